This is an optimization exercise on Yosys and OpenROAD, whose aim is small area and a short achievable clock period, not a production implementation. RTL that was checked went through simulation tests only; none was proved equivalent to the original. Runs are listed by start time; runs that overlapped did not see each other's results, and the first one shown may already differ from the original design. The series may have gaps, and a smaller design here may also do less where the tests do not look. Only the layout flow was run in runs 2 to 9, 11, 12, 14 to 17 and 22 to 24; the RTL was not checked for function there.

[run.sh]
#!/bin/bash
# synth_recipe.tcl (not shown) runs the flow's synth.tcl, then flattens the netlist and writes it again
# the make line also repeats each setting of config.mk as NAME=value (left out here)
make -C /OpenROAD-flow-scripts/flow DESIGN_CONFIG=/design/flow/config.mk WORK_HOME=/design/flow/orfs CLKGATE_MAP_FILE= SYNTH_SCRIPT=/design/flow/synth_recipe.tcl finish
[config.mk]
export PLATFORM = sky130hd
export DESIGN_NAME = resizer
export DESIGN_NICKNAME = resizer
export VERILOG_FILES = /design/flow/design.v
export SDC_FILE = /design/flow/constraint.sdc
export NUM_CORES = 4
export LEC_CHECK = 0
export CAP_MARGIN = 20
export CORE_MARGIN = 2
export CORE_UTILIZATION = 40
export SLEW_MARGIN = 20
[constraint.sdc]
create_clock -name core_clock -period 6.0 [get_ports {clk}]
set_input_delay 1.2000 -clock core_clock [delete_from_list [all_inputs] [get_ports {clk}]]
set_output_delay 1.2000 -clock core_clock [all_outputs]
set_load 0.01 [all_outputs]
[design.v]
module slave #(
	parameter	S_KEEP_WIDTH = 3,
					T_DATA_WIDTH = 1,
					BUF_IN_ENTRY_SZ = (2 + T_DATA_WIDTH)* S_KEEP_WIDTH
)(
	input clk,
	input rst,
	input s_valid_i,
	input s_last_i,
	input [S_KEEP_WIDTH-1:0] s_keep_i,
	input [T_DATA_WIDTH*S_KEEP_WIDTH-1:0] s_data_i,
	output wire s_ready_o,
	input en,
	output reg slave_entry_valid,
	output reg [BUF_IN_ENTRY_SZ-1:0] slave_entry
);
assign s_ready_o = en;
reg [BUF_IN_ENTRY_SZ-1:0] packet;
genvar i;
generate
for (i=0; i<S_KEEP_WIDTH; i=i+1)
begin : gen
	always @*
	begin
		packet[i*(2 + T_DATA_WIDTH)]=s_keep_i[i];
		if (i==S_KEEP_WIDTH-1 && s_last_i==1)
			packet[i*(2 + T_DATA_WIDTH)+1]=1;
		else
			packet[i*(2 + T_DATA_WIDTH)+1]=0;
		packet[i*(2 + T_DATA_WIDTH)+1+T_DATA_WIDTH:i*(2 + T_DATA_WIDTH)+2]=s_data_i[i*T_DATA_WIDTH +: T_DATA_WIDTH];
	end 
end
endgenerate
always @(posedge clk)
begin
	if (rst)
	begin
		slave_entry_valid <= 0;
		slave_entry <= 0;
	end
	else
	begin
		slave_entry_valid <= s_valid_i;
		slave_entry <= packet;
	end
end
endmodule
module buffer #(
	parameter	S_KEEP_WIDTH = 3,
					T_DATA_WIDTH = 1,
					M_KEEP_WIDTH = 2,
					BUF_IN_ENTRY_SZ = (2 + T_DATA_WIDTH)* S_KEEP_WIDTH,
					BUF_OUT_ENTRY_SZ = (2 + T_DATA_WIDTH)* M_KEEP_WIDTH,
					MULTIPLIER=2,
					ADDR_W=8
)(
	input clk,
	input rst,
	input slave_entry_valid,
	input [BUF_IN_ENTRY_SZ-1:0] slave_entry,
	input master_entry_ready,
	output reg [BUF_OUT_ENTRY_SZ-1:0] master_entry,
	output reg overflow,
	output reg underflow,
	output reg [BUF_OUT_ENTRY_SZ-1:0] master_entry_nx,
	output reg underflow_nx
);
reg underflowReg;
reg prevUnderflowReg;
reg [ADDR_W-1:0] waddr, raddr;
reg [ADDR_W-1:0] n_waddr, n_raddr;
reg [BUF_IN_ENTRY_SZ*BUF_OUT_ENTRY_SZ*2-1:0] storage;
reg overflow_nx, underflowReg_nx;
reg [ADDR_W-1:0] waddr_nx, raddr_nx;
reg [BUF_IN_ENTRY_SZ*BUF_OUT_ENTRY_SZ*2-1:0] storage_nx;
wire [(1<<ADDR_W)+BUF_OUT_ENTRY_SZ-1:0] storage_pad = storage;
reg [(1<<ADDR_W)+BUF_OUT_ENTRY_SZ-1:0] rd_shift;
reg [BUF_IN_ENTRY_SZ*BUF_OUT_ENTRY_SZ*2-1:0] wmask, wdata;
always @*
begin
	n_waddr = waddr+BUF_IN_ENTRY_SZ;
	n_raddr = raddr+BUF_OUT_ENTRY_SZ;
	if (slave_entry_valid && !overflow)
	begin
		if (n_waddr>=BUF_IN_ENTRY_SZ*BUF_OUT_ENTRY_SZ*MULTIPLIER)
			n_waddr=0;
	end
	if (master_entry_ready && !underflowReg)
	begin
		if (n_raddr>=BUF_IN_ENTRY_SZ*BUF_OUT_ENTRY_SZ*MULTIPLIER)
			n_raddr=0;
	end
end
always @*
begin
	master_entry_nx = master_entry;
	storage_nx = storage;
	overflow_nx = overflow;
	underflowReg_nx = underflowReg;
	waddr_nx = waddr;
	raddr_nx = raddr;
	rd_shift = storage_pad >> raddr;
	if (master_entry_ready)
		master_entry_nx = rd_shift[BUF_OUT_ENTRY_SZ-1:0];
	wmask = {BUF_IN_ENTRY_SZ{1'b1}};
	wmask = wmask << waddr;
	wdata = slave_entry;
	wdata = wdata << waddr;
	if (slave_entry_valid & ~overflow)
		storage_nx = (storage & ~wmask) | wdata;
	if (slave_entry_valid && !overflow_nx)
	begin
		underflowReg_nx=0;
		if (n_raddr-n_waddr<=BUF_IN_ENTRY_SZ && waddr<raddr)
			overflow_nx=1;
	end
	if (master_entry_ready && !underflowReg_nx)
	begin
		if (!(n_raddr-n_waddr<=BUF_IN_ENTRY_SZ && waddr<raddr))
			overflow_nx=0;
		if (n_waddr-n_raddr<=BUF_OUT_ENTRY_SZ && waddr>=raddr && waddr!=0)
			underflowReg_nx=1;
	end
	if (!underflowReg_nx)
	begin
		if (slave_entry_valid && !overflow_nx)
			waddr_nx = (M_KEEP_WIDTH>=S_KEEP_WIDTH)? 0: n_waddr;
		if (master_entry_ready)
			raddr_nx = (waddr!=raddr)? n_raddr: 0;
	end
	else
	begin
		overflow_nx=0;
		underflowReg_nx=1;
		waddr_nx=0;
		raddr_nx=0;
	end
	underflow_nx = M_KEEP_WIDTH>S_KEEP_WIDTH? 1'b1: prevUnderflowReg||underflowReg_nx;
end
always @(posedge clk)
begin
	if (rst)
	begin
		master_entry <= 0;
		storage <= 0;
		overflow <= 0;
		underflowReg <= 1;
		prevUnderflowReg <= 1;
		underflow <= 1;
		waddr <= 0;
		raddr <= 0;
	end
	else
	begin
		master_entry <= master_entry_nx;
		storage <= storage_nx;
		overflow <= overflow_nx;
		underflowReg <= underflowReg_nx;
		prevUnderflowReg <= underflowReg_nx;
		underflow <= underflow_nx;
		waddr <= waddr_nx;
		raddr <= raddr_nx;
	end
end
endmodule
module master#(
	parameter	S_KEEP_WIDTH = 3,
					T_DATA_WIDTH = 1,
					M_KEEP_WIDTH = 2,
					BUF_OUT_ENTRY_SZ = (2 + T_DATA_WIDTH)* M_KEEP_WIDTH
)(
	input clk,
	input rst,
	output reg m_valid_o,
	input m_ready_i,
	output reg m_last_o,
	output reg [M_KEEP_WIDTH-1:0] m_keep_o,
	output reg [T_DATA_WIDTH*M_KEEP_WIDTH-1:0] m_data_o,
	input underflow,
	output wire master_entry_ready,
	input [BUF_OUT_ENTRY_SZ-1:0] master_entry
);
reg prev_underflow;
reg [M_KEEP_WIDTH-1:0] lasts, keep, keepResult, prevKeepResult;
reg repetitive;
integer i, j;
assign master_entry_ready = m_ready_i & !repetitive;
always @*
begin
	for (i=0; i<M_KEEP_WIDTH; i=i+1)
	begin
		lasts[i] = master_entry[i*(2 + T_DATA_WIDTH)+1];
		keep[i] = master_entry[i*(2 + T_DATA_WIDTH)];
	end
	if (lasts!=0)
	begin
		if (repetitive)
			keepResult= ~prevKeepResult;
		else 
			keepResult=((lasts-1)|lasts)&keep;
	end
	else
		keepResult=keep;
end
always @(posedge clk)
begin
	if (rst)
	begin
		repetitive <= 0;
		prev_underflow <= 1;
		m_data_o <= 0;
		m_keep_o <= 0;
		m_valid_o <= 0;
		m_last_o <= 0;
		prevKeepResult <= 0;
	end
	else
	begin
		if (repetitive==1)
			repetitive<=0;
		prev_underflow<=underflow;
		if (lasts!=0  && lasts[M_KEEP_WIDTH-1]==0)
		begin
			if (!underflow && !repetitive)
			begin
				repetitive<=1;
			end
		end
		for (j=0; j<M_KEEP_WIDTH; j=j+1)
		begin : genr 
			m_data_o[j*T_DATA_WIDTH +: T_DATA_WIDTH] <= master_entry[j*(2 + T_DATA_WIDTH)+1+T_DATA_WIDTH -: T_DATA_WIDTH];
		end
		m_keep_o<=keepResult;
		m_valid_o <= !(underflow & prev_underflow) & keepResult!=0;
		m_last_o <= repetitive?0:lasts>0;
		prevKeepResult<=keepResult;
	end
end
endmodule
module resizer #(
	parameter	S_KEEP_WIDTH = 3,
					T_DATA_WIDTH = 4,
					M_KEEP_WIDTH = 2,
					BUF_IN_ENTRY_SZ = (2 + T_DATA_WIDTH)* S_KEEP_WIDTH,
					BUF_OUT_ENTRY_SZ = (2 + T_DATA_WIDTH)* M_KEEP_WIDTH,
					MULTIPLIER=2,
					ADDR_W=9
)(
	input clk,
	input rst,
	input s_valid_i,
	input s_last_i,
	input [S_KEEP_WIDTH-1:0] s_keep_i,
	input [T_DATA_WIDTH*S_KEEP_WIDTH-1:0] s_data_i,
	output wire s_ready_o,
	output m_valid_o,
	input m_ready_i,
	output m_last_o,
	output [M_KEEP_WIDTH-1:0] m_keep_o,
	output [T_DATA_WIDTH*M_KEEP_WIDTH-1:0] m_data_o
);
wire overflow;
wire underflow;
wire underflow_nx;
wire slave_entry_valid;
wire [BUF_IN_ENTRY_SZ-1:0] slave_entry;
wire master_entry_ready;
wire [BUF_OUT_ENTRY_SZ-1:0] master_entry;
wire [BUF_OUT_ENTRY_SZ-1:0] master_entry_nx;
slave #(.S_KEEP_WIDTH(S_KEEP_WIDTH), .T_DATA_WIDTH(T_DATA_WIDTH))
d0(
	.clk(clk),
	.rst(rst),
	.s_valid_i(s_valid_i),
	.s_last_i(s_last_i),
	.s_keep_i(s_keep_i),
	.s_data_i(s_data_i),
	.s_ready_o(s_ready_o),
	.en(~overflow),
	.slave_entry_valid(slave_entry_valid),
	.slave_entry(slave_entry)
);
buffer #(.S_KEEP_WIDTH(S_KEEP_WIDTH), .T_DATA_WIDTH(T_DATA_WIDTH), .M_KEEP_WIDTH(M_KEEP_WIDTH),
	.MULTIPLIER(MULTIPLIER), .ADDR_W(ADDR_W))
d1(
	.clk(clk),
	.rst(rst),
	.slave_entry_valid(slave_entry_valid),
	.slave_entry(slave_entry),
	.master_entry_ready(master_entry_ready),
	.master_entry(master_entry),
	.overflow(overflow),
	.underflow(underflow),
	.master_entry_nx(master_entry_nx),
	.underflow_nx(underflow_nx)
);
master #(.S_KEEP_WIDTH(S_KEEP_WIDTH), .T_DATA_WIDTH(T_DATA_WIDTH), .M_KEEP_WIDTH(M_KEEP_WIDTH))
d2(
	.clk(clk),
	.rst(rst),
	.m_valid_o(m_valid_o),
	.m_ready_i(m_ready_i),
	.m_last_o(m_last_o),
	.m_keep_o(m_keep_o),
	.m_data_o(m_data_o),
	.underflow(underflow_nx),
	.master_entry_ready(master_entry_ready),
	.master_entry(master_entry_nx)
);
endmodule
==> results by group, run 1 <==
Status
  – Status: no timing/DRC/antenna violations

Timing
  – RSZ-0062 raised after global routing: false
  – Final setup violation count: 0
  – Pins Over Slew Limit: 0
  – Final Cycle Share: 0.860
  – Clk_skew: between 60 and 70 ps
  – Rel. slew slack: 0.0960
  – Final Hold Fails: 0
  – Post-layout min period: 5160 ps
  – Max Freq: 194 MHz
  – Worst-margin pin slew: roughly 1400 ps
  – Setup TNS: 0 ps

Global route
  – First-pass GRT wire length: ~400000 µm
  – GR Layer Usage met1: 0.649
  – Largest net degree at the start of global routing: 197
  – Antenna violations before repair: slightly above 50
  – Grt total ovfl: 0
  – Met3 Resource Use GR: 0.192
  – Global routing's busiest layer: met2
  – GR Util met2: 0.686
  – Vias in the first global route: 45.4k
  – Global Route Usage Sum: 0.510

Route
  – Via density: between 7 and 8
  – First-pass DRT Iterations: 7
  – Antenna-violating nets left: 0
  – Total number of vias: 50.6k
  – DRC errors left: 0
  – DR iter-0 viols: 9388
  – Final WL: 296000 µm
  – Wirelength per Cell: approximately 43 µm

Clocking
  – Hold Buf Count CTS: 0
  – PostCTS Resize Cnt: 0
  – Clock Latency Late Sink: between 700 and 800 ps
  – CTS root buf: clkbuf_16
  – Htree depth: 2
  – CTS max path bufs: 3
  – Clock-pin slew on the worst setup and hold paths: approximately 60 ps
  – Setup bufs post-CTS: 0
  – TritonCTS Buffers: 60
  – CTS tree: done
  – Clk sinks: 487

Synthesis
  – Cell with the most instances after synthesis: nand2_1
  – Seq/Total Area, Yosys: 0.222
  – Main synth FF type: dfxtp_1
  – Post-synth ARST share: 0
  – Cell Area, Synth: roughly 0.044 mm²
  – Share of the synthesized area in the top cell type: 0.222
  – Seq cells post-synth: approximately 490
  – Top cell type by total area after synthesis: dfxtp_1
  – Post-synth cell types: 78
  – Synth area leaders: dfxtp_1 22%, mux4_2 14%, mux2i_1 10%
  – Post-synth EDFFs: 0
  – YS warnings: 3
  – Mean post-synth cell area: 7.88 µm²
  – Top cells by count, synth: 934 x nand2_1, 642 x a21oi_1, 608 x o21ai_0
  – Synth Instances: 5576
  – Post-synthesis net count: ~5.6k

Final layout
  – Final #Nets: 5441
  – Filler cells: between 10k and 15k
  – Synthesis-to-finish area growth: 9.31%
  – Share of cells above drive strength 1: 0.161
  – Final Non-Filler Cells: between 6k and 7k

Critical path
  – Most used cell, CP: o21ai_0
  – CP peak stage delay: a little under 600 ps
  – Reg2Reg Capture Point: d1.waddr[3]
  – Worst setup EP type: flop
  – Critical path launch point type: flop
  – Arrival @ worst endpoint: between 5000 and 6000 ps
  – Critical-path cell list: clkinv_2 > ha_1 > nor3_1 > xnor2_1 > o21ai_0 > nor3_1 > buf_4 > nor2_1 > inv_1 > ha_1 > fa_1 > nor2b_1 > o21ai_0 > a21oi_1 > o21ai_0 > a21oi_1 > nor2_1 > a2111oi_0 > o21ai_0 > o211ai_1 > buf_4 > mux2i_1 > nor2_1
  – Slowest cell on the critical path: dfxtp_4
  – Setup slack, reg-to-reg: 840 ps
  – R2R depth: 23
  – Crit Path Class: flop to flop
  – RR Startpoint: d1.raddr[3]
  – Worst-path maximum fanout: 24
  – CP required: around 6600 ps

Floorplanning
  – Io pins: 33
  – Die Y: approximately 340 µm
  – Core footprint: ~0.11 mm²
  – Die area: about 0.11 mm²
  – Die Wd: between 300 and 400 µm
  – Starting Density: 0.403
  – Num rows: around 120

Placement
  – PortBufs: 32
  – GP Congestion: roughly 1.2
  – Placed cells: approximately 6.7k
  – Placed wire-length estimate: 219000 µm

Worst hold path
  – Hold Crit Class: flop to flop
  – WHS Path Cells: 2
  – Hold endpoint: d1.storage[187]
  – Hold_sp: d1.storage[187]

Run
  – Max-cap violations: 0
[layer usage]
metal  vias to the layer above  routed length (µm)  part of all wire
li1                      20300                   -                 -
met1                     24700              112000              0.38
met2                      4446              114000              0.39
met3                      1068               42000              0.14
met4                        26               27700             0.094
met5                         -                 257           0.00087
[critical path: cells and delay by family, from the launching register on]
family	cells	cell delay, ps
xor+xnor	1	130
mux	1	210
flops	1	580
compound gates	8	1810
fa+ha+maj	3	940
buf+inv	4	640
simple gates	6	750
[stage by stage]
stage               utilization  setup WS [ps]  hold WS, ps  cell area [µm²]
floorplan                     -            127          437            43900
global placement          0.420            394          474            45700
detailed placement        0.420            496          481            45800
CTS                       0.439            875          491            47800
global route              0.440            320          514            47900
finish                    0.441            837          493            48000
[sequential cells by signal (all words and copies together) (netlist names)]
| name | count |
|---|---|
| d1.master_entry | 12 |
| d2.m_valid_o | 1 |
| d2.repetitive | 1 |
| d2.prev_underflow | 1 |
| d2.m_keep_o | 2 |
| d1.overflow | 1 |
| d1.storage | 432 |
| d0.slave_entry_valid | 1 |
| d1.underflowReg | 1 |
| d1.raddr | 9 |
| d2.m_last_o | 1 |
| d1.waddr | 9 |
| d0.slave_entry | 16 |
[layout make-up]
type / instances / area (µm²) / area share
Inverter: 61 / 245 / 0.00511
Tap cell: 1414 / 1770 / 0.0369
Sequential cell: 487 / 9780 / 0.204
Clock inverter: 27 / 407 / 0.00847
Multi-Input combinational cell: 4501 / 31500 / 0.657
Clock buffer: 81 / 1670 / 0.0348
Antenna cell: 64 / 160 / 0.00334
Timing Repair Buffer: 275 / 2440 / 0.0508
[cells by family after synthesis]
family	Yosys count	share of synthesized area
xor+xnor	18	0.00359
buf+inv	588	0.0659
fa+ha+maj	35	0.0103
flops	487	0.222
mux	897	0.289
compound gates	1845	0.247
simple gates	1706	0.163
[how the worst max path moves through the flow]
stage	from	end	depth (start not counted)
2_1_floorplan	d1.raddr[3]	d1.raddr[2]	25
3_3_place_gp	m_ready_i	d1.waddr[6]	21
3_5_place_dp	m_ready_i	d1.waddr[7]	21
4_1_cts	d1.raddr[3]	d1.waddr[7]	23
5_1_grt	d1.raddr[3]	d1.waddr[3]	23
6_report	d1.raddr[3]	d1.waddr[3]	23
[cell usage in the layout (no fill, tap or decap), types with 12 or more instances in the layout]
cell type / Yosys / layout
clkdlybuf4s50_1: 0 / 31
a221oi_1: 29 / 29
mux2_2: 165 / 165
nand3_1: 58 / 58
ha_1: 33 / 33
mux4_2: 277 / 277
xnor2_1: 16 / 16
nand2_1: 934 / 933
o221ai_1: 34 / 34
a31oi_1: 39 / 39
nor2b_1: 84 / 79
a2111oi_0: 13 / 13
nor2_1: 421 / 410
clkbuf_16: 0 / 60
a21o_1: 14 / 14
o21a_1: 18 / 18
a22oi_1: 103 / 102
inv_1: 56 / 52
a211oi_1: 80 / 80
o21ai_1: 12 / 14
or2_2: 23 / 23
nor3_1: 55 / 53
a21oi_1: 642 / 638
buf_4: 57 / 220
and3_1: 21 / 21
o21ai_0: 608 / 599
and2_1: 46 / 44
a311oi_1: 14 / 14
or3_1: 16 / 16
dfxtp_1: 487 / 476
mux2i_1: 453 / 450
clkbuf_1: 255 / 12
nand2b_1: 22 / 22
buf_12: 4 / 21
o22ai_1: 82 / 76
o211ai_1: 42 / 42
diode_2: 0 / 64
Power of run 1 is not shown: the default activity estimate is doubtful for this run.
==> run 2: changes to the inputs <==
==> design.v (replaced) <==
module resizer (
	input clk,
	input rst,
	input s_valid_i,
	input s_last_i,
	input [2:0] s_keep_i,
	input [11:0] s_data_i,
	output wire s_ready_o,
	output m_valid_o,
	input m_ready_i,
	output m_last_o,
	output [1:0] m_keep_o,
	output [7:0] m_data_o
);
reg        sev;         
reg [15:0] se;          
always @(posedge clk) begin
	if (rst) begin
		sev <= 1'b0;
		se  <= 16'd0;
	end else begin
		sev <= s_valid_i;
		se  <= {s_last_i, s_data_i[11:8], s_keep_i[2], s_data_i[7:4], s_keep_i[1], s_data_i[3:0], s_keep_i[0]};
	end
end
reg rst_q;
always @(posedge clk) rst_q <= rst;
reg [4:0] w;        
reg [5:0] r;        
reg ov;             
reg uf;             
reg pu;             
reg rep;            
reg [4:0] keepdat [0:71];    
reg       lastb   [0:23];    
wire wr = sev & ~ov;
genvar gs;
generate
for (gs = 0; gs < 24; gs = gs + 1) begin : slot
	wire en = rst_q | (wr & (w == gs));
	always @(posedge clk) begin
		if (en) begin
			keepdat[3*gs]   <= se[4:0];
			keepdat[3*gs+1] <= se[9:5];
			keepdat[3*gs+2] <= se[14:10];
			lastb[gs]       <= se[15];
		end
	end
end
endgenerate
reg [11:0] rd;
integer i;
always @* begin
	rd = 12'd0;
	for (i = 0; i < 36; i = i + 1) begin
		if (r == i && !rst_q)
			rd = { keepdat[2*i+1][4:1], (((2*i+1)%3)==2) ? lastb[(2*i+1)/3] : 1'b0, keepdat[2*i+1][0],
			       keepdat[2*i][4:1],   (((2*i)%3)==2)   ? lastb[(2*i)/3]   : 1'b0, keepdat[2*i][0] };
	end
end
wire [6:0] W = w * 3;
wire [6:0] R = {r, 1'b0};
reg [4:0] w_n [0:1];
reg [5:0] r_n [0:1];
reg ov_n [0:1];
reg uf_n [0:1];
reg [6:0] nw, nr;
reg c1, c2, mer, ovx, ufx;
integer k;
always @* begin
	for (k = 0; k < 2; k = k + 1) begin
		mer = k;
		nw = W + 7'd3;
		nr = R + 7'd2;
		if (sev && !ov && nw >= 72) nw = 0;
		if (mer && !uf && nr >= 72) nr = 0;
		c1 = (nr - nw) <= 3 && (nr >= nw) && W < R;
		c2 = (nw - nr) <= 2 && (nw >= nr) && W >= R && W != 0;
		ovx = ov; ufx = uf;
		if (sev && !ovx) begin
			ufx = 1'b0;
			if (c1) ovx = 1'b1;
		end
		if (mer && !ufx) begin
			if (!c1) ovx = 1'b0;
			if (c2) ufx = 1'b1;
		end
		w_n[k] = w; r_n[k] = r;
		if (!ufx) begin
			if (sev && !ovx) w_n[k] = (nw == 0) ? 5'd0 : w + 5'd1;
			if (mer) r_n[k] = (W != R) ? ((nr == 0) ? 6'd0 : r + 6'd1) : 6'd0;
		end else begin
			ovx = 1'b0; w_n[k] = 0; r_n[k] = 0;
		end
		ov_n[k] = ovx; uf_n[k] = ufx;
	end
end
reg [11:0] me;       
reg [1:0]  mk;       
reg        mv, ml;
function [1:0] keep_res(input [11:0] e, input rp, input [1:0] pk);
	reg [1:0] la, ke;
	begin
		la = {e[7], e[1]};
		ke = {e[6], e[0]};
		if (la != 0)
			keep_res = rp ? ~pk : (((la - 2'd1) | la) & ke);
		else
			keep_res = ke;
	end
endfunction
wire [11:0] e0 = me, e1 = rd;
wire u0 = uf | uf_n[0];
wire u1 = uf | uf_n[1];
wire [1:0] kr0 = keep_res(e0, rep, mk);
wire [1:0] kr1 = keep_res(e1, rep, mk);
wire mr = m_ready_i & ~rep;
wire [11:0] e_x = mr ? e1 : e0;
wire        u_x = mr ? u1 : u0;
wire [1:0]  kr_x = mr ? kr1 : kr0;
wire [1:0]  la_x = {e_x[7], e_x[1]};
always @(posedge clk) begin
	if (rst) begin
		w <= 0; r <= 0; ov <= 0; uf <= 1; pu <= 1; rep <= 0;
		me <= 0; mk <= 0; mv <= 0; ml <= 0;
	end else begin
		w  <= mr ? w_n[1] : w_n[0];
		r  <= mr ? r_n[1] : r_n[0];
		ov <= mr ? ov_n[1] : ov_n[0];
		uf <= mr ? uf_n[1] : uf_n[0];
		pu <= u_x;
		rep <= !rep && la_x[0] && !la_x[1] && !u_x;
		me <= e_x;
		mk <= kr_x;
		mv <= !(u_x & pu) & (kr_x != 0);
		ml <= rep ? 1'b0 : (la_x != 0);
	end
end
assign s_ready_o = ~ov;
assign m_valid_o = mv;
assign m_last_o  = ml;
assign m_keep_o  = mk;
assign m_data_o  = {me[11:8], me[5:2]};
endmodule
==> results by group, run 2 <==
Synthesis
  – Top cells by count, synth: 384 x edfxtp_1, 144 x nor2_1, 135 x nand2_1 (was 934 x nand2_1, 642 x a21oi_1, 608 x o21ai_0)
  – Post-synth EDFFs: 384 (was 0)
  – Cell with the most instances after synthesis: edfxtp_1 (was nand2_1)
  – YS warnings: 7 (was 3)
  – Synth Instances: 1541 (was 5576)
  – Post-synth ARST share: 0 (unchanged)
  – Post-synth cell types: 85 (was 78)
  – Seq cells post-synth: 433 (was 487)
  – Seq/Total Area, Yosys: 0.647 (was 0.222)
  – Mean post-synth cell area: 12.5 µm² (was 7.88 µm²)
  – Top cell type by total area after synthesis: edfxtp_1 (was dfxtp_1)
  – Share of the synthesized area in the top cell type: 0.597 (was 0.222)
  – Main synth FF type: edfxtp_1 (was dfxtp_1)
  – Cell Area, Synth: 0.0193 mm² (was 0.0439 mm²)
  – Post-synthesis net count: 1606 (was 5631)
  – Synth area leaders: edfxtp_1 60%, dfxtp_1 5.1%, nor2_1 2.8% (was dfxtp_1 22%, mux4_2 14%, mux2i_1 10%)

Clocking
  – Hold Buf Count CTS: 0 (unchanged)
  – TritonCTS Buffers: 46 (was 60)
  – Clk sinks: 433 (was 487)
  – Clock-pin slew on the worst setup and hold paths: 60 ps (about the same)
  – CTS max path bufs: 3 (unchanged)
  – Clock Latency Late Sink: 590 ps (was 740 ps)
  – CTS tree: done (unchanged)
  – CTS root buf: clkbuf_16 (unchanged)
  – Setup bufs post-CTS: 0 (unchanged)
  – PostCTS Resize Cnt: 0 (unchanged)
  – Htree depth: 2 (unchanged)

Global route
  – Largest net degree at the start of global routing: 49 (was 197)
  – Vias in the first global route: 13.6k (was 45.4k)
  – Met3 Resource Use GR: 0.0454 (was 0.192)
  – GR Util met2: 0.384 (was 0.686)
  – Antenna violations before repair: 0 (was 51)
  – Global routing's busiest layer: met2 (unchanged)
  – Global Route Usage Sum: 0.250 (was 0.510)
  – GR Layer Usage met1: 0.356 (was 0.649)
  – Grt total ovfl: 0 (unchanged)
  – First-pass GRT wire length: 92600 µm (was 396000 µm)

Worst hold path
  – Hold_sp: me[0] (was d1.storage[187])
  – Hold Crit Class: flop to flop (unchanged)

Critical path
  – CP required: 6480 ps (was 6570 ps)
  – CP peak stage delay: 470 ps (was 580 ps)
  – Cell family with most CP delay: compound AO/OA/AOI/OAI gates (unchanged)
  – RR Startpoint: w[1] (was d1.raddr[3])
  – Worst-path maximum fanout: 7 (was 24)
  – Critical path launch point type: flop (unchanged)
  – Slowest cell on the critical path: or3_4 (was dfxtp_4)
  – Worst setup EP type: flop (unchanged)
  – Crit Path Class: flop to flop (unchanged)
  – Arrival @ worst endpoint: 6140 ps (was 5740 ps)
  – Worst Setup SP: w[1] (was d1.raddr[3])
  – Setup slack, reg-to-reg: 340 ps (was 840 ps)
  – Critical-path cell list: ha_1 > fa_1 > xnor2_2 > inv_2 > or3_1 > a211o_1 > a211oi_4 > and2_1 > o21ai_1 > o21ai_0 > ha_1 > inv_1 > fa_1 > a21o_1 > a21oi_1 > nor2_1 > a221oi_1 > nand4_1 > a21o_1 > o2111ai_1 > a22oi_1 > or3_4 > mux2i_1 (was clkinv_2 > ha_1 > nor3_1 > xnor2_1 > o21ai_0 > nor3_1 > buf_4 > nor2_1 > inv_1 > ha_1 > fa_1 > nor2b_1 > o21ai_0 > a21oi_1 > o21ai_0 > a21oi_1 > nor2_1 > a2111oi_0 > o21ai_0 > o211ai_1 > buf_4 > mux2i_1 > nor2_1)
  – Crit path buffers/inverters: 2 (was 4)

Final layout
  – Final Core Density: 0.461 (was 0.441)
  – Most frequent cells in the layout: 384 x edfxtp_1, 144 x nor2_1, 135 x nand2_1 (was 933 x nand2_1, 638 x a21oi_1, 599 x o21ai_0)
  – Filler cells: 4247 (was 11.1k)
  – Multi-input gate area in the final layout: 0.00635 mm² (was 0.0315 mm²)
  – Biggest regs: keepdat (360), lastb (24), se (16) (was d1.storage (432), d0.slave_entry (16), d1.master_entry (12))
  – Share of cells above drive strength 1: 0.0971 (was 0.161)
  – Most common cell after layout, fill and taps aside: edfxtp_1 (was nand2_1)
  – FF+latch area: 0.0125 mm² (was 0.00978 mm²)
  – Reg with most FFs: keepdat (was d1.storage)
  – Number of diodes: 0 (was 64)
  – Final #Nets: 1675 (was 5441)
  – Synthesis-to-finish area growth: 13.9% (was 9.31%)
  – Max reg flops: 360 (was 432)

Timing
  – Final Cycle Share: 0.944 (was 0.860)
  – Post-layout min period: 5660 ps (was 5160 ps)
  – Pins Over Slew Limit: 0 (unchanged)
  – Final worst setup slack: 335 ps (was 837 ps)
  – Rel. slew slack: 0.218 (was 0.0960)
  – Setup TNS: 0 ps (unchanged)
  – RSZ-0062 raised after global routing: false (unchanged)
  – Clk_skew: 19.4 ps (was 68.0 ps)
  – Final Hold Fails: 0 (unchanged)
  – Max Freq: 177 MHz (was 194 MHz)
  – Worst-margin pin slew: 1160 ps (was 1360 ps)
  – Final setup violation count: 0 (unchanged)

Placement
  – Pre-CTS setup slack: 319 ps (was 496 ps)
  – Placed wire-length estimate: 40500 µm (was 219000 µm)
  – PortBufs: 32 (unchanged)
  – GP Congestion: 0.931 (was 1.15)

Route
  – First-pass DRT Iterations: 6 (was 7)
  – DR iter-0 viols: 1997 (was 9388)
  – Antenna-violating nets left: 0 (unchanged)
  – DRC errors left: 0 (unchanged)
  – Total number of vias: 14.3k (was 50.6k)
  – Wirelength per Cell: 27.7 µm (was 42.8 µm)
  – Final WL: 62600 µm (was 296000 µm)
  – Via density: 6.32 (was 7.32)

Status
  – Status: no timing/DRC/antenna violations (unchanged)

Floorplanning
  – Core footprint: 0.0477 mm² (was 0.109 mm²)
  – Io pins: 33 (unchanged)
  – Die Y: 224 µm (was 335 µm)
  – Starting Density: 0.405 (was 0.403)
  – Die area: 0.0501 mm² (was 0.112 mm²)
  – Num rows: 80 (was 121)
  – Die Wd: 224 µm (was 335 µm)

Run
  – Max-cap violations: 0 (unchanged)
==> run 2: cell count changes in the layout (fill, tap and decap cells not counted), sizes merged, moves of 277 or more <==
cell / delta
nand2: -799
a21oi: -571
o21ai: -539
mux2i: -447
dfxtp: -438
edfxtp: +384
mux4: -278
nor2: -277
==> run 2: kinds of logic after synthesis <==
family / Yosys count / share of synthesized area
xor+xnor: 12 / 0.00621
fa+ha+maj: 45 / 0.0299
flops: 433 / 0.647
buf+inv: 114 / 0.0245
compound gates: 451 / 0.169
simple gates: 479 / 0.119
mux: 7 / 0.00363
==> run 2: metrics by stage <==
stage | hold WS, ps | cell area [µm²] | instances
6_report | 499 | 22000 | 2262
5_1_grt | 529 | 22000 | 2262
4_1_cts | 495 | 22000 | 2262
3_5_place_dp | 485 | 20600 | 2177
3_3_place_gp | 480 | 20600 | 2177
2_1_floorplan | 469 | 19300 | 1541
==> run 2: layer usage <==
metal | share of wire | vias up
met3 | 0.10 | 127
met5 | 0 | -
met4 | 0.035 | 0
met1 | 0.41 | 7141
met2 | 0.45 | 807
li1 | - | 6214
==> run 2: worst register-to-register path: cells and delay by family, from the launching register on <==
family / cells / cell delay (ps)
compound gates: 10 / 2080
xor+xnor: 1 / 210
fa+ha+maj: 4 / 1350
buf+inv: 2 / 150
flops: 1 / 390
mux: 1 / 130
simple gates: 5 / 1260
==> run 2: layout make-up <==
| cell class | instances | area share |
|---|---|---|
| multi-input cells | 994 | 0.288 |
| clock inverters | 29 | 0.0103 |
| clock buffers | 56 | 0.0554 |
| repair buffers | 92 | 0.0348 |
| well taps | 615 | 0.0350 |
| inverters | 43 | 0.00733 |
| flip-flops and latches | 433 | 0.569 |
==> run 2: path summary, 6_finish.rpt <==
kind,cells after the start,endpoint
max,23,w[1]
min,2,me[0]
max reg2reg,23,w[1]
min reg2reg,2,me[0]
Power of run 2 is not shown: the default activity estimate is doubtful for this run.
==> run 3: changes to the inputs <==
==> design.v (replaced) <==
module resizer (
	input clk,
	input rst,
	input s_valid_i,
	input s_last_i,
	input [2:0] s_keep_i,
	input [11:0] s_data_i,
	output wire s_ready_o,
	output m_valid_o,
	input m_ready_i,
	output m_last_o,
	output [1:0] m_keep_o,
	output [7:0] m_data_o
);
reg        sev;         
reg [15:0] se;          
always @(posedge clk) begin
	if (rst) begin
		sev <= 1'b0;
		se  <= 16'd0;
	end else begin
		sev <= s_valid_i;
		se  <= {s_last_i, s_data_i[11:8], s_keep_i[2], s_data_i[7:4], s_keep_i[1], s_data_i[3:0], s_keep_i[0]};
	end
end
reg rst_q;
always @(posedge clk) rst_q <= rst;
reg [4:0] w;        
reg [5:0] r;        
reg [6:0] q;        
reg ov;             
reg uf;             
reg pu;             
reg rep;            
reg [4:0] keepdat [0:71];    
reg       lastb   [0:23];    
wire wr = sev & ~ov;
genvar gs;
generate
for (gs = 0; gs < 24; gs = gs + 1) begin : slot
	wire en = rst_q | (wr & (w == gs));
	always @(posedge clk) begin
		if (en) begin
			keepdat[3*gs]   <= se[4:0];
			keepdat[3*gs+1] <= se[9:5];
			keepdat[3*gs+2] <= se[14:10];
			lastb[gs]       <= se[15];
		end
	end
end
endgenerate
reg [11:0] rd;
integer i;
always @* begin
	rd = 12'd0;
	for (i = 0; i < 36; i = i + 1) begin
		if (r == i && !rst_q)
			rd = rd | { keepdat[2*i+1][4:1], (((2*i+1)%3)==2) ? lastb[(2*i+1)/3] : 1'b0, keepdat[2*i+1][0],
			            keepdat[2*i][4:1],   (((2*i)%3)==2)   ? lastb[(2*i)/3]   : 1'b0, keepdat[2*i][0] };
	end
end
wire p1  = (q >= 7'd68);           
wire p2  = (q[6:1] == 6'd0);       
wire p0  = (q == 7'd0);
wire w23 = (w == 5'd23);
wire r35 = (r == 6'd35);
wire wz  = (w == 5'd0);
wire a   = sev & ~ov;
wire wrapw = w23 & a;
wire [4:0] winc = w23 ? 5'd0 : w + 5'd1;
wire [5:0] rinc = r35 ? 6'd0 : r + 6'd1;
wire [6:0] q_p3 = (q >= 7'd69) ? q - 7'd69 : q + 7'd3;
wire [6:0] q_m2 = (q <= 7'd1)  ? q + 7'd70 : q - 7'd2;
wire [6:0] q_p1 = (q == 7'd71) ? 7'd0 : q + 7'd1;
reg [4:0] w_n [0:1];
reg [5:0] r_n [0:1];
reg [6:0] q_n [0:1];
reg ov_n [0:1];
reg uf_n [0:1];
reg c1, c2, mer, ovx, ufx, wi, ri;
integer k;
always @* begin
	for (k = 0; k < 2; k = k + 1) begin
		mer = k;
		c1 = p1 & ~(wrapw ^ (r35 & mer & ~uf));
		c2 = p2 & ~wz & ~wrapw;
		ovx = ov; ufx = uf;
		if (a) begin
			ufx = 1'b0;
			if (c1) ovx = 1'b1;
		end
		if (mer && !ufx) begin
			if (!c1) ovx = 1'b0;
			if (c2) ufx = 1'b1;
		end
		wi = sev & ~ovx;
		ri = mer & ~p0;
		w_n[k] = ufx ? 5'd0 : wi ? winc : w;
		r_n[k] = ufx ? 6'd0 : ri ? rinc : r;
		q_n[k] = ufx ? 7'd0 : (wi & ri) ? q_p1 : wi ? q_p3 : ri ? q_m2 : q;
		ov_n[k] = ufx ? 1'b0 : ovx;
		uf_n[k] = ufx;
	end
end
reg [11:0] me;       
reg [1:0]  mk;       
reg        mv, ml;
function [1:0] keep_res(input [11:0] e, input rp, input [1:0] pk);
	reg [1:0] la, ke;
	begin
		la = {e[7], e[1]};
		ke = {e[6], e[0]};
		if (la != 0)
			keep_res = rp ? ~pk : (((la - 2'd1) | la) & ke);
		else
			keep_res = ke;
	end
endfunction
wire u0 = uf | uf_n[0];
wire u1 = uf | uf_n[1];
wire [1:0] kr0 = keep_res(me, rep, mk);
wire [1:0] kr1 = keep_res(rd, 1'b0, mk);
wire rep0 = ~rep & me[1] & ~me[7] & ~u0;
wire rep1 = rd[1] & ~rd[7] & ~u1;
wire mv0 = ~(u0 & pu) & (kr0 != 2'd0);
wire mv1 = ~(u1 & pu) & (kr1 != 2'd0);
wire ml0 = ~rep & (me[1] | me[7]);
wire ml1 = rd[1] | rd[7];
wire mr = m_ready_i & ~rep;
always @(posedge clk) begin
	if (rst) begin
		w <= 0; r <= 0; q <= 0; ov <= 0; uf <= 1; pu <= 1; rep <= 0;
		me <= 0; mk <= 0; mv <= 0; ml <= 0;
	end else begin
		w   <= mr ? w_n[1]  : w_n[0];
		r   <= mr ? r_n[1]  : r_n[0];
		q   <= mr ? q_n[1]  : q_n[0];
		ov  <= mr ? ov_n[1] : ov_n[0];
		uf  <= mr ? uf_n[1] : uf_n[0];
		pu  <= mr ? u1      : u0;
		rep <= mr ? rep1    : rep0;
		me  <= mr ? rd      : me;
		mk  <= mr ? kr1     : kr0;
		mv  <= mr ? mv1     : mv0;
		ml  <= mr ? ml1     : ml0;
	end
end
assign s_ready_o = ~ov;
assign m_valid_o = mv;
assign m_last_o  = ml;
assign m_keep_o  = mk;
assign m_data_o  = {me[11:8], me[5:2]};
endmodule
==> results by group, run 3 <==
Synthesis
  – Top cells by count, synth: 384 x edfxtp_1, 142 x a22oi_1, 77 x nand2_1 (was 384 x edfxtp_1, 144 x nor2_1, 135 x nand2_1)
  – Post-synth ARST share: 0 (unchanged)
  – XOR/XNOR share of the synthesized area: 0.00650 (was 0.00622)
  – Mean post-synth cell area: 14.7 µm² (was 12.5 µm²)
  – Compound-Gate Fraction of Synth Area: 0.123 (was 0.169)
  – Post-synth EDFFs: 384 (unchanged)
  – YS warnings: 8 (was 7)
  – Main synth FF type: edfxtp_1 (unchanged)
  – Seq cells post-synth: 440 (was 433)
  – Share of the synthesized area in the top cell type: 0.659 (was 0.597)
  – Synth area leaders: edfxtp_1 66%, dfxtp_1 6.4%, a22oi_1 6.1% (was edfxtp_1 60%, dfxtp_1 5.1%, nor2_1 2.8%)
  – Post-synthesis adder-cell area fraction: 0.0143 (was 0.0299)
  – Top cell type by total area after synthesis: edfxtp_1 (unchanged)
  – Seq/Total Area, Yosys: 0.723 (was 0.647)
  – Cell Area, Synth: 0.0175 mm² (was 0.0193 mm²)
  – Post-Synth Simple-Gate Area: 0.108 (was 0.119)
  – Post-synthesis net count: 1227 (was 1606)
  – Post-synthesis mux area share: 0.00350 (was 0.00363)
  – Main combinational cell family by area after synthesis: compound AO/OA/AOI/OAI gates (unchanged)
  – Post-synth cell types: 73 (was 85)
  – Synth Instances: 1187 (was 1541)
  – Cell with the most instances after synthesis: edfxtp_1 (unchanged)

Final layout
  – Share of cells above drive strength 1: 0.116 (was 0.0971)
  – Reg with most FFs: keepdat (unchanged)
  – Most common cell after layout, fill and taps aside: edfxtp_1 (unchanged)
  – Max reg flops: 360 (unchanged)
  – Most frequent cells in the layout: 384 x edfxtp_1, 142 x a22oi_1, 77 x nand2_1 (was 384 x edfxtp_1, 144 x nor2_1, 135 x nand2_1)
  – Synthesis-to-finish area growth: 14.5% (was 13.9%)
  – Filler cells: 3771 (was 4247)
  – Number of diodes: 0 (unchanged)
  – Biggest regs: keepdat (360), lastb (24), se (16) (unchanged)
  – FF+latch area: 0.0127 mm² (was 0.0125 mm²)
  – Multi-input gate area in the final layout: 0.00453 mm² (was 0.00635 mm²)
  – Final #Nets: 1281 (was 1675)

Route
  – Final WL: 54300 µm (was 62600 µm)
  – Antenna-violating nets left: 0 (unchanged)
  – Wirelength per Cell: 29.2 µm (was 27.7 µm)
  – DR iter-0 viols: 1664 (was 1997)
  – First-pass DRT Iterations: 6 (unchanged)
  – Total number of vias: 11.3k (was 14.3k)
  – Via density: 6.07 (was 6.32)
  – DRC errors left: 0 (unchanged)

Critical path
  – Reg2Reg Capture Point: mv (was w[1])
  – RR Startpoint: rst_q (was w[1])
  – Arrival @ worst endpoint: 3980 ps (was 6140 ps)
  – Critical path launch point type: primary input (was flop)
  – Worst Setup SP: m_ready_i (was w[1])
  – CP required: 6470 ps (was 6480 ps)
  – Worst setup EP type: flop (unchanged)
  – Worst-path maximum fanout: 15 (was 7)
  – Crit Path Class: primary input to flop (was flop to flop)
  – Setup slack, reg-to-reg: 2600 ps (was 340 ps)
  – R2R depth: 7 (was 23)
  – Setup crit end: w[3] (was w[1])

Timing
  – Final Cycle Share: 0.585 (was 0.944)
  – Pins Over Slew Limit: 0 (unchanged)
  – Final setup violation count: 0 (unchanged)
  – Clk_skew: 24.2 ps (was 19.4 ps)
  – Worst-margin pin slew: 1230 ps (was 1160 ps)
  – Rel. slew slack: 0.177 (was 0.218)
  – Final Hold Fails: 0 (unchanged)
  – Setup TNS: 0 ps (unchanged)
  – Post-layout min period: 3510 ps (was 5660 ps)
  – Max Freq: 285 MHz (was 177 MHz)
  – RSZ-0062 raised after global routing: false (unchanged)

Clocking
  – Clk sinks: 440 (was 433)
  – CTS max path bufs: 3 (unchanged)
  – CTS tree: done (unchanged)
  – PostCTS Resize Cnt: 0 (unchanged)
  – Htree depth: 2 (unchanged)
  – Hold Buf Count CTS: 0 (unchanged)
  – TritonCTS Buffers: 45 (was 46)
  – Setup bufs post-CTS: 0 (unchanged)
  – Clock Latency Late Sink: 570 ps (was 590 ps)
  – Clock-pin slew on the worst setup and hold paths: 60 ps (about the same)
  – CTS root buf: clkbuf_16 (unchanged)

Floorplanning
  – Die Wd: 213 µm (was 224 µm)
  – Io pins: 33 (unchanged)
  – Starting Density: 0.406 (was 0.405)
  – Num rows: 76 (was 80)
  – Die Y: 213 µm (was 224 µm)
  – Die area: 0.0455 mm² (was 0.0501 mm²)
  – Core footprint: 0.0432 mm² (was 0.0477 mm²)

Global route
  – Grt total ovfl: 0 (unchanged)
  – Largest net degree at the start of global routing: 41 (was 49)
  – Vias in the first global route: 10.8k (was 13.6k)
  – Global Route Usage Sum: 0.242 (was 0.250)
  – First-pass GRT wire length: 77000 µm (was 92600 µm)
  – Antenna violations before repair: 0 (unchanged)

Placement
  – GP Congestion: 0.822 (was 0.931)
  – PortBufs: 32 (unchanged)
  – Placed wire-length estimate: 31000 µm (was 40500 µm)

Worst hold path
  – Hold Crit Class: flop to flop (unchanged)

Status
  – Status: no timing/DRC/antenna violations (unchanged)

Run
  – Max-cap violations: 0 (unchanged)
==> run 3: final cells by class <==
type	instances	area share
sequential	440	0.631
multi-input combinational	674	0.226
clock buffer	67	0.0643
tap	585	0.0365
timing repair buffer	63	0.0273
clock inverter	16	0.0115
inverter	17	0.00318
==> run 3: worst min-delay path by stage <==
stage                     slack (ps)  cells after the start     to  startpoint
after floorplan                  460                      2  me[0]       me[0]
after global placement           480                      2  me[0]       me[0]
after detailed placement         480                      2  me[0]       me[0]
after CTS                        490                      2  me[0]       me[0]
after global routing             540                      2    rep       me[1]
final                            500                      2  me[0]       me[0]
==> run 3: kinds of logic (layout without fill, tap and decap cells) <==
family	Yosys count	after routing
flops	440	440
fa+ha+maj	20	20
compound gates	296	296
xor+xnor	13	13
buf+inv	73	163
mux	6	6
simple gates	339	339
==> run 3: worst max-delay path, cell delays in order <==
cell,delay [ps]
clkdlybuf4s50_1,470
nand2b_1,580
o21ai_1,370
a211oi_1,590
o21bai_1,300
and2_1,240
o21ai_0,120
o31ai_1,100
==> run 3: routing by layer <==
layer | global-route usage | share of wire | vias to the layer above | routed length, µm
met3 | 0.0585 | 0.11 | 139 | 5930
met4 | 0.102 | 0.044 | 0 | 2410
li1 | - | - | 4826 | -
met2 | 0.376 | 0.45 | 686 | 24600
met5 | 0 | 0 | - | 0
met1 | 0.325 | 0.39 | 5645 | 21300
==> run 3: metrics by stage <==
step,worst slack [ps],hold WS [ps],area (µm²),instances,util
2_1_floorplan,3440,456,17500,1187,-
3_3_place_gp,2120,476,18500,1778,0.429
3_5_place_dp,2040,479,18500,1778,0.429
4_1_cts,2590,493,20000,1861,0.464
5_1_grt,2290,540,20000,1862,0.464
6_report,2490,496,20000,1862,0.464
Power of run 3 is not shown: the default activity estimate is doubtful for this run.
==> run 4: changes to the inputs <==
==> design.v (replaced) <==
module rz_ao222n (
	input a0, b0, a1, b1, a2, b2,
	output y
);
assign y = ~((a0 & b0) | (a1 & b1) | (a2 & b2));
endmodule
module rz_rdec (
	input  [5:0]  r,
	input         rst_q,
	output [35:0] sel
);
genvar i;
generate
for (i = 0; i < 36; i = i + 1) begin : g
	assign sel[i] = (r == i) & ~rst_q;
end
endgenerate
endmodule
module rz_read (
	input  [359:0] kd,       
	input  [23:0]  lb,       
	input  [5:0]   r,
	input          rst_q,
	output [11:0]  rd
);
wire [35:0] sel;
rz_rdec u_dec (.r(r), .rst_q(rst_q), .sel(sel));
genvar b, g;
generate
for (b = 0; b < 12; b = b + 1) begin : bt
	if ((b % 6) == 1) begin : lastbit
		localparam integer OFF = (b / 6);       
		localparam integer I0 = (OFF == 0) ? 1 : 2;
		wire [3:0] y;
		for (g = 0; g < 4; g = g + 1) begin : grp
			rz_ao222n u (
				.a0(sel[I0 + 9*g]),     .b0(lb[(2*(I0 + 9*g)     + OFF) / 3]),
				.a1(sel[I0 + 9*g + 3]), .b1(lb[(2*(I0 + 9*g + 3) + OFF) / 3]),
				.a2(sel[I0 + 9*g + 6]), .b2(lb[(2*(I0 + 9*g + 6) + OFF) / 3]),
				.y(y[g]));
		end
		assign rd[b] = ~&y;
	end else begin : kdbit
		localparam integer OFF = (b / 6);
		localparam integer F = b % 6;
		localparam integer KB = (F == 0) ? 0 : F - 1;    
		wire [11:0] y;
		for (g = 0; g < 12; g = g + 1) begin : grp
			rz_ao222n u (
				.a0(sel[3*g]),   .b0(kd[5*(2*(3*g)   + OFF) + KB]),
				.a1(sel[3*g+1]), .b1(kd[5*(2*(3*g+1) + OFF) + KB]),
				.a2(sel[3*g+2]), .b2(kd[5*(2*(3*g+2) + OFF) + KB]),
				.y(y[g]));
		end
		assign rd[b] = ~&y;
	end
end
endgenerate
endmodule
module rz_wen (
	input  [4:0]  w,
	input         wr,
	input         rst_q,
	output [23:0] en
);
genvar gs;
generate
for (gs = 0; gs < 24; gs = gs + 1) begin : slot
	assign en[gs] = rst_q | (wr & (w == gs));
end
endgenerate
endmodule
module rz_next (
	input  [4:0]  w,
	input  [5:0]  r,
	input  [6:0]  q,
	input         ov, uf, pu, rep, sev,
	input  [11:0] me,
	input  [1:0]  mk,
	input  [11:0] rd,
	output [4:0]  w_0, w_1,
	output [5:0]  r_0, r_1,
	output [6:0]  q_0, q_1,
	output        ov_0, ov_1, uf_0, uf_1, pu_0, pu_1, rep_0, rep_1,
	output [1:0]  mk_0, mk_1,
	output        mv_0, mv_1, ml_0, ml_1
);
wire p1  = (q >= 7'd68);           
wire p2  = (q[6:1] == 6'd0);       
wire p0  = (q == 7'd0);
wire w23 = (w == 5'd23);
wire r35 = (r == 6'd35);
wire wz  = (w == 5'd0);
wire a   = sev & ~ov;
wire wrapw = w23 & a;
wire [4:0] winc = w23 ? 5'd0 : w + 5'd1;
wire [5:0] rinc = r35 ? 6'd0 : r + 6'd1;
wire [6:0] q_p3 = (q >= 7'd69) ? q - 7'd69 : q + 7'd3;
wire [6:0] q_m2 = (q <= 7'd1)  ? q + 7'd70 : q - 7'd2;
wire [6:0] q_p1 = (q == 7'd71) ? 7'd0 : q + 7'd1;
reg [4:0] w_n [0:1];
reg [5:0] r_n [0:1];
reg [6:0] q_n [0:1];
reg ov_n [0:1];
reg uf_n [0:1];
reg c1, c2, mer, ovx, ufx, wi, ri;
integer k;
always @* begin
	for (k = 0; k < 2; k = k + 1) begin
		mer = k;
		c1 = p1 & ~(wrapw ^ (r35 & mer & ~uf));
		c2 = p2 & ~wz & ~wrapw;
		ovx = ov; ufx = uf;
		if (a) begin
			ufx = 1'b0;
			if (c1) ovx = 1'b1;
		end
		if (mer && !ufx) begin
			if (!c1) ovx = 1'b0;
			if (c2) ufx = 1'b1;
		end
		wi = sev & ~ovx;
		ri = mer & ~p0;
		w_n[k] = ufx ? 5'd0 : wi ? winc : w;
		r_n[k] = ufx ? 6'd0 : ri ? rinc : r;
		q_n[k] = ufx ? 7'd0 : (wi & ri) ? q_p1 : wi ? q_p3 : ri ? q_m2 : q;
		ov_n[k] = ufx ? 1'b0 : ovx;
		uf_n[k] = ufx;
	end
end
function [1:0] keep_res(input [11:0] e, input rp, input [1:0] pk);
	reg [1:0] la, ke;
	begin
		la = {e[7], e[1]};
		ke = {e[6], e[0]};
		if (la != 0)
			keep_res = rp ? ~pk : (((la - 2'd1) | la) & ke);
		else
			keep_res = ke;
	end
endfunction
wire u0 = uf | uf_n[0];
wire u1 = uf | uf_n[1];
wire [1:0] kr0 = keep_res(me, rep, mk);
wire [1:0] kr1 = keep_res(rd, 1'b0, mk);
assign w_0   = w_n[0];
assign r_0   = r_n[0];
assign q_0   = q_n[0];
assign ov_0  = ov_n[0];
assign uf_0  = uf_n[0];
assign pu_0  = u0;
assign rep_0 = ~rep & me[1] & ~me[7] & ~u0;
assign mk_0  = kr0;
assign mv_0  = ~(u0 & pu) & (kr0 != 2'd0);
assign ml_0  = ~rep & (me[1] | me[7]);
assign w_1   = rep ? w_0  : w_n[1];
assign r_1   = rep ? r_0  : r_n[1];
assign q_1   = rep ? q_0  : q_n[1];
assign ov_1  = rep ? ov_0 : ov_n[1];
assign uf_1  = rep ? uf_0 : uf_n[1];
assign pu_1  = rep ? pu_0 : u1;
assign rep_1 = rep ? rep_0 : (rd[1] & ~rd[7] & ~u1);
assign mk_1  = rep ? mk_0 : kr1;
assign mv_1  = rep ? mv_0 : (~(u1 & pu) & (kr1 != 2'd0));
assign ml_1  = rep ? ml_0 : (rd[1] | rd[7]);
endmodule
module resizer (
	input clk,
	input rst,
	input s_valid_i,
	input s_last_i,
	input [2:0] s_keep_i,
	input [11:0] s_data_i,
	output wire s_ready_o,
	output m_valid_o,
	input m_ready_i,
	output m_last_o,
	output [1:0] m_keep_o,
	output [7:0] m_data_o
);
reg        sev;         
reg [15:0] se;          
always @(posedge clk) begin
	if (rst) begin
		sev <= 1'b0;
		se  <= 16'd0;
	end else begin
		sev <= s_valid_i;
		se  <= {s_last_i, s_data_i[11:8], s_keep_i[2], s_data_i[7:4], s_keep_i[1], s_data_i[3:0], s_keep_i[0]};
	end
end
reg rst_q;
always @(posedge clk) rst_q <= rst;
reg [4:0] w;        
reg [5:0] r;        
reg [6:0] q;        
reg nov;            
reg uf;             
reg pu;             
reg rep;            
reg [11:0] me;      
reg [1:0]  mk;      
reg        mv, ml;
reg [359:0] kd;     
reg [23:0]  lb;     
wire [23:0] en;
rz_wen u_wen (.w(w), .wr(sev & nov), .rst_q(rst_q), .en(en));
genvar gs;
generate
for (gs = 0; gs < 24; gs = gs + 1) begin : slot
	always @(posedge clk) begin
		if (en[gs]) begin
			kd[15*gs +: 15] <= se[14:0];
			lb[gs]          <= se[15];
		end
	end
end
endgenerate
wire [11:0] rd;
rz_read u_read (.kd(kd), .lb(lb), .r(r), .rst_q(rst_q), .rd(rd));
wire [4:0] w_0, w_1;
wire [5:0] r_0, r_1;
wire [6:0] q_0, q_1;
wire ov_0, ov_1, uf_0, uf_1, pu_0, pu_1, rep_0, rep_1, mv_0, mv_1, ml_0, ml_1;
wire [1:0] mk_0, mk_1;
rz_next u_next (
	.w(w), .r(r), .q(q), .ov(~nov), .uf(uf), .pu(pu), .rep(rep), .sev(sev),
	.me(me), .mk(mk), .rd(rd),
	.w_0(w_0), .w_1(w_1), .r_0(r_0), .r_1(r_1), .q_0(q_0), .q_1(q_1),
	.ov_0(ov_0), .ov_1(ov_1), .uf_0(uf_0), .uf_1(uf_1), .pu_0(pu_0), .pu_1(pu_1),
	.rep_0(rep_0), .rep_1(rep_1), .mk_0(mk_0), .mk_1(mk_1),
	.mv_0(mv_0), .mv_1(mv_1), .ml_0(ml_0), .ml_1(ml_1));
wire mr = m_ready_i;
always @(posedge clk) begin
	if (rst) begin
		w <= 0; r <= 0; q <= 0; nov <= 1; uf <= 1; pu <= 1; rep <= 0;
		mk <= 0; mv <= 0; ml <= 0;
	end else begin
		w   <= mr ? w_1   : w_0;
		r   <= mr ? r_1   : r_0;
		q   <= mr ? q_1   : q_0;
		nov <= mr ? ~ov_1 : ~ov_0;
		uf  <= mr ? uf_1  : uf_0;
		pu  <= mr ? pu_1  : pu_0;
		rep <= mr ? rep_1 : rep_0;
		mk  <= mr ? mk_1  : mk_0;
		mv  <= mr ? mv_1  : mv_0;
		ml  <= mr ? ml_1  : ml_0;
	end
end
always @(posedge clk) begin
	if (rst)
		me <= 0;
	else if (mr & ~rep)
		me <= rd;
end
assign s_ready_o = nov;
assign m_valid_o = mv;
assign m_last_o  = ml;
assign m_keep_o  = mk;
assign m_data_o  = {me[11:8], me[5:2]};
endmodule
--- a/config.mk
+++ b/config.mk
@@ -9,3 +9,4 @@
 export CORE_MARGIN = 2
 export CORE_UTILIZATION = 40
 export SLEW_MARGIN = 20
+export SYNTH_HIERARCHICAL = 1
==> results by group, run 4 <==
Timing
  – Worst-margin pin slew: 1180 ps (was 1230 ps)
  – Setup TNS: 0 ps (unchanged)
  – Rel. slew slack: 0.212 (was 0.177)
  – Pins Over Slew Limit: 0 (unchanged)
  – Post-layout min period: 3720 ps (was 3510 ps)
  – Clk_skew: 23.1 ps (was 24.2 ps)
  – RSZ-0062 raised after global routing: false (unchanged)
  – Final setup violation count: 0 (unchanged)
  – Max Freq: 269 MHz (was 285 MHz)
  – Final Cycle Share: 0.619 (was 0.585)
  – Final Hold Fails: 0 (unchanged)

Final layout
  – Reg with most FFs: kd (was keepdat)
  – Biggest regs: kd (360), lb (24), se (16) (was keepdat (360), lastb (24), se (16))
  – Final #Nets: 1206 (was 1281)
  – Share of cells above drive strength 1: 0.121 (was 0.116)
  – Most frequent cells in the layout: 384 x edfxtp_1, 128 x a222oi_1, 60 x nor2_1 (was 384 x edfxtp_1, 142 x a22oi_1, 77 x nand2_1)
  – Final Non-Filler Cells: 1793 (was 1862)
  – Max reg flops: 360 (unchanged)
  – Synthesis-to-finish area growth: 13.8% (was 14.5%)
  – Final Core Density: 0.464 (about the same)
  – Most common cell after layout, fill and taps aside: edfxtp_1 (unchanged)
  – Number of diodes: 0 (unchanged)

Critical path
  – CP required: 6440 ps (was 6470 ps)
  – Crit path buffers/inverters: 0 (was 1)
  – Slowest cell on the critical path: dfxtp_1 (was a211oi_1)
  – Crit Path Class: flop to flop (was primary input to flop)
  – Critical-path cell list: or4b_1 > nor3_2 > a222oi_1 > nand4_1 > nand2b_1 > a21oi_1 > nor3_1 > a21o_1 > mux2i_1 > nor2_1 (was clkdlybuf4s50_1 > nand2b_1 > o21ai_1 > a211oi_1 > o21bai_1 > and2_1 > o21ai_0 > o31ai_1)
  – Worst-path maximum fanout: 19 (was 15)
  – Worst setup EP type: flop (unchanged)
  – Cell family with most CP delay: simple AND/OR/NAND/NOR gates (was compound AO/OA/AOI/OAI gates)
  – Arrival @ worst endpoint: 4160 ps (was 3980 ps)
  – Critical path launch point type: flop (was primary input)
  – CP peak stage delay: 820 ps (was 590 ps)

Floorplanning
  – Die Wd: 214 µm (was 213 µm)
  – Die Y: 214 µm (was 213 µm)
  – Die area: 0.0458 mm² (was 0.0455 mm²)
  – Starting Density: 0.408 (was 0.406)
  – Core footprint: 0.0433 mm² (was 0.0432 mm²)
  – Num rows: 76 (unchanged)
  – Io pins: 33 (unchanged)

Clocking
  – CTS tree: done (unchanged)
  – Hold Buf Count CTS: 0 (unchanged)
  – CTS max path bufs: 3 (unchanged)
  – CTS root buf: clkbuf_16 (unchanged)
  – Clock-pin slew on the worst setup and hold paths: 60 ps (about the same)
  – PostCTS Resize Cnt: 0 (unchanged)
  – Htree depth: 2 (unchanged)
  – Setup bufs post-CTS: 0 (unchanged)
  – TritonCTS Buffers: 44 (was 45)
  – Clk sinks: 440 (unchanged)
  – Clock Latency Late Sink: 590 ps (was 570 ps)

Status
  – Status: no timing/DRC/antenna violations (unchanged)

Run
  – Max-cap violations: 0 (unchanged)

Global route
  – Global Route Usage Sum: 0.192 (was 0.242)
  – First-pass GRT wire length: 67000 µm (was 77000 µm)
  – Largest net degree at the start of global routing: 69 (was 41)
  – Grt total ovfl: 0 (unchanged)
  – Vias in the first global route: 10.4k (was 10.8k)
  – Antenna violations before repair: 1 (was 0)

Synthesis
  – Post-synthesis net count: 1145 (was 1227)
  – Top cell type by total area after synthesis: edfxtp_1 (unchanged)
  – Synth area leaders: edfxtp_1 65%, a222oi_1 7.3%, dfxtp_1 6.4% (was edfxtp_1 66%, dfxtp_1 6.4%, a22oi_1 6.1%)
  – Seq cells post-synth: 440 (unchanged)
  – Seq/Total Area, Yosys: 0.717 (was 0.723)
  – Share of the synthesized area in the top cell type: 0.654 (was 0.659)
  – Mean post-synth cell area: 15.9 µm² (was 14.7 µm²)
  – Post-synth EDFFs: 384 (unchanged)
  – Top cells by count, synth: 384 x edfxtp_1, 128 x a222oi_1, 60 x nor2_1 (was 384 x edfxtp_1, 142 x a22oi_1, 77 x nand2_1)
  – Main synth FF type: edfxtp_1 (unchanged)
  – Post-synth cell types: 79 (was 73)
  – Cell with the most instances after synthesis: edfxtp_1 (unchanged)
  – Post-synth ARST share: 0 (unchanged)
  – Synth Instances: 1111 (was 1187)
  – Cell Area, Synth: 0.0176 mm² (was 0.0175 mm²)
  – YS warnings: 13 (was 8)

Route
  – First-pass DRT Iterations: 8 (was 6)
  – Final WL: 44800 µm (was 54300 µm)
  – Total number of vias: 10.9k (was 11.3k)
  – Wirelength per Cell: 25.0 µm (was 29.2 µm)
  – DRC errors left: 0 (unchanged)
  – Via density: 6.06 (was 6.07)
  – DR iter-0 viols: 1799 (was 1664)
  – Antenna-violating nets left: 0 (unchanged)

Placement
  – PortBufs: 32 (unchanged)
  – GP Congestion: 0.829 (was 0.822)
  – Placed wire-length estimate: 28200 µm (was 31000 µm)
  – Placed cells: 1711 (was 1778)

Worst hold path
  – Hold Crit Class: flop to flop (unchanged)
[run 4: worst min-delay path, cell delays in order (launching register included)]
cell      delay [ps]
dfxtp_1          310
nand2b_1          60
o21ai_1           50
[run 4: layout make-up]
class | instances | area, µm²
inverters | 13 | 48.8
multi-input cells | 607 | 4680
clock inverters | 25 | 226
fillers | 3732 | 23200
clock buffers | 57 | 1160
well taps | 585 | 732
repair buffers | 66 | 566
flip-flops and latches | 440 | 12700
[run 4: per-stage QoR]
| stage | worst slack, ps | hold slack (ps) | cell area, µm² |
|---|---|---|---|
| 6_report | 2280 | 462 | 20100 |
| 5_1_grt | 2050 | 479 | 20100 |
| 4_1_cts | 2230 | 465 | 20100 |
| 3_5_place_dp | 2210 | 454 | 18700 |
| 3_3_place_gp | 2270 | 454 | 18700 |
| 2_1_floorplan | 2990 | 438 | 17600 |
[run 4: path summary, 6_finish.rpt]
path         endpoint  slack [ps]  startpoint  depth (start not counted)
min            me[10]         460      me[10]                          2
max reg2reg        mv        2280        r[3]                         10
max                mv        2280        r[3]                         10
min reg2reg    me[10]         460      me[10]                          2
[run 4: layer usage]
metal  GRT usage  vias to the layer above  routed length, µm
met5           0                        -                  0
met4      0.0622                        0               1170
met3      0.0331                       55               3830
met2       0.292                      506              20200
met1       0.282                     5495              19600
li1            -                     4806                  -
[run 4: per-module statistics from Yosys, one instance, submodules excluded]
module | times used | cells inside
resizer | 1 | 569
rz_wen | 1 | 41
rz_next | 1 | 271
rz_ao222n | 128 | 1
rz_rdec | 1 | 60
rz_read | 1 | 42
[run 4: kinds of logic after synthesis]
kind of cell | after synthesis | synth area share
muxes | 34 | 0.0194
AOI/OAI and AO/OA | 256 | 0.125
adders and majority gates | 14 | 0.00993
DFF | 440 | 0.717
buffers and inverters | 64 | 0.0214
and+or+nand+nor | 291 | 0.101
xor gates and xnor gates | 12 | 0.00596
Power of run 4 is not shown: the default activity estimate is doubtful for this run.
==> run 5: changes to the inputs <==
--- a/config.mk
+++ b/config.mk
@@ -8,5 +8,6 @@
 export CAP_MARGIN = 20
 export CORE_MARGIN = 2
 export CORE_UTILIZATION = 40
+export SETUP_SLACK_MARGIN = 3.6
 export SLEW_MARGIN = 20
 export SYNTH_HIERARCHICAL = 1
==> results by group, run 5 <==
Run
  – Max-cap violations: 0 (unchanged)

Route
  – Via density: 6.03 (was 6.06)
  – Total number of vias: 11.5k (was 10.9k)
  – First-pass DRT Iterations: 6 (was 8)
  – Antenna-violating nets left: 0 (unchanged)
  – Final WL: 47800 µm (was 44800 µm)
  – DR iter-0 viols: 1609 (was 1799)
  – Wirelength per Cell: 25.0 µm (about the same)
  – DRC errors left: 0 (unchanged)

Global route
  – Grt total ovfl: 0 (unchanged)
  – Global Route Usage Sum: 0.204 (was 0.192)
  – Antenna violations before repair: 0 (was 1)
  – First-pass GRT wire length: 71100 µm (was 67000 µm)
  – Largest net degree at the start of global routing: 69 (unchanged)
  – Vias in the first global route: 11.0k (was 10.4k)

Synthesis
  – Post-synth ARST share: 0 (unchanged)
  – XOR/XNOR share of the synthesized area: 0.00596 (unchanged)
  – Mean post-synth cell area: 15.9 µm² (unchanged)
  – Compound-Gate Fraction of Synth Area: 0.125 (unchanged)
  – Post-synth EDFFs: 384 (unchanged)
  – Main combinational cell family by area after synthesis: compound AO/OA/AOI/OAI gates (unchanged)
  – Post-Synth Simple-Gate Area: 0.101 (unchanged)
  – Synth Instances: 1111 (unchanged)
  – Post-synth cell types: 79 (unchanged)
  – Top cells by count, synth: 384 x edfxtp_1, 128 x a222oi_1, 60 x nor2_1 (unchanged)
  – Seq/Total Area, Yosys: 0.717 (unchanged)
  – YS warnings: 13 (unchanged)
  – Post-synthesis adder-cell area fraction: 0.00993 (unchanged)
  – Cell Area, Synth: 0.0176 mm² (unchanged)
  – Share of the synthesized area in the top cell type: 0.654 (unchanged)
  – Cell with the most instances after synthesis: edfxtp_1 (unchanged)
  – Synth area leaders: edfxtp_1 65%, a222oi_1 7.3%, dfxtp_1 6.4% (unchanged)
  – Post-synthesis net count: 1145 (unchanged)
  – Main synth FF type: edfxtp_1 (unchanged)
  – Top cell type by total area after synthesis: edfxtp_1 (unchanged)
  – Post-synthesis mux area share: 0.0194 (unchanged)
  – Seq cells post-synth: 440 (unchanged)

Placement
  – Pre-CTS setup slack: 2300 ps (was 2210 ps)
  – Placed wire-length estimate: 28300 µm (was 28200 µm)
  – GP Congestion: 0.868 (was 0.829)
  – PortBufs: 32 (unchanged)

Final layout
  – Max reg flops: 360 (unchanged)
  – Most common cell after layout, fill and taps aside: edfxtp_1 (unchanged)
  – Reg with most FFs: kd (unchanged)
  – Most frequent cells in the layout: 384 x edfxtp_1, 128 x a222oi_1, 115 x buf_4 (was 384 x edfxtp_1, 128 x a222oi_1, 60 x nor2_1)
  – Biggest regs: kd (360), lb (24), se (16) (unchanged)
  – Synthesis-to-finish area growth: 24.7% (was 13.8%)
  – Number of diodes: 0 (unchanged)
  – Final #Nets: 1324 (was 1206)
  – Share of cells above drive strength 1: 0.293 (was 0.121)
  – Final Core Density: 0.508 (was 0.464)

Timing
  – Setup TNS: 0 ps (unchanged)
  – Final Cycle Share: 0.456 (was 0.619)
  – Worst-margin pin slew: 1010 ps (was 1180 ps)
  – Final setup violation count: 0 (unchanged)
  – Final Hold Fails: 0 (unchanged)
  – RSZ-0062 raised after global routing: true (was false)
  – Max Freq: 366 MHz (was 269 MHz)
  – Rel. slew slack: 0.328 (was 0.212)
  – Clk_skew: 27.9 ps (was 23.1 ps)
  – Pins Over Slew Limit: 0 (unchanged)
  – Post-layout min period: 2730 ps (was 3720 ps)
  – Final worst setup slack: 3270 ps (was 2280 ps)

Floorplanning
  – Die area: 0.0458 mm² (unchanged)
  – Die Wd: 214 µm (unchanged)
  – Die Y: 214 µm (unchanged)
  – Io pins: 33 (unchanged)
  – Num rows: 76 (unchanged)
  – Core footprint: 0.0433 mm² (unchanged)
  – Starting Density: 0.408 (unchanged)

Clocking
  – Clock-pin slew on the worst setup and hold paths: 70 ps (was 60 ps)
  – TritonCTS Buffers: 44 (unchanged)
  – CTS max path bufs: 3 (unchanged)
  – CTS root buf: clkbuf_16 (unchanged)
  – Clk sinks: 440 (unchanged)
  – CTS tree: done (unchanged)
  – Clock Latency Late Sink: 580 ps (was 590 ps)
  – Htree depth: 2 (unchanged)

Worst hold path
  – Hold Crit Class: flop to flop (unchanged)

Critical path
  – Crit Path Class: flop to flop (unchanged)
  – Critical path launch point type: flop (unchanged)
  – Arrival @ worst endpoint: 3180 ps (was 4160 ps)
  – Setup slack, reg-to-reg: 3270 ps (was 2280 ps)
  – Worst-path maximum fanout: 7 (was 19)
  – Worst setup EP type: flop (unchanged)
  – CP required: 6450 ps (was 6440 ps)

Status
  – Status: no timing/DRC/antenna violations (unchanged)
## run 5: cell counts after synthesis
Identical to the previous run, type by type.
## run 5: per-layer routing
| metal | GRT usage | vias up | wire, µm | part of all wire |
|---|---|---|---|---|
| li1 | - | 5051 | - | - |
| met1 | 0.299 | 5870 | 20700 | 0.43 |
| met2 | 0.305 | 509 | 21700 | 0.45 |
| met3 | 0.0298 | 92 | 3660 | 0.077 |
| met4 | 0.0834 | 0 | 1740 | 0.036 |
| met5 | 0 | - | 0 | 0 |
## run 5: repair_timing
action | in CTS | in global routing
hold buffers | 0 | 0
endpoints found under the setup margin | 49 | 52
cloned | 2 | 0
pin swaps | 69 | 86
resized for setup | 130 | 91
buffers inserted | 90 | 37
## run 5: kinds of logic (layout without fill, tap and decap cells)
kind of cell,count (synthesis),count (layout)
fa+ha+maj,14,14
buf+inv,64,277
flops,440,440
compound gates,256,256
xor+xnor,12,12
mux,34,34
simple gates,291,292
## run 5: area by class of cell
type	instances	area, µm²
Fill cell	3495	21300
Sequential cell	440	12700
Multi-Input combinational cell	608	5350
Timing Repair Buffer	183	1700
Clock buffer	56	1210
Tap cell	585	732
Clock inverter	25	216
Inverter	13	67.6
## run 5: final timing paths
check	start	endpoint	cells after the start
worst max-delay path	r[5]	me[11]	9
worst min-delay path	me[10]	me[10]	2
worst max register to register	r[5]	me[11]	9
worst min register to register	me[10]	me[10]	2
## run 5: per-module statistics from Yosys (local to each module, per instance)
module	copies in the design	flip-flops and latches
resizer	1	440
rz_wen	1	0
rz_ao222n	128	0
rz_next	1	0
rz_rdec	1	0
rz_read	1	0
## run 5: worst max-delay path: stages (launching register included)
cell	delay, ps
dfxtp_4	390
or3b_4	300
nor4_4	70
buf_4	160
buf_12	130
a222oi_1	530
nand4_1	390
or3_1	440
nand4bb_1	120
o21ai_1	70
## run 5: per-stage QoR
step                      cells  hold WS [ps]  instance area, µm²
after global placement     1700           455               18700
after detailed placement   1700           453               18700
after global routing       1910           482               22000
after CTS                  1873           463               21300
after floorplan            1111           438               17800
final                      1910           462               22000
Power of run 5 is not shown: the default activity estimate is doubtful for this run.
==> run 6: changes to the inputs <==
--- a/design.v
+++ b/design.v
@@ -4,27 +4,20 @@
 );
 assign y = ~((a0 & b0) | (a1 & b1) | (a2 & b2));
 endmodule
-module rz_rdec (
-	input  [5:0]  r,
-	input         rst_q,
-	output [35:0] sel
-);
-genvar i;
-generate
-for (i = 0; i < 36; i = i + 1) begin : g
-	assign sel[i] = (r == i) & ~rst_q;
-end
-endgenerate
-endmodule
 module rz_read (
 	input  [359:0] kd,       
 	input  [23:0]  lb,       
-	input  [5:0]   r,
-	input          rst_q,
+	input  [11:0]  r,        
+	input          rst_qn,   
 	output [11:0]  rd
 );
 wire [35:0] sel;
-rz_rdec u_dec (.r(r), .rst_q(rst_q), .sel(sel));
+genvar s;
+generate
+for (s = 0; s < 36; s = s + 1) begin : dec
+	assign sel[s] = r[6 + s/6] & r[s%6];
+end
+endgenerate
 genvar b, g;
 generate
 for (b = 0; b < 12; b = b + 1) begin : bt
@@ -39,7 +32,7 @@
 				.a2(sel[I0 + 9*g + 6]), .b2(lb[(2*(I0 + 9*g + 6) + OFF) / 3]),
 				.y(y[g]));
 		end
-		assign rd[b] = ~&y;
+		assign rd[b] = ~&y & rst_qn;
 	end else begin : kdbit
 		localparam integer OFF = (b / 6);
 		localparam integer F = b % 6;
@@ -52,7 +45,7 @@
 				.a2(sel[3*g+2]), .b2(kd[5*(2*(3*g+2) + OFF) + KB]),
 				.y(y[g]));
 		end
-		assign rd[b] = ~&y;
+		assign rd[b] = ~&y & rst_qn;
 	end
 end
 endgenerate
@@ -72,34 +65,34 @@
 endmodule
 module rz_next (
 	input  [4:0]  w,
-	input  [5:0]  r,
+	input  [11:0] r,        
 	input  [6:0]  q,
 	input         ov, uf, pu, rep, sev,
 	input  [11:0] me,
 	input  [1:0]  mk,
 	input  [11:0] rd,
 	output [4:0]  w_0, w_1,
-	output [5:0]  r_0, r_1,
+	output [11:0] r_0, r_1,
 	output [6:0]  q_0, q_1,
 	output        ov_0, ov_1, uf_0, uf_1, pu_0, pu_1, rep_0, rep_1,
 	output [1:0]  mk_0, mk_1,
 	output        mv_0, mv_1, ml_0, ml_1
 );
-wire p1  = (q >= 7'd68);           
+wire p1  = q[6] & q[2];            
 wire p2  = (q[6:1] == 6'd0);       
 wire p0  = (q == 7'd0);
 wire w23 = (w == 5'd23);
-wire r35 = (r == 6'd35);
+wire r35 = r[11] & r[5];
 wire wz  = (w == 5'd0);
 wire a   = sev & ~ov;
 wire wrapw = w23 & a;
 wire [4:0] winc = w23 ? 5'd0 : w + 5'd1;
-wire [5:0] rinc = r35 ? 6'd0 : r + 6'd1;
+wire [11:0] rinc = {r[5] ? {r[10:6], r[11]} : r[11:6], r[4:0], r[5]};
 wire [6:0] q_p3 = (q >= 7'd69) ? q - 7'd69 : q + 7'd3;
 wire [6:0] q_m2 = (q <= 7'd1)  ? q + 7'd70 : q - 7'd2;
 wire [6:0] q_p1 = (q == 7'd71) ? 7'd0 : q + 7'd1;
 reg [4:0] w_n [0:1];
-reg [5:0] r_n [0:1];
+reg [11:0] r_n [0:1];
 reg [6:0] q_n [0:1];
 reg ov_n [0:1];
 reg uf_n [0:1];
@@ -122,7 +115,7 @@
 		wi = sev & ~ovx;
 		ri = mer & ~p0;
 		w_n[k] = ufx ? 5'd0 : wi ? winc : w;
-		r_n[k] = ufx ? 6'd0 : ri ? rinc : r;
+		r_n[k] = ufx ? 12'b000001_000001 : ri ? rinc : r;
 		q_n[k] = ufx ? 7'd0 : (wi & ri) ? q_p1 : wi ? q_p3 : ri ? q_m2 : q;
 		ov_n[k] = ufx ? 1'b0 : ovx;
 		uf_n[k] = ufx;
@@ -153,16 +146,16 @@
 assign mk_0  = kr0;
 assign mv_0  = ~(u0 & pu) & (kr0 != 2'd0);
 assign ml_0  = ~rep & (me[1] | me[7]);
-assign w_1   = rep ? w_0  : w_n[1];
-assign r_1   = rep ? r_0  : r_n[1];
-assign q_1   = rep ? q_0  : q_n[1];
-assign ov_1  = rep ? ov_0 : ov_n[1];
-assign uf_1  = rep ? uf_0 : uf_n[1];
-assign pu_1  = rep ? pu_0 : u1;
-assign rep_1 = rep ? rep_0 : (rd[1] & ~rd[7] & ~u1);
-assign mk_1  = rep ? mk_0 : kr1;
-assign mv_1  = rep ? mv_0 : (~(u1 & pu) & (kr1 != 2'd0));
-assign ml_1  = rep ? ml_0 : (rd[1] | rd[7]);
+assign w_1   = w_n[1];
+assign r_1   = r_n[1];
+assign q_1   = q_n[1];
+assign ov_1  = ov_n[1];
+assign uf_1  = uf_n[1];
+assign pu_1  = u1;
+assign rep_1 = rd[1] & ~rd[7] & ~u1;
+assign mk_1  = kr1;
+assign mv_1  = ~(u1 & pu) & (kr1 != 2'd0);
+assign ml_1  = rd[1] | rd[7];
 endmodule
 module resizer (
 	input clk,
@@ -189,10 +182,13 @@
 		se  <= {s_last_i, s_data_i[11:8], s_keep_i[2], s_data_i[7:4], s_keep_i[1], s_data_i[3:0], s_keep_i[0]};
 	end
 end
-reg rst_q;
-always @(posedge clk) rst_q <= rst;
+reg rst_q, rst_qn;
+always @(posedge clk) begin
+	rst_q  <= rst;
+	rst_qn <= ~rst;
+end
 reg [4:0] w;        
-reg [5:0] r;        
+reg [11:0] r;       
 reg [6:0] q;        
 reg nov;            
 reg uf;             
@@ -217,9 +213,9 @@
 end
 endgenerate
 wire [11:0] rd;
-rz_read u_read (.kd(kd), .lb(lb), .r(r), .rst_q(rst_q), .rd(rd));
+rz_read u_read (.kd(kd), .lb(lb), .r(r), .rst_qn(rst_qn), .rd(rd));
 wire [4:0] w_0, w_1;
-wire [5:0] r_0, r_1;
+wire [11:0] r_0, r_1;
 wire [6:0] q_0, q_1;
 wire ov_0, ov_1, uf_0, uf_1, pu_0, pu_1, rep_0, rep_1, mv_0, mv_1, ml_0, ml_1;
 wire [1:0] mk_0, mk_1;
@@ -230,10 +226,10 @@
 	.ov_0(ov_0), .ov_1(ov_1), .uf_0(uf_0), .uf_1(uf_1), .pu_0(pu_0), .pu_1(pu_1),
 	.rep_0(rep_0), .rep_1(rep_1), .mk_0(mk_0), .mk_1(mk_1),
 	.mv_0(mv_0), .mv_1(mv_1), .ml_0(ml_0), .ml_1(ml_1));
-wire mr = m_ready_i;
+wire mr = m_ready_i & ~rep;
 always @(posedge clk) begin
 	if (rst) begin
-		w <= 0; r <= 0; q <= 0; nov <= 1; uf <= 1; pu <= 1; rep <= 0;
+		w <= 0; r <= 12'b000001_000001; q <= 0; nov <= 1; uf <= 1; pu <= 1; rep <= 0;
 		mk <= 0; mv <= 0; ml <= 0;
 	end else begin
 		w   <= mr ? w_1   : w_0;
@@ -248,12 +244,11 @@
 		ml  <= mr ? ml_1  : ml_0;
 	end
 end
-always @(posedge clk) begin
-	if (rst)
-		me <= 0;
-	else if (mr & ~rep)
-		me <= rd;
-end
+wire        me_en = mr | rst;
+wire [11:0] me_d  = rd & {12{~rst}};
+always @(posedge clk)
+	if (me_en)
+		me <= me_d;
 assign s_ready_o = nov;
 assign m_valid_o = mv;
 assign m_last_o  = ml;
==> results by group, run 6 <==
Critical path
  – Slowest cell on the critical path: a222oi_1 (unchanged)
  – Most used cell, CP: and2_4
  – Critical-path cell list: and2_4 > a222oi_1 > nand4_1 > o31a_1 > and2_4 > a2bb2oi_1 > nand4bb_1 > o21ai_1 (was or3b_4 > nor4_4 > buf_4 > buf_12 > a222oi_1 > nand4_1 > or3_1 > nand4bb_1 > o21ai_1)
  – CP peak stage delay: 540 ps (was 530 ps)
  – Worst-path maximum fanout: 8 (was 7)
  – R2R depth: 8 (was 9)
  – CP required: 6440 ps (was 6450 ps)
  – Crit Path Class: flop to flop (unchanged)
  – Setup slack, reg-to-reg: 3560 ps (was 3270 ps)
  – Arrival @ worst endpoint: 2880 ps (was 3180 ps)
  – Critical path launch point type: flop (unchanged)
  – Worst setup EP type: flop (unchanged)

Status
  – Status: no timing/DRC/antenna violations (unchanged)

Timing
  – Final setup violation count: 0 (unchanged)
  – Worst-margin pin slew: 1090 ps (was 1010 ps)
  – Final Cycle Share: 0.407 (was 0.456)
  – Setup TNS: 0 ps (unchanged)
  – Max Freq: 410 MHz (was 366 MHz)
  – Rel. slew slack: 0.274 (was 0.328)
  – Final worst setup slack: 3560 ps (was 3270 ps)
  – RSZ-0062 raised after global routing: true (unchanged)
  – Final Hold Fails: 0 (unchanged)
  – Post-layout min period: 2440 ps (was 2730 ps)
  – Clk_skew: 11.9 ps (was 27.9 ps)
  – Pins Over Slew Limit: 0 (unchanged)

Synthesis
  – Synth area leaders: edfxtp_1 67%, a222oi_1 7.3%, dfxtp_1 5.8% (was edfxtp_1 65%, a222oi_1 7.3%, dfxtp_1 6.4%)
  – Share of the synthesized area in the top cell type: 0.674 (was 0.654)
  – Main synth FF type: edfxtp_1 (unchanged)
  – Top cells by count, synth: 396 x edfxtp_1, 128 x a222oi_1, 51 x dfxtp_1 (was 384 x edfxtp_1, 128 x a222oi_1, 60 x nor2_1)
  – Post-synth EDFFs: 396 (was 384)
  – Seq/Total Area, Yosys: 0.732 (was 0.717)
  – Top cell type by total area after synthesis: edfxtp_1 (unchanged)
  – Mean post-synth cell area: 16.0 µm² (was 15.9 µm²)
  – Post-synthesis net count: 1138 (was 1145)
  – Cell with the most instances after synthesis: edfxtp_1 (unchanged)
  – Post-synth ARST share: 0 (unchanged)
  – Seq cells post-synth: 447 (was 440)
  – YS warnings: 13 (unchanged)
  – Cell Area, Synth: 0.0176 mm² (about the same)
  – Post-synth cell types: 71 (was 79)
  – Synth Instances: 1105 (was 1111)

Global route
  – First-pass GRT wire length: 67700 µm (was 71100 µm)
  – Vias in the first global route: 10.3k (was 11.0k)
  – Global Route Usage Sum: 0.196 (was 0.204)
  – Largest net degree at the start of global routing: 66 (was 69)
  – Grt total ovfl: 0 (unchanged)
  – Antenna violations before repair: 0 (unchanged)

Final layout
  – Max reg flops: 360 (unchanged)
  – Final Non-Filler Cells: 1805 (was 1910)
  – Final #Nets: 1219 (was 1324)
  – Reg with most FFs: kd (unchanged)
  – Share of cells above drive strength 1: 0.190 (was 0.293)
  – Biggest regs: kd (360), lb (24), se (16) (unchanged)
  – Synthesis-to-finish area growth: 16.7% (was 24.7%)
  – Final Core Density: 0.476 (was 0.508)
  – Most frequent cells in the layout: 396 x edfxtp_1, 128 x a222oi_1, 47 x buf_4 (was 384 x edfxtp_1, 128 x a222oi_1, 115 x buf_4)
  – Most common cell after layout, fill and taps aside: edfxtp_1 (unchanged)

Placement
  – GP Congestion: 0.830 (was 0.868)
  – Placed wire-length estimate: 27200 µm (was 28300 µm)
  – PortBufs: 32 (unchanged)
  – Placed cells: 1688 (was 1700)
  – Pre-CTS setup slack: 2960 ps (was 2300 ps)

Worst hold path
  – WHS Path Cells: 3 (was 2)
  – Hold Crit Class: flop to flop (unchanged)

Clocking
  – TritonCTS Buffers: 44 (unchanged)
  – Clk sinks: 447 (was 440)
  – Clock-pin slew on the worst setup and hold paths: 60 ps (was 70 ps)
  – CTS max path bufs: 3 (unchanged)
  – CTS root buf: clkbuf_16 (unchanged)
  – Htree depth: 2 (unchanged)
  – Hold Buf Count CTS: 0 (unchanged)
  – CTS tree: done (unchanged)
  – Clock Latency Late Sink: 570 ps (was 580 ps)

Route
  – Wirelength per Cell: 25.2 µm (was 25.0 µm)
  – First-pass DRT Iterations: 6 (unchanged)
  – DR iter-0 viols: 1526 (was 1609)
  – Antenna-violating nets left: 0 (unchanged)
  – Total number of vias: 10.8k (was 11.5k)
  – Via density: 5.96 (was 6.03)
  – Final WL: 45500 µm (was 47800 µm)
  – DRC errors left: 0 (unchanged)

Floorplanning
  – Die Y: 214 µm (about the same)
  – Starting Density: 0.408 (about the same)
  – Core footprint: 0.0433 mm² (unchanged)
  – Die area: 0.0458 mm² (about the same)
  – Io pins: 33 (unchanged)
  – Num rows: 76 (unchanged)
  – Die Wd: 214 µm (about the same)

Run
  – Max-cap violations: 0 (unchanged)
## run 6: cell types whose count changed in the layout (fill, tap and decap cells not counted), sizes merged, moves of 13 or more
cell and delta:
nand2b +18, nor3 -17, nor2 -29, mux2i -25
nor4 -13, and2 +38, nand4bb +14, buf -93
## run 6: worst paths after layout
kind	start	endpoint
worst min register to register	pu	mv
worst min-delay path	pu	mv
worst max register to register	r[0]	mv
worst max-delay path	r[0]	mv
## run 6: worst max-delay path: cells and delay by family, from the launching register on
| kind | cells | cell delay [ps] |
|---|---|---|
| flops | 1 | 390 |
| compound gates | 4 | 1110 |
| simple gates | 4 | 820 |
## run 6: kinds of logic (layout without fill, tap and decap cells)
family | after synthesis | count (layout) | share of synthesized area
other | 0 | 1 | 0
and+or+nand+nor | 299 | 299 | 0.107
xor gates and xnor gates | 12 | 12 | 0.00596
AOI/OAI and AO/OA | 263 | 263 | 0.124
buffers and inverters | 64 | 178 | 0.0184
DFF | 447 | 447 | 0.732
muxes | 7 | 7 | 0.00397
adders and majority gates | 13 | 13 | 0.00922
## run 6: metal layers
layer,share of wire,GRT usage,routed length (µm),vias to the layer above
met3,0.069,0.0322,3150,58
met5,0,0,0,-
met4,0.022,0.0608,1020,0
met2,0.48,0.311,21700,428
met1,0.43,0.276,19600,5499
li1,-,-,-,4774
## run 6: metrics by stage
step	hold WS [ps]	instance area, µm²
after detailed placement	583	18600
after floorplan	528	17700
after global placement	562	18600
after CTS	594	20300
after global routing	632	20600
final	596	20600
## run 6: Yosys stat by module (local to each module, per instance)
| module | times used | flip-flops and latches |
|---|---|---|
| rz_read | 1 | 0 |
| resizer | 1 | 447 |
| rz_next | 1 | 0 |
| rz_wen | 1 | 0 |
| rz_ao222n | 128 | 0 |
## run 6: area by class of cell
cell class / count / area, µm²
diodes: 1 / 2.50
clock buffers: 60 / 1250
clock inverters: 19 / 158
fillers: 3750 / 22700
inverters: 13 / 61.3
multi-input cells: 594 / 4700
flip-flops and latches: 447 / 13000
well taps: 585 / 732
repair buffers: 86 / 706
## run 6: what timing repair did
| item | in CTS | in global routing |
|---|---|---|
| cloned | 0 | 1 |
| resized for setup | 121 | 44 |
| setup buffers | 19 | 17 |
| pin swaps | 19 | 26 |
| endpoints found under the setup margin | 65 | 49 |
Power of run 6 is not shown: the default activity estimate is doubtful for this run.
==> run 7: changes to the inputs <==
--- a/config.mk
+++ b/config.mk
@@ -8,6 +8,6 @@
 export CAP_MARGIN = 20
 export CORE_MARGIN = 2
 export CORE_UTILIZATION = 40
-export SETUP_SLACK_MARGIN = 3.6
+export SETUP_SLACK_MARGIN = 4.0
 export SLEW_MARGIN = 20
 export SYNTH_HIERARCHICAL = 1
==> results by group, run 7 <==
Status
  – Status: no timing/DRC/antenna violations (unchanged)

Floorplanning
  – Die Y: 214 µm (unchanged)
  – Io pins: 33 (unchanged)
  – Num rows: 76 (unchanged)
  – Starting Density: 0.408 (unchanged)
  – Die area: 0.0458 mm² (unchanged)
  – Die Wd: 214 µm (unchanged)
  – Core footprint: 0.0433 mm² (unchanged)

Timing
  – Pins Over Slew Limit: 0 (unchanged)
  – Setup TNS: 0 ps (unchanged)
  – Rel. slew slack: 0.255 (was 0.274)
  – Post-layout min period: 2480 ps (was 2440 ps)
  – Clk_skew: 24.1 ps (was 11.9 ps)
  – Final setup violation count: 0 (unchanged)
  – Final Hold Fails: 0 (unchanged)
  – Max Freq: 403 MHz (was 410 MHz)
  – Worst-margin pin slew: 1120 ps (was 1090 ps)
  – RSZ-0062 raised after global routing: true (unchanged)
  – Final Cycle Share: 0.413 (was 0.407)

Route
  – DR iter-0 viols: 1537 (was 1526)
  – Final WL: 48400 µm (was 45500 µm)
  – Wirelength per Cell: 25.8 µm (was 25.2 µm)
  – First-pass DRT Iterations: 6 (unchanged)
  – Antenna-violating nets left: 0 (unchanged)
  – Via density: 5.99 (was 5.96)
  – DRC errors left: 0 (unchanged)
  – Total number of vias: 11.2k (was 10.8k)

Synthesis
  – Post-synth ARST share: 0 (unchanged)
  – Post-synth EDFFs: 396 (unchanged)
  – Mean post-synth cell area: 16.0 µm² (unchanged)
  – Top cell type by total area after synthesis: edfxtp_1 (unchanged)
  – Post-synth cell types: 71 (unchanged)
  – Cell Area, Synth: 0.0176 mm² (unchanged)
  – Synth Instances: 1105 (unchanged)
  – Seq/Total Area, Yosys: 0.732 (unchanged)
  – Top cells by count, synth: 396 x edfxtp_1, 128 x a222oi_1, 51 x dfxtp_1 (unchanged)
  – Synth area leaders: edfxtp_1 67%, a222oi_1 7.3%, dfxtp_1 5.8% (unchanged)
  – Seq cells post-synth: 447 (unchanged)
  – Cell with the most instances after synthesis: edfxtp_1 (unchanged)
  – Post-synthesis net count: 1138 (unchanged)
  – Main synth FF type: edfxtp_1 (unchanged)
  – YS warnings: 13 (unchanged)
  – Share of the synthesized area in the top cell type: 0.674 (unchanged)

Clocking
  – Clock Latency Late Sink: 580 ps (was 570 ps)
  – TritonCTS Buffers: 47 (was 44)
  – CTS root buf: clkbuf_16 (unchanged)
  – Hold Buf Count CTS: 0 (unchanged)
  – Clk sinks: 447 (unchanged)
  – Clock-pin slew on the worst setup and hold paths: 60 ps (about the same)
  – Htree depth: 2 (unchanged)
  – CTS tree: done (unchanged)
  – CTS max path bufs: 3 (unchanged)

Worst hold path
  – WHS Path Cells: 3 (unchanged)
  – Hold Crit Class: flop to flop (unchanged)

Final layout
  – Share of cells above drive strength 1: 0.283 (was 0.190)
  – Max reg flops: 360 (unchanged)
  – Reg with most FFs: kd (unchanged)
  – Most frequent cells in the layout: 396 x edfxtp_1, 128 x a222oi_1, 88 x buf_4 (was 396 x edfxtp_1, 128 x a222oi_1, 47 x buf_4)
  – Biggest regs: kd (360), lb (24), se (16) (unchanged)
  – Number of diodes: 0 (was 1)
  – Most common cell after layout, fill and taps aside: edfxtp_1 (unchanged)
  – Synthesis-to-finish area growth: 23.2% (was 16.7%)
  – Final #Nets: 1285 (was 1219)

Critical path
  – Crit Path Class: flop to flop (unchanged)
  – Worst-path maximum fanout: 6 (was 8)
  – Worst Setup SP: r[0] (unchanged)
  – Worst setup EP type: flop (unchanged)
  – CP required: 6460 ps (was 6440 ps)
  – Setup slack, reg-to-reg: 3520 ps (was 3560 ps)
  – Arrival @ worst endpoint: 2940 ps (was 2880 ps)
  – RR Startpoint: r[0] (unchanged)
  – R2R depth: 8 (unchanged)
  – Critical path launch point type: flop (unchanged)
  – Reg2Reg Capture Point: mv (unchanged)
  – Setup crit end: mv (unchanged)

Global route
  – Antenna violations before repair: 0 (unchanged)
  – Vias in the first global route: 10.9k (was 10.3k)
  – Grt total ovfl: 0 (unchanged)
  – Global Route Usage Sum: 0.204 (was 0.196)
  – Largest net degree at the start of global routing: 62 (was 66)
  – First-pass GRT wire length: 70300 µm (was 67700 µm)

Placement
  – PortBufs: 32 (unchanged)
  – Placed wire-length estimate: 27200 µm (about the same)
  – GP Congestion: 0.811 (was 0.830)

Run
  – Max-cap violations: 0 (unchanged)
run 7: cell types whose count changed in the layout (fill, tap and decap cells not counted), moves of 5 or more:
| cell | before | now |
|---|---|---|
| buf_4 | 47 | 88 |
| buf_6 | 4 | 23 |
| a21oi_1 | 23 | 5 |
| a21oi_2 | 3 | 17 |
| a21o_1 | 10 | 1 |
| a21o_4 | 0 | 8 |
| and2_1 | 20 | 13 |
| clkbuf_1 | 8 | 13 |
| clkbuf_16 | 45 | 50 |
| clkbuf_8 | 7 | 2 |
| dfxtp_1 | 24 | 19 |
| dfxtp_4 | 14 | 19 |
run 7: routing by layer:
layer	up-vias	global-route usage	routed length (µm)
met2	435	0.324	22900
met4	0	0.0886	1970
li1	4910	-	-
met5	-	0	0
met3	102	0.0335	3090
met1	5757	0.279	20400
run 7: cells by family (layout without fill, tap and decap cells):
group	Yosys count	in the layout	share of synthesized area
DFF	447	447	0.732
and+or+nand+nor	299	300	0.107
AOI/OAI and AO/OA	263	264	0.124
buffers and inverters	64	244	0.0184
adders and majority gates	13	13	0.00922
xor gates and xnor gates	12	12	0.00596
muxes	7	7	0.00397
run 7: timing repair:
item,in CTS,in global routing
gates cloned,4,2
buffers inserted,60,31
resized for setup,240,64
endpoints found under the setup margin,319,208
pin swaps,79,63
run 7: modules after synthesis (local to each module, per instance):
module,flip-flops and latches,cells
resizer,447,603
rz_next,0,253
rz_read,0,80
rz_wen,0,41
rz_ao222n,0,1
run 7: worst min path at each step:
stage                     startpoint  endpoint  slack, ps
after floorplan                   pu        mv        530
after global placement            pu        mv        570
after detailed placement          pu        mv        580
after CTS                         pu        mv        590
after global routing              pu        mv        650
final                             pu        mv        590
run 7: through the flow:
| step | setup slack, ps | hold WS [ps] | instance area (µm²) | std cells | utilization |
|---|---|---|---|---|---|
| after CTS | 3570 | 587 | 21200 | 1839 | 0.489 |
| after global placement | 2470 | 566 | 18700 | 1691 | 0.432 |
| after floorplan | 3740 | 528 | 17800 | 1105 | - |
| after global routing | 3520 | 655 | 21700 | 1872 | 0.503 |
| final | 3520 | 594 | 21700 | 1872 | 0.503 |
| after detailed placement | 2460 | 580 | 18700 | 1691 | 0.432 |
run 7: critical path: stages (launching register included):
cell and delay (ps):
dfxtp_4 370, and2_4 190, a222oi_1 630, nand4_1 340, o31a_1 380, and2_4 170, a2bb2oi_2 120, nand4bb_1 90
o21ai_1 60
run 7: area by class of cell:
| class | instances | area (µm²) |
|---|---|---|
| clock inverters | 20 | 174 |
| repair buffers | 147 | 1330 |
| inverters | 13 | 61.3 |
| clock buffers | 64 | 1300 |
| flip-flops and latches | 447 | 13000 |
| multi-input cells | 596 | 5140 |
| fillers | 3599 | 21500 |
| well taps | 585 | 732 |
Power of run 7 is not shown: the default activity estimate is doubtful for this run.
==> run 8: changes to the inputs <==
--- a/design.v
+++ b/design.v
@@ -8,7 +8,6 @@
 	input  [359:0] kd,       
 	input  [23:0]  lb,       
 	input  [11:0]  r,        
-	input          rst_qn,   
 	output [11:0]  rd
 );
 wire [35:0] sel;
@@ -32,7 +31,7 @@
 				.a2(sel[I0 + 9*g + 6]), .b2(lb[(2*(I0 + 9*g + 6) + OFF) / 3]),
 				.y(y[g]));
 		end
-		assign rd[b] = ~&y & rst_qn;
+		assign rd[b] = ~&y;
 	end else begin : kdbit
 		localparam integer OFF = (b / 6);
 		localparam integer F = b % 6;
@@ -45,7 +44,7 @@
 				.a2(sel[3*g+2]), .b2(kd[5*(2*(3*g+2) + OFF) + KB]),
 				.y(y[g]));
 		end
-		assign rd[b] = ~&y & rst_qn;
+		assign rd[b] = ~&y;
 	end
 end
 endgenerate
@@ -146,12 +145,12 @@
 assign mk_0  = kr0;
 assign mv_0  = ~(u0 & pu) & (kr0 != 2'd0);
 assign ml_0  = ~rep & (me[1] | me[7]);
-assign w_1   = w_n[1];
-assign r_1   = r_n[1];
-assign q_1   = q_n[1];
-assign ov_1  = ov_n[1];
-assign uf_1  = uf_n[1];
-assign pu_1  = u1;
+assign w_1   = rep ? w_0  : w_n[1];
+assign r_1   = rep ? r_0  : r_n[1];
+assign q_1   = rep ? q_0  : q_n[1];
+assign ov_1  = rep ? ov_0 : ov_n[1];
+assign uf_1  = rep ? uf_0 : uf_n[1];
+assign pu_1  = rep ? pu_0 : u1;
 assign rep_1 = rd[1] & ~rd[7] & ~u1;
 assign mk_1  = kr1;
 assign mv_1  = ~(u1 & pu) & (kr1 != 2'd0);
@@ -182,11 +181,8 @@
 		se  <= {s_last_i, s_data_i[11:8], s_keep_i[2], s_data_i[7:4], s_keep_i[1], s_data_i[3:0], s_keep_i[0]};
 	end
 end
-reg rst_q, rst_qn;
-always @(posedge clk) begin
-	rst_q  <= rst;
-	rst_qn <= ~rst;
-end
+reg rst_q;
+always @(posedge clk) rst_q <= rst;
 reg [4:0] w;        
 reg [11:0] r;       
 reg [6:0] q;        
@@ -213,7 +209,7 @@
 end
 endgenerate
 wire [11:0] rd;
-rz_read u_read (.kd(kd), .lb(lb), .r(r), .rst_qn(rst_qn), .rd(rd));
+rz_read u_read (.kd(kd), .lb(lb), .r(r), .rd(rd));
 wire [4:0] w_0, w_1;
 wire [11:0] r_0, r_1;
 wire [6:0] q_0, q_1;
@@ -226,29 +222,30 @@
 	.ov_0(ov_0), .ov_1(ov_1), .uf_0(uf_0), .uf_1(uf_1), .pu_0(pu_0), .pu_1(pu_1),
 	.rep_0(rep_0), .rep_1(rep_1), .mk_0(mk_0), .mk_1(mk_1),
 	.mv_0(mv_0), .mv_1(mv_1), .ml_0(ml_0), .ml_1(ml_1));
-wire mr = m_ready_i & ~rep;
+wire mr = m_ready_i & ~rep;    
 always @(posedge clk) begin
 	if (rst) begin
-		w <= 0; r <= 12'b000001_000001; q <= 0; nov <= 1; uf <= 1; pu <= 1; rep <= 0;
+		w <= 0; r <= 12'd0; q <= 0; nov <= 1; uf <= 1; pu <= 1; rep <= 0;
 		mk <= 0; mv <= 0; ml <= 0;
 	end else begin
-		w   <= mr ? w_1   : w_0;
-		r   <= mr ? r_1   : r_0;
-		q   <= mr ? q_1   : q_0;
-		nov <= mr ? ~ov_1 : ~ov_0;
-		uf  <= mr ? uf_1  : uf_0;
-		pu  <= mr ? pu_1  : pu_0;
+		w   <= m_ready_i ? w_1   : w_0;
+		r   <= m_ready_i ? r_1   : r_0;
+		q   <= m_ready_i ? q_1   : q_0;
+		nov <= m_ready_i ? ~ov_1 : ~ov_0;
+		uf  <= m_ready_i ? uf_1  : uf_0;
+		pu  <= m_ready_i ? pu_1  : pu_0;
 		rep <= mr ? rep_1 : rep_0;
 		mk  <= mr ? mk_1  : mk_0;
 		mv  <= mr ? mv_1  : mv_0;
 		ml  <= mr ? ml_1  : ml_0;
 	end
 end
-wire        me_en = mr | rst;
-wire [11:0] me_d  = rd & {12{~rst}};
-always @(posedge clk)
-	if (me_en)
-		me <= me_d;
+always @(posedge clk) begin
+	if (rst)
+		me <= 12'd0;
+	else
+		me <= mr ? rd : me;
+end
 assign s_ready_o = nov;
 assign m_valid_o = mv;
 assign m_last_o  = ml;
--- a/config.mk
+++ b/config.mk
@@ -8,6 +8,6 @@
 export CAP_MARGIN = 20
 export CORE_MARGIN = 2
 export CORE_UTILIZATION = 40
-export SETUP_SLACK_MARGIN = 4.0
+export SETUP_SLACK_MARGIN = 3.6
 export SLEW_MARGIN = 20
 export SYNTH_HIERARCHICAL = 1
==> results by group, run 8 <==
Route
  – Antenna-violating nets left: 0 (unchanged)
  – DR top layer: met4 (unchanged)
  – First-pass DRT Iterations: 6 (unchanged)
  – Final WL: 44900 µm (was 48400 µm)
  – Via density: 5.95 (was 5.99)
  – DR iter-0 viols: 1557 (was 1537)
  – Metal1 wirelength: 19700 µm (was 20400 µm)
  – Routed wl met3: 3490 µm (was 3090 µm)
  – Met2 routed WL: 20400 µm (was 22900 µm)
  – Wirelength per Cell: 24.5 µm (was 25.8 µm)
  – DRC errors left: 0 (unchanged)
  – Total number of vias: 10.9k (was 11.2k)

Final layout
  – Multi-input gate area in the final layout: 0.00490 mm² (was 0.00514 mm²)
  – Most frequent cells in the layout: 384 x edfxtp_1, 128 x a222oi_1, 59 x buf_4 (was 396 x edfxtp_1, 128 x a222oi_1, 88 x buf_4)
  – Most common cell after layout, fill and taps aside: edfxtp_1 (unchanged)
  – Filler cells: 3760 (was 3599)
  – Final Core Density: 0.478 (was 0.503)
  – Biggest regs: kd (360), lb (24), se (16) (unchanged)
  – Reg with most FFs: kd (unchanged)
  – FF+latch area: 0.0128 mm² (was 0.0130 mm²)
  – Number of diodes: 0 (unchanged)
  – Final #Nets: 1235 (was 1285)
  – Synthesis-to-finish area growth: 18.5% (was 23.2%)
  – Max reg flops: 360 (unchanged)
  – Share of cells above drive strength 1: 0.225 (was 0.283)

Synthesis
  – Post-synth ARST share: 0 (unchanged)
  – Main synth FF type: edfxtp_1 (unchanged)
  – Seq cells post-synth: 446 (was 447)
  – YS warnings: 13 (unchanged)
  – Top cells by count, synth: 384 x edfxtp_1, 128 x a222oi_1, 62 x dfxtp_1 (was 396 x edfxtp_1, 128 x a222oi_1, 51 x dfxtp_1)
  – Post-synthesis net count: 1134 (was 1138)
  – Cell with the most instances after synthesis: edfxtp_1 (unchanged)
  – Synth area leaders: edfxtp_1 65%, a222oi_1 7.2%, dfxtp_1 7.0% (was edfxtp_1 67%, a222oi_1 7.3%, dfxtp_1 5.8%)
  – Top cell type by total area after synthesis: edfxtp_1 (unchanged)
  – Post-synth EDFFs: 384 (was 396)
  – Mean post-synth cell area: 16.1 µm² (was 16.0 µm²)
  – Share of the synthesized area in the top cell type: 0.651 (was 0.674)
  – Seq/Total Area, Yosys: 0.721 (was 0.732)
  – Post-synth cell types: 78 (was 71)
  – Cell Area, Synth: 0.0177 mm² (was 0.0176 mm²)
  – Synth Instances: 1101 (was 1105)

Floorplanning
  – Die Y: 214 µm (about the same)
  – Starting Density: 0.403 (was 0.408)
  – Die Wd: 214 µm (about the same)
  – Num rows: 77 (was 76)
  – Core footprint: 0.0439 mm² (was 0.0433 mm²)
  – Io pins: 33 (unchanged)
  – Die area: 0.0460 mm² (was 0.0458 mm²)

Critical path
  – Worst setup EP type: flop (unchanged)
  – Crit path buffers/inverters: 0 (unchanged)
  – Setup slack, reg-to-reg: 3440 ps (was 3520 ps)
  – Critical path launch point type: flop (unchanged)
  – Critical-path cell list: nor4_4 > o21ai_4 > ha_4 > or3_4 > o221a_4 > xnor2_2 > mux2i_1 > o32ai_1 > mux2i_1 > nor2_1 (was and2_4 > a222oi_1 > nand4_1 > o31a_1 > and2_4 > a2bb2oi_2 > nand4bb_1 > o21ai_1)
  – Slowest cell on the critical path: or3_4 (was a222oi_1)
  – Arrival @ worst endpoint: 3050 ps (was 2940 ps)
  – Most used cell, CP: mux2i_1 (was and2_4)
  – Worst-path maximum fanout: 6 (unchanged)
  – CP peak stage delay: 380 ps (was 630 ps)
  – Crit Path Class: flop to flop (unchanged)
  – CP required: 6490 ps (was 6460 ps)
  – Cell family with most CP delay: simple AND/OR/NAND/NOR gates (was compound AO/OA/AOI/OAI gates)

Timing
  – Worst-margin pin slew: 1110 ps (was 1120 ps)
  – Final Cycle Share: 0.426 (was 0.413)
  – Final setup violation count: 0 (unchanged)
  – Clk_skew: 23.4 ps (was 24.1 ps)
  – Rel. slew slack: 0.257 (was 0.255)
  – Final Hold Fails: 0 (unchanged)
  – Max Freq: 391 MHz (was 403 MHz)
  – Post-layout min period: 2560 ps (was 2480 ps)
  – Setup TNS: 0 ps (unchanged)
  – Pins Over Slew Limit: 0 (unchanged)
  – RSZ-0062 raised after global routing: true (unchanged)

Clocking
  – CTS tree: done (unchanged)
  – Clk sinks: 446 (was 447)
  – TritonCTS Buffers: 47 (unchanged)
  – Htree depth: 2 (unchanged)
  – CTS max path bufs: 3 (unchanged)
  – CTS root buf: clkbuf_16 (unchanged)
  – Clock-pin slew on the worst setup and hold paths: 60 ps (about the same)
  – Clock Latency Late Sink: 590 ps (was 580 ps)

Global route
  – Antenna violations before repair: 0 (unchanged)
  – Vias in the first global route: 10.5k (was 10.9k)
  – Grt total ovfl: 0 (unchanged)
  – Largest net degree at the start of global routing: 80 (was 62)
  – Global Route Usage Sum: 0.190 (was 0.204)
  – First-pass GRT wire length: 66400 µm (was 70300 µm)

Run
  – Max-cap violations: 0 (unchanged)

Placement
  – PortBufs: 32 (unchanged)
  – Placed wire-length estimate: 27100 µm (was 27200 µm)
  – GP Congestion: 0.833 (was 0.811)

Worst hold path
  – Hold Crit Class: flop to flop (unchanged)

Status
  – Status: no timing/DRC/antenna violations (unchanged)
## run 8: cells by family after synthesis
logic type                 synth area share
adders and majority gates           0.00918
AOI/OAI and AO/OA                     0.126
xor gates and xnor gates            0.00346
DFF                                   0.721
buffers and inverters                0.0229
and+or+nand+nor                      0.0976
muxes                                0.0198
## run 8: cell type report
class                           instances  area share
Clock buffer                           64      0.0655
Clock inverter                         22     0.00983
Inverter                               16     0.00322
Multi-Input combinational cell        593       0.234
Sequential cell                       446       0.612
Tap cell                              592      0.0353
Timing Repair Buffer                   98      0.0405
## run 8: per-stage QoR
step	instances	setup WS, ps	hold WS, ps	cell area, µm²
floorplan	1101	3560	439	17800
CTS	1803	3450	471	20600
finish	1831	3440	469	21000
detailed placement	1695	3100	465	18600
global route	1831	3340	491	21000
global placement	1695	3120	460	18600
## run 8: modules after synthesis, one instance, submodules excluded
module | copies in the design | flip-flops and latches
rz_read | 1 | 0
resizer | 1 | 446
rz_next | 1 | 0
rz_ao222n | 128 | 0
rz_wen | 1 | 0
## run 8: final timing paths
check / startpoint / endpoint / cells past startpoint
min: me[8] / me[8] / 2
min reg2reg: me[8] / me[8] / 2
max reg2reg: q[6] / q[6] / 10
max: q[6] / q[6] / 10
## run 8: worst register-to-register path: cells and delay by family (launching register included)
| kind | cells | cell delay [ps] |
|---|---|---|
| compound gates | 3 | 680 |
| xor+xnor | 1 | 160 |
| flops | 1 | 370 |
| fa+ha+maj | 1 | 200 |
| mux | 2 | 230 |
| simple gates | 3 | 850 |
## run 8: what timing repair did
action,4_1_cts,5_1_grt
buffers inserted,21,26
pin swaps,30,42
setup endpoints to repair,52,41
gates cloned,1,2
hold buffers,0,0
resized for setup,133,59
## run 8: routing by layer
metal | global-route usage | vias to the layer above
met5 | 0 | -
met3 | 0.0370 | 75
li1 | - | 4834
met2 | 0.289 | 493
met1 | 0.271 | 5497
met4 | 0.0678 | 0
Power of run 8 is not shown: the default activity estimate is doubtful for this run.
==> run 9: changes to the inputs <==
--- a/config.mk
+++ b/config.mk
@@ -7,7 +7,8 @@
 export LEC_CHECK = 0
 export CAP_MARGIN = 20
 export CORE_MARGIN = 2
-export CORE_UTILIZATION = 40
+export CORE_UTILIZATION = 55
+export CTS_BUF_LIST = sky130_fd_sc_hd__clkbuf_8
 export SETUP_SLACK_MARGIN = 3.6
 export SLEW_MARGIN = 20
 export SYNTH_HIERARCHICAL = 1
==> results by group, run 9 <==
Route
  – DR iter-0 viols: 1615 (was 1557)
  – Final WL: 46600 µm (was 44900 µm)
  – Wirelength per Cell: 27.7 µm (was 24.5 µm)
  – Via density: 6.58 (was 5.95)
  – DRC errors left: 0 (unchanged)
  – Total number of vias: 11.0k (was 10.9k)
  – First-pass DRT Iterations: 6 (unchanged)
  – Antenna-violating nets left: 0 (unchanged)

Timing
  – Pins Over Slew Limit: 0 (unchanged)
  – Max Freq: 395 MHz (was 391 MHz)
  – RSZ-0062 raised after global routing: true (unchanged)
  – Post-layout min period: 2530 ps (was 2560 ps)
  – Worst-margin pin slew: 1090 ps (was 1110 ps)
  – Clk_skew: 21.3 ps (was 23.4 ps)
  – Final setup violation count: 0 (unchanged)
  – Final Hold Fails: 0 (unchanged)
  – Final Cycle Share: 0.422 (was 0.426)
  – Setup TNS: 0 ps (unchanged)
  – Rel. slew slack: 0.276 (was 0.257)

Critical path
  – Critical path launch point type: flop (unchanged)
  – Crit Path Class: flop to flop (unchanged)
  – Critical-path cell list: inv_8 > ha_4 > a21boi_4 > o21ai_4 > ha_4 > or3_4 > o221a_4 > xnor2_2 > mux2i_1 > o32ai_2 > mux2i_1 > nor2_1 (was nor4_4 > o21ai_4 > ha_4 > or3_4 > o221a_4 > xnor2_2 > mux2i_1 > o32ai_1 > mux2i_1 > nor2_1)
  – Worst-path maximum fanout: 5 (was 6)
  – Worst setup EP type: flop (unchanged)
  – CP required: 6540 ps (was 6490 ps)
  – Arrival @ worst endpoint: 3070 ps (was 3050 ps)
  – CP peak stage delay: 380 ps (about the same)
  – Slowest cell on the critical path: dfxtp_4 (was or3_4)

Synthesis
  – Cell with the most instances after synthesis: edfxtp_1 (unchanged)
  – Post-synth EDFFs: 384 (unchanged)
  – Top cells by count, synth: 384 x edfxtp_1, 128 x a222oi_1, 62 x dfxtp_1 (unchanged)
  – Cell Area, Synth: 0.0177 mm² (unchanged)
  – Post-synth cell types: 78 (unchanged)
  – Post-synth ARST share: 0 (unchanged)
  – Mean post-synth cell area: 16.1 µm² (unchanged)
  – Synth area leaders: edfxtp_1 65%, a222oi_1 7.2%, dfxtp_1 7.0% (unchanged)
  – YS warnings: 13 (unchanged)
  – Main synth FF type: edfxtp_1 (unchanged)
  – Top cell type by total area after synthesis: edfxtp_1 (unchanged)
  – Seq cells post-synth: 446 (unchanged)
  – Post-synthesis net count: 1134 (unchanged)
  – Share of the synthesized area in the top cell type: 0.651 (unchanged)
  – Synth Instances: 1101 (unchanged)
  – Seq/Total Area, Yosys: 0.721 (unchanged)

Global route
  – Met3 Resource Use GR: 0.0545 (was 0.0370)
  – GR Util met2: 0.441 (was 0.289)
  – Antenna violations before repair: 1 (was 0)
  – Global Route Usage Sum: 0.281 (was 0.190)
  – GR Layer Usage met1: 0.395 (was 0.271)
  – Grt total ovfl: 0 (unchanged)
  – Vias in the first global route: 10.8k (was 10.5k)
  – Global routing's busiest layer: met2 (unchanged)
  – First-pass GRT wire length: 68400 µm (was 66400 µm)
  – Largest net degree at the start of global routing: 80 (unchanged)

Clocking
  – CTS root buf: clkbuf_8 (was clkbuf_16)
  – TritonCTS Buffers: 73 (was 47)
  – Htree depth: 3 (was 2)
  – Clock-pin slew on the worst setup and hold paths: 60 ps (about the same)
  – CTS max path bufs: 3 (unchanged)
  – Clock Latency Late Sink: 620 ps (was 590 ps)
  – CTS tree: done (unchanged)
  – Clk sinks: 446 (unchanged)
  – Hold Buf Count CTS: 0 (unchanged)

Floorplanning
  – Die Y: 183 µm (was 214 µm)
  – Core footprint: 0.0316 mm² (was 0.0439 mm²)
  – Num rows: 65 (was 77)
  – Die area: 0.0337 mm² (was 0.0460 mm²)
  – Die Wd: 183 µm (was 214 µm)
  – Starting Density: 0.560 (was 0.403)
  – Io pins: 33 (unchanged)

Placement
  – Placed wire-length estimate: 27600 µm (was 27100 µm)
  – GP Congestion: 0.835 (was 0.833)
  – PortBufs: 32 (unchanged)
  – Placed cells: 1505 (was 1695)

Final layout
  – Synthesis-to-finish area growth: 14.8% (was 18.5%)
  – Reg with most FFs: kd (unchanged)
  – Final Non-Filler Cells: 1678 (was 1831)
  – Final #Nets: 1254 (was 1235)
  – Most frequent cells in the layout: 384 x edfxtp_1, 128 x a222oi_1, 78 x clkbuf_8 (was 384 x edfxtp_1, 128 x a222oi_1, 59 x buf_4)
  – Biggest regs: kd (360), lb (24), se (16) (unchanged)
  – Most common cell after layout, fill and taps aside: edfxtp_1 (unchanged)
  – Number of diodes: 0 (unchanged)
  – Share of cells above drive strength 1: 0.230 (was 0.225)
  – Max reg flops: 360 (unchanged)

Status
  – Status: no timing/DRC/antenna violations (unchanged)

Run
  – Max-cap violations: 0 (unchanged)

Worst hold path
  – Hold Crit Class: flop to flop (unchanged)
==> run 9: per-layer routing <==
layer	up-vias	wire [µm]
met1	5570	19800
met2	486	21700
met5	-	13
li1	4885	-
met4	2	1390
met3	92	3690
==> run 9: worst paths after layout <==
kind | slack (ps) | from | endpoint | cells past startpoint
hold / removal | 460 | me[9] | me[9] | 2
setup / recovery | 3470 | q[1] | q[6] | 12
setup reg to reg | 3470 | q[1] | q[6] | 12
hold reg to reg | 460 | me[9] | me[9] | 2
==> run 9: logic make-up (layout without fill, tap and decap cells) <==
| group | after synthesis | after routing | synth area share |
|---|---|---|---|
| xor gates and xnor gates | 7 | 7 | 0.00346 |
| buffers and inverters | 64 | 238 | 0.0229 |
| muxes | 35 | 35 | 0.0198 |
| DFF | 446 | 446 | 0.721 |
| adders and majority gates | 13 | 13 | 0.00918 |
| AOI/OAI and AO/OA | 260 | 261 | 0.126 |
| and+or+nand+nor | 276 | 276 | 0.0976 |
==> run 9: stage by stage <==
step | hold WS (ps) | utilization | setup slack [ps] | cell area [µm²]
2_1_floorplan | 439 | - | 3560 | 17800
3_3_place_gp | 454 | 0.581 | 2950 | 18400
3_5_place_dp | 456 | 0.581 | 2890 | 18400
4_1_cts | 466 | 0.635 | 3530 | 20100
5_1_grt | 488 | 0.643 | 3340 | 20300
6_report | 460 | 0.643 | 3470 | 20300
==> run 9: cell type report <==
type                       instances  area [µm²]
inverter                          16        70.1
clock buffer                      78        1070
timing repair buffer              92         742
sequential                       446       12800
fill                            2337       11300
tap                              402         503
clock inverter                    52         228
multi-input combinational        592        4880
==> run 9: Yosys stat by module (local to each module, per instance) <==
| module | cell area, µm² | cells | flops+latches |
|---|---|---|---|
| rz_next | 1790 | 260 | 0 |
| rz_read | 488 | 78 | 0 |
| resizer | 13800 | 594 | 446 |
| rz_ao222n | 10.0 | 1 | 0 |
| rz_wen | 319 | 41 | 0 |
==> run 9: critical path: cells and delay by family, from the launching register on <==
| family | cells | cell delay (ps) |
|---|---|---|
| buf+inv | 1 | 50 |
| mux | 2 | 220 |
| fa+ha+maj | 2 | 400 |
| simple gates | 2 | 430 |
| flops | 1 | 380 |
| compound gates | 4 | 800 |
| xor+xnor | 1 | 170 |
==> run 9: timing repair <==
action                                  in CTS  in global routing
cloned                                       0                  1
buffers inserted                            19                 23
pin swaps                                   27                 46
endpoints found under the setup margin      50                 45
gates resized for setup                    170                 33
Power of run 9 is not shown: the default activity estimate is doubtful for this run.
==> run 10: changes to the inputs <==
--- a/design.v
+++ b/design.v
@@ -65,37 +65,42 @@
 module rz_next (
 	input  [4:0]  w,
 	input  [11:0] r,        
-	input  [6:0]  q,
+	input  [3:0]  d,
 	input         ov, uf, pu, rep, sev,
 	input  [11:0] me,
 	input  [1:0]  mk,
 	input  [11:0] rd,
 	output [4:0]  w_0, w_1,
 	output [11:0] r_0, r_1,
-	output [6:0]  q_0, q_1,
+	output [3:0]  d_0, d_1,
 	output        ov_0, ov_1, uf_0, uf_1, pu_0, pu_1, rep_0, rep_1,
 	output [1:0]  mk_0, mk_1,
 	output        mv_0, mv_1, ml_0, ml_1
 );
-wire p1  = q[6] & q[2];            
-wire p2  = (q[6:1] == 6'd0);       
-wire p0  = (q == 7'd0);
+wire ow  = w[0];
+wire or0 = r[0] | r[3];
+wire or1 = r[1] | r[4];
+wire or2 = r[2] | r[5];
+wire dz  = (d == 4'd0);
+wire d1  = (d == 4'd1);
+wire p1  = dz & (or2 | (or1 & ~ow)) | (d1 & or0 & ow);    
+wire p2  = dz & ((or0 & ~ow) | (or1 & ow));               
+wire p0  = dz & or0 & ~ow;                                
 wire w23 = (w == 5'd23);
 wire r35 = r[11] & r[5];
 wire wz  = (w == 5'd0);
 wire a   = sev & ~ov;
 wire wrapw = w23 & a;
-wire [4:0] winc = w23 ? 5'd0 : w + 5'd1;
+wire [4:0]  winc = w23 ? 5'd0 : w + 5'd1;
 wire [11:0] rinc = {r[5] ? {r[10:6], r[11]} : r[11:6], r[4:0], r[5]};
-wire [6:0] q_p3 = (q >= 7'd69) ? q - 7'd69 : q + 7'd3;
-wire [6:0] q_m2 = (q <= 7'd1)  ? q + 7'd70 : q - 7'd2;
-wire [6:0] q_p1 = (q == 7'd71) ? 7'd0 : q + 7'd1;
-reg [4:0] w_n [0:1];
+wire [3:0]  d_up = (d == 4'd11) ? 4'd0  : d + 4'd1;
+wire [3:0]  d_dn = (d == 4'd0)  ? 4'd11 : d - 4'd1;
+reg [4:0]  w_n [0:1];
 reg [11:0] r_n [0:1];
-reg [6:0] q_n [0:1];
+reg [3:0]  d_n [0:1];
 reg ov_n [0:1];
 reg uf_n [0:1];
-reg c1, c2, mer, ovx, ufx, wi, ri;
+reg c1, c2, mer, ovx, ufx, wi, ri, wb, rb;
 integer k;
 always @* begin
 	for (k = 0; k < 2; k = k + 1) begin
@@ -113,9 +118,11 @@
 		end
 		wi = sev & ~ovx;
 		ri = mer & ~p0;
+		wb = wi & ow;       
+		rb = ri & or2;      
 		w_n[k] = ufx ? 5'd0 : wi ? winc : w;
 		r_n[k] = ufx ? 12'b000001_000001 : ri ? rinc : r;
-		q_n[k] = ufx ? 7'd0 : (wi & ri) ? q_p1 : wi ? q_p3 : ri ? q_m2 : q;
+		d_n[k] = ufx ? 4'd0 : (rb & ~wb) ? d_up : (wb & ~rb) ? d_dn : d;
 		ov_n[k] = ufx ? 1'b0 : ovx;
 		uf_n[k] = ufx;
 	end
@@ -137,7 +144,7 @@
 wire [1:0] kr1 = keep_res(rd, 1'b0, mk);
 assign w_0   = w_n[0];
 assign r_0   = r_n[0];
-assign q_0   = q_n[0];
+assign d_0   = d_n[0];
 assign ov_0  = ov_n[0];
 assign uf_0  = uf_n[0];
 assign pu_0  = u0;
@@ -145,12 +152,12 @@
 assign mk_0  = kr0;
 assign mv_0  = ~(u0 & pu) & (kr0 != 2'd0);
 assign ml_0  = ~rep & (me[1] | me[7]);
-assign w_1   = rep ? w_0  : w_n[1];
-assign r_1   = rep ? r_0  : r_n[1];
-assign q_1   = rep ? q_0  : q_n[1];
-assign ov_1  = rep ? ov_0 : ov_n[1];
-assign uf_1  = rep ? uf_0 : uf_n[1];
-assign pu_1  = rep ? pu_0 : u1;
+assign w_1   = w_n[1];
+assign r_1   = r_n[1];
+assign d_1   = d_n[1];
+assign ov_1  = ov_n[1];
+assign uf_1  = uf_n[1];
+assign pu_1  = u1;
 assign rep_1 = rd[1] & ~rd[7] & ~u1;
 assign mk_1  = kr1;
 assign mv_1  = ~(u1 & pu) & (kr1 != 2'd0);
@@ -185,7 +192,7 @@
 always @(posedge clk) rst_q <= rst;
 reg [4:0] w;        
 reg [11:0] r;       
-reg [6:0] q;        
+reg [3:0] d;        
 reg nov;            
 reg uf;             
 reg pu;             
@@ -212,28 +219,28 @@
 rz_read u_read (.kd(kd), .lb(lb), .r(r), .rd(rd));
 wire [4:0] w_0, w_1;
 wire [11:0] r_0, r_1;
-wire [6:0] q_0, q_1;
+wire [3:0] d_0, d_1;
 wire ov_0, ov_1, uf_0, uf_1, pu_0, pu_1, rep_0, rep_1, mv_0, mv_1, ml_0, ml_1;
 wire [1:0] mk_0, mk_1;
 rz_next u_next (
-	.w(w), .r(r), .q(q), .ov(~nov), .uf(uf), .pu(pu), .rep(rep), .sev(sev),
+	.w(w), .r(r), .d(d), .ov(~nov), .uf(uf), .pu(pu), .rep(rep), .sev(sev),
 	.me(me), .mk(mk), .rd(rd),
-	.w_0(w_0), .w_1(w_1), .r_0(r_0), .r_1(r_1), .q_0(q_0), .q_1(q_1),
+	.w_0(w_0), .w_1(w_1), .r_0(r_0), .r_1(r_1), .d_0(d_0), .d_1(d_1),
 	.ov_0(ov_0), .ov_1(ov_1), .uf_0(uf_0), .uf_1(uf_1), .pu_0(pu_0), .pu_1(pu_1),
 	.rep_0(rep_0), .rep_1(rep_1), .mk_0(mk_0), .mk_1(mk_1),
 	.mv_0(mv_0), .mv_1(mv_1), .ml_0(ml_0), .ml_1(ml_1));
 wire mr = m_ready_i & ~rep;    
 always @(posedge clk) begin
 	if (rst) begin
-		w <= 0; r <= 12'd0; q <= 0; nov <= 1; uf <= 1; pu <= 1; rep <= 0;
+		w <= 0; r <= 12'd0; d <= 0; nov <= 1; uf <= 1; pu <= 1; rep <= 0;
 		mk <= 0; mv <= 0; ml <= 0;
 	end else begin
-		w   <= m_ready_i ? w_1   : w_0;
-		r   <= m_ready_i ? r_1   : r_0;
-		q   <= m_ready_i ? q_1   : q_0;
-		nov <= m_ready_i ? ~ov_1 : ~ov_0;
-		uf  <= m_ready_i ? uf_1  : uf_0;
-		pu  <= m_ready_i ? pu_1  : pu_0;
+		w   <= mr ? w_1   : w_0;
+		r   <= mr ? r_1   : r_0;
+		d   <= mr ? d_1   : d_0;
+		nov <= mr ? ~ov_1 : ~ov_0;
+		uf  <= mr ? uf_1  : uf_0;
+		pu  <= mr ? pu_1  : pu_0;
 		rep <= mr ? rep_1 : rep_0;
 		mk  <= mr ? mk_1  : mk_0;
 		mv  <= mr ? mv_1  : mv_0;
--- a/config.mk
+++ b/config.mk
@@ -7,8 +7,7 @@
 export LEC_CHECK = 0
 export CAP_MARGIN = 20
 export CORE_MARGIN = 2
-export CORE_UTILIZATION = 55
-export CTS_BUF_LIST = sky130_fd_sc_hd__clkbuf_8
-export SETUP_SLACK_MARGIN = 3.6
+export CORE_UTILIZATION = 40
+export SETUP_SLACK_MARGIN = 3.8
 export SLEW_MARGIN = 20
 export SYNTH_HIERARCHICAL = 1
==> results by group, run 10 <==
Route
  – Wirelength per Cell: 25.9 µm (was 27.7 µm)
  – Total number of vias: 11.0k (about the same)
  – DR iter-0 viols: 1635 (was 1615)
  – DRC errors left: 0 (unchanged)
  – Via density: 6.12 (was 6.58)
  – Antenna-violating nets left: 0 (unchanged)
  – First-pass DRT Iterations: 7 (was 6)
  – Final WL: 46400 µm (was 46600 µm)

Run
  – Max-cap violations: 0 (unchanged)

Placement
  – Pre-CTS setup slack: 2570 ps (was 2890 ps)
  – GP Congestion: 0.839 (was 0.835)
  – PortBufs: 32 (unchanged)
  – Placed cells: 1659 (was 1505)
  – Placed wire-length estimate: 27300 µm (was 27600 µm)

Synthesis
  – Cell with the most instances after synthesis: edfxtp_1 (unchanged)
  – Compound-Gate Fraction of Synth Area: 0.121 (was 0.126)
  – Post-synth EDFFs: 384 (unchanged)
  – YS warnings: 13 (unchanged)
  – Post-synthesis adder-cell area fraction: 0.00430 (was 0.00918)
  – Post-Synth Simple-Gate Area: 0.113 (was 0.0976)
  – Top cell type by total area after synthesis: edfxtp_1 (unchanged)
  – Mean post-synth cell area: 16.2 µm² (was 16.1 µm²)
  – Post-synthesis net count: 1104 (was 1134)
  – Post-synth cell types: 70 (was 78)
  – Main synth FF type: edfxtp_1 (unchanged)
  – Post-synthesis mux area share: 0.0103 (was 0.0198)
  – XOR/XNOR share of the synthesized area: 0.00151 (was 0.00346)
  – Post-synth ARST share: 0 (unchanged)
  – Seq/Total Area, Yosys: 0.729 (was 0.721)
  – Seq cells post-synth: 443 (was 446)
  – Synth Instances: 1078 (was 1101)
  – Share of the synthesized area in the top cell type: 0.661 (was 0.651)
  – Main combinational cell family by area after synthesis: compound AO/OA/AOI/OAI gates (unchanged)
  – Cell Area, Synth: 0.0174 mm² (was 0.0177 mm²)
  – Top cells by count, synth: 384 x edfxtp_1, 128 x a222oi_1, 59 x dfxtp_1 (was 384 x edfxtp_1, 128 x a222oi_1, 62 x dfxtp_1)
  – Synth area leaders: edfxtp_1 66%, a222oi_1 7.3%, dfxtp_1 6.8% (was edfxtp_1 65%, a222oi_1 7.2%, dfxtp_1 7.0%)

Final layout
  – Number of diodes: 0 (unchanged)
  – Most common cell after layout, fill and taps aside: edfxtp_1 (unchanged)
  – Final #Nets: 1196 (was 1254)
  – Filler cells: 3645 (was 2337)
  – Max reg flops: 360 (unchanged)
  – Most frequent cells in the layout: 384 x edfxtp_1, 128 x a222oi_1, 52 x buf_4 (was 384 x edfxtp_1, 128 x a222oi_1, 78 x clkbuf_8)
  – Final Core Density: 0.476 (was 0.643)
  – Synthesis-to-finish area growth: 17.6% (was 14.8%)
  – Reg with most FFs: kd (unchanged)
  – Biggest regs: kd (360), lb (24), se (16) (unchanged)
  – Final Non-Filler Cells: 1790 (was 1678)
  – Share of cells above drive strength 1: 0.222 (was 0.230)

Worst hold path
  – WHS Path Cells: 2 (unchanged)
  – Hold_sp: me[2] (was me[9])
  – Hold Crit Class: flop to flop (unchanged)
  – Hold endpoint: me[2] (was me[9])

Critical path
  – Worst-path maximum fanout: 9 (was 5)
  – RR Startpoint: r[3] (was q[1])
  – Setup slack, reg-to-reg: 3480 ps (was 3470 ps)
  – Reg2Reg Capture Point: mv (was q[6])
  – Critical path launch point type: flop (unchanged)
  – R2R depth: 8 (was 12)
  – CP peak stage delay: 620 ps (was 380 ps)
  – Crit Path Class: flop to flop (unchanged)
  – Crit path buffers/inverters: 1 (unchanged)
  – CP required: 6430 ps (was 6540 ps)
  – Cell family with most CP delay: simple AND/OR/NAND/NOR gates (was compound AO/OA/AOI/OAI gates)
  – Slowest cell on the critical path: a222oi_1 (was dfxtp_4)
  – Arrival @ worst endpoint: 2950 ps (was 3070 ps)
  – Critical-path cell list: and2_4 > buf_4 > a222oi_1 > nand4_1 > or3_4 > a2bb2oi_2 > nand4bb_1 > o21ai_1 (was inv_8 > ha_4 > a21boi_4 > o21ai_4 > ha_4 > or3_4 > o221a_4 > xnor2_2 > mux2i_1 > o32ai_2 > mux2i_1 > nor2_1)
  – Worst setup EP type: flop (unchanged)

Timing
  – Clk_skew: 20.7 ps (was 21.3 ps)
  – Final setup violation count: 0 (unchanged)
  – Post-layout min period: 2520 ps (was 2530 ps)
  – Rel. slew slack: 0.252 (was 0.276)
  – Pins Over Slew Limit: 0 (unchanged)
  – Final worst setup slack: 3480 ps (was 3470 ps)
  – Final Cycle Share: 0.421 (was 0.422)
  – Max Freq: 396 MHz (was 395 MHz)
  – Final Hold Fails: 0 (unchanged)
  – Setup TNS: 0 ps (unchanged)
  – Worst-margin pin slew: 1120 ps (was 1090 ps)
  – RSZ-0062 raised after global routing: true (unchanged)

Clocking
  – CTS root buf: clkbuf_16 (was clkbuf_8)
  – Clk sinks: 443 (was 446)
  – Clock-pin slew on the worst setup and hold paths: 60 ps (about the same)
  – Hold Buf Count CTS: 0 (unchanged)
  – CTS max path bufs: 3 (unchanged)
  – Clock Latency Late Sink: 570 ps (was 620 ps)
  – TritonCTS Buffers: 45 (was 73)
  – Htree depth: 2 (was 3)
  – CTS tree: done (unchanged)

Floorplanning
  – Core footprint: 0.0431 mm² (was 0.0316 mm²)
  – Io pins: 33 (unchanged)
  – Die Y: 213 µm (was 183 µm)
  – Starting Density: 0.405 (was 0.560)
  – Die Wd: 213 µm (was 183 µm)
  – Num rows: 76 (was 65)
  – Die area: 0.0453 mm² (was 0.0337 mm²)

Global route
  – Antenna violations before repair: 0 (was 1)
  – First-pass GRT wire length: 68700 µm (was 68400 µm)
  – Global Route Usage Sum: 0.205 (was 0.281)
  – Largest net degree at the start of global routing: 101 (was 80)
  – Grt total ovfl: 0 (unchanged)
  – Vias in the first global route: 10.6k (was 10.8k)

Status
  – Status: no timing/DRC/antenna violations (unchanged)
[run 10: cell type report]
cell class                 instances  area [µm²]  share of cell area
clock buffer                      56        1190              0.0580
clock inverter                    26         234              0.0114
inverter                          11        46.3             0.00226
multi-input combinational        578        4710               0.230
sequential                       443       12800               0.623
tap                              585         732              0.0357
timing repair buffer              91         812              0.0396
[run 10: worst max-delay path by stage]
stage	start	endpoint	slack, ps	cells past startpoint
floorplan	d[0]	d[2]	3830	11
global placement	m_ready_i	d[3]	2640	4
detailed placement	w[0]	d[3]	2570	9
CTS	r[5]	mv	3530	8
global route	r[5]	mv	3450	8
finish	r[3]	mv	3480	8
[run 10: logic make-up after synthesis]
| group | after synthesis |
|---|---|
| AND/OR/NAND/NOR | 291 |
| multiplexers | 18 |
| AO/OA/AOI/OAI | 255 |
| buffers and inverters | 62 |
| flip-flops | 443 |
| XOR/XNOR | 3 |
| adder cells (fa/ha/maj) | 6 |
[run 10: worst register-to-register path, cell delays in order, from the launching register on]
cell and delay (ps):
dfxtp_4 390, and2_4 180, buf_4 170, a222oi_1 620, nand4_1 280, or3_4 440, a2bb2oi_2 180, nand4bb_1 90
o21ai_1 60
[run 10: metal layers]
| metal | global-route usage | up-vias | share of wire |
|---|---|---|---|
| met5 | 0 | - | 0 |
| met4 | 0.0600 | 0 | 0.026 |
| met3 | 0.0359 | 91 | 0.079 |
| met2 | 0.326 | 498 | 0.46 |
| met1 | 0.290 | 5622 | 0.43 |
| li1 | - | 4740 | - |
[run 10: through the flow]
stage	instance area (µm²)	hold slack (ps)
5_1_grt	20500	480
6_report	20500	468
4_1_cts	20200	468
3_3_place_gp	18300	453
2_1_floorplan	17500	438
3_5_place_dp	18300	458
[run 10: per-module statistics from Yosys, one instance, submodules excluded]
module     copies in the design  flops+latches  cell area (µm²)
resizer                       1            443            14000
rz_wen                        1              0              319
rz_read                       1              0              488
rz_next                       1              0             1380
rz_ao222n                   128              0             10.0
[run 10: what timing repair did]
item / CTS / global route
resized for setup: 168 / 45
endpoints found under the hold margin: 0 / 0
endpoints found under the setup margin: 166 / 213
pin swaps: 33 / 23
gates cloned: 4 / 1
setup buffers: 31 / 13
Power of run 10 is not shown: the default activity estimate is doubtful for this run.
==> run 11: changes to the inputs <==
--- a/design.v
+++ b/design.v
@@ -8,7 +8,8 @@
 	input  [359:0] kd,       
 	input  [23:0]  lb,       
 	input  [11:0]  r,        
-	output [11:0]  rd
+	output [11:0]  rd,
+	output         rz        
 );
 wire [35:0] sel;
 genvar s;
@@ -48,6 +49,28 @@
 	end
 end
 endgenerate
+wire [35:0] z;
+genvar i;
+generate
+for (i = 0; i < 36; i = i + 1) begin : zw
+	if ((i % 3) == 1) begin : l0
+		assign z[i] = kd[5*(2*i)] | (kd[5*(2*i+1)] & ~lb[(2*i)/3]);
+	end else begin : nl0
+		assign z[i] = kd[5*(2*i)] | kd[5*(2*i+1)];
+	end
+end
+endgenerate
+wire [11:0] yz;
+generate
+for (g = 0; g < 12; g = g + 1) begin : zg
+	rz_ao222n u (
+		.a0(sel[3*g]),   .b0(z[3*g]),
+		.a1(sel[3*g+1]), .b1(z[3*g+1]),
+		.a2(sel[3*g+2]), .b2(z[3*g+2]),
+		.y(yz[g]));
+end
+endgenerate
+assign rz = ~&yz;
 endmodule
 module rz_wen (
 	input  [4:0]  w,
@@ -70,6 +93,7 @@
 	input  [11:0] me,
 	input  [1:0]  mk,
 	input  [11:0] rd,
+	input         rz,       
 	output [4:0]  w_0, w_1,
 	output [11:0] r_0, r_1,
 	output [3:0]  d_0, d_1,
@@ -141,7 +165,6 @@
 wire u0 = uf | uf_n[0];
 wire u1 = uf | uf_n[1];
 wire [1:0] kr0 = keep_res(me, rep, mk);
-wire [1:0] kr1 = keep_res(rd, 1'b0, mk);
 assign w_0   = w_n[0];
 assign r_0   = r_n[0];
 assign d_0   = d_n[0];
@@ -158,9 +181,9 @@
 assign ov_1  = ov_n[1];
 assign uf_1  = uf_n[1];
 assign pu_1  = u1;
-assign rep_1 = rd[1] & ~rd[7] & ~u1;
-assign mk_1  = kr1;
-assign mv_1  = ~(u1 & pu) & (kr1 != 2'd0);
+assign rep_1 = rd[1] & ~u1;
+assign mk_1  = {rd[6] & ~rd[1], rd[0]};
+assign mv_1  = ~(u1 & pu) & rz;
 assign ml_1  = rd[1] | rd[7];
 endmodule
 module resizer (
@@ -216,7 +239,8 @@
 end
 endgenerate
 wire [11:0] rd;
-rz_read u_read (.kd(kd), .lb(lb), .r(r), .rd(rd));
+wire        rz;
+rz_read u_read (.kd(kd), .lb(lb), .r(r), .rd(rd), .rz(rz));
 wire [4:0] w_0, w_1;
 wire [11:0] r_0, r_1;
 wire [3:0] d_0, d_1;
@@ -224,7 +248,7 @@
 wire [1:0] mk_0, mk_1;
 rz_next u_next (
 	.w(w), .r(r), .d(d), .ov(~nov), .uf(uf), .pu(pu), .rep(rep), .sev(sev),
-	.me(me), .mk(mk), .rd(rd),
+	.me(me), .mk(mk), .rd(rd), .rz(rz),
 	.w_0(w_0), .w_1(w_1), .r_0(r_0), .r_1(r_1), .d_0(d_0), .d_1(d_1),
 	.ov_0(ov_0), .ov_1(ov_1), .uf_0(uf_0), .uf_1(uf_1), .pu_0(pu_0), .pu_1(pu_1),
 	.rep_0(rep_0), .rep_1(rep_1), .mk_0(mk_0), .mk_1(mk_1),
--- a/config.mk
+++ b/config.mk
@@ -8,6 +8,6 @@
 export CAP_MARGIN = 20
 export CORE_MARGIN = 2
 export CORE_UTILIZATION = 40
-export SETUP_SLACK_MARGIN = 3.8
+export SETUP_SLACK_MARGIN = 3.6
 export SLEW_MARGIN = 20
 export SYNTH_HIERARCHICAL = 1
==> results by group, run 11 <==
Floorplanning
  – Core footprint: 0.0439 mm² (was 0.0431 mm²)
  – Die Wd: 214 µm (was 213 µm)
  – Num rows: 77 (was 76)
  – Starting Density: 0.403 (was 0.405)
  – Die area: 0.0460 mm² (was 0.0453 mm²)
  – Io pins: 33 (unchanged)
  – Die Y: 214 µm (was 213 µm)

Global route
  – Antenna violations before repair: 0 (unchanged)
  – Global Route Usage Sum: 0.200 (was 0.205)
  – Vias in the first global route: 10.5k (was 10.6k)
  – First-pass GRT wire length: 69000 µm (was 68700 µm)
  – Largest net degree at the start of global routing: 101 (unchanged)
  – Grt total ovfl: 0 (unchanged)

Synthesis
  – YS warnings: 13 (unchanged)
  – Synth area leaders: edfxtp_1 65%, a222oi_1 7.9%, dfxtp_1 6.7% (was edfxtp_1 66%, a222oi_1 7.3%, dfxtp_1 6.8%)
  – Top cells by count, synth: 384 x edfxtp_1, 140 x a222oi_1, 59 x dfxtp_1 (was 384 x edfxtp_1, 128 x a222oi_1, 59 x dfxtp_1)
  – Post-synth ARST share: 0 (unchanged)
  – Synth Instances: 1118 (was 1078)
  – Mean post-synth cell area: 15.8 µm² (was 16.2 µm²)
  – Main synth FF type: edfxtp_1 (unchanged)
  – Post-synth cell types: 69 (was 70)
  – Cell with the most instances after synthesis: edfxtp_1 (unchanged)
  – Seq/Total Area, Yosys: 0.718 (was 0.729)
  – Share of the synthesized area in the top cell type: 0.651 (was 0.661)
  – Post-synthesis net count: 1144 (was 1104)
  – Cell Area, Synth: 0.0177 mm² (was 0.0174 mm²)
  – Seq cells post-synth: 443 (unchanged)
  – Top cell type by total area after synthesis: edfxtp_1 (unchanged)
  – Post-synth EDFFs: 384 (unchanged)

Critical path
  – Cell family with most CP delay: buffers and inverters (was simple AND/OR/NAND/NOR gates)
  – Slowest cell on the critical path: nor2b_2 (was a222oi_1)
  – Crit path buffers/inverters: 2 (was 1)
  – CP peak stage delay: 640 ps (was 620 ps)
  – CP required: 6450 ps (was 6430 ps)
  – Arrival @ worst endpoint: 2860 ps (was 2950 ps)
  – Worst-path maximum fanout: 41 (was 9)
  – Critical-path cell list: clkdlybuf4s50_1 > buf_4 > nor2b_2 > o21ai_1 (was and2_4 > buf_4 > a222oi_1 > nand4_1 > or3_4 > a2bb2oi_2 > nand4bb_1 > o21ai_1)
  – Critical path launch point type: primary input (was flop)
  – Worst setup EP type: flop (unchanged)
  – Crit Path Class: primary input to flop (was flop to flop)

Placement
  – PortBufs: 32 (unchanged)
  – Placed wire-length estimate: 28300 µm (was 27300 µm)
  – GP Congestion: 0.835 (was 0.839)
  – Pre-CTS setup slack: 2650 ps (was 2570 ps)

Final layout
  – Final #Nets: 1219 (was 1196)
  – Most common cell after layout, fill and taps aside: edfxtp_1 (unchanged)
  – Biggest regs: kd (360), lb (24), se (16) (unchanged)
  – Reg with most FFs: kd (unchanged)
  – Number of diodes: 0 (unchanged)
  – Synthesis-to-finish area growth: 15.7% (was 17.6%)
  – Share of cells above drive strength 1: 0.187 (was 0.222)
  – Max reg flops: 360 (unchanged)
  – Most frequent cells in the layout: 384 x edfxtp_1, 140 x a222oi_1, 47 x clkbuf_16 (was 384 x edfxtp_1, 128 x a222oi_1, 52 x buf_4)

Timing
  – Max Freq: 414 MHz (was 396 MHz)
  – Worst-margin pin slew: 1060 ps (was 1120 ps)
  – Final Hold Fails: 0 (unchanged)
  – Clk_skew: 19.8 ps (was 20.7 ps)
  – RSZ-0062 raised after global routing: true (unchanged)
  – Final setup violation count: 0 (unchanged)
  – Rel. slew slack: 0.289 (was 0.252)
  – Post-layout min period: 2410 ps (was 2520 ps)
  – Final Cycle Share: 0.402 (was 0.421)
  – Pins Over Slew Limit: 0 (unchanged)
  – Setup TNS: 0 ps (unchanged)
  – Final hold slack: 461 ps (was 468 ps)
  – Final worst setup slack: 3590 ps (was 3480 ps)

Clocking
  – CTS max path bufs: 3 (unchanged)
  – Clk sinks: 443 (unchanged)
  – Clock-pin slew on the worst setup and hold paths: 70 ps (was 60 ps)
  – Clock Latency Late Sink: 590 ps (was 570 ps)
  – CTS tree: done (unchanged)
  – TritonCTS Buffers: 46 (was 45)
  – CTS root buf: clkbuf_16 (unchanged)
  – Htree depth: 2 (unchanged)

Status
  – Status: no timing/DRC/antenna violations (unchanged)

Route
  – Final WL: 46700 µm (was 46400 µm)
  – Total number of vias: 11.0k (about the same)
  – DR iter-0 viols: 1746 (was 1635)
  – Wirelength per Cell: 25.7 µm (was 25.9 µm)
  – Antenna-violating nets left: 0 (unchanged)
  – Via density: 6.02 (was 6.12)
  – DRC errors left: 0 (unchanged)
  – First-pass DRT Iterations: 8 (was 7)

Worst hold path
  – Hold Crit Class: flop to flop (unchanged)

Run
  – Max-cap violations: 0 (unchanged)
## run 11: timing repair
item | CTS | global route
hold endpoints to repair | 0 | 0
resized for setup | 104 | 34
cloned | 3 | 0
buffers inserted | 6 | 12
endpoints found under the setup margin | 54 | 59
pin swaps | 17 | 21
hold buffers | 0 | 0
## run 11: stage by stage
step | cells | utilization | area (µm²)
6_report | 1821 | 0.466 | 20500
3_3_place_gp | 1716 | 0.424 | 18600
2_1_floorplan | 1118 | - | 17700
5_1_grt | 1821 | 0.466 | 20500
4_1_cts | 1809 | 0.462 | 20300
3_5_place_dp | 1716 | 0.424 | 18600
## run 11: final cells by class
| type | instances | area [µm²] |
|---|---|---|
| multi-input combinational | 610 | 4840 |
| clock inverter | 32 | 282 |
| timing repair buffer | 69 | 574 |
| timing repair inverter | 1 | 6.26 |
| clock buffer | 52 | 1190 |
| fill | 3848 | 23500 |
| tap | 592 | 741 |
| inverter | 22 | 95.1 |
| sequential | 443 | 12800 |
## run 11: layer usage
metal,global-route usage,vias up,wire length (µm)
met5,0,-,0
met4,0.0806,0,1450
met3,0.0315,70,3250
met2,0.306,470,21600
met1,0.286,5592,20400
li1,-,4830,-
## run 11: Yosys stat by module, one instance, submodules excluded
| module | flip-flops and latches | times used |
|---|---|---|
| rz_read | 0 | 1 |
| rz_next | 0 | 1 |
| rz_ao222n | 0 | 140 |
| resizer | 443 | 1 |
| rz_wen | 0 | 1 |
## run 11: worst paths after layout
path,startpoint,endpoint,slack [ps],cells past startpoint
hold / removal,me[11],me[11],460,2
hold reg to reg,me[11],me[11],460,2
setup / recovery,m_ready_i,w[4],3590,4
setup reg to reg,r[3],d[2],3590,8
## run 11: cells by family after synthesis
family,share of synthesized area
buffers and inverters,0.0209
xor gates and xnor gates,0.00198
DFF,0.718
AOI/OAI and AO/OA,0.123
muxes,0.0107
adders and majority gates,0.00424
and+or+nand+nor,0.121
## run 11: worst reg2reg max path, cell delays in order, from the launching register on
cell and delay, ps:
dfxtp_2 430, or2_1 280, and4_1 290, o21ai_2 250, nand2_1 240, or4_1 530, a21oi_1 140, nand2b_1 70
o21ai_1 110
Power of run 11 is not shown: the default activity estimate is doubtful for this run.
==> run 12: changes to the inputs <==
--- a/config.mk
+++ b/config.mk
@@ -7,7 +7,8 @@
 export LEC_CHECK = 0
 export CAP_MARGIN = 20
 export CORE_MARGIN = 2
-export CORE_UTILIZATION = 40
+export CORE_UTILIZATION = 55
+export CTS_BUF_LIST = sky130_fd_sc_hd__clkbuf_8
 export SETUP_SLACK_MARGIN = 3.6
 export SLEW_MARGIN = 20
 export SYNTH_HIERARCHICAL = 1
==> results by group, run 12 <==
Floorplanning
  – Num rows: 65 (was 77)
  – Starting Density: 0.560 (was 0.403)
  – Die Wd: 183 µm (was 214 µm)
  – Io pins: 33 (unchanged)
  – Core footprint: 0.0316 mm² (was 0.0439 mm²)
  – Die area: 0.0337 mm² (was 0.0460 mm²)
  – Die Y: 183 µm (was 214 µm)

Timing
  – Post-layout min period: 2470 ps (was 2410 ps)
  – RSZ-0062 raised after global routing: true (unchanged)
  – Max Freq: 405 MHz (was 414 MHz)
  – Rel. slew slack: 0.279 (was 0.289)
  – Pins Over Slew Limit: 0 (unchanged)
  – Final Hold Fails: 0 (unchanged)
  – Final Cycle Share: 0.412 (was 0.402)
  – Clk_skew: 35.0 ps (was 19.8 ps)
  – Worst-margin pin slew: 1080 ps (was 1060 ps)
  – Setup TNS: 0 ps (unchanged)
  – Final setup violation count: 0 (unchanged)

Synthesis
  – Seq cells post-synth: 443 (unchanged)
  – XOR/XNOR share of the synthesized area: 0.00198 (unchanged)
  – Synth area leaders: edfxtp_1 65%, a222oi_1 7.9%, dfxtp_1 6.7% (unchanged)
  – Top cells by count, synth: 384 x edfxtp_1, 140 x a222oi_1, 59 x dfxtp_1 (unchanged)
  – Compound-Gate Fraction of Synth Area: 0.123 (unchanged)
  – Post-synthesis adder-cell area fraction: 0.00424 (unchanged)
  – Cell Area, Synth: 0.0177 mm² (unchanged)
  – Post-synth EDFFs: 384 (unchanged)
  – Cell with the most instances after synthesis: edfxtp_1 (unchanged)
  – YS warnings: 13 (unchanged)
  – Post-synthesis net count: 1144 (unchanged)
  – Mean post-synth cell area: 15.8 µm² (unchanged)
  – Post-synth cell types: 69 (unchanged)
  – Main combinational cell family by area after synthesis: compound AO/OA/AOI/OAI gates (unchanged)
  – Seq/Total Area, Yosys: 0.718 (unchanged)
  – Synth Instances: 1118 (unchanged)
  – Share of the synthesized area in the top cell type: 0.651 (unchanged)
  – Main synth FF type: edfxtp_1 (unchanged)
  – Post-synthesis mux area share: 0.0107 (unchanged)
  – Post-Synth Simple-Gate Area: 0.121 (unchanged)
  – Post-synth ARST share: 0 (unchanged)
  – Top cell type by total area after synthesis: edfxtp_1 (unchanged)

Clocking
  – Htree depth: 3 (was 2)
  – TritonCTS Buffers: 73 (was 46)
  – Clk sinks: 443 (unchanged)
  – CTS max path bufs: 3 (unchanged)
  – Clock Latency Late Sink: 610 ps (was 590 ps)
  – CTS root buf: clkbuf_8 (was clkbuf_16)
  – Clock-pin slew on the worst setup and hold paths: 50 ps (was 70 ps)
  – CTS tree: done (unchanged)

Critical path
  – Arrival @ worst endpoint: 2940 ps (was 2860 ps)
  – CP required: 6470 ps (was 6450 ps)
  – Worst-path maximum fanout: 11 (was 41)
  – Critical path launch point type: flop (was primary input)
  – Worst setup EP type: flop (unchanged)
  – Crit Path Class: flop to flop (was primary input to flop)

Global route
  – Vias in the first global route: 10.8k (was 10.5k)
  – Grt total ovfl: 0 (unchanged)
  – Antenna violations before repair: 0 (unchanged)
  – Global Route Usage Sum: 0.288 (was 0.200)
  – Largest net degree at the start of global routing: 101 (unchanged)
  – First-pass GRT wire length: 69700 µm (was 69000 µm)

Status
  – Status: no timing/DRC/antenna violations (unchanged)

Route
  – DR iter-0 viols: 1631 (was 1746)
  – Final WL: 48000 µm (was 46700 µm)
  – Wirelength per Cell: 28.2 µm (was 25.7 µm)
  – Total number of vias: 11.4k (was 11.0k)
  – DRC errors left: 0 (unchanged)
  – First-pass DRT Iterations: 9 (was 8)
  – Antenna-violating nets left: 0 (unchanged)
  – Via density: 6.70 (was 6.02)

Final layout
  – Final Cell Area: 0.0203 mm² (was 0.0205 mm²)
  – Reg with most FFs: kd (unchanged)
  – Most common cell after layout, fill and taps aside: edfxtp_1 (unchanged)
  – Most frequent cells in the layout: 384 x edfxtp_1, 140 x a222oi_1, 83 x clkbuf_8 (was 384 x edfxtp_1, 140 x a222oi_1, 47 x clkbuf_16)
  – Max reg flops: 360 (unchanged)
  – Biggest regs: kd (360), lb (24), se (16) (unchanged)
  – Share of cells above drive strength 1: 0.218 (was 0.187)
  – Synthesis-to-finish area growth: 14.8% (was 15.7%)
  – Number of diodes: 0 (unchanged)
  – Final #Nets: 1266 (was 1219)

Placement
  – PortBufs: 32 (unchanged)
  – GP Congestion: 0.857 (was 0.835)
  – Placed wire-length estimate: 28500 µm (was 28300 µm)
  – DP Area: 0.0184 mm² (was 0.0186 mm²)

Worst hold path
  – Hold Crit Class: flop to flop (unchanged)

Run
  – Max-cap violations: 0 (unchanged)
-- run 12: cell counts after synthesis --
Identical to the previous run, type by type.
-- run 12: per-module statistics from Yosys (local to each module, per instance) --
| module | area (µm²) | flip-flops and latches | times used | cells |
|---|---|---|---|---|
| rz_wen | 319 | 0 | 1 | 41 |
| rz_ao222n | 10.0 | 0 | 140 | 1 |
| resizer | 14000 | 443 | 1 | 617 |
| rz_read | 798 | 0 | 1 | 130 |
| rz_next | 1220 | 0 | 1 | 190 |
-- run 12: final cells by class --
cell class	count	area [µm²]
flip-flops and latches	443	12800
fillers	2358	11300
multi-input cells	610	4870
clock buffers	83	1140
repair buffers	89	703
well taps	402	503
clock inverters	49	240
inverters	22	95.1
repair inverters	1	6.26
-- run 12: path summary, 6_finish.rpt --
path                             from     to  slack, ps  cells past startpoint
worst max-delay path             r[5]  me[5]       3530                      6
worst min-delay path            me[2]  me[2]        460                      2
worst max register to register   r[5]  me[5]       3530                      6
worst min register to register  me[2]  me[2]        460                      2
-- run 12: repair_timing --
| item | 4_1_cts | 5_1_grt |
|---|---|---|
| pin swaps | 25 | 36 |
| setup buffers | 23 | 15 |
| gates cloned | 3 | 0 |
| hold buffers | 0 | 0 |
| endpoints found under the setup margin | 57 | 45 |
| gates resized for setup | 106 | 51 |
-- run 12: critical path, stage by stage (launching register included) --
cell and delay (ps):
dfxtp_4 400, and2_4 210, a222oi_1 660, nand4_1 380
or3_4 510, nand4bb_1 120, o21ai_1 70
-- run 12: layer usage --
metal | vias to the layer above | global-route usage | share of wire
met4 | 0 | 0.124 | 0.035
met3 | 91 | 0.0541 | 0.087
met2 | 598 | 0.438 | 0.46
li1 | 4945 | - | -
met1 | 5744 | 0.411 | 0.42
met5 | - | 0 | 0
-- run 12: logic make-up (layout without fill, tap and decap cells) --
| family | count (synthesis) | after routing |
|---|---|---|
| buffers and inverters | 67 | 244 |
| adders and majority gates | 6 | 6 |
| and+or+nand+nor | 322 | 324 |
| xor gates and xnor gates | 4 | 4 |
| DFF | 443 | 443 |
| muxes | 19 | 19 |
| AOI/OAI and AO/OA | 257 | 257 |
-- run 12: through the flow --
stage,setup slack [ps],util,std cells,hold slack [ps]
2_1_floorplan,3630,-,1118,438
3_3_place_gp,2650,0.581,1525,452
3_5_place_dp,2660,0.581,1526,456
4_1_cts,3500,0.637,1684,466
5_1_grt,3540,0.643,1699,490
6_report,3530,0.643,1699,463
Power of run 12 is not shown: the default activity estimate is doubtful for this run.
==> run 13: changes to the inputs <==
--- a/design.v
+++ b/design.v
@@ -8,8 +8,7 @@
 	input  [359:0] kd,       
 	input  [23:0]  lb,       
 	input  [11:0]  r,        
-	output [11:0]  rd,
-	output         rz        
+	output [11:0]  rd
 );
 wire [35:0] sel;
 genvar s;
@@ -49,28 +48,6 @@
 	end
 end
 endgenerate
-wire [35:0] z;
-genvar i;
-generate
-for (i = 0; i < 36; i = i + 1) begin : zw
-	if ((i % 3) == 1) begin : l0
-		assign z[i] = kd[5*(2*i)] | (kd[5*(2*i+1)] & ~lb[(2*i)/3]);
-	end else begin : nl0
-		assign z[i] = kd[5*(2*i)] | kd[5*(2*i+1)];
-	end
-end
-endgenerate
-wire [11:0] yz;
-generate
-for (g = 0; g < 12; g = g + 1) begin : zg
-	rz_ao222n u (
-		.a0(sel[3*g]),   .b0(z[3*g]),
-		.a1(sel[3*g+1]), .b1(z[3*g+1]),
-		.a2(sel[3*g+2]), .b2(z[3*g+2]),
-		.y(yz[g]));
-end
-endgenerate
-assign rz = ~&yz;
 endmodule
 module rz_wen (
 	input  [4:0]  w,
@@ -93,7 +70,6 @@
 	input  [11:0] me,
 	input  [1:0]  mk,
 	input  [11:0] rd,
-	input         rz,       
 	output [4:0]  w_0, w_1,
 	output [11:0] r_0, r_1,
 	output [3:0]  d_0, d_1,
@@ -165,6 +141,7 @@
 wire u0 = uf | uf_n[0];
 wire u1 = uf | uf_n[1];
 wire [1:0] kr0 = keep_res(me, rep, mk);
+wire [1:0] kr1 = keep_res(rd, 1'b0, mk);
 assign w_0   = w_n[0];
 assign r_0   = r_n[0];
 assign d_0   = d_n[0];
@@ -181,9 +158,9 @@
 assign ov_1  = ov_n[1];
 assign uf_1  = uf_n[1];
 assign pu_1  = u1;
-assign rep_1 = rd[1] & ~u1;
-assign mk_1  = {rd[6] & ~rd[1], rd[0]};
-assign mv_1  = ~(u1 & pu) & rz;
+assign rep_1 = rd[1] & ~rd[7] & ~u1;
+assign mk_1  = kr1;
+assign mv_1  = ~(u1 & pu) & (kr1 != 2'd0);
 assign ml_1  = rd[1] | rd[7];
 endmodule
 module resizer (
@@ -239,8 +216,7 @@
 end
 endgenerate
 wire [11:0] rd;
-wire        rz;
-rz_read u_read (.kd(kd), .lb(lb), .r(r), .rd(rd), .rz(rz));
+rz_read u_read (.kd(kd), .lb(lb), .r(r), .rd(rd));
 wire [4:0] w_0, w_1;
 wire [11:0] r_0, r_1;
 wire [3:0] d_0, d_1;
@@ -248,7 +224,7 @@
 wire [1:0] mk_0, mk_1;
 rz_next u_next (
 	.w(w), .r(r), .d(d), .ov(~nov), .uf(uf), .pu(pu), .rep(rep), .sev(sev),
-	.me(me), .mk(mk), .rd(rd), .rz(rz),
+	.me(me), .mk(mk), .rd(rd),
 	.w_0(w_0), .w_1(w_1), .r_0(r_0), .r_1(r_1), .d_0(d_0), .d_1(d_1),
 	.ov_0(ov_0), .ov_1(ov_1), .uf_0(uf_0), .uf_1(uf_1), .pu_0(pu_0), .pu_1(pu_1),
 	.rep_0(rep_0), .rep_1(rep_1), .mk_0(mk_0), .mk_1(mk_1),
--- a/config.mk
+++ b/config.mk
@@ -7,8 +7,7 @@
 export LEC_CHECK = 0
 export CAP_MARGIN = 20
 export CORE_MARGIN = 2
-export CORE_UTILIZATION = 55
-export CTS_BUF_LIST = sky130_fd_sc_hd__clkbuf_8
+export CORE_UTILIZATION = 40
 export SETUP_SLACK_MARGIN = 3.6
 export SLEW_MARGIN = 20
 export SYNTH_HIERARCHICAL = 1
==> results by group, run 13 <==
Timing
  – Rel. slew slack: 0.235 (was 0.279)
  – Final worst setup slack: 3550 ps (was 3530 ps)
  – Final setup violation count: 0 (unchanged)
  – Max Freq: 409 MHz (was 405 MHz)
  – Setup TNS: 0 ps (unchanged)
  – Clk_skew: 20.1 ps (was 35.0 ps)
  – RSZ-0062 raised after global routing: true (unchanged)
  – Pins Over Slew Limit: 0 (unchanged)
  – Post-layout min period: 2450 ps (was 2470 ps)
  – Worst-margin pin slew: 1150 ps (was 1080 ps)
  – Final Cycle Share: 0.408 (was 0.412)
  – Final Hold Fails: 0 (unchanged)

Final layout
  – Share of cells above drive strength 1: 0.183 (was 0.218)
  – Synthesis-to-finish area growth: 15.9% (was 14.8%)
  – Number of diodes: 0 (unchanged)
  – Max reg flops: 360 (unchanged)
  – Most frequent cells in the layout: 384 x edfxtp_1, 128 x a222oi_1, 47 x nand2b_1 (was 384 x edfxtp_1, 140 x a222oi_1, 83 x clkbuf_8)
  – Final Non-Filler Cells: 1774 (was 1699)
  – Most common cell after layout, fill and taps aside: edfxtp_1 (unchanged)
  – Reg with most FFs: kd (unchanged)
  – Final Core Density: 0.469 (was 0.643)
  – Biggest regs: kd (360), lb (24), se (16) (unchanged)
  – Final #Nets: 1180 (was 1266)

Synthesis
  – Post-synthesis net count: 1104 (was 1144)
  – Post-synth ARST share: 0 (unchanged)
  – Cell Area, Synth: 0.0174 mm² (was 0.0177 mm²)
  – Share of the synthesized area in the top cell type: 0.661 (was 0.651)
  – Synth Instances: 1078 (was 1118)
  – Seq/Total Area, Yosys: 0.729 (was 0.718)
  – Post-synth EDFFs: 384 (unchanged)
  – Synth area leaders: edfxtp_1 66%, a222oi_1 7.3%, dfxtp_1 6.8% (was edfxtp_1 65%, a222oi_1 7.9%, dfxtp_1 6.7%)
  – Top cell type by total area after synthesis: edfxtp_1 (unchanged)
  – Post-synth cell types: 70 (was 69)
  – Top cells by count, synth: 384 x edfxtp_1, 128 x a222oi_1, 59 x dfxtp_1 (was 384 x edfxtp_1, 140 x a222oi_1, 59 x dfxtp_1)
  – Main synth FF type: edfxtp_1 (unchanged)
  – Seq cells post-synth: 443 (unchanged)
  – Cell with the most instances after synthesis: edfxtp_1 (unchanged)
  – Mean post-synth cell area: 16.2 µm² (was 15.8 µm²)
  – YS warnings: 13 (unchanged)

Global route
  – Antenna violations before repair: 0 (unchanged)
  – First-pass GRT wire length: 65700 µm (was 69700 µm)
  – Largest net degree at the start of global routing: 101 (unchanged)
  – Grt total ovfl: 0 (unchanged)
  – Vias in the first global route: 10.1k (was 10.8k)
  – Global Route Usage Sum: 0.197 (was 0.288)

Route
  – DRC errors left: 0 (unchanged)
  – Total number of vias: 10.7k (was 11.4k)
  – Antenna-violating nets left: 0 (unchanged)
  – DR iter-0 viols: 1629 (was 1631)
  – Via density: 6.02 (was 6.70)
  – Final WL: 45000 µm (was 48000 µm)
  – First-pass DRT Iterations: 8 (was 9)
  – Wirelength per Cell: 25.4 µm (was 28.2 µm)

Critical path
  – Slowest cell on the critical path: a222oi_1 (unchanged)
  – Critical-path cell list: and2_4 > a222oi_1 > nand4_1 > or3_4 > buf_4 > nand4bb_1 > o21ai_1 (was and2_4 > a222oi_1 > nand4_1 > or3_4 > nand4bb_1 > o21ai_1)
  – CP peak stage delay: 550 ps (was 660 ps)
  – Worst Setup SP: r[9] (was r[5])
  – Worst-path maximum fanout: 8 (was 11)
  – CP required: 6440 ps (was 6470 ps)
  – Arrival @ worst endpoint: 2890 ps (was 2940 ps)
  – R2R depth: 7 (was 6)
  – Setup slack, reg-to-reg: 3550 ps (was 3530 ps)
  – RR Startpoint: r[9] (was r[5])
  – Worst setup EP type: flop (unchanged)
  – Crit Path Class: flop to flop (unchanged)
  – Critical path launch point type: flop (unchanged)

Placement
  – GP Congestion: 0.871 (was 0.857)
  – Placed cells: 1658 (was 1526)
  – Placed wire-length estimate: 26700 µm (was 28500 µm)
  – PortBufs: 32 (unchanged)
  – Pre-CTS setup slack: 2630 ps (was 2660 ps)

Clocking
  – Clock Latency Late Sink: 580 ps (was 610 ps)
  – Clock-pin slew on the worst setup and hold paths: 60 ps (was 50 ps)
  – CTS root buf: clkbuf_16 (was clkbuf_8)
  – TritonCTS Buffers: 45 (was 73)
  – CTS max path bufs: 3 (unchanged)
  – CTS tree: done (unchanged)
  – Htree depth: 2 (was 3)
  – Clk sinks: 443 (unchanged)

Floorplanning
  – Die Y: 213 µm (was 183 µm)
  – Die area: 0.0453 mm² (was 0.0337 mm²)
  – Io pins: 33 (unchanged)
  – Starting Density: 0.405 (was 0.560)
  – Num rows: 76 (was 65)
  – Core footprint: 0.0431 mm² (was 0.0316 mm²)
  – Die Wd: 213 µm (was 183 µm)

Worst hold path
  – Hold_sp: me[3] (was me[2])
  – Hold Crit Class: flop to flop (unchanged)
  – WHS Path Cells: 2 (unchanged)

Status
  – Status: no timing/DRC/antenna violations (unchanged)

Run
  – Max-cap violations: 0 (unchanged)
run 13: cell types whose count changed after synthesis, sizes merged, moves of 3 or more:
cell,before,now
a21o,25,13
a21oi,8,14
a222oi,140,128
buf,30,34
clkbuf,14,17
inv,21,11
nand2b,45,48
nor2,36,26
nor3,3,7
o21bai,9,12
or2,29,5
run 13: cells by family after synthesis:
kind of cell    share of synthesized area
simple gates                        0.113
mux                                0.0103
buf+inv                            0.0210
fa+ha+maj                         0.00430
compound gates                      0.121
xor+xnor                          0.00151
flops                               0.729
run 13: worst max-delay path: cells and delay by family, from the launching register on:
family / cells / cell delay, ps
flip-flops: 1 / 380
AO/OA/AOI/OAI: 2 / 620
buffers and inverters: 1 / 160
AND/OR/NAND/NOR: 4 / 1140
run 13: routing by layer:
metal / vias to the layer above / track usage / part of all wire
met2: 471 / 0.295 / 0.45
met3: 52 / 0.0294 / 0.084
met5: - / 0 / 0
met1: 5451 / 0.297 / 0.45
met4: 0 / 0.0622 / 0.019
li1: 4706 / - / -
run 13: final cells by class:
cell class                 instances  area (µm²)
fill                            3671       22900
sequential                       443       12800
multi-input combinational        577        4600
clock buffer                      57        1200
tap                              585         732
timing repair buffer              76         628
clock inverter                    25         241
inverter                          11        41.3
run 13: worst paths after layout:
path                               to
worst max-delay path            me[0]
worst min-delay path            me[3]
worst min register to register  me[3]
worst max register to register  me[0]
run 13: what timing repair did:
action | in CTS | in global routing
endpoints found under the setup margin | 54 | 40
setup buffers | 9 | 21
cloned | 3 | 1
pin swaps | 21 | 31
hold buffers | 0 | 0
resized for setup | 110 | 40
endpoints found under the hold margin | 0 | 0
run 13: per-module statistics from Yosys (local to each module, per instance):
module	area [µm²]	flip-flops and latches
resizer	14000	443
rz_next	1380	0
rz_read	488	0
rz_wen	319	0
rz_ao222n	10.0	0
run 13: through the flow:
step | hold WS, ps | area (µm²)
after floorplan | 438 | 17400
after global placement | 453 | 18300
after detailed placement | 456 | 18300
after CTS | 465 | 20000
after global routing | 490 | 20200
final | 465 | 20200
Power of run 13 is not shown: the default activity estimate is doubtful for this run.
==> run 14: changes to the inputs <==
--- a/design.v
+++ b/design.v
@@ -8,7 +8,8 @@
 	input  [359:0] kd,       
 	input  [23:0]  lb,       
 	input  [11:0]  r,        
-	output [11:0]  rd
+	output [11:0]  rd,
+	output         rz        
 );
 wire [35:0] sel;
 genvar s;
@@ -48,6 +49,28 @@
 	end
 end
 endgenerate
+wire [35:0] z;
+genvar i;
+generate
+for (i = 0; i < 36; i = i + 1) begin : zw
+	if ((i % 3) == 1) begin : l0
+		assign z[i] = kd[5*(2*i)] | (kd[5*(2*i+1)] & ~lb[(2*i)/3]);
+	end else begin : nl0
+		assign z[i] = kd[5*(2*i)] | kd[5*(2*i+1)];
+	end
+end
+endgenerate
+wire [11:0] yz;
+generate
+for (g = 0; g < 12; g = g + 1) begin : zg
+	rz_ao222n u (
+		.a0(sel[3*g]),   .b0(z[3*g]),
+		.a1(sel[3*g+1]), .b1(z[3*g+1]),
+		.a2(sel[3*g+2]), .b2(z[3*g+2]),
+		.y(yz[g]));
+end
+endgenerate
+assign rz = ~&yz;
 endmodule
 module rz_wen (
 	input  [4:0]  w,
@@ -70,6 +93,7 @@
 	input  [11:0] me,
 	input  [1:0]  mk,
 	input  [11:0] rd,
+	input         rz,       
 	output [4:0]  w_0, w_1,
 	output [11:0] r_0, r_1,
 	output [3:0]  d_0, d_1,
@@ -141,7 +165,6 @@
 wire u0 = uf | uf_n[0];
 wire u1 = uf | uf_n[1];
 wire [1:0] kr0 = keep_res(me, rep, mk);
-wire [1:0] kr1 = keep_res(rd, 1'b0, mk);
 assign w_0   = w_n[0];
 assign r_0   = r_n[0];
 assign d_0   = d_n[0];
@@ -158,9 +181,9 @@
 assign ov_1  = ov_n[1];
 assign uf_1  = uf_n[1];
 assign pu_1  = u1;
-assign rep_1 = rd[1] & ~rd[7] & ~u1;
-assign mk_1  = kr1;
-assign mv_1  = ~(u1 & pu) & (kr1 != 2'd0);
+assign rep_1 = rd[1] & ~u1;
+assign mk_1  = {rd[6] & ~rd[1], rd[0]};
+assign mv_1  = ~(u1 & pu) & rz;
 assign ml_1  = rd[1] | rd[7];
 endmodule
 module resizer (
@@ -216,7 +239,8 @@
 end
 endgenerate
 wire [11:0] rd;
-rz_read u_read (.kd(kd), .lb(lb), .r(r), .rd(rd));
+wire        rz;
+rz_read u_read (.kd(kd), .lb(lb), .r(r), .rd(rd), .rz(rz));
 wire [4:0] w_0, w_1;
 wire [11:0] r_0, r_1;
 wire [3:0] d_0, d_1;
@@ -224,7 +248,7 @@
 wire [1:0] mk_0, mk_1;
 rz_next u_next (
 	.w(w), .r(r), .d(d), .ov(~nov), .uf(uf), .pu(pu), .rep(rep), .sev(sev),
-	.me(me), .mk(mk), .rd(rd),
+	.me(me), .mk(mk), .rd(rd), .rz(rz),
 	.w_0(w_0), .w_1(w_1), .r_0(r_0), .r_1(r_1), .d_0(d_0), .d_1(d_1),
 	.ov_0(ov_0), .ov_1(ov_1), .uf_0(uf_0), .uf_1(uf_1), .pu_0(pu_0), .pu_1(pu_1),
 	.rep_0(rep_0), .rep_1(rep_1), .mk_0(mk_0), .mk_1(mk_1),
==> flow/run.sh (new file) <==
#!/bin/bash
# Standard ORFS layout (standard.sh, unchanged synthesis), with two
# placement/CTS choices: plain buf_4 cells as the port buffers, and clock tree
# synthesis without dummy loads.  Each tool's output goes to its own log here.
set -uo pipefail
export BUFFER_PORTS_ARGS="-buffer_cell sky130_fd_sc_hd__buf_4"
export CTS_ARGS="-sink_clustering_enable -repair_clock_nets -dont_use_dummy_load"
bash standard.sh synth > flow_synth.log 2>&1
bash standard.sh floorplan > flow_floorplan.log 2>&1
bash standard.sh place > flow_place.log 2>&1
bash standard.sh cts > flow_cts.log 2>&1
bash standard.sh route > flow_route.log 2>&1
bash standard.sh finish > flow_finish.log 2>&1
==> standard.sh (new file) <==
#!/bin/bash
# synth_recipe.tcl (not shown) runs the flow's synth.tcl, then flattens the netlist and writes it again
# the make line also repeats each setting of config.mk as NAME=value (left out here)
make -C /OpenROAD-flow-scripts/flow DESIGN_CONFIG=/design/flow/config.mk WORK_HOME=/design/flow/orfs CLKGATE_MAP_FILE= SYNTH_SCRIPT=/design/flow/synth_recipe.tcl "${@:-finish}"
removed: run.sh
==> results by group, run 14 <==
Critical path
  – CP peak stage delay: 570 ps (was 550 ps)
  – Worst-path maximum fanout: 12 (was 8)
  – Worst setup EP type: flop (unchanged)
  – Reg2Reg Capture Point: me[3] (was me[0])
  – Setup slack, reg-to-reg: 3620 ps (was 3550 ps)
  – RR Startpoint: r[5] (was r[9])
  – Setup crit end: me[3] (was me[0])
  – Crit Path Class: flop to flop (unchanged)
  – R2R depth: 6 (was 7)
  – Slowest cell on the critical path: a222oi_1 (unchanged)
  – Critical path launch point type: flop (unchanged)
  – Critical-path cell list: and2_4 > a222oi_1 > nand4_1 > or3_1 > nand4bb_1 > o21ai_1 (was and2_4 > a222oi_1 > nand4_1 > or3_4 > buf_4 > nand4bb_1 > o21ai_1)
  – Arrival @ worst endpoint: 2800 ps (was 2890 ps)
  – Worst Setup SP: r[5] (was r[9])
  – CP required: 6420 ps (was 6440 ps)

Route
  – DRC errors left: 0 (unchanged)
  – Final WL: 45600 µm (was 45000 µm)
  – First-pass DRT Iterations: 7 (was 8)
  – Wirelength per Cell: 25.7 µm (was 25.4 µm)
  – Via density: 6.09 (was 6.02)
  – Antenna-violating nets left: 0 (unchanged)
  – DR iter-0 viols: 1443 (was 1629)
  – Total number of vias: 10.8k (was 10.7k)

Timing
  – Post-layout min period: 2380 ps (was 2450 ps)
  – Worst-margin pin slew: 1070 ps (was 1150 ps)
  – Final hold slack: 465 ps (about the same)
  – Final Cycle Share: 0.397 (was 0.408)
  – Pins Over Slew Limit: 0 (unchanged)
  – RSZ-0062 raised after global routing: true (unchanged)
  – Setup TNS: 0 ps (unchanged)
  – Clk_skew: 34.7 ps (was 20.1 ps)
  – Final Hold Fails: 0 (unchanged)
  – Final setup violation count: 0 (unchanged)
  – Max Freq: 420 MHz (was 409 MHz)
  – Rel. slew slack: 0.286 (was 0.235)

Synthesis
  – Top cell type by total area after synthesis: edfxtp_1 (unchanged)
  – Post-synthesis net count: 1144 (was 1104)
  – Post-synth cell types: 69 (was 70)
  – Cell Area, Synth: 0.0177 mm² (was 0.0174 mm²)
  – Mean post-synth cell area: 15.8 µm² (was 16.2 µm²)
  – Share of the synthesized area in the top cell type: 0.651 (was 0.661)
  – Synth area leaders: edfxtp_1 65%, a222oi_1 7.9%, dfxtp_1 6.7% (was edfxtp_1 66%, a222oi_1 7.3%, dfxtp_1 6.8%)
  – YS warnings: 13 (unchanged)
  – Post-synth ARST share: 0 (unchanged)
  – Cell with the most instances after synthesis: edfxtp_1 (unchanged)
  – Seq/Total Area, Yosys: 0.718 (was 0.729)
  – Main synth FF type: edfxtp_1 (unchanged)
  – Top cells by count, synth: 384 x edfxtp_1, 140 x a222oi_1, 59 x dfxtp_1 (was 384 x edfxtp_1, 128 x a222oi_1, 59 x dfxtp_1)
  – Post-synth EDFFs: 384 (unchanged)
  – Synth Instances: 1118 (was 1078)
  – Seq cells post-synth: 443 (unchanged)

Global route
  – Global Route Usage Sum: 0.194 (was 0.197)
  – Met3 Resource Use GR: 0.0294 (about the same)
  – GR Layer Usage met1: 0.284 (was 0.297)
  – Vias in the first global route: 10.3k (was 10.1k)
  – Largest net degree at the start of global routing: 101 (unchanged)
  – GR Util met2: 0.293 (was 0.295)
  – Grt total ovfl: 0 (unchanged)
  – Global routing's busiest layer: met2 (was met1)
  – First-pass GRT wire length: 67200 µm (was 65700 µm)
  – Antenna violations before repair: 1 (was 0)

Floorplanning
  – Starting Density: 0.403 (was 0.405)
  – Core footprint: 0.0439 mm² (was 0.0431 mm²)
  – Die Wd: 214 µm (was 213 µm)
  – Die area: 0.0460 mm² (was 0.0453 mm²)
  – Num rows: 77 (was 76)
  – Io pins: 33 (unchanged)
  – Die Y: 214 µm (was 213 µm)

Clocking
  – Clk sinks: 443 (unchanged)
  – TritonCTS Buffers: 46 (was 45)
  – CTS tree: done (unchanged)
  – Clock Latency Late Sink: 580 ps (about the same)
  – Clock-pin slew on the worst setup and hold paths: 50 ps (was 60 ps)
  – Htree depth: 2 (unchanged)
  – Hold Buf Count CTS: 0 (unchanged)
  – CTS root buf: clkbuf_16 (unchanged)
  – CTS max path bufs: 3 (unchanged)

Placement
  – PortBufs: 32 (unchanged)
  – GP Congestion: 0.851 (was 0.871)
  – Placed cells: 1712 (was 1658)
  – Placed wire-length estimate: 27900 µm (was 26700 µm)

Final layout
  – Most common cell after layout, fill and taps aside: edfxtp_1 (unchanged)
  – Share of cells above drive strength 1: 0.192 (was 0.183)
  – Multi-input gate area in the final layout: 0.00483 mm² (was 0.00460 mm²)
  – Synthesis-to-finish area growth: 13.2% (was 15.9%)
  – Reg with most FFs: kd (unchanged)
  – Final #Nets: 1212 (was 1180)
  – Number of diodes: 0 (unchanged)
  – Final Non-Filler Cells: 1776 (was 1774)
  – Final Core Density: 0.456 (was 0.469)
  – Max reg flops: 360 (unchanged)
  – Biggest regs: kd (360), lb (24), se (16) (unchanged)
  – Filler cells: 3807 (was 3671)
  – FF+latch area: 0.0128 mm² (about the same)
  – Most frequent cells in the layout: 384 x edfxtp_1, 140 x a222oi_1, 63 x buf_4 (was 384 x edfxtp_1, 128 x a222oi_1, 47 x nand2b_1)

Status
  – Status: no timing/DRC/antenna violations (unchanged)

Run
  – Max-cap violations: 0 (unchanged)

Worst hold path
  – Hold Crit Class: flop to flop (unchanged)
run 14: area by class of cell:
cell class,count,area share
repair buffers,64,0.0241
flip-flops and latches,443,0.636
clock buffers,46,0.0574
inverters,22,0.00462
well taps,592,0.0369
multi-input cells,609,0.241
run 14: critical path, delay by kind of cell, from the launching register on:
family,cells,cell delay [ps]
simple gates,4,1190
compound gates,2,640
flops,1,410
run 14: worst min-delay path by stage:
| stage | slack, ps | depth (start not counted) | endpoint | from |
|---|---|---|---|---|
| global route | 480 | 2 | me[0] | me[0] |
| finish | 470 | 2 | me[0] | me[0] |
| floorplan | 440 | 2 | me[6] | me[6] |
| detailed placement | 460 | 2 | me[6] | me[6] |
| global placement | 450 | 2 | me[0] | me[0] |
| CTS | 470 | 2 | me[0] | me[0] |
run 14: logic make-up (layout without fill, tap and decap cells):
kind of cell | after synthesis | count (layout) | synth area share
flops | 443 | 443 | 0.718
simple gates | 322 | 323 | 0.121
compound gates | 257 | 257 | 0.123
buf+inv | 67 | 132 | 0.0209
mux | 19 | 19 | 0.0107
fa+ha+maj | 6 | 6 | 0.00424
xor+xnor | 4 | 4 | 0.00198
run 14: through the flow:
stage	worst slack [ps]	area (µm²)
floorplan	3630	17700
global placement	3040	18500
detailed placement	2960	18500
CTS	3570	19800
global route	3520	20100
finish	3620	20100
run 14: metal layers:
metal / routed length, µm / vias to the layer above / share of wire
met5: 0 / - / 0
met2: 20700 / 446 / 0.45
met3: 3180 / 62 / 0.070
met4: 1320 / 0 / 0.029
li1: - / 4773 / -
met1: 20400 / 5537 / 0.45
run 14: timing repair:
action | 4_1_cts | 5_1_grt
cloned | 0 | 1
endpoints found under the setup margin | 40 | 54
pin swaps | 11 | 23
buffers inserted | 5 | 12
resized for setup | 73 | 42
run 14: per-module statistics from Yosys, one instance, submodules excluded:
module / times used / cells / area, µm²
resizer: 1 / 617 / 14000
rz_ao222n: 140 / 1 / 10.0
rz_next: 1 / 190 / 1220
rz_read: 1 / 130 / 798
rz_wen: 1 / 41 / 319
Power of run 14 is not shown: the default activity estimate is doubtful for this run.
==> run 15: changes to the inputs <==
--- a/design.v
+++ b/design.v
@@ -7,7 +7,7 @@
 module rz_read (
 	input  [359:0] kd,       
 	input  [23:0]  lb,       
-	input  [11:0]  r,        
+	input  [10:0]  r,        
 	output [11:0]  rd,
 	output         rz        
 );
@@ -15,7 +15,7 @@
 genvar s;
 generate
 for (s = 0; s < 36; s = s + 1) begin : dec
-	assign sel[s] = r[6 + s/6] & r[s%6];
+	assign sel[s] = r[5 + s/6] & r[3 + (s%6)/3] & r[s%3];
 end
 endgenerate
 genvar b, g;
@@ -87,48 +87,57 @@
 endmodule
 module rz_next (
 	input  [4:0]  w,
-	input  [11:0] r,        
+	input         w23, wz,     
+	input  [10:0] r,           
+	input         r35,         
 	input  [3:0]  d,
+	input         dz, d1,      
 	input         ov, uf, pu, rep, sev,
 	input  [11:0] me,
 	input  [1:0]  mk,
 	input  [11:0] rd,
-	input         rz,       
+	input         rz,          
 	output [4:0]  w_0, w_1,
-	output [11:0] r_0, r_1,
+	output        w23_0, w23_1, wz_0, wz_1,
+	output [10:0] r_0, r_1,
+	output        r35_0, r35_1,
 	output [3:0]  d_0, d_1,
+	output        dz_0, dz_1, d1_0, d1_1,
 	output        ov_0, ov_1, uf_0, uf_1, pu_0, pu_1, rep_0, rep_1,
 	output [1:0]  mk_0, mk_1,
 	output        mv_0, mv_1, ml_0, ml_1
 );
 wire ow  = w[0];
-wire or0 = r[0] | r[3];
-wire or1 = r[1] | r[4];
-wire or2 = r[2] | r[5];
-wire dz  = (d == 4'd0);
-wire d1  = (d == 4'd1);
+wire or0 = r[0];
+wire or1 = r[1];
+wire or2 = r[2];
 wire p1  = dz & (or2 | (or1 & ~ow)) | (d1 & or0 & ow);    
 wire p2  = dz & ((or0 & ~ow) | (or1 & ow));               
 wire p0  = dz & or0 & ~ow;                                
-wire w23 = (w == 5'd23);
-wire r35 = r[11] & r[5];
-wire wz  = (w == 5'd0);
 wire a   = sev & ~ov;
 wire wrapw = w23 & a;
 wire [4:0]  winc = w23 ? 5'd0 : w + 5'd1;
-wire [11:0] rinc = {r[5] ? {r[10:6], r[11]} : r[11:6], r[4:0], r[5]};
+wire        w22  = (w == 5'd22);
+wire [10:0] rinc;
+assign rinc[2:0]  = {r[1:0], r[2]};
+assign rinc[4:3]  = r[2] ? {r[3], r[4]} : r[4:3];
+assign rinc[10:5] = (r[2] & r[4]) ? {r[9:5], r[10]} : r[10:5];
+wire        r34  = r[10] & r[4] & r[1];
 wire [3:0]  d_up = (d == 4'd11) ? 4'd0  : d + 4'd1;
 wire [3:0]  d_dn = (d == 4'd0)  ? 4'd11 : d - 4'd1;
+wire        d11  = (d == 4'd11);
+wire        d2   = (d == 4'd2);
 reg [4:0]  w_n [0:1];
-reg [11:0] r_n [0:1];
+reg [10:0] r_n [0:1];
 reg [3:0]  d_n [0:1];
+reg w23_n [0:1], wz_n [0:1], r35_n [0:1], dz_n [0:1], d1_n [0:1];
 reg ov_n [0:1];
 reg uf_n [0:1];
-reg c1, c2, mer, ovx, ufx, wi, ri, wb, rb;
+reg c1, c2, mer, ovx, ufx, wi, ri, wb, rb, up, dn;
 integer k;
 always @* begin
 	for (k = 0; k < 2; k = k + 1) begin
-		mer = k;
+		mer = (k == 1) & ~rep;
 		c1 = p1 & ~(wrapw ^ (r35 & mer & ~uf));
 		c2 = p2 & ~wz & ~wrapw;
 		ovx = ov; ufx = uf;
@@ -144,9 +153,22 @@
 		ri = mer & ~p0;
 		wb = wi & ow;       
 		rb = ri & or2;      
-		w_n[k] = ufx ? 5'd0 : wi ? winc : w;
-		r_n[k] = ufx ? 12'b000001_000001 : ri ? rinc : r;
-		d_n[k] = ufx ? 4'd0 : (rb & ~wb) ? d_up : (wb & ~rb) ? d_dn : d;
+		up = rb & ~wb;
+		dn = wb & ~rb;
+		if (ufx) begin
+			w_n[k] = 5'd0;  w23_n[k] = 1'b0; wz_n[k] = 1'b1;
+			r_n[k] = 11'b000001_01_001; r35_n[k] = 1'b0;
+			d_n[k] = 4'd0;  dz_n[k] = 1'b1;  d1_n[k] = 1'b0;
+		end else begin
+			w_n[k]   = wi ? winc : w;
+			w23_n[k] = wi ? w22 : w23;
+			wz_n[k]  = wi ? w23 : wz;
+			r_n[k]   = ri ? rinc : r;
+			r35_n[k] = ri ? r34 : r35;
+			d_n[k]   = up ? d_up : dn ? d_dn : d;
+			dz_n[k]  = up ? d11 : dn ? d1 : dz;
+			d1_n[k]  = up ? dz : dn ? d2 : d1;
+		end
 		ov_n[k] = ufx ? 1'b0 : ovx;
 		uf_n[k] = ufx;
 	end
@@ -166,6 +188,16 @@
 wire u1 = uf | uf_n[1];
 wire [1:0] kr0 = keep_res(me, rep, mk);
 assign w_0   = w_n[0];
+assign w23_0 = w23_n[0];
+assign wz_0  = wz_n[0];
+assign r35_0 = r35_n[0];
+assign dz_0  = dz_n[0];
+assign d1_0  = d1_n[0];
+assign w23_1 = w23_n[1];
+assign wz_1  = wz_n[1];
+assign r35_1 = r35_n[1];
+assign dz_1  = dz_n[1];
+assign d1_1  = d1_n[1];
 assign r_0   = r_n[0];
 assign d_0   = d_n[0];
 assign ov_0  = ov_n[0];
@@ -214,8 +246,11 @@
 reg rst_q;
 always @(posedge clk) rst_q <= rst;
 reg [4:0] w;        
-reg [11:0] r;       
+reg w23, wz;        
+reg [10:0] r;       
+reg r35;            
 reg [3:0] d;        
+reg dz, d1;         
 reg nov;            
 reg uf;             
 reg pu;             
@@ -242,29 +277,37 @@
 wire        rz;
 rz_read u_read (.kd(kd), .lb(lb), .r(r), .rd(rd), .rz(rz));
 wire [4:0] w_0, w_1;
-wire [11:0] r_0, r_1;
+wire [10:0] r_0, r_1;
+wire w23_0, w23_1, wz_0, wz_1, r35_0, r35_1, dz_0, dz_1, d1_0, d1_1;
 wire [3:0] d_0, d_1;
 wire ov_0, ov_1, uf_0, uf_1, pu_0, pu_1, rep_0, rep_1, mv_0, mv_1, ml_0, ml_1;
 wire [1:0] mk_0, mk_1;
 rz_next u_next (
-	.w(w), .r(r), .d(d), .ov(~nov), .uf(uf), .pu(pu), .rep(rep), .sev(sev),
+	.w(w), .w23(w23), .wz(wz), .r(r), .r35(r35), .d(d), .dz(dz), .d1(d1), .ov(~nov), .uf(uf), .pu(pu), .rep(rep), .sev(sev),
 	.me(me), .mk(mk), .rd(rd), .rz(rz),
 	.w_0(w_0), .w_1(w_1), .r_0(r_0), .r_1(r_1), .d_0(d_0), .d_1(d_1),
+	.w23_0(w23_0), .w23_1(w23_1), .wz_0(wz_0), .wz_1(wz_1), .r35_0(r35_0), .r35_1(r35_1),
+	.dz_0(dz_0), .dz_1(dz_1), .d1_0(d1_0), .d1_1(d1_1),
 	.ov_0(ov_0), .ov_1(ov_1), .uf_0(uf_0), .uf_1(uf_1), .pu_0(pu_0), .pu_1(pu_1),
 	.rep_0(rep_0), .rep_1(rep_1), .mk_0(mk_0), .mk_1(mk_1),
 	.mv_0(mv_0), .mv_1(mv_1), .ml_0(ml_0), .ml_1(ml_1));
 wire mr = m_ready_i & ~rep;    
 always @(posedge clk) begin
 	if (rst) begin
-		w <= 0; r <= 12'd0; d <= 0; nov <= 1; uf <= 1; pu <= 1; rep <= 0;
+		w <= 0; w23 <= 0; wz <= 1; r <= 11'd0; r35 <= 0; d <= 0; dz <= 1; d1 <= 0; nov <= 1; uf <= 1; pu <= 1; rep <= 0;
 		mk <= 0; mv <= 0; ml <= 0;
 	end else begin
-		w   <= mr ? w_1   : w_0;
-		r   <= mr ? r_1   : r_0;
-		d   <= mr ? d_1   : d_0;
-		nov <= mr ? ~ov_1 : ~ov_0;
-		uf  <= mr ? uf_1  : uf_0;
-		pu  <= mr ? pu_1  : pu_0;
+		w   <= m_ready_i ? w_1   : w_0;
+		w23 <= m_ready_i ? w23_1 : w23_0;
+		wz  <= m_ready_i ? wz_1  : wz_0;
+		r   <= m_ready_i ? r_1   : r_0;
+		r35 <= m_ready_i ? r35_1 : r35_0;
+		d   <= m_ready_i ? d_1   : d_0;
+		dz  <= m_ready_i ? dz_1  : dz_0;
+		d1  <= m_ready_i ? d1_1  : d1_0;
+		nov <= m_ready_i ? ~ov_1 : ~ov_0;
+		uf  <= m_ready_i ? uf_1  : uf_0;
+		pu  <= m_ready_i ? pu_1  : pu_0;
 		rep <= mr ? rep_1 : rep_0;
 		mk  <= mr ? mk_1  : mk_0;
 		mv  <= mr ? mv_1  : mv_0;
--- a/config.mk
+++ b/config.mk
@@ -8,6 +8,6 @@
 export CAP_MARGIN = 20
 export CORE_MARGIN = 2
 export CORE_UTILIZATION = 40
-export SETUP_SLACK_MARGIN = 3.6
+export SETUP_SLACK_MARGIN = 3.7
 export SLEW_MARGIN = 20
 export SYNTH_HIERARCHICAL = 1
==> results by group, run 15 <==
Timing
  – Rel. slew slack: 0.245 (was 0.286)
  – Final Cycle Share: 0.394 (was 0.397)
  – Max Freq: 423 MHz (was 420 MHz)
  – Clk_skew: 48.2 ps (was 34.7 ps)
  – RSZ-0062 raised after global routing: true (unchanged)
  – Worst-margin pin slew: 1130 ps (was 1070 ps)
  – Setup TNS: 0 ps (unchanged)
  – Post-layout min period: 2360 ps (was 2380 ps)
  – Final Hold Fails: 0 (unchanged)
  – Pins Over Slew Limit: 0 (unchanged)
  – Final setup violation count: 0 (unchanged)

Critical path
  – Setup slack, reg-to-reg: 3640 ps (was 3620 ps)
  – Critical path launch point type: flop (unchanged)
  – R2R depth: 6 (unchanged)
  – RR Startpoint: r[3] (was r[5])
  – CP peak stage delay: 590 ps (was 570 ps)
  – Crit Path Class: flop to flop (unchanged)
  – Cell family with most CP delay: simple AND/OR/NAND/NOR gates (unchanged)
  – Worst setup EP type: flop (unchanged)
  – Worst-path maximum fanout: 22 (was 12)
  – Slowest cell on the critical path: a222oi_1 (unchanged)
  – Arrival @ worst endpoint: 2810 ps (was 2800 ps)
  – CP Depth: 6 (unchanged)
  – CP required: 6450 ps (was 6420 ps)
  – Reg2Reg Capture Point: me[10] (was me[3])
  – Crit path buffers/inverters: 0 (unchanged)
  – Critical-path cell list: and3_4 > a222oi_1 > nand4_1 > or3_1 > nand4bb_1 > o21ai_1 (was and2_4 > a222oi_1 > nand4_1 > or3_1 > nand4bb_1 > o21ai_1)

Clocking
  – TritonCTS Buffers: 47 (was 46)
  – CTS root buf: clkbuf_16 (unchanged)
  – CTS max path bufs: 3 (unchanged)
  – Clock Latency Late Sink: 570 ps (was 580 ps)
  – Clk sinks: 447 (was 443)
  – Hold Buf Count CTS: 0 (unchanged)
  – Htree depth: 2 (unchanged)
  – CTS tree: done (unchanged)
  – Clock-pin slew on the worst setup and hold paths: 60 ps (was 50 ps)

Synthesis
  – XOR/XNOR share of the synthesized area: 0.000981 (was 0.00198)
  – Post-Synth Simple-Gate Area: 0.111 (was 0.121)
  – Seq/Total Area, Yosys: 0.716 (was 0.718)
  – Top cell type by total area after synthesis: edfxtp_1 (unchanged)
  – Mean post-synth cell area: 15.6 µm² (was 15.8 µm²)
  – Synth Instances: 1144 (was 1118)
  – Post-synth EDFFs: 384 (unchanged)
  – Cell with the most instances after synthesis: edfxtp_1 (unchanged)
  – Post-synthesis adder-cell area fraction: 0.00350 (was 0.00424)
  – Post-synth ARST share: 0 (unchanged)
  – Post-synthesis mux area share: 0.0198 (was 0.0107)
  – YS warnings: 18 (was 13)
  – Main combinational cell family by area after synthesis: compound AO/OA/AOI/OAI gates (unchanged)
  – Share of the synthesized area in the top cell type: 0.646 (was 0.651)
  – Post-synth cell types: 73 (was 69)
  – Compound-Gate Fraction of Synth Area: 0.128 (was 0.123)
  – Main synth FF type: edfxtp_1 (unchanged)
  – Seq cells post-synth: 447 (was 443)
  – Synth area leaders: edfxtp_1 65%, a222oi_1 7.8%, dfxtp_1 7.1% (was edfxtp_1 65%, a222oi_1 7.9%, dfxtp_1 6.7%)
  – Cell Area, Synth: 0.0179 mm² (was 0.0177 mm²)
  – Top cells by count, synth: 384 x edfxtp_1, 140 x a222oi_1, 63 x dfxtp_1 (was 384 x edfxtp_1, 140 x a222oi_1, 59 x dfxtp_1)
  – Post-synthesis net count: 1169 (was 1144)

Worst hold path
  – WHS Path Cells: 2 (unchanged)
  – Hold endpoint: me[8] (was me[0])
  – Hold Crit Class: flop to flop (unchanged)
  – Hold_sp: me[8] (was me[0])

Global route
  – Global Route Usage Sum: 0.197 (was 0.194)
  – Vias in the first global route: 10.8k (was 10.3k)
  – Grt total ovfl: 0 (unchanged)
  – First-pass GRT wire length: 68900 µm (was 67200 µm)
  – Antenna violations before repair: 0 (was 1)
  – Largest net degree at the start of global routing: 81 (was 101)

Route
  – Antenna-violating nets left: 0 (unchanged)
  – DR iter-0 viols: 1638 (was 1443)
  – Final WL: 47300 µm (was 45600 µm)
  – Via density: 6.21 (was 6.09)
  – Total number of vias: 11.3k (was 10.8k)
  – DRC errors left: 0 (unchanged)
  – Wirelength per Cell: 25.9 µm (was 25.7 µm)
  – First-pass DRT Iterations: 8 (was 7)

Placement
  – GP Congestion: 0.855 (was 0.851)
  – PortBufs: 32 (unchanged)
  – Placed wire-length estimate: 28800 µm (was 27900 µm)

Final layout
  – Most common cell after layout, fill and taps aside: edfxtp_1 (unchanged)
  – Most frequent cells in the layout: 384 x edfxtp_1, 140 x a222oi_1, 69 x buf_4 (was 384 x edfxtp_1, 140 x a222oi_1, 63 x buf_4)
  – Share of cells above drive strength 1: 0.216 (was 0.192)
  – Synthesis-to-finish area growth: 15.1% (was 13.2%)
  – Biggest regs: kd (360), lb (24), se (16) (unchanged)
  – Reg with most FFs: kd (unchanged)
  – Filler cells: 3815 (was 3807)
  – Max reg flops: 360 (unchanged)
  – Final #Nets: 1258 (was 1212)

Status
  – Status: no timing/DRC/antenna violations (unchanged)

Floorplanning
  – Die area: 0.0464 mm² (was 0.0460 mm²)
  – Starting Density: 0.405 (was 0.403)
  – Die Y: 215 µm (was 214 µm)
  – Die Wd: 215 µm (was 214 µm)
  – Num rows: 77 (unchanged)
  – Core footprint: 0.0441 mm² (was 0.0439 mm²)
  – Io pins: 33 (unchanged)

Run
  – Max-cap violations: 0 (unchanged)
-- run 15: per-stage QoR --
stage | cells | util | hold slack [ps] | instance area [µm²] | worst slack [ps]
2_1_floorplan | 1144 | - | 439 | 17900 | 3980
3_3_place_gp | 1735 | 0.423 | 460 | 18700 | 3020
6_report | 1824 | 0.466 | 468 | 20600 | 3640
5_1_grt | 1823 | 0.466 | 505 | 20600 | 3580
3_5_place_dp | 1735 | 0.423 | 460 | 18700 | 3030
4_1_cts | 1802 | 0.458 | 470 | 20200 | 3650
-- run 15: Yosys stat by module (local to each module, per instance) --
module     cells  times used
resizer      597           1
rz_ao222n      1         140
rz_next      231           1
rz_read      135           1
rz_wen        41           1
-- run 15: worst max-delay path by stage --
| stage | slack, ps | end | startpoint |
|---|---|---|---|
| 5_1_grt | 3580 | me[4] | r[0] |
| 2_1_floorplan | 3980 | kd[300] | sev |
| 3_5_place_dp | 3030 | nov | nov |
| 6_report | 3640 | me[10] | r[3] |
| 4_1_cts | 3650 | me[4] | r[4] |
| 3_3_place_gp | 3020 | r35 | nov |
-- run 15: layer usage --
metal / global-route usage / up-vias / share of wire
met5: 0 / - / 0
met4: 0.0768 / 0 / 0.034
met3: 0.0361 / 78 / 0.088
met2: 0.287 / 522 / 0.43
met1: 0.292 / 5781 / 0.45
li1: - / 4937 / -
-- run 15: area by class of cell --
| type | instances | area [µm²] | share of cell area |
|---|---|---|---|
| sequential | 447 | 12800 | 0.625 |
| multi-input combinational | 634 | 4990 | 0.243 |
| clock buffer | 47 | 1180 | 0.0572 |
| tap | 592 | 741 | 0.0360 |
| timing repair buffer | 82 | 721 | 0.0351 |
| inverter | 20 | 78.8 | 0.00383 |
| timing repair inverter | 1 | 7.51 | 0.000365 |
| antenna | 1 | 2.50 | 0.000122 |
-- run 15: cells by family after synthesis --
group	count (synthesis)
muxes	35
DFF	447
AOI/OAI and AO/OA	267
xor gates and xnor gates	2
buffers and inverters	67
adders and majority gates	5
and+or+nand+nor	321
-- run 15: worst reg2reg max path, stage by stage (launching register included) --
cell and delay, ps:
dfxtp_4 440, and3_4 250, a222oi_1 600, nand4_1 350, or3_1 450, nand4bb_1 110
o21ai_1 70
-- run 15: what timing repair did --
action                     in CTS  in global routing
resized for setup              79                 47
buffers inserted               17                 18
gates cloned                    3                  3
setup endpoints to repair     102                138
pin swaps                      33                 54
Power of run 15 is not shown: the default activity estimate is doubtful for this run.
==> run 16: changes to the inputs <==
--- a/flow/run.sh
+++ b/flow/run.sh
@@ -4,7 +4,7 @@
 # synthesis without dummy loads.  Each tool's output goes to its own log here.
 set -uo pipefail
 export BUFFER_PORTS_ARGS="-buffer_cell sky130_fd_sc_hd__buf_4"
-export CTS_ARGS="-sink_clustering_enable -repair_clock_nets -dont_use_dummy_load"
+export CTS_ARGS="-sink_clustering_enable -repair_clock_nets -dont_use_dummy_load -root_buf sky130_fd_sc_hd__clkbuf_16 -buf_list sky130_fd_sc_hd__clkbuf_16 -sink_clustering_buffer sky130_fd_sc_hd__clkbuf_16 -sink_clustering_size 24 -sink_clustering_max_diameter 100"
 bash standard.sh synth > flow_synth.log 2>&1
 bash standard.sh floorplan > flow_floorplan.log 2>&1
 bash standard.sh place > flow_place.log 2>&1
==> results by group, run 16 <==
Final layout
  – FF+latch area: 0.0128 mm² (unchanged)
  – Biggest regs: kd (360), lb (24), se (16) (unchanged)
  – Most common cell after layout, fill and taps aside: edfxtp_1 (unchanged)
  – Reg with most FFs: kd (unchanged)
  – Final #Nets: 1215 (was 1258)
  – Synthesis-to-finish area growth: 10.1% (was 15.1%)
  – Max reg flops: 360 (unchanged)
  – Multi-input gate area in the final layout: 0.00489 mm² (was 0.00499 mm²)
  – Filler cells: 3869 (was 3815)
  – Most frequent cells in the layout: 384 x edfxtp_1, 140 x a222oi_1, 64 x buf_4 (was 384 x edfxtp_1, 140 x a222oi_1, 69 x buf_4)
  – Share of cells above drive strength 1: 0.180 (was 0.216)

Floorplanning
  – Die Wd: 215 µm (unchanged)
  – Starting Density: 0.405 (unchanged)
  – Die Y: 215 µm (unchanged)
  – Die area: 0.0464 mm² (unchanged)
  – Core footprint: 0.0441 mm² (unchanged)
  – Num rows: 77 (unchanged)
  – Io pins: 33 (unchanged)

Critical path
  – CP required: 6410 ps (was 6450 ps)
  – Crit Path Class: flop to flop (unchanged)
  – Arrival @ worst endpoint: 2810 ps (about the same)
  – Worst setup EP type: flop (unchanged)
  – Critical path launch point type: flop (unchanged)
  – Worst-path maximum fanout: 14 (was 22)

Synthesis
  – Post-synthesis net count: 1169 (unchanged)
  – Post-synth cell types: 73 (unchanged)
  – Top cells by count, synth: 384 x edfxtp_1, 140 x a222oi_1, 63 x dfxtp_1 (unchanged)
  – Top cell type by total area after synthesis: edfxtp_1 (unchanged)
  – Share of the synthesized area in the top cell type: 0.646 (unchanged)
  – Synth area leaders: edfxtp_1 65%, a222oi_1 7.8%, dfxtp_1 7.1% (unchanged)
  – YS warnings: 18 (unchanged)
  – Main synth FF type: edfxtp_1 (unchanged)
  – Cell with the most instances after synthesis: edfxtp_1 (unchanged)
  – Post-synth ARST share: 0 (unchanged)
  – Cell Area, Synth: 0.0179 mm² (unchanged)
  – Post-synth EDFFs: 384 (unchanged)
  – Seq/Total Area, Yosys: 0.716 (unchanged)
  – Mean post-synth cell area: 15.6 µm² (unchanged)
  – Synth Instances: 1144 (unchanged)
  – Seq cells post-synth: 447 (unchanged)

Route
  – Final WL: 45300 µm (was 47300 µm)
  – Total number of vias: 11.0k (was 11.3k)
  – Antenna-violating nets left: 0 (unchanged)
  – First-pass DRT Iterations: 8 (unchanged)
  – DRC errors left: 0 (unchanged)
  – Wirelength per Cell: 25.5 µm (was 25.9 µm)
  – DR iter-0 viols: 1741 (was 1638)
  – Via density: 6.15 (was 6.21)

Clocking
  – Clock-pin slew on the worst setup and hold paths: 90 ps (was 60 ps)
  – TritonCTS Buffers: 23 (was 47)
  – CTS tree: done (unchanged)
  – CTS max path bufs: 3 (unchanged)
  – Clock Latency Late Sink: 570 ps (about the same)
  – Clk sinks: 447 (unchanged)
  – Htree depth: 1 (was 2)
  – Hold Buf Count CTS: 0 (unchanged)
  – CTS root buf: clkbuf_16 (unchanged)

Timing
  – Post-layout min period: 2400 ps (was 2360 ps)
  – Final hold slack: 473 ps (was 468 ps)
  – Final Hold Fails: 0 (unchanged)
  – Worst-margin pin slew: 1140 ps (was 1130 ps)
  – Max Freq: 417 MHz (was 423 MHz)
  – Clk_skew: 49.2 ps (was 48.2 ps)
  – Final Cycle Share: 0.400 (was 0.394)
  – Setup TNS: 0 ps (unchanged)
  – RSZ-0062 raised after global routing: true (unchanged)
  – Rel. slew slack: 0.238 (was 0.245)
  – Pins Over Slew Limit: 0 (unchanged)
  – Final setup violation count: 0 (unchanged)

Placement
  – GP Congestion: 0.855 (unchanged)
  – PortBufs: 32 (unchanged)
  – Placed wire-length estimate: 28800 µm (unchanged)

Global route
  – Grt total ovfl: 0 (unchanged)
  – First-pass GRT wire length: 67500 µm (was 68900 µm)
  – Antenna violations before repair: 0 (unchanged)
  – Global Route Usage Sum: 0.191 (was 0.197)
  – Vias in the first global route: 10.4k (was 10.8k)
  – Largest net degree at the start of global routing: 81 (unchanged)

Run
  – Max-cap violations: 0 (unchanged)

Worst hold path
  – Hold Crit Class: flop to flop (unchanged)

Status
  – Status: no timing/DRC/antenna violations (unchanged)
==> run 16: cell counts after synthesis <==
No cell type changed its count.
==> run 16: worst paths after layout <==
| path | slack, ps | start | to | depth (start not counted) |
|---|---|---|---|---|
| worst min register to register | 470 | me[8] | me[8] | 2 |
| worst max-delay path | 3600 | r[2] | me[10] | 6 |
| worst max register to register | 3600 | r[2] | me[10] | 6 |
| worst min-delay path | 470 | me[8] | me[8] | 2 |
==> run 16: critical path, stage by stage (launching register included) <==
cell       delay, ps
dfxtp_4          420
and3_4           260
a222oi_1         570
nand4_1          360
or3_1            460
nand4bb_1        110
o21ai_1           80
==> run 16: logic make-up (layout without fill, tap and decap cells) <==
logic type      after synthesis  in the layout  share of synthesized area
xor+xnor                      2              2                   0.000981
fa+ha+maj                     5              5                    0.00350
simple gates                321            321                      0.111
other cells                   0              1                          0
buf+inv                      67            111                     0.0202
compound gates              267            267                      0.128
mux                          35             35                     0.0198
flops                       447            447                      0.716
==> run 16: repair_timing <==
item | CTS | global route
gates resized for setup | 79 | 16
hold endpoints to repair | 0 | 0
endpoints found under the setup margin | 63 | 86
pin swaps | 31 | 28
gates cloned | 1 | 0
buffers inserted | 12 | 9
==> run 16: Yosys stat by module, one instance, submodules excluded <==
module / area [µm²] / copies in the design / cells
resizer: 13900 / 1 / 597
rz_ao222n: 10.0 / 140 / 1
rz_next: 1440 / 1 / 231
rz_read: 836 / 1 / 135
rz_wen: 319 / 1 / 41
==> run 16: area by class of cell <==
cell class / count / area share
Multi-Input combinational cell: 630 / 0.249
Inverter: 20 / 0.00401
Antenna cell: 1 / 0.000127
Timing Repair inverter: 1 / 0.000382
Clock buffer: 23 / 0.0293
Sequential cell: 447 / 0.653
Timing Repair Buffer: 67 / 0.0266
Tap cell: 592 / 0.0377
==> run 16: per-stage QoR <==
| stage | area [µm²] | cells | utilization | setup WS, ps |
|---|---|---|---|---|
| after global routing | 19700 | 1780 | 0.446 | 3610 |
| after detailed placement | 18700 | 1735 | 0.423 | 3030 |
| final | 19700 | 1781 | 0.446 | 3600 |
| after floorplan | 17900 | 1144 | - | 3980 |
| after global placement | 18700 | 1735 | 0.423 | 3020 |
| after CTS | 19500 | 1771 | 0.442 | 3670 |
==> run 16: layer usage <==
metal | track usage | wire length [µm] | part of all wire | vias to the layer above
met5 | 0 | 0 | 0 | -
met4 | 0.0510 | 1250 | 0.028 | 0
met3 | 0.0293 | 3390 | 0.075 | 54
met2 | 0.279 | 19700 | 0.43 | 453
met1 | 0.294 | 21000 | 0.46 | 5607
li1 | - | - | - | 4844
Power of run 16 is not shown: the default activity estimate is doubtful for this run.
==> run 17: changes to the inputs <==
==> flow/run.sh (replaced) <==
#!/bin/bash
# Standard ORFS layout (standard.sh, unchanged synthesis), with two
# placement/CTS choices: plain buf_4 cells as the port buffers, and clock tree
# synthesis without dummy loads.  Each tool's output goes to its own log here.
set -uo pipefail
export BUFFER_PORTS_ARGS="-buffer_cell sky130_fd_sc_hd__buf_4"
export CTS_ARGS="-sink_clustering_enable -repair_clock_nets -dont_use_dummy_load -root_buf sky130_fd_sc_hd__clkbuf_16 -buf_list sky130_fd_sc_hd__clkbuf_8 -sink_clustering_buffer sky130_fd_sc_hd__clkbuf_8 -sink_clustering_size 16 -sink_clustering_max_diameter 70"
bash standard.sh synth > flow_synth.log 2>&1
bash standard.sh floorplan > flow_floorplan.log 2>&1
bash standard.sh place > flow_place.log 2>&1
bash standard.sh cts > flow_cts.log 2>&1
bash standard.sh route > flow_route.log 2>&1
bash standard.sh finish > flow_finish.log 2>&1
==> results by group, run 17 <==
Clocking
  – CTS max path bufs: 3 (unchanged)
  – Htree depth: 2 (was 1)
  – CTS root buf: clkbuf_16 (unchanged)
  – TritonCTS Buffers: 36 (was 23)
  – Clk sinks: 447 (unchanged)
  – Clock-pin slew on the worst setup and hold paths: 100 ps (was 90 ps)
  – CTS tree: done (unchanged)
  – Hold Buf Count CTS: 0 (unchanged)
  – Clock Latency Late Sink: 540 ps (was 570 ps)

Final layout
  – Max reg flops: 360 (unchanged)
  – Filler cells: 3912 (was 3869)
  – Synthesis-to-finish area growth: 9.85% (was 10.1%)
  – Share of cells above drive strength 1: 0.185 (was 0.180)
  – Most common cell after layout, fill and taps aside: edfxtp_1 (unchanged)
  – Final #Nets: 1225 (was 1215)
  – Reg with most FFs: kd (unchanged)
  – Most frequent cells in the layout: 384 x edfxtp_1, 140 x a222oi_1, 60 x buf_4 (was 384 x edfxtp_1, 140 x a222oi_1, 64 x buf_4)
  – FF+latch area: 0.0128 mm² (unchanged)
  – Biggest regs: kd (360), lb (24), se (16) (unchanged)
  – Multi-input gate area in the final layout: 0.00489 mm² (unchanged)

Timing
  – Final worst setup slack: 3620 ps (was 3600 ps)
  – Final setup violation count: 0 (unchanged)
  – Final Hold Fails: 0 (unchanged)
  – Rel. slew slack: 0.248 (was 0.238)
  – Worst-margin pin slew: 1130 ps (was 1140 ps)
  – Max Freq: 420 MHz (was 417 MHz)
  – Clk_skew: 56.6 ps (was 49.2 ps)
  – RSZ-0062 raised after global routing: true (unchanged)
  – Setup TNS: 0 ps (unchanged)
  – Final Cycle Share: 0.397 (was 0.400)
  – Pins Over Slew Limit: 0 (unchanged)
  – Post-layout min period: 2380 ps (was 2400 ps)

Route
  – Antenna-violating nets left: 0 (unchanged)
  – Wirelength per Cell: 25.6 µm (was 25.5 µm)
  – Via density: 6.18 (was 6.15)
  – DRC errors left: 0 (unchanged)
  – Total number of vias: 11.1k (was 11.0k)
  – Final WL: 45800 µm (was 45300 µm)
  – DR iter-0 viols: 1678 (was 1741)
  – First-pass DRT Iterations: 7 (was 8)

Floorplanning
  – Core footprint: 0.0441 mm² (unchanged)
  – Num rows: 77 (unchanged)
  – Io pins: 33 (unchanged)
  – Die Wd: 215 µm (unchanged)
  – Die Y: 215 µm (unchanged)
  – Die area: 0.0464 mm² (unchanged)
  – Starting Density: 0.405 (unchanged)

Synthesis
  – Top cell type by total area after synthesis: edfxtp_1 (unchanged)
  – Cell with the most instances after synthesis: edfxtp_1 (unchanged)
  – Cell Area, Synth: 0.0179 mm² (unchanged)
  – Synth area leaders: edfxtp_1 65%, a222oi_1 7.8%, dfxtp_1 7.1% (unchanged)
  – Main synth FF type: edfxtp_1 (unchanged)
  – Post-synthesis mux area share: 0.0198 (unchanged)
  – Post-synthesis net count: 1169 (unchanged)
  – YS warnings: 18 (unchanged)
  – Post-synth ARST share: 0 (unchanged)
  – Seq/Total Area, Yosys: 0.716 (unchanged)
  – Post-synthesis adder-cell area fraction: 0.00350 (unchanged)
  – Mean post-synth cell area: 15.6 µm² (unchanged)
  – Share of the synthesized area in the top cell type: 0.646 (unchanged)
  – Top cells by count, synth: 384 x edfxtp_1, 140 x a222oi_1, 63 x dfxtp_1 (unchanged)
  – Post-Synth Simple-Gate Area: 0.111 (unchanged)
  – XOR/XNOR share of the synthesized area: 0.000981 (unchanged)
  – Post-synth EDFFs: 384 (unchanged)
  – Main combinational cell family by area after synthesis: compound AO/OA/AOI/OAI gates (unchanged)
  – Post-synth cell types: 73 (unchanged)
  – Synth Instances: 1144 (unchanged)
  – Compound-Gate Fraction of Synth Area: 0.128 (unchanged)
  – Seq cells post-synth: 447 (unchanged)

Critical path
  – Crit path buffers/inverters: 0 (unchanged)
  – CP required: 6360 ps (was 6410 ps)
  – Worst-path maximum fanout: 21 (was 14)
  – Worst setup EP type: flop (unchanged)
  – Critical-path cell list: and3_4 > a222oi_1 > nand4_1 > or3_1 > nand4bb_1 > o21ai_1 (unchanged)
  – Arrival @ worst endpoint: 2740 ps (was 2810 ps)
  – CP peak stage delay: 570 ps (about the same)
  – Cell family with most CP delay: simple AND/OR/NAND/NOR gates (unchanged)
  – Critical path launch point type: flop (unchanged)
  – Crit Path Class: flop to flop (unchanged)
  – Slowest cell on the critical path: a222oi_1 (unchanged)

Global route
  – Met3 Resource Use GR: 0.0361 (was 0.0293)
  – GR Util met2: 0.278 (was 0.279)
  – Global Route Usage Sum: 0.194 (was 0.191)
  – Vias in the first global route: 10.6k (was 10.4k)
  – Largest net degree at the start of global routing: 81 (unchanged)
  – Global routing's busiest layer: met1 (unchanged)
  – Antenna violations before repair: 0 (unchanged)
  – Grt total ovfl: 0 (unchanged)
  – First-pass GRT wire length: 68000 µm (was 67500 µm)
  – GR Layer Usage met1: 0.290 (was 0.294)

Placement
  – Placed wire-length estimate: 28800 µm (unchanged)
  – GP Congestion: 0.855 (unchanged)
  – PortBufs: 32 (unchanged)
  – Pre-CTS setup slack: 3030 ps (unchanged)

Run
  – Max-cap violations: 0 (unchanged)

Worst hold path
  – Hold Crit Class: flop to flop (unchanged)

Status
  – Status: no timing/DRC/antenna violations (unchanged)
run 17: cell counts after synthesis:
Identical to the previous run, type by type.
run 17: worst min-delay path, delay by kind of cell, from the launching register on:
family	cells	cell delay, ps
AO/OA/AOI/OAI	1	50
flip-flops	1	330
AND/OR/NAND/NOR	1	60
run 17: final timing paths:
kind	startpoint	endpoint	slack, ps	cells after the start
worst max register to register	r[3]	me[10]	3620	6
worst min register to register	me[8]	me[8]	470	2
worst min-delay path	me[8]	me[8]	470	2
worst max-delay path	r[3]	me[10]	3620	6
run 17: what timing repair did:
item,4_1_cts,5_1_grt
gates resized for setup,72,24
endpoints found under the setup margin,62,58
gates cloned,1,0
buffers inserted,12,6
pin swaps,28,32
run 17: cell type report:
cell class,instances,area share
antenna,1,0.000128
clock buffer,36,0.0281
inverter,20,0.00402
multi-input combinational,630,0.249
sequential,447,0.655
tap,592,0.0378
timing repair buffer,64,0.0258
timing repair inverter,1,0.000383
run 17: metal layers:
layer	share of wire	wire [µm]
met2	0.43	19900
met4	0.031	1430
met1	0.46	21000
met3	0.075	3430
met5	0	0
run 17: cells by family after synthesis:
logic type	count (synthesis)
buffers and inverters	67
AND/OR/NAND/NOR	321
adder cells (fa/ha/maj)	5
multiplexers	35
XOR/XNOR	2
flip-flops	447
AO/OA/AOI/OAI	267
run 17: metrics by stage:
step	instance area, µm²	instances	hold slack, ps	utilization
CTS	19500	1784	477	0.442
global placement	18700	1735	460	0.423
finish	19600	1791	473	0.445
detailed placement	18700	1735	460	0.423
global route	19600	1790	513	0.445
floorplan	17900	1144	439	-
run 17: modules after synthesis (local to each module, per instance):
module,area (µm²),cells
rz_read,836,135
resizer,13900,597
rz_next,1440,231
rz_ao222n,10.0,1
rz_wen,319,41
Power of run 17 is not shown: the default activity estimate is doubtful for this run.
==> run 18: changes to the inputs <==
--- a/design.v
+++ b/design.v
@@ -4,6 +4,25 @@
 );
 assign y = ~((a0 & b0) | (a1 & b1) | (a2 & b2));
 endmodule
+module rz_nand2 (input a, b, output y);
+assign y = ~(a & b);
+endmodule
+module rz_nor3 (input a, b, c, output y);
+assign y = ~(a | b | c);
+endmodule
+module rz_or12n (input [11:0] y, output o);
+wire [5:0] p;
+wire [1:0] n;
+genvar i;
+generate
+for (i = 0; i < 6; i = i + 1) begin : l1
+	rz_nand2 u (.a(y[2*i]), .b(y[2*i+1]), .y(p[i]));
+end
+endgenerate
+rz_nor3 u_n0 (.a(p[0]), .b(p[1]), .c(p[2]), .y(n[0]));
+rz_nor3 u_n1 (.a(p[3]), .b(p[4]), .c(p[5]), .y(n[1]));
+rz_nand2 u_o (.a(n[0]), .b(n[1]), .y(o));
+endmodule
 module rz_read (
 	input  [359:0] kd,       
 	input  [23:0]  lb,       
@@ -45,7 +64,7 @@
 				.a2(sel[3*g+2]), .b2(kd[5*(2*(3*g+2) + OFF) + KB]),
 				.y(y[g]));
 		end
-		assign rd[b] = ~&y;
+		rz_or12n u_or (.y(y), .o(rd[b]));
 	end
 end
 endgenerate
@@ -70,7 +89,7 @@
 		.y(yz[g]));
 end
 endgenerate
-assign rz = ~&yz;
+rz_or12n u_orz (.y(yz), .o(rz));
 endmodule
 module rz_wen (
 	input  [4:0]  w,
==> results by group, run 18 <==
Global route
  – Global routing's busiest layer: met1 (unchanged)
  – Vias in the first global route: 10.8k (was 10.6k)
  – Global Route Usage Sum: 0.199 (was 0.194)
  – GR Util met2: 0.285 (was 0.278)
  – GR Layer Usage met1: 0.303 (was 0.290)
  – Largest net degree at the start of global routing: 81 (unchanged)
  – First-pass GRT wire length: 70000 µm (was 68000 µm)
  – Antenna violations before repair: 1 (was 0)
  – Met3 Resource Use GR: 0.0370 (was 0.0361)
  – Grt total ovfl: 0 (unchanged)

Synthesis
  – Main synth FF type: edfxtp_1 (unchanged)
  – Mean post-synth cell area: 15.1 µm² (was 15.6 µm²)
  – Top cells by count, synth: 384 x edfxtp_1, 140 x a222oi_1, 112 x nand2_1 (was 384 x edfxtp_1, 140 x a222oi_1, 63 x dfxtp_1)
  – Top cell type by total area after synthesis: edfxtp_1 (unchanged)
  – Synth Instances: 1199 (was 1144)
  – Post-synth EDFFs: 384 (unchanged)
  – Post-synthesis net count: 1224 (was 1169)
  – Post-synth ARST share: 0 (unchanged)
  – Cell Area, Synth: 0.0181 mm² (was 0.0179 mm²)
  – Share of the synthesized area in the top cell type: 0.637 (was 0.646)
  – YS warnings: 18 (unchanged)
  – Seq cells post-synth: 447 (unchanged)
  – Post-synth cell types: 73 (unchanged)
  – Seq/Total Area, Yosys: 0.706 (was 0.716)
  – Cell with the most instances after synthesis: edfxtp_1 (unchanged)
  – Synth area leaders: edfxtp_1 64%, a222oi_1 7.7%, dfxtp_1 7.0% (was edfxtp_1 65%, a222oi_1 7.8%, dfxtp_1 7.1%)

Clocking
  – TritonCTS Buffers: 36 (unchanged)
  – Clk sinks: 447 (unchanged)
  – CTS tree: done (unchanged)
  – Clock Latency Late Sink: 530 ps (was 540 ps)
  – Hold Buf Count CTS: 0 (unchanged)
  – CTS max path bufs: 3 (unchanged)
  – CTS root buf: clkbuf_16 (unchanged)
  – Clock-pin slew on the worst setup and hold paths: 110 ps (was 100 ps)
  – Htree depth: 2 (unchanged)

Final layout
  – Max reg flops: 360 (unchanged)
  – Most frequent cells in the layout: 384 x edfxtp_1, 140 x a222oi_1, 106 x nand2_1 (was 384 x edfxtp_1, 140 x a222oi_1, 60 x buf_4)
  – Number of diodes: 0 (was 1)
  – Biggest regs: kd (360), lb (24), se (16) (unchanged)
  – Multi-input gate area in the final layout: 0.00510 mm² (was 0.00489 mm²)
  – Share of cells above drive strength 1: 0.188 (was 0.185)
  – Filler cells: 3885 (was 3912)
  – FF+latch area: 0.0128 mm² (about the same)
  – Reg with most FFs: kd (unchanged)
  – Synthesis-to-finish area growth: 8.97% (was 9.85%)
  – Most common cell after layout, fill and taps aside: edfxtp_1 (unchanged)
  – Final #Nets: 1271 (was 1225)

Critical path
  – Worst setup EP type: flop (unchanged)
  – CP required: 6400 ps (was 6360 ps)
  – Slowest cell on the critical path: a222oi_1 (unchanged)
  – Crit Path Class: flop to flop (unchanged)
  – Worst-path maximum fanout: 18 (was 21)
  – Critical-path cell list: and3_1 > a222oi_1 > nand4_1 > buf_4 > or2_2 > nand4bb_1 > o21ai_0 (was and3_4 > a222oi_1 > nand4_1 > or3_1 > nand4bb_1 > o21ai_1)
  – CP peak stage delay: 520 ps (was 570 ps)
  – Arrival @ worst endpoint: 2700 ps (was 2740 ps)
  – Critical path launch point type: flop (unchanged)

Worst hold path
  – Hold Crit Class: flop to flop (unchanged)

Floorplanning
  – Core footprint: 0.0444 mm² (was 0.0441 mm²)
  – Die Y: 217 µm (was 215 µm)
  – Io pins: 33 (unchanged)
  – Num rows: 77 (unchanged)
  – Die area: 0.0470 mm² (was 0.0464 mm²)
  – Starting Density: 0.408 (was 0.405)
  – Die Wd: 217 µm (was 215 µm)

Timing
  – Final Cycle Share: 0.383 (was 0.397)
  – RSZ-0062 raised after global routing: true (unchanged)
  – Pins Over Slew Limit: 0 (unchanged)
  – Rel. slew slack: 0.262 (was 0.248)
  – Final Hold Fails: 0 (unchanged)
  – Clk_skew: 60.4 ps (was 56.6 ps)
  – Post-layout min period: 2300 ps (was 2380 ps)
  – Worst-margin pin slew: 1100 ps (was 1130 ps)
  – Max Freq: 435 MHz (was 420 MHz)
  – Final setup violation count: 0 (unchanged)
  – Setup TNS: 0 ps (unchanged)

Run
  – Max-cap violations: 0 (unchanged)

Placement
  – PortBufs: 32 (unchanged)
  – GP Congestion: 0.868 (was 0.855)
  – Placed wire-length estimate: 29100 µm (was 28800 µm)

Status
  – Status: no timing/DRC/antenna violations (unchanged)

Route
  – DRC errors left: 0 (unchanged)
  – Wirelength per Cell: 25.6 µm (about the same)
  – DR iter-0 viols: 1815 (was 1678)
  – Final WL: 47100 µm (was 45800 µm)
  – Antenna-violating nets left: 0 (unchanged)
  – Via density: 6.18 (about the same)
  – First-pass DRT Iterations: 8 (was 7)
  – Total number of vias: 11.4k (was 11.1k)
## run 18: per-layer routing
| layer | wire [µm] | part of all wire |
|---|---|---|
| met5 | 0 | 0 |
| met4 | 1340 | 0.028 |
| met3 | 4190 | 0.089 |
| met2 | 20200 | 0.43 |
| met1 | 21400 | 0.45 |
## run 18: cell type report
cell class	count	share of cell area
flip-flops and latches	447	0.651
multi-input cells	685	0.258
well taps	592	0.0375
clock buffers	36	0.0280
repair buffers	55	0.0213
inverters	20	0.00399
repair inverters	1	0.000380
## run 18: final timing paths
kind | startpoint | endpoint | slack (ps) | cells after the start
worst max-delay path | r[1] | ml | 3700 | 7
worst min-delay path | me[0] | me[0] | 470 | 2
worst max register to register | r[1] | ml | 3700 | 7
worst min register to register | me[0] | me[0] | 470 | 2
## run 18: repair_timing
item | in CTS | in global routing
buffers inserted | 8 | 2
setup endpoints to repair | 111 | 155
gates resized for setup | 41 | 36
pin swaps | 10 | 18
cloned | 1 | 0
## run 18: cells by family (layout without fill, tap and decap cells)
group,count (synthesis),count (layout),share of synthesized area
simple gates,376,376,0.123
mux,35,35,0.0195
buf+inv,67,112,0.0207
fa+ha+maj,5,5,0.00345
xor+xnor,2,2,0.000967
compound gates,267,267,0.127
flops,447,447,0.706
## run 18: worst max-delay path: cells and delay by family (launching register included)
kind            cells  cell delay, ps
flops               1             440
simple gates        4             930
buf+inv             1             190
compound gates      2             610
## run 18: per-module statistics from Yosys, one instance, submodules excluded, excerpt
module,cells inside,flops+latches,copies in the design
rz_next,231,0,1
rz_read,91,0,1
resizer,597,447,1
rz_wen,41,0,1
rz_ao222n,1,0,140
rz_nor3,1,0,22
rz_nand2,1,0,77
## run 18: stage by stage
step	area [µm²]	utilization	setup WS [ps]	hold WS (ps)	cells
after floorplan	18100	-	3980	439	1199
after detailed placement	18900	0.426	3120	465	1789
after CTS	19600	0.442	3680	478	1834
after global placement	18900	0.425	3130	455	1789
after global routing	19700	0.444	3600	501	1836
final	19700	0.444	3700	474	1836
Power of run 18 is not shown: the default activity estimate is doubtful for this run.
==> run 19: changes to the inputs <==
--- a/config.mk
+++ b/config.mk
@@ -7,7 +7,7 @@
 export LEC_CHECK = 0
 export CAP_MARGIN = 20
 export CORE_MARGIN = 2
-export CORE_UTILIZATION = 40
+export CORE_UTILIZATION = 60
 export SETUP_SLACK_MARGIN = 3.7
 export SLEW_MARGIN = 20
 export SYNTH_HIERARCHICAL = 1
==> results by group, run 19 <==
Final layout
  – Biggest regs: kd (360), lb (24), se (16) (unchanged)
  – Final Core Density: 0.654 (was 0.444)
  – Synthesis-to-finish area growth: 7.36% (was 8.97%)
  – Share of cells above drive strength 1: 0.180 (was 0.188)
  – Number of diodes: 0 (unchanged)
  – Most common cell after layout, fill and taps aside: edfxtp_1 (unchanged)
  – Max reg flops: 360 (unchanged)
  – Final #Nets: 1269 (was 1271)
  – Final Non-Filler Cells: 1632 (was 1836)
  – Most frequent cells in the layout: 384 x edfxtp_1, 140 x a222oi_1, 110 x nand2_1 (was 384 x edfxtp_1, 140 x a222oi_1, 106 x nand2_1)
  – Reg with most FFs: kd (unchanged)

Synthesis
  – Synth area leaders: edfxtp_1 64%, a222oi_1 7.7%, dfxtp_1 7.0% (unchanged)
  – Post-Synth Simple-Gate Area: 0.123 (unchanged)
  – Top cells by count, synth: 384 x edfxtp_1, 140 x a222oi_1, 112 x nand2_1 (unchanged)
  – Seq cells post-synth: 447 (unchanged)
  – Top cell type by total area after synthesis: edfxtp_1 (unchanged)
  – Post-synthesis mux area share: 0.0195 (unchanged)
  – Cell with the most instances after synthesis: edfxtp_1 (unchanged)
  – Seq/Total Area, Yosys: 0.706 (unchanged)
  – Post-synthesis net count: 1224 (unchanged)
  – Main combinational cell family by area after synthesis: compound AO/OA/AOI/OAI gates (unchanged)
  – Cell Area, Synth: 0.0181 mm² (unchanged)
  – Share of the synthesized area in the top cell type: 0.637 (unchanged)
  – Synth Instances: 1199 (unchanged)
  – Compound-Gate Fraction of Synth Area: 0.127 (unchanged)
  – Main synth FF type: edfxtp_1 (unchanged)
  – Post-synth cell types: 73 (unchanged)
  – XOR/XNOR share of the synthesized area: 0.000967 (unchanged)
  – Post-synth ARST share: 0 (unchanged)
  – Post-synth EDFFs: 384 (unchanged)
  – Mean post-synth cell area: 15.1 µm² (unchanged)
  – Post-synthesis adder-cell area fraction: 0.00345 (unchanged)
  – YS warnings: 18 (unchanged)

Timing
  – Final worst setup slack: 3680 ps (was 3700 ps)
  – Final Cycle Share: 0.387 (was 0.383)
  – Final Hold Fails: 0 (unchanged)
  – Clk_skew: 51.1 ps (was 60.4 ps)
  – Pins Over Slew Limit: 0 (unchanged)
  – RSZ-0062 raised after global routing: true (unchanged)
  – Max Freq: 431 MHz (was 435 MHz)
  – Rel. slew slack: 0.302 (was 0.262)
  – Worst-margin pin slew: 1050 ps (was 1100 ps)
  – Setup TNS: 0 ps (unchanged)
  – Post-layout min period: 2320 ps (was 2300 ps)
  – Final setup violation count: 0 (unchanged)

Placement
  – Placed cells: 1587 (was 1789)
  – PortBufs: 32 (unchanged)
  – GP Congestion: 0.852 (was 0.868)
  – Pre-CTS setup slack: 3100 ps (was 3120 ps)
  – Placed wire-length estimate: 27200 µm (was 29100 µm)

Critical path
  – Critical-path cell list: buf_4 > and3_2 > a222oi_1 > nand2_1 > nor3_2 > nand2_1 > a21boi_0 > nand4bb_1 > o21ai_1 (was and3_1 > a222oi_1 > nand4_1 > buf_4 > or2_2 > nand4bb_1 > o21ai_0)
  – RR Startpoint: r[4] (was r[1])
  – Arrival @ worst endpoint: 2700 ps (about the same)
  – Critical path launch point type: flop (unchanged)
  – Slowest cell on the critical path: dfxtp_4 (was a222oi_1)
  – R2R depth: 9 (was 7)
  – Worst-path maximum fanout: 13 (was 18)
  – Reg2Reg Capture Point: mv (was ml)
  – Worst setup EP type: flop (unchanged)
  – CP peak stage delay: 410 ps (was 520 ps)
  – Most used cell, CP: nand2_1
  – Setup slack, reg-to-reg: 3680 ps (was 3700 ps)
  – Crit Path Class: flop to flop (unchanged)
  – CP required: 6380 ps (was 6400 ps)

Route
  – First-pass DRT Iterations: 8 (unchanged)
  – DR iter-0 viols: 1763 (was 1815)
  – Wirelength per Cell: 27.2 µm (was 25.6 µm)
  – Total number of vias: 11.2k (was 11.4k)
  – Final WL: 44400 µm (was 47100 µm)
  – DRC errors left: 0 (unchanged)
  – Antenna-violating nets left: 0 (unchanged)
  – Via density: 6.89 (was 6.18)

Global route
  – Global Route Usage Sum: 0.283 (was 0.199)
  – Vias in the first global route: 10.6k (was 10.8k)
  – First-pass GRT wire length: 65500 µm (was 70000 µm)
  – Largest net degree at the start of global routing: 81 (unchanged)
  – Grt total ovfl: 0 (unchanged)
  – Antenna violations before repair: 0 (was 1)

Worst hold path
  – WHS Path Cells: 2 (unchanged)
  – Hold_sp: me[10] (was me[0])
  – Hold Crit Class: flop to flop (unchanged)
  – Hold endpoint: me[10] (was me[0])

Floorplanning
  – Die Wd: 178 µm (was 217 µm)
  – Starting Density: 0.610 (was 0.408)
  – Io pins: 33 (unchanged)
  – Core footprint: 0.0297 mm² (was 0.0444 mm²)
  – Die area: 0.0316 mm² (was 0.0470 mm²)
  – Die Y: 178 µm (was 217 µm)
  – Num rows: 63 (was 77)

Clocking
  – CTS tree: done (unchanged)
  – Htree depth: 2 (unchanged)
  – CTS root buf: clkbuf_16 (unchanged)
  – Clk sinks: 447 (unchanged)
  – Clock-pin slew on the worst setup and hold paths: 100 ps (was 110 ps)
  – CTS max path bufs: 3 (unchanged)
  – TritonCTS Buffers: 34 (was 36)
  – Clock Latency Late Sink: 490 ps (was 530 ps)

Run
  – Max-cap violations: 0 (unchanged)

Status
  – Status: no timing/DRC/antenna violations (unchanged)
==> run 19: cell types whose count changed in the layout (fill, tap and decap cells not counted), sizes merged <==
cell    before  now
buf         55   54
clkbuf      36   35
==> run 19: cell type report <==
| type | instances | area [µm²] |
|---|---|---|
| Timing Repair Buffer | 55 | 432 |
| Fill cell | 2117 | 10300 |
| Sequential cell | 447 | 12800 |
| Tap cell | 390 | 488 |
| Inverter | 20 | 78.8 |
| Clock buffer | 34 | 524 |
| Timing Repair inverter | 1 | 7.51 |
| Multi-Input combinational cell | 685 | 5090 |
==> run 19: per-stage QoR <==
stage,hold slack (ps),area [µm²]
after global placement,456,18600
after detailed placement,457,18600
after global routing,495,19400
after floorplan,439,18100
final,467,19400
after CTS,472,19300
==> run 19: per-layer routing <==
layer  up-vias  track usage  part of all wire
met1      5659        0.430              0.44
met5         -            0                 0
met2       578        0.409              0.43
met4         0       0.0936             0.029
met3        74       0.0583              0.10
li1       4935            -                 -
==> run 19: Yosys stat by module, one instance, submodules excluded, a selection <==
module | flip-flops and latches | cells | times used
rz_nand2 | 0 | 1 | 77
rz_next | 0 | 231 | 1
resizer | 447 | 597 | 1
rz_wen | 0 | 41 | 1
rz_read | 0 | 91 | 1
rz_nor3 | 0 | 1 | 22
rz_ao222n | 0 | 1 | 140
==> run 19: logic make-up (layout without fill, tap and decap cells) <==
group | after synthesis | count (layout)
AO/OA/AOI/OAI | 267 | 267
XOR/XNOR | 2 | 2
adder cells (fa/ha/maj) | 5 | 5
buffers and inverters | 67 | 110
flip-flops | 447 | 447
multiplexers | 35 | 35
AND/OR/NAND/NOR | 376 | 376
==> run 19: critical path, delay by kind of cell (launching register included) <==
kind | cells | cell delay (ps)
AOI/OAI and AO/OA | 3 | 630
buffers and inverters | 1 | 160
DFF | 1 | 410
and+or+nand+nor | 5 | 1010
==> run 19: worst max path at each step <==
stage                     startpoint      end  slack, ps  depth (start not counted)
after floorplan                  sev  kd[300]       3980                          3
after global placement           nov     d[2]       3100                          8
after detailed placement         nov     w[4]       3100                          8
after CTS                        nov      nov       3650                          8
after global routing            r[4]       mv       3650                          9
final                           r[4]       mv       3680                          9
==> run 19: timing repair <==
item,in CTS,in global routing
resized for setup,37,31
pin swaps,6,21
hold endpoints to repair,0,0
setup buffers,6,4
setup endpoints to repair,67,77
gates cloned,1,0
hold buffers,0,0
Power of run 19 is not shown: the default activity estimate is doubtful for this run.
==> run 20: changes to the inputs <==
--- a/config.mk
+++ b/config.mk
@@ -7,7 +7,7 @@
 export LEC_CHECK = 0
 export CAP_MARGIN = 20
 export CORE_MARGIN = 2
-export CORE_UTILIZATION = 60
-export SETUP_SLACK_MARGIN = 3.7
+export CORE_UTILIZATION = 70
+export SETUP_SLACK_MARGIN = 3.8
 export SLEW_MARGIN = 20
 export SYNTH_HIERARCHICAL = 1
==> results by group, run 20 <==
Status
  – Status: no timing/DRC/antenna violations (unchanged)

Synthesis
  – Synth Instances: 1199 (unchanged)
  – Seq cells post-synth: 447 (unchanged)
  – Post-synth cell types: 73 (unchanged)
  – Cell Area, Synth: 0.0181 mm² (unchanged)
  – Seq/Total Area, Yosys: 0.706 (unchanged)
  – Main synth FF type: edfxtp_1 (unchanged)
  – Synth area leaders: edfxtp_1 64%, a222oi_1 7.7%, dfxtp_1 7.0% (unchanged)
  – YS warnings: 18 (unchanged)
  – Mean post-synth cell area: 15.1 µm² (unchanged)
  – Top cell type by total area after synthesis: edfxtp_1 (unchanged)
  – Share of the synthesized area in the top cell type: 0.637 (unchanged)
  – Post-synth ARST share: 0 (unchanged)
  – Post-synthesis net count: 1224 (unchanged)
  – Post-synth EDFFs: 384 (unchanged)
  – Top cells by count, synth: 384 x edfxtp_1, 140 x a222oi_1, 112 x nand2_1 (unchanged)
  – Cell with the most instances after synthesis: edfxtp_1 (unchanged)

Critical path
  – Setup crit end: ml (was mv)
  – Critical path launch point type: flop (unchanged)
  – RR Startpoint: r[2] (was r[4])
  – Worst Setup SP: r[2] (was r[4])
  – Setup slack, reg-to-reg: 3680 ps (about the same)
  – Worst setup EP type: flop (unchanged)
  – Crit Path Class: flop to flop (unchanged)
  – Arrival @ worst endpoint: 2690 ps (was 2700 ps)
  – Reg2Reg Capture Point: ml (was mv)
  – CP required: 6380 ps (about the same)
  – R2R depth: 6 (was 9)
  – Worst-path maximum fanout: 17 (was 13)

Placement
  – PortBufs: 32 (unchanged)
  – GP Congestion: 0.878 (was 0.852)
  – DP Area: 0.0186 mm² (about the same)
  – Placed wire-length estimate: 26700 µm (was 27200 µm)

Clocking
  – CTS tree: done (unchanged)
  – Clock-pin slew on the worst setup and hold paths: 100 ps (about the same)
  – CTS root buf: clkbuf_16 (unchanged)
  – Htree depth: 2 (unchanged)
  – Clk sinks: 447 (unchanged)
  – Clock Latency Late Sink: 520 ps (was 490 ps)
  – TritonCTS Buffers: 35 (was 34)
  – CTS max path bufs: 3 (unchanged)

Route
  – Via density: 7.31 (was 6.89)
  – DR iter-0 viols: 2235 (was 1763)
  – Total number of vias: 11.6k (was 11.2k)
  – Final WL: 43900 µm (was 44400 µm)
  – Antenna-violating nets left: 0 (unchanged)
  – DRC errors left: 0 (unchanged)
  – Wirelength per Cell: 27.8 µm (was 27.2 µm)
  – First-pass DRT Iterations: 9 (was 8)

Final layout
  – Final Cell Area: 0.0196 mm² (was 0.0194 mm²)
  – Share of cells above drive strength 1: 0.199 (was 0.180)
  – Synthesis-to-finish area growth: 8.12% (was 7.36%)
  – Final #Nets: 1278 (was 1269)
  – Reg with most FFs: kd (unchanged)
  – Most frequent cells in the layout: 384 x edfxtp_1, 140 x a222oi_1, 108 x nand2_1 (was 384 x edfxtp_1, 140 x a222oi_1, 110 x nand2_1)
  – Most common cell after layout, fill and taps aside: edfxtp_1 (unchanged)
  – Max reg flops: 360 (unchanged)
  – Number of diodes: 0 (unchanged)
  – Biggest regs: kd (360), lb (24), se (16) (unchanged)
  – Filler cells: 1531 (was 2117)

Timing
  – Final hold slack: 469 ps (was 467 ps)
  – Final setup violation count: 0 (unchanged)
  – Setup TNS: 0 ps (unchanged)
  – Max Freq: 431 MHz (about the same)
  – Worst-margin pin slew: 1130 ps (was 1050 ps)
  – Final Hold Fails: 0 (unchanged)
  – Post-layout min period: 2320 ps (about the same)
  – Pins Over Slew Limit: 0 (unchanged)
  – Clk_skew: 58.3 ps (was 51.1 ps)
  – RSZ-0062 raised after global routing: true (unchanged)
  – Final Cycle Share: 0.386 (was 0.387)
  – Rel. slew slack: 0.244 (was 0.302)

Floorplanning
  – Num rows: 58 (was 63)
  – Die area: 0.0272 mm² (was 0.0316 mm²)
  – Io pins: 33 (unchanged)
  – Core footprint: 0.0253 mm² (was 0.0297 mm²)
  – Die Y: 165 µm (was 178 µm)
  – Die Wd: 165 µm (was 178 µm)
  – Starting Density: 0.715 (was 0.610)

Global route
  – Largest net degree at the start of global routing: 81 (unchanged)
  – First-pass GRT wire length: 65000 µm (was 65500 µm)
  – Global Route Usage Sum: 0.326 (was 0.283)
  – Grt total ovfl: 0 (unchanged)
  – Antenna violations before repair: 0 (unchanged)
  – Vias in the first global route: 10.8k (was 10.6k)

Worst hold path
  – Hold Crit Class: flop to flop (unchanged)

Run
  – Max-cap violations: 0 (unchanged)
-- run 20: metal layers --
layer	GRT usage	vias up	wire [µm]
met3	0.0542	83	5760
li1	-	4951	-
met1	0.493	5685	17200
met4	0.0838	0	1100
met2	0.505	837	19900
met5	0	-	0
-- run 20: per-stage QoR --
stage,instances,utilization,worst slack (ps)
after detailed placement,1525,0.733,2960
after global routing,1581,0.773,3640
after global placement,1525,0.732,3020
final,1581,0.773,3680
after floorplan,1199,-,3980
after CTS,1569,0.762,3650
-- run 20: logic make-up after synthesis --
kind of cell / Yosys count / synth area share
AOI/OAI and AO/OA: 267 / 0.127
xor gates and xnor gates: 2 / 0.000967
adders and majority gates: 5 / 0.00345
buffers and inverters: 67 / 0.0207
DFF: 447 / 0.706
muxes: 35 / 0.0195
and+or+nand+nor: 376 / 0.123
-- run 20: worst min path at each step --
stage	startpoint	end	slack, ps	cells after the start
6_report	me[6]	me[6]	470	2
5_1_grt	me[6]	me[6]	490	2
4_1_cts	me[6]	me[6]	470	2
3_5_place_dp	me[6]	me[6]	450	2
3_3_place_gp	me[6]	me[6]	450	2
2_1_floorplan	me[6]	me[6]	440	2
-- run 20: modules after synthesis (local to each module, per instance), excerpt --
module,copies in the design,cells
rz_read,1,91
rz_next,1,231
rz_nor3,22,1
resizer,1,597
rz_ao222n,140,1
rz_nand2,77,1
rz_wen,1,41
-- run 20: area by class of cell --
type	instances	area, µm²	share of cell area
timing repair buffer	63	528	0.0270
clock buffer	35	538	0.0275
multi-input combinational	685	5170	0.264
sequential	447	12800	0.656
tap	330	413	0.0211
timing repair inverter	1	7.51	0.000383
inverter	20	78.8	0.00403
-- run 20: what timing repair did --
item,4_1_cts,5_1_grt
hold buffers,0,0
gates cloned,1,0
setup endpoints to repair,96,219
pin swaps,6,26
buffers inserted,8,12
resized for setup,53,52
-- run 20: worst max-delay path: stages (launching register included) --
cell and delay [ps]:
dfxtp_4 450, and3_2 360, a222oi_1 590, nand4_1 280, or2_2 340, nand4bb_1 90
o21ai_0 90
Power of run 20 is not shown: the default activity estimate is doubtful for this run.
==> run 21: changes to the inputs <==
--- a/config.mk
+++ b/config.mk
@@ -7,7 +7,7 @@
 export LEC_CHECK = 0
 export CAP_MARGIN = 20
 export CORE_MARGIN = 2
-export CORE_UTILIZATION = 70
-export SETUP_SLACK_MARGIN = 3.8
+export CORE_UTILIZATION = 60
+export SETUP_SLACK_MARGIN = 4.0
 export SLEW_MARGIN = 20
 export SYNTH_HIERARCHICAL = 1
==> results by group, run 21 <==
Status
  – Status: no timing/DRC/antenna violations (unchanged)

Critical path
  – Slowest cell on the critical path: a222oi_1 (unchanged)
  – Crit Path Class: flop to flop (unchanged)
  – Crit path buffers/inverters: 0 (unchanged)
  – Setup slack, reg-to-reg: 3750 ps (was 3680 ps)
  – Worst setup EP type: flop (unchanged)
  – Worst-path maximum fanout: 21 (was 17)
  – Arrival @ worst endpoint: 2630 ps (was 2690 ps)
  – CP peak stage delay: 660 ps (was 590 ps)
  – Critical-path cell list: and3_4 > a222oi_1 > nand4_1 > or2_4 > nand4bb_1 > o21ai_0 (was and3_2 > a222oi_1 > nand4_1 > or2_2 > nand4bb_1 > o21ai_0)
  – CP required: 6370 ps (was 6380 ps)
  – Cell family with most CP delay: simple AND/OR/NAND/NOR gates (unchanged)
  – Critical path launch point type: flop (unchanged)

Final layout
  – Max reg flops: 360 (unchanged)
  – Most frequent cells in the layout: 384 x edfxtp_1, 140 x a222oi_1, 106 x nand2_1 (was 384 x edfxtp_1, 140 x a222oi_1, 108 x nand2_1)
  – Final Non-Filler Cells: 1672 (was 1581)
  – Final #Nets: 1309 (was 1278)
  – Biggest regs: kd (360), lb (24), se (16) (unchanged)
  – Share of cells above drive strength 1: 0.246 (was 0.199)
  – Reg with most FFs: kd (unchanged)
  – Filler cells: 2027 (was 1531)
  – Most common cell after layout, fill and taps aside: edfxtp_1 (unchanged)
  – Synthesis-to-finish area growth: 11.9% (was 8.12%)
  – Number of diodes: 0 (unchanged)

Placement
  – PortBufs: 32 (unchanged)
  – Placed wire-length estimate: 27200 µm (was 26700 µm)
  – GP Congestion: 0.852 (was 0.878)
  – Placed cells: 1587 (was 1525)

Timing
  – Final Cycle Share: 0.376 (was 0.386)
  – Setup TNS: 0 ps (unchanged)
  – Pins Over Slew Limit: 0 (unchanged)
  – Final setup violation count: 0 (unchanged)
  – RSZ-0062 raised after global routing: true (unchanged)
  – Clk_skew: 51.5 ps (was 58.3 ps)
  – Post-layout min period: 2250 ps (was 2320 ps)
  – Rel. slew slack: 0.312 (was 0.244)
  – Worst-margin pin slew: 1030 ps (was 1130 ps)
  – Max Freq: 444 MHz (was 431 MHz)
  – Final Hold Fails: 0 (unchanged)

Global route
  – Global routing's busiest layer: met1 (was met2)
  – Met3 Resource Use GR: 0.0529 (was 0.0542)
  – Vias in the first global route: 10.8k (about the same)
  – First-pass GRT wire length: 67300 µm (was 65000 µm)
  – Largest net degree at the start of global routing: 81 (unchanged)
  – Grt total ovfl: 0 (unchanged)
  – Antenna violations before repair: 0 (unchanged)
  – GR Util met2: 0.427 (was 0.505)
  – Global Route Usage Sum: 0.291 (was 0.326)
  – GR Layer Usage met1: 0.444 (was 0.493)

Synthesis
  – Synth area leaders: edfxtp_1 64%, a222oi_1 7.7%, dfxtp_1 7.0% (unchanged)
  – Seq/Total Area, Yosys: 0.706 (unchanged)
  – Top cell type by total area after synthesis: edfxtp_1 (unchanged)
  – Post-synthesis net count: 1224 (unchanged)
  – Mean post-synth cell area: 15.1 µm² (unchanged)
  – Synth Instances: 1199 (unchanged)
  – Post-synth EDFFs: 384 (unchanged)
  – Post-synth ARST share: 0 (unchanged)
  – Main synth FF type: edfxtp_1 (unchanged)
  – Post-synth cell types: 73 (unchanged)
  – Share of the synthesized area in the top cell type: 0.637 (unchanged)
  – Cell with the most instances after synthesis: edfxtp_1 (unchanged)
  – YS warnings: 18 (unchanged)
  – Cell Area, Synth: 0.0181 mm² (unchanged)
  – Seq cells post-synth: 447 (unchanged)
  – Top cells by count, synth: 384 x edfxtp_1, 140 x a222oi_1, 112 x nand2_1 (unchanged)

Route
  – First-pass DRT Iterations: 8 (was 9)
  – Via density: 6.87 (was 7.31)
  – DRC errors left: 0 (unchanged)
  – Antenna-violating nets left: 0 (unchanged)
  – Wirelength per Cell: 27.4 µm (was 27.8 µm)
  – Total number of vias: 11.5k (was 11.6k)
  – Final WL: 45800 µm (was 43900 µm)
  – DR iter-0 viols: 1859 (was 2235)

Floorplanning
  – Starting Density: 0.610 (was 0.715)
  – Io pins: 33 (unchanged)
  – Num rows: 63 (was 58)
  – Die Y: 178 µm (was 165 µm)
  – Core footprint: 0.0297 mm² (was 0.0253 mm²)
  – Die area: 0.0316 mm² (was 0.0272 mm²)
  – Die Wd: 178 µm (was 165 µm)

Clocking
  – TritonCTS Buffers: 34 (was 35)
  – Clock-pin slew on the worst setup and hold paths: 90 ps (was 100 ps)
  – CTS root buf: clkbuf_16 (unchanged)
  – Htree depth: 2 (unchanged)
  – Clock Latency Late Sink: 490 ps (was 520 ps)
  – Clk sinks: 447 (unchanged)
  – Hold Buf Count CTS: 0 (unchanged)
  – CTS max path bufs: 3 (unchanged)
  – CTS tree: done (unchanged)

Worst hold path
  – Hold Crit Class: flop to flop (unchanged)

Run
  – Max-cap violations: 0 (unchanged)
==> run 21: cell counts after synthesis <==
No cell type changed its count.
==> run 21: layout make-up <==
class                           count  area (µm²)  share of cell area
Clock buffer                       34         524              0.0259
Multi-Input combinational cell    686        5420               0.268
Inverter                           20        78.8             0.00389
Tap cell                          390         488              0.0241
Sequential cell                   447       12900               0.635
Timing Repair Buffer               93         872              0.0430
Timing Repair inverter              2        15.0            0.000741
==> run 21: worst reg2reg max path: cells and delay by family (launching register included) <==
family             cells  cell delay, ps
and+or+nand+nor        4             960
AOI/OAI and AO/OA      2             740
DFF                    1             440
==> run 21: timing repair <==
item                                    4_1_cts  5_1_grt
pin swaps                                    55       50
endpoints found under the hold margin         0        0
gates resized for setup                     159       37
endpoints found under the setup margin      282      366
gates cloned                                  4        0
setup buffers                                38        9
==> run 21: path summary, 6_finish.rpt <==
kind / startpoint / end / cells after the start
worst min register to register: me[10] / me[10] / 2
worst max register to register: r[3] / ml / 6
worst min-delay path: me[10] / me[10] / 2
worst max-delay path: r[3] / ml / 6
==> run 21: metal layers <==
metal  routed length, µm  share of wire
met3                4350          0.095
met5                   0              0
met4                1410          0.031
met1               20000           0.44
met2               20000           0.44
==> run 21: logic make-up (layout without fill, tap and decap cells) <==
logic type | after synthesis | after routing | synth area share
DFF | 447 | 447 | 0.706
and+or+nand+nor | 376 | 376 | 0.123
AOI/OAI and AO/OA | 267 | 268 | 0.127
buffers and inverters | 67 | 149 | 0.0207
muxes | 35 | 35 | 0.0195
adders and majority gates | 5 | 5 | 0.00345
xor gates and xnor gates | 2 | 2 | 0.000967
==> run 21: stage by stage <==
| stage | setup WS (ps) | hold slack, ps | util | instance area [µm²] |
|---|---|---|---|---|
| global placement | 3100 | 456 | 0.627 | 18600 |
| detailed placement | 3100 | 457 | 0.627 | 18600 |
| floorplan | 3980 | 439 | - | 18100 |
| global route | 3710 | 498 | 0.682 | 20300 |
| finish | 3750 | 472 | 0.682 | 20300 |
| CTS | 3810 | 475 | 0.674 | 20000 |
==> run 21: Yosys stat by module (local to each module, per instance), excerpt <==
module	cell area (µm²)	times used
rz_next	1440	1
rz_nand2	3.75	77
rz_nor3	10.0	22
rz_ao222n	10.0	140
rz_read	578	1
rz_wen	319	1
resizer	13900	1
Power of run 21 is not shown: the default activity estimate is doubtful for this run.
==> run 22: changes to the inputs <==
--- a/design.v
+++ b/design.v
@@ -7,26 +7,35 @@
 module rz_nand2 (input a, b, output y);
 assign y = ~(a & b);
 endmodule
-module rz_nor3 (input a, b, c, output y);
-assign y = ~(a | b | c);
+module rz_nand3 (input a, b, c, output y);
+assign y = ~(a & b & c);
+endmodule
+module rz_nor2 (input a, b, output y);
+assign y = ~(a | b);
 endmodule
 module rz_or12n (input [11:0] y, output o);
-wire [5:0] p;
+wire [3:0] p;
 wire [1:0] n;
 genvar i;
 generate
-for (i = 0; i < 6; i = i + 1) begin : l1
-	rz_nand2 u (.a(y[2*i]), .b(y[2*i+1]), .y(p[i]));
+for (i = 0; i < 4; i = i + 1) begin : l1
+	rz_nand3 u (.a(y[3*i]), .b(y[3*i+1]), .c(y[3*i+2]), .y(p[i]));
 end
 endgenerate
-rz_nor3 u_n0 (.a(p[0]), .b(p[1]), .c(p[2]), .y(n[0]));
-rz_nor3 u_n1 (.a(p[3]), .b(p[4]), .c(p[5]), .y(n[1]));
+rz_nor2 u_n0 (.a(p[0]), .b(p[1]), .y(n[0]));
+rz_nor2 u_n1 (.a(p[2]), .b(p[3]), .y(n[1]));
 rz_nand2 u_o (.a(n[0]), .b(n[1]), .y(o));
 endmodule
+module rz_nor4n (input [3:0] y, output o);
+wire [1:0] p;
+rz_nand2 u_p0 (.a(y[0]), .b(y[1]), .y(p[0]));
+rz_nand2 u_p1 (.a(y[2]), .b(y[3]), .y(p[1]));
+rz_nor2 u_o (.a(p[0]), .b(p[1]), .y(o));
+endmodule
 module rz_read (
 	input  [359:0] kd,       
 	input  [23:0]  lb,       
-	input  [10:0]  r,        
+	input  [11:0]  r,        
 	output [11:0]  rd,
 	output         rz        
 );
@@ -34,7 +43,7 @@
 genvar s;
 generate
 for (s = 0; s < 36; s = s + 1) begin : dec
-	assign sel[s] = r[5 + s/6] & r[3 + (s%6)/3] & r[s%3];
+	assign sel[s] = r[6 + s/6] & r[s%6];
 end
 endgenerate
 genvar b, g;
@@ -44,6 +53,7 @@
 		localparam integer OFF = (b / 6);       
 		localparam integer I0 = (OFF == 0) ? 1 : 2;
 		wire [3:0] y;
+		wire nrd;
 		for (g = 0; g < 4; g = g + 1) begin : grp
 			rz_ao222n u (
 				.a0(sel[I0 + 9*g]),     .b0(lb[(2*(I0 + 9*g)     + OFF) / 3]),
@@ -51,7 +61,8 @@
 				.a2(sel[I0 + 9*g + 6]), .b2(lb[(2*(I0 + 9*g + 6) + OFF) / 3]),
 				.y(y[g]));
 		end
-		assign rd[b] = ~&y;
+		rz_nor4n u_or (.y(y), .o(nrd));
+		assign rd[b] = ~nrd;
 	end else begin : kdbit
 		localparam integer OFF = (b / 6);
 		localparam integer F = b % 6;
@@ -107,7 +118,8 @@
 module rz_next (
 	input  [4:0]  w,
 	input         w23, wz,     
-	input  [10:0] r,           
+	input  [11:0] r,           
+	input  [2:0]  rk,          
 	input         r35,         
 	input  [3:0]  d,
 	input         dz, d1,      
@@ -118,7 +130,8 @@
 	input         rz,          
 	output [4:0]  w_0, w_1,
 	output        w23_0, w23_1, wz_0, wz_1,
-	output [10:0] r_0, r_1,
+	output [11:0] r_0, r_1,
+	output [2:0]  rk_0, rk_1,
 	output        r35_0, r35_1,
 	output [3:0]  d_0, d_1,
 	output        dz_0, dz_1, d1_0, d1_1,
@@ -127,9 +140,9 @@
 	output        mv_0, mv_1, ml_0, ml_1
 );
 wire ow  = w[0];
-wire or0 = r[0];
-wire or1 = r[1];
-wire or2 = r[2];
+wire or0 = rk[0];
+wire or1 = rk[1];
+wire or2 = rk[2];
 wire p1  = dz & (or2 | (or1 & ~ow)) | (d1 & or0 & ow);    
 wire p2  = dz & ((or0 & ~ow) | (or1 & ow));               
 wire p0  = dz & or0 & ~ow;                                
@@ -137,17 +150,16 @@
 wire wrapw = w23 & a;
 wire [4:0]  winc = w23 ? 5'd0 : w + 5'd1;
 wire        w22  = (w == 5'd22);
-wire [10:0] rinc;
-assign rinc[2:0]  = {r[1:0], r[2]};
-assign rinc[4:3]  = r[2] ? {r[3], r[4]} : r[4:3];
-assign rinc[10:5] = (r[2] & r[4]) ? {r[9:5], r[10]} : r[10:5];
-wire        r34  = r[10] & r[4] & r[1];
+wire [11:0] rinc = {r[5] ? {r[10:6], r[11]} : r[11:6], r[4:0], r[5]};
+wire [2:0]  rkinc = {rk[1:0], rk[2]};
+wire        r34  = r[11] & r[4];
 wire [3:0]  d_up = (d == 4'd11) ? 4'd0  : d + 4'd1;
 wire [3:0]  d_dn = (d == 4'd0)  ? 4'd11 : d - 4'd1;
 wire        d11  = (d == 4'd11);
 wire        d2   = (d == 4'd2);
 reg [4:0]  w_n [0:1];
-reg [10:0] r_n [0:1];
+reg [11:0] r_n [0:1];
+reg [2:0]  rk_n [0:1];
 reg [3:0]  d_n [0:1];
 reg w23_n [0:1], wz_n [0:1], r35_n [0:1], dz_n [0:1], d1_n [0:1];
 reg ov_n [0:1];
@@ -176,13 +188,14 @@
 		dn = wb & ~rb;
 		if (ufx) begin
 			w_n[k] = 5'd0;  w23_n[k] = 1'b0; wz_n[k] = 1'b1;
-			r_n[k] = 11'b000001_01_001; r35_n[k] = 1'b0;
+			r_n[k] = 12'b000001_000001; rk_n[k] = 3'b001; r35_n[k] = 1'b0;
 			d_n[k] = 4'd0;  dz_n[k] = 1'b1;  d1_n[k] = 1'b0;
 		end else begin
 			w_n[k]   = wi ? winc : w;
 			w23_n[k] = wi ? w22 : w23;
 			wz_n[k]  = wi ? w23 : wz;
 			r_n[k]   = ri ? rinc : r;
+			rk_n[k]  = ri ? rkinc : rk;
 			r35_n[k] = ri ? r34 : r35;
 			d_n[k]   = up ? d_up : dn ? d_dn : d;
 			dz_n[k]  = up ? d11 : dn ? d1 : dz;
@@ -210,6 +223,8 @@
 assign w23_0 = w23_n[0];
 assign wz_0  = wz_n[0];
 assign r35_0 = r35_n[0];
+assign rk_0  = rk_n[0];
+assign rk_1  = rk_n[1];
 assign dz_0  = dz_n[0];
 assign d1_0  = d1_n[0];
 assign w23_1 = w23_n[1];
@@ -266,7 +281,8 @@
 always @(posedge clk) rst_q <= rst;
 reg [4:0] w;        
 reg w23, wz;        
-reg [10:0] r;       
+reg [11:0] r;       
+reg [2:0] rk;       
 reg r35;            
 reg [3:0] d;        
 reg dz, d1;         
@@ -296,15 +312,16 @@
 wire        rz;
 rz_read u_read (.kd(kd), .lb(lb), .r(r), .rd(rd), .rz(rz));
 wire [4:0] w_0, w_1;
-wire [10:0] r_0, r_1;
+wire [11:0] r_0, r_1;
+wire [2:0] rk_0, rk_1;
 wire w23_0, w23_1, wz_0, wz_1, r35_0, r35_1, dz_0, dz_1, d1_0, d1_1;
 wire [3:0] d_0, d_1;
 wire ov_0, ov_1, uf_0, uf_1, pu_0, pu_1, rep_0, rep_1, mv_0, mv_1, ml_0, ml_1;
 wire [1:0] mk_0, mk_1;
 rz_next u_next (
-	.w(w), .w23(w23), .wz(wz), .r(r), .r35(r35), .d(d), .dz(dz), .d1(d1), .ov(~nov), .uf(uf), .pu(pu), .rep(rep), .sev(sev),
+	.w(w), .w23(w23), .wz(wz), .r(r), .rk(rk), .r35(r35), .d(d), .dz(dz), .d1(d1), .ov(~nov), .uf(uf), .pu(pu), .rep(rep), .sev(sev),
 	.me(me), .mk(mk), .rd(rd), .rz(rz),
-	.w_0(w_0), .w_1(w_1), .r_0(r_0), .r_1(r_1), .d_0(d_0), .d_1(d_1),
+	.w_0(w_0), .w_1(w_1), .r_0(r_0), .r_1(r_1), .rk_0(rk_0), .rk_1(rk_1), .d_0(d_0), .d_1(d_1),
 	.w23_0(w23_0), .w23_1(w23_1), .wz_0(wz_0), .wz_1(wz_1), .r35_0(r35_0), .r35_1(r35_1),
 	.dz_0(dz_0), .dz_1(dz_1), .d1_0(d1_0), .d1_1(d1_1),
 	.ov_0(ov_0), .ov_1(ov_1), .uf_0(uf_0), .uf_1(uf_1), .pu_0(pu_0), .pu_1(pu_1),
@@ -313,13 +330,14 @@
 wire mr = m_ready_i & ~rep;    
 always @(posedge clk) begin
 	if (rst) begin
-		w <= 0; w23 <= 0; wz <= 1; r <= 11'd0; r35 <= 0; d <= 0; dz <= 1; d1 <= 0; nov <= 1; uf <= 1; pu <= 1; rep <= 0;
+		w <= 0; w23 <= 0; wz <= 1; r <= 12'd0; rk <= 3'd0; r35 <= 0; d <= 0; dz <= 1; d1 <= 0; nov <= 1; uf <= 1; pu <= 1; rep <= 0;
 		mk <= 0; mv <= 0; ml <= 0;
 	end else begin
 		w   <= m_ready_i ? w_1   : w_0;
 		w23 <= m_ready_i ? w23_1 : w23_0;
 		wz  <= m_ready_i ? wz_1  : wz_0;
 		r   <= m_ready_i ? r_1   : r_0;
+		rk  <= m_ready_i ? rk_1  : rk_0;
 		r35 <= m_ready_i ? r35_1 : r35_0;
 		d   <= m_ready_i ? d_1   : d_0;
 		dz  <= m_ready_i ? dz_1  : dz_0;
--- a/config.mk
+++ b/config.mk
@@ -8,6 +8,6 @@
 export CAP_MARGIN = 20
 export CORE_MARGIN = 2
 export CORE_UTILIZATION = 60
-export SETUP_SLACK_MARGIN = 4.0
+export SETUP_SLACK_MARGIN = 3.7
 export SLEW_MARGIN = 20
 export SYNTH_HIERARCHICAL = 1
==> results by group, run 22 <==
Synthesis
  – Synth Instances: 1202 (was 1199)
  – Cell Area, Synth: 0.0180 mm² (was 0.0181 mm²)
  – Top cells by count, synth: 384 x edfxtp_1, 140 x a222oi_1, 70 x nor2_1 (was 384 x edfxtp_1, 140 x a222oi_1, 112 x nand2_1)
  – Post-synth EDFFs: 384 (unchanged)
  – Post-synth cell types: 74 (was 73)
  – Post-synthesis net count: 1227 (was 1224)
  – Seq/Total Area, Yosys: 0.713 (was 0.706)
  – Mean post-synth cell area: 15.0 µm² (was 15.1 µm²)
  – Cell with the most instances after synthesis: edfxtp_1 (unchanged)
  – Synth area leaders: edfxtp_1 64%, a222oi_1 7.8%, dfxtp_1 7.4% (was edfxtp_1 64%, a222oi_1 7.7%, dfxtp_1 7.0%)
  – Top cell type by total area after synthesis: edfxtp_1 (unchanged)
  – YS warnings: 19 (was 18)
  – Seq cells post-synth: 451 (was 447)
  – Main synth FF type: edfxtp_1 (unchanged)
  – Share of the synthesized area in the top cell type: 0.639 (was 0.637)
  – Post-synth ARST share: 0 (unchanged)

Final layout
  – FF+latch area: 0.0129 mm² (about the same)
  – Most frequent cells in the layout: 384 x edfxtp_1, 140 x a222oi_1, 61 x nor2_1 (was 384 x edfxtp_1, 140 x a222oi_1, 106 x nand2_1)
  – Filler cells: 2156 (was 2027)
  – Max reg flops: 360 (unchanged)
  – Final Non-Filler Cells: 1645 (was 1672)
  – Most common cell after layout, fill and taps aside: edfxtp_1 (unchanged)
  – Multi-input gate area in the final layout: 0.00493 mm² (was 0.00542 mm²)
  – Reg with most FFs: kd (unchanged)
  – Synthesis-to-finish area growth: 7.63% (was 11.9%)
  – Biggest regs: kd (360), lb (24), se (16) (unchanged)
  – Share of cells above drive strength 1: 0.147 (was 0.246)
  – Final #Nets: 1277 (was 1309)

Clocking
  – CTS max path bufs: 3 (unchanged)
  – CTS root buf: clkbuf_16 (unchanged)
  – TritonCTS Buffers: 35 (was 34)
  – Hold Buf Count CTS: 0 (unchanged)
  – Clock-pin slew on the worst setup and hold paths: 100 ps (was 90 ps)
  – CTS tree: done (unchanged)
  – Clock Latency Late Sink: 520 ps (was 490 ps)
  – Clk sinks: 451 (was 447)
  – Htree depth: 2 (unchanged)

Floorplanning
  – Die area: 0.0315 mm² (was 0.0316 mm²)
  – Io pins: 33 (unchanged)
  – Core footprint: 0.0296 mm² (was 0.0297 mm²)
  – Die Y: 177 µm (was 178 µm)
  – Die Wd: 177 µm (was 178 µm)
  – Num rows: 63 (unchanged)
  – Starting Density: 0.609 (was 0.610)

Timing
  – Clk_skew: 69.7 ps (was 51.5 ps)
  – Final Hold Fails: 0 (unchanged)
  – Setup TNS: 0 ps (unchanged)
  – Final Cycle Share: 0.402 (was 0.376)
  – Final setup violation count: 0 (unchanged)
  – Post-layout min period: 2410 ps (was 2250 ps)
  – Max Freq: 414 MHz (was 444 MHz)
  – RSZ-0062 raised after global routing: true (unchanged)
  – Pins Over Slew Limit: 0 (unchanged)
  – Rel. slew slack: 0.262 (was 0.312)
  – Final worst setup slack: 3590 ps (was 3750 ps)
  – Worst-margin pin slew: 1100 ps (was 1030 ps)

Critical path
  – Critical path launch point type: flop (unchanged)
  – Worst setup EP type: flop (unchanged)
  – Cell family with most CP delay: simple AND/OR/NAND/NOR gates (unchanged)
  – Crit Path Class: flop to flop (unchanged)
  – Crit path buffers/inverters: 1 (was 0)
  – Worst-path maximum fanout: 7 (was 21)
  – CP peak stage delay: 690 ps (was 660 ps)
  – Critical-path cell list: and2_4 > a222oi_1 > nand2_1 > nor2_4 > inv_2 > nor2b_1 > or4bb_1 > o21ai_1 (was and3_4 > a222oi_1 > nand4_1 > or2_4 > nand4bb_1 > o21ai_0)
  – Slowest cell on the critical path: a222oi_1 (unchanged)
  – CP required: 6440 ps (was 6370 ps)
  – Arrival @ worst endpoint: 2860 ps (was 2630 ps)

Route
  – Total number of vias: 11.1k (was 11.5k)
  – DRC errors left: 0 (unchanged)
  – Antenna-violating nets left: 1 (was 0)
  – Via density: 6.72 (was 6.87)
  – First-pass DRT Iterations: 8 (unchanged)
  – DR iter-0 viols: 1935 (was 1859)
  – Wirelength per Cell: 27.1 µm (was 27.4 µm)
  – Final WL: 44600 µm (was 45800 µm)

Worst hold path
  – Hold Crit Class: flop to flop (unchanged)

Status
  – Layout check failures: antenna violations
  – Status: failed layout checks (was no timing/DRC/antenna violations)

Global route
  – Antenna violations before repair: 1 (was 0)
  – First-pass GRT wire length: 64600 µm (was 67300 µm)
  – Global Route Usage Sum: 0.281 (was 0.291)
  – Vias in the first global route: 10.4k (was 10.8k)
  – Grt total ovfl: 0 (unchanged)
  – Largest net degree at the start of global routing: 85 (was 81)

Placement
  – Pre-CTS setup slack: 3180 ps (was 3100 ps)
  – Placed cells: 1595 (was 1587)
  – PortBufs: 32 (unchanged)
  – GP Congestion: 0.845 (was 0.852)
  – Placed wire-length estimate: 27100 µm (was 27200 µm)

Run
  – Max-cap violations: 0 (unchanged)
[run 22: kinds of logic (layout without fill, tap and decap cells)]
logic type	after synthesis	count (layout)	share of synthesized area
flops	451	451	0.713
simple gates	369	369	0.115
compound gates	267	267	0.125
buf+inv	69	117	0.0200
mux	36	36	0.0201
fa+ha+maj	5	5	0.00347
xor+xnor	5	5	0.00243
other cells	0	5	0
[run 22: metrics by stage]
step           instance area [µm²]   util  hold slack [ps]
2_1_floorplan                18000      -              439
3_3_place_gp                 18600  0.628              456
3_5_place_dp                 18600  0.628              466
4_1_cts                      19300  0.650              479
5_1_grt                      19400  0.655              488
6_report                     19400  0.655              476
[run 22: layer usage]
layer / up-vias / global-route usage / wire, µm
met1: 5525 / 0.398 / 18300
met3: 70 / 0.0589 / 4220
met5: - / 0 / 0
met4: 0 / 0.0977 / 1590
li1: 4925 / - / -
met2: 532 / 0.438 / 20500
[run 22: per-module statistics from Yosys, one instance, submodules excluded, excerpt]
module / flops+latches / cells inside
rz_ao222n: 0 / 1
rz_read: 0 / 86
rz_nand3: 0 / 1
rz_wen: 0 / 41
rz_nand2: 0 / 1
rz_next: 0 / 242
rz_nor2: 0 / 1
resizer: 451 / 610
[run 22: path summary, 6_finish.rpt]
kind	from	cells after the start	endpoint	slack [ps]
hold reg to reg	me[9]	2	me[9]	480
setup reg to reg	r[9]	8	mk[1]	3590
hold / removal	me[9]	2	me[9]	480
setup / recovery	r[9]	8	mk[1]	3590
[run 22: worst register-to-register path: stages (launching register included)]
cell and delay, ps:
dfxtp_4 380, and2_4 180, a222oi_1 690, nand2_1 270, nor2_4 220, inv_2 60
nor2b_1 90, or4bb_1 390, o21ai_1 80
[run 22: repair_timing]
action | CTS | global route
pin swaps | 6 | 7
setup endpoints to repair | 58 | 20
gates resized for setup | 46 | 42
setup buffers | 5 | 4
[run 22: area by class of cell]
type	count	share of cell area
flip-flops and latches	451	0.665
well taps	390	0.0251
clock buffers	35	0.0277
diodes	5	0.000644
inverters	23	0.00457
multi-input cells	682	0.254
repair buffers	59	0.0232
Power of run 22 is not shown: the default activity estimate is doubtful for this run.
==> run 23: changes to the inputs <==
--- a/config.mk
+++ b/config.mk
@@ -8,6 +8,6 @@
 export CAP_MARGIN = 20
 export CORE_MARGIN = 2
 export CORE_UTILIZATION = 60
-export SETUP_SLACK_MARGIN = 3.7
+export SETUP_SLACK_MARGIN = 3.9
 export SLEW_MARGIN = 20
 export SYNTH_HIERARCHICAL = 1
==> results by group, run 23 <==
Critical path
  – RR Startpoint: r[4] (was r[9])
  – Worst-path maximum fanout: 6 (was 7)
  – Arrival @ worst endpoint: 2740 ps (was 2860 ps)
  – Slowest cell on the critical path: a222oi_1 (unchanged)
  – Critical-path cell list: and2_4 > a222oi_1 > nand2_1 > nor2_2 > inv_2 > nor2b_1 > or4bb_1 > o21ai_0 (was and2_4 > a222oi_1 > nand2_1 > nor2_4 > inv_2 > nor2b_1 > or4bb_1 > o21ai_1)
  – Reg2Reg Capture Point: mk[1] (unchanged)
  – Crit Path Class: flop to flop (unchanged)
  – Worst setup EP type: flop (unchanged)
  – Critical path launch point type: flop (unchanged)
  – CP required: 6440 ps (about the same)
  – Setup slack, reg-to-reg: 3710 ps (was 3590 ps)
  – R2R depth: 8 (unchanged)
  – CP peak stage delay: 530 ps (was 690 ps)

Final layout
  – Reg with most FFs: kd (unchanged)
  – Share of cells above drive strength 1: 0.193 (was 0.147)
  – Biggest regs: kd (360), lb (24), se (16) (unchanged)
  – Most frequent cells in the layout: 384 x edfxtp_1, 140 x a222oi_1, 57 x buf_4 (was 384 x edfxtp_1, 140 x a222oi_1, 61 x nor2_1)
  – Final #Nets: 1292 (was 1277)
  – Max reg flops: 360 (unchanged)
  – Synthesis-to-finish area growth: 9.56% (was 7.63%)
  – Final Cell Area: 0.0198 mm² (was 0.0194 mm²)
  – Most common cell after layout, fill and taps aside: edfxtp_1 (unchanged)

Timing
  – Clk_skew: 49.6 ps (was 69.7 ps)
  – Pins Over Slew Limit: 0 (unchanged)
  – Final setup violation count: 0 (unchanged)
  – Final Cycle Share: 0.382 (was 0.402)
  – Final Hold Fails: 0 (unchanged)
  – Setup TNS: 0 ps (unchanged)
  – Worst-margin pin slew: 1130 ps (was 1100 ps)
  – Final worst setup slack: 3710 ps (was 3590 ps)
  – Max Freq: 436 MHz (was 414 MHz)
  – Post-layout min period: 2290 ps (was 2410 ps)
  – RSZ-0062 raised after global routing: true (unchanged)
  – Rel. slew slack: 0.246 (was 0.262)

Placement
  – PortBufs: 32 (unchanged)
  – GP Congestion: 0.895 (was 0.845)
  – Placed wire-length estimate: 27100 µm (about the same)
  – Pre-CTS setup slack: 3270 ps (was 3180 ps)
  – DP Area: 0.0186 mm² (about the same)

Synthesis
  – Seq/Total Area, Yosys: 0.713 (unchanged)
  – Main synth FF type: edfxtp_1 (unchanged)
  – Synth Instances: 1202 (unchanged)
  – Synth area leaders: edfxtp_1 64%, a222oi_1 7.8%, dfxtp_1 7.4% (unchanged)
  – Seq cells post-synth: 451 (unchanged)
  – Top cells by count, synth: 384 x edfxtp_1, 140 x a222oi_1, 70 x nor2_1 (unchanged)
  – Cell with the most instances after synthesis: edfxtp_1 (unchanged)
  – Post-synth ARST share: 0 (unchanged)
  – Cell Area, Synth: 0.0180 mm² (unchanged)
  – Post-synthesis net count: 1227 (unchanged)
  – Mean post-synth cell area: 15.0 µm² (unchanged)
  – Share of the synthesized area in the top cell type: 0.639 (unchanged)
  – YS warnings: 19 (unchanged)
  – Top cell type by total area after synthesis: edfxtp_1 (unchanged)
  – Post-synth EDFFs: 384 (unchanged)
  – Post-synth cell types: 74 (unchanged)

Status
  – Status: no timing/DRC/antenna violations (was failed layout checks)

Route
  – Antenna-violating nets left: 0 (was 1)
  – Wirelength per Cell: 27.5 µm (was 27.1 µm)
  – First-pass DRT Iterations: 6 (was 8)
  – Via density: 6.89 (was 6.72)
  – DRC errors left: 0 (unchanged)
  – Total number of vias: 11.4k (was 11.1k)
  – Final WL: 45500 µm (was 44600 µm)
  – DR iter-0 viols: 2021 (was 1935)

Clocking
  – Htree depth: 2 (unchanged)
  – TritonCTS Buffers: 34 (was 35)
  – Clock Latency Late Sink: 520 ps (about the same)
  – CTS root buf: clkbuf_16 (unchanged)
  – Hold Buf Count CTS: 0 (unchanged)
  – CTS max path bufs: 3 (unchanged)
  – Clk sinks: 451 (unchanged)
  – Clock-pin slew on the worst setup and hold paths: 100 ps (about the same)
  – CTS tree: done (unchanged)

Floorplanning
  – Die Wd: 177 µm (unchanged)
  – Die Y: 177 µm (unchanged)
  – Num rows: 63 (unchanged)
  – Core footprint: 0.0296 mm² (unchanged)
  – Die area: 0.0315 mm² (unchanged)
  – Io pins: 33 (unchanged)
  – Starting Density: 0.609 (unchanged)

Worst hold path
  – WHS Path Cells: 2 (unchanged)
  – Hold endpoint: me[10] (was me[9])
  – Hold_sp: me[10] (was me[9])
  – Hold Crit Class: flop to flop (unchanged)

Global route
  – First-pass GRT wire length: 66200 µm (was 64600 µm)
  – Largest net degree at the start of global routing: 85 (unchanged)
  – Global Route Usage Sum: 0.286 (was 0.281)
  – Antenna violations before repair: 0 (was 1)
  – Vias in the first global route: 10.7k (was 10.4k)
  – Grt total ovfl: 0 (unchanged)

Run
  – Max-cap violations: 0 (unchanged)
-- run 23: Yosys stat by module (local to each module, per instance), excerpt --
| module | flops+latches | copies in the design | area (µm²) |
|---|---|---|---|
| rz_nand2 | 0 | 15 | 3.75 |
| rz_ao222n | 0 | 140 | 10.0 |
| rz_wen | 0 | 1 | 319 |
| rz_nor2 | 0 | 24 | 3.75 |
| rz_read | 0 | 1 | 518 |
| rz_nand3 | 0 | 44 | 5.00 |
| resizer | 451 | 1 | 14000 |
| rz_next | 0 | 1 | 1440 |
-- run 23: critical path: cells and delay by family (launching register included) --
family / cells / cell delay [ps]
DFF: 1 / 380
and+or+nand+nor: 5 / 1140
buffers and inverters: 1 / 80
AOI/OAI and AO/OA: 2 / 610
-- run 23: area by class of cell --
cell class	count	area, µm²
antenna	1	2.50
clock buffer	34	524
fill	2128	9870
inverter	23	88.8
multi-input combinational	682	5110
sequential	451	12900
tap	390	488
timing repair buffer	75	612
-- run 23: worst max path at each step --
stage          startpoint  cells after the start  slack, ps    end
6_report             r[4]                      8       3710  mk[1]
5_1_grt               nov                      8       3710     dz
4_1_cts               rep                      7       3750     dz
3_5_place_dp          nov                      7       3270     dz
3_3_place_gp          nov                      7       3310     dz
2_1_floorplan         nov                      8       3900     dz
-- run 23: through the flow --
step / util / hold slack [ps] / instances
after floorplan: - / 439 / 1202
after global placement: 0.628 / 461 / 1594
after detailed placement: 0.628 / 456 / 1594
after CTS: 0.658 / 478 / 1639
after global routing: 0.667 / 505 / 1655
final: 0.667 / 479 / 1656
-- run 23: cells by family after synthesis --
family | Yosys count | share of synthesized area
AND/OR/NAND/NOR | 369 | 0.115
flip-flops | 451 | 0.713
adder cells (fa/ha/maj) | 5 | 0.00347
buffers and inverters | 69 | 0.0200
AO/OA/AOI/OAI | 267 | 0.125
XOR/XNOR | 5 | 0.00243
multiplexers | 36 | 0.0201
-- run 23: per-layer routing --
layer,share of wire,vias up,GRT usage
met1,0.43,5781,0.439
met4,0.036,0,0.105
met5,0,-,0
met2,0.44,590,0.416
li1,-,4959,-
met3,0.096,78,0.0458
-- run 23: timing repair --
item                                    4_1_cts  5_1_grt
pin swaps                                    22       31
gates resized for setup                     142       45
buffers inserted                             11       16
endpoints found under the setup margin      255      166
gates cloned                                  0        0
Power of run 23 is not shown: the default activity estimate is doubtful for this run.
==> run 24: changes to the inputs <==
==> flow/run.sh (replaced) <==
#!/bin/bash
# Standard ORFS layout (standard.sh, unchanged synthesis), with two
# placement/CTS choices: plain buf_4 cells as the port buffers, and clock tree
# synthesis without dummy loads.  Each tool's output goes to its own log here.
set -uo pipefail
export BUFFER_PORTS_ARGS="-buffer_cell sky130_fd_sc_hd__buf_4"
export CTS_ARGS="-sink_clustering_enable -repair_clock_nets -dont_use_dummy_load -root_buf sky130_fd_sc_hd__clkbuf_16 -buf_list sky130_fd_sc_hd__clkbuf_16 -sink_clustering_buffer sky130_fd_sc_hd__clkbuf_16 -sink_clustering_size 30 -sink_clustering_max_diameter 100"
bash standard.sh synth > flow_synth.log 2>&1
bash standard.sh floorplan > flow_floorplan.log 2>&1
bash standard.sh place > flow_place.log 2>&1
bash standard.sh cts > flow_cts.log 2>&1
bash standard.sh route > flow_route.log 2>&1
bash standard.sh finish > flow_finish.log 2>&1
--- a/config.mk
+++ b/config.mk
@@ -8,6 +8,6 @@
 export CAP_MARGIN = 20
 export CORE_MARGIN = 2
 export CORE_UTILIZATION = 60
-export SETUP_SLACK_MARGIN = 3.9
+export SETUP_SLACK_MARGIN = 3.8
 export SLEW_MARGIN = 20
 export SYNTH_HIERARCHICAL = 1
==> results by group, run 24 <==
Route
  – DRC errors left: 0 (unchanged)
  – Via density: 6.77 (was 6.89)
  – Wirelength per Cell: 27.1 µm (was 27.5 µm)
  – First-pass DRT Iterations: 8 (was 6)
  – Antenna-violating nets left: 0 (unchanged)
  – Total number of vias: 11.1k (was 11.4k)
  – DR iter-0 viols: 1874 (was 2021)
  – Final WL: 44500 µm (was 45500 µm)

Final layout
  – Number of diodes: 0 (was 1)
  – Synthesis-to-finish area growth: 8.74% (was 9.56%)
  – Most common cell after layout, fill and taps aside: edfxtp_1 (unchanged)
  – Final Core Density: 0.662 (was 0.667)
  – Biggest regs: kd (360), lb (24), se (16) (unchanged)
  – Most frequent cells in the layout: 384 x edfxtp_1, 140 x a222oi_1, 60 x nor2_1 (was 384 x edfxtp_1, 140 x a222oi_1, 57 x buf_4)
  – Final #Nets: 1277 (was 1292)
  – Max reg flops: 360 (unchanged)
  – Share of cells above drive strength 1: 0.172 (was 0.193)
  – Reg with most FFs: kd (unchanged)

Clocking
  – Hold Buf Count CTS: 0 (unchanged)
  – CTS root buf: clkbuf_16 (unchanged)
  – Clk sinks: 451 (unchanged)
  – Clock Latency Late Sink: 550 ps (was 520 ps)
  – CTS max path bufs: 3 (unchanged)
  – TritonCTS Buffers: 19 (was 34)
  – Clock-pin slew on the worst setup and hold paths: 110 ps (was 100 ps)
  – Htree depth: 1 (was 2)
  – CTS tree: done (unchanged)

Synthesis
  – Post-synth cell types: 74 (unchanged)
  – Synth Instances: 1202 (unchanged)
  – Post-synth EDFFs: 384 (unchanged)
  – Post-synthesis net count: 1227 (unchanged)
  – Seq/Total Area, Yosys: 0.713 (unchanged)
  – Synth area leaders: edfxtp_1 64%, a222oi_1 7.8%, dfxtp_1 7.4% (unchanged)
  – Post-synth ARST share: 0 (unchanged)
  – Share of the synthesized area in the top cell type: 0.639 (unchanged)
  – Top cell type by total area after synthesis: edfxtp_1 (unchanged)
  – Top cells by count, synth: 384 x edfxtp_1, 140 x a222oi_1, 70 x nor2_1 (unchanged)
  – YS warnings: 19 (unchanged)
  – Mean post-synth cell area: 15.0 µm² (unchanged)
  – Seq cells post-synth: 451 (unchanged)
  – Cell Area, Synth: 0.0180 mm² (unchanged)
  – Cell with the most instances after synthesis: edfxtp_1 (unchanged)
  – Main synth FF type: edfxtp_1 (unchanged)

Timing
  – Max Freq: 414 MHz (was 436 MHz)
  – Final worst setup slack: 3590 ps (was 3710 ps)
  – RSZ-0062 raised after global routing: true (unchanged)
  – Worst-margin pin slew: 1100 ps (was 1130 ps)
  – Setup TNS: 0 ps (unchanged)
  – Post-layout min period: 2410 ps (was 2290 ps)
  – Final setup violation count: 0 (unchanged)
  – Final Cycle Share: 0.402 (was 0.382)
  – Clk_skew: 67.4 ps (was 49.6 ps)
  – Final Hold Fails: 0 (unchanged)
  – Rel. slew slack: 0.266 (was 0.246)
  – Pins Over Slew Limit: 0 (unchanged)

Worst hold path
  – Hold_sp: me[6] (was me[10])
  – WHS Path Cells: 2 (unchanged)
  – Hold Crit Class: flop to flop (unchanged)
  – Hold endpoint: me[6] (was me[10])

Run
  – Max-cap violations: 0 (unchanged)

Global route
  – Global Route Usage Sum: 0.278 (was 0.286)
  – Grt total ovfl: 0 (unchanged)
  – Antenna violations before repair: 1 (was 0)
  – Largest net degree at the start of global routing: 85 (unchanged)
  – Vias in the first global route: 10.4k (was 10.7k)
  – First-pass GRT wire length: 64100 µm (was 66200 µm)

Status
  – Status: no timing/DRC/antenna violations (unchanged)

Floorplanning
  – Io pins: 33 (unchanged)
  – Starting Density: 0.609 (unchanged)
  – Die Y: 177 µm (unchanged)
  – Die Wd: 177 µm (unchanged)
  – Die area: 0.0315 mm² (unchanged)
  – Num rows: 63 (unchanged)
  – Core footprint: 0.0296 mm² (unchanged)

Placement
  – PortBufs: 32 (unchanged)
  – Placed wire-length estimate: 27100 µm (about the same)
  – Pre-CTS setup slack: 3180 ps (was 3270 ps)
  – GP Congestion: 0.845 (was 0.895)

Critical path
  – Setup slack, reg-to-reg: 3590 ps (was 3710 ps)
  – Worst-path maximum fanout: 4 (was 6)
  – Critical path launch point type: flop (unchanged)
  – CP peak stage delay: 700 ps (was 530 ps)
  – CP required: 6470 ps (was 6440 ps)
  – R2R depth: 8 (unchanged)
  – Critical-path cell list: and2_4 > a222oi_1 > nand2_1 > nor2_4 > inv_2 > nor2b_1 > or4bb_1 > o21ai_0 (was and2_4 > a222oi_1 > nand2_1 > nor2_2 > inv_2 > nor2b_1 > or4bb_1 > o21ai_0)
  – Worst setup EP type: flop (unchanged)
  – Reg2Reg Capture Point: mk[1] (unchanged)
  – Arrival @ worst endpoint: 2880 ps (was 2740 ps)
  – Crit Path Class: flop to flop (unchanged)
  – Slowest cell on the critical path: a222oi_1 (unchanged)
  – RR Startpoint: r[1] (was r[4])
[run 24: timing repair]
item / in CTS / in global routing
endpoints found under the hold margin: 0 / 0
gates resized for setup: 96 / 51
pin swaps: 18 / 28
endpoints found under the setup margin: 161 / 202
setup buffers: 8 / 17
[run 24: layout make-up]
| class | instances | area, µm² |
|---|---|---|
| well taps | 390 | 488 |
| fillers | 2135 | 10000 |
| repair buffers | 75 | 638 |
| multi-input cells | 682 | 5000 |
| flip-flops and latches | 451 | 12900 |
| inverters | 23 | 88.8 |
| clock buffers | 19 | 475 |
[run 24: per-module statistics from Yosys (local to each module, per instance), excerpt]
module     cell area (µm²)  cells inside  flops+latches  copies in the design
rz_nand3              5.00             1              0                    44
rz_ao222n             10.0             1              0                   140
resizer              14000           610            451                     1
rz_next               1440           242              0                     1
rz_nand2              3.75             1              0                    15
rz_nor2               3.75             1              0                    24
rz_wen                 319            41              0                     1
rz_read                518            86              0                     1
[run 24: logic make-up after synthesis]
group           synth area share
simple gates               0.115
buf+inv                   0.0200
compound gates             0.125
flops                      0.713
fa+ha+maj                0.00347
xor+xnor                 0.00243
mux                       0.0201
[run 24: how the worst max path moves through the flow]
stage,depth (start not counted),to,startpoint
floorplan,8,dz,nov
CTS,8,mk[1],r[1]
finish,8,mk[1],r[1]
global route,8,mk[1],r[1]
global placement,8,mk[1],r[1]
detailed placement,8,ml,r[1]
[run 24: metrics by stage]
stage / hold WS, ps / instance area [µm²] / cells
2_1_floorplan: 439 / 18000 / 1202
3_3_place_gp: 456 / 18600 / 1595
3_5_place_dp: 466 / 18600 / 1595
4_1_cts: 483 / 19400 / 1622
5_1_grt: 492 / 19600 / 1640
6_report: 476 / 19600 / 1640
[run 24: worst max-delay path: cells and delay by family, from the launching register on]
family	cells	cell delay [ps]
flops	1	390
simple gates	5	1120
compound gates	2	770
buf+inv	1	60
[run 24: routing by layer]
metal | vias to the layer above | GRT usage | wire (µm)
li1 | 4924 | - | -
met1 | 5580 | 0.391 | 18300
met2 | 521 | 0.439 | 20500
met3 | 78 | 0.0514 | 3900
met4 | 0 | 0.0960 | 1830
met5 | - | 0 | 0
Power of run 24 is not shown: the default activity estimate is doubtful for this run.
==> run 25: changes to the inputs <==
--- a/design.v
+++ b/design.v
@@ -37,7 +37,8 @@
 	input  [23:0]  lb,       
 	input  [11:0]  r,        
 	output [11:0]  rd,
-	output         rz        
+	output         rz,       
+	output         rk1       
 );
 wire [35:0] sel;
 genvar s;
@@ -101,6 +102,27 @@
 end
 endgenerate
 rz_or12n u_orz (.y(yz), .o(rz));
+wire [35:0] k1;
+generate
+for (i = 0; i < 36; i = i + 1) begin : k1w
+	if ((i % 3) == 1) begin : l0
+		assign k1[i] = kd[5*(2*i+1)] & ~lb[(2*i)/3];
+	end else begin : nl0
+		assign k1[i] = kd[5*(2*i+1)];
+	end
+end
+endgenerate
+wire [11:0] yk;
+generate
+for (g = 0; g < 12; g = g + 1) begin : kg
+	rz_ao222n u (
+		.a0(sel[3*g]),   .b0(k1[3*g]),
+		.a1(sel[3*g+1]), .b1(k1[3*g+1]),
+		.a2(sel[3*g+2]), .b2(k1[3*g+2]),
+		.y(yk[g]));
+end
+endgenerate
+rz_or12n u_ork (.y(yk), .o(rk1));
 endmodule
 module rz_wen (
 	input  [4:0]  w,
@@ -128,6 +150,7 @@
 	input  [1:0]  mk,
 	input  [11:0] rd,
 	input         rz,          
+	input         rk1,         
 	output [4:0]  w_0, w_1,
 	output        w23_0, w23_1, wz_0, wz_1,
 	output [11:0] r_0, r_1,
@@ -248,7 +271,7 @@
 assign uf_1  = uf_n[1];
 assign pu_1  = u1;
 assign rep_1 = rd[1] & ~u1;
-assign mk_1  = {rd[6] & ~rd[1], rd[0]};
+assign mk_1  = {rk1, rd[0]};
 assign mv_1  = ~(u1 & pu) & rz;
 assign ml_1  = rd[1] | rd[7];
 endmodule
@@ -309,8 +332,8 @@
 end
 endgenerate
 wire [11:0] rd;
-wire        rz;
-rz_read u_read (.kd(kd), .lb(lb), .r(r), .rd(rd), .rz(rz));
+wire        rz, rk1;
+rz_read u_read (.kd(kd), .lb(lb), .r(r), .rd(rd), .rz(rz), .rk1(rk1));
 wire [4:0] w_0, w_1;
 wire [11:0] r_0, r_1;
 wire [2:0] rk_0, rk_1;
@@ -320,7 +343,7 @@
 wire [1:0] mk_0, mk_1;
 rz_next u_next (
 	.w(w), .w23(w23), .wz(wz), .r(r), .rk(rk), .r35(r35), .d(d), .dz(dz), .d1(d1), .ov(~nov), .uf(uf), .pu(pu), .rep(rep), .sev(sev),
-	.me(me), .mk(mk), .rd(rd), .rz(rz),
+	.me(me), .mk(mk), .rd(rd), .rz(rz), .rk1(rk1),
 	.w_0(w_0), .w_1(w_1), .r_0(r_0), .r_1(r_1), .rk_0(rk_0), .rk_1(rk_1), .d_0(d_0), .d_1(d_1),
 	.w23_0(w23_0), .w23_1(w23_1), .wz_0(wz_0), .wz_1(wz_1), .r35_0(r35_0), .r35_1(r35_1),
 	.dz_0(dz_0), .dz_1(dz_1), .d1_0(d1_0), .d1_1(d1_1),
==> flow/run.sh (replaced) <==
#!/bin/bash
# Standard ORFS layout (standard.sh, unchanged synthesis), with two
# placement/CTS choices: plain buf_4 cells as the port buffers, and clock tree
# synthesis without dummy loads.  Each tool's output goes to its own log here.
set -uo pipefail
export BUFFER_PORTS_ARGS="-buffer_cell sky130_fd_sc_hd__buf_4"
export CTS_ARGS="-sink_clustering_enable -repair_clock_nets -dont_use_dummy_load -root_buf sky130_fd_sc_hd__clkbuf_16 -buf_list sky130_fd_sc_hd__clkbuf_8 -sink_clustering_buffer sky130_fd_sc_hd__clkbuf_8 -sink_clustering_size 16 -sink_clustering_max_diameter 70"
bash standard.sh synth > flow_synth.log 2>&1
bash standard.sh floorplan > flow_floorplan.log 2>&1
bash standard.sh place > flow_place.log 2>&1
bash standard.sh cts > flow_cts.log 2>&1
bash standard.sh route > flow_route.log 2>&1
bash standard.sh finish > flow_finish.log 2>&1
--- a/config.mk
+++ b/config.mk
@@ -8,6 +8,6 @@
 export CAP_MARGIN = 20
 export CORE_MARGIN = 2
 export CORE_UTILIZATION = 60
-export SETUP_SLACK_MARGIN = 3.8
+export SETUP_SLACK_MARGIN = 3.9
 export SLEW_MARGIN = 20
 export SYNTH_HIERARCHICAL = 1
==> results by group, run 25 <==
Critical path
  – Worst-path maximum fanout: 6 (was 4)
  – Crit path buffers/inverters: 0 (was 1)
  – Critical path launch point type: flop (unchanged)
  – CP Depth: 7 (was 8)
  – Cell family with most CP delay: simple AND/OR/NAND/NOR gates (unchanged)
  – Critical-path cell list: and2_4 > a222oi_1 > nand3_1 > nor2_4 > nand2_2 > nand4bb_1 > o21ai_0 (was and2_4 > a222oi_1 > nand2_1 > nor2_4 > inv_2 > nor2b_1 > or4bb_1 > o21ai_0)
  – CP peak stage delay: 690 ps (was 700 ps)
  – Worst setup EP type: flop (unchanged)
  – R2R depth: 7 (was 8)
  – Slowest cell on the critical path: a222oi_1 (unchanged)
  – CP required: 6400 ps (was 6470 ps)
  – Crit Path Class: flop to flop (unchanged)
  – Arrival @ worst endpoint: 2600 ps (was 2880 ps)

Synthesis
  – Post-synth EDFFs: 384 (unchanged)
  – Top cells by count, synth: 384 x edfxtp_1, 152 x a222oi_1, 77 x nor2_1 (was 384 x edfxtp_1, 140 x a222oi_1, 70 x nor2_1)
  – Mean post-synth cell area: 15.0 µm² (about the same)
  – Top cell type by total area after synthesis: edfxtp_1 (unchanged)
  – Seq/Total Area, Yosys: 0.706 (was 0.713)
  – Seq cells post-synth: 451 (unchanged)
  – Post-synthesis net count: 1243 (was 1227)
  – Synth area leaders: edfxtp_1 63%, a222oi_1 8.3%, dfxtp_1 7.4% (was edfxtp_1 64%, a222oi_1 7.8%, dfxtp_1 7.4%)
  – Main synth FF type: edfxtp_1 (unchanged)
  – Post-synth ARST share: 0 (unchanged)
  – YS warnings: 19 (unchanged)
  – Cell Area, Synth: 0.0182 mm² (was 0.0180 mm²)
  – Cell with the most instances after synthesis: edfxtp_1 (unchanged)
  – Synth Instances: 1218 (was 1202)
  – Post-synth cell types: 61 (was 74)
  – Share of the synthesized area in the top cell type: 0.632 (was 0.639)

Timing
  – Setup TNS: 0 ps (unchanged)
  – Final Cycle Share: 0.367 (was 0.402)
  – RSZ-0062 raised after global routing: true (unchanged)
  – Final setup violation count: 0 (unchanged)
  – Clk_skew: 47.4 ps (was 67.4 ps)
  – Rel. slew slack: 0.270 (was 0.266)
  – Worst-margin pin slew: 1090 ps (was 1100 ps)
  – Pins Over Slew Limit: 0 (unchanged)
  – Post-layout min period: 2200 ps (was 2410 ps)
  – Final Hold Fails: 0 (unchanged)
  – Max Freq: 454 MHz (was 414 MHz)

Clocking
  – Clk sinks: 451 (unchanged)
  – Clock Latency Late Sink: 510 ps (was 550 ps)
  – CTS max path bufs: 3 (unchanged)
  – CTS root buf: clkbuf_16 (unchanged)
  – Htree depth: 2 (was 1)
  – CTS tree: done (unchanged)
  – TritonCTS Buffers: 35 (was 19)
  – Hold Buf Count CTS: 0 (unchanged)
  – Clock-pin slew on the worst setup and hold paths: 100 ps (was 110 ps)

Route
  – Wirelength per Cell: 27.4 µm (was 27.1 µm)
  – DR iter-0 viols: 1761 (was 1874)
  – Antenna-violating nets left: 0 (unchanged)
  – First-pass DRT Iterations: 6 (was 8)
  – DRC errors left: 0 (unchanged)
  – Final WL: 46800 µm (was 44500 µm)
  – Via density: 6.86 (was 6.77)
  – Total number of vias: 11.7k (was 11.1k)

Final layout
  – Number of diodes: 0 (unchanged)
  – Most frequent cells in the layout: 384 x edfxtp_1, 152 x a222oi_1, 82 x buf_4 (was 384 x edfxtp_1, 140 x a222oi_1, 60 x nor2_1)
  – Final Cell Area: 0.0203 mm² (was 0.0196 mm²)
  – Max reg flops: 360 (unchanged)
  – Final #Nets: 1346 (was 1277)
  – FF+latch area: 0.0129 mm² (about the same)
  – Share of cells above drive strength 1: 0.243 (was 0.172)
  – Most common cell after layout, fill and taps aside: edfxtp_1 (unchanged)
  – Biggest regs: kd (360), lb (24), se (16) (unchanged)
  – Multi-input gate area in the final layout: 0.00536 mm² (was 0.00500 mm²)
  – Filler cells: 2092 (was 2135)
  – Synthesis-to-finish area growth: 11.1% (was 8.74%)
  – Reg with most FFs: kd (unchanged)

Floorplanning
  – Starting Density: 0.612 (was 0.609)
  – Core footprint: 0.0298 mm² (was 0.0296 mm²)
  – Die Wd: 178 µm (was 177 µm)
  – Num rows: 63 (unchanged)
  – Die Y: 178 µm (was 177 µm)
  – Die area: 0.0318 mm² (was 0.0315 mm²)
  – Io pins: 33 (unchanged)

Global route
  – First-pass GRT wire length: 67200 µm (was 64100 µm)
  – Vias in the first global route: 10.7k (was 10.4k)
  – Largest net degree at the start of global routing: 85 (unchanged)
  – Antenna violations before repair: 0 (was 1)
  – Global Route Usage Sum: 0.289 (was 0.278)
  – Grt total ovfl: 0 (unchanged)

Worst hold path
  – WHS Path Cells: 2 (unchanged)
  – Hold Crit Class: flop to flop (unchanged)

Placement
  – PortBufs: 32 (unchanged)
  – GP Congestion: 0.823 (was 0.845)
  – Placed wire-length estimate: 27400 µm (was 27100 µm)
  – DP Area: 0.0188 mm² (was 0.0186 mm²)

Run
  – Max-cap violations: 0 (unchanged)

Status
  – Status: no timing/DRC/antenna violations (unchanged)
==> run 25: changes by cell type after synthesis, sizes merged, moves of 2 or more <==
cell     before  now
mux2i        34   38
inv          22   11
a22oi         2    0
a2bb2oi       2    0
nor2         71   80
or2          27   40
o21ai        34   37
a222oi      140  152
nor2b        27   38
nand2b       28   25
nor3          5    2
a21o         25   14
nand3b        6    4
a21oi        30   33
==> run 25: what timing repair did <==
item / CTS / global route
cloned: 3 / 4
pin swaps: 24 / 57
setup endpoints to repair: 186 / 151
resized for setup: 132 / 58
buffers inserted: 26 / 29
==> run 25: layer usage <==
| metal | GRT usage | share of wire | vias up |
|---|---|---|---|
| met2 | 0.444 | 0.46 | 575 |
| li1 | - | - | 5132 |
| met1 | 0.428 | 0.42 | 5947 |
| met3 | 0.0462 | 0.087 | 72 |
| met5 | 0 | 0 | - |
| met4 | 0.0921 | 0.028 | 0 |
==> run 25: path summary, 6_finish.rpt <==
check / from / to / slack [ps]
setup / recovery: r[3] / me[2] / 3800
hold / removal: me[10] / me[10] / 480
setup reg to reg: r[3] / me[2] / 3800
hold reg to reg: me[10] / me[10] / 480
==> run 25: layout make-up <==
class                   count  area share
clock buffers              35      0.0266
inverters                  11     0.00235
multi-input cells         716       0.265
flip-flops and latches    451       0.639
well taps                 390      0.0241
repair buffers            104      0.0428
repair inverters            2    0.000741
==> run 25: kinds of logic after synthesis <==
family,share of synthesized area
flip-flops,0.706
AND/OR/NAND/NOR,0.125
AO/OA/AOI/OAI,0.125
buffers and inverters,0.0168
multiplexers,0.0221
XOR/XNOR,0.00240
adder cells (fa/ha/maj),0.00343
==> run 25: worst register-to-register path: cells and delay by family (launching register included) <==
family	cells	cell delay, ps
and+or+nand+nor	5	920
AOI/OAI and AO/OA	2	790
DFF	1	400
==> run 25: per-stage QoR <==
| stage | hold WS [ps] | utilization | std cells | worst slack [ps] |
|---|---|---|---|---|
| floorplan | 439 | - | 1218 | 3990 |
| global placement | 454 | 0.632 | 1612 | 2930 |
| detailed placement | 459 | 0.632 | 1612 | 2810 |
| CTS | 482 | 0.667 | 1676 | 3800 |
| global route | 494 | 0.680 | 1709 | 3770 |
| finish | 480 | 0.680 | 1709 | 3800 |
==> run 25: per-module statistics from Yosys, one instance, submodules excluded, a selection <==
module	times used	cells	flops+latches	cell area, µm²
rz_nand2	16	1	0	3.75
rz_wen	1	41	0	319
rz_read	1	86	0	623
rz_next	1	239	0	1380
rz_nor2	26	1	0	3.75
rz_nand3	48	1	0	5.00
resizer	1	610	451	14000
rz_ao222n	152	1	0	10.0
Power of run 25 is not shown: the default activity estimate is doubtful for this run.
==> run 26: changes to the inputs <==
--- a/config.mk
+++ b/config.mk
@@ -8,6 +8,6 @@
 export CAP_MARGIN = 20
 export CORE_MARGIN = 2
 export CORE_UTILIZATION = 60
-export SETUP_SLACK_MARGIN = 3.9
+export SETUP_SLACK_MARGIN = 3.8
 export SLEW_MARGIN = 20
 export SYNTH_HIERARCHICAL = 1
==> results by group, run 26 <==
Status
  – Status: no timing/DRC/antenna violations (unchanged)

Timing
  – Setup TNS: 0 ps (unchanged)
  – Pins Over Slew Limit: 0 (unchanged)
  – Rel. slew slack: 0.279 (was 0.270)
  – Final setup violation count: 0 (unchanged)
  – Worst-margin pin slew: 1080 ps (was 1090 ps)
  – Clk_skew: 48.2 ps (was 47.4 ps)
  – Final Hold Fails: 0 (unchanged)
  – Post-layout min period: 2240 ps (was 2200 ps)
  – Max Freq: 446 MHz (was 454 MHz)
  – RSZ-0062 raised after global routing: true (unchanged)
  – Final Cycle Share: 0.373 (was 0.367)

Critical path
  – Crit Path Class: flop to flop (unchanged)
  – Worst-path maximum fanout: 12 (was 6)
  – CP peak stage delay: 590 ps (was 690 ps)
  – CP required: 6400 ps (about the same)
  – Crit path buffers/inverters: 0 (unchanged)
  – Setup slack, reg-to-reg: 3760 ps (was 3800 ps)
  – Cell family with most CP delay: simple AND/OR/NAND/NOR gates (unchanged)
  – Critical path launch point type: flop (unchanged)
  – Worst setup EP type: flop (unchanged)
  – Arrival @ worst endpoint: 2640 ps (was 2600 ps)
  – Slowest cell on the critical path: a222oi_1 (unchanged)
  – RR Startpoint: r[3] (unchanged)
  – Worst Setup SP: r[3] (unchanged)
  – Critical-path cell list: and2_4 > a222oi_1 > nand3_1 > nor2_2 > nand2_1 > nand4bb_1 > o21ai_1 (was and2_4 > a222oi_1 > nand3_1 > nor2_4 > nand2_2 > nand4bb_1 > o21ai_0)

Floorplanning
  – Num rows: 63 (unchanged)
  – Core footprint: 0.0298 mm² (unchanged)
  – Die area: 0.0318 mm² (unchanged)
  – Die Y: 178 µm (unchanged)
  – Starting Density: 0.612 (unchanged)
  – Die Wd: 178 µm (unchanged)
  – Io pins: 33 (unchanged)

Global route
  – First-pass GRT wire length: 66300 µm (was 67200 µm)
  – Largest net degree at the start of global routing: 85 (unchanged)
  – Grt total ovfl: 0 (unchanged)
  – Vias in the first global route: 10.6k (was 10.7k)
  – Global Route Usage Sum: 0.285 (was 0.289)
  – Antenna violations before repair: 0 (unchanged)

Clocking
  – TritonCTS Buffers: 35 (unchanged)
  – CTS tree: done (unchanged)
  – CTS max path bufs: 3 (unchanged)
  – Clock Latency Late Sink: 510 ps (about the same)
  – Htree depth: 2 (unchanged)
  – Clk sinks: 451 (unchanged)
  – CTS root buf: clkbuf_16 (unchanged)
  – Clock-pin slew on the worst setup and hold paths: 100 ps (about the same)

Synthesis
  – Post-synth ARST share: 0 (unchanged)
  – Post-synthesis adder-cell area fraction: 0.00343 (unchanged)
  – Top cells by count, synth: 384 x edfxtp_1, 152 x a222oi_1, 77 x nor2_1 (unchanged)
  – Compound-Gate Fraction of Synth Area: 0.125 (unchanged)
  – YS warnings: 19 (unchanged)
  – Seq/Total Area, Yosys: 0.706 (unchanged)
  – Main combinational cell family by area after synthesis: simple AND/OR/NAND/NOR gates (unchanged)
  – Synth area leaders: edfxtp_1 63%, a222oi_1 8.3%, dfxtp_1 7.4% (unchanged)
  – Post-Synth Simple-Gate Area: 0.125 (unchanged)
  – Share of the synthesized area in the top cell type: 0.632 (unchanged)
  – Synth Instances: 1218 (unchanged)
  – Post-synth cell types: 61 (unchanged)
  – Main synth FF type: edfxtp_1 (unchanged)
  – Cell Area, Synth: 0.0182 mm² (unchanged)
  – Post-synth EDFFs: 384 (unchanged)
  – XOR/XNOR share of the synthesized area: 0.00240 (unchanged)
  – Top cell type by total area after synthesis: edfxtp_1 (unchanged)
  – Cell with the most instances after synthesis: edfxtp_1 (unchanged)
  – Seq cells post-synth: 451 (unchanged)
  – Mean post-synth cell area: 15.0 µm² (unchanged)
  – Post-synthesis net count: 1243 (unchanged)
  – Post-synthesis mux area share: 0.0221 (unchanged)

Final layout
  – Max reg flops: 360 (unchanged)
  – Most common cell after layout, fill and taps aside: edfxtp_1 (unchanged)
  – Synthesis-to-finish area growth: 8.55% (was 11.1%)
  – Reg with most FFs: kd (unchanged)
  – Share of cells above drive strength 1: 0.197 (was 0.243)
  – Final #Nets: 1309 (was 1346)
  – Most frequent cells in the layout: 384 x edfxtp_1, 152 x a222oi_1, 69 x nor2_1 (was 384 x edfxtp_1, 152 x a222oi_1, 82 x buf_4)
  – Biggest regs: kd (360), lb (24), se (16) (unchanged)
  – Number of diodes: 0 (unchanged)
  – Final Cell Area: 0.0198 mm² (was 0.0203 mm²)

Worst hold path
  – Hold Crit Class: flop to flop (unchanged)
  – Hold_sp: me[2] (was me[10])

Route
  – DRC errors left: 0 (unchanged)
  – Via density: 6.84 (was 6.86)
  – First-pass DRT Iterations: 8 (was 6)
  – Final WL: 45400 µm (was 46800 µm)
  – Antenna-violating nets left: 0 (unchanged)
  – DR iter-0 viols: 1852 (was 1761)
  – Total number of vias: 11.4k (was 11.7k)
  – Wirelength per Cell: 27.1 µm (was 27.4 µm)

Placement
  – DP Area: 0.0188 mm² (unchanged)
  – GP Congestion: 0.823 (unchanged)
  – Placed wire-length estimate: 27400 µm (unchanged)
  – PortBufs: 32 (unchanged)

Run
  – Max-cap violations: 0 (unchanged)
run 26: worst min-delay path, stage by stage (launching register included):
cell and delay [ps]:
dfxtp_2 330, nand2b_1 50, o21ai_0 60
run 26: cells by family (layout without fill, tap and decap cells):
| logic type | Yosys count | after routing |
|---|---|---|
| compound gates | 269 | 269 |
| xor+xnor | 5 | 5 |
| fa+ha+maj | 5 | 5 |
| buf+inv | 56 | 119 |
| flops | 451 | 451 |
| mux | 40 | 40 |
| simple gates | 392 | 393 |
run 26: layer usage:
layer	vias to the layer above	GRT usage	routed length [µm]
met5	-	0	0
met4	0	0.0796	1090
met3	63	0.0439	4040
met2	540	0.439	21100
met1	5782	0.426	19200
li1	5056	-	-
run 26: per-stage QoR:
step / hold WS, ps / std cells / setup WS [ps] / utilization
5_1_grt: 494 / 1672 / 3740 / 0.665
3_5_place_dp: 459 / 1612 / 2810 / 0.632
6_report: 475 / 1672 / 3760 / 0.665
2_1_floorplan: 439 / 1218 / 3990 / -
3_3_place_gp: 454 / 1612 / 2930 / 0.632
4_1_cts: 478 / 1659 / 3710 / 0.659
run 26: modules after synthesis, one instance, submodules excluded, a selection:
module,area (µm²),cells inside,times used,flip-flops and latches
rz_nor2,3.75,1,26,0
rz_next,1380,239,1,0
resizer,14000,610,1,451
rz_nand2,3.75,1,16,0
rz_wen,319,41,1,0
rz_nand3,5.00,1,48,0
rz_ao222n,10.0,1,152,0
rz_read,623,86,1,0
run 26: final timing paths:
path           end  cells after the start
min          me[2]                      2
max          me[9]                      7
min reg2reg  me[2]                      2
max reg2reg  me[9]                      7
run 26: final cells by class:
type | instances | area (µm²)
Tap cell | 390 | 488
Inverter | 11 | 45.0
Multi-Input combinational cell | 712 | 5220
Timing Repair Buffer | 72 | 571
Timing Repair inverter | 1 | 7.51
Fill cell | 2137 | 9990
Sequential cell | 451 | 12900
Clock buffer | 35 | 538
run 26: what timing repair did:
item,4_1_cts,5_1_grt
setup buffers,10,13
hold buffers,0,0
resized for setup,86,44
cloned,2,0
setup endpoints to repair,111,155
pin swaps,18,19
Power of run 26 is not shown: the default activity estimate is doubtful for this run.
==> run 27: changes to the inputs <==
--- a/config.mk
+++ b/config.mk
@@ -8,6 +8,7 @@
 export CAP_MARGIN = 20
 export CORE_MARGIN = 2
 export CORE_UTILIZATION = 60
-export SETUP_SLACK_MARGIN = 3.8
+export PLACE_DENSITY = 0.7
+export SETUP_SLACK_MARGIN = 3.85
 export SLEW_MARGIN = 20
 export SYNTH_HIERARCHICAL = 1
==> results by group, run 27 <==
Status
  – Status: no timing/DRC/antenna violations (unchanged)

Global route
  – First-pass GRT wire length: 68100 µm (was 66300 µm)
  – Vias in the first global route: 11.0k (was 10.6k)
  – Grt total ovfl: 0 (unchanged)
  – Global Route Usage Sum: 0.292 (was 0.285)
  – Largest net degree at the start of global routing: 85 (unchanged)
  – Antenna violations before repair: 0 (unchanged)

Synthesis
  – Cell with the most instances after synthesis: edfxtp_1 (unchanged)
  – Top cells by count, synth: 384 x edfxtp_1, 152 x a222oi_1, 77 x nor2_1 (unchanged)
  – Post-synth ARST share: 0 (unchanged)
  – Mean post-synth cell area: 15.0 µm² (unchanged)
  – Post-synthesis net count: 1243 (unchanged)
  – Seq cells post-synth: 451 (unchanged)
  – YS warnings: 19 (unchanged)
  – Synth Instances: 1218 (unchanged)
  – Post-synth EDFFs: 384 (unchanged)
  – Seq/Total Area, Yosys: 0.706 (unchanged)
  – Cell Area, Synth: 0.0182 mm² (unchanged)
  – Share of the synthesized area in the top cell type: 0.632 (unchanged)
  – Main synth FF type: edfxtp_1 (unchanged)
  – Synth area leaders: edfxtp_1 63%, a222oi_1 8.3%, dfxtp_1 7.4% (unchanged)
  – Post-synth cell types: 61 (unchanged)
  – Top cell type by total area after synthesis: edfxtp_1 (unchanged)

Floorplanning
  – Core footprint: 0.0298 mm² (unchanged)
  – Die area: 0.0318 mm² (unchanged)
  – Io pins: 33 (unchanged)
  – Die Wd: 178 µm (unchanged)
  – Num rows: 63 (unchanged)
  – Die Y: 178 µm (unchanged)
  – Starting Density: 0.612 (unchanged)

Placement
  – Pre-CTS setup slack: 2790 ps (was 2810 ps)
  – Placed wire-length estimate: 27300 µm (was 27400 µm)
  – GP Congestion: 0.847 (was 0.823)
  – PortBufs: 32 (unchanged)

Critical path
  – Worst-path maximum fanout: 13 (was 12)
  – Worst Setup SP: r[2] (was r[3])
  – Crit Path Class: flop to flop (unchanged)
  – Worst setup EP type: flop (unchanged)
  – Critical path launch point type: flop (unchanged)
  – RR Startpoint: r[2] (was r[3])
  – Arrival @ worst endpoint: 2650 ps (was 2640 ps)
  – CP required: 6370 ps (was 6400 ps)

Clocking
  – CTS root buf: clkbuf_16 (unchanged)
  – Htree depth: 2 (unchanged)
  – Clk sinks: 451 (unchanged)
  – TritonCTS Buffers: 35 (unchanged)
  – CTS tree: done (unchanged)
  – Clock Latency Late Sink: 510 ps (about the same)
  – Hold Buf Count CTS: 0 (unchanged)
  – CTS max path bufs: 3 (unchanged)
  – Clock-pin slew on the worst setup and hold paths: 100 ps (about the same)

Timing
  – Worst-margin pin slew: 927 ps (was 1080 ps)
  – Final setup violation count: 0 (unchanged)
  – Final Hold Fails: 0 (unchanged)
  – Final Cycle Share: 0.380 (was 0.373)
  – Setup TNS: 0 ps (unchanged)
  – Post-layout min period: 2280 ps (was 2240 ps)
  – Pins Over Slew Limit: 0 (unchanged)
  – Rel. slew slack: 0.381 (was 0.279)
  – Max Freq: 438 MHz (was 446 MHz)
  – Clk_skew: 57.9 ps (was 48.2 ps)
  – Final worst setup slack: 3720 ps (was 3760 ps)
  – RSZ-0062 raised after global routing: true (unchanged)

Final layout
  – Most frequent cells in the layout: 384 x edfxtp_1, 152 x a222oi_1, 69 x buf_4 (was 384 x edfxtp_1, 152 x a222oi_1, 69 x nor2_1)
  – Number of diodes: 0 (unchanged)
  – Max reg flops: 360 (unchanged)
  – Biggest regs: kd (360), lb (24), se (16) (unchanged)
  – Share of cells above drive strength 1: 0.223 (was 0.197)
  – Reg with most FFs: kd (unchanged)
  – Most common cell after layout, fill and taps aside: edfxtp_1 (unchanged)
  – Filler cells: 2137 (unchanged)
  – Final #Nets: 1323 (was 1309)
  – Synthesis-to-finish area growth: 10.0% (was 8.55%)

Route
  – DR top layer: met4 (unchanged)
  – DRC errors left: 0 (unchanged)
  – Antenna-violating nets left: 0 (unchanged)
  – Final WL: 46300 µm (was 45400 µm)
  – Total number of vias: 11.7k (was 11.4k)
  – Via density: 6.93 (was 6.84)
  – Metal1 wirelength: 19200 µm (unchanged)
  – Met2 routed WL: 21400 µm (was 21100 µm)
  – Wirelength per Cell: 27.5 µm (was 27.1 µm)
  – First-pass DRT Iterations: 9 (was 8)
  – Routed wl met3: 4270 µm (was 4040 µm)
  – DR iter-0 viols: 1818 (was 1852)

Worst hold path
  – Hold Crit Class: flop to flop (unchanged)
  – Hold_sp: me[6] (was me[2])

Run
  – Max-cap violations: 0 (unchanged)
## run 27: what timing repair did
action / 4_1_cts / 5_1_grt
gates resized for setup: 113 / 58
gates cloned: 2 / 1
setup endpoints to repair: 111 / 249
buffers inserted: 18 / 19
pin swaps: 22 / 25
## run 27: through the flow
step | utilization | cell area, µm² | std cells | hold slack [ps]
floorplan | - | 18200 | 1218 | 439
global placement | 0.632 | 18800 | 1611 | 455
detailed placement | 0.632 | 18800 | 1611 | 461
CTS | 0.662 | 19700 | 1666 | 478
global route | 0.673 | 20100 | 1686 | 501
finish | 0.673 | 20100 | 1686 | 476
## run 27: cell type report
class / instances / area, µm² / area share
Sequential cell: 451 / 12900 / 0.645
Multi-Input combinational cell: 712 / 5310 / 0.264
Timing Repair Buffer: 86 / 744 / 0.0371
Clock buffer: 35 / 538 / 0.0268
Tap cell: 390 / 488 / 0.0243
Inverter: 11 / 45.0 / 0.00224
Timing Repair inverter: 1 / 7.51 / 0.000374
## run 27: path summary, 6_finish.rpt
| path | end | slack [ps] | cells after the start |
|---|---|---|---|
| hold / removal | me[6] | 480 | 2 |
| setup reg to reg | ml | 3720 | 8 |
| setup / recovery | ml | 3720 | 8 |
| hold reg to reg | me[6] | 480 | 2 |
## run 27: modules after synthesis (local to each module, per instance), a selection
module	flip-flops and latches	cells	cell area, µm²	times used
rz_ao222n	0	1	10.0	152
rz_next	0	239	1380	1
resizer	451	610	14000	1
rz_read	0	86	623	1
rz_nand3	0	1	5.00	48
rz_nor2	0	1	3.75	26
rz_wen	0	41	319	1
rz_nand2	0	1	3.75	16
## run 27: logic make-up (layout without fill, tap and decap cells)
kind of cell | count (synthesis) | after routing | synth area share
and+or+nand+nor | 392 | 393 | 0.125
DFF | 451 | 451 | 0.706
xor gates and xnor gates | 5 | 5 | 0.00240
AOI/OAI and AO/OA | 269 | 269 | 0.125
buffers and inverters | 56 | 133 | 0.0168
adders and majority gates | 5 | 5 | 0.00343
muxes | 40 | 40 | 0.0221
## run 27: per-layer routing
layer,track usage,vias to the layer above
li1,-,5088
met1,0.433,5901
met5,0,-
met4,0.0955,0
met2,0.452,628
met3,0.0411,69
## run 27: critical path: stages, from the launching register on
cell and delay, ps:
dfxtp_2 410, and2_4 260, a222oi_1 590, nand2_1 140
nor2_2 220, inv_1 90, or2_4 240, or4bb_1 160
o21ai_1 60
Power of run 27 is not shown: the default activity estimate is doubtful for this run.
==> run 28: changes to the inputs <==
==> flow/run.sh (replaced) <==
#!/bin/bash
# Standard ORFS layout (standard.sh, unchanged synthesis), with two
# placement/CTS choices: plain buf_4 cells as the port buffers, and clock tree
# synthesis without dummy loads.  Each tool's output goes to its own log here.
set -uo pipefail
export BUFFER_PORTS_ARGS="-buffer_cell sky130_fd_sc_hd__buf_4"
export CTS_ARGS="-sink_clustering_enable -repair_clock_nets -dont_use_dummy_load -root_buf sky130_fd_sc_hd__clkbuf_16 -buf_list sky130_fd_sc_hd__clkbuf_8 -sink_clustering_buffer sky130_fd_sc_hd__clkbuf_8 -sink_clustering_size 16 -sink_clustering_max_diameter 70 -branching_point_buffers_distance 400 -distance_between_buffers 400"
bash standard.sh synth > flow_synth.log 2>&1
bash standard.sh floorplan > flow_floorplan.log 2>&1
bash standard.sh place > flow_place.log 2>&1
bash standard.sh cts > flow_cts.log 2>&1
bash standard.sh route > flow_route.log 2>&1
bash standard.sh finish > flow_finish.log 2>&1
--- a/config.mk
+++ b/config.mk
@@ -8,7 +8,6 @@
 export CAP_MARGIN = 20
 export CORE_MARGIN = 2
 export CORE_UTILIZATION = 60
-export PLACE_DENSITY = 0.7
-export SETUP_SLACK_MARGIN = 3.85
+export SETUP_SLACK_MARGIN = 3.8
 export SLEW_MARGIN = 20
 export SYNTH_HIERARCHICAL = 1
==> results by group, run 28 <==
Global route
  – Grt total ovfl: 0 (unchanged)
  – First-pass GRT wire length: 66300 µm (was 68100 µm)
  – Largest net degree at the start of global routing: 85 (unchanged)
  – Vias in the first global route: 10.6k (was 11.0k)
  – Global Route Usage Sum: 0.285 (was 0.292)
  – Antenna violations before repair: 0 (unchanged)

Route
  – Via density: 6.84 (was 6.93)
  – Final WL: 45400 µm (was 46300 µm)
  – DR iter-0 viols: 1852 (was 1818)
  – DRC errors left: 0 (unchanged)
  – Wirelength per Cell: 27.1 µm (was 27.5 µm)
  – First-pass DRT Iterations: 8 (was 9)
  – Antenna-violating nets left: 0 (unchanged)
  – Total number of vias: 11.4k (was 11.7k)

Critical path
  – CP required: 6400 ps (was 6370 ps)
  – Worst setup EP type: flop (unchanged)
  – Crit Path Class: flop to flop (unchanged)
  – Worst-path maximum fanout: 12 (was 13)
  – Arrival @ worst endpoint: 2640 ps (was 2650 ps)
  – Critical path launch point type: flop (unchanged)

Placement
  – GP Congestion: 0.823 (was 0.847)
  – PortBufs: 32 (unchanged)
  – Pre-CTS setup slack: 2810 ps (was 2790 ps)
  – Placed wire-length estimate: 27400 µm (was 27300 µm)

Final layout
  – Final #Nets: 1309 (was 1323)
  – Max reg flops: 360 (unchanged)
  – Share of cells above drive strength 1: 0.197 (was 0.223)
  – Most common cell after layout, fill and taps aside: edfxtp_1 (unchanged)
  – Final Core Density: 0.665 (was 0.673)
  – Most frequent cells in the layout: 384 x edfxtp_1, 152 x a222oi_1, 69 x nor2_1 (was 384 x edfxtp_1, 152 x a222oi_1, 69 x buf_4)
  – Biggest regs: kd (360), lb (24), se (16) (unchanged)
  – Synthesis-to-finish area growth: 8.55% (was 10.0%)
  – Number of diodes: 0 (unchanged)
  – Reg with most FFs: kd (unchanged)

Clocking
  – Clk sinks: 451 (unchanged)
  – Htree depth: 2 (unchanged)
  – Clock-pin slew on the worst setup and hold paths: 100 ps (about the same)
  – Clock Latency Late Sink: 510 ps (about the same)
  – CTS max path bufs: 3 (unchanged)
  – CTS tree: done (unchanged)
  – Hold Buf Count CTS: 0 (unchanged)
  – TritonCTS Buffers: 35 (unchanged)
  – CTS root buf: clkbuf_16 (unchanged)

Timing
  – Post-layout min period: 2240 ps (was 2280 ps)
  – Worst-margin pin slew: 1080 ps (was 927 ps)
  – Pins Over Slew Limit: 0 (unchanged)
  – RSZ-0062 raised after global routing: true (unchanged)
  – Setup TNS: 0 ps (unchanged)
  – Clk_skew: 48.2 ps (was 57.9 ps)
  – Rel. slew slack: 0.279 (was 0.381)
  – Max Freq: 446 MHz (was 438 MHz)
  – Final Cycle Share: 0.373 (was 0.380)
  – Final setup violation count: 0 (unchanged)
  – Final worst setup slack: 3760 ps (was 3720 ps)
  – Final Hold Fails: 0 (unchanged)

Synthesis
  – Share of the synthesized area in the top cell type: 0.632 (unchanged)
  – Synth area leaders: edfxtp_1 63%, a222oi_1 8.3%, dfxtp_1 7.4% (unchanged)
  – Cell with the most instances after synthesis: edfxtp_1 (unchanged)
  – Top cells by count, synth: 384 x edfxtp_1, 152 x a222oi_1, 77 x nor2_1 (unchanged)
  – Post-synth ARST share: 0 (unchanged)
  – Seq/Total Area, Yosys: 0.706 (unchanged)
  – Post-synthesis net count: 1243 (unchanged)
  – Synth Instances: 1218 (unchanged)
  – Cell Area, Synth: 0.0182 mm² (unchanged)
  – Main synth FF type: edfxtp_1 (unchanged)
  – Post-synth cell types: 61 (unchanged)
  – Top cell type by total area after synthesis: edfxtp_1 (unchanged)
  – YS warnings: 19 (unchanged)
  – Seq cells post-synth: 451 (unchanged)
  – Mean post-synth cell area: 15.0 µm² (unchanged)
  – Post-synth EDFFs: 384 (unchanged)

Status
  – Status: no timing/DRC/antenna violations (unchanged)

Floorplanning
  – Die Y: 178 µm (unchanged)
  – Core footprint: 0.0298 mm² (unchanged)
  – Die area: 0.0318 mm² (unchanged)
  – Io pins: 33 (unchanged)
  – Starting Density: 0.612 (unchanged)
  – Num rows: 63 (unchanged)
  – Die Wd: 178 µm (unchanged)

Worst hold path
  – Hold Crit Class: flop to flop (unchanged)

Run
  – Max-cap violations: 0 (unchanged)
==> run 28: cells by family (layout without fill, tap and decap cells) <==
kind of cell    Yosys count  after routing  share of synthesized area
buf+inv                  56            119                     0.0168
fa+ha+maj                 5              5                    0.00343
simple gates            392            393                      0.125
xor+xnor                  5              5                    0.00240
mux                      40             40                     0.0221
compound gates          269            269                      0.125
flops                   451            451                      0.706
==> run 28: what timing repair did <==
action                     CTS  global route
pin swaps                   18            19
cloned                       2             0
buffers inserted            10            13
setup endpoints to repair  111           155
resized for setup           86            44
hold endpoints to repair     0             0
==> run 28: final timing paths <==
kind | from | endpoint | slack, ps | cells past startpoint
min reg2reg | me[2] | me[2] | 480 | 2
max | r[3] | me[9] | 3760 | 7
max reg2reg | r[3] | me[9] | 3760 | 7
min | me[2] | me[2] | 480 | 2
==> run 28: layout make-up <==
class	count	area, µm²
Sequential cell	451	12900
Tap cell	390	488
Fill cell	2137	9990
Clock buffer	35	538
Multi-Input combinational cell	712	5220
Inverter	11	45.0
Timing Repair inverter	1	7.51
Timing Repair Buffer	72	571
==> run 28: Yosys stat by module (local to each module, per instance), excerpt <==
module,cell area [µm²],times used,flops+latches
resizer,14000,1,451
rz_next,1380,1,0
rz_nand3,5.00,48,0
rz_nand2,3.75,16,0
rz_wen,319,1,0
rz_ao222n,10.0,152,0
rz_read,623,1,0
rz_nor2,3.75,26,0
==> run 28: per-layer routing <==
metal | global-route usage | up-vias | wire (µm)
li1 | - | 5056 | -
met1 | 0.426 | 5782 | 19200
met2 | 0.439 | 540 | 21100
met3 | 0.0439 | 63 | 4040
met4 | 0.0796 | 0 | 1090
met5 | 0 | - | 0
==> run 28: worst max-delay path: stages, from the launching register on <==
cell       delay, ps
dfxtp_4          420
and2_4           220
a222oi_1         590
nand3_1          290
nor2_2           240
nand2_1          160
nand4bb_1        140
o21ai_1           80
==> run 28: through the flow <==
stage          hold WS, ps  cells  cell area, µm²
6_report               475   1672           19800
4_1_cts                478   1659           19600
2_1_floorplan          439   1218           18200
3_3_place_gp           454   1612           18800
5_1_grt                494   1672           19800
3_5_place_dp           459   1612           18800
Power of run 28 is not shown: the default activity estimate is doubtful for this run.
==> run 29: changes to the inputs <==
==> flow/run.sh (replaced) <==
#!/bin/bash
# Standard ORFS layout (standard.sh, unchanged synthesis), with two
# placement/CTS choices: plain buf_4 cells as the port buffers, and clock tree
# synthesis without dummy loads.  Each tool's output goes to its own log here.
set -uo pipefail
export BUFFER_PORTS_ARGS="-buffer_cell sky130_fd_sc_hd__buf_4"
export CTS_ARGS="-sink_clustering_enable -repair_clock_nets -dont_use_dummy_load -root_buf sky130_fd_sc_hd__clkbuf_16 -buf_list {sky130_fd_sc_hd__clkbuf_16 sky130_fd_sc_hd__clkbuf_8} -sink_clustering_buffer sky130_fd_sc_hd__clkbuf_8 -sink_clustering_size 16 -sink_clustering_max_diameter 70"
bash standard.sh synth > flow_synth.log 2>&1
bash standard.sh floorplan > flow_floorplan.log 2>&1
bash standard.sh place > flow_place.log 2>&1
bash standard.sh cts > flow_cts.log 2>&1
bash standard.sh route > flow_route.log 2>&1
bash standard.sh finish > flow_finish.log 2>&1
==> results by group, run 29 <==
Global route
  – Vias in the first global route: 10.6k (unchanged)
  – Global routing's busiest layer: met2 (unchanged)
  – Global Route Usage Sum: 0.285 (unchanged)
  – Antenna violations before repair: 0 (unchanged)
  – Largest net degree at the start of global routing: 85 (unchanged)
  – GR Util met2: 0.439 (unchanged)
  – Met3 Resource Use GR: 0.0439 (unchanged)
  – Grt total ovfl: 0 (unchanged)
  – GR Layer Usage met1: 0.426 (unchanged)
  – First-pass GRT wire length: 66300 µm (unchanged)

Synthesis
  – Share of the synthesized area in the top cell type: 0.632 (unchanged)
  – Post-synth cell types: 61 (unchanged)
  – XOR/XNOR share of the synthesized area: 0.00240 (unchanged)
  – Post-synthesis mux area share: 0.0221 (unchanged)
  – Cell Area, Synth: 0.0182 mm² (unchanged)
  – Cell with the most instances after synthesis: edfxtp_1 (unchanged)
  – Synth area leaders: edfxtp_1 63%, a222oi_1 8.3%, dfxtp_1 7.4% (unchanged)
  – Main synth FF type: edfxtp_1 (unchanged)
  – Top cells by count, synth: 384 x edfxtp_1, 152 x a222oi_1, 77 x nor2_1 (unchanged)
  – Post-synth ARST share: 0 (unchanged)
  – Synth Instances: 1218 (unchanged)
  – Top cell type by total area after synthesis: edfxtp_1 (unchanged)
  – Compound-Gate Fraction of Synth Area: 0.125 (unchanged)
  – Seq/Total Area, Yosys: 0.706 (unchanged)
  – Main combinational cell family by area after synthesis: simple AND/OR/NAND/NOR gates (unchanged)
  – Post-synthesis net count: 1243 (unchanged)
  – Post-synth EDFFs: 384 (unchanged)
  – Post-Synth Simple-Gate Area: 0.125 (unchanged)
  – Seq cells post-synth: 451 (unchanged)
  – Post-synthesis adder-cell area fraction: 0.00343 (unchanged)
  – YS warnings: 19 (unchanged)
  – Mean post-synth cell area: 15.0 µm² (unchanged)

Timing
  – Worst-margin pin slew: 1080 ps (unchanged)
  – Clk_skew: 48.2 ps (unchanged)
  – Final Hold Fails: 0 (unchanged)
  – Rel. slew slack: 0.279 (unchanged)
  – Setup TNS: 0 ps (unchanged)
  – RSZ-0062 raised after global routing: true (unchanged)
  – Final Cycle Share: 0.373 (unchanged)
  – Pins Over Slew Limit: 0 (unchanged)
  – Final setup violation count: 0 (unchanged)
  – Post-layout min period: 2240 ps (unchanged)
  – Max Freq: 446 MHz (unchanged)

Final layout
  – Number of diodes: 0 (unchanged)
  – Biggest regs: kd (360), lb (24), se (16) (unchanged)
  – Reg with most FFs: kd (unchanged)
  – Most common cell after layout, fill and taps aside: edfxtp_1 (unchanged)
  – Most frequent cells in the layout: 384 x edfxtp_1, 152 x a222oi_1, 69 x nor2_1 (unchanged)
  – Final #Nets: 1309 (unchanged)
  – Max reg flops: 360 (unchanged)
  – Share of cells above drive strength 1: 0.197 (unchanged)
  – Synthesis-to-finish area growth: 8.55% (unchanged)

Critical path
  – RR Startpoint: r[3] (unchanged)
  – Setup crit end: me[9] (unchanged)
  – Setup slack, reg-to-reg: 3760 ps (about the same)
  – CP required: 6400 ps (about the same)
  – Worst setup EP type: flop (unchanged)
  – Crit Path Class: flop to flop (unchanged)
  – Worst Setup SP: r[3] (unchanged)
  – Worst-path maximum fanout: 12 (unchanged)
  – R2R depth: 7 (unchanged)
  – Reg2Reg Capture Point: me[9] (unchanged)
  – Arrival @ worst endpoint: 2640 ps (about the same)
  – Critical path launch point type: flop (unchanged)

Clocking
  – Clk sinks: 451 (unchanged)
  – CTS tree: done (unchanged)
  – Hold Buf Count CTS: 0 (unchanged)
  – Htree depth: 2 (unchanged)
  – CTS root buf: clkbuf_16 (unchanged)
  – Clock Latency Late Sink: 510 ps (about the same)
  – Clock-pin slew on the worst setup and hold paths: 100 ps (about the same)
  – TritonCTS Buffers: 35 (unchanged)
  – CTS max path bufs: 3 (unchanged)

Route
  – Wirelength per Cell: 27.1 µm (unchanged)
  – First-pass DRT Iterations: 8 (unchanged)
  – Antenna-violating nets left: 0 (unchanged)
  – DR iter-0 viols: 1852 (unchanged)
  – Via density: 6.84 (unchanged)
  – Final WL: 45400 µm (unchanged)
  – DRC errors left: 0 (unchanged)
  – Total number of vias: 11.4k (unchanged)

Run
  – Max-cap violations: 0 (unchanged)

Floorplanning
  – Die Wd: 178 µm (unchanged)
  – Io pins: 33 (unchanged)
  – Core footprint: 0.0298 mm² (unchanged)
  – Num rows: 63 (unchanged)
  – Starting Density: 0.612 (unchanged)
  – Die Y: 178 µm (unchanged)
  – Die area: 0.0318 mm² (unchanged)

Placement
  – GP Congestion: 0.823 (unchanged)
  – Placed wire-length estimate: 27400 µm (unchanged)
  – PortBufs: 32 (unchanged)

Worst hold path
  – Hold Crit Class: flop to flop (unchanged)
  – Hold_sp: me[2] (unchanged)

Status
  – Status: no timing/DRC/antenna violations (unchanged)
[run 29: cell counts after synthesis]
No cell type changed its count.
[run 29: cells by family after synthesis]
kind of cell / Yosys count
AOI/OAI and AO/OA: 269
xor gates and xnor gates: 5
adders and majority gates: 5
buffers and inverters: 56
DFF: 451
muxes: 40
and+or+nand+nor: 392
[run 29: how the worst min path moves through the flow]
stage / to / cells after the start
5_1_grt: me[3] / 2
4_1_cts: me[8] / 2
3_3_place_gp: me[10] / 2
3_5_place_dp: me[9] / 2
6_report: me[2] / 2
2_1_floorplan: me[6] / 2
[run 29: critical path, cell delays in order (launching register included)]
cell and delay, ps:
dfxtp_4 420, and2_4 220, a222oi_1 590, nand3_1 290, nor2_2 240, nand2_1 160
nand4bb_1 140, o21ai_1 80
[run 29: through the flow]
stage	area, µm²	utilization	setup WS (ps)	hold WS, ps	cells
detailed placement	18800	0.632	2810	459	1612
global placement	18800	0.632	2930	454	1612
floorplan	18200	-	3990	439	1218
global route	19800	0.665	3740	494	1672
finish	19800	0.665	3760	475	1672
CTS	19600	0.659	3710	478	1659
[run 29: final cells by class]
class	instances	area [µm²]
timing repair buffer	72	571
timing repair inverter	1	7.51
inverter	11	45.0
clock buffer	35	538
multi-input combinational	712	5220
sequential	451	12900
tap	390	488
fill	2137	9990
[run 29: layer usage]
layer	share of wire	wire, µm
met2	0.46	21100
met5	0	0
met1	0.42	19200
met3	0.089	4040
met4	0.024	1090
[run 29: per-module statistics from Yosys (local to each module, per instance), excerpt]
module     flops+latches  area [µm²]  cells
resizer              451       14000    610
rz_nor2                0        3.75      1
rz_read                0         623     86
rz_ao222n              0        10.0      1
rz_wen                 0         319     41
rz_next                0        1380    239
[run 29: timing repair]
action                                  4_1_cts  5_1_grt
endpoints found under the setup margin      111      155
resized for setup                            86       44
pin swaps                                    18       19
buffers inserted                             10       13
gates cloned                                  2        0
Power of run 29 is not shown: the default activity estimate is doubtful for this run.
==> run 30: changes to the inputs <==
==> flow/run.sh (replaced) <==
#!/bin/bash
# Standard ORFS layout (standard.sh, unchanged synthesis), with two
# placement/CTS choices: plain buf_4 cells as the port buffers, and clock tree
# synthesis without dummy loads.  Each tool's output goes to its own log here.
set -uo pipefail
export BUFFER_PORTS_ARGS="-buffer_cell sky130_fd_sc_hd__buf_4"
export CTS_ARGS="-sink_clustering_enable -repair_clock_nets -dont_use_dummy_load -root_buf sky130_fd_sc_hd__clkbuf_16 -buf_list sky130_fd_sc_hd__clkbuf_8 -sink_clustering_buffer sky130_fd_sc_hd__clkbuf_8 -sink_clustering_size 16 -sink_clustering_max_diameter 70"
bash standard.sh synth > flow_synth.log 2>&1
bash standard.sh floorplan > flow_floorplan.log 2>&1
bash standard.sh place > flow_place.log 2>&1
bash standard.sh cts > flow_cts.log 2>&1
bash standard.sh route > flow_route.log 2>&1
bash standard.sh finish > flow_finish.log 2>&1
--- a/config.mk
+++ b/config.mk
@@ -7,7 +7,7 @@
 export LEC_CHECK = 0
 export CAP_MARGIN = 20
 export CORE_MARGIN = 2
-export CORE_UTILIZATION = 60
+export CORE_UTILIZATION = 50
 export SETUP_SLACK_MARGIN = 3.8
 export SLEW_MARGIN = 20
 export SYNTH_HIERARCHICAL = 1
==> results by group, run 30 <==
Synthesis
  – Cell Area, Synth: 0.0182 mm² (unchanged)
  – Post-synthesis net count: 1243 (unchanged)
  – Post-synth EDFFs: 384 (unchanged)
  – Seq cells post-synth: 451 (unchanged)
  – Post-synth ARST share: 0 (unchanged)
  – Main synth FF type: edfxtp_1 (unchanged)
  – Synth area leaders: edfxtp_1 63%, a222oi_1 8.3%, dfxtp_1 7.4% (unchanged)
  – YS warnings: 19 (unchanged)
  – Top cells by count, synth: 384 x edfxtp_1, 152 x a222oi_1, 77 x nor2_1 (unchanged)
  – Cell with the most instances after synthesis: edfxtp_1 (unchanged)
  – Post-synth cell types: 61 (unchanged)
  – Synth Instances: 1218 (unchanged)
  – Mean post-synth cell area: 15.0 µm² (unchanged)
  – Share of the synthesized area in the top cell type: 0.632 (unchanged)
  – Seq/Total Area, Yosys: 0.706 (unchanged)
  – Top cell type by total area after synthesis: edfxtp_1 (unchanged)

Timing
  – Max Freq: 439 MHz (was 446 MHz)
  – Final Cycle Share: 0.379 (was 0.373)
  – Final worst setup slack: 3720 ps (was 3760 ps)
  – Pins Over Slew Limit: 0 (unchanged)
  – Clk_skew: 76.9 ps (was 48.2 ps)
  – Final Hold Fails: 0 (unchanged)
  – Final setup violation count: 0 (unchanged)
  – Worst-margin pin slew: 1080 ps (about the same)
  – Setup TNS: 0 ps (unchanged)
  – RSZ-0062 raised after global routing: true (unchanged)
  – Post-layout min period: 2280 ps (was 2240 ps)
  – Rel. slew slack: 0.281 (was 0.279)

Critical path
  – Worst-path maximum fanout: 3 (was 12)
  – Arrival @ worst endpoint: 1080 ps (was 2640 ps)
  – Crit Path Class: flop to output port (was flop to flop)
  – Critical path launch point type: flop (unchanged)
  – CP required: 4800 ps (was 6400 ps)
  – Worst setup EP type: output port (was flop)

Route
  – Final WL: 46900 µm (was 45400 µm)
  – DRC errors left: 0 (unchanged)
  – Wirelength per Cell: 26.8 µm (was 27.1 µm)
  – Total number of vias: 11.3k (was 11.4k)
  – Antenna-violating nets left: 0 (unchanged)
  – DR iter-0 viols: 1511 (was 1852)
  – First-pass DRT Iterations: 6 (was 8)
  – Via density: 6.48 (was 6.84)

Floorplanning
  – Io pins: 33 (unchanged)
  – Core footprint: 0.0357 mm² (was 0.0298 mm²)
  – Die Wd: 195 µm (was 178 µm)
  – Num rows: 69 (was 63)
  – Starting Density: 0.510 (was 0.612)
  – Die area: 0.0380 mm² (was 0.0318 mm²)
  – Die Y: 195 µm (was 178 µm)

Clocking
  – Clock Latency Late Sink: 540 ps (was 510 ps)
  – Clock-pin slew on the worst setup and hold paths: 100 ps (about the same)
  – TritonCTS Buffers: 36 (was 35)
  – CTS tree: done (unchanged)
  – Hold Buf Count CTS: 0 (unchanged)
  – CTS max path bufs: 3 (unchanged)
  – Htree depth: 2 (unchanged)
  – CTS root buf: clkbuf_16 (unchanged)
  – Clk sinks: 451 (unchanged)

Global route
  – Antenna violations before repair: 0 (unchanged)
  – Grt total ovfl: 0 (unchanged)
  – Global Route Usage Sum: 0.244 (was 0.285)
  – Vias in the first global route: 11.0k (was 10.6k)
  – Largest net degree at the start of global routing: 85 (unchanged)
  – First-pass GRT wire length: 69100 µm (was 66300 µm)

Final layout
  – Final #Nets: 1315 (was 1309)
  – Filler cells: 2884 (was 2137)
  – Biggest regs: kd (360), lb (24), se (16) (unchanged)
  – Most frequent cells in the layout: 384 x edfxtp_1, 152 x a222oi_1, 66 x nor2_1 (was 384 x edfxtp_1, 152 x a222oi_1, 69 x nor2_1)
  – Max reg flops: 360 (unchanged)
  – Share of cells above drive strength 1: 0.212 (was 0.197)
  – Reg with most FFs: kd (unchanged)
  – Synthesis-to-finish area growth: 9.90% (was 8.55%)
  – Most common cell after layout, fill and taps aside: edfxtp_1 (unchanged)

Status
  – Status: no timing/DRC/antenna violations (unchanged)

Run
  – Max-cap violations: 0 (unchanged)

Placement
  – GP Congestion: 0.834 (was 0.823)
  – Placed wire-length estimate: 27600 µm (was 27400 µm)
  – Pre-CTS setup slack: 2750 ps (was 2810 ps)
  – PortBufs: 32 (unchanged)

Worst hold path
  – Hold Crit Class: flop to flop (unchanged)
==> run 30: cell counts after synthesis <==
No cell type changed its count.
==> run 30: cell families (layout without fill, tap and decap cells) <==
group / count (synthesis) / after routing / synth area share
DFF: 451 / 451 / 0.706
and+or+nand+nor: 392 / 393 / 0.125
adders and majority gates: 5 / 5 / 0.00343
xor gates and xnor gates: 5 / 5 / 0.00240
buffers and inverters: 56 / 125 / 0.0168
AOI/OAI and AO/OA: 269 / 269 / 0.125
muxes: 40 / 40 / 0.0221
other: 0 / 1 / 0
==> run 30: repair_timing <==
item | CTS | global route
setup buffers | 16 | 11
gates cloned | 2 | 0
pin swaps | 15 | 21
hold endpoints to repair | 0 | 0
resized for setup | 99 | 48
setup endpoints to repair | 133 | 178
==> run 30: layout make-up <==
type                    instances  area (µm²)  area share
repair buffers                 77         646      0.0322
well taps                     461         577      0.0288
diodes                          1        2.50    0.000125
clock buffers                  36         552      0.0275
multi-input cells             712        5300       0.264
repair inverters                1        7.51    0.000374
flip-flops and latches        451       12900       0.644
inverters                      11        45.0     0.00225
==> run 30: routing by layer <==
layer / wire length [µm] / vias to the layer above / track usage
met5: 0 / - / 0
met1: 20200 / 5767 / 0.345
met2: 21600 / 433 / 0.388
met4: 1300 / 0 / 0.0772
met3: 3770 / 70 / 0.0434
li1: - / 5067 / -
==> run 30: worst paths after layout <==
check                           depth (start not counted)   from        end  slack (ps)
worst max-delay path                                    2    nov  s_ready_o        3720
worst min-delay path                                    2  me[6]      me[6]         470
worst max register to register                          8   r[1]         ml        3740
worst min register to register                          2  me[6]      me[6]         470
==> run 30: stage by stage <==
step	utilization	area (µm²)	std cells	hold slack, ps
after floorplan	-	18200	1218	439
after global placement	0.530	18900	1684	453
after detailed placement	0.530	18900	1684	455
after CTS	0.555	19800	1738	474
after global routing	0.561	20000	1749	502
final	0.561	20000	1750	470
==> run 30: worst max-delay path, stage by stage, from the launching register on <==
cell,delay (ps)
dfxtp_2,350
buf_6,110
buf_6,110
==> run 30: per-module statistics from Yosys, one instance, submodules excluded, a selection <==
| module | copies in the design | flip-flops and latches | cells inside |
|---|---|---|---|
| resizer | 1 | 451 | 610 |
| rz_ao222n | 152 | 0 | 1 |
| rz_nand2 | 16 | 0 | 1 |
| rz_nand3 | 48 | 0 | 1 |
| rz_next | 1 | 0 | 239 |
| rz_nor2 | 26 | 0 | 1 |
| rz_read | 1 | 0 | 86 |
| rz_wen | 1 | 0 | 41 |
Power of run 30 is not shown: the default activity estimate is doubtful for this run.
==> run 31: changes to the inputs <==
--- a/config.mk
+++ b/config.mk
@@ -7,7 +7,7 @@
 export LEC_CHECK = 0
 export CAP_MARGIN = 20
 export CORE_MARGIN = 2
-export CORE_UTILIZATION = 50
-export SETUP_SLACK_MARGIN = 3.8
+export CORE_UTILIZATION = 70
+export SETUP_SLACK_MARGIN = 3.85
 export SLEW_MARGIN = 20
 export SYNTH_HIERARCHICAL = 1
==> results by group, run 31 <==
Status
  – Status: no timing/DRC/antenna violations (unchanged)

Timing
  – Post-layout min period: 2210 ps (was 2280 ps)
  – Final hold slack: 468 ps (was 470 ps)
  – Worst-margin pin slew: 1130 ps (was 1080 ps)
  – Final Hold Fails: 0 (unchanged)
  – Setup TNS: 0 ps (unchanged)
  – Clk_skew: 32.2 ps (was 76.9 ps)
  – Final Cycle Share: 0.368 (was 0.379)
  – Rel. slew slack: 0.246 (was 0.281)
  – Pins Over Slew Limit: 0 (unchanged)
  – Final setup violation count: 0 (unchanged)
  – Max Freq: 453 MHz (was 439 MHz)
  – RSZ-0062 raised after global routing: true (unchanged)

Synthesis
  – Cell Area, Synth: 0.0182 mm² (unchanged)
  – Main combinational cell family by area after synthesis: simple AND/OR/NAND/NOR gates (unchanged)
  – Post-synthesis adder-cell area fraction: 0.00343 (unchanged)
  – Seq cells post-synth: 451 (unchanged)
  – Post-synth EDFFs: 384 (unchanged)
  – Post-synthesis mux area share: 0.0221 (unchanged)
  – Cell with the most instances after synthesis: edfxtp_1 (unchanged)
  – Seq/Total Area, Yosys: 0.706 (unchanged)
  – Compound-Gate Fraction of Synth Area: 0.125 (unchanged)
  – Post-synth cell types: 61 (unchanged)
  – Share of the synthesized area in the top cell type: 0.632 (unchanged)
  – Synth area leaders: edfxtp_1 63%, a222oi_1 8.3%, dfxtp_1 7.4% (unchanged)
  – Post-Synth Simple-Gate Area: 0.125 (unchanged)
  – YS warnings: 19 (unchanged)
  – Post-synthesis net count: 1243 (unchanged)
  – Top cell type by total area after synthesis: edfxtp_1 (unchanged)
  – Main synth FF type: edfxtp_1 (unchanged)
  – Synth Instances: 1218 (unchanged)
  – Post-synth ARST share: 0 (unchanged)
  – Top cells by count, synth: 384 x edfxtp_1, 152 x a222oi_1, 77 x nor2_1 (unchanged)
  – XOR/XNOR share of the synthesized area: 0.00240 (unchanged)
  – Mean post-synth cell area: 15.0 µm² (unchanged)

Floorplanning
  – Starting Density: 0.706 (was 0.510)
  – Die Y: 165 µm (was 195 µm)
  – Die area: 0.0274 mm² (was 0.0380 mm²)
  – Die Wd: 165 µm (was 195 µm)
  – Io pins: 33 (unchanged)
  – Num rows: 59 (was 69)
  – Core footprint: 0.0258 mm² (was 0.0357 mm²)

Route
  – Wirelength per Cell: 27.3 µm (was 26.8 µm)
  – DRC errors left: 0 (unchanged)
  – DR iter-0 viols: 2141 (was 1511)
  – Total number of vias: 11.5k (was 11.3k)
  – Antenna-violating nets left: 0 (unchanged)
  – Final WL: 44100 µm (was 46900 µm)
  – First-pass DRT Iterations: 10 (was 6)
  – Via density: 7.12 (was 6.48)

Critical path
  – Crit Path Class: flop to flop (was flop to output port)
  – Critical path launch point type: flop (unchanged)
  – Worst-path maximum fanout: 7 (was 3)
  – CP required: 6390 ps (was 4800 ps)
  – Crit path buffers/inverters: 1 (was 2)
  – Critical-path cell list: and2_4 > a222oi_1 > nand2_1 > nor2_2 > inv_2 > or2_4 > or4bb_1 > o21ai_1 (was buf_6 > buf_6)
  – Worst setup EP type: flop (was output port)
  – Cell family with most CP delay: simple AND/OR/NAND/NOR gates (was flip-flops)
  – CP peak stage delay: 620 ps (was 350 ps)
  – Slowest cell on the critical path: a222oi_1 (was dfxtp_2)
  – Arrival @ worst endpoint: 2600 ps (was 1080 ps)

Clocking
  – Hold Buf Count CTS: 0 (unchanged)
  – TritonCTS Buffers: 34 (was 36)
  – CTS max path bufs: 3 (unchanged)
  – Clock Latency Late Sink: 500 ps (was 540 ps)
  – Clk sinks: 451 (unchanged)
  – CTS tree: done (unchanged)
  – Htree depth: 2 (unchanged)
  – Clock-pin slew on the worst setup and hold paths: 100 ps (about the same)
  – CTS root buf: clkbuf_16 (unchanged)

Placement
  – Placed wire-length estimate: 26000 µm (was 27600 µm)
  – GP Congestion: 0.886 (was 0.834)
  – PortBufs: 32 (unchanged)

Final layout
  – Most frequent cells in the layout: 384 x edfxtp_1, 152 x a222oi_1, 64 x nor2_1 (was 384 x edfxtp_1, 152 x a222oi_1, 66 x nor2_1)
  – Final #Nets: 1309 (was 1315)
  – Biggest regs: kd (360), lb (24), se (16) (unchanged)
  – Final Core Density: 0.768 (was 0.561)
  – Reg with most FFs: kd (unchanged)
  – Max reg flops: 360 (unchanged)
  – Synthesis-to-finish area growth: 8.83% (was 9.90%)
  – Number of diodes: 0 (was 1)
  – Filler cells: 1579 (was 2884)
  – Share of cells above drive strength 1: 0.211 (was 0.212)
  – Most common cell after layout, fill and taps aside: edfxtp_1 (unchanged)

Global route
  – Largest net degree at the start of global routing: 85 (unchanged)
  – First-pass GRT wire length: 63500 µm (was 69100 µm)
  – Antenna violations before repair: 0 (unchanged)
  – Global Route Usage Sum: 0.321 (was 0.244)
  – Grt total ovfl: 0 (unchanged)
  – Vias in the first global route: 10.8k (was 11.0k)

Run
  – Max-cap violations: 0 (unchanged)

Worst hold path
  – Hold Crit Class: flop to flop (unchanged)
[run 31: cell counts after synthesis]
Identical to the previous run, type by type.
[run 31: cell families (layout without fill, tap and decap cells)]
kind of cell | Yosys count | count (layout)
AOI/OAI and AO/OA | 269 | 269
xor gates and xnor gates | 5 | 5
adders and majority gates | 5 | 5
buffers and inverters | 56 | 119
DFF | 451 | 451
muxes | 40 | 40
and+or+nand+nor | 392 | 393
[run 31: worst paths after layout]
kind,start,end,slack (ps),cells after the start
worst max-delay path,r[4],ml,3790,8
worst min-delay path,me[6],me[6],470,2
worst max register to register,r[4],ml,3790,8
worst min register to register,me[6],me[6],470,2
[run 31: stage by stage]
step	cells	instance area, µm²	worst slack, ps
6_report	1617	19900	3790
5_1_grt	1617	19900	3700
4_1_cts	1600	19600	3740
3_5_place_dp	1550	18700	2870
3_3_place_gp	1550	18700	2940
2_1_floorplan	1218	18200	3990
[run 31: modules after synthesis (local to each module, per instance), a selection]
module     flops+latches  cells inside  cell area (µm²)
resizer              451           610            14000
rz_next                0           239             1380
rz_read                0            86              623
rz_wen                 0            41              319
rz_ao222n              0             1             10.0
rz_nand3               0             1             5.00
rz_nand2               0             1             3.75
rz_nor2                0             1             3.75
[run 31: area by class of cell]
| class | instances | area [µm²] | area share |
|---|---|---|---|
| clock buffers | 34 | 524 | 0.0264 |
| inverters | 11 | 45.0 | 0.00227 |
| multi-input cells | 712 | 5310 | 0.267 |
| flip-flops and latches | 451 | 12900 | 0.651 |
| well taps | 335 | 419 | 0.0211 |
| repair buffers | 73 | 614 | 0.0309 |
| repair inverters | 1 | 7.51 | 0.000378 |
[run 31: routing by layer]
layer / vias up / global-route usage / wire, µm
li1: 5053 / - / -
met1: 5701 / 0.473 / 17500
met2: 662 / 0.475 / 19700
met3: 104 / 0.0524 / 4830
met4: 0 / 0.154 / 2030
met5: - / 0 / 0
[run 31: worst register-to-register path, delay by kind of cell, from the launching register on]
| family | cells | cell delay (ps) |
|---|---|---|
| AO/OA/AOI/OAI | 2 | 670 |
| buffers and inverters | 1 | 70 |
| flip-flops | 1 | 400 |
| AND/OR/NAND/NOR | 5 | 960 |
[run 31: repair_timing]
action	in CTS	in global routing
gates resized for setup	107	61
pin swaps	11	19
endpoints found under the setup margin	167	224
cloned	2	0
hold endpoints to repair	0	0
setup buffers	14	17
Power of run 31 is not shown: the default activity estimate is doubtful for this run.
==> run 32: changes to the inputs <==
--- a/config.mk
+++ b/config.mk
@@ -8,6 +8,6 @@
 export CAP_MARGIN = 20
 export CORE_MARGIN = 2
 export CORE_UTILIZATION = 70
-export SETUP_SLACK_MARGIN = 3.85
+export SETUP_SLACK_MARGIN = 3.8
 export SLEW_MARGIN = 20
 export SYNTH_HIERARCHICAL = 1
==> results by group, run 32 <==
Worst hold path
  – Hold endpoint: me[6] (unchanged)
  – WHS Path Cells: 2 (unchanged)
  – Hold_sp: me[6] (unchanged)
  – Hold Crit Class: flop to flop (unchanged)

Final layout
  – Max reg flops: 360 (unchanged)
  – Reg with most FFs: kd (unchanged)
  – Share of cells above drive strength 1: 0.197 (was 0.211)
  – Filler cells: 1598 (was 1579)
  – Most frequent cells in the layout: 384 x edfxtp_1, 152 x a222oi_1, 66 x nor2_1, 66 x buf_4 (was 384 x edfxtp_1, 152 x a222oi_1, 64 x nor2_1)
  – Number of diodes: 0 (unchanged)
  – Synthesis-to-finish area growth: 7.98% (was 8.83%)
  – Biggest regs: kd (360), lb (24), se (16) (unchanged)
  – Final #Nets: 1305 (was 1309)
  – Most common cell after layout, fill and taps aside: edfxtp_1 (unchanged)

Floorplanning
  – Die Y: 165 µm (unchanged)
  – Die area: 0.0274 mm² (unchanged)
  – Io pins: 33 (unchanged)
  – Die Wd: 165 µm (unchanged)
  – Num rows: 59 (unchanged)
  – Core footprint: 0.0258 mm² (unchanged)
  – Starting Density: 0.706 (unchanged)

Route
  – DR iter-0 viols: 2210 (was 2141)
  – Final WL: 44200 µm (was 44100 µm)
  – Total number of vias: 11.6k (was 11.5k)
  – Via density: 7.19 (was 7.12)
  – First-pass DRT Iterations: 9 (was 10)
  – Wirelength per Cell: 27.4 µm (was 27.3 µm)
  – DRC errors left: 0 (unchanged)
  – Antenna-violating nets left: 0 (unchanged)

Critical path
  – Critical path launch point type: flop (unchanged)
  – Cell family with most CP delay: simple AND/OR/NAND/NOR gates (unchanged)
  – Critical-path cell list: and2_4 > a222oi_1 > nand2_1 > nor2_2 > inv_2 > or2_4 > or4bb_1 > o21ai_1 (unchanged)
  – CP peak stage delay: 700 ps (was 620 ps)
  – Crit path buffers/inverters: 1 (unchanged)
  – RR Startpoint: r[1] (was r[4])
  – Crit Path Class: flop to flop (unchanged)
  – Reg2Reg Capture Point: ml (unchanged)
  – CP required: 6390 ps (about the same)
  – Worst-path maximum fanout: 6 (was 7)
  – Arrival @ worst endpoint: 2610 ps (was 2600 ps)
  – Setup slack, reg-to-reg: 3780 ps (was 3790 ps)
  – Slowest cell on the critical path: a222oi_1 (unchanged)
  – Worst setup EP type: flop (unchanged)
  – R2R depth: 8 (unchanged)

Clocking
  – Clock Latency Late Sink: 500 ps (about the same)
  – CTS max path bufs: 3 (unchanged)
  – CTS root buf: clkbuf_16 (unchanged)
  – CTS tree: done (unchanged)
  – Clock-pin slew on the worst setup and hold paths: 110 ps (was 100 ps)
  – TritonCTS Buffers: 34 (unchanged)
  – Hold Buf Count CTS: 0 (unchanged)
  – Clk sinks: 451 (unchanged)
  – Htree depth: 2 (unchanged)

Timing
  – RSZ-0062 raised after global routing: true (unchanged)
  – Setup TNS: 0 ps (unchanged)
  – Rel. slew slack: 0.242 (was 0.246)
  – Final hold slack: 469 ps (was 468 ps)
  – Max Freq: 451 MHz (was 453 MHz)
  – Final setup violation count: 0 (unchanged)
  – Final worst setup slack: 3780 ps (was 3790 ps)
  – Post-layout min period: 2220 ps (was 2210 ps)
  – Final Hold Fails: 0 (unchanged)
  – Worst-margin pin slew: 1140 ps (was 1130 ps)
  – Clk_skew: 30.5 ps (was 32.2 ps)
  – Final Cycle Share: 0.370 (was 0.368)
  – Pins Over Slew Limit: 0 (unchanged)

Synthesis
  – Seq/Total Area, Yosys: 0.706 (unchanged)
  – Cell Area, Synth: 0.0182 mm² (unchanged)
  – Post-synth cell types: 61 (unchanged)
  – Synth area leaders: edfxtp_1 63%, a222oi_1 8.3%, dfxtp_1 7.4% (unchanged)
  – Share of the synthesized area in the top cell type: 0.632 (unchanged)
  – Top cells by count, synth: 384 x edfxtp_1, 152 x a222oi_1, 77 x nor2_1 (unchanged)
  – Synth Instances: 1218 (unchanged)
  – Mean post-synth cell area: 15.0 µm² (unchanged)
  – Top cell type by total area after synthesis: edfxtp_1 (unchanged)
  – Post-synth EDFFs: 384 (unchanged)
  – Post-synth ARST share: 0 (unchanged)
  – Cell with the most instances after synthesis: edfxtp_1 (unchanged)
  – Post-synthesis net count: 1243 (unchanged)
  – YS warnings: 19 (unchanged)
  – Seq cells post-synth: 451 (unchanged)
  – Main synth FF type: edfxtp_1 (unchanged)

Global route
  – Largest net degree at the start of global routing: 85 (unchanged)
  – Grt total ovfl: 0 (unchanged)
  – Global Route Usage Sum: 0.321 (about the same)
  – Vias in the first global route: 10.8k (about the same)
  – Antenna violations before repair: 0 (unchanged)
  – First-pass GRT wire length: 63500 µm (about the same)

Placement
  – Pre-CTS setup slack: 2870 ps (unchanged)
  – PortBufs: 32 (unchanged)
  – GP Congestion: 0.886 (unchanged)
  – Placed wire-length estimate: 26000 µm (unchanged)

Status
  – Status: no timing/DRC/antenna violations (unchanged)

Run
  – Max-cap violations: 0 (unchanged)
-- run 32: per-layer routing --
metal	track usage	routed length (µm)	up-vias
met2	0.476	19700	734
met5	0	0	-
met1	0.474	17400	5703
met3	0.0504	4930	104
met4	0.155	2180	0
li1	-	-	5061
-- run 32: cell families (layout without fill, tap and decap cells) --
logic type / Yosys count / count (layout) / share of synthesized area
compound gates: 269 / 271 / 0.125
xor+xnor: 5 / 5 / 0.00240
fa+ha+maj: 5 / 5 / 0.00343
buf+inv: 56 / 113 / 0.0168
flops: 451 / 451 / 0.706
mux: 40 / 40 / 0.0221
simple gates: 392 / 393 / 0.125
-- run 32: worst min-delay path, delay by kind of cell (launching register included) --
kind / cells / cell delay (ps)
DFF: 1 / 320
and+or+nand+nor: 1 / 60
AOI/OAI and AO/OA: 1 / 50
-- run 32: layout make-up --
type                       count  area (µm²)  area share
clock buffer                  34         524      0.0266
tap                          335         419      0.0213
inverter                      11        45.0     0.00229
sequential                   451       12900       0.656
timing repair buffer          67         500      0.0254
timing repair inverter         1        7.51    0.000381
multi-input combinational    714        5290       0.268
-- run 32: per-module statistics from Yosys, one instance, submodules excluded, excerpt --
module     cell area [µm²]  cells
resizer              14000    610
rz_wen                 319     41
rz_nand3              5.00      1
rz_nor2               3.75      1
rz_read                623     86
rz_nand2              3.75      1
rz_ao222n             10.0      1
rz_next               1380    239
-- run 32: per-stage QoR --
| stage | instance area (µm²) | utilization | std cells |
|---|---|---|---|
| detailed placement | 18700 | 0.724 | 1550 |
| floorplan | 18200 | - | 1218 |
| global placement | 18700 | 0.724 | 1550 |
| finish | 19700 | 0.762 | 1613 |
| global route | 19700 | 0.762 | 1613 |
| CTS | 19500 | 0.754 | 1600 |
-- run 32: repair_timing --
action | CTS | global route
buffers inserted | 13 | 12
gates cloned | 3 | 1
pin swaps | 11 | 14
endpoints found under the setup margin | 138 | 145
resized for setup | 74 | 51
-- run 32: worst max path at each step --
stage               start    end  cells after the start
global route          sev  kd[6]                      3
floorplan             rst     dz                      4
finish               r[1]     ml                      8
CTS                  r[4]     ml                      8
detailed placement    nov   d[3]                     10
global placement      nov   d[3]                     10
Power of run 32 is not shown: the default activity estimate is doubtful for this run.
==> run 33: changes to the inputs <==
==> flow/run.sh (replaced) <==
#!/bin/bash
# Standard ORFS layout (standard.sh, unchanged synthesis), with two
# placement/CTS choices: plain buf_4 cells as the port buffers, and clock tree
# synthesis without dummy loads.  Each tool's output goes to its own log here.
set -uo pipefail
export BUFFER_PORTS_ARGS="-buffer_cell sky130_fd_sc_hd__buf_4"
export CTS_ARGS="-sink_clustering_enable -repair_clock_nets -dont_use_dummy_load -root_buf sky130_fd_sc_hd__clkbuf_16 -buf_list sky130_fd_sc_hd__clkbuf_4 -sink_clustering_buffer sky130_fd_sc_hd__clkbuf_4 -sink_clustering_size 10 -sink_clustering_max_diameter 50"
bash standard.sh synth > flow_synth.log 2>&1
bash standard.sh floorplan > flow_floorplan.log 2>&1
bash standard.sh place > flow_place.log 2>&1
bash standard.sh cts > flow_cts.log 2>&1
bash standard.sh route > flow_route.log 2>&1
bash standard.sh finish > flow_finish.log 2>&1
==> results by group, run 33 <==
Status
  – Status: no timing/DRC/antenna violations (unchanged)

Timing
  – Post-layout min period: 2240 ps (was 2220 ps)
  – Final Hold Fails: 0 (unchanged)
  – Rel. slew slack: 0.238 (was 0.242)
  – Worst-margin pin slew: 1140 ps (about the same)
  – Pins Over Slew Limit: 0 (unchanged)
  – Final Cycle Share: 0.373 (was 0.370)
  – Clk_skew: 55.4 ps (was 30.5 ps)
  – Final setup violation count: 0 (unchanged)
  – Setup TNS: 0 ps (unchanged)
  – Max Freq: 447 MHz (was 451 MHz)
  – RSZ-0062 raised after global routing: true (unchanged)

Clocking
  – Clk sinks: 451 (unchanged)
  – Htree depth: 2 (unchanged)
  – TritonCTS Buffers: 53 (was 34)
  – CTS max path bufs: 3 (unchanged)
  – Clock-pin slew on the worst setup and hold paths: 110 ps (about the same)
  – CTS root buf: clkbuf_16 (unchanged)
  – CTS tree: done (unchanged)
  – Clock Latency Late Sink: 530 ps (was 500 ps)

Critical path
  – Slowest cell on the critical path: a222oi_1 (unchanged)
  – Crit Path Class: flop to flop (unchanged)
  – Worst setup EP type: flop (unchanged)
  – Arrival @ worst endpoint: 2620 ps (was 2610 ps)
  – Critical path launch point type: flop (unchanged)
  – Critical-path cell list: and2_4 > a222oi_1 > nand3_2 > nor2_4 > nand2_1 > a21boi_0 > or4bb_1 > o21ai_0 (was and2_4 > a222oi_1 > nand2_1 > nor2_2 > inv_2 > or2_4 > or4bb_1 > o21ai_1)
  – CP required: 6380 ps (was 6390 ps)
  – Worst-path maximum fanout: 12 (was 6)
  – CP peak stage delay: 490 ps (was 700 ps)

Run
  – Max-cap violations: 0 (unchanged)

Floorplanning
  – Die Y: 165 µm (unchanged)
  – Num rows: 59 (unchanged)
  – Io pins: 33 (unchanged)
  – Die area: 0.0274 mm² (unchanged)
  – Core footprint: 0.0258 mm² (unchanged)
  – Die Wd: 165 µm (unchanged)
  – Starting Density: 0.706 (unchanged)

Synthesis
  – Top cell type by total area after synthesis: edfxtp_1 (unchanged)
  – Synth area leaders: edfxtp_1 63%, a222oi_1 8.3%, dfxtp_1 7.4% (unchanged)
  – Post-synthesis net count: 1243 (unchanged)
  – Main synth FF type: edfxtp_1 (unchanged)
  – Synth Instances: 1218 (unchanged)
  – Cell Area, Synth: 0.0182 mm² (unchanged)
  – YS warnings: 19 (unchanged)
  – Share of the synthesized area in the top cell type: 0.632 (unchanged)
  – Post-synth EDFFs: 384 (unchanged)
  – Post-synth cell types: 61 (unchanged)
  – Top cells by count, synth: 384 x edfxtp_1, 152 x a222oi_1, 77 x nor2_1 (unchanged)
  – Cell with the most instances after synthesis: edfxtp_1 (unchanged)
  – Mean post-synth cell area: 15.0 µm² (unchanged)
  – Seq cells post-synth: 451 (unchanged)
  – Seq/Total Area, Yosys: 0.706 (unchanged)
  – Post-synth ARST share: 0 (unchanged)

Global route
  – Largest net degree at the start of global routing: 85 (unchanged)
  – Grt total ovfl: 0 (unchanged)
  – Vias in the first global route: 10.9k (was 10.8k)
  – Global Route Usage Sum: 0.325 (was 0.321)
  – Antenna violations before repair: 0 (unchanged)
  – First-pass GRT wire length: 64400 µm (was 63500 µm)

Final layout
  – Max reg flops: 360 (unchanged)
  – Most common cell after layout, fill and taps aside: edfxtp_1 (unchanged)
  – Synthesis-to-finish area growth: 8.77% (was 7.98%)
  – Biggest regs: kd (360), lb (24), se (16) (unchanged)
  – Reg with most FFs: kd (unchanged)
  – Final Non-Filler Cells: 1649 (was 1613)
  – Most frequent cells in the layout: 384 x edfxtp_1, 152 x a222oi_1, 73 x buf_4 (was 384 x edfxtp_1, 152 x a222oi_1, 66 x nor2_1, 66 x buf_4)
  – Final Cell Area: 0.0198 mm² (was 0.0197 mm²)
  – Final #Nets: 1341 (was 1305)
  – Number of diodes: 0 (unchanged)
  – Share of cells above drive strength 1: 0.220 (was 0.197)

Placement
  – Placed cells: 1550 (unchanged)
  – GP Congestion: 0.886 (unchanged)
  – DP Area: 0.0187 mm² (unchanged)
  – Placed wire-length estimate: 26000 µm (unchanged)
  – PortBufs: 32 (unchanged)

Route
  – Wirelength per Cell: 27.2 µm (was 27.4 µm)
  – DRC errors left: 0 (unchanged)
  – Final WL: 44800 µm (was 44200 µm)
  – Via density: 7.15 (was 7.19)
  – First-pass DRT Iterations: 8 (was 9)
  – Total number of vias: 11.8k (was 11.6k)
  – Antenna-violating nets left: 0 (unchanged)
  – DR iter-0 viols: 2025 (was 2210)

Worst hold path
  – Hold Crit Class: flop to flop (unchanged)
[run 33: cell counts after synthesis]
No cell type changed its count.
[run 33: area by class of cell]
cell class	instances	area [µm²]
flip-flops and latches	451	12900
inverters	11	45.0
repair buffers	84	658
well taps	335	419
fillers	1580	6000
clock buffers	53	485
multi-input cells	714	5310
repair inverters	1	7.51
[run 33: through the flow]
stage                      util  setup slack, ps  hold WS (ps)
after floorplan               -             3990           439
after global placement    0.724             2940           455
after detailed placement  0.724             2870           455
after CTS                 0.752             3710           474
after global routing      0.768             3720           505
final                     0.768             3760           472
[run 33: timing repair]
item	CTS	global route
resized for setup	71	69
setup buffers	15	27
hold buffers	0	0
endpoints found under the setup margin	115	112
pin swaps	11	21
cloned	2	2
[run 33: final timing paths]
check	from	endpoint	slack, ps	cells after the start
worst max register to register	r[3]	mv	3760	8
worst min register to register	me[6]	me[6]	470	2
worst max-delay path	r[3]	mv	3760	8
worst min-delay path	me[6]	me[6]	470	2
[run 33: worst max-delay path, delay by kind of cell, from the launching register on]
| family | cells | cell delay (ps) |
|---|---|---|
| flip-flops | 1 | 470 |
| AND/OR/NAND/NOR | 5 | 960 |
| AO/OA/AOI/OAI | 3 | 680 |
[run 33: kinds of logic (layout without fill, tap and decap cells)]
group | after synthesis | after routing | synth area share
AO/OA/AOI/OAI | 269 | 271 | 0.125
XOR/XNOR | 5 | 5 | 0.00240
adder cells (fa/ha/maj) | 5 | 5 | 0.00343
buffers and inverters | 56 | 149 | 0.0168
flip-flops | 451 | 451 | 0.706
multiplexers | 40 | 40 | 0.0221
AND/OR/NAND/NOR | 392 | 393 | 0.125
[run 33: modules after synthesis (local to each module, per instance), a selection]
module	cells	copies in the design	flops+latches
rz_nand2	1	16	0
rz_ao222n	1	152	0
rz_wen	41	1	0
resizer	610	1	451
rz_nand3	1	48	0
rz_next	239	1	0
rz_read	86	1	0
[run 33: per-layer routing]
layer | wire length (µm) | vias up | track usage
met1 | 17200 | 5738 | 0.470
met3 | 5700 | 113 | 0.0684
met5 | 0 | - | 0
met2 | 19800 | 793 | 0.482
li1 | - | 5143 | -
met4 | 2090 | 0 | 0.152
Power of run 33 is not shown: the default activity estimate is doubtful for this run.
==> run 34: changes to the inputs <==
==> flow/run.sh (replaced) <==
#!/bin/bash
# Standard ORFS layout (standard.sh, unchanged synthesis), with two
# placement/CTS choices: plain buf_4 cells as the port buffers, and clock tree
# synthesis without dummy loads.  Each tool's output goes to its own log here.
set -uo pipefail
export BUFFER_PORTS_ARGS="-buffer_cell sky130_fd_sc_hd__buf_4"
export CTS_ARGS="-sink_clustering_enable -repair_clock_nets -dont_use_dummy_load -root_buf sky130_fd_sc_hd__clkbuf_16 -buf_list sky130_fd_sc_hd__clkbuf_8 -sink_clustering_buffer sky130_fd_sc_hd__clkbuf_8 -sink_clustering_size 16 -sink_clustering_max_diameter 70"
bash standard.sh synth > flow_synth.log 2>&1
bash standard.sh floorplan > flow_floorplan.log 2>&1
bash standard.sh place > flow_place.log 2>&1
bash standard.sh cts > flow_cts.log 2>&1
bash standard.sh route > flow_route.log 2>&1
bash standard.sh finish > flow_finish.log 2>&1
--- a/config.mk
+++ b/config.mk
@@ -8,6 +8,6 @@
 export CAP_MARGIN = 20
 export CORE_MARGIN = 2
 export CORE_UTILIZATION = 70
-export SETUP_SLACK_MARGIN = 3.8
+export SETUP_SLACK_MARGIN = 3.75
 export SLEW_MARGIN = 20
 export SYNTH_HIERARCHICAL = 1
==> results by group, run 34 <==
Status
  – Status: no timing/DRC/antenna violations (unchanged)

Timing
  – Final Hold Fails: 0 (unchanged)
  – Final Cycle Share: 0.372 (was 0.373)
  – Rel. slew slack: 0.239 (was 0.238)
  – Setup TNS: 0 ps (unchanged)
  – Max Freq: 448 MHz (was 447 MHz)
  – Final setup violation count: 0 (unchanged)
  – Clk_skew: 33.3 ps (was 55.4 ps)
  – RSZ-0062 raised after global routing: true (unchanged)
  – Worst-margin pin slew: 1140 ps (about the same)
  – Post-layout min period: 2230 ps (was 2240 ps)
  – Pins Over Slew Limit: 0 (unchanged)

Synthesis
  – Main synth FF type: edfxtp_1 (unchanged)
  – Share of the synthesized area in the top cell type: 0.632 (unchanged)
  – Cell with the most instances after synthesis: edfxtp_1 (unchanged)
  – Top cell type by total area after synthesis: edfxtp_1 (unchanged)
  – Post-synth EDFFs: 384 (unchanged)
  – Top cells by count, synth: 384 x edfxtp_1, 152 x a222oi_1, 77 x nor2_1 (unchanged)
  – Mean post-synth cell area: 15.0 µm² (unchanged)
  – Synth Instances: 1218 (unchanged)
  – Post-synth ARST share: 0 (unchanged)
  – Cell Area, Synth: 0.0182 mm² (unchanged)
  – Seq/Total Area, Yosys: 0.706 (unchanged)
  – Seq cells post-synth: 451 (unchanged)
  – Post-synthesis net count: 1243 (unchanged)
  – Synth area leaders: edfxtp_1 63%, a222oi_1 8.3%, dfxtp_1 7.4% (unchanged)
  – Post-synth cell types: 61 (unchanged)
  – YS warnings: 19 (unchanged)

Route
  – Via density: 7.14 (was 7.15)
  – Wirelength per Cell: 27.2 µm (about the same)
  – DRC errors left: 0 (unchanged)
  – Final WL: 43900 µm (was 44800 µm)
  – Antenna-violating nets left: 0 (unchanged)
  – Total number of vias: 11.5k (was 11.8k)
  – DR iter-0 viols: 2162 (was 2025)
  – First-pass DRT Iterations: 8 (unchanged)

Global route
  – First-pass GRT wire length: 63500 µm (was 64400 µm)
  – Grt total ovfl: 0 (unchanged)
  – Vias in the first global route: 10.8k (was 10.9k)
  – Antenna violations before repair: 0 (unchanged)
  – Largest net degree at the start of global routing: 85 (unchanged)
  – Global Route Usage Sum: 0.321 (was 0.325)

Clocking
  – CTS root buf: clkbuf_16 (unchanged)
  – TritonCTS Buffers: 34 (was 53)
  – Hold Buf Count CTS: 0 (unchanged)
  – CTS tree: done (unchanged)
  – Clock-pin slew on the worst setup and hold paths: 100 ps (was 110 ps)
  – Clk sinks: 451 (unchanged)
  – Htree depth: 2 (unchanged)
  – Clock Latency Late Sink: 510 ps (was 530 ps)
  – CTS max path bufs: 3 (unchanged)

Final layout
  – Final #Nets: 1304 (was 1341)
  – Biggest regs: kd (360), lb (24), se (16) (unchanged)
  – Most common cell after layout, fill and taps aside: edfxtp_1 (unchanged)
  – Final Core Density: 0.760 (was 0.768)
  – Synthesis-to-finish area growth: 7.63% (was 8.77%)
  – Share of cells above drive strength 1: 0.183 (was 0.220)
  – Number of diodes: 0 (unchanged)
  – Max reg flops: 360 (unchanged)
  – Filler cells: 1613 (was 1580)
  – Reg with most FFs: kd (unchanged)
  – Most frequent cells in the layout: 384 x edfxtp_1, 152 x a222oi_1, 69 x nor2_1 (was 384 x edfxtp_1, 152 x a222oi_1, 73 x buf_4)

Floorplanning
  – Die area: 0.0274 mm² (unchanged)
  – Io pins: 33 (unchanged)
  – Die Y: 165 µm (unchanged)
  – Core footprint: 0.0258 mm² (unchanged)
  – Num rows: 59 (unchanged)
  – Die Wd: 165 µm (unchanged)
  – Starting Density: 0.706 (unchanged)

Critical path
  – Arrival @ worst endpoint: 2620 ps (about the same)
  – Setup slack, reg-to-reg: 3770 ps (was 3760 ps)
  – Worst setup EP type: flop (unchanged)
  – CP required: 6390 ps (was 6380 ps)
  – Crit Path Class: flop to flop (unchanged)
  – Critical path launch point type: flop (unchanged)
  – Worst-path maximum fanout: 12 (unchanged)

Placement
  – Placed wire-length estimate: 26000 µm (unchanged)
  – PortBufs: 32 (unchanged)
  – GP Congestion: 0.886 (unchanged)

Worst hold path
  – Hold Crit Class: flop to flop (unchanged)

Run
  – Max-cap violations: 0 (unchanged)
run 34: cell type report:
cell class	instances	area, µm²	area share
multi-input cells	713	5220	0.266
clock buffers	34	524	0.0267
well taps	335	419	0.0213
flip-flops and latches	451	12900	0.657
repair buffers	67	513	0.0261
inverters	11	45.0	0.00229
repair inverters	1	7.51	0.000382
run 34: path summary, 6_finish.rpt:
kind,from,to,cells past startpoint
worst min-delay path,me[6],me[6],2
worst max register to register,r[0],me[10],7
worst max-delay path,r[0],me[10],7
worst min register to register,me[6],me[6],2
run 34: kinds of logic (layout without fill, tap and decap cells):
group | count (synthesis) | after routing | share of synthesized area
mux | 40 | 40 | 0.0221
flops | 451 | 451 | 0.706
buf+inv | 56 | 113 | 0.0168
simple gates | 392 | 393 | 0.125
xor+xnor | 5 | 5 | 0.00240
compound gates | 269 | 270 | 0.125
fa+ha+maj | 5 | 5 | 0.00343
run 34: per-stage QoR:
step	setup slack (ps)	instances	area, µm²	hold slack [ps]
floorplan	3990	1218	18200	439
global placement	2940	1550	18700	455
detailed placement	2870	1550	18700	455
CTS	3750	1600	19500	471
global route	3700	1612	19600	503
finish	3770	1612	19600	468
run 34: routing by layer:
| metal | up-vias | global-route usage | wire length (µm) |
|---|---|---|---|
| li1 | 5044 | - | - |
| met1 | 5639 | 0.476 | 17300 |
| met2 | 724 | 0.476 | 19500 |
| met3 | 107 | 0.0487 | 4940 |
| met4 | 0 | 0.154 | 2150 |
| met5 | - | 0 | 0 |
run 34: worst max-delay path: stages (launching register included):
cell and delay, ps:
dfxtp_1 470, and2_4 280, a222oi_1 510, nand3_1 330
nor2_2 280, nand2_1 80, nand4bb_1 110, o21ai_1 80
run 34: repair_timing:
item,CTS,global route
setup buffers,13,12
resized for setup,55,41
gates cloned,3,0
pin swaps,9,9
setup endpoints to repair,79,95
run 34: modules after synthesis, one instance, submodules excluded, a selection:
module     cells inside  flip-flops and latches
rz_nor2               1                       0
rz_next             239                       0
resizer             610                     451
rz_read              86                       0
rz_nand3              1                       0
rz_ao222n             1                       0
rz_nand2              1                       0
rz_wen               41                       0
Power of run 34 is not shown: the default activity estimate is doubtful for this run.

-- afterwards: timing with drivers on the ports --
Ports are ideal in the flow. The routed layouts listed here were re-timed in OpenROAD. Step 1, drivers: a clkbuf_16 drives clk and a buf_2 each remaining input, both assumed. Step 2 adds t to the input delays and takes it off the output delays; t is the mean of the earliest and latest rising clock arrival at the registers after step 1. Input paths then give back, and output paths get back, about the clock's delay inside the block. Slacks: no drivers / after step 1 / after step 2; pairs: no drivers / after step 1.
run | t (ns) | slack for setup (ns) | worst hold slack (ns) | worst setup path at the end | worst data-port slew with drivers (ns)
run 1 | 0.781 | 0.837 / 0.837 / 0.367 | 0.493 / 0.493 / 0.493 | input to register | 0.06
run 2 | 0.633 | 0.335 / 0.335 / 0.335 | 0.499 / 0.499 / 0.499 | register to register | 0.05
run 3 | 0.611 | 2.490 / 2.520 / 1.909 | 0.496 / 0.496 / 0.496 | input to register | 0.04
run 4 | 0.633 | 2.285 / 2.285 / 2.285 | 0.462 / 0.462 / 0.462 | register to register | 0.04
run 5 | 0.629 | 3.266 / 3.266 / 3.266 | 0.462 / 0.462 / 0.462 | register to register | 0.04
run 6 | 0.615 | 3.560 / 3.559 / 3.130 | 0.596 / 0.596 / 0.596 | input to register | 0.04
run 7 | 0.625 | 3.520 / 3.517 / 3.404 | 0.594 / 0.594 / 0.594 | input to register | 0.04
run 8 | 0.630 | 3.444 / 3.444 / 3.113 | 0.469 / 0.469 / 0.469 | input to register | 0.04
run 9 | 0.661 | 3.467 / 3.467 / 3.125 | 0.460 / 0.460 / 0.460 | input to register | 0.04
run 10 | 0.612 | 3.477 / 3.477 / 3.050 | 0.468 / 0.468 / 0.468 | input to register | 0.06
run 11 | 0.639 | 3.585 / 3.586 / 2.975 | 0.461 / 0.461 / 0.461 | input to register | 0.04
run 12 | 0.647 | 3.530 / 3.530 / 2.952 | 0.463 / 0.463 / 0.463 | input to register | 0.05
run 13 | 0.622 | 3.555 / 3.555 / 3.156 | 0.465 / 0.465 / 0.465 | input to register | 0.05
run 14 | 0.609 | 3.618 / 3.618 / 3.109 | 0.465 / 0.465 / 0.465 | input to register | 0.03
run 15 | 0.608 | 3.638 / 3.629 / 3.293 | 0.468 / 0.468 / 0.468 | input to register | 0.04
run 16 | 0.595 | 3.601 / 3.601 / 3.314 | 0.473 / 0.473 / 0.473 | input to register | 0.04
run 17 | 0.568 | 3.619 / 3.619 / 3.319 | 0.473 / 0.473 / 0.473 | input to register | 0.04
run 18 | 0.566 | 3.703 / 3.684 / 3.286 | 0.474 / 0.474 / 0.474 | input to register | 0.04
run 19 | 0.535 | 3.679 / 3.679 / 3.413 | 0.467 / 0.467 / 0.467 | input to register | 0.03
run 20 | 0.542 | 3.682 / 3.682 / 3.374 | 0.469 / 0.469 / 0.469 | input to register | 0.04
run 21 | 0.537 | 3.746 / 3.746 / 3.589 | 0.472 / 0.472 / 0.472 | input to register | 0.04
run 22 | 0.534 | 3.586 / 3.586 / 3.517 | 0.476 / 0.476 / 0.476 | input to register | 0.04
run 23 | 0.549 | 3.705 / 3.705 / 3.487 | 0.479 / 0.479 / 0.479 | input to register | 0.04
run 24 | 0.566 | 3.586 / 3.586 / 3.540 | 0.476 / 0.476 / 0.476 | input to register | 0.04
run 25 | 0.542 | 3.798 / 3.767 / 3.443 | 0.480 / 0.480 / 0.480 | input to register | 0.05
run 26 | 0.542 | 3.759 / 3.759 / 3.462 | 0.475 / 0.475 / 0.475 | input to register | 0.05
run 27 | 0.534 | 3.717 / 3.717 / 3.418 | 0.476 / 0.476 / 0.476 | input to register | 0.04
run 28 | 0.542 | 3.759 / 3.759 / 3.462 | 0.475 / 0.475 / 0.475 | input to register | 0.05
run 29 | 0.542 | 3.759 / 3.759 / 3.462 | 0.475 / 0.475 / 0.475 | input to register | 0.05
run 30 | 0.554 | 3.724 / 3.666 / 3.515 | 0.470 / 0.470 / 0.470 | input to register | 0.04
run 31 | 0.541 | 3.794 / 3.794 / 3.529 | 0.468 / 0.468 / 0.468 | input to register | 0.04
run 32 | 0.543 | 3.783 / 3.783 / 3.526 | 0.469 / 0.469 / 0.469 | input to register | 0.04
run 33 | 0.557 | 3.761 / 3.761 / 3.518 | 0.472 / 0.472 / 0.472 | input to register | 0.04
run 34 | 0.544 | 3.769 / 3.769 / 3.518 | 0.468 / 0.468 / 0.468 | input to register | 0.04
The setup slack of run 11, which loses most, moves by +0.001 ns with the drivers and by -0.610 ns with both steps.
